From an optimization exercise on the open Yosys and OpenROAD flow, aimed at small area, a short achievable clock period and few clock cycles per item; shortcuts taken in it are not production practice. At most, simulation tests tie the RTL to the original design; equivalence was not proved. Order is by start time. A run may have started before the one above it ended, and the first run may already hold edits. Some runs may be left out. An edit can pass the tests and still lose a function that they never use. No functional check of the RTL was part of runs 2 to 4. Power and IR drop assume default switching activity.

<file path="design/flow/design.v">
module datapath(clk, reset, input_data, addr_x, wr_en_x, value_w, en_pipe, clear_acc, en_acc, output_data,relu);
parameter DATA_LENGTH = 14;
parameter MATRIX_ROW_LENGTH = 8;
parameter MATRIX_COL_LENGTH = 8;
parameter PIPELINE_LENGTH = 8;
localparam MATRIX_SIZE = MATRIX_ROW_LENGTH * MATRIX_COL_LENGTH/PIPELINE_LENGTH;
localparam VECTOR_SIZE = MATRIX_COL_LENGTH;
input clk, reset, wr_en_x, clear_acc, en_acc, en_pipe, relu;
input signed [DATA_LENGTH-1:0] input_data;
input [$clog2(VECTOR_SIZE)-1:0] addr_x ;
input signed [DATA_LENGTH-1:0] value_w;
output logic signed [DATA_LENGTH-1:0] output_data;
logic signed [DATA_LENGTH-1: 0]input_data_holder;                                      
wire [DATA_LENGTH-1:0] wire_mem_x_data_out;
wire [DATA_LENGTH-1:0] wire_mult_to_pipe;
wire [DATA_LENGTH-1:0] wire_pipe_to_add;
wire [DATA_LENGTH-1:0] wire_add_to_reg28b;
wire [DATA_LENGTH-1:0] wire_reg28b_to_Relu;
always_ff @(posedge clk)begin
   input_data_holder <= input_data ;
end
memory #(DATA_LENGTH,VECTOR_SIZE) memoryXInst(.clk(clk), .data_in(input_data_holder), .data_out(wire_mem_x_data_out), .addr(addr_x), .wr_en(wr_en_x));
multiplier #(DATA_LENGTH) multiplier_inst(.a_in(wire_mem_x_data_out), .b_in(value_w), .mult_out(wire_mult_to_pipe));
register28b #(DATA_LENGTH) pipelineReg_inst(.data(wire_mult_to_pipe), .en(en_pipe), .clk(clk), .reset(reset), .out(wire_pipe_to_add));
adder #(DATA_LENGTH) adder_inst(.productAB(wire_pipe_to_add), .preSum(wire_reg28b_to_Relu), .out(wire_add_to_reg28b));
register28b #(DATA_LENGTH) reg28b_add_to_out_inst(.clk(clk), .reset(clear_acc), .en(en_acc), .data(wire_add_to_reg28b), .out(wire_reg28b_to_Relu));
relumod #(DATA_LENGTH) relu_inst(.relu(relu), .d_in(wire_reg28b_to_Relu), .d_out(output_data));
endmodule
module control(clk, reset, done_out, done_P, input_valid, input_ready, output_valid, output_ready, addr_x, wr_en_x, addr_w, clear_acc, en_acc,en_pipe);
parameter unsigned MATRIX_ROW_LENGTH = 8;
parameter unsigned MATRIX_COL_LENGTH = 8;
parameter unsigned PIPELINE_LENGTH = 8;
localparam unsigned MATRIX_SIZE = MATRIX_ROW_LENGTH * MATRIX_COL_LENGTH/PIPELINE_LENGTH;
localparam unsigned VECTOR_SIZE = MATRIX_COL_LENGTH;
localparam unsigned DATA_SIZE = VECTOR_SIZE;
input clk, reset, input_valid, output_ready,done_out,done_P;
output logic [$clog2(VECTOR_SIZE)-1:0] addr_x;
output logic [$clog2(MATRIX_SIZE)-1:0] addr_w;
output logic wr_en_x, clear_acc, en_acc, input_ready, output_valid,en_pipe;
logic local_valid, local_ready,local_wr_en_x; 
logic start_computing;          
logic unsigned [$clog2(DATA_SIZE):0]count_input_data;                                     
logic unsigned [$clog2(MATRIX_SIZE):0]count_w_addr;
logic unsigned [$clog2(VECTOR_SIZE):0]count_x_addr;
logic unsigned [$clog2(MATRIX_SIZE):0]count_compute;
logic unsigned [$clog2(3+DATA_SIZE):0]counter;
always_ff @(posedge clk) begin 
    if(reset)begin                                                                                 
        local_ready <= 1;                                                                   
        input_ready <= 1;
        local_valid <= 0;
        output_valid <= 0;
        count_input_data <= 0;
        count_w_addr <= 0;
        count_x_addr <= 0;
        count_compute <= 0;
        counter <= 0;
        addr_x <=0;
        addr_w <=0 ;
        local_wr_en_x <= 0;
        wr_en_x <= 0;
        en_acc <= 0;
	    en_pipe <= 0;
        clear_acc <= 1;
        start_computing <= 0;    
   end 
    else begin
        if(count_input_data != DATA_SIZE &&(!input_valid && !start_computing))begin                
            if (local_wr_en_x == 1) begin
                local_wr_en_x <= 0;
                wr_en_x <= 0;
            end
        end
        else if((input_valid && local_ready)||count_input_data == DATA_SIZE) begin                  
            if(count_input_data < DATA_SIZE) begin                                                  
                local_wr_en_x <= 1;
                wr_en_x <= 1;
                count_input_data <= count_input_data +1;                                                
                if(count_input_data != 0)begin                                                                  
                    count_x_addr <= count_x_addr +1;
                    addr_x <= count_x_addr +1 ;
                end
            end                                                                          
            else if(count_input_data == DATA_SIZE) begin                                                
                start_computing <= 1;                                                                    
                count_w_addr <= 0;                                                                       
                addr_w <=  0 ;                                                                           
                addr_x <= 0;
                count_x_addr <= 0;
                count_input_data <= 0;
                local_wr_en_x <= 0;
                wr_en_x <= 0;
                count_compute <= count_compute+1;
                counter <= 1;
            end   
            if(count_input_data +1 == DATA_SIZE)begin                                                    
                local_ready <= 0 ;                                                                       
                input_ready <= 0;
            end
        end
        else if(start_computing) begin                                                                   
            if( count_compute%MATRIX_COL_LENGTH != 0)begin                                               
                counter <= counter +1;
                count_w_addr <= count_w_addr +1;
                addr_w <= count_w_addr +1 ;                                       
                count_x_addr <= count_x_addr +1;
                addr_x <= count_x_addr +1 ;    
                count_compute <= count_compute +1;
                if(counter+1 == 2)begin
                    en_pipe <= 1;
                end
                else if(counter +1 == 3)begin
                    en_acc <= 1;
                    clear_acc <= 0;
                end
            end
            else if(count_compute%MATRIX_COL_LENGTH == 0) begin                                          
                if(count_compute != MATRIX_SIZE) begin 
                    if(local_valid && done_P)begin                                                 
                        clear_acc <= 1;
                        output_valid <= 0;
                        local_valid <= 0;
                        count_x_addr <= 0;
                        count_w_addr <= count_w_addr +1;
                        addr_w <= count_w_addr +1 ;  
                        addr_x <= 0 ;
                        en_acc <= 0;
                        en_pipe <= 0;
                        counter <= 1;
                        count_compute <= count_compute+1;
                    end
                    else if(!output_ready && local_valid )begin                                          
                        en_acc <= 0;
                    end 
                    else if(local_valid !=1)begin   
                        counter <= counter +1;
                        if(counter + 1 == 3)begin
                            en_acc <= 1;
                            clear_acc <= 0;
                        end                                                                               
                        else if(counter + 1 == unsigned'(VECTOR_SIZE + 3))begin                                   
                            local_valid <= 1;
                            output_valid <= 1;
                            en_acc <= 0;
                        end
                    end
                end
                else begin                                                                               
                    if(local_valid && done_out)begin                                                 
                        start_computing <= 0;
                        en_acc <= 0;
                        en_pipe <= 0;
                        clear_acc <= 1;
                        local_valid <= 0;
                        output_valid <= 0;
                        counter <= 0;
                        count_compute <= 0;
                        count_w_addr <= 0;
                        count_x_addr <= 0;
                        addr_w <= 0;
                        addr_x <= 0;
                        local_ready <= 1;
                        input_ready<=1;   
                    end
                    else if(!output_ready && local_valid )begin                                          
                        en_acc <= 0;
                    end 
                    else if(local_valid !=1)begin                                                      
                        counter <= counter +1;
                        if(counter +1 == 3)begin
                            en_acc <= 1;
                            clear_acc <= 0;
                        end
                        else if(counter + 1 == unsigned'(VECTOR_SIZE + 3))begin
                            local_valid <= 1;
                            output_valid <= 1;
                            en_acc <= 0;
                        end
                    end
                end
            end
        end
    end
end  
endmodule
module memory(clk, data_in, data_out, addr, wr_en);
parameter WIDTH = 16, SIZE = 64;
localparam LOGSIZE = $clog2(SIZE);
input [WIDTH-1:0] data_in;
output logic [WIDTH-1:0] data_out;
input [LOGSIZE-1:0] addr;
input clk, wr_en;
logic [SIZE-1:0][WIDTH-1:0] mem;
always_ff @(posedge clk) begin
    data_out <= mem[addr];
if (wr_en)
    mem[addr] <= data_in;
end
endmodule
module adder(preSum, productAB, out);
parameter WIDTH = 28;
input signed[WIDTH-1:0] preSum, productAB;
output logic signed[WIDTH-1:0] out;
logic signed[WIDTH-1:0] local_value;
always_comb begin
    local_value = productAB + preSum;
    if(preSum>0 && productAB >0 && local_value<0) begin
        local_value[WIDTH-1]=0;
            for(int i =0; i<WIDTH-1; i++)begin
                local_value[i] = 1;
            end
    end
    else if(preSum <0 && productAB <0 && local_value>=0) begin
        local_value[WIDTH-1]=1;
            for(int i =0; i<WIDTH-1; i++)begin
                local_value[i] = 0;
            end
    end
    out = local_value;
end
endmodule
module multiplier(a_in, b_in, mult_out);
parameter WIDTH = 14;
localparam WIDTH2 = WIDTH +WIDTH ;      
input logic signed [WIDTH-1:0] a_in, b_in;
output logic signed [WIDTH-1:0] mult_out;
logic signed [WIDTH2-1:0] local_value;
logic signed [WIDTH-1:0] smallest_value;
logic signed [WIDTH-1:0] biggest_value;
always_comb begin
    smallest_value[WIDTH-1] = 1;
    biggest_value [WIDTH-1] = 0;
    for(int i =0; i < WIDTH-1; i++)begin
        smallest_value[i] = 0;
        biggest_value [i] = 1;
    end
    local_value = a_in * b_in;
    mult_out = 0;
    if(local_value > biggest_value || local_value < smallest_value)begin 
        if((a_in >0 && b_in >0) || (a_in <0 && b_in <0))begin 
                mult_out = biggest_value;
        end
        else if((a_in >0 && b_in <0) || (a_in <0 && b_in >0))begin 
                mult_out = smallest_value;
        end
    end
    else begin
        mult_out = local_value;
    end
end   
endmodule
module register28b(data, en, clk, reset, out);
parameter WIDTH = 28;
input logic signed [WIDTH-1:0] data;
input en, reset, clk ;
output logic signed [WIDTH-1:0] out;
always_ff @(posedge clk) begin
    if (reset) begin
        out <= 0;
    end
    else if (en) begin
        out <= data;
    end
end
endmodule
module relumod(relu, d_in, d_out);
    parameter WIDTH = 14;
    input logic relu;
    input logic signed[WIDTH-1:0] d_in;
    output logic signed[WIDTH-1:0] d_out;
    always_comb begin
    if(relu == 1)
        if(d_in <= 0)
            d_out = 0; 
        else 
            d_out = d_in;
    else 
        d_out = d_in;
    end
endmodule
module demux(clk,reset,out_ready,local_valid,data,valid_out, out_data, done_out, done_P);
parameter DATA_LENGTH = 14;
parameter MATRIX_ROW_LENGTH = 8;
parameter PIPELINE_LENGTH = 8;
input clk,reset,out_ready,local_valid;
input logic signed [PIPELINE_LENGTH-1:0][DATA_LENGTH-1:0] data;
output logic signed [DATA_LENGTH-1:0] out_data;
output logic valid_out, done_out, done_P;
logic unsigned [$clog2(MATRIX_ROW_LENGTH):0] counter;
logic unsigned [$clog2(PIPELINE_LENGTH):0] counterP;
logic wait_one;
always_ff @(posedge clk) begin
    if (reset) begin
        out_data <= 0;
        counter <= 0;
        counterP <= 0;
        done_out <= 0;
        done_P <= 0;
        valid_out <= 0;
    end
    else if(out_ready && local_valid)begin
        if(counterP == PIPELINE_LENGTH)begin
            if(counter == MATRIX_ROW_LENGTH)begin
            valid_out <= 0;
            out_data <= 0;
            done_out <= 1;
            counter <= 0;
            end
            else begin
            valid_out <= 0;
            out_data <= 0;
            done_P <= 1;
            end
            counterP <= 0 ;
            wait_one <= 1;
        end
        else begin
        if(!wait_one)begin
        done_out <= 0;
        done_P <= 0;
        valid_out <= 1;
        out_data <= data[counterP];
        counter <= counter+1;
        counterP <= counterP+1;
        end
        end
    end
    else if(!local_valid)begin 
        done_out <= 0;
        done_P <= 0;
        wait_one <= 0;
    end 
end
endmodule
module net_16_16_8_4_16_1_8(clk, reset, input_valid, input_ready, input_data, output_valid, output_ready, output_data);
parameter DATA_LENGTH = 16 ;
parameter N = 16 ;
parameter M1 = 16 ;
parameter M2 =8 ;
parameter M3 =4 ;
parameter P1 =1 ;
parameter P2 =1 ;
parameter P3 =1 ;
input logic clk, reset, input_valid, output_ready ; 
input signed [DATA_LENGTH-1:0] input_data;
output signed [DATA_LENGTH-1:0] output_data;
output output_valid, input_ready;
wire signed[DATA_LENGTH-1:0] wire_l1_output_data;
wire wire_l1_output_valid;
wire wire_l1_output_ready;
wire signed[DATA_LENGTH-1:0] wire_l2_output_data;
wire wire_l2_output_valid;
wire wire_l2_output_ready;
l1_fc_16_16_16_1_1#(DATA_LENGTH,M1,P1,N) l1_inst(.clk(clk), .reset(reset), .input_valid(input_valid), .input_ready(input_ready), .input_data(input_data), .output_valid(wire_l1_output_valid), .output_ready(wire_l1_output_ready), .output_data(wire_l1_output_data));
l2_fc_8_16_16_1_1#(DATA_LENGTH,M2,P2,M1) l2_inst(.clk(clk), .reset(reset), .input_valid(wire_l1_output_valid), .input_ready(wire_l1_output_ready), .input_data(wire_l1_output_data), .output_valid(wire_l2_output_valid), .output_ready(wire_l2_output_ready), .output_data(wire_l2_output_data));
l3_fc_4_8_16_1_1#(DATA_LENGTH,M3,P3,M2) l3_inst(.clk(clk), .reset(reset), .input_valid(wire_l2_output_valid), .input_ready(wire_l2_output_ready), .input_data(wire_l2_output_data), .output_valid(output_valid), .output_ready(output_ready), .output_data(output_data));
endmodule
module l1_fc_16_16_16_1_1(clk, reset, input_valid, input_ready, input_data, output_valid, output_ready, output_data);
parameter DATA_LENGTH = 16 ;
parameter MATRIX_ROW_LENGTH = 16 ;
parameter PIPELINE_LENGTH = 1 ;
parameter MATRIX_COL_LENGTH = 16 ;
localparam MATRIX_SIZE = MATRIX_ROW_LENGTH * MATRIX_COL_LENGTH/PIPELINE_LENGTH;
localparam VECTOR_SIZE = MATRIX_COL_LENGTH;
input clk, reset, input_valid, output_ready;
input signed [DATA_LENGTH-1:0] input_data;
output signed [DATA_LENGTH-1:0] output_data;
output output_valid, input_ready;
wire [$clog2(VECTOR_SIZE)-1:0]wire_addr_x;
wire wire_wr_en_x;
wire [$clog2(MATRIX_SIZE)-1:0]wire_addr_w;
wire wire_clear_acc;
wire wire_en_acc;
wire wire_en_pipe;
wire wire_done_out;
logic wire_relu;
wire signed [PIPELINE_LENGTH-1:0][DATA_LENGTH-1:0] wire_demux_data; 
wire wire_output_valid;
wire wire_done_P;
wire signed [DATA_LENGTH-1:0] wire_mem_w_data_out0;
always_ff @(posedge clk)begin
if(reset)begin
wire_relu <= 1 ;
end 
end 
control #(MATRIX_ROW_LENGTH,MATRIX_COL_LENGTH,PIPELINE_LENGTH) control_inst(.clk(clk), .reset(reset), .done_out(wire_done_out), .done_P(wire_done_P), .input_valid(input_valid), .addr_x(wire_addr_x), .wr_en_x(wire_wr_en_x), .addr_w(wire_addr_w), .clear_acc(wire_clear_acc), .en_acc(wire_en_acc), .en_pipe(wire_en_pipe), .input_ready(input_ready), .output_valid(wire_output_valid), .output_ready(output_ready));
l1_fc_16_16_16_1_1_W_rom0 ROMWInst0(.clk(clk), .z(wire_mem_w_data_out0), .addr(wire_addr_w));
datapath #(DATA_LENGTH,MATRIX_ROW_LENGTH,MATRIX_COL_LENGTH,PIPELINE_LENGTH) datapath_inst0(.clk(clk), .reset(reset), .input_data(input_data), .addr_x(wire_addr_x), .wr_en_x(wire_wr_en_x), .value_w(wire_mem_w_data_out0), .clear_acc(wire_clear_acc), .en_pipe(wire_en_pipe), .en_acc(wire_en_acc), .output_data(wire_demux_data[0]), .relu(wire_relu));
demux #(DATA_LENGTH,MATRIX_ROW_LENGTH,PIPELINE_LENGTH) demux_inst(.clk(clk), .reset(reset), .out_ready(output_ready),.local_valid(wire_output_valid), .data(wire_demux_data), .valid_out(output_valid), .out_data(output_data), .done_out(wire_done_out) , .done_P(wire_done_P));
endmodule
module l1_fc_16_16_16_1_1_W_rom0(clk, addr, z);
   input clk;
   input [7:0] addr;
   output logic signed [15:0] z;
   always_ff @(posedge clk) begin
      case(addr)
        0: z <= signed'(16'd118);
        1: z <= signed'(-16'd55);
        2: z <= signed'(16'd120);
        3: z <= signed'(-16'd4);
        4: z <= signed'(16'd103);
        5: z <= signed'(16'd56);
        6: z <= signed'(-16'd74);
        7: z <= signed'(16'd61);
        8: z <= signed'(-16'd22);
        9: z <= signed'(-16'd66);
        10: z <= signed'(16'd97);
        11: z <= signed'(-16'd46);
        12: z <= signed'(-16'd117);
        13: z <= signed'(-16'd58);
        14: z <= signed'(-16'd31);
        15: z <= signed'(16'd81);
        16: z <= signed'(16'd16);
        17: z <= signed'(16'd67);
        18: z <= signed'(16'd120);
        19: z <= signed'(16'd39);
        20: z <= signed'(16'd57);
        21: z <= signed'(16'd72);
        22: z <= signed'(-16'd19);
        23: z <= signed'(16'd25);
        24: z <= signed'(16'd52);
        25: z <= signed'(-16'd61);
        26: z <= signed'(-16'd104);
        27: z <= signed'(-16'd37);
        28: z <= signed'(-16'd116);
        29: z <= signed'(16'd97);
        30: z <= signed'(-16'd125);
        31: z <= signed'(16'd120);
        32: z <= signed'(-16'd27);
        33: z <= signed'(-16'd123);
        34: z <= signed'(16'd0);
        35: z <= signed'(-16'd120);
        36: z <= signed'(16'd29);
        37: z <= signed'(-16'd52);
        38: z <= signed'(16'd67);
        39: z <= signed'(16'd79);
        40: z <= signed'(-16'd53);
        41: z <= signed'(-16'd94);
        42: z <= signed'(16'd59);
        43: z <= signed'(-16'd105);
        44: z <= signed'(16'd127);
        45: z <= signed'(-16'd74);
        46: z <= signed'(-16'd97);
        47: z <= signed'(-16'd128);
        48: z <= signed'(-16'd46);
        49: z <= signed'(16'd13);
        50: z <= signed'(16'd104);
        51: z <= signed'(-16'd121);
        52: z <= signed'(-16'd16);
        53: z <= signed'(-16'd57);
        54: z <= signed'(-16'd37);
        55: z <= signed'(-16'd110);
        56: z <= signed'(-16'd41);
        57: z <= signed'(16'd84);
        58: z <= signed'(16'd29);
        59: z <= signed'(-16'd35);
        60: z <= signed'(16'd109);
        61: z <= signed'(16'd40);
        62: z <= signed'(16'd86);
        63: z <= signed'(16'd69);
        64: z <= signed'(16'd87);
        65: z <= signed'(16'd1);
        66: z <= signed'(-16'd127);
        67: z <= signed'(16'd124);
        68: z <= signed'(16'd14);
        69: z <= signed'(16'd103);
        70: z <= signed'(-16'd93);
        71: z <= signed'(16'd36);
        72: z <= signed'(16'd87);
        73: z <= signed'(-16'd96);
        74: z <= signed'(-16'd46);
        75: z <= signed'(-16'd49);
        76: z <= signed'(16'd50);
        77: z <= signed'(16'd62);
        78: z <= signed'(16'd118);
        79: z <= signed'(16'd31);
        80: z <= signed'(-16'd104);
        81: z <= signed'(16'd61);
        82: z <= signed'(-16'd61);
        83: z <= signed'(-16'd59);
        84: z <= signed'(16'd48);
        85: z <= signed'(-16'd33);
        86: z <= signed'(16'd49);
        87: z <= signed'(16'd67);
        88: z <= signed'(-16'd39);
        89: z <= signed'(16'd34);
        90: z <= signed'(-16'd107);
        91: z <= signed'(-16'd59);
        92: z <= signed'(-16'd44);
        93: z <= signed'(-16'd120);
        94: z <= signed'(-16'd14);
        95: z <= signed'(16'd30);
        96: z <= signed'(16'd8);
        97: z <= signed'(-16'd32);
        98: z <= signed'(-16'd114);
        99: z <= signed'(-16'd91);
        100: z <= signed'(-16'd113);
        101: z <= signed'(16'd73);
        102: z <= signed'(-16'd52);
        103: z <= signed'(16'd0);
        104: z <= signed'(-16'd29);
        105: z <= signed'(16'd64);
        106: z <= signed'(-16'd106);
        107: z <= signed'(16'd41);
        108: z <= signed'(16'd28);
        109: z <= signed'(-16'd87);
        110: z <= signed'(16'd81);
        111: z <= signed'(-16'd66);
        112: z <= signed'(-16'd7);
        113: z <= signed'(16'd61);
        114: z <= signed'(-16'd99);
        115: z <= signed'(16'd74);
        116: z <= signed'(-16'd112);
        117: z <= signed'(16'd92);
        118: z <= signed'(-16'd113);
        119: z <= signed'(16'd23);
        120: z <= signed'(-16'd83);
        121: z <= signed'(-16'd116);
        122: z <= signed'(16'd49);
        123: z <= signed'(16'd42);
        124: z <= signed'(16'd32);
        125: z <= signed'(-16'd74);
        126: z <= signed'(16'd84);
        127: z <= signed'(16'd70);
        128: z <= signed'(16'd2);
        129: z <= signed'(16'd88);
        130: z <= signed'(16'd30);
        131: z <= signed'(-16'd92);
        132: z <= signed'(-16'd99);
        133: z <= signed'(16'd116);
        134: z <= signed'(16'd72);
        135: z <= signed'(16'd73);
        136: z <= signed'(-16'd119);
        137: z <= signed'(16'd122);
        138: z <= signed'(16'd19);
        139: z <= signed'(16'd106);
        140: z <= signed'(16'd87);
        141: z <= signed'(16'd42);
        142: z <= signed'(16'd80);
        143: z <= signed'(-16'd27);
        144: z <= signed'(-16'd89);
        145: z <= signed'(16'd64);
        146: z <= signed'(-16'd83);
        147: z <= signed'(-16'd14);
        148: z <= signed'(16'd88);
        149: z <= signed'(-16'd96);
        150: z <= signed'(-16'd105);
        151: z <= signed'(16'd75);
        152: z <= signed'(16'd50);
        153: z <= signed'(16'd37);
        154: z <= signed'(16'd98);
        155: z <= signed'(16'd24);
        156: z <= signed'(16'd55);
        157: z <= signed'(-16'd124);
        158: z <= signed'(-16'd93);
        159: z <= signed'(-16'd56);
        160: z <= signed'(-16'd52);
        161: z <= signed'(16'd2);
        162: z <= signed'(16'd74);
        163: z <= signed'(-16'd29);
        164: z <= signed'(-16'd121);
        165: z <= signed'(-16'd25);
        166: z <= signed'(16'd54);
        167: z <= signed'(16'd53);
        168: z <= signed'(-16'd104);
        169: z <= signed'(-16'd2);
        170: z <= signed'(16'd98);
        171: z <= signed'(-16'd86);
        172: z <= signed'(-16'd41);
        173: z <= signed'(16'd71);
        174: z <= signed'(16'd40);
        175: z <= signed'(-16'd127);
        176: z <= signed'(16'd21);
        177: z <= signed'(16'd15);
        178: z <= signed'(-16'd75);
        179: z <= signed'(-16'd29);
        180: z <= signed'(16'd106);
        181: z <= signed'(-16'd48);
        182: z <= signed'(-16'd100);
        183: z <= signed'(16'd122);
        184: z <= signed'(16'd42);
        185: z <= signed'(16'd75);
        186: z <= signed'(16'd93);
        187: z <= signed'(16'd55);
        188: z <= signed'(16'd91);
        189: z <= signed'(16'd110);
        190: z <= signed'(-16'd71);
        191: z <= signed'(16'd102);
        192: z <= signed'(-16'd108);
        193: z <= signed'(16'd87);
        194: z <= signed'(16'd64);
        195: z <= signed'(-16'd16);
        196: z <= signed'(-16'd17);
        197: z <= signed'(16'd78);
        198: z <= signed'(-16'd49);
        199: z <= signed'(-16'd8);
        200: z <= signed'(16'd106);
        201: z <= signed'(16'd17);
        202: z <= signed'(16'd63);
        203: z <= signed'(-16'd115);
        204: z <= signed'(16'd122);
        205: z <= signed'(-16'd49);
        206: z <= signed'(-16'd119);
        207: z <= signed'(-16'd78);
        208: z <= signed'(16'd94);
        209: z <= signed'(16'd64);
        210: z <= signed'(16'd83);
        211: z <= signed'(-16'd40);
        212: z <= signed'(16'd14);
        213: z <= signed'(16'd33);
        214: z <= signed'(16'd37);
        215: z <= signed'(16'd33);
        216: z <= signed'(16'd112);
        217: z <= signed'(16'd63);
        218: z <= signed'(16'd42);
        219: z <= signed'(16'd65);
        220: z <= signed'(16'd78);
        221: z <= signed'(16'd95);
        222: z <= signed'(-16'd14);
        223: z <= signed'(-16'd12);
        224: z <= signed'(-16'd9);
        225: z <= signed'(-16'd64);
        226: z <= signed'(16'd114);
        227: z <= signed'(-16'd117);
        228: z <= signed'(-16'd80);
        229: z <= signed'(-16'd90);
        230: z <= signed'(-16'd62);
        231: z <= signed'(-16'd56);
        232: z <= signed'(-16'd22);
        233: z <= signed'(-16'd94);
        234: z <= signed'(-16'd98);
        235: z <= signed'(-16'd106);
        236: z <= signed'(-16'd94);
        237: z <= signed'(-16'd48);
        238: z <= signed'(16'd55);
        239: z <= signed'(-16'd121);
        240: z <= signed'(16'd114);
        241: z <= signed'(16'd65);
        242: z <= signed'(-16'd121);
        243: z <= signed'(16'd48);
        244: z <= signed'(16'd119);
        245: z <= signed'(-16'd18);
        246: z <= signed'(-16'd109);
        247: z <= signed'(-16'd23);
        248: z <= signed'(-16'd12);
        249: z <= signed'(16'd44);
        250: z <= signed'(-16'd122);
        251: z <= signed'(16'd19);
        252: z <= signed'(-16'd105);
        253: z <= signed'(16'd91);
        254: z <= signed'(16'd115);
        255: z <= signed'(-16'd102);
      endcase
   end
endmodule
module l2_fc_8_16_16_1_1(clk, reset, input_valid, input_ready, input_data, output_valid, output_ready, output_data);
parameter DATA_LENGTH = 16 ;
parameter MATRIX_ROW_LENGTH = 8 ;
parameter PIPELINE_LENGTH = 1 ;
parameter MATRIX_COL_LENGTH = 16 ;
localparam MATRIX_SIZE = MATRIX_ROW_LENGTH * MATRIX_COL_LENGTH/PIPELINE_LENGTH;
localparam VECTOR_SIZE = MATRIX_COL_LENGTH;
input clk, reset, input_valid, output_ready;
input signed [DATA_LENGTH-1:0] input_data;
output signed [DATA_LENGTH-1:0] output_data;
output output_valid, input_ready;
wire [$clog2(VECTOR_SIZE)-1:0]wire_addr_x;
wire wire_wr_en_x;
wire [$clog2(MATRIX_SIZE)-1:0]wire_addr_w;
wire wire_clear_acc;
wire wire_en_acc;
wire wire_en_pipe;
wire wire_done_out;
logic wire_relu;
wire signed [PIPELINE_LENGTH-1:0][DATA_LENGTH-1:0] wire_demux_data; 
wire wire_output_valid;
wire wire_done_P;
wire signed [DATA_LENGTH-1:0] wire_mem_w_data_out0;
always_ff @(posedge clk)begin
if(reset)begin
wire_relu <= 1 ;
end 
end 
control #(MATRIX_ROW_LENGTH,MATRIX_COL_LENGTH,PIPELINE_LENGTH) control_inst(.clk(clk), .reset(reset), .done_out(wire_done_out), .done_P(wire_done_P), .input_valid(input_valid), .addr_x(wire_addr_x), .wr_en_x(wire_wr_en_x), .addr_w(wire_addr_w), .clear_acc(wire_clear_acc), .en_acc(wire_en_acc), .en_pipe(wire_en_pipe), .input_ready(input_ready), .output_valid(wire_output_valid), .output_ready(output_ready));
l2_fc_8_16_16_1_1_W_rom0 ROMWInst0(.clk(clk), .z(wire_mem_w_data_out0), .addr(wire_addr_w));
datapath #(DATA_LENGTH,MATRIX_ROW_LENGTH,MATRIX_COL_LENGTH,PIPELINE_LENGTH) datapath_inst0(.clk(clk), .reset(reset), .input_data(input_data), .addr_x(wire_addr_x), .wr_en_x(wire_wr_en_x), .value_w(wire_mem_w_data_out0), .clear_acc(wire_clear_acc), .en_pipe(wire_en_pipe), .en_acc(wire_en_acc), .output_data(wire_demux_data[0]), .relu(wire_relu));
demux #(DATA_LENGTH,MATRIX_ROW_LENGTH,PIPELINE_LENGTH) demux_inst(.clk(clk), .reset(reset), .out_ready(output_ready),.local_valid(wire_output_valid), .data(wire_demux_data), .valid_out(output_valid), .out_data(output_data), .done_out(wire_done_out) , .done_P(wire_done_P));
endmodule
module l2_fc_8_16_16_1_1_W_rom0(clk, addr, z);
   input clk;
   input [6:0] addr;
   output logic signed [15:0] z;
   always_ff @(posedge clk) begin
      case(addr)
        0: z <= signed'(16'd22);
        1: z <= signed'(-16'd126);
        2: z <= signed'(16'd68);
        3: z <= signed'(-16'd112);
        4: z <= signed'(-16'd77);
        5: z <= signed'(-16'd102);
        6: z <= signed'(-16'd70);
        7: z <= signed'(-16'd13);
        8: z <= signed'(16'd74);
        9: z <= signed'(16'd104);
        10: z <= signed'(16'd59);
        11: z <= signed'(-16'd49);
        12: z <= signed'(16'd53);
        13: z <= signed'(16'd18);
        14: z <= signed'(-16'd36);
        15: z <= signed'(-16'd3);
        16: z <= signed'(16'd122);
        17: z <= signed'(16'd119);
        18: z <= signed'(-16'd49);
        19: z <= signed'(-16'd61);
        20: z <= signed'(16'd96);
        21: z <= signed'(-16'd47);
        22: z <= signed'(-16'd51);
        23: z <= signed'(16'd59);
        24: z <= signed'(16'd67);
        25: z <= signed'(16'd62);
        26: z <= signed'(16'd34);
        27: z <= signed'(-16'd47);
        28: z <= signed'(-16'd106);
        29: z <= signed'(-16'd11);
        30: z <= signed'(16'd51);
        31: z <= signed'(16'd11);
        32: z <= signed'(-16'd104);
        33: z <= signed'(16'd61);
        34: z <= signed'(16'd17);
        35: z <= signed'(-16'd77);
        36: z <= signed'(-16'd41);
        37: z <= signed'(-16'd110);
        38: z <= signed'(16'd8);
        39: z <= signed'(-16'd67);
        40: z <= signed'(-16'd15);
        41: z <= signed'(16'd68);
        42: z <= signed'(16'd105);
        43: z <= signed'(16'd80);
        44: z <= signed'(16'd45);
        45: z <= signed'(16'd27);
        46: z <= signed'(-16'd68);
        47: z <= signed'(16'd21);
        48: z <= signed'(16'd31);
        49: z <= signed'(16'd17);
        50: z <= signed'(16'd44);
        51: z <= signed'(-16'd45);
        52: z <= signed'(16'd103);
        53: z <= signed'(-16'd33);
        54: z <= signed'(16'd102);
        55: z <= signed'(16'd79);
        56: z <= signed'(16'd52);
        57: z <= signed'(16'd75);
        58: z <= signed'(16'd99);
        59: z <= signed'(-16'd27);
        60: z <= signed'(-16'd28);
        61: z <= signed'(16'd94);
        62: z <= signed'(16'd112);
        63: z <= signed'(16'd14);
        64: z <= signed'(16'd122);
        65: z <= signed'(-16'd44);
        66: z <= signed'(16'd127);
        67: z <= signed'(16'd101);
        68: z <= signed'(-16'd84);
        69: z <= signed'(16'd96);
        70: z <= signed'(-16'd60);
        71: z <= signed'(16'd80);
        72: z <= signed'(-16'd6);
        73: z <= signed'(16'd7);
        74: z <= signed'(-16'd69);
        75: z <= signed'(16'd93);
        76: z <= signed'(16'd101);
        77: z <= signed'(16'd97);
        78: z <= signed'(16'd112);
        79: z <= signed'(-16'd41);
        80: z <= signed'(-16'd50);
        81: z <= signed'(-16'd22);
        82: z <= signed'(16'd58);
        83: z <= signed'(-16'd4);
        84: z <= signed'(-16'd31);
        85: z <= signed'(-16'd111);
        86: z <= signed'(-16'd36);
        87: z <= signed'(-16'd123);
        88: z <= signed'(16'd15);
        89: z <= signed'(16'd114);
        90: z <= signed'(16'd114);
        91: z <= signed'(16'd30);
        92: z <= signed'(-16'd67);
        93: z <= signed'(-16'd128);
        94: z <= signed'(16'd47);
        95: z <= signed'(-16'd61);
        96: z <= signed'(-16'd70);
        97: z <= signed'(-16'd79);
        98: z <= signed'(16'd80);
        99: z <= signed'(16'd85);
        100: z <= signed'(16'd16);
        101: z <= signed'(16'd59);
        102: z <= signed'(16'd126);
        103: z <= signed'(16'd70);
        104: z <= signed'(-16'd80);
        105: z <= signed'(16'd6);
        106: z <= signed'(16'd62);
        107: z <= signed'(16'd124);
        108: z <= signed'(16'd42);
        109: z <= signed'(16'd29);
        110: z <= signed'(-16'd54);
        111: z <= signed'(-16'd26);
        112: z <= signed'(16'd69);
        113: z <= signed'(16'd11);
        114: z <= signed'(-16'd91);
        115: z <= signed'(16'd93);
        116: z <= signed'(16'd118);
        117: z <= signed'(-16'd77);
        118: z <= signed'(16'd77);
        119: z <= signed'(16'd51);
        120: z <= signed'(-16'd17);
        121: z <= signed'(16'd13);
        122: z <= signed'(-16'd43);
        123: z <= signed'(16'd61);
        124: z <= signed'(16'd41);
        125: z <= signed'(16'd3);
        126: z <= signed'(-16'd56);
        127: z <= signed'(16'd56);
      endcase
   end
endmodule
module l3_fc_4_8_16_1_1(clk, reset, input_valid, input_ready, input_data, output_valid, output_ready, output_data);
parameter DATA_LENGTH = 16 ;
parameter MATRIX_ROW_LENGTH = 4 ;
parameter PIPELINE_LENGTH = 1 ;
parameter MATRIX_COL_LENGTH = 8 ;
localparam MATRIX_SIZE = MATRIX_ROW_LENGTH * MATRIX_COL_LENGTH/PIPELINE_LENGTH;
localparam VECTOR_SIZE = MATRIX_COL_LENGTH;
input clk, reset, input_valid, output_ready;
input signed [DATA_LENGTH-1:0] input_data;
output signed [DATA_LENGTH-1:0] output_data;
output output_valid, input_ready;
wire [$clog2(VECTOR_SIZE)-1:0]wire_addr_x;
wire wire_wr_en_x;
wire [$clog2(MATRIX_SIZE)-1:0]wire_addr_w;
wire wire_clear_acc;
wire wire_en_acc;
wire wire_en_pipe;
wire wire_done_out;
logic wire_relu;
wire signed [PIPELINE_LENGTH-1:0][DATA_LENGTH-1:0] wire_demux_data; 
wire wire_output_valid;
wire wire_done_P;
wire signed [DATA_LENGTH-1:0] wire_mem_w_data_out0;
always_ff @(posedge clk)begin
if(reset)begin
wire_relu <= 1 ;
end 
end 
control #(MATRIX_ROW_LENGTH,MATRIX_COL_LENGTH,PIPELINE_LENGTH) control_inst(.clk(clk), .reset(reset), .done_out(wire_done_out), .done_P(wire_done_P), .input_valid(input_valid), .addr_x(wire_addr_x), .wr_en_x(wire_wr_en_x), .addr_w(wire_addr_w), .clear_acc(wire_clear_acc), .en_acc(wire_en_acc), .en_pipe(wire_en_pipe), .input_ready(input_ready), .output_valid(wire_output_valid), .output_ready(output_ready));
l3_fc_4_8_16_1_1_W_rom0 ROMWInst0(.clk(clk), .z(wire_mem_w_data_out0), .addr(wire_addr_w));
datapath #(DATA_LENGTH,MATRIX_ROW_LENGTH,MATRIX_COL_LENGTH,PIPELINE_LENGTH) datapath_inst0(.clk(clk), .reset(reset), .input_data(input_data), .addr_x(wire_addr_x), .wr_en_x(wire_wr_en_x), .value_w(wire_mem_w_data_out0), .clear_acc(wire_clear_acc), .en_pipe(wire_en_pipe), .en_acc(wire_en_acc), .output_data(wire_demux_data[0]), .relu(wire_relu));
demux #(DATA_LENGTH,MATRIX_ROW_LENGTH,PIPELINE_LENGTH) demux_inst(.clk(clk), .reset(reset), .out_ready(output_ready),.local_valid(wire_output_valid), .data(wire_demux_data), .valid_out(output_valid), .out_data(output_data), .done_out(wire_done_out) , .done_P(wire_done_P));
endmodule
module l3_fc_4_8_16_1_1_W_rom0(clk, addr, z);
   input clk;
   input [4:0] addr;
   output logic signed [15:0] z;
   always_ff @(posedge clk) begin
      case(addr)
        0: z <= signed'(16'd114);
        1: z <= signed'(16'd26);
        2: z <= signed'(16'd17);
        3: z <= signed'(16'd44);
        4: z <= signed'(-16'd20);
        5: z <= signed'(-16'd59);
        6: z <= signed'(16'd1);
        7: z <= signed'(-16'd20);
        8: z <= signed'(-16'd54);
        9: z <= signed'(16'd121);
        10: z <= signed'(16'd41);
        11: z <= signed'(-16'd123);
        12: z <= signed'(-16'd114);
        13: z <= signed'(-16'd97);
        14: z <= signed'(-16'd3);
        15: z <= signed'(16'd34);
        16: z <= signed'(-16'd21);
        17: z <= signed'(16'd58);
        18: z <= signed'(-16'd40);
        19: z <= signed'(-16'd85);
        20: z <= signed'(-16'd57);
        21: z <= signed'(-16'd93);
        22: z <= signed'(-16'd120);
        23: z <= signed'(-16'd106);
        24: z <= signed'(-16'd122);
        25: z <= signed'(16'd13);
        26: z <= signed'(-16'd36);
        27: z <= signed'(-16'd23);
        28: z <= signed'(16'd105);
        29: z <= signed'(-16'd25);
        30: z <= signed'(-16'd5);
        31: z <= signed'(-16'd115);
      endcase
   end
endmodule
</file>
<file path="design/flow/run.sh">
#!/bin/bash
# synth_recipe.tcl (not shown) runs the flow's synth.tcl, then flattens the netlist and writes it again
# the make line also repeats each setting of config.mk as NAME=value (left out here)
make -C /OpenROAD-flow-scripts/flow DESIGN_CONFIG=/design/flow/config.mk WORK_HOME=/design/flow/orfs CLKGATE_MAP_FILE= SYNTH_SCRIPT=/design/flow/synth_recipe.tcl finish
</file>
<file path="design/flow/config.mk">
export PLATFORM = sky130hd
export DESIGN_NAME = net_16_16_8_4_16_1_8
export DESIGN_NICKNAME = net_16_16_8_4_16_1_8
export VERILOG_FILES = /design/flow/design.v
export SDC_FILE = /design/flow/constraint.sdc
export NUM_CORES = 4
export LEC_CHECK = 0
export CAP_MARGIN = 20
export CORE_MARGIN = 2
export CORE_UTILIZATION = 40
export SLEW_MARGIN = 20
</file>
<file path="design/flow/constraint.sdc">
create_clock -name core_clock -period 10.0 [get_ports {clk}]
set_input_delay 2.0000 -clock core_clock [delete_from_list [all_inputs] [get_ports {clk}]]
set_output_delay 2.0000 -clock core_clock [all_outputs]
set_load 0.01 [all_outputs]
</file>
==> impl_metrics.csv, run 1 <==
group,metric,value,unit
synth,yosysSeqAreaShare,33.8,%
detailed_routing,wirelength,221,mm
synth,avgSynthCellArea,10.3,sq um
clock_network,cts_buffers,116,
placement,place_area,83400,sq um
clock_network,cts.repair.resized,0,
power,vdd_ir_drop_max,0.000367,V
clock_network,cts_hold_buf,0,
worst_setup_path,end_kind,"flop",
clock_network,clock-sinks,1043,
detailed_routing,drc_errors,0,
synth,yosysUniqueCellTypes,98,
worst_setup_path,critPathLaunchType,"flop",
synth,synth_ff_type,"edfxtp_1",
layout,drive_gt1_share,9.92,%
clock_network,cts-root-buf,"clkbuf_16",
synth,synth-seq-cells,1043,
placement,place_hpwl,155,mm
timing,finalMaxSlewViolations,0,
synth,syn_area,80700,sq um
timing,skew,106,ps
timing,hold_slack,348,ps
placement,io_buffers,37,
detailed_routing,routed-via-count,59760,
clock_network,htree_levels,3,
synth,synth-xor-area-share,2.04,%
die,start_util,40.3,%
grt,grt_use_total,21.4,%
power,p_per_area,168,nW/um^2
min_path,min_path_type,"reg -> reg",
synth,synth_top_family_by_area,"adder cells",
detailed_routing,dr.pass1.iters,6,
synth,yosys_warnings,21,
timing,post-route-min-period,8690,ps
timing,hold_viol,0,
synth,synth_mux_area_share,8.56,%
die,die_area,205000,sq um
power,power,14.7,mW
worst_setup_path,crit_required,10630,ps
timing,fmax,0.115,GHz
synth,synth_edf_count,643,
layout,final_area,87600,sq um
timing,relSlewSlack,17.5,%
timing,setup_tns,0,ps
synth,syn_nets,8903,
clock_network,post-cts-setup-buffers,0,
die,io_pins,38,
synth,synthCells,7852,
die,die_h,453,um
timing,rsz0062_at_grt,"false",
detailed_routing,drtIter0Drc,5418,
detailed_routing,viasPerCell,5.76,
clock_network,clk_latency,820,ps
worst_setup_path,cp.arrival,9310,ps
grt,antenna_found_initial,8,
placement,dp_cells,10155,
timing,worstMarginPinSlew,1240,ps
worst_setup_path,crit_fanout,35,
layout,finalNonFillerCells,10377,
layout,layout.nets,8670,
die,die_w,453,um
outcome,outcome,"no timing/DRC/antenna violations",
die,row_count,164,
synth,synth-compound-area-share,14.5,%
detailed_routing,avgRoutedWirePerCell,21.3,um
detailed_routing,ant_nets,0,
timing,setup_violations,0,
layout,largest_registers,"l1_inst.datapath_inst0.memoryXInst.mem: 256 flops, l2_inst.datapath_inst0.memoryXInst.mem: 256 flops, l3_inst.datapath_inst0.memoryXInst.mem: 128 flops",
placement,gp_congestion,0.895,
grt,grt_overflow,0,
power,p_leak,34.8,nW
timing,timing.final.crit_share,86.9,%
job,cap_violations,0,
synth,synthAdderAreaFrac,22.1,%
grt,grt_pass1_wl,350,mm
clock_network,clk_pin_slew_worst_paths,60,ps
synth,yosys.area_share.simple,12.1,%
synth,synthArstFlopShare,0,%
die,core_region_area,200000,sq um
layout,syn_to_final_growth,8.47,%
grt,grt_max_degree,199,
worst_setup_path,criticalPathCategory,"reg -> reg",
clock_network,cts.path.max_buffers,3,
clock_network,cts_tree,"built",
grt,grt_pass1_vias,60519,
## report_power, final
| group | switching, mW | internal, mW |
|---|---|---|
| logic | 3.34 | 2.17 |
| registers | 0.0666 | 4.59 |
| clock network | 1.92 | 2.60 |
| total | 5.33 | 9.37 |
## worst max-delay path, cell delays in order, from the launching register on
cell	delay (ps)
dfxtp_1	1050
inv_1	580
nor2_1	340
a21oi_1	190
fa_1	550
inv_1	60
fa_1	570
fa_1	430
fa_1	490
inv_1	50
fa_1	480
inv_1	40
ha_1	500
nand4_1	220
or4_1	590
o31ai_1	400
o41ai_1	130
xnor2_1	160
a2111oi_0	410
nand4_1	240
o41ai_4	100
buf_4	320
o21ai_2	300
a311oi_1	320
## final timing paths
check / slack [ps] / cells past startpoint / startpoint / to
setup / recovery: 1310 / 23 / l2_inst.ROMWInst0.z[14] / l2_inst.datapath_inst0.pipelineReg_inst.out[4]
hold / removal: 350 / 0 / l2_inst.demux_inst.out_data[2] / l3_inst.datapath_inst0.input_data_holder[2]
setup reg to reg: 1310 / 23 / l2_inst.ROMWInst0.z[14] / l2_inst.datapath_inst0.pipelineReg_inst.out[4]
hold reg to reg: 350 / 0 / l2_inst.demux_inst.out_data[2] / l3_inst.datapath_inst0.input_data_holder[2]
## metrics by stage
| stage | util, % | worst slack, ps |
|---|---|---|
| after floorplan | - | 2740 |
| after global placement | 41.7 | 1580 |
| after detailed placement | 41.7 | 1450 |
| after CTS | 43.7 | 1330 |
| after global routing | 43.8 | 500 |
| final | 43.8 | 1310 |
## synthesized netlist by cell type (all sizes together), types with 89 or more instances
| library cell | n | share of area [%] |
|---|---|---|
| inv | 967 | 4.5 |
| fa | 653 | 16 |
| edfxtp | 643 | 24 |
| nand2 | 614 | 2.9 |
| nor2 | 568 | 2.6 |
| a22o | 459 | 5.0 |
| dfxtp | 400 | 9.9 |
| clkbuf | 399 | 1.9 |
| a21oi | 384 | 2.4 |
| ha | 378 | 5.9 |
| and2 | 287 | 2.2 |
| o21ai | 260 | 1.6 |
| mux4 | 206 | 5.7 |
| mux2 | 174 | 2.4 |
| nor3 | 158 | 0.99 |
| xnor2 | 99 | 1.1 |
| buf | 94 | 0.48 |
| nand3 | 92 | 0.58 |
| xor2 | 89 | 0.97 |
## final cells by class
class / instances / area (sq um)
timing repair buffer: 142 / 1180
clock inverter: 63 / 831
sequential: 1043 / 27400
clock buffer: 156 / 3260
tap: 2656 / 3320
antenna: 1 / 2.50
multi-input combinational: 5339 / 47900
fill: 18888 / 113000
inverter: 977 / 3670
## per-layer routing
layer,part of all wire [%],vias to the layer above,GRT usage [%]
li1,-,27132,-
met1,44,30293,29.4
met2,48,1987,35.5
met3,5.8,346,2.50
met4,2.7,2,6.12
met5,0.0059,-,0
## layout by cell type, fill, tap and decap left out, types with 18 or more instances in the layout
cell type and instances:
inv_1 965, fa_1 653, edfxtp_1 643, nand2_1 614
nor2_1 565, a22o_1 459, dfxtp_1 386, a21oi_1 380
ha_1 378, and2_1 282, o21ai_0 237, mux4_2 206
mux2_2 174, nor3_1 156, clkbuf_16 118, buf_4 102
xnor2_1 99, nand3_1 91, xor2_1 89, nand2b_1 62
a22oi_1 52, a311oi_1 51, a21o_1 48, a31oi_1 48
nor4_1 46, o211ai_1 46, nand4_1 44, a211oi_1 38
o21a_1 37, clkdlybuf4s50_1 36, and3_1 35, mux2i_1 31
nor2b_1 30, or3_1 30, clkinv_2 21, a221oi_1 20
o21ai_1 20, clkbuf_1 20, o22ai_1 18
## logic make-up after synthesis
group | Yosys count
AND/OR/NAND/NOR | 2057
XOR/XNOR | 188
flip-flops | 1043
buffers and inverters | 1470
multiplexers | 411
adder cells (fa/ha/maj) | 1037
AO/OA/AOI/OAI | 1646
Testbench counts, summed over its fixed seeds: cycles 94,000, vectors 192.
==> run 2, diff against run 1 <==
==> design/flow/design.v (replaced) <==
module mac_s (input clk, input [15:0] x, input [11:0] code, input fp, output reg [15:0] acc);
  wire n1 = ((code[1] & x[0])) ^ code[0];
  wire n2 = ((code[1] & x[1]) | (code[2] & x[0])) ^ code[0];
  wire n3 = ((code[1] & x[2]) | (code[2] & x[1])) ^ code[0];
  wire n4 = ((code[1] & x[3]) | (code[2] & x[2])) ^ code[0];
  wire n5 = ((code[1] & x[4]) | (code[2] & x[3])) ^ code[0];
  wire n6 = ((code[1] & x[5]) | (code[2] & x[4])) ^ code[0];
  wire n7 = ((code[1] & x[6]) | (code[2] & x[5])) ^ code[0];
  wire n8 = ((code[1] & x[7]) | (code[2] & x[6])) ^ code[0];
  wire n9 = ((code[1] & x[8]) | (code[2] & x[7])) ^ code[0];
  wire n10 = ((code[1] & x[9]) | (code[2] & x[8])) ^ code[0];
  wire n11 = ((code[1] & x[10]) | (code[2] & x[9])) ^ code[0];
  wire n12 = ((code[1] & x[11]) | (code[2] & x[10])) ^ code[0];
  wire n13 = ((code[1] & x[12]) | (code[2] & x[11])) ^ code[0];
  wire n14 = ((code[1] & x[13]) | (code[2] & x[12])) ^ code[0];
  wire n15 = ((code[1] & x[14]) | (code[2] & x[13])) ^ code[0];
  wire n16 = ((code[1] & x[15]) | (code[2] & x[14])) ^ code[0];
  wire n17 = ((code[1] & x[15]) | (code[2] & x[15])) ^ code[0];
  wire n18 = ~n17;
  wire n19 = ((code[4] & x[0])) ^ code[3];
  wire n20 = ((code[4] & x[1]) | (code[5] & x[0])) ^ code[3];
  wire n21 = ((code[4] & x[2]) | (code[5] & x[1])) ^ code[3];
  wire n22 = ((code[4] & x[3]) | (code[5] & x[2])) ^ code[3];
  wire n23 = ((code[4] & x[4]) | (code[5] & x[3])) ^ code[3];
  wire n24 = ((code[4] & x[5]) | (code[5] & x[4])) ^ code[3];
  wire n25 = ((code[4] & x[6]) | (code[5] & x[5])) ^ code[3];
  wire n26 = ((code[4] & x[7]) | (code[5] & x[6])) ^ code[3];
  wire n27 = ((code[4] & x[8]) | (code[5] & x[7])) ^ code[3];
  wire n28 = ((code[4] & x[9]) | (code[5] & x[8])) ^ code[3];
  wire n29 = ((code[4] & x[10]) | (code[5] & x[9])) ^ code[3];
  wire n30 = ((code[4] & x[11]) | (code[5] & x[10])) ^ code[3];
  wire n31 = ((code[4] & x[12]) | (code[5] & x[11])) ^ code[3];
  wire n32 = ((code[4] & x[13]) | (code[5] & x[12])) ^ code[3];
  wire n33 = ((code[4] & x[14]) | (code[5] & x[13])) ^ code[3];
  wire n34 = ((code[4] & x[15]) | (code[5] & x[14])) ^ code[3];
  wire n35 = ((code[4] & x[15]) | (code[5] & x[15])) ^ code[3];
  wire n36 = ~n35;
  wire n37 = ((code[7] & x[0])) ^ code[6];
  wire n38 = ((code[7] & x[1]) | (code[8] & x[0])) ^ code[6];
  wire n39 = ((code[7] & x[2]) | (code[8] & x[1])) ^ code[6];
  wire n40 = ((code[7] & x[3]) | (code[8] & x[2])) ^ code[6];
  wire n41 = ((code[7] & x[4]) | (code[8] & x[3])) ^ code[6];
  wire n42 = ((code[7] & x[5]) | (code[8] & x[4])) ^ code[6];
  wire n43 = ((code[7] & x[6]) | (code[8] & x[5])) ^ code[6];
  wire n44 = ((code[7] & x[7]) | (code[8] & x[6])) ^ code[6];
  wire n45 = ((code[7] & x[8]) | (code[8] & x[7])) ^ code[6];
  wire n46 = ((code[7] & x[9]) | (code[8] & x[8])) ^ code[6];
  wire n47 = ((code[7] & x[10]) | (code[8] & x[9])) ^ code[6];
  wire n48 = ((code[7] & x[11]) | (code[8] & x[10])) ^ code[6];
  wire n49 = ((code[7] & x[12]) | (code[8] & x[11])) ^ code[6];
  wire n50 = ((code[7] & x[13]) | (code[8] & x[12])) ^ code[6];
  wire n51 = ((code[7] & x[14]) | (code[8] & x[13])) ^ code[6];
  wire n52 = ((code[7] & x[15]) | (code[8] & x[14])) ^ code[6];
  wire n53 = ((code[7] & x[15]) | (code[8] & x[15])) ^ code[6];
  wire n54 = ~n53;
  wire n55 = ((code[10] & x[0])) ^ code[9];
  wire n56 = ((code[10] & x[1]) | (code[11] & x[0])) ^ code[9];
  wire n57 = ((code[10] & x[2]) | (code[11] & x[1])) ^ code[9];
  wire n58 = ((code[10] & x[3]) | (code[11] & x[2])) ^ code[9];
  wire n59 = ((code[10] & x[4]) | (code[11] & x[3])) ^ code[9];
  wire n60 = ((code[10] & x[5]) | (code[11] & x[4])) ^ code[9];
  wire n61 = ((code[10] & x[6]) | (code[11] & x[5])) ^ code[9];
  wire n62 = ((code[10] & x[7]) | (code[11] & x[6])) ^ code[9];
  wire n63 = ((code[10] & x[8]) | (code[11] & x[7])) ^ code[9];
  wire n64 = ((code[10] & x[9]) | (code[11] & x[8])) ^ code[9];
  wire n65 = ((code[10] & x[10]) | (code[11] & x[9])) ^ code[9];
  wire n66 = ((code[10] & x[11]) | (code[11] & x[10])) ^ code[9];
  wire n67 = ((code[10] & x[12]) | (code[11] & x[11])) ^ code[9];
  wire n68 = ((code[10] & x[13]) | (code[11] & x[12])) ^ code[9];
  wire n69 = ((code[10] & x[14]) | (code[11] & x[13])) ^ code[9];
  wire n70 = ((code[10] & x[15]) | (code[11] & x[14])) ^ code[9];
  wire n71 = ((code[10] & x[15]) | (code[11] & x[15])) ^ code[9];
  wire n72 = ~n71;
  wire n73 = ~n18;
  wire n74 = ~n34;
  wire n75 = ~n52;
  wire n76 = ~n70;
  wire n77 = n7 ^ n23; wire n78 = n7 & n23;
  wire n79 = n8 ^ n24; wire n80 = n8 & n24;
  wire n81 = n9 ^ n25; wire n82 = n9 & n25;
  wire n83 = n10 ^ n26; wire n84 = n10 & n26;
  wire n85 = n11 ^ n27; wire n86 = n11 & n27;
  wire n87 = n12 ^ n28; wire n88 = n12 & n28;
  wire n89 = n13 ^ n29; wire n90 = n13 & n29;
  wire n91 = n14 ^ n30; wire n92 = n14 & n30;
  wire n93 = n15 ^ n31; wire n94 = n15 & n31;
  wire n95 = n16 ^ n32; wire n96 = n16 & n32;
  wire n97 = n33 ^ n49; wire n98 = n33 & n49;
  wire n99 = n50 ^ n66; wire n100 = n50 & n66;
  wire n101 = n36 ^ n51; wire n102 = n36 & n51;
  wire n103 = n5 ^ n21; wire n104 = n5 & n21;
  wire n105 = n6 ^ n22; wire n106 = n6 & n22;
  wire n107 = n39 ^ n55 ^ code[9]; wire n108 = (n39 & n55) | (n39 & code[9]) | (n55 & code[9]);
  wire n109 = n40 ^ n56 ^ n79; wire n110 = (n40 & n56) | (n40 & n79) | (n56 & n79);
  wire n111 = n41 ^ n57 ^ n81; wire n112 = (n41 & n57) | (n41 & n81) | (n57 & n81);
  wire n113 = n42 ^ n58 ^ n83; wire n114 = (n42 & n58) | (n42 & n83) | (n58 & n83);
  wire n115 = n43 ^ n59 ^ n85; wire n116 = (n43 & n59) | (n43 & n85) | (n59 & n85);
  wire n117 = n44 ^ n60 ^ n87; wire n118 = (n44 & n60) | (n44 & n87) | (n60 & n87);
  wire n119 = n45 ^ n61 ^ n89; wire n120 = (n45 & n61) | (n45 & n89) | (n61 & n89);
  wire n121 = n46 ^ n62 ^ n91; wire n122 = (n46 & n62) | (n46 & n91) | (n62 & n91);
  wire n123 = n47 ^ n63 ^ n93; wire n124 = (n47 & n63) | (n47 & n93) | (n63 & n93);
  wire n125 = n48 ^ n64 ^ n95; wire n126 = (n48 & n64) | (n48 & n95) | (n64 & n95);
  wire n127 = n65 ^ n73 ^ n97; wire n128 = (n65 & n73) | (n65 & n97) | (n73 & n97);
  wire n129 = n18 ^ n74 ^ n99; wire n130 = (n18 & n74) | (n18 & n99) | (n74 & n99);
  wire n131 = n67 ^ n34 ^ n101; wire n132 = (n67 & n34) | (n67 & n101) | (n34 & n101);
  wire n133 = n68 ^ n75; wire n134 = n68 & n75;
  wire n135 = n54 ^ n69; wire n136 = n54 & n69;
  wire n137 = n3 ^ n19; wire n138 = n3 & n19;
  wire n139 = n4 ^ n20; wire n140 = n4 & n20;
  wire n141 = n37 ^ code[6] ^ n103; wire n142 = (n37 & code[6]) | (n37 & n103) | (code[6] & n103);
  wire n143 = n38 ^ n105 ^ n104; wire n144 = (n38 & n105) | (n38 & n104) | (n105 & n104);
  wire n145 = n77 ^ n107 ^ n106; wire n146 = (n77 & n107) | (n77 & n106) | (n107 & n106);
  wire n147 = n78 ^ n109 ^ n108; wire n148 = (n78 & n109) | (n78 & n108) | (n109 & n108);
  wire n149 = n80 ^ n111 ^ n110; wire n150 = (n80 & n111) | (n80 & n110) | (n111 & n110);
  wire n151 = n82 ^ n113 ^ n112; wire n152 = (n82 & n113) | (n82 & n112) | (n113 & n112);
  wire n153 = n84 ^ n115 ^ n114; wire n154 = (n84 & n115) | (n84 & n114) | (n115 & n114);
  wire n155 = n86 ^ n117 ^ n116; wire n156 = (n86 & n117) | (n86 & n116) | (n117 & n116);
  wire n157 = n88 ^ n119 ^ n118; wire n158 = (n88 & n119) | (n88 & n118) | (n119 & n118);
  wire n159 = n90 ^ n121 ^ n120; wire n160 = (n90 & n121) | (n90 & n120) | (n121 & n120);
  wire n161 = n92 ^ n123 ^ n122; wire n162 = (n92 & n123) | (n92 & n122) | (n123 & n122);
  wire n163 = n94 ^ n125 ^ n124; wire n164 = (n94 & n125) | (n94 & n124) | (n125 & n124);
  wire n165 = n96 ^ n127 ^ n126; wire n166 = (n96 & n127) | (n96 & n126) | (n127 & n126);
  wire n167 = n98 ^ n129 ^ n128; wire n168 = (n98 & n129) | (n98 & n128) | (n129 & n128);
  wire n169 = n100 ^ n131 ^ n130; wire n170 = (n100 & n131) | (n100 & n130) | (n131 & n130);
  wire n171 = n102 ^ n133 ^ n132; wire n172 = (n102 & n133) | (n102 & n132) | (n133 & n132);
  wire n173 = n52 ^ n135 ^ n134; wire n174 = (n52 & n135) | (n52 & n134) | (n135 & n134);
  wire n175 = n76 ^ n136; wire n176 = n76 & n136;
  wire n177 = n72 ^ n70; wire n178 = n72 & n70;
  wire [23:0] aw = {1'b1, n177, n175, n173, n171, n169, n167, n165, n163, n161, n159, n157, n155, n153, n151, n149, n147, n145, n143, n141, n139, code[3], n2, n1};
  wire [23:0] bw = {n178, n176, n174, n172, n170, n168, n166, n164, n162, n160, n158, n156, n154, n152, n150, n148, n146, n144, n142, n140, n138, n137, 1'b0, code[0]};
  reg [23:0] ca, cb;
  always @(posedge clk) begin ca <= aw; cb <= bw; end
  wire m1 = ca[0] ^ cb[0]; wire m2 = ca[0] & cb[0];
  wire m3 = ca[1] ^ cb[1]; wire m4 = ca[1] & cb[1];
  wire m5 = ca[2] ^ cb[2]; wire m6 = ca[2] & cb[2];
  wire m7 = ca[3] ^ cb[3]; wire m8 = ca[3] & cb[3];
  wire m9 = ca[4] ^ cb[4]; wire m10 = ca[4] & cb[4];
  wire m11 = ca[5] ^ cb[5]; wire m12 = ca[5] & cb[5];
  wire m13 = ca[6] ^ cb[6]; wire m14 = ca[6] & cb[6];
  wire m15 = ca[7] ^ cb[7]; wire m16 = ca[7] & cb[7];
  wire m17 = ca[8] ^ cb[8]; wire m18 = ca[8] & cb[8];
  wire m19 = ca[9] ^ cb[9]; wire m20 = ca[9] & cb[9];
  wire m21 = ca[10] ^ cb[10]; wire m22 = ca[10] & cb[10];
  wire m23 = ca[11] ^ cb[11]; wire m24 = ca[11] & cb[11];
  wire m25 = ca[12] ^ cb[12]; wire m26 = ca[12] & cb[12];
  wire m27 = ca[13] ^ cb[13]; wire m28 = ca[13] & cb[13];
  wire m29 = ca[14] ^ cb[14]; wire m30 = ca[14] & cb[14];
  wire m31 = ca[15] ^ cb[15]; wire m32 = ca[15] & cb[15];
  wire m33 = ca[16] ^ cb[16]; wire m34 = ca[16] & cb[16];
  wire m35 = ca[17] ^ cb[17]; wire m36 = ca[17] & cb[17];
  wire m37 = ca[18] ^ cb[18]; wire m38 = ca[18] & cb[18];
  wire m39 = ca[19] ^ cb[19]; wire m40 = ca[19] & cb[19];
  wire m41 = ca[20] ^ cb[20]; wire m42 = ca[20] & cb[20];
  wire m43 = ca[21] ^ cb[21]; wire m44 = ca[21] & cb[21];
  wire m45 = ca[22] ^ cb[22]; wire m46 = ca[22] & cb[22];
  wire m47 = ca[23] ^ cb[23]; wire m48 = ca[23] & cb[23];
  wire m49 = m4 | (m3 & m2);
  wire m50 = m3 & m1;
  wire m51 = m8 | (m7 & m6);
  wire m52 = m7 & m5;
  wire m53 = m12 | (m11 & m10);
  wire m54 = m11 & m9;
  wire m55 = m16 | (m15 & m14);
  wire m56 = m15 & m13;
  wire m57 = m20 | (m19 & m18);
  wire m58 = m19 & m17;
  wire m59 = m24 | (m23 & m22);
  wire m60 = m23 & m21;
  wire m61 = m28 | (m27 & m26);
  wire m62 = m27 & m25;
  wire m63 = m32 | (m31 & m30);
  wire m64 = m31 & m29;
  wire m65 = m36 | (m35 & m34);
  wire m66 = m35 & m33;
  wire m67 = m40 | (m39 & m38);
  wire m68 = m39 & m37;
  wire m69 = m44 | (m43 & m42);
  wire m70 = m43 & m41;
  wire m71 = m48 | (m47 & m46);
  wire m72 = m47 & m45;
  wire m73 = m51 | (m52 & m49);
  wire m74 = m52 & m50;
  wire m75 = m55 | (m56 & m53);
  wire m76 = m56 & m54;
  wire m77 = m59 | (m60 & m57);
  wire m78 = m60 & m58;
  wire m79 = m63 | (m64 & m61);
  wire m80 = m64 & m62;
  wire m81 = m67 | (m68 & m65);
  wire m82 = m68 & m66;
  wire m83 = m71 | (m72 & m69);
  wire m84 = m72 & m70;
  wire m85 = m75 | (m76 & m73);
  wire m86 = m76 & m74;
  wire m87 = m79 | (m80 & m77);
  wire m88 = m80 & m78;
  wire m89 = m83 | (m84 & m81);
  wire m90 = m84 & m82;
  wire m91 = m87 | (m88 & m85);
  wire m92 = m88 & m86;
  wire m93 = m89 | (m90 & m91);
  wire m94 = m90 & m92;
  wire m95 = m77 | (m78 & m85);
  wire m96 = m78 & m86;
  wire m97 = m81 | (m82 & m91);
  wire m98 = m82 & m92;
  wire m99 = m53 | (m54 & m73);
  wire m100 = m54 & m74;
  wire m101 = m57 | (m58 & m85);
  wire m102 = m58 & m86;
  wire m103 = m61 | (m62 & m95);
  wire m104 = m62 & m96;
  wire m105 = m65 | (m66 & m91);
  wire m106 = m66 & m92;
  wire m107 = m69 | (m70 & m97);
  wire m108 = m70 & m98;
  wire m109 = m6 | (m5 & m49);
  wire m110 = m5 & m50;
  wire m111 = m10 | (m9 & m73);
  wire m112 = m9 & m74;
  wire m113 = m14 | (m13 & m99);
  wire m114 = m13 & m100;
  wire m115 = m18 | (m17 & m85);
  wire m116 = m17 & m86;
  wire m117 = m22 | (m21 & m101);
  wire m118 = m21 & m102;
  wire m119 = m26 | (m25 & m95);
  wire m120 = m25 & m96;
  wire m121 = m30 | (m29 & m103);
  wire m122 = m29 & m104;
  wire m123 = m34 | (m33 & m91);
  wire m124 = m33 & m92;
  wire m125 = m38 | (m37 & m105);
  wire m126 = m37 & m106;
  wire m127 = m42 | (m41 & m97);
  wire m128 = m41 & m98;
  wire m129 = m46 | (m45 & m107);
  wire m130 = m45 & m108;
  wire m131 = m3 ^ m2;
  wire m132 = m5 ^ m49;
  wire m133 = m7 ^ m109;
  wire m134 = m9 ^ m73;
  wire m135 = m11 ^ m111;
  wire m136 = m13 ^ m99;
  wire m137 = m15 ^ m113;
  wire m138 = m17 ^ m85;
  wire m139 = m19 ^ m115;
  wire m140 = m21 ^ m101;
  wire m141 = m23 ^ m117;
  wire m142 = m25 ^ m95;
  wire m143 = m27 ^ m119;
  wire m144 = m29 ^ m103;
  wire m145 = m31 ^ m121;
  wire m146 = m33 ^ m91;
  wire m147 = m35 ^ m123;
  wire m148 = m37 ^ m105;
  wire m149 = m39 ^ m125;
  wire m150 = m41 ^ m97;
  wire m151 = m43 ^ m127;
  wire m152 = m45 ^ m107;
  wire m153 = m47 ^ m129;
  wire [23:0] pr = {m153, m152, m151, m150, m149, m148, m147, m146, m145, m144, m143, m142, m141, m140, m139, m138, m137, m136, m135, m134, m133, m132, m131, m1};
  wire povf = ~((&pr[23:15]) | ~(|pr[23:15]));
  reg [15:0] p;
  always @(posedge clk) p <= povf ? {pr[23], {15{~pr[23]}}} : pr[15:0];
  wire k1 = acc[0] ^ p[0]; wire k2 = acc[0] & p[0];
  wire k3 = acc[1] ^ p[1]; wire k4 = acc[1] & p[1];
  wire k5 = acc[2] ^ p[2]; wire k6 = acc[2] & p[2];
  wire k7 = acc[3] ^ p[3]; wire k8 = acc[3] & p[3];
  wire k9 = acc[4] ^ p[4]; wire k10 = acc[4] & p[4];
  wire k11 = acc[5] ^ p[5]; wire k12 = acc[5] & p[5];
  wire k13 = acc[6] ^ p[6]; wire k14 = acc[6] & p[6];
  wire k15 = acc[7] ^ p[7]; wire k16 = acc[7] & p[7];
  wire k17 = acc[8] ^ p[8]; wire k18 = acc[8] & p[8];
  wire k19 = acc[9] ^ p[9]; wire k20 = acc[9] & p[9];
  wire k21 = acc[10] ^ p[10]; wire k22 = acc[10] & p[10];
  wire k23 = acc[11] ^ p[11]; wire k24 = acc[11] & p[11];
  wire k25 = acc[12] ^ p[12]; wire k26 = acc[12] & p[12];
  wire k27 = acc[13] ^ p[13]; wire k28 = acc[13] & p[13];
  wire k29 = acc[14] ^ p[14]; wire k30 = acc[14] & p[14];
  wire k31 = acc[15] ^ p[15]; wire k32 = acc[15] & p[15];
  wire k33 = k4 | (k3 & k2);
  wire k34 = k3 & k1;
  wire k35 = k8 | (k7 & k6);
  wire k36 = k7 & k5;
  wire k37 = k12 | (k11 & k10);
  wire k38 = k11 & k9;
  wire k39 = k16 | (k15 & k14);
  wire k40 = k15 & k13;
  wire k41 = k20 | (k19 & k18);
  wire k42 = k19 & k17;
  wire k43 = k24 | (k23 & k22);
  wire k44 = k23 & k21;
  wire k45 = k28 | (k27 & k26);
  wire k46 = k27 & k25;
  wire k47 = k32 | (k31 & k30);
  wire k48 = k31 & k29;
  wire k49 = k35 | (k36 & k33);
  wire k50 = k36 & k34;
  wire k51 = k39 | (k40 & k37);
  wire k52 = k40 & k38;
  wire k53 = k43 | (k44 & k41);
  wire k54 = k44 & k42;
  wire k55 = k47 | (k48 & k45);
  wire k56 = k48 & k46;
  wire k57 = k51 | (k52 & k49);
  wire k58 = k52 & k50;
  wire k59 = k55 | (k56 & k53);
  wire k60 = k56 & k54;
  wire k61 = k59 | (k60 & k57);
  wire k62 = k60 & k58;
  wire k63 = k53 | (k54 & k57);
  wire k64 = k54 & k58;
  wire k65 = k37 | (k38 & k49);
  wire k66 = k38 & k50;
  wire k67 = k41 | (k42 & k57);
  wire k68 = k42 & k58;
  wire k69 = k45 | (k46 & k63);
  wire k70 = k46 & k64;
  wire k71 = k6 | (k5 & k33);
  wire k72 = k5 & k34;
  wire k73 = k10 | (k9 & k49);
  wire k74 = k9 & k50;
  wire k75 = k14 | (k13 & k65);
  wire k76 = k13 & k66;
  wire k77 = k18 | (k17 & k57);
  wire k78 = k17 & k58;
  wire k79 = k22 | (k21 & k67);
  wire k80 = k21 & k68;
  wire k81 = k26 | (k25 & k63);
  wire k82 = k25 & k64;
  wire k83 = k30 | (k29 & k69);
  wire k84 = k29 & k70;
  wire k85 = k3 ^ k2;
  wire k86 = k5 ^ k33;
  wire k87 = k7 ^ k71;
  wire k88 = k9 ^ k49;
  wire k89 = k11 ^ k73;
  wire k90 = k13 ^ k65;
  wire k91 = k15 ^ k75;
  wire k92 = k17 ^ k57;
  wire k93 = k19 ^ k77;
  wire k94 = k21 ^ k67;
  wire k95 = k23 ^ k79;
  wire k96 = k25 ^ k63;
  wire k97 = k27 ^ k81;
  wire k98 = k29 ^ k69;
  wire k99 = k31 ^ k83;
  wire [15:0] s = {k99, k98, k97, k96, k95, k94, k93, k92, k91, k90, k89, k88, k87, k86, k85, k1};
  wire sovf = (acc[15] == p[15]) & (s[15] != p[15]);
  always @(posedge clk) acc <= fp ? p : sovf ? {p[15], {15{~p[15]}}} : s;
endmodule
module mac_u (input clk, input [15:0] x, input [11:0] code, input fp, output reg [15:0] acc);
  wire n1 = ((code[1] & x[0])) ^ code[0];
  wire n2 = ((code[1] & x[1]) | (code[2] & x[0])) ^ code[0];
  wire n3 = ((code[1] & x[2]) | (code[2] & x[1])) ^ code[0];
  wire n4 = ((code[1] & x[3]) | (code[2] & x[2])) ^ code[0];
  wire n5 = ((code[1] & x[4]) | (code[2] & x[3])) ^ code[0];
  wire n6 = ((code[1] & x[5]) | (code[2] & x[4])) ^ code[0];
  wire n7 = ((code[1] & x[6]) | (code[2] & x[5])) ^ code[0];
  wire n8 = ((code[1] & x[7]) | (code[2] & x[6])) ^ code[0];
  wire n9 = ((code[1] & x[8]) | (code[2] & x[7])) ^ code[0];
  wire n10 = ((code[1] & x[9]) | (code[2] & x[8])) ^ code[0];
  wire n11 = ((code[1] & x[10]) | (code[2] & x[9])) ^ code[0];
  wire n12 = ((code[1] & x[11]) | (code[2] & x[10])) ^ code[0];
  wire n13 = ((code[1] & x[12]) | (code[2] & x[11])) ^ code[0];
  wire n14 = ((code[1] & x[13]) | (code[2] & x[12])) ^ code[0];
  wire n15 = ((code[1] & x[14]) | (code[2] & x[13])) ^ code[0];
  wire n16 = ((code[2] & x[14])) ^ code[0];
  wire n17 = (1'b0) ^ code[0];
  wire n18 = ~n17;
  wire n19 = ((code[4] & x[0])) ^ code[3];
  wire n20 = ((code[4] & x[1]) | (code[5] & x[0])) ^ code[3];
  wire n21 = ((code[4] & x[2]) | (code[5] & x[1])) ^ code[3];
  wire n22 = ((code[4] & x[3]) | (code[5] & x[2])) ^ code[3];
  wire n23 = ((code[4] & x[4]) | (code[5] & x[3])) ^ code[3];
  wire n24 = ((code[4] & x[5]) | (code[5] & x[4])) ^ code[3];
  wire n25 = ((code[4] & x[6]) | (code[5] & x[5])) ^ code[3];
  wire n26 = ((code[4] & x[7]) | (code[5] & x[6])) ^ code[3];
  wire n27 = ((code[4] & x[8]) | (code[5] & x[7])) ^ code[3];
  wire n28 = ((code[4] & x[9]) | (code[5] & x[8])) ^ code[3];
  wire n29 = ((code[4] & x[10]) | (code[5] & x[9])) ^ code[3];
  wire n30 = ((code[4] & x[11]) | (code[5] & x[10])) ^ code[3];
  wire n31 = ((code[4] & x[12]) | (code[5] & x[11])) ^ code[3];
  wire n32 = ((code[4] & x[13]) | (code[5] & x[12])) ^ code[3];
  wire n33 = ((code[4] & x[14]) | (code[5] & x[13])) ^ code[3];
  wire n34 = ((code[5] & x[14])) ^ code[3];
  wire n35 = (1'b0) ^ code[3];
  wire n36 = ~n35;
  wire n37 = ((code[7] & x[0])) ^ code[6];
  wire n38 = ((code[7] & x[1]) | (code[8] & x[0])) ^ code[6];
  wire n39 = ((code[7] & x[2]) | (code[8] & x[1])) ^ code[6];
  wire n40 = ((code[7] & x[3]) | (code[8] & x[2])) ^ code[6];
  wire n41 = ((code[7] & x[4]) | (code[8] & x[3])) ^ code[6];
  wire n42 = ((code[7] & x[5]) | (code[8] & x[4])) ^ code[6];
  wire n43 = ((code[7] & x[6]) | (code[8] & x[5])) ^ code[6];
  wire n44 = ((code[7] & x[7]) | (code[8] & x[6])) ^ code[6];
  wire n45 = ((code[7] & x[8]) | (code[8] & x[7])) ^ code[6];
  wire n46 = ((code[7] & x[9]) | (code[8] & x[8])) ^ code[6];
  wire n47 = ((code[7] & x[10]) | (code[8] & x[9])) ^ code[6];
  wire n48 = ((code[7] & x[11]) | (code[8] & x[10])) ^ code[6];
  wire n49 = ((code[7] & x[12]) | (code[8] & x[11])) ^ code[6];
  wire n50 = ((code[7] & x[13]) | (code[8] & x[12])) ^ code[6];
  wire n51 = ((code[7] & x[14]) | (code[8] & x[13])) ^ code[6];
  wire n52 = ((code[8] & x[14])) ^ code[6];
  wire n53 = (1'b0) ^ code[6];
  wire n54 = ~n53;
  wire n55 = ((code[10] & x[0])) ^ code[9];
  wire n56 = ((code[10] & x[1]) | (code[11] & x[0])) ^ code[9];
  wire n57 = ((code[10] & x[2]) | (code[11] & x[1])) ^ code[9];
  wire n58 = ((code[10] & x[3]) | (code[11] & x[2])) ^ code[9];
  wire n59 = ((code[10] & x[4]) | (code[11] & x[3])) ^ code[9];
  wire n60 = ((code[10] & x[5]) | (code[11] & x[4])) ^ code[9];
  wire n61 = ((code[10] & x[6]) | (code[11] & x[5])) ^ code[9];
  wire n62 = ((code[10] & x[7]) | (code[11] & x[6])) ^ code[9];
  wire n63 = ((code[10] & x[8]) | (code[11] & x[7])) ^ code[9];
  wire n64 = ((code[10] & x[9]) | (code[11] & x[8])) ^ code[9];
  wire n65 = ((code[10] & x[10]) | (code[11] & x[9])) ^ code[9];
  wire n66 = ((code[10] & x[11]) | (code[11] & x[10])) ^ code[9];
  wire n67 = ((code[10] & x[12]) | (code[11] & x[11])) ^ code[9];
  wire n68 = ((code[10] & x[13]) | (code[11] & x[12])) ^ code[9];
  wire n69 = ((code[10] & x[14]) | (code[11] & x[13])) ^ code[9];
  wire n70 = ((code[11] & x[14])) ^ code[9];
  wire n71 = (1'b0) ^ code[9];
  wire n72 = ~n71;
  wire n73 = ~n18;
  wire n74 = ~n34;
  wire n75 = ~n52;
  wire n76 = ~n70;
  wire n77 = n7 ^ n23; wire n78 = n7 & n23;
  wire n79 = n8 ^ n24; wire n80 = n8 & n24;
  wire n81 = n9 ^ n25; wire n82 = n9 & n25;
  wire n83 = n10 ^ n26; wire n84 = n10 & n26;
  wire n85 = n11 ^ n27; wire n86 = n11 & n27;
  wire n87 = n12 ^ n28; wire n88 = n12 & n28;
  wire n89 = n13 ^ n29; wire n90 = n13 & n29;
  wire n91 = n14 ^ n30; wire n92 = n14 & n30;
  wire n93 = n15 ^ n31; wire n94 = n15 & n31;
  wire n95 = n16 ^ n32; wire n96 = n16 & n32;
  wire n97 = n33 ^ n49; wire n98 = n33 & n49;
  wire n99 = n50 ^ n66; wire n100 = n50 & n66;
  wire n101 = n36 ^ n51; wire n102 = n36 & n51;
  wire n103 = n5 ^ n21; wire n104 = n5 & n21;
  wire n105 = n6 ^ n22; wire n106 = n6 & n22;
  wire n107 = n39 ^ n55 ^ code[9]; wire n108 = (n39 & n55) | (n39 & code[9]) | (n55 & code[9]);
  wire n109 = n40 ^ n56 ^ n79; wire n110 = (n40 & n56) | (n40 & n79) | (n56 & n79);
  wire n111 = n41 ^ n57 ^ n81; wire n112 = (n41 & n57) | (n41 & n81) | (n57 & n81);
  wire n113 = n42 ^ n58 ^ n83; wire n114 = (n42 & n58) | (n42 & n83) | (n58 & n83);
  wire n115 = n43 ^ n59 ^ n85; wire n116 = (n43 & n59) | (n43 & n85) | (n59 & n85);
  wire n117 = n44 ^ n60 ^ n87; wire n118 = (n44 & n60) | (n44 & n87) | (n60 & n87);
  wire n119 = n45 ^ n61 ^ n89; wire n120 = (n45 & n61) | (n45 & n89) | (n61 & n89);
  wire n121 = n46 ^ n62 ^ n91; wire n122 = (n46 & n62) | (n46 & n91) | (n62 & n91);
  wire n123 = n47 ^ n63 ^ n93; wire n124 = (n47 & n63) | (n47 & n93) | (n63 & n93);
  wire n125 = n48 ^ n64 ^ n95; wire n126 = (n48 & n64) | (n48 & n95) | (n64 & n95);
  wire n127 = n65 ^ n73 ^ n97; wire n128 = (n65 & n73) | (n65 & n97) | (n73 & n97);
  wire n129 = n18 ^ n74 ^ n99; wire n130 = (n18 & n74) | (n18 & n99) | (n74 & n99);
  wire n131 = n67 ^ n34 ^ n101; wire n132 = (n67 & n34) | (n67 & n101) | (n34 & n101);
  wire n133 = n68 ^ n75; wire n134 = n68 & n75;
  wire n135 = n54 ^ n69; wire n136 = n54 & n69;
  wire n137 = n3 ^ n19; wire n138 = n3 & n19;
  wire n139 = n4 ^ n20; wire n140 = n4 & n20;
  wire n141 = n37 ^ code[6] ^ n103; wire n142 = (n37 & code[6]) | (n37 & n103) | (code[6] & n103);
  wire n143 = n38 ^ n105 ^ n104; wire n144 = (n38 & n105) | (n38 & n104) | (n105 & n104);
  wire n145 = n77 ^ n107 ^ n106; wire n146 = (n77 & n107) | (n77 & n106) | (n107 & n106);
  wire n147 = n78 ^ n109 ^ n108; wire n148 = (n78 & n109) | (n78 & n108) | (n109 & n108);
  wire n149 = n80 ^ n111 ^ n110; wire n150 = (n80 & n111) | (n80 & n110) | (n111 & n110);
  wire n151 = n82 ^ n113 ^ n112; wire n152 = (n82 & n113) | (n82 & n112) | (n113 & n112);
  wire n153 = n84 ^ n115 ^ n114; wire n154 = (n84 & n115) | (n84 & n114) | (n115 & n114);
  wire n155 = n86 ^ n117 ^ n116; wire n156 = (n86 & n117) | (n86 & n116) | (n117 & n116);
  wire n157 = n88 ^ n119 ^ n118; wire n158 = (n88 & n119) | (n88 & n118) | (n119 & n118);
  wire n159 = n90 ^ n121 ^ n120; wire n160 = (n90 & n121) | (n90 & n120) | (n121 & n120);
  wire n161 = n92 ^ n123 ^ n122; wire n162 = (n92 & n123) | (n92 & n122) | (n123 & n122);
  wire n163 = n94 ^ n125 ^ n124; wire n164 = (n94 & n125) | (n94 & n124) | (n125 & n124);
  wire n165 = n96 ^ n127 ^ n126; wire n166 = (n96 & n127) | (n96 & n126) | (n127 & n126);
  wire n167 = n98 ^ n129 ^ n128; wire n168 = (n98 & n129) | (n98 & n128) | (n129 & n128);
  wire n169 = n100 ^ n131 ^ n130; wire n170 = (n100 & n131) | (n100 & n130) | (n131 & n130);
  wire n171 = n102 ^ n133 ^ n132; wire n172 = (n102 & n133) | (n102 & n132) | (n133 & n132);
  wire n173 = n52 ^ n135 ^ n134; wire n174 = (n52 & n135) | (n52 & n134) | (n135 & n134);
  wire n175 = n76 ^ n136; wire n176 = n76 & n136;
  wire n177 = n72 ^ n70; wire n178 = n72 & n70;
  wire [23:0] aw = {1'b1, n177, n175, n173, n171, n169, n167, n165, n163, n161, n159, n157, n155, n153, n151, n149, n147, n145, n143, n141, n139, code[3], n2, n1};
  wire [23:0] bw = {n178, n176, n174, n172, n170, n168, n166, n164, n162, n160, n158, n156, n154, n152, n150, n148, n146, n144, n142, n140, n138, n137, 1'b0, code[0]};
  reg [23:0] ca, cb;
  always @(posedge clk) begin ca <= aw; cb <= bw; end
  wire m1 = ca[0] ^ cb[0]; wire m2 = ca[0] & cb[0];
  wire m3 = ca[1] ^ cb[1]; wire m4 = ca[1] & cb[1];
  wire m5 = ca[2] ^ cb[2]; wire m6 = ca[2] & cb[2];
  wire m7 = ca[3] ^ cb[3]; wire m8 = ca[3] & cb[3];
  wire m9 = ca[4] ^ cb[4]; wire m10 = ca[4] & cb[4];
  wire m11 = ca[5] ^ cb[5]; wire m12 = ca[5] & cb[5];
  wire m13 = ca[6] ^ cb[6]; wire m14 = ca[6] & cb[6];
  wire m15 = ca[7] ^ cb[7]; wire m16 = ca[7] & cb[7];
  wire m17 = ca[8] ^ cb[8]; wire m18 = ca[8] & cb[8];
  wire m19 = ca[9] ^ cb[9]; wire m20 = ca[9] & cb[9];
  wire m21 = ca[10] ^ cb[10]; wire m22 = ca[10] & cb[10];
  wire m23 = ca[11] ^ cb[11]; wire m24 = ca[11] & cb[11];
  wire m25 = ca[12] ^ cb[12]; wire m26 = ca[12] & cb[12];
  wire m27 = ca[13] ^ cb[13]; wire m28 = ca[13] & cb[13];
  wire m29 = ca[14] ^ cb[14]; wire m30 = ca[14] & cb[14];
  wire m31 = ca[15] ^ cb[15]; wire m32 = ca[15] & cb[15];
  wire m33 = ca[16] ^ cb[16]; wire m34 = ca[16] & cb[16];
  wire m35 = ca[17] ^ cb[17]; wire m36 = ca[17] & cb[17];
  wire m37 = ca[18] ^ cb[18]; wire m38 = ca[18] & cb[18];
  wire m39 = ca[19] ^ cb[19]; wire m40 = ca[19] & cb[19];
  wire m41 = ca[20] ^ cb[20]; wire m42 = ca[20] & cb[20];
  wire m43 = ca[21] ^ cb[21]; wire m44 = ca[21] & cb[21];
  wire m45 = ca[22] ^ cb[22]; wire m46 = ca[22] & cb[22];
  wire m47 = ca[23] ^ cb[23]; wire m48 = ca[23] & cb[23];
  wire m49 = m4 | (m3 & m2);
  wire m50 = m3 & m1;
  wire m51 = m8 | (m7 & m6);
  wire m52 = m7 & m5;
  wire m53 = m12 | (m11 & m10);
  wire m54 = m11 & m9;
  wire m55 = m16 | (m15 & m14);
  wire m56 = m15 & m13;
  wire m57 = m20 | (m19 & m18);
  wire m58 = m19 & m17;
  wire m59 = m24 | (m23 & m22);
  wire m60 = m23 & m21;
  wire m61 = m28 | (m27 & m26);
  wire m62 = m27 & m25;
  wire m63 = m32 | (m31 & m30);
  wire m64 = m31 & m29;
  wire m65 = m36 | (m35 & m34);
  wire m66 = m35 & m33;
  wire m67 = m40 | (m39 & m38);
  wire m68 = m39 & m37;
  wire m69 = m44 | (m43 & m42);
  wire m70 = m43 & m41;
  wire m71 = m48 | (m47 & m46);
  wire m72 = m47 & m45;
  wire m73 = m51 | (m52 & m49);
  wire m74 = m52 & m50;
  wire m75 = m55 | (m56 & m53);
  wire m76 = m56 & m54;
  wire m77 = m59 | (m60 & m57);
  wire m78 = m60 & m58;
  wire m79 = m63 | (m64 & m61);
  wire m80 = m64 & m62;
  wire m81 = m67 | (m68 & m65);
  wire m82 = m68 & m66;
  wire m83 = m71 | (m72 & m69);
  wire m84 = m72 & m70;
  wire m85 = m75 | (m76 & m73);
  wire m86 = m76 & m74;
  wire m87 = m79 | (m80 & m77);
  wire m88 = m80 & m78;
  wire m89 = m83 | (m84 & m81);
  wire m90 = m84 & m82;
  wire m91 = m87 | (m88 & m85);
  wire m92 = m88 & m86;
  wire m93 = m89 | (m90 & m91);
  wire m94 = m90 & m92;
  wire m95 = m77 | (m78 & m85);
  wire m96 = m78 & m86;
  wire m97 = m81 | (m82 & m91);
  wire m98 = m82 & m92;
  wire m99 = m53 | (m54 & m73);
  wire m100 = m54 & m74;
  wire m101 = m57 | (m58 & m85);
  wire m102 = m58 & m86;
  wire m103 = m61 | (m62 & m95);
  wire m104 = m62 & m96;
  wire m105 = m65 | (m66 & m91);
  wire m106 = m66 & m92;
  wire m107 = m69 | (m70 & m97);
  wire m108 = m70 & m98;
  wire m109 = m6 | (m5 & m49);
  wire m110 = m5 & m50;
  wire m111 = m10 | (m9 & m73);
  wire m112 = m9 & m74;
  wire m113 = m14 | (m13 & m99);
  wire m114 = m13 & m100;
  wire m115 = m18 | (m17 & m85);
  wire m116 = m17 & m86;
  wire m117 = m22 | (m21 & m101);
  wire m118 = m21 & m102;
  wire m119 = m26 | (m25 & m95);
  wire m120 = m25 & m96;
  wire m121 = m30 | (m29 & m103);
  wire m122 = m29 & m104;
  wire m123 = m34 | (m33 & m91);
  wire m124 = m33 & m92;
  wire m125 = m38 | (m37 & m105);
  wire m126 = m37 & m106;
  wire m127 = m42 | (m41 & m97);
  wire m128 = m41 & m98;
  wire m129 = m46 | (m45 & m107);
  wire m130 = m45 & m108;
  wire m131 = m3 ^ m2;
  wire m132 = m5 ^ m49;
  wire m133 = m7 ^ m109;
  wire m134 = m9 ^ m73;
  wire m135 = m11 ^ m111;
  wire m136 = m13 ^ m99;
  wire m137 = m15 ^ m113;
  wire m138 = m17 ^ m85;
  wire m139 = m19 ^ m115;
  wire m140 = m21 ^ m101;
  wire m141 = m23 ^ m117;
  wire m142 = m25 ^ m95;
  wire m143 = m27 ^ m119;
  wire m144 = m29 ^ m103;
  wire m145 = m31 ^ m121;
  wire m146 = m33 ^ m91;
  wire m147 = m35 ^ m123;
  wire m148 = m37 ^ m105;
  wire m149 = m39 ^ m125;
  wire m150 = m41 ^ m97;
  wire m151 = m43 ^ m127;
  wire m152 = m45 ^ m107;
  wire m153 = m47 ^ m129;
  wire [23:0] pr = {m153, m152, m151, m150, m149, m148, m147, m146, m145, m144, m143, m142, m141, m140, m139, m138, m137, m136, m135, m134, m133, m132, m131, m1};
  wire povf = ~((&pr[23:15]) | ~(|pr[23:15]));
  reg [15:0] p;
  always @(posedge clk) p <= povf ? {pr[23], {15{~pr[23]}}} : pr[15:0];
  wire k1 = acc[0] ^ p[0]; wire k2 = acc[0] & p[0];
  wire k3 = acc[1] ^ p[1]; wire k4 = acc[1] & p[1];
  wire k5 = acc[2] ^ p[2]; wire k6 = acc[2] & p[2];
  wire k7 = acc[3] ^ p[3]; wire k8 = acc[3] & p[3];
  wire k9 = acc[4] ^ p[4]; wire k10 = acc[4] & p[4];
  wire k11 = acc[5] ^ p[5]; wire k12 = acc[5] & p[5];
  wire k13 = acc[6] ^ p[6]; wire k14 = acc[6] & p[6];
  wire k15 = acc[7] ^ p[7]; wire k16 = acc[7] & p[7];
  wire k17 = acc[8] ^ p[8]; wire k18 = acc[8] & p[8];
  wire k19 = acc[9] ^ p[9]; wire k20 = acc[9] & p[9];
  wire k21 = acc[10] ^ p[10]; wire k22 = acc[10] & p[10];
  wire k23 = acc[11] ^ p[11]; wire k24 = acc[11] & p[11];
  wire k25 = acc[12] ^ p[12]; wire k26 = acc[12] & p[12];
  wire k27 = acc[13] ^ p[13]; wire k28 = acc[13] & p[13];
  wire k29 = acc[14] ^ p[14]; wire k30 = acc[14] & p[14];
  wire k31 = acc[15] ^ p[15]; wire k32 = acc[15] & p[15];
  wire k33 = k4 | (k3 & k2);
  wire k34 = k3 & k1;
  wire k35 = k8 | (k7 & k6);
  wire k36 = k7 & k5;
  wire k37 = k12 | (k11 & k10);
  wire k38 = k11 & k9;
  wire k39 = k16 | (k15 & k14);
  wire k40 = k15 & k13;
  wire k41 = k20 | (k19 & k18);
  wire k42 = k19 & k17;
  wire k43 = k24 | (k23 & k22);
  wire k44 = k23 & k21;
  wire k45 = k28 | (k27 & k26);
  wire k46 = k27 & k25;
  wire k47 = k32 | (k31 & k30);
  wire k48 = k31 & k29;
  wire k49 = k35 | (k36 & k33);
  wire k50 = k36 & k34;
  wire k51 = k39 | (k40 & k37);
  wire k52 = k40 & k38;
  wire k53 = k43 | (k44 & k41);
  wire k54 = k44 & k42;
  wire k55 = k47 | (k48 & k45);
  wire k56 = k48 & k46;
  wire k57 = k51 | (k52 & k49);
  wire k58 = k52 & k50;
  wire k59 = k55 | (k56 & k53);
  wire k60 = k56 & k54;
  wire k61 = k59 | (k60 & k57);
  wire k62 = k60 & k58;
  wire k63 = k53 | (k54 & k57);
  wire k64 = k54 & k58;
  wire k65 = k37 | (k38 & k49);
  wire k66 = k38 & k50;
  wire k67 = k41 | (k42 & k57);
  wire k68 = k42 & k58;
  wire k69 = k45 | (k46 & k63);
  wire k70 = k46 & k64;
  wire k71 = k6 | (k5 & k33);
  wire k72 = k5 & k34;
  wire k73 = k10 | (k9 & k49);
  wire k74 = k9 & k50;
  wire k75 = k14 | (k13 & k65);
  wire k76 = k13 & k66;
  wire k77 = k18 | (k17 & k57);
  wire k78 = k17 & k58;
  wire k79 = k22 | (k21 & k67);
  wire k80 = k21 & k68;
  wire k81 = k26 | (k25 & k63);
  wire k82 = k25 & k64;
  wire k83 = k30 | (k29 & k69);
  wire k84 = k29 & k70;
  wire k85 = k3 ^ k2;
  wire k86 = k5 ^ k33;
  wire k87 = k7 ^ k71;
  wire k88 = k9 ^ k49;
  wire k89 = k11 ^ k73;
  wire k90 = k13 ^ k65;
  wire k91 = k15 ^ k75;
  wire k92 = k17 ^ k57;
  wire k93 = k19 ^ k77;
  wire k94 = k21 ^ k67;
  wire k95 = k23 ^ k79;
  wire k96 = k25 ^ k63;
  wire k97 = k27 ^ k81;
  wire k98 = k29 ^ k69;
  wire k99 = k31 ^ k83;
  wire [15:0] s = {k99, k98, k97, k96, k95, k94, k93, k92, k91, k90, k89, k88, k87, k86, k85, k1};
  wire sovf = (acc[15] == p[15]) & (s[15] != p[15]);
  always @(posedge clk) acc <= fp ? p : sovf ? {p[15], {15{~p[15]}}} : s;
endmodule
module net_16_16_8_4_16_1_8(clk, reset, input_valid, input_ready, input_data, output_valid, output_ready, output_data);
input clk, reset, input_valid, output_ready;
input signed [15:0] input_data;
output signed [15:0] output_data;
output output_valid, input_ready;
reg [3:0] col1;
reg rdy;
assign input_ready = rdy;
wire in_fire = input_valid & rdy;
reg [15:0] x1;
reg f1x, l1x, f1m, l1m, f1p, l1p, done1;
reg [15:0] x2buf [0:15];
reg x2full; reg [3:0] col2;
reg [15:0] x2;
reg f2x, l2x, f2m, l2m, f2p, l2p, done2;
reg [15:0] x3buf [0:7];
reg x3full; reg [2:0] col3;
reg [15:0] x3;
reg f3x, l3x, f3m, l3m, f3p, l3p, done3;
reg [15:0] ob [0:3];
reg [3:0] ov;
assign output_data = ob[0];
assign output_valid = ov[0];
wire out_fire = ov[0] & output_ready;
wire ob_empty = ~ov[0];
wire [15:0] acc1 [0:15];
wire [15:0] acc2 [0:7];
wire [15:0] acc3 [0:3];
wire l3_pending = l3x | l3m | l3p | done3;
wire x3_free4 = ~x3full | ((col3 >= 3'd3) & ob_empty & ~l3_pending);
wire issue3 = x3full & ((col3 != 3'd7) | ob_empty);
wire issue2 = x2full & ((col2 != 4'd15) | x3_free4);
wire x2_free5 = ~x2full | ((col2 >= 4'd10) & x3_free4);
wire [3:0] col1_n = col1 + {3'd0, in_fire};
wire [15:0] x2sel = x2buf[col2];
wire [15:0] x3sel = x3buf[col3];
always @(posedge clk) begin
  x1 <= in_fire ? input_data : 16'd0;
  f1x <= in_fire & (col1 == 4'd0); l1x <= in_fire & (col1 == 4'd15);
  f1m <= f1x; l1m <= l1x; f1p <= f1m; l1p <= l1m;
  x2 <= issue2 ? {1'b0, x2sel[14:0] & {15{~x2sel[15]}}} : 16'd0;
  f2x <= issue2 & (col2 == 4'd0); l2x <= issue2 & (col2 == 4'd15);
  f2m <= f2x; l2m <= l2x; f2p <= f2m; l2p <= l2m;
  x3 <= issue3 ? {1'b0, x3sel[14:0] & {15{~x3sel[15]}}} : 16'd0;
  f3x <= issue3 & (col3 == 3'd0); l3x <= issue3 & (col3 == 3'd7);
  f3m <= f3x; l3m <= l3x; f3p <= f3m; l3p <= l3m;
  if (reset) begin
    col1 <= 4'd0; rdy <= 1'b1;
    f1x <= 1'b0; l1x <= 1'b0; f1m <= 1'b0; l1m <= 1'b0; f1p <= 1'b0; l1p <= 1'b0; done1 <= 1'b0;
    x2full <= 1'b0; col2 <= 4'd0;
    f2x <= 1'b0; l2x <= 1'b0; f2m <= 1'b0; l2m <= 1'b0; f2p <= 1'b0; l2p <= 1'b0; done2 <= 1'b0;
    x3full <= 1'b0; col3 <= 3'd0;
    f3x <= 1'b0; l3x <= 1'b0; f3m <= 1'b0; l3m <= 1'b0; f3p <= 1'b0; l3p <= 1'b0; done3 <= 1'b0;
    ov <= 4'd0;
  end else begin
    col1 <= col1_n;
    rdy <= (col1_n != 4'd15) | x2_free5;
    done1 <= l1p;
    if (issue2) col2 <= col2 + 4'd1;
    if (done1) x2full <= 1'b1; else if (issue2 & (col2 == 4'd15)) x2full <= 1'b0;
    done2 <= l2p;
    if (issue3) col3 <= col3 + 3'd1;
    if (done2) x3full <= 1'b1; else if (issue3 & (col3 == 3'd7)) x3full <= 1'b0;
    done3 <= l3p;
    if (done3) ov <= 4'b1111; else if (out_fire) ov <= {1'b0, ov[3:1]};
  end
end
always @(posedge clk) begin
  if (done1) begin
    x2buf[0] <= acc1[0];
    x2buf[1] <= acc1[1];
    x2buf[2] <= acc1[2];
    x2buf[3] <= acc1[3];
    x2buf[4] <= acc1[4];
    x2buf[5] <= acc1[5];
    x2buf[6] <= acc1[6];
    x2buf[7] <= acc1[7];
    x2buf[8] <= acc1[8];
    x2buf[9] <= acc1[9];
    x2buf[10] <= acc1[10];
    x2buf[11] <= acc1[11];
    x2buf[12] <= acc1[12];
    x2buf[13] <= acc1[13];
    x2buf[14] <= acc1[14];
    x2buf[15] <= acc1[15];
  end
  if (done2) begin
    x3buf[0] <= acc2[0];
    x3buf[1] <= acc2[1];
    x3buf[2] <= acc2[2];
    x3buf[3] <= acc2[3];
    x3buf[4] <= acc2[4];
    x3buf[5] <= acc2[5];
    x3buf[6] <= acc2[6];
    x3buf[7] <= acc2[7];
  end
  if (done3) begin
    ob[0] <= {1'b0, acc3[0][14:0] & {15{~acc3[0][15]}}};
    ob[1] <= {1'b0, acc3[1][14:0] & {15{~acc3[1][15]}}};
    ob[2] <= {1'b0, acc3[2][14:0] & {15{~acc3[2][15]}}};
    ob[3] <= {1'b0, acc3[3][14:0] & {15{~acc3[3][15]}}};
  end else if (out_fire) begin
    ob[0] <= ob[1];
    ob[1] <= ob[2];
    ob[2] <= ob[3];
  end
end
localparam [191:0] m1_0_T = 192'h482142625a9b6959426050dd41a6e54289630188286aa8e5;
reg [11:0] m1_0_k;
always @(posedge clk) m1_0_k <= m1_0_T[col1*12 +: 12];
mac_s m1_0 (.clk(clk), .x(x1), .code(m1_0_k), .fp(f1p), .acc(acc1[0]));
localparam [191:0] m1_1_T = 192'h828a13942a9871bb286134d012a0da4a842a563828413080;
reg [11:0] m1_1_k;
always @(posedge clk) m1_1_k <= m1_1_T[col1*12 +: 12];
mac_s m1_1 (.clk(clk), .x(x1), .code(m1_1_k), .fp(f1p), .acc(acc1[1]));
localparam [191:0] m1_2_T = 192'ha00b036e5803aa341b75569b48341369811aaa8000a12152;
reg [11:0] m1_2_k;
always @(posedge clk) m1_2_k <= m1_2_T[col1*12 +: 12];
mac_s m1_2 (.clk(clk), .x(x1), .code(m1_2_k), .fp(f1p), .acc(acc1[2]));
localparam [191:0] m1_3_T = 192'h4124a54e88da71a11a4906a3a9571b6230c0a238e809a695;
reg [11:0] m1_3_k;
always @(posedge clk) m1_3_k <= m1_3_T[col1*12 +: 12];
mac_s m1_3 (.clk(clk), .x(x1), .code(m1_3_k), .fp(f1p), .acc(acc1[3]));
localparam [191:0] m1_4_T = 192'h1038e54054d56836957404a3550753963085818a020024a3;
reg [11:0] m1_4_k;
always @(posedge clk) m1_4_k <= m1_4_T[col1*12 +: 12];
mac_s m1_4 (.clk(clk), .x(x1), .code(m1_4_k), .fp(f1p), .acc(acc1[4]));
localparam [191:0] m1_5_T = 192'h1050d5aa8690612a9255572a4134c27034c061261341ab28;
reg [11:0] m1_5_k;
always @(posedge clk) m1_5_k <= m1_5_T[col1*12 +: 12];
mac_s m1_5 (.clk(clk), .x(x1), .code(m1_5_k), .fp(f1p), .acc(acc1[5]));
localparam [191:0] m1_6_T = 192'h6054826ea1184eaaa54001530006984aaa83752a851400a8;
reg [11:0] m1_6_k;
always @(posedge clk) m1_6_k <= m1_6_T[col1*12 +: 12];
mac_s m1_6 (.clk(clk), .x(x1), .code(m1_6_k), .fp(f1p), .acc(acc1[6]));
localparam [191:0] m1_7_T = 192'h4254906e55404dd4c2a986da0a3a83518a8049db1a41a02a;
reg [11:0] m1_7_k;
always @(posedge clk) m1_7_k <= m1_7_T[col1*12 +: 12];
mac_s m1_7 (.clk(clk), .x(x1), .code(m1_7_k), .fp(f1p), .acc(acc1[7]));
localparam [191:0] m1_8_T = 192'h1524804dd4a38dd09381daaa4aa4a88d0b1a750105528015;
reg [11:0] m1_8_k;
always @(posedge clk) m1_8_k <= m1_8_T[col1*12 +: 12];
mac_s m1_8 (.clk(clk), .x(x1), .code(m1_8_k), .fp(f1p), .acc(acc1[8]));
localparam [191:0] m1_9_T = 192'h6a8753a104e31289555524d549baa37405280d56da400763;
reg [11:0] m1_9_k;
always @(posedge clk) m1_9_k <= m1_9_T[col1*12 +: 12];
mac_s m1_9 (.clk(clk), .x(x1), .code(m1_9_k), .fp(f1p), .acc(acc1[9]));
localparam [191:0] m1_10_T = 192'ha024e84236a36dd955005b284d24e5163a2315349d015698;
reg [11:0] m1_10_k;
always @(posedge clk) m1_10_k <= m1_10_T[col1*12 +: 12];
mac_s m1_10 (.clk(clk), .x(x1), .code(m1_10_k), .fp(f1p), .acc(acc1[10]));
localparam [191:0] m1_11_T = 192'h96562a8c551b4e351a49b4dd81db186808dd1536d2083092;
reg [11:0] m1_11_k;
always @(posedge clk) m1_11_k <= m1_11_T[col1*12 +: 12];
mac_s m1_11 (.clk(clk), .x(x1), .code(m1_11_k), .fp(f1p), .acc(acc1[11]));
localparam [191:0] m1_12_T = 192'h6d5aaa68381da9a4030828dd0286834850c30c04004a3a90;
reg [11:0] m1_12_k;
always @(posedge clk) m1_12_k <= m1_12_T[col1*12 +: 12];
mac_s m1_12 (.clk(clk), .x(x1), .code(m1_12_k), .fp(f1p), .acc(acc1[12]));
localparam [191:0] m1_13_T = 192'hd00d55034854024dd4038c0542552542085728493400505;
reg [11:0] m1_13_k;
always @(posedge clk) m1_13_k <= m1_13_T[col1*12 +: 12];
mac_s m1_13 (.clk(clk), .x(x1), .code(m1_13_k), .fp(f1p), .acc(acc1[13]));
localparam [191:0] m1_14_T = 192'ha234e3680755aa5b057550dd6a86157656c0a9b8d56000e3;
reg [11:0] m1_14_k;
always @(posedge clk) m1_14_k <= m1_14_T[col1*12 +: 12];
mac_s m1_14 (.clk(clk), .x(x1), .code(m1_14_k), .fp(f1p), .acc(acc1[14]));
localparam [191:0] m1_15_T = 192'hb1d8d351baa3093a254d80d00eaa930c58e34c0a234028d5;
reg [11:0] m1_15_k;
always @(posedge clk) m1_15_k <= m1_15_T[col1*12 +: 12];
mac_s m1_15 (.clk(clk), .x(x1), .code(m1_15_k), .fp(f1p), .acc(acc1[15]));
localparam [191:0] m2_0_T = 192'h1a7180954d268341b8e849d0d361db1d6d3a80410a150a5;
reg [11:0] m2_0_k;
always @(posedge clk) m2_0_k <= m2_0_T[col2*12 +: 12];
mac_u m2_0 (.clk(clk), .x(x2), .code(m2_0_k), .fp(f2p), .acc(acc2[0]));
localparam [191:0] m2_1_T = 192'h9b4d30d2aa568255540541341b69a6829406136838e381d;
reg [11:0] m2_1_k;
always @(posedge clk) m2_1_k <= m2_1_T[col2*12 +: 12];
mac_u m2_1 (.clk(clk), .x(x2), .code(m2_1_k), .fp(f2p), .acc(acc2[1]));
localparam [191:0] m2_2_T = 192'h9261811b4da4808ea4100c261a0a8a956a36d308241ab28;
reg [11:0] m2_2_k;
always @(posedge clk) m2_2_k <= m2_2_T[col2*12 +: 12];
mac_u m2_2 (.clk(clk), .x(x2), .code(m2_2_k), .fp(f2p), .acc(acc2[2]));
localparam [191:0] m2_3_T = 192'h858c050515015295349b4d04839657039636934d8082103;
reg [11:0] m2_3_k;
always @(posedge clk) m2_3_k <= m2_3_T[col2*12 +: 12];
mac_u m2_3 (.clk(clk), .x(x2), .code(m2_3_k), .fp(f2p), .acc(acc2[3]));
localparam [191:0] m2_4_T = 192'h6a38c094295251a61b02301d4806109406d895280369081d;
reg [11:0] m2_4_k;
always @(posedge clk) m2_4_k <= m2_4_T[col2*12 +: 12];
mac_u m2_4 (.clk(clk), .x(x2), .code(m2_4_k), .fp(f2p), .acc(acc2[4]));
localparam [191:0] m2_5_T = 192'h6134c3a0061a1058d58d5083a12718a8214201841d0dd685;
reg [11:0] m2_5_k;
always @(posedge clk) m2_5_k <= m2_5_T[col2*12 +: 12];
mac_u m2_5 (.clk(clk), .x(x2), .code(m2_5_k), .fp(f2p), .acc(acc2[5]));
localparam [191:0] m2_6_T = 192'h16569d11a4dd8184050256c042580541b0804924806c261d;
reg [11:0] m2_6_k;
always @(posedge clk) m2_6_k <= m2_6_T[col2*12 +: 12];
mac_u m2_6 (.clk(clk), .x(x2), .code(m2_6_k), .fp(f2p), .acc(acc2[6]));
localparam [191:0] m2_7_T = 192'h4286a80134ea41a69209a0c34d349a6d38e551a75209b412;
reg [11:0] m2_7_k;
always @(posedge clk) m2_7_k <= m2_7_T[col2*12 +: 12];
mac_u m2_7 (.clk(clk), .x(x2), .code(m2_7_k), .fp(f2p), .acc(acc2[7]));
localparam [95:0] m3_0_T = 96'hd80026120d84d808211d8d5;
reg [11:0] m3_0_k;
always @(posedge clk) m3_0_k <= m3_0_T[col3*12 +: 12];
mac_u m3_0 (.clk(clk), .x(x3), .code(m3_0_k), .fp(f3p), .acc(acc3[0]));
localparam [95:0] m3_1_T = 96'h55501ab03a85a124ea82a69d;
reg [11:0] m3_1_k;
always @(posedge clk) m3_1_k <= m3_1_T[col3*12 +: 12];
mac_u m3_1 (.clk(clk), .x(x3), .code(m3_1_k), .fp(f3p), .acc(acc3[1]));
localparam [95:0] m3_2_T = 96'haa5aa87536236db72841d0db;
reg [11:0] m3_2_k;
always @(posedge clk) m3_2_k <= m3_2_T[col3*12 +: 12];
mac_u m3_2 (.clk(clk), .x(x3), .code(m3_2_k), .fp(f3p), .acc(acc3[2]));
localparam [95:0] m3_3_T = 96'ha9a01b1638ea0ea71809aa25;
reg [11:0] m3_3_k;
always @(posedge clk) m3_3_k <= m3_3_T[col3*12 +: 12];
mac_u m3_3 (.clk(clk), .x(x3), .code(m3_3_k), .fp(f3p), .acc(acc3[3]));
endmodule
==> impl_metrics.csv, run 2 <==
group,metric,value,unit
outcome,outcome,"no timing/DRC/antenna violations",
worst_setup_path,crit_required,10790,ps
synth,yosys-top-cells-area,"dfxtp_1 28%, fa_1 14%, ha_1 11%",
detailed_routing,viasPerCell,5.38,
die,row_count,250,
clock_network,cts_tree,"built",
worst_setup_path,critPathLaunchType,"flop",
die,core_region_area,463000,sq um
layout,drive_gt1_share,5.99,%
worst_setup_path,endpoint,"m1_14.p[3]",
detailed_routing,wirelength,520,mm
grt,antenna_found_initial,28,
synth,synth_top_area_share,27.9,%
clock_network,clk_pin_slew_worst_paths,60,ps
timing,worstMarginPinSlew,1260,ps
synth,synth_common_cells,"2587 x dfxtp_1, 2143 x inv_1, 1621 x a22oi_1",
layout,layout.nets,20830,
worst_setup_path,criticalPathCategory,"reg -> reg",
power,p_per_area,220,nW/um^2
die,start_util,40.1,%
synth,yosysTopAreaCell,"dfxtp_1",
synth,synthCells,18559,
die,io_pins,38,
clock_network,cts.repair.resized,0,
detailed_routing,dr_wl_met3,33.6,mm
detailed_routing,topRoutingLayerUsed,"met5",
clock_network,clock-sinks,3031,
detailed_routing,avgRoutedWirePerCell,21.3,um
grt,grt_pass1_vias,132293,
worst_setup_path,worst_r2r_endpoint,"m1_14.p[3]",
die,die_area,470000,sq um
synth,syn_nets,21508,
layout,regMostFlops,"x2buf",
worst_setup_path,crit_fanout,15,
timing,fmax,0.230,GHz
synth,synthArstFlopShare,0,%
synth,synth-seq-cells,3031,
grt,grt_max_degree,209,
timing,hold_slack,433,ps
timing,post-route-min-period,4350,ps
min_path,min_path_type,"reg -> reg",
worst_setup_path,end_kind,"flop",
layout,largest_registers,"x2buf: 256 flops, x3buf: 128 flops, ob: 60 flops",
worst_setup_path,reg2regPathDepth,13,
synth,yosys_warnings,9,
job,cap_violations,0,
clock_network,cts-root-buf,"clkbuf_16",
layout,final_util,43.9,%
synth,synth.most_common_cell,"dfxtp_1",
layout,layout_common_cells,"2526 x dfxtp_1, 2142 x inv_1, 1621 x a22oi_1",
power,p_leak,85.8,nW
detailed_routing,dr.pass1.iters,9,
synth,avgSynthCellArea,10.0,sq um
synth,syn_area,186000,sq um
power,p_seq_share,38.9,%
timing,hold_viol,0,
power,p_sw_share,34.8,%
grt,grt_pass1_wl,801,mm
layout,fillers,43902,
layout,largest_reg_flops,256,
detailed_routing,wl_met2,238,mm
grt,grt_overflow,0,
layout,layout_commonest_cell,"dfxtp_1",
detailed_routing,ant_nets,0,
synth,synth_ff_type,"dfxtp_1",
layout,multiInputGateArea,108000,sq um
power,vdd_ir_drop_max,0.000137,V
power,p_int,29.1,mW
worst_setup_path,rrSetupSlack,5650,ps
timing,skew,61.0,ps
die,die_w,686,um
detailed_routing,drc_errors,0,
clock_network,htree_levels,5,
power,pwr-share-comb,31.4,%
timing,finalMaxSlewViolations,0,
timing,rsz0062_at_grt,"false",
worst_setup_path,rr_startpoint,"m1_14.cb[0]",
worst_setup_path,cp.arrival,5140,ps
detailed_routing,drt-met1-wl,224,mm
power,clockPowerShare,29.7,%
synth,yosysUniqueCellTypes,75,
grt,grt_use_total,21.7,%
clock_network,cts.path.max_buffers,4,
placement,io_buffers,36,
timing,setup_violations,0,
die,die_h,686,um
timing,setup_tns,0,ps
detailed_routing,drtIter0Drc,10985,
worst_setup_path,crit_path_start,"m1_14.cb[0]",
placement,place_hpwl,368,mm
timing,relSlewSlack,15.4,%
layout,regArea,65300,sq um
layout,syn_to_final_growth,9.26,%
clock_network,cts_hold_buf,0,
synth,synth_edf_count,444,
power,power,44.6,mW
detailed_routing,routed-via-count,131215,
clock_network,cts_buffers,348,
placement,gp_congestion,0.964,
synth,yosysSeqAreaShare,35.0,%
timing,timing.final.crit_share,43.5,%
clock_network,clk_latency,980,ps
power,p_sw,15.6,mW
clock_network,post-cts-setup-buffers,0,
run 2: how the worst min path moves through the flow:
| stage | startpoint | to | slack, ps | depth (start not counted) |
|---|---|---|---|---|
| floorplan | m1_0_k[3] | m1_0.ca[2] | 330 | 0 |
| global placement | l1p | done1 | 420 | 1 |
| detailed placement | m2_3.acc[13] | x3buf[3][13] | 420 | 0 |
| CTS | m2_3.acc[13] | x3buf[3][13] | 440 | 0 |
| global route | f1m | f1p | 440 | 1 |
| finish | l2p | done2 | 430 | 1 |
run 2: metal layers:
layer / up-vias / GRT usage (%)
met1: 64393 / 28.6
met4: 28 / 9.35
met2: 4220 / 35.5
met5: - / 0
met3: 1044 / 3.32
li1: 61530 / -
run 2: area by class of cell:
class                   instances  area share, %
inverters                    2151           3.98
clock inverters               178          0.984
well taps                    6174           3.81
repair buffers                225          0.892
clock buffers                 474           4.90
diodes                         18         0.0222
multi-input cells           12124           53.3
flip-flops and latches       3031           32.1
run 2: stage by stage:
stage                     instances  instance area (sq um)  setup slack (ps)
after floorplan               18559                 186000              3460
after global placement        23704                 191000              5450
after detailed placement      23704                 191000              5350
after CTS                     24356                 203000              5320
after global routing          24361                 203000              5210
final                         24375                 203000              5650
run 2: critical path: stages, from the launching register on:
cell and delay [ps]:
dfxtp_1 300, ha_1 190, ha_1 210, a211oi_1 340, o211ai_1 150, a221oi_1 600
a21oi_1 260, a31o_2 300, fa_1 440, nor4bb_1 150, nand2_1 60, nor4_1 50
a21oi_1 880, o21ai_0 230
run 2: power by group through the flow:
stage          logic (mW)  clock network (mW)  registers [mW]
2_1_floorplan        11.2                   0            16.4
3_3_place_gp         13.5                   0            17.6
3_5_place_dp         14.0                   0            17.6
4_1_cts              14.1                13.5            17.4
5_1_grt              16.5                14.0            17.7
6_report             14.0                13.2            17.4
run 2: logic make-up after synthesis:
logic type	Yosys count	synth area share, %
AOI/OAI and AO/OA	4665	16.2
DFF	3031	35.0
buffers and inverters	3404	6.89
xor gates and xnor gates	2312	10.9
adders and majority gates	2929	25.0
other	1	0.00202
muxes	95	0.584
and+or+nand+nor	2122	5.34
==> run 3, diff against run 2 <==
--- a/design/flow/config.mk
+++ b/design/flow/config.mk
@@ -7,5 +7,6 @@
 export LEC_CHECK = 0
+export ABC_CLOCK_PERIOD_IN_PS = 3000
 export CAP_MARGIN = 20
 export CORE_MARGIN = 2
-export CORE_UTILIZATION = 40
+export CORE_UTILIZATION = 60
 export SLEW_MARGIN = 20
==> impl_metrics.csv, run 3 <==
group,metric,value,unit
die,core_region_area,309000,sq um
detailed_routing,drtIter0Drc,12348,
timing,timing.final.crit_share,45.3,%
worst_setup_path,end_kind,"flop",
die,row_count,204,
worst_setup_path,worst_r2r_endpoint,"m2_3.p[8]",
clock_network,clock-sinks,3031,
power,p_int,28.9,mW
clock_network,cts_hold_buf,0,
layout,finalNonFillerCells,22296,
worst_setup_path,crit_required,10830,ps
synth,synth.most_common_cell,"dfxtp_1",
power,p_seq_share,39.4,%
power,vdd_ir_drop_max,0.000150,V
layout,layout.nets,20828,
layout,drive_gt1_share,5.88,%
clock_network,post-cts-setup-buffers,0,
worst_setup_path,crit_path_start,"m2_3.cb[0]",
layout,regMostFlops,"x2buf",
clock_network,htree_levels,5,
grt,grt_pass1_vias,129980,
worst_setup_path,rr_startpoint,"m2_3.cb[0]",
layout,fillers,25374,
outcome,outcome,"no timing/DRC/antenna violations",
synth,syn_nets,21508,
placement,gp_congestion,0.956,
clock_network,clk_pin_slew_worst_paths,60,ps
layout,largest_reg_flops,256,
timing,hold_viol,0,
job,cap_violations,0,
power,power,44.3,mW
timing,setup_tns,0,ps
synth,yosysTopAreaCell,"dfxtp_1",
clock_network,cts.repair.resized,0,
timing,finalMaxSlewViolations,0,
timing,skew,38.5,ps
placement,place_ws,5360,ps
timing,relSlewSlack,20.3,%
grt,grt_pass1_wl,791,mm
layout,layout_common_cells,"2534 x dfxtp_1, 2142 x inv_1, 1621 x a22oi_1",
layout,regArea,65200,sq um
clock_network,cts.path.max_buffers,4,
synth,synthCells,18559,
layout,largest_registers,"x2buf: 256 flops, x3buf: 128 flops, ob: 60 flops",
clock_network,cts-root-buf,"clkbuf_16",
die,start_util,60.2,%
synth,avgSynthCellArea,10.0,sq um
worst_setup_path,endpoint,"m2_3.p[8]",
synth,yosys-top-cells-area,"dfxtp_1 28%, fa_1 14%, ha_1 11%",
worst_setup_path,reg2regPathDepth,13,
detailed_routing,wirelength,515,mm
power,clockPowerShare,28.9,%
power,p_per_area,221,nW/um^2
detailed_routing,dr.pass1.iters,6,
worst_setup_path,critPathLaunchType,"flop",
timing,fmax,0.221,GHz
grt,grt_overflow,0,
clock_network,clk_latency,930,ps
grt,grt_max_degree,251,
synth,synth_ff_type,"dfxtp_1",
worst_setup_path,crit_fanout,16,
detailed_routing,avgRoutedWirePerCell,23.1,um
synth,synthArstFlopShare,0,%
layout,multiInputGateArea,108000,sq um
worst_setup_path,criticalPathCategory,"reg -> reg",
die,io_pins,38,
placement,dp_cells,21660,
die,die_h,560,um
detailed_routing,viasPerCell,5.88,
power,pwr-share-comb,31.6,%
timing,worstMarginPinSlew,1190,ps
clock_network,cts_tree,"built",
grt,antenna_found_initial,31,
synth,synth_common_cells,"2587 x dfxtp_1, 2143 x inv_1, 1621 x a22oi_1",
clock_network,cts_buffers,336,
detailed_routing,ant_nets,0,
worst_setup_path,cp.arrival,5360,ps
timing,rsz0062_at_grt,"false",
timing,post-route-min-period,4530,ps
synth,syn_area,186000,sq um
synth,yosysUniqueCellTypes,75,
synth,yosys_warnings,9,
synth,synth_edf_count,444,
layout,layout_commonest_cell,"dfxtp_1",
synth,synth_top_area_share,27.9,%
detailed_routing,drc_errors,0,
placement,io_buffers,36,
synth,synth-seq-cells,3031,
die,die_area,314000,sq um
die,die_w,560,um
detailed_routing,routed-via-count,131111,
timing,hold_slack,418,ps
layout,syn_to_final_growth,7.70,%
power,p_sw_share,34.8,%
synth,yosysSeqAreaShare,35.0,%
timing,setup_ws,5470,ps
power,p_sw,15.4,mW
worst_setup_path,rrSetupSlack,5470,ps
power,p_leak,85.7,nW
min_path,min_path_type,"reg -> reg",
timing,setup_violations,0,
grt,grt_use_total,32.4,%
placement,place_hpwl,364,mm
==> run 3: cell counts after synthesis <==
No cell type changed its count.
==> run 3: power groups by stage <==
stage / clock [mW] / combinational [mW] / sequential (mW)
2_1_floorplan: 0 / 11.2 / 16.4
3_3_place_gp: 0 / 13.5 / 17.7
3_5_place_dp: 0 / 13.9 / 17.7
4_1_cts: 13.0 / 14.0 / 17.5
5_1_grt: 13.5 / 16.4 / 17.7
6_report: 12.8 / 14.0 / 17.5
==> run 3: critical path: stages, from the launching register on <==
cell and delay (ps):
dfxtp_1 300, ha_1 180, ha_1 210, a211oi_1 330
o211ai_1 150, a221oi_1 570, a21oi_1 240, a31o_2 300
fa_1 370, xnor2_1 210, nor4_1 70, a31oi_1 800
nand2_1 500, o21ai_0 200
==> run 3: kinds of logic after synthesis <==
logic type	count (synthesis)	share of synthesized area [%]
AO/OA/AOI/OAI	4665	16.2
XOR/XNOR	2312	10.9
adder cells (fa/ha/maj)	2929	25.0
buffers and inverters	3404	6.89
flip-flops	3031	35.0
multiplexers	95	0.584
other	1	0.00202
AND/OR/NAND/NOR	2122	5.34
==> run 3: worst min path at each step <==
| stage | startpoint | to | slack (ps) | cells after the start |
|---|---|---|---|---|
| 6_report | f1m | f1p | 420 | 1 |
| 5_1_grt | l1x | l1m | 440 | 1 |
| 4_1_cts | l1x | l1m | 430 | 1 |
| 3_5_place_dp | m1_13.acc[0] | x2buf[13][0] | 420 | 0 |
| 3_3_place_gp | l1x | l1m | 420 | 1 |
| 2_1_floorplan | m1_0_k[3] | m1_0.ca[2] | 330 | 0 |
==> run 3: cell type report <==
cell class              count  share of cell area (%)
diodes                     20                  0.0250
clock buffers             471                    5.00
clock inverters           144                   0.738
inverters                2151                    4.03
multi-input cells       12124                    54.0
flip-flops and latches   3031                    32.6
well taps                4120                    2.58
repair buffers            235                   0.977
==> run 3: per-stage QoR <==
stage | utilization (%) | cell area (sq um)
floorplan | - | 186000
global placement | 61.1 | 188000
detailed placement | 61.1 | 188000
CTS | 64.8 | 200000
global route | 64.8 | 200000
finish | 64.8 | 200000
==> run 3: layer usage <==
metal | GRT usage, % | vias to the layer above | wire (um)
li1 | - | 61533 | -
met1 | 43.0 | 63862 | 217000
met2 | 52.7 | 4744 | 238000
met3 | 4.63 | 964 | 35500
met4 | 14.7 | 8 | 25300
met5 | 0 | - | 60
==> run 4, diff against run 3 <==
==> design/flow/flow/run.sh (new file) <==
#!/bin/bash
# Standard ORFS layout (standard.sh), with timing repair aimed at a tighter
# setup target than the 10 ns clock: repair_timing treats paths with less than
# SETUP_SLACK_MARGIN ns of slack as violations. Constraints (SDC) are unchanged.
set -o pipefail
MARGIN=$(cat flow/margin.txt 2>/dev/null || echo 6.4)
bash standard.sh SETUP_SLACK_MARGIN=$MARGIN finish 2>&1 | tee flow_make.log
==> design/flow/flow/margin.txt (new file) <==
6.4
==> design/flow/standard.sh (new file) <==
#!/bin/bash
# synth_recipe.tcl (not shown) runs the flow's synth.tcl, then flattens the netlist and writes it again
# the make line also repeats each setting of config.mk as NAME=value (left out here)
make -C /OpenROAD-flow-scripts/flow DESIGN_CONFIG=/design/flow/config.mk WORK_HOME=/design/flow/orfs CLKGATE_MAP_FILE= SYNTH_SCRIPT=/design/flow/synth_recipe.tcl "${@:-finish}"
--- a/design/flow/config.mk
+++ b/design/flow/config.mk
@@ -7,6 +7,5 @@
 export LEC_CHECK = 0
-export ABC_CLOCK_PERIOD_IN_PS = 3000
 export CAP_MARGIN = 20
 export CORE_MARGIN = 2
-export CORE_UTILIZATION = 60
+export CORE_UTILIZATION = 40
 export SLEW_MARGIN = 20
removed: design/flow/run.sh
==> impl_metrics.csv, run 4 <==
group,metric,value,unit
layout,layout_common_cells,"2519 x dfxtp_1, 2121 x inv_1, 1600 x a22oi_1",
synth,synth_ff_type,"dfxtp_1",
timing,setup_tns,0,ps
grt,grt_util_met1,28.6,%
timing,timing.final.crit_share,35.8,%
grt,antenna_found_initial,30,
die,io_pins,38,
power,p_sw_share,35.4,%
worst_setup_path,critPathBufInv,2,
power,p_leak,88.0,nW
clock_network,clock-sinks,3031,
synth,syn_area,186000,sq um
detailed_routing,viasPerCell,5.39,
layout,layout_commonest_cell,"dfxtp_1",
die,die_h,686,um
detailed_routing,avgRoutedWirePerCell,21.6,um
synth,synth_edf_count,444,
power,p_per_area,223,nW/um^2
detailed_routing,ant_nets,0,
clock_network,clk_pin_slew_worst_paths,60,ps
placement,io_buffers,36,
timing,worstMarginPinSlew,1250,ps
power,power,46.6,mW
worst_setup_path,crit_required,10820,ps
worst_setup_path,crit_family,"compound AO/OA/AOI/OAI gates",
power,pwr-share-comb,34.0,%
layout,drive_gt1_share,9.57,%
grt,use_met3,3.00,%
clock_network,cts-root-buf,"clkbuf_16",
grt,grt_pass1_vias,132041,
die,die_w,686,um
timing,hold_viol,0,
min_path,min_path_type,"reg -> reg",
worst_setup_path,crit_chain,"inv_1 > ha_1 > buf_4 > and2_1 > a222oi_1 > nand2_1 > a221oi_1 > nor2_1",
synth,synth-seq-cells,3031,
power,vdd_ir_drop_max,0.000158,V
synth,syn_nets,21508,
detailed_routing,wirelength,530,mm
power,p_int,30.1,mW
synth,yosysTopAreaCell,"dfxtp_1",
grt,grt_overflow,0,
clock_network,cts_tree,"built",
detailed_routing,routed-via-count,132349,
die,row_count,250,
detailed_routing,dr.pass1.iters,7,
detailed_routing,drc_errors,0,
power,p_seq_share,37.4,%
placement,gp_congestion,0.981,
die,die_area,470000,sq um
power,p_sw,16.5,mW
timing,relSlewSlack,15.9,%
synth,synthCells,18559,
synth,avgSynthCellArea,10.0,sq um
grt,use_met2,35.5,%
layout,regMostFlops,"x2buf",
die,core_region_area,463000,sq um
grt,grt.busiest_layer,"met2",
layout,fillers,43368,
timing,post-route-min-period,3580,ps
outcome,outcome,"no timing/DRC/antenna violations",
layout,layout.nets,21020,
timing,skew,63.6,ps
synth,yosys_warnings,9,
worst_setup_path,end_kind,"flop",
timing,fmax,0.280,GHz
timing,finalMaxSlewViolations,0,
detailed_routing,drtIter0Drc,10745,
clock_network,cts_hold_buf,0,
placement,place_hpwl,369,mm
layout,largest_reg_flops,256,
synth,yosysUniqueCellTypes,75,
synth,yosys-top-cells-area,"dfxtp_1 28%, fa_1 14%, ha_1 11%",
grt,grt_max_degree,110,
worst_setup_path,slowest_delay,1120,ps
worst_setup_path,crit_fanout,13,
clock_network,cts.path.max_buffers,4,
timing,rsz0062_at_grt,"true",
clock_network,clk_latency,1000,ps
job,cap_violations,0,
worst_setup_path,cp.arrival,4400,ps
grt,grt_pass1_wl,804,mm
synth,synth_common_cells,"2587 x dfxtp_1, 2143 x inv_1, 1621 x a22oi_1",
power,clockPowerShare,28.6,%
synth,synth_top_area_share,27.9,%
layout,syn_to_final_growth,12.2,%
die,start_util,40.1,%
synth,synthArstFlopShare,0,%
layout,largest_registers,"x2buf: 256 flops, x3buf: 128 flops, ob: 60 flops",
synth,synth.most_common_cell,"dfxtp_1",
clock_network,cts_buffers,340,
grt,grt_use_total,21.8,%
clock_network,htree_levels,5,
timing,setup_violations,0,
worst_setup_path,critPathLaunchType,"flop",
synth,yosysSeqAreaShare,35.0,%
worst_setup_path,criticalPathCategory,"reg -> reg",
worst_setup_path,crit_slowest_cell,"a222oi_1",
[run 4: cell counts after synthesis]
No cell type changed its count.
[run 4: repair_timing]
action | 4_1_cts | 5_1_grt
cloned | 12 | 37
setup buffers | 57 | 78
gates resized for setup | 370 | 569
endpoints found under the setup margin | 911 | 905
pin swaps | 71 | 206
hold endpoints to repair | 0 | 0
[run 4: metrics by stage]
stage | setup WS, ps | instances | cell area [sq um] | utilization [%] | hold WS, ps
after CTS | 6350 | 24416 | 205000 | 44.3 | 426
after floorplan | 6410 | 18559 | 186000 | - | 329
after detailed placement | 5320 | 23718 | 191000 | 41.2 | 420
after global routing | 6310 | 24536 | 209000 | 45.0 | 443
final | 6420 | 24547 | 209000 | 45.1 | 432
after global placement | 5380 | 23718 | 191000 | 41.2 | 416
[run 4: area by class of cell]
type	instances	area (sq um)	share of cell area, %
antenna	15	37.5	0.0180
multi-input combinational	12160	112000	53.8
sequential	3031	65300	31.3
inverter	2151	8080	3.88
clock inverter	168	2160	1.03
timing repair buffer	387	3190	1.53
clock buffer	461	9810	4.70
tap	6174	7720	3.70
[run 4: worst paths after layout]
check / from / end / slack (ps) / depth (start not counted)
setup / recovery: col3[0] / x3[2] / 6420 / 8
hold / removal: l1p / done1 / 430 / 1
setup reg to reg: col3[0] / x3[2] / 6420 / 8
hold reg to reg: l1p / done1 / 430 / 1
[run 4: power by group through the flow]
stage                     clock network (mW)  registers (mW)  logic [mW]
final                                   13.3            17.4        15.8
after global routing                    14.0            17.7        18.3
after CTS                               13.6            17.4        14.7
after detailed placement                   0            17.6        14.0
after global placement                     0            17.6        13.6
after floorplan                            0            16.4        11.2
[run 4: worst register-to-register path, stage by stage, from the launching register on]
cell and delay, ps:
dfxtp_1 500, inv_1 200, ha_1 240, buf_4 180, and2_1 470, a222oi_1 1140, nand2_1 340, a221oi_1 290
nor2_1 60
[run 4: metal layers]
layer / wire, um / up-vias
li1: - / 61959
met1: 226000 / 65140
met2: 243000 / 4147
met3: 32300 / 1083
met4: 27600 / 20
met5: 150 / -
[run 4: kinds of logic (layout without fill, tap and decap cells)]
group	count (synthesis)	count (layout)	share of synthesized area [%]
XOR/XNOR	2312	2312	10.9
adder cells (fa/ha/maj)	2929	2929	25.0
other	1	16	0.00202
buffers and inverters	3404	3167	6.89
multiplexers	95	95	0.584
flip-flops	3031	3031	35.0
AND/OR/NAND/NOR	2122	2149	5.34
AO/OA/AOI/OAI	4665	4674	16.2
==> run 5, diff against run 4 <==
--- a/design/flow/design.v
+++ b/design/flow/design.v
@@ -704,2 +704,355 @@
 endmodule
+module mac_r (input clk, input [15:0] x, input [11:0] code, input fp, output reg [15:0] acc, output reg [15:0] acc2);
+  wire n1 = ((code[1] & x[0])) ^ code[0];
+  wire n2 = ((code[1] & x[1]) | (code[2] & x[0])) ^ code[0];
+  wire n3 = ((code[1] & x[2]) | (code[2] & x[1])) ^ code[0];
+  wire n4 = ((code[1] & x[3]) | (code[2] & x[2])) ^ code[0];
+  wire n5 = ((code[1] & x[4]) | (code[2] & x[3])) ^ code[0];
+  wire n6 = ((code[1] & x[5]) | (code[2] & x[4])) ^ code[0];
+  wire n7 = ((code[1] & x[6]) | (code[2] & x[5])) ^ code[0];
+  wire n8 = ((code[1] & x[7]) | (code[2] & x[6])) ^ code[0];
+  wire n9 = ((code[1] & x[8]) | (code[2] & x[7])) ^ code[0];
+  wire n10 = ((code[1] & x[9]) | (code[2] & x[8])) ^ code[0];
+  wire n11 = ((code[1] & x[10]) | (code[2] & x[9])) ^ code[0];
+  wire n12 = ((code[1] & x[11]) | (code[2] & x[10])) ^ code[0];
+  wire n13 = ((code[1] & x[12]) | (code[2] & x[11])) ^ code[0];
+  wire n14 = ((code[1] & x[13]) | (code[2] & x[12])) ^ code[0];
+  wire n15 = ((code[1] & x[14]) | (code[2] & x[13])) ^ code[0];
+  wire n16 = ((code[2] & x[14])) ^ code[0];
+  wire n17 = (1'b0) ^ code[0];
+  wire n18 = ~n17;
+  wire n19 = ((code[4] & x[0])) ^ code[3];
+  wire n20 = ((code[4] & x[1]) | (code[5] & x[0])) ^ code[3];
+  wire n21 = ((code[4] & x[2]) | (code[5] & x[1])) ^ code[3];
+  wire n22 = ((code[4] & x[3]) | (code[5] & x[2])) ^ code[3];
+  wire n23 = ((code[4] & x[4]) | (code[5] & x[3])) ^ code[3];
+  wire n24 = ((code[4] & x[5]) | (code[5] & x[4])) ^ code[3];
+  wire n25 = ((code[4] & x[6]) | (code[5] & x[5])) ^ code[3];
+  wire n26 = ((code[4] & x[7]) | (code[5] & x[6])) ^ code[3];
+  wire n27 = ((code[4] & x[8]) | (code[5] & x[7])) ^ code[3];
+  wire n28 = ((code[4] & x[9]) | (code[5] & x[8])) ^ code[3];
+  wire n29 = ((code[4] & x[10]) | (code[5] & x[9])) ^ code[3];
+  wire n30 = ((code[4] & x[11]) | (code[5] & x[10])) ^ code[3];
+  wire n31 = ((code[4] & x[12]) | (code[5] & x[11])) ^ code[3];
+  wire n32 = ((code[4] & x[13]) | (code[5] & x[12])) ^ code[3];
+  wire n33 = ((code[4] & x[14]) | (code[5] & x[13])) ^ code[3];
+  wire n34 = ((code[5] & x[14])) ^ code[3];
+  wire n35 = (1'b0) ^ code[3];
+  wire n36 = ~n35;
+  wire n37 = ((code[7] & x[0])) ^ code[6];
+  wire n38 = ((code[7] & x[1]) | (code[8] & x[0])) ^ code[6];
+  wire n39 = ((code[7] & x[2]) | (code[8] & x[1])) ^ code[6];
+  wire n40 = ((code[7] & x[3]) | (code[8] & x[2])) ^ code[6];
+  wire n41 = ((code[7] & x[4]) | (code[8] & x[3])) ^ code[6];
+  wire n42 = ((code[7] & x[5]) | (code[8] & x[4])) ^ code[6];
+  wire n43 = ((code[7] & x[6]) | (code[8] & x[5])) ^ code[6];
+  wire n44 = ((code[7] & x[7]) | (code[8] & x[6])) ^ code[6];
+  wire n45 = ((code[7] & x[8]) | (code[8] & x[7])) ^ code[6];
+  wire n46 = ((code[7] & x[9]) | (code[8] & x[8])) ^ code[6];
+  wire n47 = ((code[7] & x[10]) | (code[8] & x[9])) ^ code[6];
+  wire n48 = ((code[7] & x[11]) | (code[8] & x[10])) ^ code[6];
+  wire n49 = ((code[7] & x[12]) | (code[8] & x[11])) ^ code[6];
+  wire n50 = ((code[7] & x[13]) | (code[8] & x[12])) ^ code[6];
+  wire n51 = ((code[7] & x[14]) | (code[8] & x[13])) ^ code[6];
+  wire n52 = ((code[8] & x[14])) ^ code[6];
+  wire n53 = (1'b0) ^ code[6];
+  wire n54 = ~n53;
+  wire n55 = ((code[10] & x[0])) ^ code[9];
+  wire n56 = ((code[10] & x[1]) | (code[11] & x[0])) ^ code[9];
+  wire n57 = ((code[10] & x[2]) | (code[11] & x[1])) ^ code[9];
+  wire n58 = ((code[10] & x[3]) | (code[11] & x[2])) ^ code[9];
+  wire n59 = ((code[10] & x[4]) | (code[11] & x[3])) ^ code[9];
+  wire n60 = ((code[10] & x[5]) | (code[11] & x[4])) ^ code[9];
+  wire n61 = ((code[10] & x[6]) | (code[11] & x[5])) ^ code[9];
+  wire n62 = ((code[10] & x[7]) | (code[11] & x[6])) ^ code[9];
+  wire n63 = ((code[10] & x[8]) | (code[11] & x[7])) ^ code[9];
+  wire n64 = ((code[10] & x[9]) | (code[11] & x[8])) ^ code[9];
+  wire n65 = ((code[10] & x[10]) | (code[11] & x[9])) ^ code[9];
+  wire n66 = ((code[10] & x[11]) | (code[11] & x[10])) ^ code[9];
+  wire n67 = ((code[10] & x[12]) | (code[11] & x[11])) ^ code[9];
+  wire n68 = ((code[10] & x[13]) | (code[11] & x[12])) ^ code[9];
+  wire n69 = ((code[10] & x[14]) | (code[11] & x[13])) ^ code[9];
+  wire n70 = ((code[11] & x[14])) ^ code[9];
+  wire n71 = (1'b0) ^ code[9];
+  wire n72 = ~n71;
+  wire n73 = ~n18;
+  wire n74 = ~n34;
+  wire n75 = ~n52;
+  wire n76 = ~n70;
+  wire n77 = n7 ^ n23; wire n78 = n7 & n23;
+  wire n79 = n8 ^ n24; wire n80 = n8 & n24;
+  wire n81 = n9 ^ n25; wire n82 = n9 & n25;
+  wire n83 = n10 ^ n26; wire n84 = n10 & n26;
+  wire n85 = n11 ^ n27; wire n86 = n11 & n27;
+  wire n87 = n12 ^ n28; wire n88 = n12 & n28;
+  wire n89 = n13 ^ n29; wire n90 = n13 & n29;
+  wire n91 = n14 ^ n30; wire n92 = n14 & n30;
+  wire n93 = n15 ^ n31; wire n94 = n15 & n31;
+  wire n95 = n16 ^ n32; wire n96 = n16 & n32;
+  wire n97 = n33 ^ n49; wire n98 = n33 & n49;
+  wire n99 = n50 ^ n66; wire n100 = n50 & n66;
+  wire n101 = n36 ^ n51; wire n102 = n36 & n51;
+  wire n103 = n5 ^ n21; wire n104 = n5 & n21;
+  wire n105 = n6 ^ n22; wire n106 = n6 & n22;
+  wire n107 = n39 ^ n55 ^ code[9]; wire n108 = (n39 & n55) | (n39 & code[9]) | (n55 & code[9]);
+  wire n109 = n40 ^ n56 ^ n79; wire n110 = (n40 & n56) | (n40 & n79) | (n56 & n79);
+  wire n111 = n41 ^ n57 ^ n81; wire n112 = (n41 & n57) | (n41 & n81) | (n57 & n81);
+  wire n113 = n42 ^ n58 ^ n83; wire n114 = (n42 & n58) | (n42 & n83) | (n58 & n83);
+  wire n115 = n43 ^ n59 ^ n85; wire n116 = (n43 & n59) | (n43 & n85) | (n59 & n85);
+  wire n117 = n44 ^ n60 ^ n87; wire n118 = (n44 & n60) | (n44 & n87) | (n60 & n87);
+  wire n119 = n45 ^ n61 ^ n89; wire n120 = (n45 & n61) | (n45 & n89) | (n61 & n89);
+  wire n121 = n46 ^ n62 ^ n91; wire n122 = (n46 & n62) | (n46 & n91) | (n62 & n91);
+  wire n123 = n47 ^ n63 ^ n93; wire n124 = (n47 & n63) | (n47 & n93) | (n63 & n93);
+  wire n125 = n48 ^ n64 ^ n95; wire n126 = (n48 & n64) | (n48 & n95) | (n64 & n95);
+  wire n127 = n65 ^ n73 ^ n97; wire n128 = (n65 & n73) | (n65 & n97) | (n73 & n97);
+  wire n129 = n18 ^ n74 ^ n99; wire n130 = (n18 & n74) | (n18 & n99) | (n74 & n99);
+  wire n131 = n67 ^ n34 ^ n101; wire n132 = (n67 & n34) | (n67 & n101) | (n34 & n101);
+  wire n133 = n68 ^ n75; wire n134 = n68 & n75;
+  wire n135 = n54 ^ n69; wire n136 = n54 & n69;
+  wire n137 = n3 ^ n19; wire n138 = n3 & n19;
+  wire n139 = n4 ^ n20; wire n140 = n4 & n20;
+  wire n141 = n37 ^ code[6] ^ n103; wire n142 = (n37 & code[6]) | (n37 & n103) | (code[6] & n103);
+  wire n143 = n38 ^ n105 ^ n104; wire n144 = (n38 & n105) | (n38 & n104) | (n105 & n104);
+  wire n145 = n77 ^ n107 ^ n106; wire n146 = (n77 & n107) | (n77 & n106) | (n107 & n106);
+  wire n147 = n78 ^ n109 ^ n108; wire n148 = (n78 & n109) | (n78 & n108) | (n109 & n108);
+  wire n149 = n80 ^ n111 ^ n110; wire n150 = (n80 & n111) | (n80 & n110) | (n111 & n110);
+  wire n151 = n82 ^ n113 ^ n112; wire n152 = (n82 & n113) | (n82 & n112) | (n113 & n112);
+  wire n153 = n84 ^ n115 ^ n114; wire n154 = (n84 & n115) | (n84 & n114) | (n115 & n114);
+  wire n155 = n86 ^ n117 ^ n116; wire n156 = (n86 & n117) | (n86 & n116) | (n117 & n116);
+  wire n157 = n88 ^ n119 ^ n118; wire n158 = (n88 & n119) | (n88 & n118) | (n119 & n118);
+  wire n159 = n90 ^ n121 ^ n120; wire n160 = (n90 & n121) | (n90 & n120) | (n121 & n120);
+  wire n161 = n92 ^ n123 ^ n122; wire n162 = (n92 & n123) | (n92 & n122) | (n123 & n122);
+  wire n163 = n94 ^ n125 ^ n124; wire n164 = (n94 & n125) | (n94 & n124) | (n125 & n124);
+  wire n165 = n96 ^ n127 ^ n126; wire n166 = (n96 & n127) | (n96 & n126) | (n127 & n126);
+  wire n167 = n98 ^ n129 ^ n128; wire n168 = (n98 & n129) | (n98 & n128) | (n129 & n128);
+  wire n169 = n100 ^ n131 ^ n130; wire n170 = (n100 & n131) | (n100 & n130) | (n131 & n130);
+  wire n171 = n102 ^ n133 ^ n132; wire n172 = (n102 & n133) | (n102 & n132) | (n133 & n132);
+  wire n173 = n52 ^ n135 ^ n134; wire n174 = (n52 & n135) | (n52 & n134) | (n135 & n134);
+  wire n175 = n76 ^ n136; wire n176 = n76 & n136;
+  wire n177 = n72 ^ n70; wire n178 = n72 & n70;
+  wire [23:0] aw = {1'b1, n177, n175, n173, n171, n169, n167, n165, n163, n161, n159, n157, n155, n153, n151, n149, n147, n145, n143, n141, n139, code[3], n2, n1};
+  wire [23:0] bw = {n178, n176, n174, n172, n170, n168, n166, n164, n162, n160, n158, n156, n154, n152, n150, n148, n146, n144, n142, n140, n138, n137, 1'b0, code[0]};
+  reg [23:0] ca, cb;
+  always @(posedge clk) begin ca <= aw; cb <= bw; end
+  wire m1 = ca[0] ^ cb[0]; wire m2 = ca[0] & cb[0];
+  wire m3 = ca[1] ^ cb[1]; wire m4 = ca[1] & cb[1];
+  wire m5 = ca[2] ^ cb[2]; wire m6 = ca[2] & cb[2];
+  wire m7 = ca[3] ^ cb[3]; wire m8 = ca[3] & cb[3];
+  wire m9 = ca[4] ^ cb[4]; wire m10 = ca[4] & cb[4];
+  wire m11 = ca[5] ^ cb[5]; wire m12 = ca[5] & cb[5];
+  wire m13 = ca[6] ^ cb[6]; wire m14 = ca[6] & cb[6];
+  wire m15 = ca[7] ^ cb[7]; wire m16 = ca[7] & cb[7];
+  wire m17 = ca[8] ^ cb[8]; wire m18 = ca[8] & cb[8];
+  wire m19 = ca[9] ^ cb[9]; wire m20 = ca[9] & cb[9];
+  wire m21 = ca[10] ^ cb[10]; wire m22 = ca[10] & cb[10];
+  wire m23 = ca[11] ^ cb[11]; wire m24 = ca[11] & cb[11];
+  wire m25 = ca[12] ^ cb[12]; wire m26 = ca[12] & cb[12];
+  wire m27 = ca[13] ^ cb[13]; wire m28 = ca[13] & cb[13];
+  wire m29 = ca[14] ^ cb[14]; wire m30 = ca[14] & cb[14];
+  wire m31 = ca[15] ^ cb[15]; wire m32 = ca[15] & cb[15];
+  wire m33 = ca[16] ^ cb[16]; wire m34 = ca[16] & cb[16];
+  wire m35 = ca[17] ^ cb[17]; wire m36 = ca[17] & cb[17];
+  wire m37 = ca[18] ^ cb[18]; wire m38 = ca[18] & cb[18];
+  wire m39 = ca[19] ^ cb[19]; wire m40 = ca[19] & cb[19];
+  wire m41 = ca[20] ^ cb[20]; wire m42 = ca[20] & cb[20];
+  wire m43 = ca[21] ^ cb[21]; wire m44 = ca[21] & cb[21];
+  wire m45 = ca[22] ^ cb[22]; wire m46 = ca[22] & cb[22];
+  wire m47 = ca[23] ^ cb[23]; wire m48 = ca[23] & cb[23];
+  wire m49 = m4 | (m3 & m2);
+  wire m50 = m3 & m1;
+  wire m51 = m8 | (m7 & m6);
+  wire m52 = m7 & m5;
+  wire m53 = m12 | (m11 & m10);
+  wire m54 = m11 & m9;
+  wire m55 = m16 | (m15 & m14);
+  wire m56 = m15 & m13;
+  wire m57 = m20 | (m19 & m18);
+  wire m58 = m19 & m17;
+  wire m59 = m24 | (m23 & m22);
+  wire m60 = m23 & m21;
+  wire m61 = m28 | (m27 & m26);
+  wire m62 = m27 & m25;
+  wire m63 = m32 | (m31 & m30);
+  wire m64 = m31 & m29;
+  wire m65 = m36 | (m35 & m34);
+  wire m66 = m35 & m33;
+  wire m67 = m40 | (m39 & m38);
+  wire m68 = m39 & m37;
+  wire m69 = m44 | (m43 & m42);
+  wire m70 = m43 & m41;
+  wire m71 = m48 | (m47 & m46);
+  wire m72 = m47 & m45;
+  wire m73 = m51 | (m52 & m49);
+  wire m74 = m52 & m50;
+  wire m75 = m55 | (m56 & m53);
+  wire m76 = m56 & m54;
+  wire m77 = m59 | (m60 & m57);
+  wire m78 = m60 & m58;
+  wire m79 = m63 | (m64 & m61);
+  wire m80 = m64 & m62;
+  wire m81 = m67 | (m68 & m65);
+  wire m82 = m68 & m66;
+  wire m83 = m71 | (m72 & m69);
+  wire m84 = m72 & m70;
+  wire m85 = m75 | (m76 & m73);
+  wire m86 = m76 & m74;
+  wire m87 = m79 | (m80 & m77);
+  wire m88 = m80 & m78;
+  wire m89 = m83 | (m84 & m81);
+  wire m90 = m84 & m82;
+  wire m91 = m87 | (m88 & m85);
+  wire m92 = m88 & m86;
+  wire m93 = m89 | (m90 & m91);
+  wire m94 = m90 & m92;
+  wire m95 = m77 | (m78 & m85);
+  wire m96 = m78 & m86;
+  wire m97 = m81 | (m82 & m91);
+  wire m98 = m82 & m92;
+  wire m99 = m53 | (m54 & m73);
+  wire m100 = m54 & m74;
+  wire m101 = m57 | (m58 & m85);
+  wire m102 = m58 & m86;
+  wire m103 = m61 | (m62 & m95);
+  wire m104 = m62 & m96;
+  wire m105 = m65 | (m66 & m91);
+  wire m106 = m66 & m92;
+  wire m107 = m69 | (m70 & m97);
+  wire m108 = m70 & m98;
+  wire m109 = m6 | (m5 & m49);
+  wire m110 = m5 & m50;
+  wire m111 = m10 | (m9 & m73);
+  wire m112 = m9 & m74;
+  wire m113 = m14 | (m13 & m99);
+  wire m114 = m13 & m100;
+  wire m115 = m18 | (m17 & m85);
+  wire m116 = m17 & m86;
+  wire m117 = m22 | (m21 & m101);
+  wire m118 = m21 & m102;
+  wire m119 = m26 | (m25 & m95);
+  wire m120 = m25 & m96;
+  wire m121 = m30 | (m29 & m103);
+  wire m122 = m29 & m104;
+  wire m123 = m34 | (m33 & m91);
+  wire m124 = m33 & m92;
+  wire m125 = m38 | (m37 & m105);
+  wire m126 = m37 & m106;
+  wire m127 = m42 | (m41 & m97);
+  wire m128 = m41 & m98;
+  wire m129 = m46 | (m45 & m107);
+  wire m130 = m45 & m108;
+  wire m131 = m3 ^ m2;
+  wire m132 = m5 ^ m49;
+  wire m133 = m7 ^ m109;
+  wire m134 = m9 ^ m73;
+  wire m135 = m11 ^ m111;
+  wire m136 = m13 ^ m99;
+  wire m137 = m15 ^ m113;
+  wire m138 = m17 ^ m85;
+  wire m139 = m19 ^ m115;
+  wire m140 = m21 ^ m101;
+  wire m141 = m23 ^ m117;
+  wire m142 = m25 ^ m95;
+  wire m143 = m27 ^ m119;
+  wire m144 = m29 ^ m103;
+  wire m145 = m31 ^ m121;
+  wire m146 = m33 ^ m91;
+  wire m147 = m35 ^ m123;
+  wire m148 = m37 ^ m105;
+  wire m149 = m39 ^ m125;
+  wire m150 = m41 ^ m97;
+  wire m151 = m43 ^ m127;
+  wire m152 = m45 ^ m107;
+  wire m153 = m47 ^ m129;
+  wire [23:0] pr = {m153, m152, m151, m150, m149, m148, m147, m146, m145, m144, m143, m142, m141, m140, m139, m138, m137, m136, m135, m134, m133, m132, m131, m1};
+  wire povf = ~((&pr[23:15]) | ~(|pr[23:15]));
+  reg [15:0] p;
+  always @(posedge clk) p <= povf ? {pr[23], {15{~pr[23]}}} : pr[15:0];
+  wire k1 = acc2[0] ^ p[0]; wire k2 = acc2[0] & p[0];
+  wire k3 = acc2[1] ^ p[1]; wire k4 = acc2[1] & p[1];
+  wire k5 = acc2[2] ^ p[2]; wire k6 = acc2[2] & p[2];
+  wire k7 = acc2[3] ^ p[3]; wire k8 = acc2[3] & p[3];
+  wire k9 = acc2[4] ^ p[4]; wire k10 = acc2[4] & p[4];
+  wire k11 = acc2[5] ^ p[5]; wire k12 = acc2[5] & p[5];
+  wire k13 = acc2[6] ^ p[6]; wire k14 = acc2[6] & p[6];
+  wire k15 = acc2[7] ^ p[7]; wire k16 = acc2[7] & p[7];
+  wire k17 = acc2[8] ^ p[8]; wire k18 = acc2[8] & p[8];
+  wire k19 = acc2[9] ^ p[9]; wire k20 = acc2[9] & p[9];
+  wire k21 = acc2[10] ^ p[10]; wire k22 = acc2[10] & p[10];
+  wire k23 = acc2[11] ^ p[11]; wire k24 = acc2[11] & p[11];
+  wire k25 = acc2[12] ^ p[12]; wire k26 = acc2[12] & p[12];
+  wire k27 = acc2[13] ^ p[13]; wire k28 = acc2[13] & p[13];
+  wire k29 = acc2[14] ^ p[14]; wire k30 = acc2[14] & p[14];
+  wire k31 = acc2[15] ^ p[15]; wire k32 = acc2[15] & p[15];
+  wire k33 = k4 | (k3 & k2);
+  wire k34 = k3 & k1;
+  wire k35 = k8 | (k7 & k6);
+  wire k36 = k7 & k5;
+  wire k37 = k12 | (k11 & k10);
+  wire k38 = k11 & k9;
+  wire k39 = k16 | (k15 & k14);
+  wire k40 = k15 & k13;
+  wire k41 = k20 | (k19 & k18);
+  wire k42 = k19 & k17;
+  wire k43 = k24 | (k23 & k22);
+  wire k44 = k23 & k21;
+  wire k45 = k28 | (k27 & k26);
+  wire k46 = k27 & k25;
+  wire k47 = k32 | (k31 & k30);
+  wire k48 = k31 & k29;
+  wire k49 = k35 | (k36 & k33);
+  wire k50 = k36 & k34;
+  wire k51 = k39 | (k40 & k37);
+  wire k52 = k40 & k38;
+  wire k53 = k43 | (k44 & k41);
+  wire k54 = k44 & k42;
+  wire k55 = k47 | (k48 & k45);
+  wire k56 = k48 & k46;
+  wire k57 = k51 | (k52 & k49);
+  wire k58 = k52 & k50;
+  wire k59 = k55 | (k56 & k53);
+  wire k60 = k56 & k54;
+  wire k61 = k59 | (k60 & k57);
+  wire k62 = k60 & k58;
+  wire k63 = k53 | (k54 & k57);
+  wire k64 = k54 & k58;
+  wire k65 = k37 | (k38 & k49);
+  wire k66 = k38 & k50;
+  wire k67 = k41 | (k42 & k57);
+  wire k68 = k42 & k58;
+  wire k69 = k45 | (k46 & k63);
+  wire k70 = k46 & k64;
+  wire k71 = k6 | (k5 & k33);
+  wire k72 = k5 & k34;
+  wire k73 = k10 | (k9 & k49);
+  wire k74 = k9 & k50;
+  wire k75 = k14 | (k13 & k65);
+  wire k76 = k13 & k66;
+  wire k77 = k18 | (k17 & k57);
+  wire k78 = k17 & k58;
+  wire k79 = k22 | (k21 & k67);
+  wire k80 = k21 & k68;
+  wire k81 = k26 | (k25 & k63);
+  wire k82 = k25 & k64;
+  wire k83 = k30 | (k29 & k69);
+  wire k84 = k29 & k70;
+  wire k85 = k3 ^ k2;
+  wire k86 = k5 ^ k33;
+  wire k87 = k7 ^ k71;
+  wire k88 = k9 ^ k49;
+  wire k89 = k11 ^ k73;
+  wire k90 = k13 ^ k65;
+  wire k91 = k15 ^ k75;
+  wire k92 = k17 ^ k57;
+  wire k93 = k19 ^ k77;
+  wire k94 = k21 ^ k67;
+  wire k95 = k23 ^ k79;
+  wire k96 = k25 ^ k63;
+  wire k97 = k27 ^ k81;
+  wire k98 = k29 ^ k69;
+  wire k99 = k31 ^ k83;
+  wire [15:0] s = {k99, k98, k97, k96, k95, k94, k93, k92, k91, k90, k89, k88, k87, k86, k85, k1};
+  wire sovf = (acc2[15] == p[15]) & (s[15] != p[15]);
+  always @(posedge clk) acc <= fp ? p : sovf ? {p[15], {15{~p[15]}}} : s;
+  always @(posedge clk) acc2 <= acc;
+endmodule
 module net_16_16_8_4_16_1_8(clk, reset, input_valid, input_ready, input_data, output_valid, output_ready, output_data);
@@ -720,3 +1073,3 @@
 reg [15:0] x3buf [0:7];
-reg x3full; reg [2:0] col3;
+reg x3full; reg [3:0] i3; reg run3;
 reg [15:0] x3;
@@ -725,2 +1078,4 @@
 reg [3:0] ov;
+reg [15:0] wb [0:3];
+reg wfull;
 assign output_data = ob[0];
@@ -731,11 +1086,13 @@
 wire [15:0] acc2 [0:7];
-wire [15:0] acc3 [0:3];
+wire [15:0] acc3 [0:3];    
 wire l3_pending = l3x | l3m | l3p | done3;
-wire x3_free4 = ~x3full | ((col3 >= 3'd3) & ob_empty & ~l3_pending);
-wire issue3 = x3full & ((col3 != 3'd7) | ob_empty);
+wire start3 = x3full & ~run3 & ((~ov[0] & ~wfull) | (~l3_pending & ~(ov[0] & wfull)));
+wire issue3 = run3 | start3;
+wire x3_free4 = ~x3full | (run3 & (i3 >= 4'd11));
 wire issue2 = x2full & ((col2 != 4'd15) | x3_free4);
-wire x2_free5 = ~x2full | ((col2 >= 4'd10) & x3_free4);
+wire x2_free5 = ~x2full | ((col2 >= 4'd10) & (~x3full | (run3 & (({1'b0, i3} + 5'd4) >= {1'b0, col2}))));
+wire move = ~ov[0] & wfull;
 wire [3:0] col1_n = col1 + {3'd0, in_fire};
 wire [15:0] x2sel = x2buf[col2];
-wire [15:0] x3sel = x3buf[col3];
+wire [15:0] x3sel = x3buf[i3[3:1]];
 always @(posedge clk) begin
@@ -748,3 +1105,3 @@
   x3 <= issue3 ? {1'b0, x3sel[14:0] & {15{~x3sel[15]}}} : 16'd0;
-  f3x <= issue3 & (col3 == 3'd0); l3x <= issue3 & (col3 == 3'd7);
+  f3x <= issue3 & (i3[3:1] == 3'd0); l3x <= issue3 & (i3 == 4'd15);
   f3m <= f3x; l3m <= l3x; f3p <= f3m; l3p <= l3m;
@@ -755,3 +1112,3 @@
     f2x <= 1'b0; l2x <= 1'b0; f2m <= 1'b0; l2m <= 1'b0; f2p <= 1'b0; l2p <= 1'b0; done2 <= 1'b0;
-    x3full <= 1'b0; col3 <= 3'd0;
+    x3full <= 1'b0; i3 <= 4'd0; run3 <= 1'b0; wfull <= 1'b0;
     f3x <= 1'b0; l3x <= 1'b0; f3m <= 1'b0; l3m <= 1'b0; f3p <= 1'b0; l3p <= 1'b0; done3 <= 1'b0;
@@ -765,6 +1122,8 @@
     done2 <= l2p;
-    if (issue3) col3 <= col3 + 3'd1;
-    if (done2) x3full <= 1'b1; else if (issue3 & (col3 == 3'd7)) x3full <= 1'b0;
+    if (issue3) i3 <= i3 + 4'd1;
+    if (start3) run3 <= 1'b1; else if (i3 == 4'd15) run3 <= 1'b0;
+    if (done2) x3full <= 1'b1; else if (issue3 & (i3 == 4'd15)) x3full <= 1'b0;
     done3 <= l3p;
-    if (done3) ov <= 4'b1111; else if (out_fire) ov <= {1'b0, ov[3:1]};
+    if ((done3 & ~ov[0] & ~wfull) | move) ov <= 4'b1111; else if (out_fire) ov <= {1'b0, ov[3:1]};
+    if (done3 & (ov[0] | wfull)) wfull <= 1'b1; else if (move) wfull <= 1'b0;
   end
@@ -800,3 +1159,14 @@
   end
-  if (done3) begin
+  if (done3 & (ov[0] | wfull)) begin
+    wb[0] <= {1'b0, acc3[0][14:0] & {15{~acc3[0][15]}}};
+    wb[1] <= {1'b0, acc3[1][14:0] & {15{~acc3[1][15]}}};
+    wb[2] <= {1'b0, acc3[2][14:0] & {15{~acc3[2][15]}}};
+    wb[3] <= {1'b0, acc3[3][14:0] & {15{~acc3[3][15]}}};
+  end
+  if (move) begin
+    ob[0] <= wb[0];
+    ob[1] <= wb[1];
+    ob[2] <= wb[2];
+    ob[3] <= wb[3];
+  end else if (done3 & ~ov[0] & ~wfull) begin
     ob[0] <= {1'b0, acc3[0][14:0] & {15{~acc3[0][15]}}};
@@ -907,18 +1277,10 @@
 mac_u m2_7 (.clk(clk), .x(x2), .code(m2_7_k), .fp(f2p), .acc(acc2[7]));
-localparam [95:0] m3_0_T = 96'hd80026120d84d808211d8d5;
+localparam [191:0] m3_0_T = 192'h5550d801a002b03612a850d8a124d84ea08282a11d69d8d5;
 reg [11:0] m3_0_k;
-always @(posedge clk) m3_0_k <= m3_0_T[col3*12 +: 12];
-mac_u m3_0 (.clk(clk), .x(x3), .code(m3_0_k), .fp(f3p), .acc(acc3[0]));
-localparam [95:0] m3_1_T = 96'h55501ab03a85a124ea82a69d;
+always @(posedge clk) m3_0_k <= m3_0_T[i3*12 +: 12];
+mac_r m3_0 (.clk(clk), .x(x3), .code(m3_0_k), .fp(f3p), .acc(acc3[1]), .acc2(acc3[0]));
+localparam [191:0] m3_1_T = 192'ha9aaa501baa81637538ea6230ea6db71872809a41da250db;
 reg [11:0] m3_1_k;
-always @(posedge clk) m3_1_k <= m3_1_T[col3*12 +: 12];
-mac_u m3_1 (.clk(clk), .x(x3), .code(m3_1_k), .fp(f3p), .acc(acc3[1]));
-localparam [95:0] m3_2_T = 96'haa5aa87536236db72841d0db;
-reg [11:0] m3_2_k;
-always @(posedge clk) m3_2_k <= m3_2_T[col3*12 +: 12];
-mac_u m3_2 (.clk(clk), .x(x3), .code(m3_2_k), .fp(f3p), .acc(acc3[2]));
-localparam [95:0] m3_3_T = 96'ha9a01b1638ea0ea71809aa25;
-reg [11:0] m3_3_k;
-always @(posedge clk) m3_3_k <= m3_3_T[col3*12 +: 12];
-mac_u m3_3 (.clk(clk), .x(x3), .code(m3_3_k), .fp(f3p), .acc(acc3[3]));
+always @(posedge clk) m3_1_k <= m3_1_T[i3*12 +: 12];
+mac_r m3_1 (.clk(clk), .x(x3), .code(m3_1_k), .fp(f3p), .acc(acc3[3]), .acc2(acc3[2]));
 endmodule
==> impl_metrics.csv, run 5 <==
group,metric,value,unit
die,core_region_area,442000,sq um
synth,yosys_warnings,12,
grt,grt_use_total,21.7,%
grt,antenna_found_initial,36,
synth,synth_top_area_share,27.6,%
detailed_routing,routed-via-count,125842,
worst_setup_path,rrSetupSlack,6370,ps
clock_network,cts.path.max_buffers,4,
grt,grt_max_degree,177,
layout,layout_commonest_cell,"dfxtp_1",
timing,hold_slack,338,ps
power,p_int,30.0,mW
layout,multiInputGateArea,106000,sq um
worst_setup_path,reg2regPathDepth,8,
timing,skew,94.3,ps
die,io_pins,38,
timing,setup_tns,0,ps
worst_setup_path,crit_fanout,80,
synth,synth_common_cells,"2453 x dfxtp_1, 1943 x inv_1, 1544 x a22oi_1",
clock_network,clk_latency,1000,ps
power,pwr-share-comb,35.1,%
die,die_w,671,um
layout,largest_registers,"x2buf: 256 flops, x3buf: 128 flops",
layout,drive_gt1_share,10.1,%
clock_network,cts_hold_buf,0,
layout,largest_reg_flops,256,
timing,fmax,0.276,GHz
min_path,min_path_type,"reg -> reg",
min_path,whs_path_depth,0,
synth,yosys-top-cells-area,"dfxtp_1 28%, fa_1 14%, ha_1 11%",
grt,use_met2,34.7,%
layout,finalNonFillerCells,23289,
grt,grt.busiest_layer,"met2",
die,start_util,40.2,%
placement,io_buffers,36,
synth,yosysTopAreaCell,"dfxtp_1",
worst_setup_path,cp.arrival,4480,ps
power,p_seq_share,37.1,%
synth,syn_nets,20277,
power,p_sw,16.9,mW
synth,synth_edf_count,504,
worst_setup_path,crit_required,10850,ps
synth,synth-seq-cells,2957,
worst_setup_path,worst_r2r_endpoint,"x2[10]",
timing,setup_violations,0,
timing,timing.final.crit_share,36.3,%
grt,grt_pass1_wl,766,mm
grt,grt_overflow,0,
clock_network,cts_tree,"built",
timing,relSlewSlack,10.3,%
synth,avgSynthCellArea,10.2,sq um
grt,use_met3,3.20,%
synth,synth_ff_type,"dfxtp_1",
layout,fillers,41056,
timing,post-route-min-period,3630,ps
detailed_routing,viasPerCell,5.40,
power,clockPowerShare,27.8,%
clock_network,clock-sinks,2957,
placement,dp_cells,22448,
layout,regArea,64500,sq um
worst_setup_path,end_kind,"flop",
grt,grt_util_met1,28.3,%
power,p_leak,84.2,nW
synth,synthArstFlopShare,0,%
layout,syn_to_final_growth,12.8,%
timing,rsz0062_at_grt,"true",
timing,finalMaxSlewViolations,0,
detailed_routing,ant_nets,0,
detailed_routing,drc_errors,0,
synth,yosysUniqueCellTypes,88,
clock_network,cts_buffers,335,
placement,gp_congestion,0.994,
clock_network,cts-root-buf,"clkbuf_16",
die,die_h,671,um
placement,place_hpwl,352,mm
layout,regMostFlops,"x2buf",
layout,layout.nets,19805,
grt,grt_pass1_vias,126531,
min_path,holdPathEnd,"m3_1.acc2[3]",
job,cap_violations,0,
clock_network,clk_pin_slew_worst_paths,60,ps
worst_setup_path,criticalPathCategory,"reg -> reg",
power,p_sw_share,36.1,%
worst_setup_path,rr_startpoint,"col2[3]",
timing,hold_viol,0,
die,die_area,450000,sq um
detailed_routing,wirelength,505,mm
synth,yosysSeqAreaShare,36.1,%
power,vdd_ir_drop_max,0.000157,V
min_path,min-delay-start,"m3_1.acc[3]",
synth,syn_area,178000,sq um
layout,layout_common_cells,"2314 x dfxtp_1, 1924 x inv_1, 1543 x a22oi_1",
outcome,outcome,"no timing/DRC/antenna violations",
worst_setup_path,critPathLaunchType,"flop",
timing,worstMarginPinSlew,1340,ps
synth,synthCells,17525,
power,p_per_area,234,nW/um^2
synth,synth.most_common_cell,"dfxtp_1",
detailed_routing,drtIter0Drc,11485,
clock_network,htree_levels,5,
die,row_count,244,
detailed_routing,avgRoutedWirePerCell,21.7,um
detailed_routing,dr.pass1.iters,9,
-- run 5: cell count changes after synthesis, sizes merged, moves of 92 or more --
| cell | change |
|---|---|
| dfxtp | -134 |
| o21ai | -156 |
| fa | -92 |
| xnor2 | -114 |
| inv | -203 |
| ha | -105 |
-- run 5: cell families after synthesis --
group	count (synthesis)	share of synthesized area (%)
compound gates	4390	16.1
xor+xnor	2168	10.7
fa+ha+maj	2733	24.4
buf+inv	3150	6.73
flops	2957	36.1
mux	148	0.897
other cells	1	0.00211
simple gates	1978	5.18
-- run 5: worst max-delay path, stage by stage, from the launching register on --
cell and delay, ps:
dfxtp_4 640, buf_4 660, inv_2 200, buf_4 380
nor3_4 710, a22oi_1 340, nand4_1 230, nor3_1 130
nor3_1 190
-- run 5: power groups by stage --
stage	logic [mW]	clock network (mW)	registers (mW)
floorplan	11.6	0	16.2
CTS	15.3	13.3	17.3
global placement	14.1	0	17.5
global route	19.0	13.8	17.7
detailed placement	14.5	0	17.5
finish	16.5	13.1	17.4
-- run 5: layout make-up --
type / count / area share, %
clock inverter: 167 / 1.16
antenna: 47 / 0.0586
timing repair buffer: 365 / 1.55
sequential: 2957 / 32.1
clock buffer: 455 / 4.74
tap: 5904 / 3.68
multi-input combinational: 11443 / 53.0
inverter: 1951 / 3.65
-- run 5: worst max path at each step --
stage / start / to / slack [ps] / cells after the start
after floorplan: done2 / x3buf[0][0] / 6410 / 0
after global placement: m1_12.cb[0] / m1_12.p[2] / 5420 / 14
after detailed placement: m1_12.ca[3] / m1_12.p[10] / 5350 / 13
after CTS: m2_3.cb[0] / m2_3.p[3] / 6370 / 15
after global routing: m2_3.cb[5] / m2_3.p[6] / 6180 / 14
final: col2[3] / x2[10] / 6370 / 8
-- run 5: through the flow --
step / worst slack, ps / instance area (sq um) / power (mW) / util, %
after detailed placement: 5350 / 183000 / 32.1 / 41.3
after global routing: 6180 / 201000 / 50.4 / 45.4
after CTS: 6370 / 197000 / 45.9 / 44.5
after global placement: 5420 / 183000 / 31.6 / 41.3
final: 6370 / 201000 / 46.9 / 45.4
after floorplan: 6410 / 178000 / 27.8 / -
-- run 5: what timing repair did --
item,4_1_cts,5_1_grt
endpoints found under the setup margin,913,814
buffers inserted,54,80
resized for setup,386,745
cloned,8,27
pin swaps,95,268
-- run 5: metal layers --
metal / routed length, um / up-vias
met2: 229000 / 4221
met3: 33700 / 1065
met5: 112 / -
met4: 29300 / 16
met1: 213000 / 61823
li1: - / 58717
Testbench counts for the RTL of run 5, summed over its fixed seeds: cycles 3,456, vectors 192.
==> run 6, diff against run 5 <==
--- a/design/flow/design.v
+++ b/design/flow/design.v
@@ -704,3 +704,3 @@
 endmodule
-module mac_r (input clk, input [15:0] x, input [11:0] code, input fp, output reg [15:0] acc, output reg [15:0] acc2);
+module mac_r (input clk, input [15:0] x, input [11:0] code, input fp, input en, output reg [15:0] acc, output reg [15:0] acc2);
   wire n1 = ((code[1] & x[0])) ^ code[0];
@@ -1054,4 +1054,3 @@
   wire sovf = (acc2[15] == p[15]) & (s[15] != p[15]);
-  always @(posedge clk) acc <= fp ? p : sovf ? {p[15], {15{~p[15]}}} : s;
-  always @(posedge clk) acc2 <= acc;
+  always @(posedge clk) if (en) begin acc <= fp ? p : sovf ? {p[15], {15{~p[15]}}} : s; acc2 <= acc; end
 endmodule
@@ -1068,3 +1067,3 @@
 reg f1x, l1x, f1m, l1m, f1p, l1p, done1;
-reg [15:0] x2buf [0:15];
+reg [15:0] x2buf [0:15];    
 reg x2full; reg [3:0] col2;
@@ -1078,4 +1077,3 @@
 reg [3:0] ov;
-reg [15:0] wb [0:3];
-reg wfull;
+reg res3;    
 assign output_data = ob[0];
@@ -1088,3 +1086,5 @@
 wire l3_pending = l3x | l3m | l3p | done3;
-wire start3 = x3full & ~run3 & ((~ov[0] & ~wfull) | (~l3_pending & ~(ov[0] & wfull)));
+wire fin3 = done3 | res3;
+wire unload3 = fin3 & ob_empty;
+wire start3 = x3full & ~run3 & ~res3 & (~l3_pending | ob_empty);
 wire issue3 = run3 | start3;
@@ -1093,5 +1093,4 @@
 wire x2_free5 = ~x2full | ((col2 >= 4'd10) & (~x3full | (run3 & (({1'b0, i3} + 5'd4) >= {1'b0, col2}))));
-wire move = ~ov[0] & wfull;
 wire [3:0] col1_n = col1 + {3'd0, in_fire};
-wire [15:0] x2sel = x2buf[col2];
+wire [15:0] x2sel = x2buf[0];
 wire [15:0] x3sel = x3buf[i3[3:1]];
@@ -1112,3 +1111,3 @@
     f2x <= 1'b0; l2x <= 1'b0; f2m <= 1'b0; l2m <= 1'b0; f2p <= 1'b0; l2p <= 1'b0; done2 <= 1'b0;
-    x3full <= 1'b0; i3 <= 4'd0; run3 <= 1'b0; wfull <= 1'b0;
+    x3full <= 1'b0; i3 <= 4'd0; run3 <= 1'b0; res3 <= 1'b0;
     f3x <= 1'b0; l3x <= 1'b0; f3m <= 1'b0; l3m <= 1'b0; f3p <= 1'b0; l3p <= 1'b0; done3 <= 1'b0;
@@ -1126,4 +1125,4 @@
     done3 <= l3p;
-    if ((done3 & ~ov[0] & ~wfull) | move) ov <= 4'b1111; else if (out_fire) ov <= {1'b0, ov[3:1]};
-    if (done3 & (ov[0] | wfull)) wfull <= 1'b1; else if (move) wfull <= 1'b0;
+    res3 <= fin3 & ~ob_empty;
+    if (unload3) ov <= 4'b1111; else if (out_fire) ov <= {1'b0, ov[3:1]};
   end
@@ -1148,2 +1147,18 @@
     x2buf[15] <= acc1[15];
+  end else begin
+    if (issue2) x2buf[0] <= x2buf[1];
+    x2buf[1] <= x2buf[2];
+    x2buf[2] <= x2buf[3];
+    x2buf[3] <= x2buf[4];
+    x2buf[4] <= x2buf[5];
+    x2buf[5] <= x2buf[6];
+    x2buf[6] <= x2buf[7];
+    x2buf[7] <= x2buf[8];
+    x2buf[8] <= x2buf[9];
+    x2buf[9] <= x2buf[10];
+    x2buf[10] <= x2buf[11];
+    x2buf[11] <= x2buf[12];
+    x2buf[12] <= x2buf[13];
+    x2buf[13] <= x2buf[14];
+    x2buf[14] <= x2buf[15];
   end
@@ -1159,14 +1174,3 @@
   end
-  if (done3 & (ov[0] | wfull)) begin
-    wb[0] <= {1'b0, acc3[0][14:0] & {15{~acc3[0][15]}}};
-    wb[1] <= {1'b0, acc3[1][14:0] & {15{~acc3[1][15]}}};
-    wb[2] <= {1'b0, acc3[2][14:0] & {15{~acc3[2][15]}}};
-    wb[3] <= {1'b0, acc3[3][14:0] & {15{~acc3[3][15]}}};
-  end
-  if (move) begin
-    ob[0] <= wb[0];
-    ob[1] <= wb[1];
-    ob[2] <= wb[2];
-    ob[3] <= wb[3];
-  end else if (done3 & ~ov[0] & ~wfull) begin
+  if (unload3) begin
     ob[0] <= {1'b0, acc3[0][14:0] & {15{~acc3[0][15]}}};
@@ -1280,3 +1284,3 @@
 always @(posedge clk) m3_0_k <= m3_0_T[i3*12 +: 12];
-mac_r m3_0 (.clk(clk), .x(x3), .code(m3_0_k), .fp(f3p), .acc(acc3[1]), .acc2(acc3[0]));
+mac_r m3_0 (.clk(clk), .x(x3), .code(m3_0_k), .fp(f3p), .en(~(fin3 & ~ob_empty)), .acc(acc3[1]), .acc2(acc3[0]));
 localparam [191:0] m3_1_T = 192'ha9aaa501baa81637538ea6230ea6db71872809a41da250db;
@@ -1284,3 +1288,3 @@
 always @(posedge clk) m3_1_k <= m3_1_T[i3*12 +: 12];
-mac_r m3_1 (.clk(clk), .x(x3), .code(m3_1_k), .fp(f3p), .acc(acc3[3]), .acc2(acc3[2]));
+mac_r m3_1 (.clk(clk), .x(x3), .code(m3_1_k), .fp(f3p), .en(~(fin3 & ~ob_empty)), .acc(acc3[3]), .acc2(acc3[2]));
 endmodule
==> design/flow/flow/margin.txt (replaced) <==
6.6
--- a/design/flow/config.mk
+++ b/design/flow/config.mk
@@ -7,2 +7,3 @@
 export LEC_CHECK = 0
+export ABC_AREA = 1
 export CAP_MARGIN = 20
==> impl_metrics.csv, run 6 <==
group,metric,value,unit
clock_network,cts_hold_buf,0,
synth,yosysSeqAreaShare,34.9,%
grt,grt_util_met1,28.0,%
detailed_routing,drc_errors,0,
layout,layout_common_cells,"2833 x nand2_1, 2751 x inv_1, 2597 x dfxtp_1",
power,power,45.7,mW
layout,regArea,60900,sq um
grt,grt_overflow,0,
timing,worstMarginPinSlew,1160,ps
outcome,outcome,"no timing/DRC/antenna violations",
clock_network,htree_levels,5,
timing,rsz0062_at_grt,"true",
worst_setup_path,criticalPathCategory,"reg -> out",
layout,regMostFlops,"x2buf",
timing,fmax,0.283,GHz
worst_setup_path,crit_slowest_cell,"dfxtp_4",
worst_setup_path,crit_fanout,2,
clock_network,clk_pin_slew_worst_paths,60,ps
layout,fillers,41664,
min_path,min_path_type,"reg -> reg",
grt,grt_pass1_vias,127897,
synth,yosysUniqueCellTypes,58,
grt,grt_pass1_wl,744,mm
job,cap_violations,0,
synth,synthCells,19253,
synth,syn_nets,22007,
grt,use_met3,2.72,%
layout,final_util,44.4,%
synth,yosys-top-cells-area,"dfxtp_1 30%, fa_1 14%, ha_1 11%",
clock_network,cts_tree,"built",
worst_setup_path,crit_chain,"buf_6",
detailed_routing,viasPerCell,5.14,
synth,yosys_warnings,10,
layout,largest_reg_flops,256,
synth,synth.most_common_cell,"nand2_1",
power,p_leak,92.5,nW
worst_setup_path,crit_family,"flip-flops",
detailed_routing,drtIter0Drc,9734,
layout,layout.nets,21624,
grt,grt_use_total,21.4,%
grt,antenna_found_initial,14,
die,io_pins,38,
power,vdd_ir_drop_max,0.000207,V
clock_network,cts.path.max_buffers,4,
timing,skew,55.8,ps
worst_setup_path,cp.arrival,1530,ps
timing,finalMaxSlewViolations,0,
die,row_count,242,
synth,syn_area,174000,sq um
layout,largest_registers,"x2buf: 256 flops, x3buf: 128 flops, ob: 60 flops",
timing,relSlewSlack,22.6,%
clock_network,cts-root-buf,"clkbuf_16",
detailed_routing,dr.pass1.iters,6,
synth,synth_common_cells,"2936 x nand2_1, 2778 x inv_1, 2613 x dfxtp_1",
die,start_util,40.1,%
die,die_w,664,um
timing,hold_viol,0,
layout,drive_gt1_share,6.17,%
layout,syn_to_final_growth,10.5,%
clock_network,clk_latency,980,ps
die,core_region_area,434000,sq um
worst_setup_path,crit_required,8000,ps
grt,grt_max_degree,125,
timing,timing.final.crit_share,35.3,%
synth,synth_ff_type,"dfxtp_1",
clock_network,clock-sinks,2897,
layout,final_area,192000,sq um
synth,synth_edf_count,284,
layout,layout_commonest_cell,"nand2_1",
timing,post-route-min-period,3530,ps
synth,yosysTopAreaCell,"dfxtp_1",
detailed_routing,avgRoutedWirePerCell,19.4,um
grt,grt.busiest_layer,"met2",
worst_setup_path,slowest_delay,440,ps
worst_setup_path,critPathBufInv,1,
synth,synth_top_area_share,30.0,%
timing,setup_violations,0,
power,p_per_area,237,nW/um^2
placement,place_hpwl,344,mm
placement,io_buffers,36,
worst_setup_path,end_kind,"output pin",
synth,synthArstFlopShare,0,%
timing,setup_tns,0,ps
detailed_routing,routed-via-count,127943,
placement,place_area,178000,sq um
synth,synth-seq-cells,2897,
synth,avgSynthCellArea,9.04,sq um
placement,gp_congestion,0.956,
layout,multiInputGateArea,100000,sq um
worst_setup_path,critPathLaunchType,"flop",
clock_network,cts_buffers,325,
die,die_area,441000,sq um
detailed_routing,ant_nets,0,
die,die_h,664,um
grt,use_met2,35.5,%
detailed_routing,wirelength,483,mm
[run 6: what timing repair did]
item / in CTS / in global routing
cloned: 0 / 19
gates resized for setup: 181 / 405
buffers inserted: 6 / 93
endpoints found under the setup margin: 653 / 834
pin swaps: 4 / 75
[run 6: final timing paths]
path              startpoint  slack (ps)  depth (start not counted)     endpoint
setup reg to reg     col1[1]        6550                          7    m1_5_k[3]
setup / recovery         rdy        6470                          1  input_ready
hold / removal           f2m         390                          2          f2p
hold reg to reg          f2m         390                          2          f2p
[run 6: report_power, final]
| part | switching, mW | total, mW | internal (mW) | leakage (nW) |
|---|---|---|---|---|
| Sequential | 1.87 | 16.5 | 14.6 | 24.2 |
| Clock | 5.15 | 12.7 | 7.53 | 5.50 |
| Combinational | 9.71 | 16.5 | 6.83 | 62.8 |
| Total | 16.7 | 45.7 | 29.0 | 92.5 |
[run 6: stage by stage]
| stage | setup WS [ps] | cells | hold slack (ps) |
|---|---|---|---|
| floorplan | 6620 | 19253 | 326 |
| finish | 6470 | 24869 | 392 |
| detailed placement | 5780 | 24158 | 382 |
| CTS | 6370 | 24750 | 392 |
| global route | 6420 | 24864 | 410 |
| global placement | 5770 | 24158 | 381 |
[run 6: cell families (layout without fill, tap and decap cells)]
logic type / count (synthesis) / after routing / synth area share (%)
other cells: 1 / 7 / 0.00215
compound gates: 3052 / 3052 / 10.2
mux: 1 / 1 / 0.00575
flops: 2897 / 2897 / 34.9
simple gates: 4583 / 4596 / 10.5
buf+inv: 3823 / 3686 / 8.54
xor+xnor: 2162 / 2162 / 10.9
fa+ha+maj: 2734 / 2734 / 24.9
[run 6: cell type report]
class	count	area share, %
antenna	6	0.00780
clock buffer	432	4.76
clock inverter	154	1.11
inverter	2856	5.70
multi-input combinational	12546	52.0
sequential	2897	31.6
tap	5734	3.73
timing repair buffer	239	1.06
timing repair inverter	5	0.0156
[run 6: per-layer routing]
layer | vias to the layer above | wire length [um]
met3 | 967 | 28000
li1 | 61078 | -
met5 | - | 49
met2 | 3973 | 224000
met4 | 8 | 22100
met1 | 61917 | 208000
Testbench counts for the RTL of run 6, summed over its fixed seeds: cycles 3,456, vectors 192.
==> run 7, diff against run 6 <==
--- a/design/flow/design.v
+++ b/design/flow/design.v
@@ -1,2 +1,3 @@
-module mac_s (input clk, input [15:0] x, input [11:0] code, input fp, output reg [15:0] acc);
+module mac_s (input clk, input [15:0] x, input [12:0] code, input fp, output reg [15:0] acc);
+  wire wneg = code[12];
   wire n1 = ((code[1] & x[0])) ^ code[0];
@@ -128,6 +129,9 @@
   wire n177 = n72 ^ n70; wire n178 = n72 & n70;
-  wire [23:0] aw = {1'b1, n177, n175, n173, n171, n169, n167, n165, n163, n161, n159, n157, n155, n153, n151, n149, n147, n145, n143, n141, n139, code[3], n2, n1};
-  wire [23:0] bw = {n178, n176, n174, n172, n170, n168, n166, n164, n162, n160, n158, n156, n154, n152, n150, n148, n146, n144, n142, n140, n138, n137, 1'b0, code[0]};
-  reg [23:0] ca, cb;
-  always @(posedge clk) begin ca <= aw; cb <= bw; end
+  wire [15:0] aw = {n163, n161, n159, n157, n155, n153, n151, n149, n147, n145, n143, n141, n139, code[3], n2, n1};
+  wire [15:0] bw = {n162, n160, n158, n156, n154, n152, n150, n148, n146, n144, n142, n140, n138, n137, 1'b0, code[0]};
+  wire hw = (n165) ^ (n164);
+  wire zw = (((n167) ^ (n166)) ~^ ((n165) | (n164))) & (((n169) ^ (n168)) ~^ ((n167) | (n166))) & (((n171) ^ (n170)) ~^ ((n169) | (n168))) & (((n173) ^ (n172)) ~^ ((n171) | (n170))) & (((n175) ^ (n174)) ~^ ((n173) | (n172))) & (((n177) ^ (n176)) ~^ ((n175) | (n174))) & (((1'b1) ^ (n178)) ~^ ((n177) | (n176)));
+  wire ow = (((n167) ^ (n166)) ^ ((n165) & (n164))) & (((n169) ^ (n168)) ^ ((n167) & (n166))) & (((n171) ^ (n170)) ^ ((n169) & (n168))) & (((n173) ^ (n172)) ^ ((n171) & (n170))) & (((n175) ^ (n174)) ^ ((n173) & (n172))) & (((n177) ^ (n176)) ^ ((n175) & (n174))) & (((1'b1) ^ (n178)) ^ ((n177) & (n176)));
+  reg [15:0] ca, cb; reg ch, cz, co, cs;
+  always @(posedge clk) begin ca <= aw; cb <= bw; ch <= hw; cz <= zw; co <= ow; cs <= (x[15] ^ wneg); end
   wire m1 = ca[0] ^ cb[0]; wire m2 = ca[0] & cb[0];
@@ -148,119 +152,74 @@
   wire m31 = ca[15] ^ cb[15]; wire m32 = ca[15] & cb[15];
-  wire m33 = ca[16] ^ cb[16]; wire m34 = ca[16] & cb[16];
-  wire m35 = ca[17] ^ cb[17]; wire m36 = ca[17] & cb[17];
-  wire m37 = ca[18] ^ cb[18]; wire m38 = ca[18] & cb[18];
-  wire m39 = ca[19] ^ cb[19]; wire m40 = ca[19] & cb[19];
-  wire m41 = ca[20] ^ cb[20]; wire m42 = ca[20] & cb[20];
-  wire m43 = ca[21] ^ cb[21]; wire m44 = ca[21] & cb[21];
-  wire m45 = ca[22] ^ cb[22]; wire m46 = ca[22] & cb[22];
-  wire m47 = ca[23] ^ cb[23]; wire m48 = ca[23] & cb[23];
-  wire m49 = m4 | (m3 & m2);
-  wire m50 = m3 & m1;
-  wire m51 = m8 | (m7 & m6);
-  wire m52 = m7 & m5;
-  wire m53 = m12 | (m11 & m10);
-  wire m54 = m11 & m9;
-  wire m55 = m16 | (m15 & m14);
-  wire m56 = m15 & m13;
-  wire m57 = m20 | (m19 & m18);
-  wire m58 = m19 & m17;
-  wire m59 = m24 | (m23 & m22);
-  wire m60 = m23 & m21;
-  wire m61 = m28 | (m27 & m26);
-  wire m62 = m27 & m25;
-  wire m63 = m32 | (m31 & m30);
-  wire m64 = m31 & m29;
-  wire m65 = m36 | (m35 & m34);
-  wire m66 = m35 & m33;
-  wire m67 = m40 | (m39 & m38);
-  wire m68 = m39 & m37;
-  wire m69 = m44 | (m43 & m42);
-  wire m70 = m43 & m41;
-  wire m71 = m48 | (m47 & m46);
-  wire m72 = m47 & m45;
-  wire m73 = m51 | (m52 & m49);
-  wire m74 = m52 & m50;
-  wire m75 = m55 | (m56 & m53);
-  wire m76 = m56 & m54;
-  wire m77 = m59 | (m60 & m57);
-  wire m78 = m60 & m58;
-  wire m79 = m63 | (m64 & m61);
-  wire m80 = m64 & m62;
-  wire m81 = m67 | (m68 & m65);
-  wire m82 = m68 & m66;
-  wire m83 = m71 | (m72 & m69);
-  wire m84 = m72 & m70;
-  wire m85 = m75 | (m76 & m73);
-  wire m86 = m76 & m74;
-  wire m87 = m79 | (m80 & m77);
-  wire m88 = m80 & m78;
-  wire m89 = m83 | (m84 & m81);
-  wire m90 = m84 & m82;
-  wire m91 = m87 | (m88 & m85);
-  wire m92 = m88 & m86;
-  wire m93 = m89 | (m90 & m91);
-  wire m94 = m90 & m92;
-  wire m95 = m77 | (m78 & m85);
-  wire m96 = m78 & m86;
-  wire m97 = m81 | (m82 & m91);
-  wire m98 = m82 & m92;
-  wire m99 = m53 | (m54 & m73);
-  wire m100 = m54 & m74;
-  wire m101 = m57 | (m58 & m85);
-  wire m102 = m58 & m86;
-  wire m103 = m61 | (m62 & m95);
-  wire m104 = m62 & m96;
-  wire m105 = m65 | (m66 & m91);
-  wire m106 = m66 & m92;
-  wire m107 = m69 | (m70 & m97);
-  wire m108 = m70 & m98;
-  wire m109 = m6 | (m5 & m49);
-  wire m110 = m5 & m50;
-  wire m111 = m10 | (m9 & m73);
-  wire m112 = m9 & m74;
-  wire m113 = m14 | (m13 & m99);
-  wire m114 = m13 & m100;
-  wire m115 = m18 | (m17 & m85);
-  wire m116 = m17 & m86;
-  wire m117 = m22 | (m21 & m101);
-  wire m118 = m21 & m102;
-  wire m119 = m26 | (m25 & m95);
-  wire m120 = m25 & m96;
-  wire m121 = m30 | (m29 & m103);
-  wire m122 = m29 & m104;
-  wire m123 = m34 | (m33 & m91);
-  wire m124 = m33 & m92;
-  wire m125 = m38 | (m37 & m105);
-  wire m126 = m37 & m106;
-  wire m127 = m42 | (m41 & m97);
-  wire m128 = m41 & m98;
-  wire m129 = m46 | (m45 & m107);
-  wire m130 = m45 & m108;
-  wire m131 = m3 ^ m2;
-  wire m132 = m5 ^ m49;
-  wire m133 = m7 ^ m109;
-  wire m134 = m9 ^ m73;
-  wire m135 = m11 ^ m111;
-  wire m136 = m13 ^ m99;
-  wire m137 = m15 ^ m113;
-  wire m138 = m17 ^ m85;
-  wire m139 = m19 ^ m115;
-  wire m140 = m21 ^ m101;
-  wire m141 = m23 ^ m117;
-  wire m142 = m25 ^ m95;
-  wire m143 = m27 ^ m119;
-  wire m144 = m29 ^ m103;
-  wire m145 = m31 ^ m121;
-  wire m146 = m33 ^ m91;
-  wire m147 = m35 ^ m123;
-  wire m148 = m37 ^ m105;
-  wire m149 = m39 ^ m125;
-  wire m150 = m41 ^ m97;
-  wire m151 = m43 ^ m127;
-  wire m152 = m45 ^ m107;
-  wire m153 = m47 ^ m129;
-  wire [23:0] pr = {m153, m152, m151, m150, m149, m148, m147, m146, m145, m144, m143, m142, m141, m140, m139, m138, m137, m136, m135, m134, m133, m132, m131, m1};
-  wire povf = ~((&pr[23:15]) | ~(|pr[23:15]));
+  wire m33 = m4 | (m3 & m2);
+  wire m34 = m3 & m1;
+  wire m35 = m8 | (m7 & m6);
+  wire m36 = m7 & m5;
+  wire m37 = m12 | (m11 & m10);
+  wire m38 = m11 & m9;
+  wire m39 = m16 | (m15 & m14);
+  wire m40 = m15 & m13;
+  wire m41 = m20 | (m19 & m18);
+  wire m42 = m19 & m17;
+  wire m43 = m24 | (m23 & m22);
+  wire m44 = m23 & m21;
+  wire m45 = m28 | (m27 & m26);
+  wire m46 = m27 & m25;
+  wire m47 = m32 | (m31 & m30);
+  wire m48 = m31 & m29;
+  wire m49 = m35 | (m36 & m33);
+  wire m50 = m36 & m34;
+  wire m51 = m39 | (m40 & m37);
+  wire m52 = m40 & m38;
+  wire m53 = m43 | (m44 & m41);
+  wire m54 = m44 & m42;
+  wire m55 = m47 | (m48 & m45);
+  wire m56 = m48 & m46;
+  wire m57 = m51 | (m52 & m49);
+  wire m58 = m52 & m50;
+  wire m59 = m55 | (m56 & m53);
+  wire m60 = m56 & m54;
+  wire m61 = m59 | (m60 & m57);
+  wire m62 = m60 & m58;
+  wire m63 = m53 | (m54 & m57);
+  wire m64 = m54 & m58;
+  wire m65 = m37 | (m38 & m49);
+  wire m66 = m38 & m50;
+  wire m67 = m41 | (m42 & m57);
+  wire m68 = m42 & m58;
+  wire m69 = m45 | (m46 & m63);
+  wire m70 = m46 & m64;
+  wire m71 = m6 | (m5 & m33);
+  wire m72 = m5 & m34;
+  wire m73 = m10 | (m9 & m49);
+  wire m74 = m9 & m50;
+  wire m75 = m14 | (m13 & m65);
+  wire m76 = m13 & m66;
+  wire m77 = m18 | (m17 & m57);
+  wire m78 = m17 & m58;
+  wire m79 = m22 | (m21 & m67);
+  wire m80 = m21 & m68;
+  wire m81 = m26 | (m25 & m63);
+  wire m82 = m25 & m64;
+  wire m83 = m30 | (m29 & m69);
+  wire m84 = m29 & m70;
+  wire m85 = m3 ^ m2;
+  wire m86 = m5 ^ m33;
+  wire m87 = m7 ^ m71;
+  wire m88 = m9 ^ m49;
+  wire m89 = m11 ^ m73;
+  wire m90 = m13 ^ m65;
+  wire m91 = m15 ^ m75;
+  wire m92 = m17 ^ m57;
+  wire m93 = m19 ^ m77;
+  wire m94 = m21 ^ m67;
+  wire m95 = m23 ^ m79;
+  wire m96 = m25 ^ m63;
+  wire m97 = m27 ^ m81;
+  wire m98 = m29 ^ m69;
+  wire m99 = m31 ^ m83;
+  wire [15:0] pr = {m99, m98, m97, m96, m95, m94, m93, m92, m91, m90, m89, m88, m87, m86, m85, m1};
+  wire c16 = m61;
+  wire pok = (cz & (ch == c16) & ~pr[15]) | (co & (ch != c16) & pr[15]);
   reg [15:0] p;
-  always @(posedge clk) p <= povf ? {pr[23], {15{~pr[23]}}} : pr[15:0];
+  always @(posedge clk) p <= pok ? pr : {cs, {15{~cs}}};
   wire k1 = acc[0] ^ p[0]; wire k2 = acc[0] & p[0];
@@ -352,3 +311,4 @@
 endmodule
-module mac_u (input clk, input [15:0] x, input [11:0] code, input fp, output reg [15:0] acc);
+module mac_u (input clk, input [15:0] x, input [12:0] code, input fp, output reg [15:0] acc);
+  wire wneg = code[12];
   wire n1 = ((code[1] & x[0])) ^ code[0];
@@ -480,6 +440,9 @@
   wire n177 = n72 ^ n70; wire n178 = n72 & n70;
-  wire [23:0] aw = {1'b1, n177, n175, n173, n171, n169, n167, n165, n163, n161, n159, n157, n155, n153, n151, n149, n147, n145, n143, n141, n139, code[3], n2, n1};
-  wire [23:0] bw = {n178, n176, n174, n172, n170, n168, n166, n164, n162, n160, n158, n156, n154, n152, n150, n148, n146, n144, n142, n140, n138, n137, 1'b0, code[0]};
-  reg [23:0] ca, cb;
-  always @(posedge clk) begin ca <= aw; cb <= bw; end
+  wire [15:0] aw = {n163, n161, n159, n157, n155, n153, n151, n149, n147, n145, n143, n141, n139, code[3], n2, n1};
+  wire [15:0] bw = {n162, n160, n158, n156, n154, n152, n150, n148, n146, n144, n142, n140, n138, n137, 1'b0, code[0]};
+  wire hw = (n165) ^ (n164);
+  wire zw = (((n167) ^ (n166)) ~^ ((n165) | (n164))) & (((n169) ^ (n168)) ~^ ((n167) | (n166))) & (((n171) ^ (n170)) ~^ ((n169) | (n168))) & (((n173) ^ (n172)) ~^ ((n171) | (n170))) & (((n175) ^ (n174)) ~^ ((n173) | (n172))) & (((n177) ^ (n176)) ~^ ((n175) | (n174))) & (((1'b1) ^ (n178)) ~^ ((n177) | (n176)));
+  wire ow = (((n167) ^ (n166)) ^ ((n165) & (n164))) & (((n169) ^ (n168)) ^ ((n167) & (n166))) & (((n171) ^ (n170)) ^ ((n169) & (n168))) & (((n173) ^ (n172)) ^ ((n171) & (n170))) & (((n175) ^ (n174)) ^ ((n173) & (n172))) & (((n177) ^ (n176)) ^ ((n175) & (n174))) & (((1'b1) ^ (n178)) ^ ((n177) & (n176)));
+  reg [15:0] ca, cb; reg ch, cz, co, cs;
+  always @(posedge clk) begin ca <= aw; cb <= bw; ch <= hw; cz <= zw; co <= ow; cs <= wneg; end
   wire m1 = ca[0] ^ cb[0]; wire m2 = ca[0] & cb[0];
@@ -500,119 +463,74 @@
   wire m31 = ca[15] ^ cb[15]; wire m32 = ca[15] & cb[15];
-  wire m33 = ca[16] ^ cb[16]; wire m34 = ca[16] & cb[16];
-  wire m35 = ca[17] ^ cb[17]; wire m36 = ca[17] & cb[17];
-  wire m37 = ca[18] ^ cb[18]; wire m38 = ca[18] & cb[18];
-  wire m39 = ca[19] ^ cb[19]; wire m40 = ca[19] & cb[19];
-  wire m41 = ca[20] ^ cb[20]; wire m42 = ca[20] & cb[20];
-  wire m43 = ca[21] ^ cb[21]; wire m44 = ca[21] & cb[21];
-  wire m45 = ca[22] ^ cb[22]; wire m46 = ca[22] & cb[22];
-  wire m47 = ca[23] ^ cb[23]; wire m48 = ca[23] & cb[23];
-  wire m49 = m4 | (m3 & m2);
-  wire m50 = m3 & m1;
-  wire m51 = m8 | (m7 & m6);
-  wire m52 = m7 & m5;
-  wire m53 = m12 | (m11 & m10);
-  wire m54 = m11 & m9;
-  wire m55 = m16 | (m15 & m14);
-  wire m56 = m15 & m13;
-  wire m57 = m20 | (m19 & m18);
-  wire m58 = m19 & m17;
-  wire m59 = m24 | (m23 & m22);
-  wire m60 = m23 & m21;
-  wire m61 = m28 | (m27 & m26);
-  wire m62 = m27 & m25;
-  wire m63 = m32 | (m31 & m30);
-  wire m64 = m31 & m29;
-  wire m65 = m36 | (m35 & m34);
-  wire m66 = m35 & m33;
-  wire m67 = m40 | (m39 & m38);
-  wire m68 = m39 & m37;
-  wire m69 = m44 | (m43 & m42);
-  wire m70 = m43 & m41;
-  wire m71 = m48 | (m47 & m46);
-  wire m72 = m47 & m45;
-  wire m73 = m51 | (m52 & m49);
-  wire m74 = m52 & m50;
-  wire m75 = m55 | (m56 & m53);
-  wire m76 = m56 & m54;
-  wire m77 = m59 | (m60 & m57);
-  wire m78 = m60 & m58;
-  wire m79 = m63 | (m64 & m61);
-  wire m80 = m64 & m62;
-  wire m81 = m67 | (m68 & m65);
-  wire m82 = m68 & m66;
-  wire m83 = m71 | (m72 & m69);
-  wire m84 = m72 & m70;
-  wire m85 = m75 | (m76 & m73);
-  wire m86 = m76 & m74;
-  wire m87 = m79 | (m80 & m77);
-  wire m88 = m80 & m78;
-  wire m89 = m83 | (m84 & m81);
-  wire m90 = m84 & m82;
-  wire m91 = m87 | (m88 & m85);
-  wire m92 = m88 & m86;
-  wire m93 = m89 | (m90 & m91);
-  wire m94 = m90 & m92;
-  wire m95 = m77 | (m78 & m85);
-  wire m96 = m78 & m86;
-  wire m97 = m81 | (m82 & m91);
-  wire m98 = m82 & m92;
-  wire m99 = m53 | (m54 & m73);
-  wire m100 = m54 & m74;
-  wire m101 = m57 | (m58 & m85);
-  wire m102 = m58 & m86;
-  wire m103 = m61 | (m62 & m95);
-  wire m104 = m62 & m96;
-  wire m105 = m65 | (m66 & m91);
-  wire m106 = m66 & m92;
-  wire m107 = m69 | (m70 & m97);
-  wire m108 = m70 & m98;
-  wire m109 = m6 | (m5 & m49);
-  wire m110 = m5 & m50;
-  wire m111 = m10 | (m9 & m73);
-  wire m112 = m9 & m74;
-  wire m113 = m14 | (m13 & m99);
-  wire m114 = m13 & m100;
-  wire m115 = m18 | (m17 & m85);
-  wire m116 = m17 & m86;
-  wire m117 = m22 | (m21 & m101);
-  wire m118 = m21 & m102;
-  wire m119 = m26 | (m25 & m95);
-  wire m120 = m25 & m96;
-  wire m121 = m30 | (m29 & m103);
-  wire m122 = m29 & m104;
-  wire m123 = m34 | (m33 & m91);
-  wire m124 = m33 & m92;
-  wire m125 = m38 | (m37 & m105);
-  wire m126 = m37 & m106;
-  wire m127 = m42 | (m41 & m97);
-  wire m128 = m41 & m98;
-  wire m129 = m46 | (m45 & m107);
-  wire m130 = m45 & m108;
-  wire m131 = m3 ^ m2;
-  wire m132 = m5 ^ m49;
-  wire m133 = m7 ^ m109;
-  wire m134 = m9 ^ m73;
-  wire m135 = m11 ^ m111;
-  wire m136 = m13 ^ m99;
-  wire m137 = m15 ^ m113;
-  wire m138 = m17 ^ m85;
-  wire m139 = m19 ^ m115;
-  wire m140 = m21 ^ m101;
-  wire m141 = m23 ^ m117;
-  wire m142 = m25 ^ m95;
-  wire m143 = m27 ^ m119;
-  wire m144 = m29 ^ m103;
-  wire m145 = m31 ^ m121;
-  wire m146 = m33 ^ m91;
-  wire m147 = m35 ^ m123;
-  wire m148 = m37 ^ m105;
-  wire m149 = m39 ^ m125;
-  wire m150 = m41 ^ m97;
-  wire m151 = m43 ^ m127;
-  wire m152 = m45 ^ m107;
-  wire m153 = m47 ^ m129;
-  wire [23:0] pr = {m153, m152, m151, m150, m149, m148, m147, m146, m145, m144, m143, m142, m141, m140, m139, m138, m137, m136, m135, m134, m133, m132, m131, m1};
-  wire povf = ~((&pr[23:15]) | ~(|pr[23:15]));
+  wire m33 = m4 | (m3 & m2);
+  wire m34 = m3 & m1;
+  wire m35 = m8 | (m7 & m6);
+  wire m36 = m7 & m5;
+  wire m37 = m12 | (m11 & m10);
+  wire m38 = m11 & m9;
+  wire m39 = m16 | (m15 & m14);
+  wire m40 = m15 & m13;
+  wire m41 = m20 | (m19 & m18);
+  wire m42 = m19 & m17;
+  wire m43 = m24 | (m23 & m22);
+  wire m44 = m23 & m21;
+  wire m45 = m28 | (m27 & m26);
+  wire m46 = m27 & m25;
+  wire m47 = m32 | (m31 & m30);
+  wire m48 = m31 & m29;
+  wire m49 = m35 | (m36 & m33);
+  wire m50 = m36 & m34;
+  wire m51 = m39 | (m40 & m37);
+  wire m52 = m40 & m38;
+  wire m53 = m43 | (m44 & m41);
+  wire m54 = m44 & m42;
+  wire m55 = m47 | (m48 & m45);
+  wire m56 = m48 & m46;
+  wire m57 = m51 | (m52 & m49);
+  wire m58 = m52 & m50;
+  wire m59 = m55 | (m56 & m53);
+  wire m60 = m56 & m54;
+  wire m61 = m59 | (m60 & m57);
+  wire m62 = m60 & m58;
+  wire m63 = m53 | (m54 & m57);
+  wire m64 = m54 & m58;
+  wire m65 = m37 | (m38 & m49);
+  wire m66 = m38 & m50;
+  wire m67 = m41 | (m42 & m57);
+  wire m68 = m42 & m58;
+  wire m69 = m45 | (m46 & m63);
+  wire m70 = m46 & m64;
+  wire m71 = m6 | (m5 & m33);
+  wire m72 = m5 & m34;
+  wire m73 = m10 | (m9 & m49);
+  wire m74 = m9 & m50;
+  wire m75 = m14 | (m13 & m65);
+  wire m76 = m13 & m66;
+  wire m77 = m18 | (m17 & m57);
+  wire m78 = m17 & m58;
+  wire m79 = m22 | (m21 & m67);
+  wire m80 = m21 & m68;
+  wire m81 = m26 | (m25 & m63);
+  wire m82 = m25 & m64;
+  wire m83 = m30 | (m29 & m69);
+  wire m84 = m29 & m70;
+  wire m85 = m3 ^ m2;
+  wire m86 = m5 ^ m33;
+  wire m87 = m7 ^ m71;
+  wire m88 = m9 ^ m49;
+  wire m89 = m11 ^ m73;
+  wire m90 = m13 ^ m65;
+  wire m91 = m15 ^ m75;
+  wire m92 = m17 ^ m57;
+  wire m93 = m19 ^ m77;
+  wire m94 = m21 ^ m67;
+  wire m95 = m23 ^ m79;
+  wire m96 = m25 ^ m63;
+  wire m97 = m27 ^ m81;
+  wire m98 = m29 ^ m69;
+  wire m99 = m31 ^ m83;
+  wire [15:0] pr = {m99, m98, m97, m96, m95, m94, m93, m92, m91, m90, m89, m88, m87, m86, m85, m1};
+  wire c16 = m61;
+  wire pok = (cz & (ch == c16) & ~pr[15]) | (co & (ch != c16) & pr[15]);
   reg [15:0] p;
-  always @(posedge clk) p <= povf ? {pr[23], {15{~pr[23]}}} : pr[15:0];
+  always @(posedge clk) p <= pok ? pr : {cs, {15{~cs}}};
   wire k1 = acc[0] ^ p[0]; wire k2 = acc[0] & p[0];
@@ -704,3 +622,4 @@
 endmodule
-module mac_r (input clk, input [15:0] x, input [11:0] code, input fp, input en, output reg [15:0] acc, output reg [15:0] acc2);
+module mac_r (input clk, input [15:0] x, input [12:0] code, input fp, input en, output reg [15:0] acc, output reg [15:0] acc2);
+  wire wneg = code[12];
   wire n1 = ((code[1] & x[0])) ^ code[0];
@@ -832,6 +751,9 @@
   wire n177 = n72 ^ n70; wire n178 = n72 & n70;
-  wire [23:0] aw = {1'b1, n177, n175, n173, n171, n169, n167, n165, n163, n161, n159, n157, n155, n153, n151, n149, n147, n145, n143, n141, n139, code[3], n2, n1};
-  wire [23:0] bw = {n178, n176, n174, n172, n170, n168, n166, n164, n162, n160, n158, n156, n154, n152, n150, n148, n146, n144, n142, n140, n138, n137, 1'b0, code[0]};
-  reg [23:0] ca, cb;
-  always @(posedge clk) begin ca <= aw; cb <= bw; end
+  wire [15:0] aw = {n163, n161, n159, n157, n155, n153, n151, n149, n147, n145, n143, n141, n139, code[3], n2, n1};
+  wire [15:0] bw = {n162, n160, n158, n156, n154, n152, n150, n148, n146, n144, n142, n140, n138, n137, 1'b0, code[0]};
+  wire hw = (n165) ^ (n164);
+  wire zw = (((n167) ^ (n166)) ~^ ((n165) | (n164))) & (((n169) ^ (n168)) ~^ ((n167) | (n166))) & (((n171) ^ (n170)) ~^ ((n169) | (n168))) & (((n173) ^ (n172)) ~^ ((n171) | (n170))) & (((n175) ^ (n174)) ~^ ((n173) | (n172))) & (((n177) ^ (n176)) ~^ ((n175) | (n174))) & (((1'b1) ^ (n178)) ~^ ((n177) | (n176)));
+  wire ow = (((n167) ^ (n166)) ^ ((n165) & (n164))) & (((n169) ^ (n168)) ^ ((n167) & (n166))) & (((n171) ^ (n170)) ^ ((n169) & (n168))) & (((n173) ^ (n172)) ^ ((n171) & (n170))) & (((n175) ^ (n174)) ^ ((n173) & (n172))) & (((n177) ^ (n176)) ^ ((n175) & (n174))) & (((1'b1) ^ (n178)) ^ ((n177) & (n176)));
+  reg [15:0] ca, cb; reg ch, cz, co, cs;
+  always @(posedge clk) begin ca <= aw; cb <= bw; ch <= hw; cz <= zw; co <= ow; cs <= wneg; end
   wire m1 = ca[0] ^ cb[0]; wire m2 = ca[0] & cb[0];
@@ -852,119 +774,74 @@
   wire m31 = ca[15] ^ cb[15]; wire m32 = ca[15] & cb[15];
-  wire m33 = ca[16] ^ cb[16]; wire m34 = ca[16] & cb[16];
-  wire m35 = ca[17] ^ cb[17]; wire m36 = ca[17] & cb[17];
-  wire m37 = ca[18] ^ cb[18]; wire m38 = ca[18] & cb[18];
-  wire m39 = ca[19] ^ cb[19]; wire m40 = ca[19] & cb[19];
-  wire m41 = ca[20] ^ cb[20]; wire m42 = ca[20] & cb[20];
-  wire m43 = ca[21] ^ cb[21]; wire m44 = ca[21] & cb[21];
-  wire m45 = ca[22] ^ cb[22]; wire m46 = ca[22] & cb[22];
-  wire m47 = ca[23] ^ cb[23]; wire m48 = ca[23] & cb[23];
-  wire m49 = m4 | (m3 & m2);
-  wire m50 = m3 & m1;
-  wire m51 = m8 | (m7 & m6);
-  wire m52 = m7 & m5;
-  wire m53 = m12 | (m11 & m10);
-  wire m54 = m11 & m9;
-  wire m55 = m16 | (m15 & m14);
-  wire m56 = m15 & m13;
-  wire m57 = m20 | (m19 & m18);
-  wire m58 = m19 & m17;
-  wire m59 = m24 | (m23 & m22);
-  wire m60 = m23 & m21;
-  wire m61 = m28 | (m27 & m26);
-  wire m62 = m27 & m25;
-  wire m63 = m32 | (m31 & m30);
-  wire m64 = m31 & m29;
-  wire m65 = m36 | (m35 & m34);
-  wire m66 = m35 & m33;
-  wire m67 = m40 | (m39 & m38);
-  wire m68 = m39 & m37;
-  wire m69 = m44 | (m43 & m42);
-  wire m70 = m43 & m41;
-  wire m71 = m48 | (m47 & m46);
-  wire m72 = m47 & m45;
-  wire m73 = m51 | (m52 & m49);
-  wire m74 = m52 & m50;
-  wire m75 = m55 | (m56 & m53);
-  wire m76 = m56 & m54;
-  wire m77 = m59 | (m60 & m57);
-  wire m78 = m60 & m58;
-  wire m79 = m63 | (m64 & m61);
-  wire m80 = m64 & m62;
-  wire m81 = m67 | (m68 & m65);
-  wire m82 = m68 & m66;
-  wire m83 = m71 | (m72 & m69);
-  wire m84 = m72 & m70;
-  wire m85 = m75 | (m76 & m73);
-  wire m86 = m76 & m74;
-  wire m87 = m79 | (m80 & m77);
-  wire m88 = m80 & m78;
-  wire m89 = m83 | (m84 & m81);
-  wire m90 = m84 & m82;
-  wire m91 = m87 | (m88 & m85);
-  wire m92 = m88 & m86;
-  wire m93 = m89 | (m90 & m91);
-  wire m94 = m90 & m92;
-  wire m95 = m77 | (m78 & m85);
-  wire m96 = m78 & m86;
-  wire m97 = m81 | (m82 & m91);
-  wire m98 = m82 & m92;
-  wire m99 = m53 | (m54 & m73);
-  wire m100 = m54 & m74;
-  wire m101 = m57 | (m58 & m85);
-  wire m102 = m58 & m86;
-  wire m103 = m61 | (m62 & m95);
-  wire m104 = m62 & m96;
-  wire m105 = m65 | (m66 & m91);
-  wire m106 = m66 & m92;
-  wire m107 = m69 | (m70 & m97);
-  wire m108 = m70 & m98;
-  wire m109 = m6 | (m5 & m49);
-  wire m110 = m5 & m50;
-  wire m111 = m10 | (m9 & m73);
-  wire m112 = m9 & m74;
-  wire m113 = m14 | (m13 & m99);
-  wire m114 = m13 & m100;
-  wire m115 = m18 | (m17 & m85);
-  wire m116 = m17 & m86;
-  wire m117 = m22 | (m21 & m101);
-  wire m118 = m21 & m102;
-  wire m119 = m26 | (m25 & m95);
-  wire m120 = m25 & m96;
-  wire m121 = m30 | (m29 & m103);
-  wire m122 = m29 & m104;
-  wire m123 = m34 | (m33 & m91);
-  wire m124 = m33 & m92;
-  wire m125 = m38 | (m37 & m105);
-  wire m126 = m37 & m106;
-  wire m127 = m42 | (m41 & m97);
-  wire m128 = m41 & m98;
-  wire m129 = m46 | (m45 & m107);
-  wire m130 = m45 & m108;
-  wire m131 = m3 ^ m2;
-  wire m132 = m5 ^ m49;
-  wire m133 = m7 ^ m109;
-  wire m134 = m9 ^ m73;
-  wire m135 = m11 ^ m111;
-  wire m136 = m13 ^ m99;
-  wire m137 = m15 ^ m113;
-  wire m138 = m17 ^ m85;
-  wire m139 = m19 ^ m115;
-  wire m140 = m21 ^ m101;
-  wire m141 = m23 ^ m117;
-  wire m142 = m25 ^ m95;
-  wire m143 = m27 ^ m119;
-  wire m144 = m29 ^ m103;
-  wire m145 = m31 ^ m121;
-  wire m146 = m33 ^ m91;
-  wire m147 = m35 ^ m123;
-  wire m148 = m37 ^ m105;
-  wire m149 = m39 ^ m125;
-  wire m150 = m41 ^ m97;
-  wire m151 = m43 ^ m127;
-  wire m152 = m45 ^ m107;
-  wire m153 = m47 ^ m129;
-  wire [23:0] pr = {m153, m152, m151, m150, m149, m148, m147, m146, m145, m144, m143, m142, m141, m140, m139, m138, m137, m136, m135, m134, m133, m132, m131, m1};
-  wire povf = ~((&pr[23:15]) | ~(|pr[23:15]));
+  wire m33 = m4 | (m3 & m2);
+  wire m34 = m3 & m1;
+  wire m35 = m8 | (m7 & m6);
+  wire m36 = m7 & m5;
+  wire m37 = m12 | (m11 & m10);
+  wire m38 = m11 & m9;
+  wire m39 = m16 | (m15 & m14);
+  wire m40 = m15 & m13;
+  wire m41 = m20 | (m19 & m18);
+  wire m42 = m19 & m17;
+  wire m43 = m24 | (m23 & m22);
+  wire m44 = m23 & m21;
+  wire m45 = m28 | (m27 & m26);
+  wire m46 = m27 & m25;
+  wire m47 = m32 | (m31 & m30);
+  wire m48 = m31 & m29;
+  wire m49 = m35 | (m36 & m33);
+  wire m50 = m36 & m34;
+  wire m51 = m39 | (m40 & m37);
+  wire m52 = m40 & m38;
+  wire m53 = m43 | (m44 & m41);
+  wire m54 = m44 & m42;
+  wire m55 = m47 | (m48 & m45);
+  wire m56 = m48 & m46;
+  wire m57 = m51 | (m52 & m49);
+  wire m58 = m52 & m50;
+  wire m59 = m55 | (m56 & m53);
+  wire m60 = m56 & m54;
+  wire m61 = m59 | (m60 & m57);
+  wire m62 = m60 & m58;
+  wire m63 = m53 | (m54 & m57);
+  wire m64 = m54 & m58;
+  wire m65 = m37 | (m38 & m49);
+  wire m66 = m38 & m50;
+  wire m67 = m41 | (m42 & m57);
+  wire m68 = m42 & m58;
+  wire m69 = m45 | (m46 & m63);
+  wire m70 = m46 & m64;
+  wire m71 = m6 | (m5 & m33);
+  wire m72 = m5 & m34;
+  wire m73 = m10 | (m9 & m49);
+  wire m74 = m9 & m50;
+  wire m75 = m14 | (m13 & m65);
+  wire m76 = m13 & m66;
+  wire m77 = m18 | (m17 & m57);
+  wire m78 = m17 & m58;
+  wire m79 = m22 | (m21 & m67);
+  wire m80 = m21 & m68;
+  wire m81 = m26 | (m25 & m63);
+  wire m82 = m25 & m64;
+  wire m83 = m30 | (m29 & m69);
+  wire m84 = m29 & m70;
+  wire m85 = m3 ^ m2;
+  wire m86 = m5 ^ m33;
+  wire m87 = m7 ^ m71;
+  wire m88 = m9 ^ m49;
+  wire m89 = m11 ^ m73;
+  wire m90 = m13 ^ m65;
+  wire m91 = m15 ^ m75;
+  wire m92 = m17 ^ m57;
+  wire m93 = m19 ^ m77;
+  wire m94 = m21 ^ m67;
+  wire m95 = m23 ^ m79;
+  wire m96 = m25 ^ m63;
+  wire m97 = m27 ^ m81;
+  wire m98 = m29 ^ m69;
+  wire m99 = m31 ^ m83;
+  wire [15:0] pr = {m99, m98, m97, m96, m95, m94, m93, m92, m91, m90, m89, m88, m87, m86, m85, m1};
+  wire c16 = m61;
+  wire pok = (cz & (ch == c16) & ~pr[15]) | (co & (ch != c16) & pr[15]);
   reg [15:0] p;
-  always @(posedge clk) p <= povf ? {pr[23], {15{~pr[23]}}} : pr[15:0];
+  always @(posedge clk) p <= pok ? pr : {cs, {15{~cs}}};
   wire k1 = acc2[0] ^ p[0]; wire k2 = acc2[0] & p[0];
@@ -1185,105 +1062,105 @@
 end
-localparam [191:0] m1_0_T = 192'h482142625a9b6959426050dd41a6e54289630188286aa8e5;
-reg [11:0] m1_0_k;
-always @(posedge clk) m1_0_k <= m1_0_T[col1*12 +: 12];
+localparam [207:0] m1_0_T = 208'h241450ac4ba9bb4aa50ac0b0dd20d5b9485096380c20a2d548e5;
+reg [12:0] m1_0_k;
+always @(posedge clk) m1_0_k <= m1_0_T[col1*13 +: 13];
 mac_s m1_0 (.clk(clk), .x(x1), .code(m1_0_k), .fp(f1p), .acc(acc1[0]));
-localparam [191:0] m1_1_T = 192'h828a13942a9871bb286134d012a0da4a842a563828413080;
-reg [11:0] m1_1_k;
-always @(posedge clk) m1_1_k <= m1_1_T[col1*12 +: 12];
+localparam [207:0] m1_1_T = 208'h414684d285a98b8deca2c264d0095436895042a2b1a0a0826080;
+reg [12:0] m1_1_k;
+always @(posedge clk) m1_1_k <= m1_1_T[col1*13 +: 13];
 mac_s m1_1 (.clk(clk), .x(x1), .code(m1_1_k), .fp(f1p), .acc(acc1[1]));
-localparam [191:0] m1_2_T = 192'ha00b036e5803aa341b75569b48341369811aaa8000a12152;
-reg [11:0] m1_2_k;
-always @(posedge clk) m1_2_k <= m1_2_T[col1*12 +: 12];
+localparam [207:0] m1_2_T = 208'hd006c0edca803d51906eeab69b241904ed3011ad540003425152;
+reg [12:0] m1_2_k;
+always @(posedge clk) m1_2_k <= m1_2_T[col1*13 +: 13];
 mac_s m1_2 (.clk(clk), .x(x1), .code(m1_2_k), .fp(f1p), .acc(acc1[2]));
-localparam [191:0] m1_3_T = 192'h4124a54e88da71a11a4906a3a9571b6230c0a238e809a695;
-reg [11:0] m1_3_k;
-always @(posedge clk) m1_3_k <= m1_3_T[col1*12 +: 12];
+localparam [207:0] m1_3_T = 208'h20912949d08dab8d04689216a3d4adc6ec470c0d11a3a0135695;
+reg [12:0] m1_3_k;
+always @(posedge clk) m1_3_k <= m1_3_T[col1*13 +: 13];
 mac_s m1_3 (.clk(clk), .x(x1), .code(m1_3_k), .fp(f1p), .acc(acc1[3]));
-localparam [191:0] m1_4_T = 192'h1038e54054d56836957404a3550753963085818a020024a3;
-reg [11:0] m1_4_k;
-always @(posedge clk) m1_4_k <= m1_4_T[col1*12 +: 12];
+localparam [207:0] m1_4_T = 208'h81a39480a4d5b41da56e804a32a85d4d2c608540c68080044a3;
+reg [12:0] m1_4_k;
+always @(posedge clk) m1_4_k <= m1_4_T[col1*13 +: 13];
 mac_s m1_4 (.clk(clk), .x(x1), .code(m1_4_k), .fp(f1p), .acc(acc1[4]));
-localparam [191:0] m1_5_T = 192'h1050d5aa8690612a9255572a4134c27034c061261341ab28;
-reg [11:0] m1_5_k;
-always @(posedge clk) m1_5_k <= m1_5_T[col1*12 +: 12];
+localparam [207:0] m1_5_T = 208'h82c357551690b096a48aab72a209930ae064c0b09584c835b28;
+reg [12:0] m1_5_k;
+always @(posedge clk) m1_5_k <= m1_5_T[col1*13 +: 13];
 mac_s m1_5 (.clk(clk), .x(x1), .code(m1_5_k), .fp(f1p), .acc(acc1[5]));
-localparam [191:0] m1_6_T = 192'h6054826ea1184eaaa54001530006984aaa83752a851400a8;
-reg [11:0] m1_6_k;
-always @(posedge clk) m1_6_k <= m1_6_T[col1*12 +: 12];
+localparam [207:0] m1_6_T = 208'hb02920add41182756a948011530005a60955a83ba96a162800a8;
+reg [12:0] m1_6_k;
+always @(posedge clk) m1_6_k <= m1_6_T[col1*13 +: 13];
 mac_s m1_6 (.clk(clk), .x(x1), .code(m1_6_k), .fp(f1p), .acc(acc1[6]));
-localparam [191:0] m1_7_T = 192'h4254906e55404dd4c2a986da0a3a83518a8049db1a41a02a;
-reg [11:0] m1_7_k;
-always @(posedge clk) m1_7_k <= m1_7_T[col1*12 +: 12];
+localparam [207:0] m1_7_T = 208'h2129242dca54026e930b5316da051ea0ca31a8024eec6883502a;
+reg [12:0] m1_7_k;
+always @(posedge clk) m1_7_k <= m1_7_T[col1*13 +: 13];
 mac_s m1_7 (.clk(clk), .x(x1), .code(m1_7_k), .fp(f1p), .acc(acc1[7]));
-localparam [191:0] m1_8_T = 192'h1524804dd4a38dd09381daaa4aa4a88d0b1a750105528015;
-reg [11:0] m1_8_k;
-always @(posedge clk) m1_8_k <= m1_8_T[col1*12 +: 12];
+localparam [207:0] m1_8_T = 208'h8a912009ba4a346e824d03baaa25512a11a1b1aba80414a50015;
+reg [12:0] m1_8_k;
+always @(posedge clk) m1_8_k <= m1_8_T[col1*13 +: 13];
 mac_s m1_8 (.clk(clk), .x(x1), .code(m1_8_k), .fp(f1p), .acc(acc1[8]));
-localparam [191:0] m1_9_T = 192'h6a8753a104e31289555524d549baa37405280d56da400763;
-reg [11:0] m1_9_k;
-always @(posedge clk) m1_9_k <= m1_9_T[col1*12 +: 12];
+localparam [207:0] m1_9_T = 208'hb545d4f4204e30942554aa44d524dea8ee8052886adb68801763;
+reg [12:0] m1_9_k;
+always @(posedge clk) m1_9_k <= m1_9_T[col1*13 +: 13];
 mac_s m1_9 (.clk(clk), .x(x1), .code(m1_9_k), .fp(f1p), .acc(acc1[9]));
-localparam [191:0] m1_10_T = 192'ha024e84236a36dd955005b284d24e5163a2315349d015698;
-reg [11:0] m1_10_k;
-always @(posedge clk) m1_10_k <= m1_10_T[col1*12 +: 12];
+localparam [207:0] m1_10_T = 208'hd0113a08476a3b6ea55600bb2826913962c7a238a9927402b698;
+reg [12:0] m1_10_k;
+always @(posedge clk) m1_10_k <= m1_10_T[col1*13 +: 13];
 mac_s m1_10 (.clk(clk), .x(x1), .code(m1_10_k), .fp(f1p), .acc(acc1[10]));
-localparam [191:0] m1_11_T = 192'h96562a8c551b4e351a49b4dd81db186808dd1536d2083092;
-reg [11:0] m1_11_k;
-always @(posedge clk) m1_11_k <= m1_11_T[col1*12 +: 12];
+localparam [207:0] m1_11_T = 208'h4b2d8a918a51b27194689364dd40eec62d008dd8a9db48106092;
+reg [12:0] m1_11_k;
+always @(posedge clk) m1_11_k <= m1_11_T[col1*13 +: 13];
 mac_s m1_11 (.clk(clk), .x(x1), .code(m1_11_k), .fp(f1p), .acc(acc1[11]));
-localparam [191:0] m1_12_T = 192'h6d5aaa68381da9a4030828dd0286834850c30c04004a3a90;
-reg [11:0] m1_12_k;
-always @(posedge clk) m1_12_k <= m1_12_T[col1*12 +: 12];
+localparam [207:0] m1_12_T = 208'hb6aeaaad0681dd4d100c1048dd8145a0c90b0c38601000947a90;
+reg [12:0] m1_12_k;
+always @(posedge clk) m1_12_k <= m1_12_T[col1*13 +: 13];
 mac_s m1_12 (.clk(clk), .x(x1), .code(m1_12_k), .fp(f1p), .acc(acc1[12]));
-localparam [191:0] m1_13_T = 192'hd00d55034854024dd4038c0542552542085728493400505;
-reg [11:0] m1_13_k;
-always @(posedge clk) m1_13_k <= m1_13_T[col1*12 +: 12];
+localparam [207:0] m1_13_T = 208'h8684354a0648520113748068c02a11548a84085b94124c800505;
+reg [12:0] m1_13_k;
+always @(posedge clk) m1_13_k <= m1_13_T[col1*13 +: 13];
 mac_s m1_13 (.clk(clk), .x(x1), .code(m1_13_k), .fp(f1p), .acc(acc1[13]));
-localparam [191:0] m1_14_T = 192'ha234e3680755aa5b057550dd6a86157656c0a9b8d56000e3;
-reg [11:0] m1_14_k;
-always @(posedge clk) m1_14_k <= m1_14_T[col1*12 +: 12];
+localparam [207:0] m1_14_T = 208'hd11938ed01755d52ec16eab0ddb545856ecb6c0d4da356c010e3;
+reg [12:0] m1_14_k;
+always @(posedge clk) m1_14_k <= m1_14_T[col1*13 +: 13];
 mac_s m1_14 (.clk(clk), .x(x1), .code(m1_14_k), .fp(f1p), .acc(acc1[14]));
-localparam [191:0] m1_15_T = 192'hb1d8d351baa3093a254d80d00eaa930c58e34c0a234028d5;
-reg [11:0] m1_15_k;
-always @(posedge clk) m1_15_k <= m1_15_T[col1*12 +: 12];
+localparam [207:0] m1_15_T = 208'hd8ea34ca37aa3049e8949b10d08756a4e18a8e3260688c8048d5;
+reg [12:0] m1_15_k;
+always @(posedge clk) m1_15_k <= m1_15_T[col1*13 +: 13];
 mac_s m1_15 (.clk(clk), .x(x1), .code(m1_15_k), .fp(f1p), .acc(acc1[15]));
-localparam [191:0] m2_0_T = 192'h1a7180954d268341b8e849d0d361db1d6d3a80410a150a5;
-reg [11:0] m2_0_k;
-always @(posedge clk) m2_0_k <= m2_0_T[col2*12 +: 12];
+localparam [207:0] m2_0_T = 208'h80d5c6012a4d2b41906d1d049d869d87763b6d3d40104342a0a5;
+reg [12:0] m2_0_k;
+always @(posedge clk) m2_0_k <= m2_0_T[col2*13 +: 13];
 mac_u m2_0 (.clk(clk), .x(x2), .code(m2_0_k), .fp(f2p), .acc(acc2[0]));
-localparam [191:0] m2_1_T = 192'h9b4d30d2aa568255540541341b69a6829406136838e381d;
-reg [11:0] m2_1_k;
-always @(posedge clk) m2_1_k <= m2_1_T[col2*12 +: 12];
+localparam [207:0] m2_1_T = 208'h4d934e1a5aa5b41155480a41320dda6ad04940b09da0d1c681d;
+reg [12:0] m2_1_k;
+always @(posedge clk) m2_1_k <= m2_1_T[col2*13 +: 13];
 mac_u m2_1 (.clk(clk), .x(x2), .code(m2_1_k), .fp(f2p), .acc(acc2[1]));
-localparam [191:0] m2_2_T = 192'h9261811b4da4808ea4100c261a0a8a956a36d308241ab28;
-reg [11:0] m2_2_k;
-always @(posedge clk) m2_2_k <= m2_2_T[col2*12 +: 12];
+localparam [207:0] m2_2_T = 208'h4958602364da24023a88210c2b0d02a352b6a3b698208835b28;
+reg [12:0] m2_2_k;
+always @(posedge clk) m2_2_k <= m2_2_T[col2*13 +: 13];
 mac_u m2_2 (.clk(clk), .x(x2), .code(m2_2_k), .fp(f2p), .acc(acc2[2]));
-localparam [191:0] m2_3_T = 192'h858c050515015295349b4d04839657039636934d8082103;
-reg [11:0] m2_3_k;
-always @(posedge clk) m2_3_k <= m2_3_T[col2*12 +: 12];
+localparam [207:0] m2_3_T = 208'h42a300a0b1508a9254c9364d0241a596e06963b499360104103;
+reg [12:0] m2_3_k;
+always @(posedge clk) m2_3_k <= m2_3_T[col2*13 +: 13];
 mac_u m2_3 (.clk(clk), .x(x2), .code(m2_3_k), .fp(f2p), .acc(acc2[3]));
-localparam [191:0] m2_4_T = 192'h6a38c094295251a61b02301d4806109406d895280369081d;
-reg [11:0] m2_4_k;
-always @(posedge clk) m2_4_k <= m2_4_T[col2*12 +: 12];
+localparam [207:0] m2_4_T = 208'hb51a30128495228d586c04701d24058412816d84a9200ed2081d;
+reg [12:0] m2_4_k;
+always @(posedge clk) m2_4_k <= m2_4_T[col2*13 +: 13];
 mac_u m2_4 (.clk(clk), .x(x2), .code(m2_4_k), .fp(f2p), .acc(acc2[4]));
-localparam [191:0] m2_5_T = 192'h6134c3a0061a1058d58d5083a12718a8214201841d0dd685;
-reg [11:0] m2_5_k;
-always @(posedge clk) m2_5_k <= m2_5_T[col2*12 +: 12];
+localparam [207:0] m2_5_T = 208'hb09930f40161a082a3551aa083d095c6350514280c10761bb685;
+reg [12:0] m2_5_k;
+always @(posedge clk) m2_5_k <= m2_5_T[col2*13 +: 13];
 mac_u m2_5 (.clk(clk), .x(x2), .code(m2_5_k), .fp(f2p), .acc(acc2[5]));
-localparam [191:0] m2_6_T = 192'h16569d11a4dd8184050256c042580541b0804924806c261d;
-reg [11:0] m2_6_k;
-always @(posedge clk) m2_6_k <= m2_6_T[col2*12 +: 12];
+localparam [207:0] m2_6_T = 208'h8b2da742344dd40c101404b6c0212a0148360802491202d8561d;
+reg [12:0] m2_6_k;
+always @(posedge clk) m2_6_k <= m2_6_T[col2*13 +: 13];
 mac_u m2_6 (.clk(clk), .x(x2), .code(m2_6_k), .fp(f2p), .acc(acc2[6]));
-localparam [191:0] m2_7_T = 192'h4286a80134ea41a69209a0c34d349a6d38e551a75209b412;
-reg [11:0] m2_7_k;
-always @(posedge clk) m2_7_k <= m2_7_T[col2*12 +: 12];
+localparam [207:0] m2_7_T = 208'h2145aa00264ea20d5a481350c3269926ada68e528d5d48136412;
+reg [12:0] m2_7_k;
+always @(posedge clk) m2_7_k <= m2_7_T[col2*13 +: 13];
 mac_u m2_7 (.clk(clk), .x(x2), .code(m2_7_k), .fp(f2p), .acc(acc2[7]));
-localparam [191:0] m3_0_T = 192'h5550d801a002b03612a850d8a124d84ea08282a11d69d8d5;
-reg [11:0] m3_0_k;
-always @(posedge clk) m3_0_k <= m3_0_T[i3*12 +: 12];
+localparam [207:0] m3_0_T = 208'h2aac362034002d81d84b50b0d8d0913609d40824150476d3a8d5;
+reg [12:0] m3_0_k;
+always @(posedge clk) m3_0_k <= m3_0_T[i3*13 +: 13];
 mac_r m3_0 (.clk(clk), .x(x3), .code(m3_0_k), .fp(f3p), .en(~(fin3 & ~ob_empty)), .acc(acc3[1]), .acc2(acc3[0]));
-localparam [191:0] m3_1_T = 192'ha9aaa501baa81637538ea6230ea6db71872809a41da250db;
-reg [11:0] m3_1_k;
-always @(posedge clk) m3_1_k <= m3_1_T[i3*12 +: 12];
+localparam [207:0] m3_1_T = 208'hd4d6a96037aa88b1dd4d1d56238755b6ee3172804d107744b0db;
+reg [12:0] m3_1_k;
+always @(posedge clk) m3_1_k <= m3_1_T[i3*13 +: 13];
 mac_r m3_1 (.clk(clk), .x(x3), .code(m3_1_k), .fp(f3p), .en(~(fin3 & ~ob_empty)), .acc(acc3[3]), .acc2(acc3[2]));
==> impl_metrics.csv, run 7 <==
group,metric,value,unit
synth,synth_top_area_share,27.1,%
grt,antenna_found_initial,27,
timing,hold_viol,0,
power,p_seq_share,32.7,%
timing,relSlewSlack,31.3,%
die,die_area,440000,sq um
timing,setup_violations,0,
timing,worstMarginPinSlew,1030,ps
grt,grt_use_total,22.3,%
worst_setup_path,criticalPathCategory,"reg -> reg",
die,core_region_area,434000,sq um
clock_network,cts_buffers,312,
worst_setup_path,crit_required,10830,ps
layout,regMostFlops,"x2buf",
timing,timing.final.crit_share,35.2,%
worst_setup_path,crit_fanout,6,
clock_network,cts_tree,"built",
synth,avgSynthCellArea,8.95,sq um
synth,synth.most_common_cell,"nand2_1",
layout,drive_gt1_share,11.4,%
power,clockPowerShare,27.1,%
layout,largest_reg_flops,256,
power,p_per_area,223,nW/um^2
detailed_routing,routed-via-count,131701,
worst_setup_path,cp.arrival,4350,ps
outcome,outcome,"complete, but fails checks",
synth,synth_top_family_by_area,"adder cells",
worst_setup_path,slowest_delay,440,ps
detailed_routing,drc_errors,0,
clock_network,cts_hold_buf,0,
synth,synth-xor-area-share,11.8,%
layout,layout.nets,22245,
placement,io_buffers,36,
worst_setup_path,critPathLaunchType,"flop",
layout,layout_commonest_cell,"nand2_1",
detailed_routing,drtIter0Drc,10162,
grt,grt_pass1_vias,130478,
die,start_util,40.1,%
synth,synth_mux_area_share,0.0518,%
worst_setup_path,rrSetupSlack,6480,ps
worst_setup_path,crit_family,"adder cells",
synth,synth_edf_count,284,
die,die_h,663,um
synth,yosysTopAreaCell,"dfxtp_1",
min_path,min_path_type,"reg -> reg",
die,io_pins,38,
die,row_count,242,
layout,layout_common_cells,"3005 x nand2_1, 2758 x inv_1, 2273 x dfxtp_1",
power,vdd_ir_drop_max,0.000286,V
clock_network,cts.path.max_buffers,4,
synth,synthCells,19437,
detailed_routing,ant_nets,1,
power,p_sw,16.5,mW
synth,yosysSeqAreaShare,32.0,%
synth,syn_nets,22282,
grt,grt_overflow,0,
layout,final_area,197000,sq um
worst_setup_path,critPathBufInv,6,
synth,synthAdderAreaFrac,25.2,%
detailed_routing,viasPerCell,5.18,
synth,yosys.area_share.simple,12.0,%
timing,skew,64.1,ps
synth,yosys_warnings,10,
synth,synth-compound-area-share,10.1,%
synth,syn_area,174000,sq um
worst_setup_path,end_kind,"flop",
grt,grt_max_degree,152,
detailed_routing,wirelength,510,mm
layout,syn_to_final_growth,13.3,%
worst_setup_path,cp_common_cell,"ha_1",
timing,rsz0062_at_grt,"true",
worst_setup_path,crit_chain,"clkinv_16 > buf_12 > buf_8 > buf_16 > buf_4 > o22ai_1 > xor2_1 > ha_1 > inv_1 > fa_1 > ha_1 > nand2_2 > o21ai_2 > a211oi_2 > o211ai_1 > nor4_1",
timing,fmax,0.284,GHz
placement,place_area,178000,sq um
synth,synth_common_cells,"3041 x nand2_1, 2908 x inv_1, 2351 x dfxtp_1",
synth,synthArstFlopShare,0,%
clock_network,clock-sinks,2635,
worst_setup_path,crit_slowest_cell,"fa_1",
power,p_int,27.5,mW
detailed_routing,avgRoutedWirePerCell,20.1,um
outcome,so_faults,"antenna violations",
layout,final_util,45.4,%
synth,yosys-top-cells-area,"dfxtp_1 27%, fa_1 13%, ha_1 12%",
placement,gp_congestion,0.954,
power,pwr-share-comb,40.2,%
synth,synth_ff_type,"dfxtp_1",
layout,largest_registers,"x2buf: 256 flops, x3buf: 128 flops, ob: 60 flops",
clock_network,htree_levels,5,
clock_network,cts-root-buf,"clkbuf_16",
job,cap_violations,0,
power,power,44.0,mW
grt,grt_pass1_wl,771,mm
timing,post-route-min-period,3520,ps
clock_network,clk_latency,960,ps
timing,setup_tns,0,ps
power,p_sw_share,37.5,%
synth,yosysUniqueCellTypes,57,
detailed_routing,dr.pass1.iters,6,
timing,finalMaxSlewViolations,0,
clock_network,clk_pin_slew_worst_paths,60,ps
placement,place_hpwl,355,mm
power,p_leak,94.6,nW
synth,synth-seq-cells,2635,
die,die_w,663,um
run 7: cell types whose count changed after synthesis, sizes merged, moves of 51 or more:
cell / change
nand3: +121
o22ai: +76
xnor2: +136
inv: +174
ha: +179
dfxtp: -262
a21oi: -56
nand2: +347
a31o: +51
nor2: -248
buf: -58
o21ai: -275
fa: -88
run 7: power groups by stage:
stage               Combinational [mW]  Sequential, mW  Clock [mW]
floorplan                         13.0            14.0           0
global placement                  16.3            14.6           0
detailed placement                16.7            14.6           0
CTS                               16.9            14.4        12.2
global route                      20.2            14.6        12.6
finish                            17.7            14.4        11.9
run 7: final cells by class:
class                   instances  area, sq um
clock buffers                 418         8790
repair buffers                579         5870
diodes                         12         30.0
flip-flops and latches       2635        55700
clock inverters               152         2000
inverters                    3028        12100
repair inverters               11          115
fillers                     41760       237000
multi-input cells           12833       105000
well taps                    5734         7170
run 7: path summary, 6_finish.rpt:
path	start	endpoint	cells past startpoint
worst max-delay path	x1[14]	m1_7.co	16
worst min register to register	m2_5_k[12]	m2_5.cs	0
worst max register to register	x1[14]	m1_7.co	16
worst min-delay path	m2_5_k[12]	m2_5.cs	0
run 7: stage by stage:
stage / hold WS, ps / cells / worst slack (ps)
after floorplan: 310 / 19437 / 6600
after CTS: 313 / 25080 / 6430
final: 312 / 25402 / 6480
after detailed placement: 312 / 24372 / 5450
after global routing: 330 / 25392 / 6270
after global placement: 311 / 24372 / 5490
run 7: worst register-to-register path, stage by stage, from the launching register on:
cell and delay (ps):
dfxtp_4 420, clkinv_16 80, buf_12 140, buf_8 130, buf_16 150, buf_4 160, o22ai_1 190, xor2_1 210
ha_1 260, inv_1 80, fa_1 440, ha_1 380, nand2_2 80, o21ai_2 50, a211oi_2 200, o211ai_1 120
nor4_1 290
run 7: metal layers:
layer  global-route usage, %  vias up  share of wire, %
li1                        -    62352                 -
met1                    28.9    63966                42
met2                    37.0     4258                47
met3                    3.15     1111               6.1
met4                    9.51       14               4.8
met5                       0        -             0.020
run 7: what timing repair did:
action                                  in CTS  in global routing
buffers inserted                           108                297
hold endpoints to repair                     0                  0
cloned                                      30                 13
pin swaps                                   18                261
gates resized for setup                    348                588
endpoints found under the setup margin     365                488
run 7: kinds of logic (layout without fill, tap and decap cells):
logic type	after synthesis	after routing
AOI/OAI and AO/OA	2908	2908
muxes	8	8
other	1	13
and+or+nand+nor	4754	4756
buffers and inverters	3971	4188
xor gates and xnor gates	2335	2335
DFF	2635	2635
adders and majority gates	2825	2825
Testbench counts for the RTL of run 7, summed over its fixed seeds: cycles 3,456, vectors 192.
==> run 8, diff against run 7 <==
==> design/flow/design.v: back to that of run 6 <==
--- a/design/flow/config.mk
+++ b/design/flow/config.mk
@@ -11,2 +11,4 @@
 export CORE_UTILIZATION = 40
+export CTS_CLUSTER_DIAMETER = 100
+export CTS_CLUSTER_SIZE = 30
 export SLEW_MARGIN = 20
==> impl_metrics.csv, run 8 <==
group,metric,value,unit
outcome,outcome,"no timing/DRC/antenna violations",
timing,setup_violations,0,
clock_network,cts_buffers,125,
power,p_sw,15.6,mW
clock_network,clk_latency,970,ps
timing,finalMaxSlewViolations,0,
synth,synth_top_area_share,30.0,%
detailed_routing,routed-via-count,126352,
die,core_region_area,434000,sq um
clock_network,cts.path.max_buffers,4,
detailed_routing,avgRoutedWirePerCell,19.4,um
synth,syn_nets,22007,
worst_setup_path,crit_family,"simple AND/OR/NAND/NOR gates",
layout,largest_registers,"x2buf: 256 flops, x3buf: 128 flops, ob: 60 flops",
die,die_w,664,um
die,io_pins,38,
worst_setup_path,cp.depth,7,
power,clockPowerShare,16.7,%
worst_setup_path,criticalPathCategory,"reg -> reg",
power,vdd_ir_drop_max,0.000220,V
worst_setup_path,critPathBufInv,2,
power,p_int,24.0,mW
synth,synth.most_common_cell,"nand2_1",
timing,post-route-min-period,3580,ps
synth,synth_ff_type,"dfxtp_1",
synth,yosys_warnings,10,
detailed_routing,drtIter0Drc,9803,
worst_setup_path,crit_required,10650,ps
timing,relSlewSlack,19.1,%
placement,io_buffers,36,
die,row_count,242,
synth,yosysSeqAreaShare,34.9,%
worst_setup_path,cp_common_cell,"nor2_1",
detailed_routing,dr.pass1.iters,7,
layout,layout_common_cells,"2832 x nand2_1, 2753 x inv_1, 2595 x dfxtp_1",
die,die_h,664,um
placement,gp_congestion,0.956,
grt,grt_overflow,0,
worst_setup_path,crit_fanout,14,
power,p_seq_share,41.6,%
layout,finalNonFillerCells,24491,
worst_setup_path,crit_slowest_cell,"nor2_1",
grt,grt_pass1_wl,733,mm
worst_setup_path,slowest_delay,640,ps
layout,syn_to_final_growth,6.37,%
die,start_util,40.1,%
die,die_area,441000,sq um
min_path,min_path_type,"reg -> reg",
timing,timing.final.crit_share,35.8,%
power,p_leak,89.0,nW
placement,dp_cells,24158,
worst_setup_path,crit_chain,"buf_4 > inv_1 > ha_1 > nand2_1 > nor2_1 > nor2_1 > o21ai_0",
layout,multiInputGateArea,100000,sq um
power,p_sw_share,39.4,%
detailed_routing,ant_nets,0,
layout,layout.nets,21428,
placement,place_hpwl,344,mm
synth,syn_area,174000,sq um
detailed_routing,viasPerCell,5.16,
layout,regMostFlops,"x2buf",
timing,worstMarginPinSlew,1210,ps
synth,avgSynthCellArea,9.04,sq um
layout,layout_commonest_cell,"nand2_1",
worst_setup_path,cp.arrival,4220,ps
clock_network,cts_tree,"built",
grt,grt_pass1_vias,125390,
clock_network,clk_pin_slew_worst_paths,110,ps
grt,grt_max_degree,125,
timing,hold_viol,0,
synth,synthArstFlopShare,0,%
grt,antenna_found_initial,15,
detailed_routing,wirelength,476,mm
layout,largest_reg_flops,256,
clock_network,cts_hold_buf,0,
synth,yosys-top-cells-area,"dfxtp_1 30%, fa_1 14%, ha_1 11%",
detailed_routing,drc_errors,0,
worst_setup_path,end_kind,"flop",
job,cap_violations,0,
synth,synth-seq-cells,2897,
layout,drive_gt1_share,4.43,%
layout,regArea,60900,sq um
clock_network,cts-root-buf,"clkbuf_16",
synth,synth_edf_count,284,
synth,yosysUniqueCellTypes,58,
clock_network,htree_levels,3,
timing,skew,57.2,ps
power,pwr-share-comb,41.8,%
timing,setup_tns,0,ps
layout,fillers,42426,
synth,synthCells,19253,
synth,synth_common_cells,"2936 x nand2_1, 2778 x inv_1, 2613 x dfxtp_1",
power,p_per_area,213,nW/um^2
grt,grt_use_total,21.0,%
synth,yosysTopAreaCell,"dfxtp_1",
worst_setup_path,critPathLaunchType,"flop",
worst_setup_path,reg2regPathDepth,7,
timing,rsz0062_at_grt,"true",
clock_network,clock-sinks,2897,
timing,fmax,0.280,GHz
min_path,whs_path_depth,2,
[run 8: changes by cell type after synthesis, moves of 105 or more]
cell	previous run	this run
dfxtp_1	2351	2613
o21ai_0	525	791
buf_2	150	292
ha_1	1692	1513
nand2_2	215	17
nor2_1	750	1033
nand2_1	3041	2936
xnor2_1	339	198
inv_1	2908	2778
[run 8: power by group through the flow]
stage | sequential (mW) | combinational, mW | clock [mW]
after global placement | 16.6 | 15.3 | 0
after floorplan | 15.9 | 12.4 | 0
after global routing | 16.7 | 19.3 | 7.13
after CTS | 16.4 | 16.0 | 6.79
after detailed placement | 16.7 | 15.7 | 0
final | 16.4 | 16.5 | 6.59
[run 8: cell type report]
| cell class | instances | area share [%] |
|---|---|---|
| antenna | 6 | 0.00811 |
| clock buffer | 159 | 1.81 |
| clock inverter | 45 | 0.349 |
| inverter | 2856 | 5.91 |
| multi-input combinational | 12545 | 54.0 |
| sequential | 2897 | 32.9 |
| tap | 5734 | 3.87 |
| timing repair buffer | 244 | 1.12 |
| timing repair inverter | 5 | 0.0162 |
[run 8: stage by stage]
step	utilization (%)	worst slack [ps]	cell area [sq um]	hold WS (ps)	power (mW)
CTS	42.1	6360	183000	400	39.2
global placement	41.1	5770	178000	381	32.0
detailed placement	41.1	5780	178000	382	32.4
global route	42.7	6390	185000	412	43.2
finish	42.7	6420	185000	399	39.5
floorplan	-	6620	174000	326	28.3
[run 8: kinds of logic (layout without fill, tap and decap cells)]
logic type,Yosys count,count (layout),share of synthesized area (%)
AND/OR/NAND/NOR,4583,4595,10.5
buffers and inverters,3823,3309,8.54
AO/OA/AOI/OAI,3052,3052,10.2
flip-flops,2897,2897,34.9
adder cells (fa/ha/maj),2734,2734,24.9
XOR/XNOR,2162,2162,10.9
other,1,7,0.00215
multiplexers,1,1,0.00575
[run 8: timing repair]
action                                  in CTS  in global routing
resized for setup                          190                383
setup buffers                                5                100
pin swaps                                    4                 84
hold endpoints to repair                     0                  0
cloned                                       0                 17
endpoints found under the setup margin     667                815
[run 8: worst paths after layout]
check / from / endpoint / slack [ps]
setup / recovery: col1[1] / m1_5_k[3] / 6420
hold / removal: l2p / done2 / 400
setup reg to reg: col1[1] / m1_5_k[3] / 6420
hold reg to reg: l2p / done2 / 400
[run 8: metal layers]
metal  share of wire (%)  GRT usage (%)
met4                 4.2           8.16
met5               0.015              0
met2                  47           35.2
met1                  44           28.0
met3                 5.4           2.13
[run 8: tightest hold or removal path, cell delays in order, from the launching register on]
cell	delay, ps
dfxtp_1	310
inv_1	40
nor2_1	30
Testbench counts for the RTL of run 8, summed over its fixed seeds: cycles 3,456, vectors 192.
==> run 9, diff against run 8 <==
--- a/design/flow/design.v
+++ b/design/flow/design.v
@@ -73,59 +73,52 @@
   wire n72 = ~n71;
-  wire n73 = ~n18;
-  wire n74 = ~n34;
-  wire n75 = ~n52;
-  wire n76 = ~n70;
-  wire n77 = n7 ^ n23; wire n78 = n7 & n23;
-  wire n79 = n8 ^ n24; wire n80 = n8 & n24;
-  wire n81 = n9 ^ n25; wire n82 = n9 & n25;
-  wire n83 = n10 ^ n26; wire n84 = n10 & n26;
-  wire n85 = n11 ^ n27; wire n86 = n11 & n27;
-  wire n87 = n12 ^ n28; wire n88 = n12 & n28;
-  wire n89 = n13 ^ n29; wire n90 = n13 & n29;
-  wire n91 = n14 ^ n30; wire n92 = n14 & n30;
-  wire n93 = n15 ^ n31; wire n94 = n15 & n31;
-  wire n95 = n16 ^ n32; wire n96 = n16 & n32;
-  wire n97 = n33 ^ n49; wire n98 = n33 & n49;
-  wire n99 = n50 ^ n66; wire n100 = n50 & n66;
-  wire n101 = n36 ^ n51; wire n102 = n36 & n51;
-  wire n103 = n5 ^ n21; wire n104 = n5 & n21;
-  wire n105 = n6 ^ n22; wire n106 = n6 & n22;
-  wire n107 = n39 ^ n55 ^ code[9]; wire n108 = (n39 & n55) | (n39 & code[9]) | (n55 & code[9]);
-  wire n109 = n40 ^ n56 ^ n79; wire n110 = (n40 & n56) | (n40 & n79) | (n56 & n79);
-  wire n111 = n41 ^ n57 ^ n81; wire n112 = (n41 & n57) | (n41 & n81) | (n57 & n81);
-  wire n113 = n42 ^ n58 ^ n83; wire n114 = (n42 & n58) | (n42 & n83) | (n58 & n83);
-  wire n115 = n43 ^ n59 ^ n85; wire n116 = (n43 & n59) | (n43 & n85) | (n59 & n85);
-  wire n117 = n44 ^ n60 ^ n87; wire n118 = (n44 & n60) | (n44 & n87) | (n60 & n87);
-  wire n119 = n45 ^ n61 ^ n89; wire n120 = (n45 & n61) | (n45 & n89) | (n61 & n89);
-  wire n121 = n46 ^ n62 ^ n91; wire n122 = (n46 & n62) | (n46 & n91) | (n62 & n91);
-  wire n123 = n47 ^ n63 ^ n93; wire n124 = (n47 & n63) | (n47 & n93) | (n63 & n93);
-  wire n125 = n48 ^ n64 ^ n95; wire n126 = (n48 & n64) | (n48 & n95) | (n64 & n95);
-  wire n127 = n65 ^ n73 ^ n97; wire n128 = (n65 & n73) | (n65 & n97) | (n73 & n97);
-  wire n129 = n18 ^ n74 ^ n99; wire n130 = (n18 & n74) | (n18 & n99) | (n74 & n99);
-  wire n131 = n67 ^ n34 ^ n101; wire n132 = (n67 & n34) | (n67 & n101) | (n34 & n101);
-  wire n133 = n68 ^ n75; wire n134 = n68 & n75;
-  wire n135 = n54 ^ n69; wire n136 = n54 & n69;
-  wire n137 = n3 ^ n19; wire n138 = n3 & n19;
-  wire n139 = n4 ^ n20; wire n140 = n4 & n20;
-  wire n141 = n37 ^ code[6] ^ n103; wire n142 = (n37 & code[6]) | (n37 & n103) | (code[6] & n103);
-  wire n143 = n38 ^ n105 ^ n104; wire n144 = (n38 & n105) | (n38 & n104) | (n105 & n104);
-  wire n145 = n77 ^ n107 ^ n106; wire n146 = (n77 & n107) | (n77 & n106) | (n107 & n106);
-  wire n147 = n78 ^ n109 ^ n108; wire n148 = (n78 & n109) | (n78 & n108) | (n109 & n108);
-  wire n149 = n80 ^ n111 ^ n110; wire n150 = (n80 & n111) | (n80 & n110) | (n111 & n110);
-  wire n151 = n82 ^ n113 ^ n112; wire n152 = (n82 & n113) | (n82 & n112) | (n113 & n112);
-  wire n153 = n84 ^ n115 ^ n114; wire n154 = (n84 & n115) | (n84 & n114) | (n115 & n114);
-  wire n155 = n86 ^ n117 ^ n116; wire n156 = (n86 & n117) | (n86 & n116) | (n117 & n116);
-  wire n157 = n88 ^ n119 ^ n118; wire n158 = (n88 & n119) | (n88 & n118) | (n119 & n118);
-  wire n159 = n90 ^ n121 ^ n120; wire n160 = (n90 & n121) | (n90 & n120) | (n121 & n120);
-  wire n161 = n92 ^ n123 ^ n122; wire n162 = (n92 & n123) | (n92 & n122) | (n123 & n122);
-  wire n163 = n94 ^ n125 ^ n124; wire n164 = (n94 & n125) | (n94 & n124) | (n125 & n124);
-  wire n165 = n96 ^ n127 ^ n126; wire n166 = (n96 & n127) | (n96 & n126) | (n127 & n126);
-  wire n167 = n98 ^ n129 ^ n128; wire n168 = (n98 & n129) | (n98 & n128) | (n129 & n128);
-  wire n169 = n100 ^ n131 ^ n130; wire n170 = (n100 & n131) | (n100 & n130) | (n131 & n130);
-  wire n171 = n102 ^ n133 ^ n132; wire n172 = (n102 & n133) | (n102 & n132) | (n133 & n132);
-  wire n173 = n52 ^ n135 ^ n134; wire n174 = (n52 & n135) | (n52 & n134) | (n135 & n134);
-  wire n175 = n76 ^ n136; wire n176 = n76 & n136;
-  wire n177 = n72 ^ n70; wire n178 = n72 & n70;
-  wire [23:0] aw = {1'b1, n177, n175, n173, n171, n169, n167, n165, n163, n161, n159, n157, n155, n153, n151, n149, n147, n145, n143, n141, n139, code[3], n2, n1};
-  wire [23:0] bw = {n178, n176, n174, n172, n170, n168, n166, n164, n162, n160, n158, n156, n154, n152, n150, n148, n146, n144, n142, n140, n138, n137, 1'b0, code[0]};
+  wire n73 = n7 ^ n23; wire n74 = n7 & n23;
+  wire n75 = n8 ^ n24; wire n76 = n8 & n24;
+  wire n77 = n9 ^ n25; wire n78 = n9 & n25;
+  wire n79 = n10 ^ n26; wire n80 = n10 & n26;
+  wire n81 = n11 ^ n27; wire n82 = n11 & n27;
+  wire n83 = n12 ^ n28; wire n84 = n12 & n28;
+  wire n85 = n13 ^ n29; wire n86 = n13 & n29;
+  wire n87 = n14 ^ n30; wire n88 = n14 & n30;
+  wire n89 = n15 ^ n31; wire n90 = n15 & n31;
+  wire n91 = n16 ^ n32; wire n92 = n16 & n32;
+  wire n93 = n18 ^ n33 ^ n49; wire n94 = (n18 & n33) | (n18 & n49) | (n33 & n49);
+  wire n95 = n34 ^ n50; wire n96 = n34 & n50;
+  wire n97 = n5 ^ n21; wire n98 = n5 & n21;
+  wire n99 = n6 ^ n22; wire n100 = n6 & n22;
+  wire n101 = n39 ^ n55 ^ code[9]; wire n102 = (n39 & n55) | (n39 & code[9]) | (n55 & code[9]);
+  wire n103 = n40 ^ n56 ^ n75; wire n104 = (n40 & n56) | (n40 & n75) | (n56 & n75);
+  wire n105 = n41 ^ n57 ^ n77; wire n106 = (n41 & n57) | (n41 & n77) | (n57 & n77);
+  wire n107 = n42 ^ n58 ^ n79; wire n108 = (n42 & n58) | (n42 & n79) | (n58 & n79);
+  wire n109 = n43 ^ n59 ^ n81; wire n110 = (n43 & n59) | (n43 & n81) | (n59 & n81);
+  wire n111 = n44 ^ n60 ^ n83; wire n112 = (n44 & n60) | (n44 & n83) | (n60 & n83);
+  wire n113 = n45 ^ n61 ^ n85; wire n114 = (n45 & n61) | (n45 & n85) | (n61 & n85);
+  wire n115 = n46 ^ n62 ^ n87; wire n116 = (n46 & n62) | (n46 & n87) | (n62 & n87);
+  wire n117 = n47 ^ n63 ^ n89; wire n118 = (n47 & n63) | (n47 & n89) | (n63 & n89);
+  wire n119 = n48 ^ n64 ^ n91; wire n120 = (n48 & n64) | (n48 & n91) | (n64 & n91);
+  wire n121 = n65 ^ 1'b1 ^ n93; wire n122 = (n65 & 1'b1) | (n65 & n93) | (1'b1 & n93);
+  wire n123 = n66 ^ 1'b1 ^ n95; wire n124 = (n66 & 1'b1) | (n66 & n95) | (1'b1 & n95);
+  wire n125 = n36 ^ n51 ^ n67; wire n126 = (n36 & n51) | (n36 & n67) | (n51 & n67);
+  wire n127 = n52 ^ n68; wire n128 = n52 & n68;
+  wire n129 = n3 ^ n19; wire n130 = n3 & n19;
+  wire n131 = n4 ^ n20; wire n132 = n4 & n20;
+  wire n133 = n37 ^ code[6] ^ n97; wire n134 = (n37 & code[6]) | (n37 & n97) | (code[6] & n97);
+  wire n135 = n38 ^ n99 ^ n98; wire n136 = (n38 & n99) | (n38 & n98) | (n99 & n98);
+  wire n137 = n73 ^ n101 ^ n100; wire n138 = (n73 & n101) | (n73 & n100) | (n101 & n100);
+  wire n139 = n74 ^ n103 ^ n102; wire n140 = (n74 & n103) | (n74 & n102) | (n103 & n102);
+  wire n141 = n76 ^ n105 ^ n104; wire n142 = (n76 & n105) | (n76 & n104) | (n105 & n104);
+  wire n143 = n78 ^ n107 ^ n106; wire n144 = (n78 & n107) | (n78 & n106) | (n107 & n106);
+  wire n145 = n80 ^ n109 ^ n108; wire n146 = (n80 & n109) | (n80 & n108) | (n109 & n108);
+  wire n147 = n82 ^ n111 ^ n110; wire n148 = (n82 & n111) | (n82 & n110) | (n111 & n110);
+  wire n149 = n84 ^ n113 ^ n112; wire n150 = (n84 & n113) | (n84 & n112) | (n113 & n112);
+  wire n151 = n86 ^ n115 ^ n114; wire n152 = (n86 & n115) | (n86 & n114) | (n115 & n114);
+  wire n153 = n88 ^ n117 ^ n116; wire n154 = (n88 & n117) | (n88 & n116) | (n117 & n116);
+  wire n155 = n90 ^ n119 ^ n118; wire n156 = (n90 & n119) | (n90 & n118) | (n119 & n118);
+  wire n157 = n92 ^ n121 ^ n120; wire n158 = (n92 & n121) | (n92 & n120) | (n121 & n120);
+  wire n159 = n94 ^ n123 ^ n122; wire n160 = (n94 & n123) | (n94 & n122) | (n123 & n122);
+  wire n161 = n96 ^ n125 ^ n124; wire n162 = (n96 & n125) | (n96 & n124) | (n125 & n124);
+  wire n163 = 1'b1 ^ n127 ^ n126; wire n164 = (1'b1 & n127) | (1'b1 & n126) | (n127 & n126);
+  wire n165 = n54 ^ n69 ^ n128; wire n166 = (n54 & n69) | (n54 & n128) | (n69 & n128);
+  wire n167 = n70 ^ 1'b1; wire n168 = n70 & 1'b1;
+  wire [23:0] aw = {1'b1, n72, n167, n165, n163, n161, n159, n157, n155, n153, n151, n149, n147, n145, n143, n141, n139, n137, n135, n133, n131, code[3], n2, n1};
+  wire [23:0] bw = {1'b0, n168, n166, n164, n162, n160, n158, n156, n154, n152, n150, n148, n146, n144, n142, n140, n138, n136, n134, n132, n130, n129, 1'b0, code[0]};
   reg [23:0] ca, cb;
@@ -425,59 +418,52 @@
   wire n72 = ~n71;
-  wire n73 = ~n18;
-  wire n74 = ~n34;
-  wire n75 = ~n52;
-  wire n76 = ~n70;
-  wire n77 = n7 ^ n23; wire n78 = n7 & n23;
-  wire n79 = n8 ^ n24; wire n80 = n8 & n24;
-  wire n81 = n9 ^ n25; wire n82 = n9 & n25;
-  wire n83 = n10 ^ n26; wire n84 = n10 & n26;
-  wire n85 = n11 ^ n27; wire n86 = n11 & n27;
-  wire n87 = n12 ^ n28; wire n88 = n12 & n28;
-  wire n89 = n13 ^ n29; wire n90 = n13 & n29;
-  wire n91 = n14 ^ n30; wire n92 = n14 & n30;
-  wire n93 = n15 ^ n31; wire n94 = n15 & n31;
-  wire n95 = n16 ^ n32; wire n96 = n16 & n32;
-  wire n97 = n33 ^ n49; wire n98 = n33 & n49;
-  wire n99 = n50 ^ n66; wire n100 = n50 & n66;
-  wire n101 = n36 ^ n51; wire n102 = n36 & n51;
-  wire n103 = n5 ^ n21; wire n104 = n5 & n21;
-  wire n105 = n6 ^ n22; wire n106 = n6 & n22;
-  wire n107 = n39 ^ n55 ^ code[9]; wire n108 = (n39 & n55) | (n39 & code[9]) | (n55 & code[9]);
-  wire n109 = n40 ^ n56 ^ n79; wire n110 = (n40 & n56) | (n40 & n79) | (n56 & n79);
-  wire n111 = n41 ^ n57 ^ n81; wire n112 = (n41 & n57) | (n41 & n81) | (n57 & n81);
-  wire n113 = n42 ^ n58 ^ n83; wire n114 = (n42 & n58) | (n42 & n83) | (n58 & n83);
-  wire n115 = n43 ^ n59 ^ n85; wire n116 = (n43 & n59) | (n43 & n85) | (n59 & n85);
-  wire n117 = n44 ^ n60 ^ n87; wire n118 = (n44 & n60) | (n44 & n87) | (n60 & n87);
-  wire n119 = n45 ^ n61 ^ n89; wire n120 = (n45 & n61) | (n45 & n89) | (n61 & n89);
-  wire n121 = n46 ^ n62 ^ n91; wire n122 = (n46 & n62) | (n46 & n91) | (n62 & n91);
-  wire n123 = n47 ^ n63 ^ n93; wire n124 = (n47 & n63) | (n47 & n93) | (n63 & n93);
-  wire n125 = n48 ^ n64 ^ n95; wire n126 = (n48 & n64) | (n48 & n95) | (n64 & n95);
-  wire n127 = n65 ^ n73 ^ n97; wire n128 = (n65 & n73) | (n65 & n97) | (n73 & n97);
-  wire n129 = n18 ^ n74 ^ n99; wire n130 = (n18 & n74) | (n18 & n99) | (n74 & n99);
-  wire n131 = n67 ^ n34 ^ n101; wire n132 = (n67 & n34) | (n67 & n101) | (n34 & n101);
-  wire n133 = n68 ^ n75; wire n134 = n68 & n75;
-  wire n135 = n54 ^ n69; wire n136 = n54 & n69;
-  wire n137 = n3 ^ n19; wire n138 = n3 & n19;
-  wire n139 = n4 ^ n20; wire n140 = n4 & n20;
-  wire n141 = n37 ^ code[6] ^ n103; wire n142 = (n37 & code[6]) | (n37 & n103) | (code[6] & n103);
-  wire n143 = n38 ^ n105 ^ n104; wire n144 = (n38 & n105) | (n38 & n104) | (n105 & n104);
-  wire n145 = n77 ^ n107 ^ n106; wire n146 = (n77 & n107) | (n77 & n106) | (n107 & n106);
-  wire n147 = n78 ^ n109 ^ n108; wire n148 = (n78 & n109) | (n78 & n108) | (n109 & n108);
-  wire n149 = n80 ^ n111 ^ n110; wire n150 = (n80 & n111) | (n80 & n110) | (n111 & n110);
-  wire n151 = n82 ^ n113 ^ n112; wire n152 = (n82 & n113) | (n82 & n112) | (n113 & n112);
-  wire n153 = n84 ^ n115 ^ n114; wire n154 = (n84 & n115) | (n84 & n114) | (n115 & n114);
-  wire n155 = n86 ^ n117 ^ n116; wire n156 = (n86 & n117) | (n86 & n116) | (n117 & n116);
-  wire n157 = n88 ^ n119 ^ n118; wire n158 = (n88 & n119) | (n88 & n118) | (n119 & n118);
-  wire n159 = n90 ^ n121 ^ n120; wire n160 = (n90 & n121) | (n90 & n120) | (n121 & n120);
-  wire n161 = n92 ^ n123 ^ n122; wire n162 = (n92 & n123) | (n92 & n122) | (n123 & n122);
-  wire n163 = n94 ^ n125 ^ n124; wire n164 = (n94 & n125) | (n94 & n124) | (n125 & n124);
-  wire n165 = n96 ^ n127 ^ n126; wire n166 = (n96 & n127) | (n96 & n126) | (n127 & n126);
-  wire n167 = n98 ^ n129 ^ n128; wire n168 = (n98 & n129) | (n98 & n128) | (n129 & n128);
-  wire n169 = n100 ^ n131 ^ n130; wire n170 = (n100 & n131) | (n100 & n130) | (n131 & n130);
-  wire n171 = n102 ^ n133 ^ n132; wire n172 = (n102 & n133) | (n102 & n132) | (n133 & n132);
-  wire n173 = n52 ^ n135 ^ n134; wire n174 = (n52 & n135) | (n52 & n134) | (n135 & n134);
-  wire n175 = n76 ^ n136; wire n176 = n76 & n136;
-  wire n177 = n72 ^ n70; wire n178 = n72 & n70;
-  wire [23:0] aw = {1'b1, n177, n175, n173, n171, n169, n167, n165, n163, n161, n159, n157, n155, n153, n151, n149, n147, n145, n143, n141, n139, code[3], n2, n1};
-  wire [23:0] bw = {n178, n176, n174, n172, n170, n168, n166, n164, n162, n160, n158, n156, n154, n152, n150, n148, n146, n144, n142, n140, n138, n137, 1'b0, code[0]};
+  wire n73 = n7 ^ n23; wire n74 = n7 & n23;
+  wire n75 = n8 ^ n24; wire n76 = n8 & n24;
+  wire n77 = n9 ^ n25; wire n78 = n9 & n25;
+  wire n79 = n10 ^ n26; wire n80 = n10 & n26;
+  wire n81 = n11 ^ n27; wire n82 = n11 & n27;
+  wire n83 = n12 ^ n28; wire n84 = n12 & n28;
+  wire n85 = n13 ^ n29; wire n86 = n13 & n29;
+  wire n87 = n14 ^ n30; wire n88 = n14 & n30;
+  wire n89 = n15 ^ n31; wire n90 = n15 & n31;
+  wire n91 = n16 ^ n32; wire n92 = n16 & n32;
+  wire n93 = n18 ^ n33 ^ n49; wire n94 = (n18 & n33) | (n18 & n49) | (n33 & n49);
+  wire n95 = n34 ^ n50; wire n96 = n34 & n50;
+  wire n97 = n5 ^ n21; wire n98 = n5 & n21;
+  wire n99 = n6 ^ n22; wire n100 = n6 & n22;
+  wire n101 = n39 ^ n55 ^ code[9]; wire n102 = (n39 & n55) | (n39 & code[9]) | (n55 & code[9]);
+  wire n103 = n40 ^ n56 ^ n75; wire n104 = (n40 & n56) | (n40 & n75) | (n56 & n75);
+  wire n105 = n41 ^ n57 ^ n77; wire n106 = (n41 & n57) | (n41 & n77) | (n57 & n77);
+  wire n107 = n42 ^ n58 ^ n79; wire n108 = (n42 & n58) | (n42 & n79) | (n58 & n79);
+  wire n109 = n43 ^ n59 ^ n81; wire n110 = (n43 & n59) | (n43 & n81) | (n59 & n81);
+  wire n111 = n44 ^ n60 ^ n83; wire n112 = (n44 & n60) | (n44 & n83) | (n60 & n83);
+  wire n113 = n45 ^ n61 ^ n85; wire n114 = (n45 & n61) | (n45 & n85) | (n61 & n85);
+  wire n115 = n46 ^ n62 ^ n87; wire n116 = (n46 & n62) | (n46 & n87) | (n62 & n87);
+  wire n117 = n47 ^ n63 ^ n89; wire n118 = (n47 & n63) | (n47 & n89) | (n63 & n89);
+  wire n119 = n48 ^ n64 ^ n91; wire n120 = (n48 & n64) | (n48 & n91) | (n64 & n91);
+  wire n121 = n65 ^ 1'b1 ^ n93; wire n122 = (n65 & 1'b1) | (n65 & n93) | (1'b1 & n93);
+  wire n123 = n66 ^ 1'b1 ^ n95; wire n124 = (n66 & 1'b1) | (n66 & n95) | (1'b1 & n95);
+  wire n125 = n36 ^ n51 ^ n67; wire n126 = (n36 & n51) | (n36 & n67) | (n51 & n67);
+  wire n127 = n52 ^ n68; wire n128 = n52 & n68;
+  wire n129 = n3 ^ n19; wire n130 = n3 & n19;
+  wire n131 = n4 ^ n20; wire n132 = n4 & n20;
+  wire n133 = n37 ^ code[6] ^ n97; wire n134 = (n37 & code[6]) | (n37 & n97) | (code[6] & n97);
+  wire n135 = n38 ^ n99 ^ n98; wire n136 = (n38 & n99) | (n38 & n98) | (n99 & n98);
+  wire n137 = n73 ^ n101 ^ n100; wire n138 = (n73 & n101) | (n73 & n100) | (n101 & n100);
+  wire n139 = n74 ^ n103 ^ n102; wire n140 = (n74 & n103) | (n74 & n102) | (n103 & n102);
+  wire n141 = n76 ^ n105 ^ n104; wire n142 = (n76 & n105) | (n76 & n104) | (n105 & n104);
+  wire n143 = n78 ^ n107 ^ n106; wire n144 = (n78 & n107) | (n78 & n106) | (n107 & n106);
+  wire n145 = n80 ^ n109 ^ n108; wire n146 = (n80 & n109) | (n80 & n108) | (n109 & n108);
+  wire n147 = n82 ^ n111 ^ n110; wire n148 = (n82 & n111) | (n82 & n110) | (n111 & n110);
+  wire n149 = n84 ^ n113 ^ n112; wire n150 = (n84 & n113) | (n84 & n112) | (n113 & n112);
+  wire n151 = n86 ^ n115 ^ n114; wire n152 = (n86 & n115) | (n86 & n114) | (n115 & n114);
+  wire n153 = n88 ^ n117 ^ n116; wire n154 = (n88 & n117) | (n88 & n116) | (n117 & n116);
+  wire n155 = n90 ^ n119 ^ n118; wire n156 = (n90 & n119) | (n90 & n118) | (n119 & n118);
+  wire n157 = n92 ^ n121 ^ n120; wire n158 = (n92 & n121) | (n92 & n120) | (n121 & n120);
+  wire n159 = n94 ^ n123 ^ n122; wire n160 = (n94 & n123) | (n94 & n122) | (n123 & n122);
+  wire n161 = n96 ^ n125 ^ n124; wire n162 = (n96 & n125) | (n96 & n124) | (n125 & n124);
+  wire n163 = 1'b1 ^ n127 ^ n126; wire n164 = (1'b1 & n127) | (1'b1 & n126) | (n127 & n126);
+  wire n165 = n54 ^ n69 ^ n128; wire n166 = (n54 & n69) | (n54 & n128) | (n69 & n128);
+  wire n167 = n70 ^ 1'b1; wire n168 = n70 & 1'b1;
+  wire [23:0] aw = {1'b1, n72, n167, n165, n163, n161, n159, n157, n155, n153, n151, n149, n147, n145, n143, n141, n139, n137, n135, n133, n131, code[3], n2, n1};
+  wire [23:0] bw = {1'b0, n168, n166, n164, n162, n160, n158, n156, n154, n152, n150, n148, n146, n144, n142, n140, n138, n136, n134, n132, n130, n129, 1'b0, code[0]};
   reg [23:0] ca, cb;
@@ -777,59 +763,52 @@
   wire n72 = ~n71;
-  wire n73 = ~n18;
-  wire n74 = ~n34;
-  wire n75 = ~n52;
-  wire n76 = ~n70;
-  wire n77 = n7 ^ n23; wire n78 = n7 & n23;
-  wire n79 = n8 ^ n24; wire n80 = n8 & n24;
-  wire n81 = n9 ^ n25; wire n82 = n9 & n25;
-  wire n83 = n10 ^ n26; wire n84 = n10 & n26;
-  wire n85 = n11 ^ n27; wire n86 = n11 & n27;
-  wire n87 = n12 ^ n28; wire n88 = n12 & n28;
-  wire n89 = n13 ^ n29; wire n90 = n13 & n29;
-  wire n91 = n14 ^ n30; wire n92 = n14 & n30;
-  wire n93 = n15 ^ n31; wire n94 = n15 & n31;
-  wire n95 = n16 ^ n32; wire n96 = n16 & n32;
-  wire n97 = n33 ^ n49; wire n98 = n33 & n49;
-  wire n99 = n50 ^ n66; wire n100 = n50 & n66;
-  wire n101 = n36 ^ n51; wire n102 = n36 & n51;
-  wire n103 = n5 ^ n21; wire n104 = n5 & n21;
-  wire n105 = n6 ^ n22; wire n106 = n6 & n22;
-  wire n107 = n39 ^ n55 ^ code[9]; wire n108 = (n39 & n55) | (n39 & code[9]) | (n55 & code[9]);
-  wire n109 = n40 ^ n56 ^ n79; wire n110 = (n40 & n56) | (n40 & n79) | (n56 & n79);
-  wire n111 = n41 ^ n57 ^ n81; wire n112 = (n41 & n57) | (n41 & n81) | (n57 & n81);
-  wire n113 = n42 ^ n58 ^ n83; wire n114 = (n42 & n58) | (n42 & n83) | (n58 & n83);
-  wire n115 = n43 ^ n59 ^ n85; wire n116 = (n43 & n59) | (n43 & n85) | (n59 & n85);
-  wire n117 = n44 ^ n60 ^ n87; wire n118 = (n44 & n60) | (n44 & n87) | (n60 & n87);
-  wire n119 = n45 ^ n61 ^ n89; wire n120 = (n45 & n61) | (n45 & n89) | (n61 & n89);
-  wire n121 = n46 ^ n62 ^ n91; wire n122 = (n46 & n62) | (n46 & n91) | (n62 & n91);
-  wire n123 = n47 ^ n63 ^ n93; wire n124 = (n47 & n63) | (n47 & n93) | (n63 & n93);
-  wire n125 = n48 ^ n64 ^ n95; wire n126 = (n48 & n64) | (n48 & n95) | (n64 & n95);
-  wire n127 = n65 ^ n73 ^ n97; wire n128 = (n65 & n73) | (n65 & n97) | (n73 & n97);
-  wire n129 = n18 ^ n74 ^ n99; wire n130 = (n18 & n74) | (n18 & n99) | (n74 & n99);
-  wire n131 = n67 ^ n34 ^ n101; wire n132 = (n67 & n34) | (n67 & n101) | (n34 & n101);
-  wire n133 = n68 ^ n75; wire n134 = n68 & n75;
-  wire n135 = n54 ^ n69; wire n136 = n54 & n69;
-  wire n137 = n3 ^ n19; wire n138 = n3 & n19;
-  wire n139 = n4 ^ n20; wire n140 = n4 & n20;
-  wire n141 = n37 ^ code[6] ^ n103; wire n142 = (n37 & code[6]) | (n37 & n103) | (code[6] & n103);
-  wire n143 = n38 ^ n105 ^ n104; wire n144 = (n38 & n105) | (n38 & n104) | (n105 & n104);
-  wire n145 = n77 ^ n107 ^ n106; wire n146 = (n77 & n107) | (n77 & n106) | (n107 & n106);
-  wire n147 = n78 ^ n109 ^ n108; wire n148 = (n78 & n109) | (n78 & n108) | (n109 & n108);
-  wire n149 = n80 ^ n111 ^ n110; wire n150 = (n80 & n111) | (n80 & n110) | (n111 & n110);
-  wire n151 = n82 ^ n113 ^ n112; wire n152 = (n82 & n113) | (n82 & n112) | (n113 & n112);
-  wire n153 = n84 ^ n115 ^ n114; wire n154 = (n84 & n115) | (n84 & n114) | (n115 & n114);
-  wire n155 = n86 ^ n117 ^ n116; wire n156 = (n86 & n117) | (n86 & n116) | (n117 & n116);
-  wire n157 = n88 ^ n119 ^ n118; wire n158 = (n88 & n119) | (n88 & n118) | (n119 & n118);
-  wire n159 = n90 ^ n121 ^ n120; wire n160 = (n90 & n121) | (n90 & n120) | (n121 & n120);
-  wire n161 = n92 ^ n123 ^ n122; wire n162 = (n92 & n123) | (n92 & n122) | (n123 & n122);
-  wire n163 = n94 ^ n125 ^ n124; wire n164 = (n94 & n125) | (n94 & n124) | (n125 & n124);
-  wire n165 = n96 ^ n127 ^ n126; wire n166 = (n96 & n127) | (n96 & n126) | (n127 & n126);
-  wire n167 = n98 ^ n129 ^ n128; wire n168 = (n98 & n129) | (n98 & n128) | (n129 & n128);
-  wire n169 = n100 ^ n131 ^ n130; wire n170 = (n100 & n131) | (n100 & n130) | (n131 & n130);
-  wire n171 = n102 ^ n133 ^ n132; wire n172 = (n102 & n133) | (n102 & n132) | (n133 & n132);
-  wire n173 = n52 ^ n135 ^ n134; wire n174 = (n52 & n135) | (n52 & n134) | (n135 & n134);
-  wire n175 = n76 ^ n136; wire n176 = n76 & n136;
-  wire n177 = n72 ^ n70; wire n178 = n72 & n70;
-  wire [23:0] aw = {1'b1, n177, n175, n173, n171, n169, n167, n165, n163, n161, n159, n157, n155, n153, n151, n149, n147, n145, n143, n141, n139, code[3], n2, n1};
-  wire [23:0] bw = {n178, n176, n174, n172, n170, n168, n166, n164, n162, n160, n158, n156, n154, n152, n150, n148, n146, n144, n142, n140, n138, n137, 1'b0, code[0]};
+  wire n73 = n7 ^ n23; wire n74 = n7 & n23;
+  wire n75 = n8 ^ n24; wire n76 = n8 & n24;
+  wire n77 = n9 ^ n25; wire n78 = n9 & n25;
+  wire n79 = n10 ^ n26; wire n80 = n10 & n26;
+  wire n81 = n11 ^ n27; wire n82 = n11 & n27;
+  wire n83 = n12 ^ n28; wire n84 = n12 & n28;
+  wire n85 = n13 ^ n29; wire n86 = n13 & n29;
+  wire n87 = n14 ^ n30; wire n88 = n14 & n30;
+  wire n89 = n15 ^ n31; wire n90 = n15 & n31;
+  wire n91 = n16 ^ n32; wire n92 = n16 & n32;
+  wire n93 = n18 ^ n33 ^ n49; wire n94 = (n18 & n33) | (n18 & n49) | (n33 & n49);
+  wire n95 = n34 ^ n50; wire n96 = n34 & n50;
+  wire n97 = n5 ^ n21; wire n98 = n5 & n21;
+  wire n99 = n6 ^ n22; wire n100 = n6 & n22;
+  wire n101 = n39 ^ n55 ^ code[9]; wire n102 = (n39 & n55) | (n39 & code[9]) | (n55 & code[9]);
+  wire n103 = n40 ^ n56 ^ n75; wire n104 = (n40 & n56) | (n40 & n75) | (n56 & n75);
+  wire n105 = n41 ^ n57 ^ n77; wire n106 = (n41 & n57) | (n41 & n77) | (n57 & n77);
+  wire n107 = n42 ^ n58 ^ n79; wire n108 = (n42 & n58) | (n42 & n79) | (n58 & n79);
+  wire n109 = n43 ^ n59 ^ n81; wire n110 = (n43 & n59) | (n43 & n81) | (n59 & n81);
+  wire n111 = n44 ^ n60 ^ n83; wire n112 = (n44 & n60) | (n44 & n83) | (n60 & n83);
+  wire n113 = n45 ^ n61 ^ n85; wire n114 = (n45 & n61) | (n45 & n85) | (n61 & n85);
+  wire n115 = n46 ^ n62 ^ n87; wire n116 = (n46 & n62) | (n46 & n87) | (n62 & n87);
+  wire n117 = n47 ^ n63 ^ n89; wire n118 = (n47 & n63) | (n47 & n89) | (n63 & n89);
+  wire n119 = n48 ^ n64 ^ n91; wire n120 = (n48 & n64) | (n48 & n91) | (n64 & n91);
+  wire n121 = n65 ^ 1'b1 ^ n93; wire n122 = (n65 & 1'b1) | (n65 & n93) | (1'b1 & n93);
+  wire n123 = n66 ^ 1'b1 ^ n95; wire n124 = (n66 & 1'b1) | (n66 & n95) | (1'b1 & n95);
+  wire n125 = n36 ^ n51 ^ n67; wire n126 = (n36 & n51) | (n36 & n67) | (n51 & n67);
+  wire n127 = n52 ^ n68; wire n128 = n52 & n68;
+  wire n129 = n3 ^ n19; wire n130 = n3 & n19;
+  wire n131 = n4 ^ n20; wire n132 = n4 & n20;
+  wire n133 = n37 ^ code[6] ^ n97; wire n134 = (n37 & code[6]) | (n37 & n97) | (code[6] & n97);
+  wire n135 = n38 ^ n99 ^ n98; wire n136 = (n38 & n99) | (n38 & n98) | (n99 & n98);
+  wire n137 = n73 ^ n101 ^ n100; wire n138 = (n73 & n101) | (n73 & n100) | (n101 & n100);
+  wire n139 = n74 ^ n103 ^ n102; wire n140 = (n74 & n103) | (n74 & n102) | (n103 & n102);
+  wire n141 = n76 ^ n105 ^ n104; wire n142 = (n76 & n105) | (n76 & n104) | (n105 & n104);
+  wire n143 = n78 ^ n107 ^ n106; wire n144 = (n78 & n107) | (n78 & n106) | (n107 & n106);
+  wire n145 = n80 ^ n109 ^ n108; wire n146 = (n80 & n109) | (n80 & n108) | (n109 & n108);
+  wire n147 = n82 ^ n111 ^ n110; wire n148 = (n82 & n111) | (n82 & n110) | (n111 & n110);
+  wire n149 = n84 ^ n113 ^ n112; wire n150 = (n84 & n113) | (n84 & n112) | (n113 & n112);
+  wire n151 = n86 ^ n115 ^ n114; wire n152 = (n86 & n115) | (n86 & n114) | (n115 & n114);
+  wire n153 = n88 ^ n117 ^ n116; wire n154 = (n88 & n117) | (n88 & n116) | (n117 & n116);
+  wire n155 = n90 ^ n119 ^ n118; wire n156 = (n90 & n119) | (n90 & n118) | (n119 & n118);
+  wire n157 = n92 ^ n121 ^ n120; wire n158 = (n92 & n121) | (n92 & n120) | (n121 & n120);
+  wire n159 = n94 ^ n123 ^ n122; wire n160 = (n94 & n123) | (n94 & n122) | (n123 & n122);
+  wire n161 = n96 ^ n125 ^ n124; wire n162 = (n96 & n125) | (n96 & n124) | (n125 & n124);
+  wire n163 = 1'b1 ^ n127 ^ n126; wire n164 = (1'b1 & n127) | (1'b1 & n126) | (n127 & n126);
+  wire n165 = n54 ^ n69 ^ n128; wire n166 = (n54 & n69) | (n54 & n128) | (n69 & n128);
+  wire n167 = n70 ^ 1'b1; wire n168 = n70 & 1'b1;
+  wire [23:0] aw = {1'b1, n72, n167, n165, n163, n161, n159, n157, n155, n153, n151, n149, n147, n145, n143, n141, n139, n137, n135, n133, n131, code[3], n2, n1};
+  wire [23:0] bw = {1'b0, n168, n166, n164, n162, n160, n158, n156, n154, n152, n150, n148, n146, n144, n142, n140, n138, n136, n134, n132, n130, n129, 1'b0, code[0]};
   reg [23:0] ca, cb;
==> impl_metrics.csv, run 9 <==
group,metric,value,unit
layout,finalNonFillerCells,24703,
clock_network,cts_tree,"built",
layout,regMostFlops,"x2buf",
die,die_h,661,um
timing,skew,78.4,ps
detailed_routing,routed-via-count,127269,
worst_setup_path,critPathBufInv,1,
placement,gp_congestion,0.970,
grt,antenna_found_initial,17,
timing,setup_violations,0,
synth,yosysTopAreaCell,"dfxtp_1",
clock_network,cts.path.max_buffers,4,
synth,synth-seq-cells,2871,
detailed_routing,viasPerCell,5.15,
outcome,outcome,"no timing/DRC/antenna violations",
timing,relSlewSlack,21.8,%
timing,post-route-min-period,3600,ps
synth,syn_area,173000,sq um
grt,grt_pass1_vias,125972,
grt,grt_overflow,0,
die,start_util,40.1,%
min_path,min_path_type,"reg -> reg",
worst_setup_path,rrSetupSlack,6630,ps
synth,synth_common_cells,"3458 x nand2_1, 2950 x inv_1, 2587 x dfxtp_1",
layout,drive_gt1_share,4.25,%
synth,synthArstFlopShare,0,%
worst_setup_path,slowest_delay,490,ps
clock_network,cts-root-buf,"clkbuf_16",
clock_network,clk_pin_slew_worst_paths,120,ps
worst_setup_path,crit_fanout,1,
worst_setup_path,critPathLaunchType,"flop",
synth,yosysSeqAreaShare,35.0,%
timing,finalMaxSlewViolations,0,
synth,yosys-top-cells-area,"dfxtp_1 30%, fa_1 14%, ha_1 11%",
die,core_region_area,430000,sq um
die,row_count,241,
detailed_routing,drtIter0Drc,9678,
layout,layout.nets,21544,
synth,syn_nets,22044,
detailed_routing,dr.pass1.iters,8,
layout,fillers,42051,
grt,grt_use_total,21.7,%
worst_setup_path,crit_slowest_cell,"edfxtp_1",
timing,rsz0062_at_grt,"true",
min_path,min-delay-start,"l2p",
placement,place_hpwl,350,mm
clock_network,clock-sinks,2871,
layout,largest_registers,"x2buf: 256 flops, x3buf: 128 flops, ob: 60 flops",
worst_setup_path,rr_startpoint,"x1[6]",
layout,layout_common_cells,"3390 x nand2_1, 2942 x inv_1, 2575 x dfxtp_1",
power,p_leak,89.7,nW
clock_network,cts_buffers,137,
synth,yosys_warnings,10,
placement,place_area,177000,sq um
synth,synth_edf_count,284,
synth,synth.most_common_cell,"nand2_1",
die,die_area,437000,sq um
timing,setup_tns,0,ps
placement,dp_cells,24281,
worst_setup_path,worst_r2r_endpoint,"m1_4.ca[8]",
job,cap_violations,0,
worst_setup_path,crit_path_start,"ob[0][7]",
placement,io_buffers,36,
worst_setup_path,criticalPathCategory,"reg -> out",
detailed_routing,drc_errors,0,
worst_setup_path,crit_required,8000,ps
min_path,whs_path_depth,2,
detailed_routing,ant_nets,0,
power,vdd_ir_drop_max,0.000257,V
grt,grt_pass1_wl,746,mm
worst_setup_path,end_kind,"output pin",
synth,yosysUniqueCellTypes,49,
synth,synthCells,19392,
synth,synth_top_area_share,30.0,%
detailed_routing,wirelength,491,mm
timing,hold_viol,0,
min_path,holdPathEnd,"done2",
clock_network,clk_latency,960,ps
worst_setup_path,cp.arrival,1600,ps
power,power,42.3,mW
worst_setup_path,crit_family,"flip-flops",
timing,worstMarginPinSlew,1170,ps
layout,final_area,185000,sq um
layout,syn_to_final_growth,6.94,%
worst_setup_path,crit_chain,"buf_2",
clock_network,htree_levels,4,
timing,fmax,0.278,GHz
worst_setup_path,reg2regPathDepth,9,
timing,hold_slack,403,ps
layout,largest_reg_flops,256,
timing,timing.final.crit_share,36.0,%
layout,layout_commonest_cell,"nand2_1",
power,p_per_area,229,nW/um^2
synth,avgSynthCellArea,8.90,sq um
die,die_w,661,um
detailed_routing,avgRoutedWirePerCell,19.9,um
die,io_pins,38,
synth,synth_ff_type,"dfxtp_1",
grt,grt_max_degree,88,
[run 9: area by class of cell]
| cell class | instances | area (sq um) | share of cell area, % |
|---|---|---|---|
| clock inverter | 66 | 1010 | 0.547 |
| inverter | 3015 | 11500 | 6.21 |
| antenna | 9 | 22.5 | 0.0122 |
| timing repair buffer | 291 | 2470 | 1.34 |
| sequential | 2871 | 60300 | 32.7 |
| multi-input combinational | 12575 | 98400 | 53.4 |
| clock buffer | 165 | 3620 | 1.96 |
| tap | 5710 | 7140 | 3.87 |
| timing repair inverter | 1 | 5.00 | 0.00271 |
[run 9: worst reg2reg max path: stages (launching register included)]
cell	delay [ps]
dfxtp_1	360
inv_4	490
buf_4	610
o22ai_1	230
xor2_1	180
ha_1	300
inv_1	50
fa_1	480
inv_1	50
fa_1	490
[run 9: worst max-delay path by stage]
stage	to	slack, ps	cells past startpoint
6_report	output_data[7]	6400	1
5_1_grt	output_data[7]	6370	1
4_1_cts	output_data[7]	6350	1
3_5_place_dp	m1_9.ca[15]	5940	10
3_3_place_gp	m1_9.ca[15]	5990	10
2_1_floorplan	rdy	6670	10
[run 9: logic make-up after synthesis]
logic type / Yosys count / share of synthesized area [%]
flops: 2871 / 35.0
buf+inv: 3980 / 8.83
xor+xnor: 2143 / 10.9
other cells: 1 / 0.00217
simple gates: 4823 / 11.0
fa+ha+maj: 2632 / 24.2
compound gates: 2942 / 10.1
[run 9: repair_timing]
action | in CTS | in global routing
resized for setup | 152 | 258
buffers inserted | 10 | 135
pin swaps | 3 | 112
setup endpoints to repair | 514 | 879
hold buffers | 0 | 0
gates cloned | 2 | 35
[run 9: power by group]
| group | leakage, nW | internal (mW) | total, mW | switching (mW) |
|---|---|---|---|---|
| logic | 63.4 | 7.65 | 18.4 | 10.8 |
| registers | 24.1 | 14.6 | 16.7 | 2.11 |
| clock network | 2.25 | 2.98 | 7.22 | 4.24 |
[run 9: stage by stage]
step                      worst slack [ps]  utilization, %
final                                 6400            42.9
after global routing                  6370            42.9
after CTS                             6350            42.3
after detailed placement              5940            41.2
after global placement                5990            41.1
after floorplan                       6670               -
[run 9: routing by layer]
metal	track usage [%]	up-vias	routed length, um
li1	-	60830	-
met1	29.0	61676	214000
met2	35.7	3909	226000
met3	2.62	850	28200
met4	9.00	4	22500
met5	0	-	26
Testbench counts for the RTL of run 9, summed over its fixed seeds: cycles 3,456, vectors 192.
==> run 10, diff against run 9 <==
==> design/flow/flow/margin.txt (replaced) <==
6.8
==> impl_metrics.csv, run 10 <==
group,metric,value,unit
clock_network,clock-sinks,2871,
grt,grt_pass1_wl,746,mm
worst_setup_path,end_kind,"output pin",
clock_network,clk_pin_slew_worst_paths,120,ps
layout,final_util,43.3,%
worst_setup_path,crit_chain,"buf_2",
synth,synthArstFlopShare,0,%
grt,grt_max_degree,132,
job,cap_violations,0,
worst_setup_path,cp.arrival,1620,ps
synth,synth-seq-cells,2871,
layout,largest_registers,"x2buf: 256 flops, x3buf: 128 flops, ob: 60 flops",
layout,drive_gt1_share,5.80,%
placement,place_hpwl,346,mm
layout,syn_to_final_growth,8.01,%
die,die_h,661,um
placement,place_area,177000,sq um
die,core_region_area,430000,sq um
detailed_routing,drtIter0Drc,9784,
worst_setup_path,rr_startpoint,"col1[0]",
power,p_leak,90.2,nW
timing,rsz0062_at_grt,"true",
detailed_routing,avgRoutedWirePerCell,19.6,um
synth,avgSynthCellArea,8.90,sq um
die,die_area,437000,sq um
power,clockPowerShare,16.9,%
min_path,holdPathEnd,"x2buf[8][4]",
synth,yosysUniqueCellTypes,49,
detailed_routing,ant_nets,0,
detailed_routing,routed-via-count,127834,
power,pwr-share-comb,43.9,%
min_path,min_path_type,"reg -> reg",
min_path,whs_path_depth,2,
worst_setup_path,crit_slowest_cell,"edfxtp_1",
worst_setup_path,criticalPathCategory,"reg -> out",
timing,setup_tns,0,ps
layout,layout_common_cells,"3287 x nand2_1, 2920 x inv_1, 2564 x dfxtp_1",
layout,regMostFlops,"x2buf",
clock_network,htree_levels,4,
synth,synth_top_area_share,30.0,%
worst_setup_path,crit_family,"flip-flops",
synth,synth_common_cells,"3458 x nand2_1, 2950 x inv_1, 2587 x dfxtp_1",
power,p_int,25.3,mW
timing,skew,61.2,ps
timing,hold_slack,394,ps
synth,synth.most_common_cell,"nand2_1",
layout,layout.nets,21598,
placement,gp_congestion,0.961,
worst_setup_path,rrSetupSlack,6840,ps
synth,syn_nets,22044,
worst_setup_path,worst_r2r_endpoint,"m1_0_k[6]",
timing,setup_violations,0,
outcome,outcome,"no timing/DRC/antenna violations",
power,p_seq_share,39.2,%
synth,synth_ff_type,"dfxtp_1",
timing,fmax,0.276,GHz
worst_setup_path,reg2regPathDepth,6,
synth,synthCells,19392,
synth,yosysSeqAreaShare,35.0,%
layout,final_area,186000,sq um
clock_network,cts-root-buf,"clkbuf_16",
timing,timing.final.crit_share,36.2,%
die,start_util,40.1,%
worst_setup_path,slowest_delay,490,ps
layout,layout_commonest_cell,"nand2_1",
detailed_routing,wirelength,486,mm
timing,relSlewSlack,23.0,%
clock_network,cts_tree,"built",
placement,io_buffers,36,
grt,grt_use_total,21.8,%
layout,fillers,41979,
clock_network,cts_hold_buf,0,
min_path,min-delay-start,"x2buf[9][4]",
power,p_per_area,228,nW/um^2
synth,yosys-top-cells-area,"dfxtp_1 30%, fa_1 14%, ha_1 11%",
timing,hold_viol,0,
synth,yosysTopAreaCell,"dfxtp_1",
worst_setup_path,crit_fanout,1,
detailed_routing,drc_errors,0,
worst_setup_path,crit_required,8000,ps
worst_setup_path,critPathLaunchType,"flop",
worst_setup_path,crit_path_start,"ob[0][13]",
clock_network,cts_buffers,138,
synth,yosys_warnings,10,
grt,grt_overflow,0,
power,vdd_ir_drop_max,0.000168,V
timing,post-route-min-period,3620,ps
detailed_routing,dr.pass1.iters,6,
clock_network,clk_latency,950,ps
die,io_pins,38,
synth,syn_area,173000,sq um
timing,worstMarginPinSlew,1150,ps
grt,antenna_found_initial,11,
layout,largest_reg_flops,256,
timing,finalMaxSlewViolations,0,
synth,synth_edf_count,284,
clock_network,cts.path.max_buffers,4,
power,p_sw,17.2,mW
grt,grt_pass1_vias,126995,
die,die_w,661,um
power,p_sw_share,40.4,%
worst_setup_path,critPathBufInv,1,
detailed_routing,viasPerCell,5.16,
die,row_count,241,
==> run 10: kinds of logic (layout without fill, tap and decap cells) <==
family                   after synthesis  after routing  synth area share (%)
AND/OR/NAND/NOR                     4823           4865                  11.0
buffers and inverters               3980           3585                  8.83
flip-flops                          2871           2871                  35.0
XOR/XNOR                            2143           2143                  10.9
other                                  1              4               0.00217
adder cells (fa/ha/maj)             2632           2632                  24.2
AO/OA/AOI/OAI                       2942           2942                  10.1
==> run 10: area by class of cell <==
class	instances	area (sq um)	share of cell area, %
tap	5710	7140	3.83
sequential	2871	60400	32.4
timing repair buffer	337	2950	1.58
clock inverter	64	887	0.476
multi-input combinational	12583	99700	53.5
inverter	3015	11600	6.20
clock buffer	169	3720	1.99
antenna	3	7.51	0.00403
==> run 10: worst register-to-register path, stage by stage, from the launching register on <==
cell,delay (ps)
dfxtp_1,810
inv_1,410
ha_1,480
nand2_1,160
inv_1,60
nand2_1,550
nand3_1,420
==> run 10: through the flow <==
step                      setup WS, ps  total power, mW  cells
after global routing              6320             46.4  24750
final                             6380             42.5  24752
after CTS                         6310             42.2  24636
after detailed placement          6070             34.6  24289
after global placement            6070             34.0  24289
after floorplan                   6800             30.0  19392
==> run 10: layer usage <==
layer	global-route usage, %	part of all wire (%)	up-vias
li1	-	-	60971
met1	28.7	43	62335
met2	36.4	47	3695
met3	2.35	5.3	825
met4	8.81	4.3	8
met5	0	0.012	-
==> run 10: timing repair <==
item,4_1_cts,5_1_grt
cloned,19,23
pin swaps,73,120
buffers inserted,95,90
resized for setup,325,488
setup endpoints to repair,1223,984
==> run 10: worst max-delay path by stage <==
stage                                 end  cells past startpoint
after floorplan                       rdy                     10
after global placement       m1_11.ca[15]                     10
after detailed placement     m1_11.ca[15]                     10
after CTS                  output_data[1]                      1
after global routing       output_data[1]                      1
final                     output_data[13]                      1
==> run 10: power by group through the flow <==
stage	Sequential, mW	Combinational [mW]	Clock [mW]
5_1_grt	17.0	21.7	7.71
3_3_place_gp	16.9	17.1	0
6_report	16.7	18.7	7.17
2_1_floorplan	16.0	14.0	0
4_1_cts	16.7	18.2	7.35
3_5_place_dp	16.9	17.7	0
==> run 11, diff against run 10 <==
==> design/flow/flow/margin.txt (replaced) <==
6.7
--- a/design/flow/config.mk
+++ b/design/flow/config.mk
@@ -12,3 +12,3 @@
 export CTS_CLUSTER_DIAMETER = 100
-export CTS_CLUSTER_SIZE = 30
+export CTS_CLUSTER_SIZE = 20
 export SLEW_MARGIN = 20
==> impl_metrics.csv, run 11 <==
group,metric,value,unit
worst_setup_path,crit_fanout,1,
synth,yosysTopAreaCell,"dfxtp_1",
min_path,holdPathEnd,"f2m",
worst_setup_path,crit_required,8000,ps
grt,grt_max_degree,113,
synth,avgSynthCellArea,8.90,sq um
power,power,42.6,mW
timing,rsz0062_at_grt,"true",
timing,relSlewSlack,24.3,%
timing,setup_tns,0,ps
worst_setup_path,criticalPathCategory,"reg -> out",
grt,grt_pass1_vias,126212,
timing,skew,64.6,ps
clock_network,cts-root-buf,"clkbuf_16",
timing,finalMaxSlewViolations,0,
timing,worstMarginPinSlew,1120,ps
placement,io_buffers,36,
worst_setup_path,critPathLaunchType,"flop",
synth,yosysSeqAreaShare,35.0,%
grt,use_met3,2.69,%
placement,place_hpwl,348,mm
layout,largest_registers,"x2buf: 256 flops, x3buf: 128 flops, ob: 60 flops",
die,die_w,661,um
detailed_routing,avgRoutedWirePerCell,19.7,um
synth,yosys-top-cells-area,"dfxtp_1 30%, fa_1 14%, ha_1 11%",
layout,drive_gt1_share,4.82,%
layout,regMostFlops,"x2buf",
synth,synth_common_cells,"3458 x nand2_1, 2950 x inv_1, 2587 x dfxtp_1",
clock_network,htree_levels,4,
power,p_leak,90.1,nW
timing,post-route-min-period,3580,ps
placement,place_area,177000,sq um
detailed_routing,ant_nets,0,
timing,setup_violations,0,
grt,grt_util_met1,28.6,%
detailed_routing,routed-via-count,127798,
synth,synth_edf_count,284,
worst_setup_path,slowest_delay,480,ps
layout,layout_common_cells,"3357 x nand2_1, 2939 x inv_1, 2572 x dfxtp_1",
worst_setup_path,crit_chain,"buf_2",
grt,use_met2,36.1,%
die,io_pins,38,
layout,largest_reg_flops,256,
timing,fmax,0.280,GHz
power,vdd_ir_drop_max,0.000175,V
clock_network,clk_pin_slew_worst_paths,80,ps
placement,gp_congestion,0.954,
die,core_region_area,430000,sq um
worst_setup_path,reg2regPathDepth,4,
worst_setup_path,rr_startpoint,"col2[0]",
synth,yosysUniqueCellTypes,49,
min_path,whs_path_depth,2,
timing,hold_viol,0,
worst_setup_path,worst_r2r_endpoint,"m2_1_k[9]",
synth,syn_nets,22044,
grt,grt_pass1_wl,744,mm
worst_setup_path,critPathBufInv,1,
clock_network,cts_tree,"built",
worst_setup_path,rrSetupSlack,6760,ps
die,die_area,437000,sq um
clock_network,clk_latency,970,ps
worst_setup_path,crit_family,"flip-flops",
worst_setup_path,crit_slowest_cell,"edfxtp_1",
power,p_per_area,230,nW/um^2
min_path,min_path_type,"reg -> reg",
grt,grt.busiest_layer,"met2",
clock_network,cts.path.max_buffers,4,
die,row_count,241,
grt,grt_overflow,0,
die,start_util,40.1,%
layout,fillers,42008,
grt,antenna_found_initial,11,
timing,timing.final.crit_share,35.8,%
layout,syn_to_final_growth,7.64,%
die,die_h,661,um
min_path,min-delay-start,"f2x",
synth,yosys_warnings,10,
worst_setup_path,cp.arrival,1580,ps
outcome,outcome,"no timing/DRC/antenna violations",
detailed_routing,wirelength,488,mm
synth,syn_area,173000,sq um
detailed_routing,dr.pass1.iters,6,
clock_network,clock-sinks,2871,
grt,grt_use_total,21.7,%
synth,synthCells,19392,
synth,synth-seq-cells,2871,
detailed_routing,viasPerCell,5.17,
synth,synth.most_common_cell,"nand2_1",
clock_network,cts_buffers,170,
synth,synthArstFlopShare,0,%
layout,layout_commonest_cell,"nand2_1",
detailed_routing,drtIter0Drc,9910,
synth,synth_ff_type,"dfxtp_1",
detailed_routing,drc_errors,0,
job,cap_violations,0,
worst_setup_path,end_kind,"output pin",
layout,layout.nets,21605,
synth,synth_top_area_share,30.0,%
layout,final_area,186000,sq um
## run 11: cell types whose count changed in the layout (fill, tap and decap cells not counted), moves of 15 or more
| cell | delta |
|---|---|
| nand2_1 | +70 |
| buf_6 | -16 |
| o21ai_0 | +22 |
| o21ai_1 | -21 |
| ha_4 | -16 |
| clkbuf_1 | +15 |
| ha_1 | +18 |
| nand2_2 | -57 |
| inv_1 | +19 |
| clkbuf_16 | +31 |
## run 11: timing repair
action	in CTS	in global routing
hold buffers	0	0
resized for setup	210	366
gates cloned	3	41
endpoints found under the setup margin	998	972
hold endpoints to repair	0	0
pin swaps	14	130
buffers inserted	21	140
## run 11: kinds of logic (layout without fill, tap and decap cells)
| family | after synthesis | after routing | synth area share [%] |
|---|---|---|---|
| AOI/OAI and AO/OA | 2942 | 2942 | 10.1 |
| xor gates and xnor gates | 2143 | 2143 | 10.9 |
| other | 1 | 8 | 0.00217 |
| DFF | 2871 | 2871 | 35.0 |
| and+or+nand+nor | 4823 | 4864 | 11.0 |
| buffers and inverters | 3980 | 3568 | 8.83 |
| adders and majority gates | 2632 | 2632 | 24.2 |
## run 11: how the worst max path moves through the flow
stage | from | slack (ps) | depth (start not counted) | endpoint
6_report | ob[0][14] | 6420 | 1 | output_data[14]
5_1_grt | ob[0][14] | 6370 | 1 | output_data[14]
4_1_cts | ob[0][14] | 6340 | 1 | output_data[14]
3_5_place_dp | input_valid | 6120 | 10 | rdy
3_3_place_gp | input_valid | 6080 | 10 | rdy
2_1_floorplan | input_valid | 6750 | 10 | rdy
## run 11: area by class of cell
type	instances	area, sq um	share of cell area (%)
multi-input combinational	12582	99000	53.3
sequential	2871	60400	32.5
inverter	3015	11500	6.18
tap	5710	7140	3.85
clock buffer	215	4540	2.44
timing repair buffer	310	2700	1.45
clock inverter	25	422	0.227
antenna	7	17.5	0.00943
timing repair inverter	3	15.0	0.00808
## run 11: power breakdown
group	leakage, nW	switching, mW	internal, mW
clock	2.40	4.13	3.37
sequential	24.1	2.02	14.6
combinational	63.7	10.8	7.71
total	90.1	17.0	25.7
## run 11: per-layer routing
layer  vias up  routed length, um
li1      60975                  -
met4         8              21000
met3       848              28400
met5         -                 58
met2      3868             227000
met1     62099             212000
## run 11: through the flow
stage	instances	setup WS (ps)	utilization, %	hold slack [ps]
finish	24738	6420	43.2	393
global route	24733	6370	43.2	416
floorplan	19392	6750	-	329
global placement	24284	6080	41.2	381
detailed placement	24284	6120	41.2	382
CTS	24548	6340	42.5	396
## run 11: worst register-to-register path, stage by stage (launching register included)
cell      delay, ps
dfxtp_1         830
inv_1           570
ha_1            580
nor2_1          140
o311ai_0        900
==> run 12, diff against run 11 <==
--- a/design/flow/design.v
+++ b/design/flow/design.v
@@ -1164,65 +1164,51 @@
 end
-localparam [191:0] m1_0_T = 192'h482142625a9b6959426050dd41a6e54289630188286aa8e5;
+reg [15:0] oh1;    
+always @(posedge clk) if (reset) oh1 <= 16'd1; else if (in_fire) oh1 <= {oh1[14:0], oh1[15]};
 reg [11:0] m1_0_k;
-always @(posedge clk) m1_0_k <= m1_0_T[col1*12 +: 12];
+always @(posedge clk) m1_0_k <= {|(oh1 & 16'h1415), |(oh1 & 16'haae2), |(oh1 & 16'h3a42), |(oh1 & 16'h4410), |(oh1 & 16'h9943), |(oh1 & 16'h4551), |(oh1 & 16'h2077), |(oh1 & 16'h1988), |(oh1 & 16'h11ae), |(oh1 & 16'h2b41), |(oh1 & 16'hd492), |(oh1 & 16'h3b51)};
 mac_s m1_0 (.clk(clk), .x(x1), .code(m1_0_k), .fp(f1p), .acc(acc1[0]));
-localparam [191:0] m1_1_T = 192'h828a13942a9871bb286134d012a0da4a842a563828413080;
 reg [11:0] m1_1_k;
-always @(posedge clk) m1_1_k <= m1_1_T[col1*12 +: 12];
+always @(posedge clk) m1_1_k <= {|(oh1 & 16'hf404), |(oh1 & 16'h0b3a), |(oh1 & 16'h5e00), |(oh1 & 16'h2c88), |(oh1 & 16'h1161), |(oh1 & 16'h2148), |(oh1 & 16'h84bc), |(oh1 & 16'h5b42), |(oh1 & 16'h9cf4), |(oh1 & 16'h0000), |(oh1 & 16'h6ada), |(oh1 & 16'h4a0a)};
 mac_s m1_1 (.clk(clk), .x(x1), .code(m1_1_k), .fp(f1p), .acc(acc1[1]));
-localparam [191:0] m1_2_T = 192'ha00b036e5803aa341b75569b48341369811aaa8000a12152;
 reg [11:0] m1_2_k;
-always @(posedge clk) m1_2_k <= m1_2_T[col1*12 +: 12];
+always @(posedge clk) m1_2_k <= {|(oh1 & 16'hd80a), |(oh1 & 16'h27e0), |(oh1 & 16'heb2a), |(oh1 & 16'h4211), |(oh1 & 16'h29a8), |(oh1 & 16'h2201), |(oh1 & 16'h2808), |(oh1 & 16'h0773), |(oh1 & 16'h0538), |(oh1 & 16'h2200), |(oh1 & 16'h5dd3), |(oh1 & 16'h7fc0)};
 mac_s m1_2 (.clk(clk), .x(x1), .code(m1_2_k), .fp(f1p), .acc(acc1[2]));
-localparam [191:0] m1_3_T = 192'h4124a54e88da71a11a4906a3a9571b6230c0a238e809a695;
 reg [11:0] m1_3_k;
-always @(posedge clk) m1_3_k <= m1_3_T[col1*12 +: 12];
+always @(posedge clk) m1_3_k <= {|(oh1 & 16'h108c), |(oh1 & 16'heb61), |(oh1 & 16'h09e9), |(oh1 & 16'h0c40), |(oh1 & 16'h7397), |(oh1 & 16'h3014), |(oh1 & 16'h612c), |(oh1 & 16'h9ec3), |(oh1 & 16'h3c46), |(oh1 & 16'h4081), |(oh1 & 16'h9d6a), |(oh1 & 16'h41e9)};
 mac_s m1_3 (.clk(clk), .x(x1), .code(m1_3_k), .fp(f1p), .acc(acc1[3]));
-localparam [191:0] m1_4_T = 192'h1038e54054d56836957404a3550753963085818a020024a3;
 reg [11:0] m1_4_k;
-always @(posedge clk) m1_4_k <= m1_4_T[col1*12 +: 12];
+always @(posedge clk) m1_4_k <= {|(oh1 & 16'h402c), |(oh1 & 16'h3fc1), |(oh1 & 16'h0e44), |(oh1 & 16'h82e0), |(oh1 & 16'h5d11), |(oh1 & 16'h52e0), |(oh1 & 16'h4121), |(oh1 & 16'h14c8), |(oh1 & 16'h0008), |(oh1 & 16'h7410), |(oh1 & 16'h8967), |(oh1 & 16'hfd71)};
 mac_s m1_4 (.clk(clk), .x(x1), .code(m1_4_k), .fp(f1p), .acc(acc1[4]));
-localparam [191:0] m1_5_T = 192'h1050d5aa8690612a9255572a4134c27034c061261341ab28;
 reg [11:0] m1_5_k;
-always @(posedge clk) m1_5_k <= m1_5_T[col1*12 +: 12];
+always @(posedge clk) m1_5_k <= {|(oh1 & 16'h2401), |(oh1 & 16'h1bfe), |(oh1 & 16'h3d2d), |(oh1 & 16'h8321), |(oh1 & 16'h7450), |(oh1 & 16'h4250), |(oh1 & 16'h2101), |(oh1 & 16'h5e8e), |(oh1 & 16'h2103), |(oh1 & 16'hc200), |(oh1 & 16'h0dee), |(oh1 & 16'hc2a4)};
 mac_s m1_5 (.clk(clk), .x(x1), .code(m1_5_k), .fp(f1p), .acc(acc1[5]));
-localparam [191:0] m1_6_T = 192'h6054826ea1184eaaa54001530006984aaa83752a851400a8;
 reg [11:0] m1_6_k;
-always @(posedge clk) m1_6_k <= m1_6_T[col1*12 +: 12];
+always @(posedge clk) m1_6_k <= {|(oh1 & 16'h0414), |(oh1 & 16'hea68), |(oh1 & 16'ha45c), |(oh1 & 16'h110a), |(oh1 & 16'h6c75), |(oh1 & 16'h290a), |(oh1 & 16'h2c21), |(oh1 & 16'h1148), |(oh1 & 16'h3861), |(oh1 & 16'h8404), |(oh1 & 16'h6938), |(oh1 & 16'h8514)};
 mac_s m1_6 (.clk(clk), .x(x1), .code(m1_6_k), .fp(f1p), .acc(acc1[6]));
-localparam [191:0] m1_7_T = 192'h4254906e55404dd4c2a986da0a3a83518a8049db1a41a02a;
 reg [11:0] m1_7_k;
-always @(posedge clk) m1_7_k <= m1_7_T[col1*12 +: 12];
+always @(posedge clk) m1_7_k <= {|(oh1 & 16'h0254), |(oh1 & 16'hfd2a), |(oh1 & 16'h2354), |(oh1 & 16'h1024), |(oh1 & 16'h6fd8), |(oh1 & 16'h3d00), |(oh1 & 16'ha081), |(oh1 & 16'h4b2e), |(oh1 & 16'h0b2f), |(oh1 & 16'ha808), |(oh1 & 16'h05c7), |(oh1 & 16'ha8c8)};
 mac_s m1_7 (.clk(clk), .x(x1), .code(m1_7_k), .fp(f1p), .acc(acc1[7]));
-localparam [191:0] m1_8_T = 192'h1524804dd4a38dd09381daaa4aa4a88d0b1a750105528015;
 reg [11:0] m1_8_k;
-always @(posedge clk) m1_8_k <= m1_8_T[col1*12 +: 12];
+always @(posedge clk) m1_8_k <= {|(oh1 & 16'h0b30), |(oh1 & 16'h70ca), |(oh1 & 16'h0118), |(oh1 & 16'h801e), |(oh1 & 16'h7de0), |(oh1 & 16'ha828), |(oh1 & 16'h11c2), |(oh1 & 16'hae39), |(oh1 & 16'h2bd2), |(oh1 & 16'h2a05), |(oh1 & 16'h9590), |(oh1 & 16'h3e05)};
 mac_s m1_8 (.clk(clk), .x(x1), .code(m1_8_k), .fp(f1p), .acc(acc1[8]));
-localparam [191:0] m1_9_T = 192'h6a8753a104e31289555524d549baa37405280d56da400763;
 reg [11:0] m1_9_k;
-always @(posedge clk) m1_9_k <= m1_9_T[col1*12 +: 12];
+always @(posedge clk) m1_9_k <= {|(oh1 & 16'h2440), |(oh1 & 16'hd3b7), |(oh1 & 16'he065), |(oh1 & 16'h4e31), |(oh1 & 16'h91cc), |(oh1 & 16'h572d), |(oh1 & 16'h9851), |(oh1 & 16'h678c), |(oh1 & 16'h8894), |(oh1 & 16'h0508), |(oh1 & 16'h52c5), |(oh1 & 16'h55c9)};
 mac_s m1_9 (.clk(clk), .x(x1), .code(m1_9_k), .fp(f1p), .acc(acc1[9]));
-localparam [191:0] m1_10_T = 192'ha024e84236a36dd955005b284d24e5163a2315349d015698;
 reg [11:0] m1_10_k;
-always @(posedge clk) m1_10_k <= m1_10_T[col1*12 +: 12];
+always @(posedge clk) m1_10_k <= {|(oh1 & 16'h8510), |(oh1 & 16'h78c5), |(oh1 & 16'h9911), |(oh1 & 16'h0528), |(oh1 & 16'h58c5), |(oh1 & 16'h4ce8), |(oh1 & 16'h7170), |(oh1 & 16'h0c8f), |(oh1 & 16'h4905), |(oh1 & 16'h0e46), |(oh1 & 16'hb0b8), |(oh1 & 16'h3e7e)};
 mac_s m1_10 (.clk(clk), .x(x1), .code(m1_10_k), .fp(f1p), .acc(acc1[10]));
-localparam [191:0] m1_11_T = 192'h96562a8c551b4e351a49b4dd81db186808dd1536d2083092;
 reg [11:0] m1_11_k;
-always @(posedge clk) m1_11_k <= m1_11_T[col1*12 +: 12];
+always @(posedge clk) m1_11_k <= {|(oh1 & 16'ha0d0), |(oh1 & 16'h5f24), |(oh1 & 16'h4064), |(oh1 & 16'h9448), |(oh1 & 16'h2b37), |(oh1 & 16'ha91c), |(oh1 & 16'hc800), |(oh1 & 16'h17dd), |(oh1 & 16'h57d0), |(oh1 & 16'ha190), |(oh1 & 16'h5e0f), |(oh1 & 16'hbb9a)};
 mac_s m1_11 (.clk(clk), .x(x1), .code(m1_11_k), .fp(f1p), .acc(acc1[11]));
-localparam [191:0] m1_12_T = 192'h6d5aaa68381da9a4030828dd0286834850c30c04004a3a90;
 reg [11:0] m1_12_k;
-always @(posedge clk) m1_12_k <= m1_12_T[col1*12 +: 12];
+always @(posedge clk) m1_12_k <= {|(oh1 & 16'h5901), |(oh1 & 16'ha466), |(oh1 & 16'he841), |(oh1 & 16'h0000), |(oh1 & 16'heb7b), |(oh1 & 16'h8118), |(oh1 & 16'h4082), |(oh1 & 16'h9901), |(oh1 & 16'h5980), |(oh1 & 16'h9120), |(oh1 & 16'h6e52), |(oh1 & 16'hb572)};
 mac_s m1_12 (.clk(clk), .x(x1), .code(m1_12_k), .fp(f1p), .acc(acc1[12]));
-localparam [191:0] m1_13_T = 192'hd00d55034854024dd4038c0542552542085728493400505;
 reg [11:0] m1_13_k;
-always @(posedge clk) m1_13_k <= m1_13_T[col1*12 +: 12];
+always @(posedge clk) m1_13_k <= {|(oh1 & 16'h0100), |(oh1 & 16'h3eef), |(oh1 & 16'h0008), |(oh1 & 16'h20e9), |(oh1 & 16'hd514), |(oh1 & 16'hc5e0), |(oh1 & 16'h0008), |(oh1 & 16'hc444), |(oh1 & 16'h0408), |(oh1 & 16'h5411), |(oh1 & 16'h2ae4), |(oh1 & 16'h7615)};
 mac_s m1_13 (.clk(clk), .x(x1), .code(m1_13_k), .fp(f1p), .acc(acc1[13]));
-localparam [191:0] m1_14_T = 192'ha234e3680755aa5b057550dd6a86157656c0a9b8d56000e3;
 reg [11:0] m1_14_k;
-always @(posedge clk) m1_14_k <= m1_14_T[col1*12 +: 12];
+always @(posedge clk) m1_14_k <= {|(oh1 & 16'h8c0c), |(oh1 & 16'h72f2), |(oh1 & 16'hbefa), |(oh1 & 16'h1620), |(oh1 & 16'h699d), |(oh1 & 16'h5335), |(oh1 & 16'hc8a1), |(oh1 & 16'h134c), |(oh1 & 16'h0188), |(oh1 & 16'h1f64), |(oh1 & 16'hc009), |(oh1 & 16'hdf6d)};
 mac_s m1_14 (.clk(clk), .x(x1), .code(m1_14_k), .fp(f1p), .acc(acc1[14]));
-localparam [191:0] m1_15_T = 192'hb1d8d351baa3093a254d80d00eaa930c58e34c0a234028d5;
 reg [11:0] m1_15_k;
-always @(posedge clk) m1_15_k <= m1_15_T[col1*12 +: 12];
+always @(posedge clk) m1_15_k <= {|(oh1 & 16'hd455), |(oh1 & 16'h220a), |(oh1 & 16'h9444), |(oh1 & 16'ha000), |(oh1 & 16'h5bf9), |(oh1 & 16'h43b9), |(oh1 & 16'h1494), |(oh1 & 16'heb41), |(oh1 & 16'ha280), |(oh1 & 16'h8421), |(oh1 & 16'h78d6), |(oh1 & 16'hfc75)};
 mac_s m1_15 (.clk(clk), .x(x1), .code(m1_15_k), .fp(f1p), .acc(acc1[15]));
==> impl_metrics.csv, run 12 <==
group,metric,value,unit
synth,synth_edf_count,284,
synth,synth_common_cells,"3351 x nand2_1, 2910 x inv_1, 2603 x dfxtp_1",
worst_setup_path,crit_family,"flip-flops",
timing,setup_ws,6460,ps
timing,timing.final.crit_share,35.4,%
detailed_routing,ant_nets,0,
layout,multiInputGateArea,98800,sq um
worst_setup_path,slowest_delay,460,ps
worst_setup_path,rr_startpoint,"x2[11]",
timing,hold_slack,364,ps
layout,largest_registers,"x2buf: 256 flops, x3buf: 128 flops, ob: 60 flops",
layout,regArea,60700,sq um
clock_network,clk_latency,930,ps
synth,avgSynthCellArea,8.95,sq um
clock_network,clock-sinks,2887,
die,core_region_area,431000,sq um
layout,final_area,186000,sq um
worst_setup_path,reg2regPathDepth,9,
grt,antenna_found_initial,13,
timing,worstMarginPinSlew,1190,ps
die,start_util,40.1,%
clock_network,htree_levels,4,
worst_setup_path,crit_chain,"buf_6",
min_path,whs_path_depth,2,
clock_network,cts_hold_buf,0,
timing,skew,62.1,ps
timing,finalMaxSlewViolations,0,
detailed_routing,dr.pass1.iters,8,
placement,place_ws,5260,ps
detailed_routing,viasPerCell,5.17,
die,die_w,661,um
worst_setup_path,critPathLaunchType,"flop",
worst_setup_path,critPathBufInv,1,
worst_setup_path,cp.arrival,1540,ps
worst_setup_path,crit_slowest_cell,"edfxtp_1",
worst_setup_path,worst_r2r_endpoint,"m2_4.ca[14]",
layout,finalNonFillerCells,24633,
synth,syn_area,173000,sq um
layout,regMostFlops,"x2buf",
worst_setup_path,rrSetupSlack,6720,ps
power,p_per_area,245,nW/um^2
min_path,min-delay-start,"f2m",
synth,synthCells,19327,
synth,yosys-top-cells-area,"dfxtp_1 30%, fa_1 14%, ha_1 10%",
outcome,outcome,"no timing/DRC/antenna violations",
timing,setup_tns,0,ps
clock_network,cts_tree,"built",
synth,yosysUniqueCellTypes,55,
detailed_routing,topRoutingLayerUsed,"met5",
timing,setup_violations,0,
placement,place_hpwl,341,mm
min_path,holdPathEnd,"f2p",
timing,fmax,0.282,GHz
layout,layout.nets,21488,
synth,syn_nets,21963,
detailed_routing,wirelength,482,mm
clock_network,cts-root-buf,"clkbuf_16",
placement,dp_cells,24199,
layout,drive_gt1_share,4.96,%
detailed_routing,drt-met1-wl,205,mm
timing,post-route-min-period,3540,ps
synth,yosys_warnings,10,
worst_setup_path,criticalPathCategory,"reg -> out",
grt,grt_use_total,21.4,%
grt,grt_pass1_vias,125927,
clock_network,clk_pin_slew_worst_paths,90,ps
grt,grt_pass1_wl,737,mm
timing,hold_viol,0,
detailed_routing,wl_met2,225,mm
synth,yosysTopAreaCell,"dfxtp_1",
worst_setup_path,end_kind,"output pin",
synth,synthArstFlopShare,0,%
placement,gp_congestion,0.957,
layout,fillers,42174,
layout,layout_common_cells,"3220 x nand2_1, 2889 x inv_1, 2585 x dfxtp_1",
die,die_h,661,um
timing,rsz0062_at_grt,"true",
detailed_routing,routed-via-count,127407,
power,p_leak,89.5,nW
synth,synth-seq-cells,2887,
clock_network,cts.path.max_buffers,4,
detailed_routing,avgRoutedWirePerCell,19.6,um
min_path,min_path_type,"reg -> reg",
detailed_routing,dr_wl_met3,26.3,mm
worst_setup_path,crit_fanout,1,
die,row_count,241,
grt,grt_max_degree,92,
timing,relSlewSlack,20.7,%
job,cap_violations,0,
layout,layout_commonest_cell,"nand2_1",
layout,largest_reg_flops,256,
die,io_pins,38,
layout,final_util,43.1,%
die,die_area,437000,sq um
detailed_routing,drtIter0Drc,9856,
synth,synth_top_area_share,30.1,%
placement,io_buffers,36,
synth,yosysSeqAreaShare,35.1,%
placement,place_area,177000,sq um
power,vdd_ir_drop_max,0.000162,V
layout,syn_to_final_growth,7.30,%
clock_network,cts_buffers,172,
worst_setup_path,crit_required,8000,ps
synth,synth_ff_type,"dfxtp_1",
synth,synth.most_common_cell,"nand2_1",
grt,grt_overflow,0,
power,power,45.5,mW
detailed_routing,drc_errors,0,
-- run 12: cell types whose count changed in the layout (fill, tap and decap cells not counted), sizes merged, moves of 16 or more --
| cell | delta |
|---|---|
| inv | -28 |
| dfxtp | +16 |
| nand2 | -107 |
| o21ai | -43 |
| buf | -21 |
| nand3 | +76 |
| ha | -16 |
| o22ai | -18 |
| nand4 | +21 |
-- run 12: cells by family after synthesis --
logic type / count (synthesis) / share of synthesized area [%]
muxes: 1 / 0.00579
other: 1 / 0.00217
and+or+nand+nor: 4842 / 11.1
AOI/OAI and AO/OA: 2876 / 9.95
buffers and inverters: 3960 / 8.95
xor gates and xnor gates: 2144 / 10.9
DFF: 2887 / 35.1
adders and majority gates: 2616 / 24.0
-- run 12: where the power goes --
group	switching [mW]	internal, mW	leakage, nW	total (mW)
registers	2.16	14.8	24.2	17.0
logic	12.3	8.69	62.8	21.0
clock network	4.17	3.35	2.39	7.52
total	18.6	26.9	89.5	45.5
-- run 12: tightest hold or removal path, delay by kind of cell, from the launching register on --
kind / cells / cell delay, ps
buffers and inverters: 1 / 40
flip-flops: 1 / 300
AND/OR/NAND/NOR: 1 / 30
-- run 12: layout make-up --
type	instances	area share, %
multi-input cells	12519	53.3
flip-flops and latches	2887	32.7
inverters	2979	6.12
well taps	5710	3.85
clock buffers	214	2.42
repair buffers	289	1.38
clock inverters	25	0.239
repair inverters	4	0.0121
diodes	6	0.00809
-- run 12: worst max-delay path by stage --
stage | from | endpoint | slack (ps) | cells past startpoint
2_1_floorplan | output_ready | ov[1] | 6820 | 3
3_3_place_gp | input_valid | rdy | 5220 | 9
3_5_place_dp | input_valid | rdy | 5260 | 9
4_1_cts | ob[0][14] | output_data[14] | 6350 | 1
5_1_grt | ob[0][0] | output_data[0] | 6370 | 1
6_report | ob[0][0] | output_data[0] | 6460 | 1
-- run 12: what timing repair did --
item / CTS / global route
resized for setup: 249 / 383
gates cloned: 7 / 36
pin swaps: 30 / 110
endpoints found under the setup margin: 944 / 987
setup buffers: 39 / 107
-- run 12: per-layer routing --
metal,track usage [%],vias to the layer above
met3,2.43,950
met1,27.7,61911
met4,10.0,6
met5,0,-
li1,-,60761
met2,35.8,3779
Testbench counts for the RTL of run 12, summed over its fixed seeds: cycles 3,456, vectors 192.
==> run 13, diff against run 12 <==
--- a/design/flow/design.v
+++ b/design/flow/design.v
@@ -1153,2 +1153,3 @@
   end
+  if (reset) ob[0] <= 16'd0; else
   if (unload3) begin
==> impl_metrics.csv, run 13 <==
group,metric,value,unit
outcome,outcome,"no timing/DRC/antenna violations",
detailed_routing,viasPerCell,5.13,
synth,avgSynthCellArea,8.93,sq um
detailed_routing,drc_errors,0,
layout,final_area,186000,sq um
layout,layout_common_cells,"3272 x nand2_1, 2870 x inv_1, 2589 x dfxtp_1",
worst_setup_path,reg2regPathDepth,7,
timing,rsz0062_at_grt,"true",
layout,finalNonFillerCells,24644,
die,io_pins,38,
grt,grt_overflow,0,
worst_setup_path,slowest_delay,440,ps
synth,syn_nets,21961,
worst_setup_path,critPathBufInv,1,
timing,relSlewSlack,25.8,%
placement,dp_cells,24216,
die,die_h,661,um
detailed_routing,wirelength,489,mm
min_path,whs_path_depth,2,
worst_setup_path,crit_slowest_cell,"dfxtp_4",
synth,yosysSeqAreaShare,35.0,%
worst_setup_path,critPathLaunchType,"flop",
timing,post-route-min-period,3510,ps
synth,yosysUniqueCellTypes,49,
synth,yosys-top-cells-area,"dfxtp_1 30%, fa_1 14%, ha_1 10%",
synth,syn_area,173000,sq um
synth,yosys_warnings,10,
layout,final_util,43.1,%
detailed_routing,routed-via-count,126539,
timing,skew,47.1,ps
worst_setup_path,crit_required,8000,ps
worst_setup_path,cp.depth,1,
power,p_seq_share,37.4,%
die,start_util,40.1,%
worst_setup_path,crit_path_start,"rdy",
grt,grt_max_degree,158,
layout,layout_commonest_cell,"nand2_1",
placement,place_area,177000,sq um
synth,synth_top_area_share,30.4,%
synth,yosysTopAreaCell,"dfxtp_1",
timing,setup_ws,6490,ps
worst_setup_path,crit_fanout,2,
timing,finalMaxSlewViolations,0,
worst_setup_path,worst_r2r_endpoint,"m1_6.ca[7]",
worst_setup_path,crit_chain,"buf_6",
layout,fillers,41991,
synth,synth_ff_type,"dfxtp_1",
power,p_leak,89.5,nW
die,die_w,661,um
placement,place_ws,5520,ps
placement,place_hpwl,347,mm
timing,setup_violations,0,
worst_setup_path,endpoint,"input_ready",
min_path,min_path_type,"reg -> reg",
timing,worstMarginPinSlew,1110,ps
power,p_sw_share,40.9,%
worst_setup_path,crit_family,"flip-flops",
power,p_sw,18.5,mW
clock_network,htree_levels,4,
placement,io_buffers,36,
synth,synth.most_common_cell,"nand2_1",
layout,layout.nets,21487,
power,clockPowerShare,16.4,%
die,row_count,241,
detailed_routing,drtIter0Drc,9226,
worst_setup_path,cp.arrival,1510,ps
synth,synth_common_cells,"3385 x nand2_1, 2888 x inv_1, 2618 x dfxtp_1",
clock_network,clk_pin_slew_worst_paths,90,ps
synth,synth-seq-cells,2887,
layout,largest_reg_flops,256,
worst_setup_path,rrSetupSlack,6720,ps
worst_setup_path,end_kind,"output pin",
clock_network,cts_tree,"built",
grt,grt_use_total,21.6,%
timing,setup_tns,0,ps
detailed_routing,dr.pass1.iters,7,
worst_setup_path,rr_startpoint,"x1[0]",
clock_network,cts.path.max_buffers,4,
layout,drive_gt1_share,4.94,%
timing,fmax,0.285,GHz
power,power,45.4,mW
die,die_area,437000,sq um
synth,synth_edf_count,269,
detailed_routing,ant_nets,0,
clock_network,cts_hold_buf,0,
clock_network,cts_buffers,172,
clock_network,clk_latency,940,ps
power,p_per_area,245,nW/um^2
grt,grt_pass1_wl,740,mm
layout,regMostFlops,"x2buf",
placement,gp_congestion,0.958,
layout,syn_to_final_growth,7.49,%
worst_setup_path,criticalPathCategory,"reg -> out",
power,vdd_ir_drop_max,0.000207,V
layout,largest_registers,"x2buf: 256 flops, x3buf: 128 flops, ob: 60 flops",
timing,hold_viol,0,
power,p_int,26.8,mW
power,pwr-share-comb,46.2,%
synth,synthArstFlopShare,0,%
clock_network,clock-sinks,2887,
timing,hold_slack,378,ps
grt,antenna_found_initial,23,
die,core_region_area,430000,sq um
synth,synthCells,19325,
job,cap_violations,0,
timing,timing.final.crit_share,35.1,%
detailed_routing,avgRoutedWirePerCell,19.8,um
clock_network,cts-root-buf,"clkbuf_16",
grt,grt_pass1_vias,124496,
==> run 13: logic make-up after synthesis <==
logic type / count (synthesis) / synth area share [%]
AO/OA/AOI/OAI: 2870 / 9.95
XOR/XNOR: 2146 / 10.9
adder cells (fa/ha/maj): 2616 / 24.1
buffers and inverters: 3930 / 8.84
flip-flops: 2887 / 35.0
other: 1 / 0.00217
AND/OR/NAND/NOR: 4875 / 11.2
==> run 13: cell type report <==
type | instances | area, sq um | area share, %
flip-flops and latches | 2887 | 60600 | 32.6
repair buffers | 287 | 2610 | 1.41
clock inverters | 24 | 328 | 0.177
multi-input cells | 12546 | 99000 | 53.4
repair inverters | 3 | 15.0 | 0.00809
well taps | 5710 | 7140 | 3.85
clock buffers | 215 | 4560 | 2.46
diodes | 18 | 45.0 | 0.0243
inverters | 2954 | 11300 | 6.07
==> run 13: worst min-delay path by stage <==
stage	endpoint	startpoint	slack [ps]
final	l2p	l2m	380
after global routing	f2m	f2x	400
after CTS	l2p	l2m	380
after detailed placement	done2	l2p	390
after global placement	f1p	f1m	380
after floorplan	m1_0.ca[2]	m1_0_k[3]	330
==> run 13: power by group through the flow <==
stage / clock network (mW) / logic, mW / registers (mW)
finish: 7.46 / 21.0 / 17.0
global route: 8.04 / 24.5 / 17.3
CTS: 7.67 / 20.4 / 16.9
global placement: 0 / 19.6 / 17.2
detailed placement: 0 / 20.1 / 17.2
floorplan: 0 / 15.8 / 16.3
==> run 13: repair_timing <==
| item | 4_1_cts | 5_1_grt |
|---|---|---|
| gates cloned | 5 | 38 |
| resized for setup | 285 | 391 |
| pin swaps | 25 | 111 |
| setup endpoints to repair | 912 | 958 |
| setup buffers | 28 | 100 |
==> run 13: layer usage <==
layer / routed length (um) / vias to the layer above / track usage, %
met4: 24300 / 4 / 9.84
met5: 27 / - / 0
met1: 214000 / 61117 / 28.7
met3: 26400 / 862 / 2.35
met2: 224000 / 3730 / 35.2
li1: - / 60826 / -
==> run 13: worst min-delay path, delay by kind of cell (launching register included) <==
kind / cells / cell delay, ps
and+or+nand+nor: 1 / 30
DFF: 1 / 300
buffers and inverters: 1 / 40
Testbench counts for the RTL of run 13, summed over its fixed seeds: cycles 3,456, vectors 192.
==> run 14, diff against run 13 <==
==> design/flow/flow/margin.txt (replaced) <==
6.8
==> impl_metrics.csv, run 14 <==
group,metric,value,unit
outcome,outcome,"no timing/DRC/antenna violations",
clock_network,clk_pin_slew_worst_paths,90,ps
power,power,45.6,mW
grt,grt_pass1_vias,126001,
die,die_h,661,um
worst_setup_path,reg2regPathDepth,9,
worst_setup_path,cp.depth,1,
min_path,min-delay-start,"l1m",
timing,rsz0062_at_grt,"true",
worst_setup_path,worst_r2r_endpoint,"m1_7.ca[15]",
clock_network,cts_tree,"built",
synth,synth_ff_type,"dfxtp_1",
detailed_routing,drtIter0Drc,9702,
detailed_routing,dr.pass1.iters,6,
clock_network,cts.path.max_buffers,4,
synth,synth.most_common_cell,"nand2_1",
synth,synth-seq-cells,2887,
min_path,whs_path_depth,2,
worst_setup_path,critPathLaunchType,"flop",
synth,synth_common_cells,"3385 x nand2_1, 2888 x inv_1, 2618 x dfxtp_1",
power,vdd_ir_drop_max,0.000193,V
synth,synth_edf_count,269,
timing,post-route-min-period,3460,ps
timing,worstMarginPinSlew,1180,ps
die,die_w,661,um
clock_network,clock-sinks,2887,
detailed_routing,routed-via-count,127027,
clock_network,cts_hold_buf,0,
synth,synthCells,19325,
placement,io_buffers,36,
timing,finalMaxSlewViolations,0,
synth,syn_nets,21961,
die,core_region_area,430000,sq um
worst_setup_path,end_kind,"output pin",
synth,avgSynthCellArea,8.93,sq um
synth,yosys-top-cells-area,"dfxtp_1 30%, fa_1 14%, ha_1 10%",
placement,place_hpwl,345,mm
die,die_area,437000,sq um
worst_setup_path,crit_fanout,2,
min_path,min_path_type,"reg -> reg",
worst_setup_path,crit_required,8000,ps
placement,gp_congestion,0.963,
timing,setup_violations,0,
detailed_routing,drc_errors,0,
power,p_per_area,244,nW/um^2
min_path,holdPathEnd,"l1p",
layout,largest_registers,"x2buf: 256 flops, x3buf: 128 flops, ob: 60 flops",
synth,yosysUniqueCellTypes,49,
layout,layout_commonest_cell,"nand2_1",
worst_setup_path,crit_family,"flip-flops",
layout,layout_common_cells,"3206 x nand2_1, 2849 x inv_1, 2581 x dfxtp_1",
clock_network,cts_buffers,173,
die,start_util,40.1,%
worst_setup_path,crit_chain,"buf_6",
detailed_routing,viasPerCell,5.15,
synth,synth_top_area_share,30.4,%
layout,drive_gt1_share,6.08,%
layout,largest_reg_flops,256,
die,row_count,241,
timing,timing.final.crit_share,34.6,%
worst_setup_path,rrSetupSlack,6820,ps
timing,setup_tns,0,ps
synth,yosysSeqAreaShare,35.0,%
die,io_pins,38,
synth,yosysTopAreaCell,"dfxtp_1",
timing,hold_viol,0,
detailed_routing,avgRoutedWirePerCell,19.8,um
grt,grt_pass1_wl,749,mm
detailed_routing,ant_nets,0,
clock_network,clk_latency,960,ps
job,cap_violations,0,
power,p_leak,89.9,nW
layout,layout.nets,21527,
synth,yosys_warnings,10,
timing,skew,98.4,ps
worst_setup_path,cp.arrival,1460,ps
worst_setup_path,slowest_delay,420,ps
layout,regMostFlops,"x2buf",
layout,fillers,41904,
synth,synthArstFlopShare,0,%
layout,syn_to_final_growth,8.37,%
worst_setup_path,criticalPathCategory,"reg -> out",
clock_network,cts-root-buf,"clkbuf_16",
timing,fmax,0.289,GHz
clock_network,htree_levels,4,
synth,syn_area,173000,sq um
worst_setup_path,critPathBufInv,1,
worst_setup_path,crit_slowest_cell,"dfxtp_4",
grt,antenna_found_initial,18,
worst_setup_path,rr_startpoint,"x1[14]",
grt,grt_max_degree,128,
grt,grt_overflow,0,
timing,relSlewSlack,21.0,%
detailed_routing,wirelength,489,mm
grt,grt_use_total,21.9,%
layout,final_util,43.5,%
run 14: what timing repair did:
item | CTS | global route
hold endpoints to repair | 0 | 0
cloned | 21 | 21
resized for setup | 396 | 531
endpoints found under the setup margin | 1227 | 1035
pin swaps | 71 | 134
buffers inserted | 82 | 97
run 14: routing by layer:
metal,global-route usage [%],up-vias,wire length [um]
li1,-,60912,-
met1,29.0,61596,213000
met2,36.1,3675,227000
met3,2.31,836,25400
met4,9.45,8,23200
met5,0,-,49
run 14: cell families (layout without fill, tap and decap cells):
logic type / after synthesis / count (layout) / share of synthesized area (%)
adders and majority gates: 2616 / 2616 / 24.1
AOI/OAI and AO/OA: 2870 / 2870 / 9.95
and+or+nand+nor: 4875 / 4915 / 11.2
DFF: 2887 / 2887 / 35.0
xor gates and xnor gates: 2146 / 2146 / 10.9
other: 1 / 15 / 0.00217
buffers and inverters: 3930 / 3527 / 8.84
run 14: metrics by stage:
stage / instances / cell area, sq um / hold slack, ps / setup WS (ps)
floorplan: 19325 / 173000 / 326 / 6840
global placement: 24205 / 177000 / 391 / 5240
detailed placement: 24205 / 177000 / 388 / 5270
CTS: 24554 / 184000 / 398 / 6450
global route: 24677 / 187000 / 417 / 6490
finish: 24686 / 187000 / 398 / 6540
run 14: how the worst max path moves through the flow:
stage                start             end
6_report          ob[0][1]  output_data[1]
5_1_grt           ob[0][1]  output_data[1]
4_1_cts                rdy     input_ready
3_5_place_dp   input_valid             rdy
3_3_place_gp   input_valid             rdy
2_1_floorplan  input_valid             rdy
run 14: report_power, final:
part           internal, mW  leakage [nW]  switching (mW)
combinational          8.85          63.3            12.4
sequential             14.8          24.2            2.09
clock                  3.36          2.43            4.15
run 14: final cells by class:
class,count,area [sq um],area share [%]
Tap cell,5710,7140,3.82
Timing Repair Buffer,326,3200,1.71
Multi-Input combinational cell,12548,99800,53.4
Clock buffer,223,4640,2.48
Inverter,2954,11300,6.03
Clock inverter,23,350,0.187
Timing Repair inverter,1,5.00,0.00268
Antenna cell,14,35.0,0.0187
Sequential cell,2887,60600,32.4
==> run 15, diff against run 14 <==
--- a/design/flow/design.v
+++ b/design/flow/design.v
@@ -1043,3 +1043,3 @@
 assign input_ready = rdy;
-wire in_fire = input_valid & rdy;
+wire in_fire = input_valid & ~rdy_n;
 reg [15:0] x1;
@@ -1057,6 +1057,7 @@
 reg res3;    
+reg rdy_n, ov0_n;    
 assign output_data = ob[0];
 assign output_valid = ov[0];
-wire out_fire = ov[0] & output_ready;
-wire ob_empty = ~ov[0];
+wire out_fire = ~ov0_n & output_ready;
+wire ob_empty = ov0_n;
 wire [15:0] acc1 [0:15];
@@ -1086,3 +1087,3 @@
   if (reset) begin
-    col1 <= 4'd0; rdy <= 1'b1;
+    col1 <= 4'd0; rdy <= 1'b1; rdy_n <= 1'b0; ov0_n <= 1'b1;
     f1x <= 1'b0; l1x <= 1'b0; f1m <= 1'b0; l1m <= 1'b0; f1p <= 1'b0; l1p <= 1'b0; done1 <= 1'b0;
@@ -1096,2 +1097,3 @@
     rdy <= (col1_n != 4'd15) | x2_free5;
+    rdy_n <= ~((col1_n != 4'd15) | x2_free5);
     done1 <= l1p;
@@ -1106,2 +1108,3 @@
     if (unload3) ov <= 4'b1111; else if (out_fire) ov <= {1'b0, ov[3:1]};
+    if (unload3) ov0_n <= 1'b0; else if (out_fire) ov0_n <= ~ov[1];
   end
==> impl_metrics.csv, run 15 <==
group,metric,value,unit
outcome,outcome,"no timing/DRC/antenna violations",
worst_setup_path,crit_slowest_cell,"dfxtp_4",
synth,synth_common_cells,"3444 x nand2_1, 2904 x inv_1, 2620 x dfxtp_1",
synth,synth_ff_type,"dfxtp_1",
grt,grt_pass1_wl,743,mm
clock_network,cts_tree,"built",
clock_network,cts-root-buf,"clkbuf_16",
power,p_leak,90.3,nW
layout,drive_gt1_share,6.16,%
worst_setup_path,critPathBufInv,1,
layout,largest_registers,"x2buf: 256 flops, x3buf: 128 flops, ob: 60 flops",
worst_setup_path,crit_chain,"buf_6",
die,io_pins,38,
synth,synth-seq-cells,2889,
synth,yosysUniqueCellTypes,53,
die,die_w,661,um
timing,hold_viol,0,
synth,synth.most_common_cell,"nand2_1",
layout,finalNonFillerCells,24762,
layout,layout_commonest_cell,"nand2_1",
detailed_routing,ant_nets,0,
clock_network,cts.path.max_buffers,4,
timing,skew,56.7,ps
timing,finalMaxSlewViolations,0,
placement,dp_cells,24272,
placement,place_area,177000,sq um
min_path,min_path_type,"reg -> reg",
detailed_routing,avgRoutedWirePerCell,19.7,um
die,row_count,241,
power,power,45.7,mW
grt,grt_use_total,21.7,%
placement,io_buffers,36,
worst_setup_path,crit_required,8000,ps
grt,grt_max_degree,143,
placement,gp_congestion,0.954,
synth,syn_nets,22021,
detailed_routing,viasPerCell,5.15,
grt,antenna_found_initial,20,
timing,setup_tns,0,ps
synth,yosys-top-cells-area,"dfxtp_1 30%, fa_1 14%, ha_1 10%",
clock_network,clk_latency,950,ps
timing,worstMarginPinSlew,1170,ps
layout,syn_to_final_growth,8.37,%
worst_setup_path,crit_fanout,2,
layout,regMostFlops,"x2buf",
detailed_routing,wirelength,488,mm
clock_network,clock-sinks,2889,
timing,fmax,0.288,GHz
die,die_area,437000,sq um
clock_network,clk_pin_slew_worst_paths,90,ps
worst_setup_path,cp.arrival,1480,ps
timing,setup_ws,6520,ps
placement,place_ws,5690,ps
detailed_routing,routed-via-count,127618,
synth,synth_edf_count,269,
worst_setup_path,criticalPathCategory,"reg -> out",
timing,setup_violations,0,
synth,syn_area,173000,sq um
grt,grt_pass1_vias,126453,
die,die_h,661,um
grt,grt_overflow,0,
detailed_routing,drtIter0Drc,9744,
layout,largest_reg_flops,256,
detailed_routing,drc_errors,0,
timing,hold_slack,359,ps
synth,synthCells,19385,
die,start_util,40.1,%
power,p_per_area,244,nW/um^2
synth,yosys_warnings,10,
power,vdd_ir_drop_max,0.000251,V
worst_setup_path,slowest_delay,410,ps
worst_setup_path,end_kind,"output pin",
layout,final_util,43.5,%
layout,final_area,187000,sq um
timing,relSlewSlack,21.9,%
clock_network,cts_buffers,172,
timing,rsz0062_at_grt,"true",
clock_network,htree_levels,4,
placement,place_hpwl,344,mm
timing,timing.final.crit_share,34.8,%
worst_setup_path,crit_family,"flip-flops",
synth,synthArstFlopShare,0,%
timing,post-route-min-period,3480,ps
die,core_region_area,430000,sq um
synth,avgSynthCellArea,8.91,sq um
synth,synth_top_area_share,30.4,%
job,cap_violations,0,
layout,layout.nets,21608,
synth,yosysTopAreaCell,"dfxtp_1",
detailed_routing,dr.pass1.iters,6,
synth,yosysSeqAreaShare,35.0,%
worst_setup_path,critPathLaunchType,"flop",
layout,layout_common_cells,"3254 x nand2_1, 2867 x inv_1, 2583 x dfxtp_1",
[run 15: cell types whose count changed after synthesis, moves of 13 or more]
| cell | previous run | this run |
|---|---|---|
| clkbuf_1 | 448 | 489 |
| o21ai_0 | 479 | 459 |
| nand3b_1 | 40 | 27 |
| a31oi_1 | 117 | 102 |
| a211oi_1 | 42 | 27 |
| a21oi_1 | 452 | 493 |
| nand3_1 | 359 | 341 |
| inv_1 | 2888 | 2904 |
| buf_2 | 350 | 307 |
| nand2_1 | 3385 | 3444 |
[run 15: path summary, 6_finish.rpt]
check | startpoint | endpoint | slack [ps] | cells past startpoint
setup / recovery | ob[0][4] | output_data[4] | 6520 | 1
hold / removal | f3m | f3p | 360 | 2
setup reg to reg | m2_3.ca[0] | m2_3.p[10] | 6840 | 20
hold reg to reg | f3m | f3p | 360 | 2
[run 15: final cells by class]
type	count	area, sq um
clock inverters	27	374
well taps	5710	7140
flip-flops and latches	2889	60600
fillers	41929	243000
diodes	8	20.0
clock buffers	219	4550
repair buffers	335	3170
repair inverters	2	12.5
multi-input cells	12590	99900
inverters	2982	11400
[run 15: tightest hold or removal path: stages (launching register included)]
cell and delay (ps):
dfxtp_1 300, inv_1 40, nor2_1 30
[run 15: cell families (layout without fill, tap and decap cells)]
kind of cell    count (synthesis)  after routing  synth area share, %
mux                             1              1              0.00579
simple gates                 4914           4960                 11.3
flops                        2889           2889                 35.0
buf+inv                      3952           3565                 8.83
other cells                     1              9              0.00217
xor+xnor                     2144           2144                 10.9
compound gates               2868           2868                 9.91
fa+ha+maj                    2616           2616                 24.0
[run 15: repair_timing]
action | CTS | global route
hold buffers | 0 | 0
gates cloned | 17 | 31
pin swaps | 65 | 139
gates resized for setup | 375 | 533
endpoints found under the setup margin | 1335 | 1020
buffers inserted | 78 | 110
[run 15: per-layer routing]
layer	part of all wire [%]	up-vias	track usage [%]
li1	-	61057	-
met1	43	61779	28.6
met2	46	3818	35.3
met3	5.7	960	2.82
met4	5.1	4	10.1
met5	0.0055	-	0
[run 15: power by group]
part           internal, mW  leakage [nW]  total, mW  switching, mW
Sequential             14.8          24.2       17.0           2.16
Combinational          8.82          63.6       21.2           12.4
Clock                  3.33          2.40       7.49           4.17
Total                  27.0          90.3       45.7           18.7
Testbench counts for the RTL of run 15, summed over its fixed seeds: cycles 3,456, vectors 192.

[separate check: timing with driven ports]
In the flow no input, the clock included, has a driving cell. The finished layouts below were timed again as built, in two steps. Step 1, drivers: a clkbuf_16 drives clk and a buf_2 each remaining input, both assumed. Step 2 adds t to the input delays and takes it off the output delays; t is the mean of the earliest and latest rising clock arrival at the registers after step 1. Input paths then give back, and output paths get back, about the clock's delay inside the block. a / b / c = ideal / step 1 / step 2; a / b = the first two.
run	t (ns)	slack for setup (ns)	worst setup path after step 2
run 1	0.848	1.312 / 1.312 / 1.312	register to register
run 2	1.070	5.649 / 5.641 / 5.649	register to register
run 3	1.034	5.466 / 5.466 / 5.466	register to register
run 4	1.089	6.423 / 6.386 / 5.790	input to register
run 5	1.050	6.372 / 6.371 / 5.761	input to register
run 6	1.066	6.470 / 6.351 / 5.862	input to register
run 7	1.038	6.481 / 6.383 / 5.848	input to register
run 8	1.065	6.424 / 6.344 / 5.844	input to register
run 9	1.034	6.401 / 6.285 / 6.022	input to register
run 10	1.038	6.380 / 6.259 / 6.122	input to register
run 11	1.038	6.424 / 6.306 / 6.085	input to register
run 12	1.019	6.459 / 6.339 / 5.871	input to register
run 13	1.019	6.487 / 6.372 / 5.879	input to register
run 14	1.032	6.536 / 6.413 / 5.825	input to register
run 15	1.038	6.524 / 6.406 / 6.028	input to register
The setup slack of run 14, which loses most, moves by -0.123 ns with the drivers and by -0.711 ns with both steps.
